What follows belongs to an exercise in optimizing a design on an open flow for small area and a short achievable clock period; a production flow would make more cautious choices.
RTL that was checked went through simulation tests only; none was proved equivalent to the original.
Order is by start time. A run may have started before the one above it ended, and the first run may already hold edits.
Not every run is shown, and edits may drop behaviour that the tests do not exercise.
The RTL of runs 5 to 19, 21, 23 to 38, 41, 42, 46, 49, 50, 58, 62 and 63 was laid out without a check of its function.
No activity file was given, so power comes from the tool's default toggle rates.

### design/flow/config.mk
export PLATFORM = sky130hd
export DESIGN_NAME = CPU
export DESIGN_NICKNAME = CPU
export VERILOG_FILES = /design/flow/design.v
export SDC_FILE = /design/flow/constraint.sdc
export NUM_CORES = 4
export LEC_CHECK = 0
export CAP_MARGIN = 20
export CORE_MARGIN = 2
export CORE_UTILIZATION = 40
export SLEW_MARGIN = 20
### design/flow/constraint.sdc
create_clock -name core_clock -period 12.5 [get_ports {clk}]
set_input_delay 2.5000 -clock core_clock [delete_from_list [all_inputs] [get_ports {clk}]]
set_output_delay 2.5000 -clock core_clock [all_outputs]
set_load 0.01 [all_outputs]
### design/flow/design.v
module Nand(
	input logic a,
	input logic b,
	output logic out
);
	assign out = ~(a & b);
endmodule
module Not(
	input logic in,
	output logic out
);
	Nand nand_(
		.a(in),
		.b(in),
		.out(out)
	);
endmodule
module And(
	input logic a,
	input logic b,
	output logic out
);
	logic nand_out;
	Nand nand_(
		.a(a),
		.b(b),
		.out(nand_out)
	);
	Not not_(
		.in(nand_out),
		.out(out)
	);
endmodule
module Or(
	input logic a,
	input logic b,
	output logic out
);
	logic not_a_out;
	Not not_a(
		.in(a),
		.out(not_a_out)
	);
	logic not_b_out;
	Not not_b(
		.in(b),
		.out(not_b_out)
	);
	Nand nand_(
		.a(not_a_out),
		.b(not_b_out),
		.out(out)
	);
endmodule
module Xor(
	input logic a,
	input logic b,
	output logic out
);
	logic a_or_b;
	Or or_(
		.a(a),
		.b(b),
		.out(a_or_b)
	);
	logic a_nand_b;
	Nand nand_(
		.a(a),
		.b(b),
		.out(a_nand_b)
	);
	And and_(
		.a(a_or_b),
		.b(a_nand_b),
		.out(out)
	);
endmodule
module Mux(
	input logic a,
	input logic b,
	input logic sel,
	output logic out
);
	logic not_sel;
	Not not_(
		.in(sel),
		.out(not_sel)
	);
	logic a_and_not_sel;
	And and1(
		.a(a),
		.b(not_sel),
		.out(a_and_not_sel)
	);
	logic b_and_sel;
	And and2(
		.a(b),
		.b(sel),
		.out(b_and_sel)
	);
	Or or_(
		.a(a_and_not_sel),
		.b(b_and_sel),
		.out(out)
	);
endmodule
module Mux16(
	input logic [msb:lsb] a,
	input logic [msb:lsb] b,
	input logic sel,
	output logic [msb:lsb] out
);
	localparam lsb = 0;
	localparam msb = 15;
	for (genvar i = lsb; i <= msb; ++i)
	begin : mux_loop
		Mux mux(
			.a(a[i]),
			.b(b[i]),
			.sel(sel),
			.out(out[i])
		);
	end
endmodule
module Not16(
	input logic [msb:lsb] in,
	output logic [msb:lsb] out
);
	localparam lsb = 0;
	localparam msb = 15;
	for (genvar i = lsb; i <= msb; ++i)
	begin : not_loop
		Not not_(
			.in(in[i]),
			.out(out[i])
		);
	end
endmodule
module And16(
	input logic [msb:lsb] a,
	input logic [msb:lsb] b,
	output logic [msb:lsb] out
);
	localparam lsb = 0;
	localparam msb = 15;
	for (genvar i = lsb; i <= msb; ++i)
	begin : and_loop
		And and_(
			.a(a[i]),
			.b(b[i]),
			.out(out[i])
		);
	end
endmodule
module Or8Way(
	input logic [7:0] in,
	output logic out
);
	logic or1_out;
	Or or1(
		.a(in[0]),
		.b(in[1]),
		.out(or1_out)
	);
	logic or2_out;
	Or or2(
		.a(in[2]),
		.b(in[3]),
		.out(or2_out)
	);
	logic or3_out;
	Or or3(
		.a(in[4]),
		.b(in[5]),
		.out(or3_out)
	);
	logic or4_out;
	Or or4(
		.a(in[6]),
		.b(in[7]),
		.out(or4_out)
	);
	logic or5_out;
	Or or5(
		.a(or1_out),
		.b(or2_out),
		.out(or5_out)
	);
	logic or6_out;
	Or or6(
		.a(or3_out),
		.b(or4_out),
		.out(or6_out)
	);
	Or or7(
		.a(or5_out),
		.b(or6_out),
		.out(out)
	);
endmodule
module HalfAdder(
	input logic a,
	input logic b,
	output logic sum,
	output logic carry
);
	Xor xor_(
		.a(a),
		.b(b),
		.out(sum)
	);
	And and_(
		.a(a),
		.b(b),
		.out(carry)
	);
endmodule
module FullAdder(
	input logic a,
	input logic b,
	input logic c,
	output logic sum,
	output logic carry
);
	logic sum1;
	logic carry1;
	HalfAdder ha1(
		.a(a),
		.b(b),
		.sum(sum1),
		.carry(carry1)
	);
	logic carry2;
	HalfAdder ha2(
		.a(sum1),
		.b(c),
		.sum(sum),
		.carry(carry2)
	);
	Or or_(
		.a(carry1),
		.b(carry2),
		.out(carry)
	);
endmodule
module Add16(
	input logic [msb:lsb] a,
	input logic [msb:lsb] b,
	output logic [msb:lsb] out
);
	localparam lsb = 0;
	localparam msb = 15;
	logic carries [lsb + 1:msb + 1];  
	HalfAdder ha(
		.a(a[lsb]),
		.b(b[lsb]),
		.sum(out[lsb]),
		.carry(carries[lsb + 1])
	);
	for (genvar i = lsb + 1; i <= msb; ++i)
	begin : adder_loop
		FullAdder fa(
			.a(a[i]),
			.b(b[i]),
			.c(carries[i]),
			.sum(out[i]),
			.carry(carries[i + 1])
		);
	end
endmodule
module Inc16(
	input logic [msb:lsb] in,
	output logic [msb:lsb] out
);
	localparam lsb = 0;
	localparam msb = 15;
	logic carries [lsb:msb + 1];  
	assign carries[lsb] = 1;
	for (genvar i = lsb; i <= msb; ++i)
	begin : adder_loop
		HalfAdder ha(
			.a(in[i]),
			.b(carries[i]),
			.sum(out[i]),
			.carry(carries[i + 1])
		);
	end
endmodule
module ALU(
	input logic [msb:lsb] x,
	input logic [msb:lsb] y,
	input logic zx,
	input logic nx,
	input logic zy,
	input logic ny,
	input logic f,
	input logic no,
	output logic [msb:lsb] out,
	output logic zr,
	output logic ng
);
	localparam lsb = 0;
	localparam msb = 15;
	logic [msb:lsb] in [0:1];
	assign in[0] = x;
	assign in[1] = y;
	logic z [0:1];
	assign z[0] = zx;
	assign z[1] = zy;
	logic n [0:1];
	assign n[0] = nx;
	assign n[1] = ny;
	logic [msb:lsb] operands [0:1];
	for (genvar i = 0; i <= 1; ++i)
	begin : operands_loop
		logic [msb:lsb] mux_z_out;
		Mux16 mux_z(
			.a(in[i]),
			.b(0),
			.sel(z[i]),
			.out(mux_z_out)
		);
		logic [msb:lsb] not_mux_z_out;
		Not16 not_mux_z(
			.in(mux_z_out),
			.out(not_mux_z_out)
		);
		Mux16 mux_n(
			.a(mux_z_out),
			.b(not_mux_z_out),
			.sel(n[i]),
			.out(operands[i])
		);
	end
	logic [msb:lsb] x_and_y;
	And16 and_operands(
		.a(operands[0]),
		.b(operands[1]),
		.out(x_and_y)
	);
	logic [msb:lsb] x_plus_y;
	Add16 add_operands(
		.a(operands[0]),
		.b(operands[1]),
		.out(x_plus_y)
	);
	logic [msb:lsb] mux_f_out;
	Mux16 mux_f(
		.a(x_and_y),
		.b(x_plus_y),
		.sel(f),
		.out(mux_f_out)
	);
	logic [msb:lsb] not_mux_f_out;
	Not16 not_mux_f(
		.in(mux_f_out),
		.out(not_mux_f_out)
	);
	Mux16 mux_no(
		.a(mux_f_out),
		.b(not_mux_f_out),
		.sel(no),
		.out(out)
	);
	logic or1_out;
	Or8Way or1(
		.in(out[msb / 2 : lsb]),
		.out(or1_out)
	);
	logic or2_out;
	Or8Way or2(
		.in(out[msb : msb / 2 + 1]),
		.out(or2_out)
	);
	logic or3_out;
	Or or3(
		.a(or1_out),
		.b(or2_out),
		.out(or3_out)
	);
	Not not_or3(
		.in(or3_out),
		.out(zr)
	);
	assign ng = out[msb];
endmodule
module DFF(
	input logic clk,
	input logic in,
	output logic out
);
	always_ff @(posedge clk)
		out <= in;
endmodule
module Bit(
	input logic clk,
	input logic in,
	input logic load,
	output logic out
);
	logic mux_out;
	Mux mux(
		.a(out),
		.b(in),
		.sel(load),
		.out(mux_out)
	);
	DFF dff(
		.clk(clk),
		.in(mux_out),
		.out(out)
	);
endmodule
module Register(
	input logic clk,
	input logic [msb:lsb] in,
	input logic load,
	output logic [msb:lsb] out
);
	localparam lsb = 0;
	localparam msb = 15;
	for (genvar i = lsb; i <= msb; ++i)
	begin : bit_loop
		Bit bit_(
			.clk(clk),
			.in(in[i]),
			.load(load),
			.out(out[i])
		);
	end
endmodule
module PC(
	input logic clk,
	input logic [15:0] in,
	input logic inc,
	input logic load,
	input logic reset,
	output logic [15:0] out
);
	logic [15:0] incremented;
	Inc16 inc16(
		.in(out),
		.out(incremented)
	);
	logic [15:0] mux_inc_out;
	Mux16 mux_inc(
		.a(out),
		.b(incremented),
		.sel(inc),
		.out(mux_inc_out)
	);
	logic [15:0] mux_load_out;
	Mux16 mux_load(
		.a(mux_inc_out),
		.b(in),
		.sel(load),
		.out(mux_load_out)
	);
	logic [15:0] mux_reset_out;
	Mux16 mux_reset(
		.a(mux_load_out),
		.b(0),
		.sel(reset),
		.out(mux_reset_out)
	);
	Register register(
		.clk(clk),
		.in(mux_reset_out),
		.load(1),
		.out(out)
	);
endmodule
module CPU(
	input logic clk,
	input logic [15:0] inM,
	input logic [15:0] instruction,
	input logic reset,
	output logic [15:0] outM,
	output logic writeM,
	output logic [14:0] addressM,
	output logic [14:0] pc
);
	logic [15:0] A_in;
	Mux16 mux_A(
		.a({1'b0, instruction[14:0]}),  
		.b(outM),  
		.sel(instruction[15]),
		.out(A_in)
	);
	logic [15:0] A_out;
	Register A(
		.clk(clk),
		.in(A_in),
		.load(~instruction[15] | instruction[5]),  
		.out(A_out)
	);
	logic [15:0] D_out;
	Register D(
		.clk(clk),
		.in(outM),  
		.load(instruction[15] & instruction[4]),  
		.out(D_out)
	);
	logic [15:0] mux_a_out;  
	Mux16 mux_a(
		.a(A_out),  
		.b(inM),  
		.sel(instruction[12]),  
		.out(mux_a_out)
	);
	logic zr;
	logic ng;
	ALU ALU(
		.x(D_out),
		.y(mux_a_out),
		.zx(instruction[11]),
		.nx(instruction[10]),
		.zy(instruction[9]),
		.ny(instruction[8]),
		.f(instruction[7]),
		.no(instruction[6]),
		.out(outM),
		.zr(zr),
		.ng(ng)
	);
	PC PC(
		.clk(clk),
		.in(A_out),  
		.inc(1),
		.load(
			instruction[15] & (
				instruction[2] & ng
				| instruction[1] & zr
				| instruction[0] & ~ng & ~zr
			)
		),
		.reset(reset),
		/*verilator lint_off WIDTHEXPAND*/
		.out(pc)
		/*verilator lint_on WIDTHEXPAND*/
	);
	assign writeM = instruction[15] & instruction[3];  
	assign addressM = A_out[14:0];
endmodule
### design/flow/run.sh
#!/bin/bash
# synth_recipe.tcl (not shown) runs the flow's synth.tcl, then flattens the netlist and writes it again
# the make line also repeats each setting of config.mk as NAME=value (left out here)
make -C /OpenROAD-flow-scripts/flow DESIGN_CONFIG=/design/flow/config.mk WORK_HOME=/design/flow/orfs CLKGATE_MAP_FILE= SYNTH_SCRIPT=/design/flow/synth_recipe.tcl finish
==> impl_metrics.py, run 1 <==
metrics = {
    "outcome": {
        "outcome": "complete, no violations",
    },
    "die": {
        "core_um2": 10700,
        "die_w_um": 108,
        "num_rows": 38,
        "dieArea_um2": 11700,
        "fp.dieH_um": 108,
        "ioPinCount": 81,
        "initial_core_util_pct": 40.6,
    },
    "route": {
        "firstDrtPassIters": 4,
        "ant_nets": 0,
        "vias": 3134,
        "avgRoutedWirePerCell_um": 17.6,
        "vias_per_cell": 5.09,
        "wirelength_um": 10800,
        "drcViolationCount": 0,
        "drt_iter0_drc": 153,
    },
    "min_path": {
        "hp-class": "reg2reg",
    },
    "power": {
        "p_leak_nw": 2.14,
        "combPwrFrac_pct": 51.5,
        "internal_power_uw": 431,
        "fin_total_pwr_uw": 690,
        "seq_power_share_pct": 31.9,
        "switchingPower_uw": 258,
        "pwr-share-clk_pct": 16.6,
        "p_sw_share_pct": 37.5,
        "vdd_drop_max_uv": 63.5,
        "p_per_area_nw_per_um2": 136,
    },
    "yosys": {
        "ys_seq_area_share_pct": 28.9,
        "syn_area_per_cell_um2": 9.84,
        "synthTopCellsByArea": "edfxtp_1, ha_1, buf_4",
        "async_flop_share_pct": 0,
        "synth.distinct_cells": 53,
        "syn_nets": 520,
        "synth_top_area_share_pct": 22.0,
        "ys_dominant_reg_cell": "edfxtp_1",
        "synth_warnings": 18,
        "syn_inst": 443,
        "synth_common_cells": "buf_4, inv_1, xnor2_1",
        "ys_ff_latch": 47,
        "synth_area_um2": 4360,
        "synth_area_leader_cell": "edfxtp_1",
        "synth_edf_count": 32,
        "synth.most_common_cell": "buf_4",
    },
    "grt": {
        "overflow": 0,
        "grt_pass1_wl_um": 17100,
        "first_global_vias": 3122,
        "antenna_found_initial": 0,
        "grt_max_degree": 44,
        "track_usage_pct": 19.0,
    },
    "setup_path": {
        "crit_family": "adder cells",
        "worst-endpoint-arrival_ps": 9740,
        "max_stage_delay_ps": 490,
        "path_buf_inv": 4,
        "endpoint_kind": "output pin",
        "path_class": "in2out",
        "cp_slowest_cell": "clkdlybuf4s50_1",
        "crit_fanout": 4,
        "critPathRequiredTime_ps": 10000,
        "start_kind": "input port",
    },
    "sta": {
        "timing.final.crit_share_pct": 98.0,
        "slew_headroom_pct": 38.2,
        "finalMaxSlewViolations": 0,
        "tightest_slew_ps": 926,
        "skew_ps": 12.2,
        "report.final.hold_viol_count": 0,
        "max_clock_freq_mhz": 81.7,
        "fin_crit_ps": 12240,
        "finalSetupViolCount": 0,
        "finalSetupTns_ps": 0,
        "fin_hold_ws_ps": 581,
    },
    "cells_and_area": {
        "multi_input_area_um2": 2470,
        "finalNetCount": 552,
        "fin_util_pct": 47.3,
        "fill_cells": 1041,
        "antennaDiodeCount": 0,
        "layout-drive-gt1-share_pct": 14.1,
        "syn_to_final_growth_pct": 16.7,
        "final_cells": 616,
        "seqCellArea_um2": 1260,
    },
    "clock_network": {
        "clkSinkCount": 47,
        "cts-buffers-inserted": 5,
        "clock_latency_ps": 310,
        "cts_max_level": 2,
        "post_cts_buffers": 0,
        "cts-root-buf": "clkbuf_8",
        "path_clk_slew_ps": 100,
        "cts_tree": "yes",
        "clk_path_buf_depth": 2,
    },
    "placement": {
        "port_buffers": 80,
        "gp_congestion": 0.874,
        "dp.cells": 608,
        "dp_hpwl_um": 8190,
    },
    "job": {
        "drv_cap": 0,
    },
}
-- through the flow --
stage	instance area [um2]	setup WS (ps)
after detailed placement	4960	-502
final	5090	255
after CTS	5070	43.0
after global placement	4960	-380
after global routing	5090	-3.11
after floorplan	4360	131
-- layout by cell type (no fill, tap or decap), types with 5 or more instances in the layout --
cell,instances
buf_4,19
mux2i_1,22
edfxtp_1,32
a31oi_1,5
clkbuf_8,5
clkdlybuf4s50_1,76
a21oi_1,15
nand2_1,11
ha_1,28
nor2_1,20
fa_2,7
nor3_1,12
nand2b_1,17
dfxtp_1,15
inv_1,34
and3_1,6
fa_1,7
o31ai_1,13
mux2_2,14
xor2_1,16
nand4_1,14
xnor2_1,33
o21ai_0,8
-- tightest hold or removal path, delay by kind of cell, from the launching register on --
kind / cells / cell delay [ps]
flip-flops: 1 / 340
multiplexers: 1 / 120
AND/OR/NAND/NOR: 1 / 90
-- repair_timing --
| action | CTS | global route |
|---|---|---|
| hold buffers | 0 | 0 |
| pin swaps | 1 | 1 |
| resized for setup | 5 | 6 |
| endpoints found under the setup margin | 3 | 3 |
-- cell families after synthesis --
group / count (synthesis) / synth area share [%]
buffers and inverters: 110 / 14.8
and+or+nand+nor: 108 / 14.7
adders and majority gates: 43 / 14.8
DFF: 47 / 28.9
xor gates and xnor gates: 50 / 10.2
muxes: 38 / 9.24
AOI/OAI and AO/OA: 47 / 7.32
-- per-layer routing --
layer  track usage, %  part of all wire [%]  up-vias
li1                 -                     -     1513
met1             27.4                    47     1516
met2             29.9                    46      101
met3             2.83                   5.7        4
met4             4.85                  0.73        0
met5                0                     0        -
-- layout make-up --
type,count,area share [%]
repair buffers,99,18.4
clock buffers,6,1.84
multi-input cells,286,48.5
clock inverters,2,0.344
well taps,140,3.44
flip-flops and latches,47,24.8
inverters,36,2.66
-- power by group through the flow --
| stage | Clock, mW | Combinational, mW | Sequential [mW] |
|---|---|---|---|
| after global placement | 0 | 0.349 | 0.224 |
| after detailed placement | 0 | 0.354 | 0.225 |
| after CTS | 0.116 | 0.356 | 0.221 |
| after global routing | 0.122 | 0.391 | 0.223 |
| after floorplan | 0 | 0.262 | 0.215 |
| final | 0.114 | 0.355 | 0.220 |
-- worst paths after layout --
check,start,end,slack [ps],cells after the start
setup / recovery,inM[0],outM[15],260,25
hold / removal,PC.register.bit_loop[0].bit_.dff.out$_DFF_P_,PC.register.bit_loop[0].bit_.dff.out$_DFF_P_,580,2
setup reg to reg,flip-flop,PC.register.bit_loop[0].bit_.dff.out$_DFF_P_,4020,26
hold reg to reg,PC.register.bit_loop[0].bit_.dff.out$_DFF_P_,PC.register.bit_loop[0].bit_.dff.out$_DFF_P_,580,2
==> inputs of run 2 (changes only) <==
==> design/flow/design.v (replaced) <==
module CPU(
	input logic clk,
	input logic [15:0] inM,
	input logic [15:0] instruction,
	input logic reset,
	output logic [15:0] outM,
	output logic writeM,
	output logic [14:0] addressM,
	output logic [14:0] pc
);
	logic [15:0] A, D;
	logic [14:0] PC;
	wire c = instruction[15];
	wire [15:0] y0 = instruction[12] ? inM : A;
	wire [15:0] x = ({16{~instruction[11]}} & D) ^ {16{instruction[10]}};
	wire [15:0] y = ({16{~instruction[9]}} & y0) ^ {16{instruction[8]}};
	wire [15:0] r = instruction[7] ? (x + y) : (x & y);
	assign outM = r ^ {16{instruction[6]}};
	wire zr = (outM == 16'd0);
	wire ng = outM[15];
	wire jmp = c & ((instruction[2] & ng) | (instruction[1] & zr) | (instruction[0] & ~ng & ~zr));
	always_ff @(posedge clk) begin
		if (~c) A <= {1'b0, instruction[14:0]};
		else if (instruction[5]) A <= outM;
		if (c & instruction[4]) D <= outM;
		if (reset) PC <= 15'd0;
		else if (jmp) PC <= A[14:0];
		else PC <= PC + 15'd1;
	end
	assign writeM = c & instruction[3];
	assign addressM = A[14:0];
	assign pc = PC;
endmodule
==> impl_metrics.py, run 2 <==
metrics = {
    "outcome": {
        "outcome": "complete, no violations",
    },
    "route": {
        "wirelength_um": 11300,
        "ant_nets": 0,
        "avgRoutedWirePerCell_um": 16.7,
        "firstDrtPassIters": 5,
        "vias": 3684,
        "drcViolationCount": 0,
        "drt_iter0_drc": 218,
        "vias_per_cell": 5.46,
    },
    "die": {
        "fp.dieH_um": 109,
        "ioPinCount": 81,
        "num_rows": 38,
        "die_w_um": 109,
        "core_um2": 10700,
        "dieArea_um2": 11800,
        "initial_core_util_pct": 40.8,
    },
    "grt": {
        "track_usage_pct": 19.8,
        "antenna_found_initial": 0,
        "overflow": 0,
        "grt_max_degree": 44,
        "grt_pass1_wl_um": 18200,
        "first_global_vias": 3561,
    },
    "sta": {
        "skew_ps": 11.1,
        "tightest_slew_ps": 1100,
        "finalSetupTns_ps": 0,
        "report.final.hold_viol_count": 0,
        "setup_ws_ps": 2920,
        "finalSetupViolCount": 0,
        "fin_hold_ws_ps": 547,
        "timing.final.crit_share_pct": 76.7,
        "finalMaxSlewViolations": 0,
        "slew_headroom_pct": 26.3,
        "max_clock_freq_mhz": 104,
        "rsz0062_at_grt": "false",
        "fin_crit_ps": 9580,
    },
    "yosys": {
        "synth_area_leader_cell": "edfxtp_1",
        "synth_warnings": 1,
        "syn_nets": 539,
        "async_flop_share_pct": 0,
        "synth_common_cells": "nor2_1, xnor2_1, edfxtp_1",
        "syn_inst": 487,
        "synthTopCellsByArea": "edfxtp_1, dfxtp_1, xnor2_1",
        "synth_edf_count": 31,
        "synth.most_common_cell": "nor2_1",
        "synth.distinct_cells": 70,
        "syn_area_per_cell_um2": 8.99,
        "ys_seq_area_share_pct": 28.6,
        "synth_area_um2": 4380,
        "ys_dominant_reg_cell": "edfxtp_1",
        "synth_top_area_share_pct": 21.3,
        "ys_ff_latch": 47,
    },
    "clock_network": {
        "cts-buffers-inserted": 5,
        "clkSinkCount": 47,
        "cts-root-buf": "clkbuf_8",
        "cts_hold_buf": 0,
        "post_cts_resized": 0,
        "clock_latency_ps": 320,
        "cts_tree": "yes",
        "post_cts_buffers": 0,
        "cts_max_level": 2,
        "path_clk_slew_ps": 90,
        "clk_path_buf_depth": 2,
    },
    "job": {
        "drv_cap": 0,
    },
    "setup_path": {
        "r2r_slack_ps": 7760,
        "path_class": "in2out",
        "crit_fanout": 17,
        "start_kind": "input port",
        "worst-endpoint-arrival_ps": 7080,
        "endpoint_kind": "output pin",
        "critPathRequiredTime_ps": 10000,
    },
    "placement": {
        "port_buffers": 80,
        "pre_cts_slack_ps": 2930,
        "dp.cells": 667,
        "dp_hpwl_um": 8420,
        "gp_congestion": 0.882,
        "place_area_um2": 5130,
    },
    "power": {
        "fin_total_pwr_uw": 724,
        "p_leak_nw": 1.99,
        "p_per_area_nw_per_um2": 138,
        "vdd_drop_max_uv": 48.5,
    },
    "cells_and_area": {
        "final_cell_mix": "clkdlybuf4s50_1, nor2_1, xnor2_1",
        "antennaDiodeCount": 0,
        "top_regs": "A: 16 flops, D: 16 flops, PC: 15 flops",
        "syn_to_final_growth_pct": 20.0,
        "layout-drive-gt1-share_pct": 7.66,
        "final_cells": 675,
        "mostFrequentLayoutCell": "clkdlybuf4s50_1",
        "final_area_um2": 5260,
        "fill_cells": 1070,
        "fin_util_pct": 48.9,
        "finalNetCount": 586,
    },
    "min_path": {
        "hp-class": "reg2reg",
    },
}
[run 2: logic make-up (layout without fill, tap and decap cells)]
| family | count (synthesis) | in the layout | synth area share [%] |
|---|---|---|---|
| simple gates | 177 | 177 | 20.9 |
| compound gates | 83 | 83 | 14.5 |
| buf+inv | 57 | 105 | 6.77 |
| xor+xnor | 56 | 56 | 11.2 |
| mux | 49 | 49 | 12.7 |
| flops | 47 | 47 | 28.6 |
| fa+ha+maj | 18 | 18 | 5.31 |
[run 2: metal layers]
layer  global-route usage [%]  routed length (um)  up-vias
li1                         -                   -     1833
met1                     26.8                5310     1732
met2                     33.3                5170      108
met3                     2.81                 645       11
met4                     4.58                 174        0
met5                        0                   0        -
[run 2: worst paths after layout]
path,startpoint,end,cells after the start
min reg2reg,A[15]$_SDFFE_PN0P_,A[15]$_SDFFE_PN0P_,2
max,instruction[12],outM[12],13
min,A[15]$_SDFFE_PN0P_,A[15]$_SDFFE_PN0P_,2
max reg2reg,A[0]$_DFFE_PP_,PC[2]$_SDFF_PP0_,14
[run 2: cell type report]
| type | instances | area [um2] | area share, % |
|---|---|---|---|
| multi-input cells | 383 | 2830 | 53.9 |
| flip-flops and latches | 47 | 1250 | 23.8 |
| repair buffers | 83 | 823 | 15.7 |
| well taps | 140 | 175 | 3.33 |
| clock buffers | 8 | 123 | 2.33 |
| inverters | 14 | 52.6 | 1.00 |
[run 2: critical path, cell delays in order]
cell	delay, ps
clkdlybuf4s50_1	1090
mux2i_1	270
nor2_1	70
xor2_1	170
ha_1	330
fa_1	450
a211oi_1	320
nor4_1	120
or4_1	440
and3_1	200
or4_1	420
and2_1	210
clkdlybuf4s50_1	480
[run 2: power by group]
group          switching, mW  internal, mW  total, mW
Combinational          0.200         0.183      0.383
Sequential            0.0182         0.199      0.217
Clock                 0.0602        0.0641      0.124
Total                  0.278         0.446      0.724
==> inputs of run 3 (changes only) <==
--- a/design/flow/config.mk
+++ b/design/flow/config.mk
@@ -8,4 +8,5 @@
 export CAP_MARGIN = 20
 export CORE_MARGIN = 2
 export CORE_UTILIZATION = 40
+export SETUP_SLACK_MARGIN = 5
 export SLEW_MARGIN = 20
==> impl_metrics.py, run 3 <==
metrics = {
    "outcome": {
        "outcome": "complete, no violations",
    },
    "route": {
        "avgRoutedWirePerCell_um": 18.7,
        "vias": 4036,
        "ant_nets": 0,
        "drcViolationCount": 0,
        "route.met3.wl_um": 792,
        "drt_iter0_drc": 282,
        "wirelength_um": 13600,
    },
    "sta": {
        "finalSetupTns_ps": 0,
        "report.final.hold_viol_count": 0,
        "timing.final.crit_share_pct": 62.8,
        "skew_ps": 11.3,
        "slew_headroom_pct": 31.8,
        "fin_crit_ps": 7850,
        "tightest_slew_ps": 1020,
        "rsz0062_at_grt": "true",
    },
    "grt": {
        "antenna_found_initial": 1,
        "grt_max_degree": 44,
        "grt_pass1_wl_um": 20400,
        "track_usage_pct": 22.4,
        "grt-busiest-layer": "met2",
        "overflow": 0,
        "grt_util_met3_pct": 3.83,
    },
    "clock_network": {
        "clk_path_buf_depth": 2,
        "post_cts_buffers": 23,
        "cts-buffers-inserted": 5,
        "path_clk_slew_ps": 90,
        "cts_tree": "yes",
        "cts_hold_buf": 0,
        "cts_max_level": 2,
        "cts-root-buf": "clkbuf_8",
    },
    "setup_path": {
        "cp_slowest_cell": "or4_4",
        "max_stage_delay_ps": 440,
        "path_buf_inv": 3,
        "endpoint_kind": "output pin",
        "cp_common_cell": "or4_4",
        "crit_chain": "buf_16 -> mux2i_1 -> nor2_1 -> xor2_2 -> buf_4 -> fa_2 -> a211oi_4 -> nor4_4 -> or4_4 -> and3_4 -> or4_4 -> and2_4 -> buf_6",
        "worst-endpoint-arrival_ps": 5350,
        "critPathRequiredTime_ps": 10000,
        "start_kind": "input port",
        "crit_fanout": 5,
    },
    "power": {
        "internal_power_uw": 541,
        "seq_power_share_pct": 24.4,
        "top_power_group": "combinational logic",
        "p_sw_share_pct": 39.5,
        "powerSeq_uw": 218,
        "fin_total_pwr_uw": 894,
        "p_per_area_nw_per_um2": 143,
        "power_clock_uw": 125,
    },
    "yosys": {
        "ys_dominant_reg_cell": "edfxtp_1",
        "ys_ff_latch": 47,
        "synth_edf_count": 31,
        "synth_warnings": 1,
        "synth_area_leader_cell": "edfxtp_1",
        "syn_inst": 487,
        "synth.distinct_cells": 70,
        "ys_seq_area_share_pct": 28.6,
        "synth_top_area_share_pct": 21.3,
        "syn_nets": 539,
        "syn_area_per_cell_um2": 8.99,
    },
    "min_path": {
        "hp-class": "reg2reg",
    },
    "cells_and_area": {
        "final_cell_mix": "buf_4, clkdlybuf4s50_1, nor2_1",
        "finalNetCount": 639,
    },
    "die": {
        "dieArea_um2": 11800,
        "fp.dieH_um": 109,
        "core_um2": 10700,
        "initial_core_util_pct": 40.8,
    },
    "job": {
        "drv_cap": 0,
    },
    "placement": {
        "gp_congestion": 0.898,
        "dp_hpwl_um": 8700,
        "port_buffers": 80,
    },
}
==> run 3: final timing paths <==
| path | slack (ps) | cells after the start | to | from |
|---|---|---|---|---|
| worst max-delay path | 4650 | 13 | outM[12] | instruction[12] |
| worst min-delay path | 530 | 2 | A[15]$_SDFFE_PN0P_ | A[15]$_SDFFE_PN0P_ |
| worst max register to register | 7600 | 18 | PC[0]$_SDFF_PP0_ | A[1]$_DFFE_PP_ |
| worst min register to register | 530 | 2 | A[15]$_SDFFE_PN0P_ | A[15]$_SDFFE_PN0P_ |
==> run 3: kinds of logic after synthesis <==
group / Yosys count / synth area share [%]
and+or+nand+nor: 177 / 20.9
AOI/OAI and AO/OA: 83 / 14.5
adders and majority gates: 18 / 5.31
xor gates and xnor gates: 56 / 11.2
buffers and inverters: 57 / 6.77
muxes: 49 / 12.7
DFF: 47 / 28.6
==> run 3: final cells by class <==
| class | count | area [um2] | area share (%) |
|---|---|---|---|
| multi-input cells | 383 | 3400 | 54.2 |
| diodes | 1 | 2.50 | 0.0399 |
| repair buffers | 136 | 1270 | 20.2 |
| clock buffers | 8 | 123 | 1.95 |
| well taps | 140 | 175 | 2.79 |
| flip-flops and latches | 47 | 1250 | 19.9 |
| inverters | 14 | 52.6 | 0.837 |
==> run 3: worst min-delay path: cells and delay by family, from the launching register on <==
kind / cells / cell delay [ps]
flip-flops: 1 / 340
multiplexers: 1 / 60
AND/OR/NAND/NOR: 1 / 90
==> run 3: per-stage QoR <==
stage	cell area, um2	setup slack [ps]	utilization [%]	hold slack [ps]
after global routing	6280	4550	58.4	558
after CTS	5760	4460	53.6	531
after global placement	5160	3100	48.1	502
after detailed placement	5160	3100	48.1	510
after floorplan	4470	4830	-	482
final	6280	4650	58.4	527
==> inputs of run 4 (changes only) <==
==> design/flow/flow/run.sh (new file) <==
#!/bin/bash
cp standard.sh standard_sh_copy.txt
cp config.mk config_copy.txt
export BUFFER_PORTS_ARGS="-buffer_cell sky130_fd_sc_hd__buf_1"
bash standard.sh > standard.log 2>&1
==> design/flow/standard.sh (new file) <==
#!/bin/bash
# synth_recipe.tcl (not shown) runs the flow's synth.tcl, then flattens the netlist and writes it again
# the make line also repeats each setting of config.mk as NAME=value (left out here)
make -C /OpenROAD-flow-scripts/flow DESIGN_CONFIG=/design/flow/config.mk WORK_HOME=/design/flow/orfs CLKGATE_MAP_FILE= SYNTH_SCRIPT=/design/flow/synth_recipe.tcl "${@:-finish}"
--- a/design/flow/config.mk
+++ b/design/flow/config.mk
@@ -8,5 +8,4 @@
 export CAP_MARGIN = 20
 export CORE_MARGIN = 2
 export CORE_UTILIZATION = 40
-export SETUP_SLACK_MARGIN = 5
 export SLEW_MARGIN = 20
removed: design/flow/run.sh
==> impl_metrics.py, run 4 <==
metrics = {
    "setup_path": {
        "crit_fanout": 17,
        "path_buf_inv": 2,
        "reg2reg_from": "A[2]$_DFFE_PP_",
        "cp_slowest_cell": "buf_1",
        "worst-endpoint-arrival_ps": 5980,
        "r2r-end": "PC[2]$_SDFF_PP0_",
        "critPathRequiredTime_ps": 10000,
        "r2r_slack_ps": 7650,
        "start_kind": "input port",
        "reg2reg_depth": 13,
        "endpoint_kind": "output pin",
        "max_stage_delay_ps": 530,
    },
    "power": {
        "p_per_area_nw_per_um2": 140,
        "fin_total_pwr_uw": 664,
    },
    "clock_network": {
        "post_cts_buffers": 0,
        "clk_path_buf_depth": 2,
        "cts-root-buf": "clkbuf_8",
        "cts_tree": "yes",
        "cts-buffers-inserted": 5,
        "path_clk_slew_ps": 90,
        "cts_hold_buf": 0,
        "cts_max_level": 2,
    },
    "cells_and_area": {
        "finalNetCount": 588,
        "antennaDiodeCount": 0,
        "mostFrequentLayoutCell": "buf_1",
        "final_area_um2": 4760,
        "final_cell_mix": "buf_1, nor2_1, xnor2_1",
        "fin_util_pct": 44.3,
    },
    "yosys": {
        "syn_inst": 487,
        "synth.distinct_cells": 70,
        "ys_dominant_reg_cell": "edfxtp_1",
        "synth_area_leader_cell": "edfxtp_1",
        "synth_warnings": 1,
        "syn_nets": 539,
        "ys_ff_latch": 47,
        "ys_seq_area_share_pct": 28.6,
        "synth_edf_count": 31,
        "syn_area_per_cell_um2": 8.99,
    },
    "min_path": {
        "hp-class": "reg2reg",
        "min_path_cells": 2,
        "hp-start": "A[15]$_SDFFE_PN0P_",
        "whs_endpoint": "A[15]$_SDFFE_PN0P_",
    },
    "sta": {
        "setup_ws_ps": 4020,
        "fin_hold_ws_ps": 529,
        "tightest_slew_ps": 886,
        "slew_headroom_pct": 41.0,
        "rsz0062_at_grt": "false",
        "finalMaxSlewViolations": 0,
        "finalSetupTns_ps": 0,
        "report.final.hold_viol_count": 0,
        "timing.final.crit_share_pct": 67.9,
        "skew_ps": 12.9,
        "fin_crit_ps": 8480,
    },
    "route": {
        "ant_nets": 0,
        "drcViolationCount": 0,
        "avgRoutedWirePerCell_um": 16.7,
        "drt_iter0_drc": 357,
    },
    "grt": {
        "grt_pass1_wl_um": 17700,
        "overflow": 0,
        "antenna_found_initial": 0,
        "track_usage_pct": 19.3,
    },
    "die": {
        "fp.dieH_um": 109,
        "core_um2": 10700,
        "initial_core_util_pct": 40.8,
    },
    "placement": {
        "pre_cts_slack_ps": 3840,
        "port_buffers": 80,
        "dp_hpwl_um": 8390,
        "place_area_um2": 4650,
        "gp_congestion": 0.895,
    },
    "outcome": {
        "outcome": "complete, no violations",
    },
    "job": {
        "drv_cap": 0,
    },
}
run 4: cell counts after synthesis:
Identical to the previous run, type by type.
run 4: worst max-delay path by stage:
stage / startpoint / to / slack, ps / depth (start not counted)
finish: instruction[9] / outM[12] / 4020 / 12
global route: instruction[9] / outM[12] / 3800 / 12
CTS: instruction[8] / outM[12] / 3820 / 11
detailed placement: instruction[8] / outM[12] / 3840 / 11
global placement: instruction[8] / outM[12] / 3940 / 11
floorplan: instruction[12] / outM[12] / 4060 / 13
run 4: power by group:
part | total, mW | internal [mW] | switching, mW
Sequential | 0.218 | 0.199 | 0.0186
Combinational | 0.334 | 0.133 | 0.201
Clock | 0.113 | 0.0517 | 0.0612
run 4: metal layers:
metal / GRT usage [%] / up-vias / wire (um)
met5: 0 / - / 0
li1: - / 1838 / -
met3: 3.23 / 19 / 713
met4: 5.77 / 0 / 206
met2: 31.6 / 153 / 5220
met1: 26.3 / 1740 / 5190
run 4: worst reg2reg max path, cell delays in order, from the launching register on:
cell and delay, ps:
edfxtp_1 460, mux2i_1 160, nor2_1 90, xor2_1 180, ha_1 400, o211ai_1 350, o211a_1 270, a221oi_1 80
a2111oi_2 560, or4b_1 590, a2111oi_4 380, nand4_1 200, a31oi_4 630, mux2_1 400
run 4: area by class of cell:
type	count	area [um2]
fill	1073	5990
clock buffer	6	93.8
inverter	14	52.6
timing repair buffer	85	340
clock inverter	2	13.8
sequential	47	1250
multi-input combinational	383	2830
tap	140	175
run 4: cells by family after synthesis:
group,count (synthesis),share of synthesized area [%]
buffers and inverters,57,6.77
and+or+nand+nor,177,20.9
adders and majority gates,18,5.31
AOI/OAI and AO/OA,83,14.5
DFF,47,28.6
xor gates and xnor gates,56,11.2
muxes,49,12.7
==> inputs of run 5 (changes only) <==
--- a/design/flow/design.v
+++ b/design/flow/design.v
@@ -10,12 +10,38 @@
 );
 	logic [15:0] A, D;
 	logic [14:0] PC;
-	wire c = instruction[15];
-	wire [15:0] y0 = instruction[12] ? inM : A;
-	wire [15:0] x = ({16{~instruction[11]}} & D) ^ {16{instruction[10]}};
-	wire [15:0] y = ({16{~instruction[9]}} & y0) ^ {16{instruction[8]}};
-	wire [15:0] r = instruction[7] ? (x + y) : (x & y);
-	assign outM = r ^ {16{instruction[6]}};
+	wire c  = instruction[15];
+	wire am = instruction[12];
+	wire zx = instruction[11];
+	wire nx = instruction[10];
+	wire zy = instruction[9];
+	wire ny = instruction[8];
+	wire f  = instruction[7];
+	wire no = instruction[6];
+	wire [15:0] x = ({16{~zx}} & D) ^ {16{nx}};
+	wire [15:0] y = ((am ? inM : A) & {16{~zy}}) ^ {16{ny}};
+	wire [15:0] g = x & y;
+	wire [15:0] p = x ^ y;
+	wire [15:0] gf = g & {16{f}};
+	logic [15:0] G [0:4];
+	logic [15:0] P [0:4];
+	assign G[0] = gf;
+	assign P[0] = p;
+	for (genvar l = 0; l < 4; l++) begin : lvl
+		for (genvar i = 0; i < 16; i++) begin : bitn
+			if ((i >> l) & 1) begin : comb
+				localparam int j = ((i >> l) << l) - 1;
+				assign G[l+1][i] = G[l][i] | (P[l][i] & G[l][j]);
+				assign P[l+1][i] = P[l][i] & P[l][j];
+			end else begin : pass
+				assign G[l+1][i] = G[l][i];
+				assign P[l+1][i] = P[l][i];
+			end
+		end
+	end
+	wire [15:0] cin = {G[4][14:0], 1'b0};
+	wire [15:0] t = (f ? p : g) ^ {16{no}};
+	assign outM = t ^ cin;
 	wire zr = (outM == 16'd0);
 	wire ng = outM[15];
 	wire jmp = c & ((instruction[2] & ng) | (instruction[1] & zr) | (instruction[0] & ~ng & ~zr));
==> impl_metrics.py, run 5 <==
metrics = {
    "yosys": {
        "async_flop_share_pct": 0,
        "synth_edf_count": 31,
        "syn_area_per_cell_um2": 9.43,
        "synthMuxAreaShare_pct": 14.5,
        "synth_warnings": 3,
        "synth-xor-area-share_pct": 15.4,
        "ys_seq_area_share_pct": 31.0,
        "synth.distinct_cells": 52,
        "synth-simple-area-share_pct": 18.0,
        "ys_ff_latch": 47,
        "synth_top_family_by_area": "simple AND/OR/NAND/NOR gates",
        "synth_compound_area_share_pct": 9.39,
        "syn_inst": 428,
        "synth_area_leader_cell": "edfxtp_1",
        "ys_dominant_reg_cell": "edfxtp_1",
        "syn_nets": 479,
        "synth-adder-area-share_pct": 5.27,
    },
    "route": {
        "drcViolationCount": 0,
        "avgRoutedWirePerCell_um": 16.5,
        "ant_nets": 0,
        "drt_iter0_drc": 224,
    },
    "setup_path": {
        "critPathLaunch": "instruction[12]",
        "crit_fanout": 17,
        "cp_slowest_cell": "a2111o_1",
        "max_stage_delay_ps": 470,
        "r2r-end": "PC[0]$_SDFF_PP0_",
        "critPathRequiredTime_ps": 10000,
        "reg2reg_depth": 14,
        "reg2reg_from": "A[3]$_DFFE_PP_",
        "start_kind": "input port",
        "endpoint_kind": "output pin",
        "worst-endpoint-arrival_ps": 5880,
    },
    "grt": {
        "overflow": 0,
        "track_usage_pct": 18.6,
        "grt_max_degree": 33,
        "grt_pass1_wl_um": 16200,
        "antenna_found_initial": 0,
    },
    "cells_and_area": {
        "finalNetCount": 530,
        "layout-drive-gt1-share_pct": 9.38,
        "mostFrequentLayoutCell": "buf_1",
        "fill_cells": 996,
        "final_cell_mix": "buf_1, nor2_1, xnor2_1",
        "antennaDiodeCount": 0,
    },
    "min_path": {
        "whs_endpoint": "A[15]$_SDFFE_PN0P_",
        "hp-class": "reg2reg",
        "min_path_cells": 2,
        "hp-start": "A[15]$_SDFFE_PN0P_",
    },
    "die": {
        "core_um2": 9770,
        "fp.dieH_um": 104,
        "initial_core_util_pct": 41.3,
    },
    "sta": {
        "setup_ws_ps": 4120,
        "tightest_slew_ps": 981,
        "skew_ps": 10.1,
        "timing.final.crit_share_pct": 67.0,
        "report.final.hold_viol_count": 0,
        "finalMaxSlewViolations": 0,
        "fin_crit_ps": 8380,
        "finalSetupTns_ps": 0,
        "slew_headroom_pct": 34.6,
        "rsz0062_at_grt": "false",
    },
    "placement": {
        "port_buffers": 80,
        "dp_hpwl_um": 7720,
        "pre_cts_slack_ps": 3690,
    },
    "power": {
        "p_leak_nw": 1.72,
        "p_per_area_nw_per_um2": 150,
    },
    "job": {
        "drv_cap": 0,
    },
    "clock_network": {
        "cts-root-buf": "clkbuf_8",
        "cts-buffers-inserted": 5,
        "cts_hold_buf": 0,
        "post_cts_buffers": 0,
    },
    "outcome": {
        "outcome": "complete, no violations",
    },
}
==> run 5: cell count changes after synthesis, sizes merged, moves of 3 or more <==
cell / change
a211oi: -4
a21oi: -11
and3: -4
inv: -7
mux2i: +4
nand2: -4
nand3: -5
nor2: -5
nor3: -14
xnor2: +3
xor2: +12
==> run 5: area by class of cell <==
type / instances / area [um2] / share of cell area [%]
multi-input combinational: 334 / 2530 / 57.0
timing repair buffer: 85 / 342 / 7.71
sequential: 47 / 1250 / 28.2
inverter: 6 / 22.5 / 0.508
tap: 133 / 166 / 3.76
clock buffer: 8 / 123 / 2.77
==> run 5: metal layers <==
metal  share of wire [%]  vias up  GRT usage (%)
met5                   0        -              0
met4                 1.1        0           4.05
met3                 5.6        8           3.32
met2                  46       83           30.2
met1                  48     1524           25.9
li1                    -     1586              -
==> run 5: worst max-delay path, delay by kind of cell <==
kind	cells	cell delay, ps
AOI/OAI and AO/OA	4	1310
xor gates and xnor gates	3	650
buffers and inverters	2	630
muxes	2	350
adders and majority gates	1	350
and+or+nand+nor	1	70
==> run 5: stage by stage <==
| stage | hold WS (ps) | area (um2) | total power [mW] | utilization (%) |
|---|---|---|---|---|
| 6_report | 547 | 4430 | 0.663 | 45.3 |
| 5_1_grt | 608 | 4430 | 0.710 | 45.3 |
| 4_1_cts | 557 | 4430 | 0.668 | 45.3 |
| 3_5_place_dp | 534 | 4300 | 0.546 | 44.0 |
| 3_3_place_gp | 499 | 4300 | 0.541 | 44.0 |
| 2_1_floorplan | 482 | 4040 | 0.472 | - |
==> run 5: power by group <==
part           internal (mW)  leakage [nW]  total (mW)  switching [mW]
registers              0.203         0.434       0.224          0.0212
logic                  0.134          1.22       0.319           0.185
clock network         0.0640        0.0618       0.120          0.0563
total                  0.401          1.72       0.663           0.262
==> inputs of run 6 (changes only) <==
==> design/flow/flow/run.sh (replaced) <==
#!/bin/bash
# Layout flow: the standard ORFS flow (standard.sh) with two changes:
#  - synthesis maps the logic with the ABC script in flow/abc.script
#    (ORFS's synth.tcl otherwise unchanged; same -nofsm -noshare, flatten and renames)
#  - port buffers are sky130_fd_sc_hd__buf_1 instead of the default choice
set -euo pipefail
W=$PWD
sed "s#log_cmd abc {\*}\$abc_args#log_cmd abc {*}[lreplace \$abc_args 1 1 $W/flow/abc.script]#" \
  "$FLOW_HOME/scripts/synth.tcl" > "$W/synth_custom.tcl"
grep -q "flow/abc.script" "$W/synth_custom.tcl"
sed "s#\$::env(SCRIPTS_DIR)/synth.tcl#$W/synth_custom.tcl#" synth_recipe.tcl > "$W/synth_top.tcl"
grep -q "synth_custom.tcl" "$W/synth_top.tcl"
EXTRA=()
if [[ -f flow/make_args.txt ]]; then mapfile -t EXTRA < <(grep -v '^\s*$' flow/make_args.txt); fi
bash standard.sh SYNTH_SCRIPT="$W/synth_top.tcl" \
  "BUFFER_PORTS_ARGS=-buffer_cell sky130_fd_sc_hd__buf_1" "${EXTRA[@]}" finish > "$W/flow.log" 2>&1
==> design/flow/flow/abc.script (new file) <==
strash; dch; map -a; topo; stime -c
==> design/flow/flow/make_args.txt (new file) <==
==> impl_metrics.py, run 6 <==
metrics = {
    "power": {
        "fin_total_pwr_uw": 601,
        "switchingPower_uw": 250,
        "combPwrFrac_pct": 42.7,
        "p_sw_share_pct": 41.5,
        "internal_power_uw": 351,
        "p_leak_nw": 1.51,
        "pwr-share-clk_pct": 19.8,
        "seq_power_share_pct": 37.5,
        "p_per_area_nw_per_um2": 153,
    },
    "min_path": {
        "hp-start": "PC[0]$_SDFF_PP0_",
        "hp-class": "reg2reg",
    },
    "die": {
        "initial_core_util_pct": 41.8,
        "core_um2": 8300,
    },
    "placement": {
        "gp_congestion": 0.905,
        "pre_cts_slack_ps": 3120,
        "port_buffers": 80,
    },
    "setup_path": {
        "endpoint_kind": "output pin",
        "max_stage_delay_ps": 590,
        "worst-endpoint-arrival_ps": 7020,
        "critPathRequiredTime_ps": 10000,
        "critPathLaunch": "instruction[12]",
        "start_kind": "input port",
        "crit_fanout": 18,
        "cp_slowest_cell": "a2111oi_0",
        "crit_family": "buffers and inverters",
        "reg2reg_from": "A[1]$_DFFE_PP_",
        "path_buf_inv": 6,
    },
    "cells_and_area": {
        "antennaDiodeCount": 0,
        "layout-drive-gt1-share_pct": 2.35,
        "mostFrequentLayoutCell": "nand2_1",
        "multi_input_area_um2": 1980,
        "fill_cells": 862,
        "final_cell_mix": "nand2_1, buf_1, xor2_1",
        "finalNetCount": 561,
        "final_area_um2": 3920,
        "seqCellArea_um2": 1250,
    },
    "yosys": {
        "syn_nets": 487,
        "ys_dominant_reg_cell": "edfxtp_1",
        "synth.distinct_cells": 26,
        "syn_inst": 436,
        "synth_warnings": 3,
        "synth_common_cells": "nand2_1, xor2_1, a21oi_1",
        "synth_area_leader_cell": "edfxtp_1",
        "ys_ff_latch": 47,
        "syn_area_per_cell_um2": 7.96,
        "ys_seq_area_share_pct": 36.0,
    },
    "route": {
        "ant_nets": 0,
        "avgRoutedWirePerCell_um": 15.4,
        "drcViolationCount": 0,
        "drt_iter0_drc": 119,
    },
    "clock_network": {
        "clk_path_buf_depth": 2,
        "cts-buffers-inserted": 5,
        "post_cts_buffers": 0,
        "cts_hold_buf": 0,
    },
    "sta": {
        "report.final.hold_viol_count": 0,
        "skew_ps": 6.10,
        "fin_hold_ws_ps": 508,
        "finalMaxSlewViolations": 0,
        "fin_crit_ps": 9520,
        "setup_ws_ps": 2980,
        "slew_headroom_pct": 28.7,
        "tightest_slew_ps": 1070,
        "timing.final.crit_share_pct": 76.1,
        "finalSetupTns_ps": 0,
    },
    "grt": {
        "overflow": 0,
        "grt_max_degree": 28,
        "antenna_found_initial": 0,
        "track_usage_pct": 20.3,
        "grt_pass1_wl_um": 15400,
    },
    "job": {
        "drv_cap": 0,
    },
    "outcome": {
        "outcome": "complete, no violations",
    },
}
[run 6: changes by cell type after synthesis, sizes merged, moves of 19 or more]
| cell | change |
|---|---|
| mux2 | -26 |
| nand2b | -22 |
| clkinv | +33 |
| xnor2 | -29 |
| a21oi | +23 |
| nand2 | +106 |
| nor2b | -19 |
| nor2 | -22 |
| xor2 | +31 |
| mux2i | -26 |
[run 6: power by group through the flow]
stage	Combinational, mW	Sequential (mW)	Clock (mW)
4_1_cts	0.257	0.226	0.121
6_report	0.257	0.225	0.119
3_5_place_dp	0.255	0.229	0
5_1_grt	0.288	0.229	0.127
3_3_place_gp	0.252	0.228	0
2_1_floorplan	0.182	0.227	0
[run 6: kinds of logic (layout without fill, tap and decap cells)]
| group | after synthesis | count (layout) | share of synthesized area, % |
|---|---|---|---|
| AND/OR/NAND/NOR | 171 | 171 | 19.8 |
| XOR/XNOR | 73 | 73 | 18.4 |
| AO/OA/AOI/OAI | 79 | 79 | 12.6 |
| buffers and inverters | 49 | 124 | 7.03 |
| flip-flops | 47 | 47 | 36.0 |
| adder cells (fa/ha/maj) | 17 | 17 | 6.13 |
[run 6: layer usage]
layer  global-route usage, %  share of wire, %
met1                    29.5                49
met3                    2.88               5.1
met5                       0                 0
met4                    4.44              0.85
met2                    32.3                45
[run 6: worst paths after layout]
| check | endpoint | slack, ps | depth (start not counted) |
|---|---|---|---|
| worst max-delay path | outM[13] | 2980 | 18 |
| worst min-delay path | PC[0]$_SDFF_PP0_ | 510 | 1 |
| worst max register to register | PC[14]$_SDFF_PP0_ | 6890 | 23 |
| worst min register to register | PC[0]$_SDFF_PP0_ | 510 | 1 |
[run 6: area by class of cell]
cell class	count	share of cell area, %
inverters	33	3.16
repair buffers	83	8.23
clock inverters	3	1.21
multi-input cells	340	50.4
flip-flops and latches	47	31.9
well taps	105	3.35
clock buffers	5	1.75
==> inputs of run 7 (changes only) <==
--- a/design/flow/config.mk
+++ b/design/flow/config.mk
@@ -8,4 +8,5 @@
 export CAP_MARGIN = 20
 export CORE_MARGIN = 2
 export CORE_UTILIZATION = 40
+export SETUP_SLACK_MARGIN = 3.5
 export SLEW_MARGIN = 20
==> impl_metrics.py, run 7 <==
metrics = {
    "yosys": {
        "syn_inst": 436,
        "synth-adder-area-share_pct": 6.13,
        "ys_dominant_reg_cell": "edfxtp_1",
        "ys_seq_area_share_pct": 36.0,
        "synth-simple-area-share_pct": 19.8,
        "synth.distinct_cells": 26,
        "synth_common_cells": "nand2_1, xor2_1, a21oi_1",
        "syn_nets": 487,
        "synth_area_leader_cell": "edfxtp_1",
        "syn_area_per_cell_um2": 7.96,
        "synth_top_family_by_area": "simple AND/OR/NAND/NOR gates",
        "synth_warnings": 3,
        "ys_ff_latch": 47,
    },
    "grt": {
        "first_global_vias": 2993,
        "grtUsageMet2_pct": 32.3,
        "grt_max_degree": 28,
        "overflow": 0,
        "antenna_found_initial": 0,
        "use_met1_pct": 29.5,
        "grt_util_met3_pct": 2.88,
        "grt-busiest-layer": "met2",
        "grt_pass1_wl_um": 15400,
        "track_usage_pct": 20.3,
    },
    "die": {
        "core_um2": 8300,
        "num_rows": 33,
        "initial_core_util_pct": 41.8,
    },
    "power": {
        "switchingPower_uw": 250,
        "seq_power_share_pct": 37.4,
        "power_clock_uw": 119,
        "comb_power_uw": 258,
        "pwr-share-clk_pct": 19.7,
        "p_sw_share_pct": 41.5,
        "combPwrFrac_pct": 42.9,
        "internal_power_uw": 352,
    },
    "cells_and_area": {
        "fill_cells": 861,
        "antennaDiodeCount": 0,
        "finalNetCount": 561,
        "mostFrequentLayoutCell": "nand2_1",
        "final_cell_mix": "nand2_1, buf_1, xor2_1",
        "layout-drive-gt1-share_pct": 3.13,
    },
    "route": {
        "topRoutingLayerUsed": "met4",
        "ant_nets": 0,
        "drcViolationCount": 0,
        "met1_length_um": 4610,
        "met2_length_um": 4340,
        "drt_iter0_drc": 131,
        "route.met3.wl_um": 486,
        "avgRoutedWirePerCell_um": 15.5,
    },
    "sta": {
        "slew_headroom_pct": 29.1,
        "fin_crit_ps": 8600,
        "timing.final.crit_share_pct": 68.8,
        "report.final.hold_viol_count": 0,
        "finalSetupTns_ps": 0,
        "skew_ps": 5.94,
        "tightest_slew_ps": 1060,
        "finalMaxSlewViolations": 0,
    },
    "job": {
        "drv_cap": 0,
    },
    "clock_network": {
        "clk_path_buf_depth": 2,
        "cts_hold_buf": 0,
        "cts-buffers-inserted": 5,
    },
    "setup_path": {
        "endpoint_kind": "output pin",
        "crit_fanout": 17,
        "start_kind": "input port",
        "worst-endpoint-arrival_ps": 6100,
        "critPathRequiredTime_ps": 10000,
        "cp_slowest_cell": "buf_1",
        "max_stage_delay_ps": 760,
    },
    "min_path": {
        "hp-class": "reg2reg",
    },
    "placement": {
        "gp_congestion": 0.905,
        "port_buffers": 80,
    },
    "outcome": {
        "outcome": "complete, no violations",
    },
}
[run 7: area by class of cell]
type | count | area (um2) | share of cell area (%)
repair buffers | 83 | 324 | 8.24
inverters | 33 | 129 | 3.28
flip-flops and latches | 47 | 1250 | 31.8
clock inverters | 3 | 47.5 | 1.21
multi-input cells | 340 | 1980 | 50.4
well taps | 105 | 131 | 3.34
clock buffers | 5 | 68.8 | 1.75
[run 7: worst paths after layout]
check | startpoint | end | slack [ps] | depth (start not counted)
setup / recovery | instruction[8] | outM[13] | 3900 | 15
hold / removal | PC[0]$_SDFF_PP0_ | PC[0]$_SDFF_PP0_ | 510 | 1
setup reg to reg | A[1]$_DFFE_PP_ | PC[14]$_SDFF_PP0_ | 7260 | 23
hold reg to reg | PC[0]$_SDFF_PP0_ | PC[0]$_SDFF_PP0_ | 510 | 1
[run 7: logic make-up (layout without fill, tap and decap cells)]
kind of cell,count (synthesis),in the layout
and+or+nand+nor,171,171
AOI/OAI and AO/OA,79,79
xor gates and xnor gates,73,73
buffers and inverters,49,124
DFF,47,47
adders and majority gates,17,17
[run 7: what timing repair did]
item / CTS / global route
buffers inserted: 0 / 0
gates resized for setup: 2 / 3
endpoints found under the hold margin: 0 / 0
setup endpoints to repair: 7 / 6
gates cloned: 0 / 0
[run 7: stage by stage]
stage               utilization, %  power (mW)  hold WS (ps)  std cells  worst slack (ps)
floorplan                        -       0.409           491        436              4570
global placement              45.8       0.480           477        608              3360
detailed placement            45.8       0.484           494        608              3120
CTS                           47.3       0.604           516        616              3550
global route                  47.4       0.646           535        616              3580
finish                        47.4       0.602           508        616              3900
[run 7: critical path, delay by kind of cell]
kind,cells,cell delay (ps)
adders and majority gates,1,340
AOI/OAI and AO/OA,4,1210
and+or+nand+nor,3,340
xor gates and xnor gates,2,420
buffers and inverters,5,1280
==> inputs of run 8 (changes only) <==
--- a/design/flow/config.mk
+++ b/design/flow/config.mk
@@ -8,5 +8,5 @@
 export CAP_MARGIN = 20
 export CORE_MARGIN = 2
 export CORE_UTILIZATION = 40
-export SETUP_SLACK_MARGIN = 3.5
+export SETUP_SLACK_MARGIN = 4.5
 export SLEW_MARGIN = 20
==> impl_metrics.py, run 8 <==
metrics = {
    "outcome": {
        "outcome": "complete, no violations",
    },
    "yosys": {
        "syn_inst": 436,
        "ys_seq_area_share_pct": 36.0,
        "ys_ff_latch": 47,
        "ys_dominant_reg_cell": "edfxtp_1",
        "syn_nets": 487,
        "syn_area_per_cell_um2": 7.96,
        "synth_area_leader_cell": "edfxtp_1",
        "synth.distinct_cells": 26,
        "synth_common_cells": "nand2_1, xor2_1, a21oi_1",
        "synth_warnings": 3,
    },
    "min_path": {
        "hp-class": "reg2reg",
        "min_path_cells": 1,
        "whs_endpoint": "PC[0]$_SDFF_PP0_",
        "hp-start": "PC[0]$_SDFF_PP0_",
    },
    "sta": {
        "tightest_slew_ps": 759,
        "finalMaxSlewViolations": 0,
        "fin_crit_ps": 7900,
        "timing.final.crit_share_pct": 63.2,
        "setup_ws_ps": 4600,
        "report.final.hold_viol_count": 0,
        "skew_ps": 5.91,
    },
    "cells_and_area": {
        "finalNetCount": 564,
        "layout-drive-gt1-share_pct": 5.64,
        "final_cells": 619,
        "top_regs": "A: 16 flops, D: 16 flops, PC: 15 flops",
        "fin_util_pct": 48.4,
        "mostFrequentLayoutCell": "nand2_1",
        "antennaDiodeCount": 0,
        "final_cell_mix": "nand2_1, buf_1, xor2_1",
    },
    "grt": {
        "track_usage_pct": 20.8,
        "grtUsageMet2_pct": 33.5,
        "grt_max_degree": 28,
        "use_met1_pct": 29.7,
        "grt_pass1_wl_um": 15700,
        "grt_util_met3_pct": 2.88,
        "overflow": 0,
        "antenna_found_initial": 0,
        "first_global_vias": 3043,
    },
    "setup_path": {
        "r2r_slack_ps": 7600,
        "worst-endpoint-arrival_ps": 5400,
        "start_kind": "input port",
        "reg2reg_depth": 24,
        "endpoint_kind": "output pin",
        "r2r-end": "PC[14]$_SDFF_PP0_",
        "path_buf_inv": 7,
        "crit_fanout": 18,
        "cp_slowest_cell": "xor2_1",
        "reg2reg_from": "A[1]$_DFFE_PP_",
    },
    "power": {
        "seq_power_share_pct": 36.5,
        "p_sw_share_pct": 41.6,
        "switchingPower_uw": 256,
        "pwr-share-clk_pct": 19.4,
        "combPwrFrac_pct": 44.1,
        "internal_power_uw": 360,
    },
    "clock_network": {
        "clk_path_buf_depth": 2,
        "cts-root-buf": "clkbuf_8",
        "cts_hold_buf": 0,
    },
    "placement": {
        "port_buffers": 80,
        "dp.cells": 608,
        "pre_cts_slack_ps": 3120,
        "gp_congestion": 0.905,
    },
    "die": {
        "initial_core_util_pct": 41.8,
        "core_um2": 8300,
        "num_rows": 33,
        "fp.dieH_um": 97.2,
    },
    "route": {
        "drcViolationCount": 0,
        "ant_nets": 0,
        "drt_iter0_drc": 135,
        "avgRoutedWirePerCell_um": 15.6,
    },
    "job": {
        "drv_cap": 0,
    },
}
## run 8: cell counts after synthesis
Identical to the previous run, type by type.
## run 8: through the flow
| step | hold WS, ps | power (mW) | cell area, um2 |
|---|---|---|---|
| finish | 508 | 0.616 | 4020 |
| detailed placement | 494 | 0.484 | 3800 |
| global placement | 477 | 0.480 | 3800 |
| floorplan | 491 | 0.409 | 3470 |
| global route | 535 | 0.659 | 4020 |
| CTS | 516 | 0.614 | 4000 |
## run 8: layout make-up
class | instances | area [um2]
fill | 850 | 4280
tap | 105 | 131
inverter | 33 | 153
clock inverter | 3 | 47.5
sequential | 47 | 1250
timing repair buffer | 86 | 355
multi-input combinational | 340 | 2010
clock buffer | 5 | 68.8
## run 8: logic make-up after synthesis
kind of cell,after synthesis,synth area share [%]
simple gates,171,19.8
fa+ha+maj,17,6.13
flops,47,36.0
xor+xnor,73,18.4
buf+inv,49,7.03
compound gates,79,12.6
## run 8: how the worst max path moves through the flow
stage	from	endpoint	slack, ps	depth (start not counted)
detailed placement	instruction[12]	outM[13]	3120	18
finish	instruction[12]	outM[13]	4600	19
global route	instruction[12]	outM[13]	4460	19
floorplan	instruction[10]	outM[13]	4570	14
global placement	instruction[12]	outM[13]	3360	18
CTS	instruction[11]	outM[13]	4520	17
## run 8: timing repair
item                       4_1_cts  5_1_grt
setup endpoints to repair       17        7
pin swaps                        2        2
setup buffers                    2        1
resized for setup               21        4
## run 8: power by group through the flow
stage                     combinational (mW)  sequential, mW  clock (mW)
final                                  0.271           0.225       0.120
after global routing                   0.303           0.229       0.127
after CTS                              0.267           0.226       0.121
after detailed placement               0.255           0.229           0
after global placement                 0.252           0.228           0
after floorplan                        0.182           0.227           0
## run 8: layer usage
layer  wire length, um  part of all wire, %
met1              4690                   48
met2              4440                   46
met3               443                  4.6
met4                99                  1.0
met5                 0                    0
==> inputs of run 9 (changes only) <==
--- a/design/flow/config.mk
+++ b/design/flow/config.mk
@@ -8,5 +8,5 @@
 export CAP_MARGIN = 20
 export CORE_MARGIN = 2
 export CORE_UTILIZATION = 40
-export SETUP_SLACK_MARGIN = 4.5
+export SETUP_SLACK_MARGIN = 5
 export SLEW_MARGIN = 20
==> impl_metrics.py, run 9 <==
metrics = {
    "die": {
        "initial_core_util_pct": 41.8,
        "num_rows": 33,
        "core_um2": 8300,
        "fp.dieH_um": 97.2,
        "taps": 105,
    },
    "yosys": {
        "syn_inst": 436,
        "syn_nets": 487,
        "synth-xor-area-share_pct": 18.4,
        "synth_common_cells": "nand2_1, xor2_1, a21oi_1",
        "synth-simple-area-share_pct": 19.8,
        "synth_compound_area_share_pct": 12.6,
        "synthMuxAreaShare_pct": 0,
        "synth.distinct_cells": 26,
        "syn_area_per_cell_um2": 7.96,
        "synth-adder-area-share_pct": 6.13,
        "synth_area_leader_cell": "edfxtp_1",
        "synth_warnings": 3,
        "ys_seq_area_share_pct": 36.0,
        "synth_top_family_by_area": "simple AND/OR/NAND/NOR gates",
        "ys_ff_latch": 47,
    },
    "grt": {
        "grt_pass1_wl_um": 16300,
        "antenna_found_initial": 0,
        "first_global_vias": 3203,
        "track_usage_pct": 21.5,
        "grt_max_degree": 28,
        "overflow": 0,
    },
    "cells_and_area": {
        "n_all_inverters": 33,
        "final_area_um2": 4420,
        "antennaDiodeCount": 0,
        "seq_share_pct": 28.3,
        "final-clk-cell-share_pct": 2.27,
        "fill_cells": 798,
        "multi_input_area_um2": 2130,
        "n_all_buffers": 122,
        "finalNetCount": 600,
        "mostFrequentLayoutCell": "nand2_1",
        "final_cell_mix": "nand2_1, buf_1, xor2_1",
        "dominant_cells": "multi-input combinational cells",
        "buffer_area_share_pct": 14.9,
        "seqCellArea_um2": 1250,
        "layout-drive-gt1-share_pct": 16.0,
        "seq_cells": 47,
        "multi_input_area_share_pct": 48.1,
        "top_regs": "A: 16 flops, D: 16 flops, PC: 15 flops",
        "clock_buffers": 6,
        "num-multi-input-gates": 340,
    },
    "sta": {
        "skew_ps": 11.7,
        "fin_crit_ps": 7510,
        "timing.final.crit_share_pct": 60.1,
        "tightest_slew_ps": 643,
        "finalMaxSlewViolations": 0,
        "report.final.hold_viol_count": 0,
    },
    "setup_path": {
        "crit_fanout": 7,
        "start_kind": "input port",
        "path_buf_inv": 5,
        "endpoint_kind": "output pin",
        "cp_slowest_cell": "a2111oi_4",
        "worst-endpoint-arrival_ps": 5010,
    },
    "route": {
        "avgRoutedWirePerCell_um": 15.7,
        "ant_nets": 0,
        "drt_iter0_drc": 181,
        "drcViolationCount": 0,
    },
    "placement": {
        "gp_congestion": 0.903,
        "port_buffers": 80,
        "place_area_um2": 3820,
    },
    "job": {
        "drv_cap": 0,
    },
    "clock_network": {
        "cts_hold_buf": 0,
        "cts-root-buf": "clkbuf_8",
        "cts_tree": "yes",
    },
    "outcome": {
        "outcome": "complete, no violations",
    },
    "min_path": {
        "hp-class": "reg2reg",
    },
}
-- run 9: cell counts after synthesis --
No cell type changed its count.
-- run 9: stage by stage --
stage / power (mW) / hold WS, ps / std cells / setup slack (ps) / util, %
after detailed placement: 0.486 / 477 / 608 / 3730 / 46.0
final: 0.687 / 498 / 654 / 4990 / 53.2
after CTS: 0.661 / 499 / 645 / 4820 / 51.9
after global routing: 0.733 / 544 / 654 / 4780 / 53.2
after global placement: 0.483 / 469 / 608 / 3860 / 46.0
after floorplan: 0.411 / 491 / 436 / 5050 / -
-- run 9: report_power, final --
group / internal, mW / total (mW) / leakage (nW) / switching [mW]
clock network: 0.0507 / 0.106 / 0.0527 / 0.0552
registers: 0.204 / 0.225 / 0.438 / 0.0209
logic: 0.153 / 0.356 / 1.29 / 0.203
total: 0.408 / 0.687 / 1.78 / 0.279
-- run 9: per-layer routing --
layer,vias up,global-route usage (%),part of all wire (%)
met5,-,0,0
met4,0,5.74,1.7
met3,22,3.67,6.2
met2,129,35.3,47
met1,1557,29.3,45
li1,1675,-,-
-- run 9: final timing paths --
kind | startpoint | end | slack (ps) | cells after the start
max | instruction[12] | outM[10] | 4990 | 16
min | PC[0]$_SDFF_PP0_ | PC[0]$_SDFF_PP0_ | 500 | 1
max reg2reg | A[1]$_DFFE_PP_ | PC[12]$_SDFF_PP0_ | 7340 | 32
min reg2reg | PC[0]$_SDFF_PP0_ | PC[0]$_SDFF_PP0_ | 500 | 1
-- run 9: repair_timing --
action / in CTS / in global routing
pin swaps: 11 / 14
gates resized for setup: 41 / 13
setup buffers: 30 / 9
setup endpoints to repair: 18 / 15
==> inputs of run 10 (changes only) <==
==> design/flow/flow/make_args.txt (replaced) <==
SETUP_SLACK_MARGIN=6
--- a/design/flow/config.mk
+++ b/design/flow/config.mk
@@ -8,5 +8,4 @@
 export CAP_MARGIN = 20
 export CORE_MARGIN = 2
 export CORE_UTILIZATION = 40
-export SETUP_SLACK_MARGIN = 5
 export SLEW_MARGIN = 20
==> impl_metrics.py, run 10 <==
metrics = {
    "sta": {
        "tightest_slew_ps": 651,
        "fin_hold_ws_ps": 518,
        "finalMaxSlewViolations": 0,
        "setup_ws_ps": 4780,
        "report.final.hold_viol_count": 0,
        "finalSetupTns_ps": 0,
        "timing.final.crit_share_pct": 61.7,
        "fin_crit_ps": 7720,
    },
    "cells_and_area": {
        "fin_util_pct": 57.4,
        "final_area_um2": 4770,
        "mostFrequentLayoutCell": "nand2_1",
        "finalNetCount": 610,
        "final_cells": 665,
        "final_cell_mix": "nand2_1, buf_1, xor2_1",
        "fill_cells": 758,
        "antennaDiodeCount": 0,
        "layout-drive-gt1-share_pct": 24.5,
        "top_regs": "A: 16 flops, D: 16 flops, PC: 15 flops",
    },
    "route": {
        "met1_length_um": 4930,
        "topRoutingLayerUsed": "met4",
        "route.met3.wl_um": 628,
        "drcViolationCount": 0,
        "drt_iter0_drc": 210,
        "met2_length_um": 5300,
        "avgRoutedWirePerCell_um": 16.6,
        "ant_nets": 0,
    },
    "grt": {
        "antenna_found_initial": 0,
        "use_met1_pct": 29.4,
        "grt_util_met3_pct": 2.73,
        "overflow": 0,
        "grtUsageMet2_pct": 37.4,
        "grt_pass1_wl_um": 16600,
        "grt-busiest-layer": "met2",
        "track_usage_pct": 21.9,
        "grt_max_degree": 28,
    },
    "outcome": {
        "outcome": "complete, no violations",
    },
    "power": {
        "fin_total_pwr_uw": 737,
    },
    "yosys": {
        "synth.distinct_cells": 26,
        "synth_area_leader_cell": "edfxtp_1",
        "synth-adder-area-share_pct": 6.13,
        "syn_inst": 436,
        "synth-xor-area-share_pct": 18.4,
        "syn_area_per_cell_um2": 7.96,
        "ys_ff_latch": 47,
        "synth_compound_area_share_pct": 12.6,
        "synth-simple-area-share_pct": 19.8,
        "ys_seq_area_share_pct": 36.0,
        "synth_top_family_by_area": "simple AND/OR/NAND/NOR gates",
        "synth_common_cells": "nand2_1, xor2_1, a21oi_1",
        "synthMuxAreaShare_pct": 0,
        "syn_nets": 487,
    },
    "setup_path": {
        "cp_slowest_cell": "a21oi_1",
        "crit_fanout": 8,
        "endpoint_kind": "output pin",
        "start_kind": "input port",
        "path_buf_inv": 6,
        "worst-endpoint-arrival_ps": 5220,
        "reg2reg_depth": 26,
    },
    "placement": {
        "gp_congestion": 0.882,
        "dp.cells": 608,
        "pre_cts_slack_ps": 3800,
        "port_buffers": 80,
    },
    "job": {
        "drv_cap": 0,
    },
    "clock_network": {
        "cts_tree": "yes",
        "cts_hold_buf": 0,
        "cts-root-buf": "clkbuf_8",
    },
    "min_path": {
        "hp-class": "reg2reg",
        "min_path_cells": 2,
    },
    "die": {
        "num_rows": 33,
        "core_um2": 8300,
        "initial_core_util_pct": 41.8,
    },
}
run 10: cell counts after synthesis:
Identical to the previous run, type by type.
run 10: cell families after synthesis:
group | count (synthesis)
and+or+nand+nor | 171
AOI/OAI and AO/OA | 79
xor gates and xnor gates | 73
DFF | 47
buffers and inverters | 49
adders and majority gates | 17
run 10: path summary, 6_finish.rpt:
check	to	slack (ps)	startpoint
worst min-delay path	PC[7]$_SDFF_PP0_	520	PC[7]$_SDFF_PP0_
worst min register to register	PC[7]$_SDFF_PP0_	520	PC[7]$_SDFF_PP0_
worst max register to register	PC[12]$_SDFF_PP0_	8120	A[3]$_DFFE_PP_
worst max-delay path	outM[13]	4780	instruction[12]
run 10: repair_timing:
action | 4_1_cts | 5_1_grt
pin swaps | 20 | 12
endpoints found under the setup margin | 31 | 31
gates resized for setup | 51 | 38
setup buffers | 32 | 16
gates cloned | 0 | 1
run 10: layout make-up:
cell class | count | area [um2] | share of cell area (%)
Clock buffer | 5 | 68.8 | 1.44
Clock inverter | 3 | 47.5 | 0.997
Inverter | 33 | 170 | 3.57
Multi-Input combinational cell | 341 | 2310 | 48.4
Sequential cell | 47 | 1250 | 26.2
Tap cell | 105 | 131 | 2.76
Timing Repair Buffer | 131 | 791 | 16.6
run 10: worst reg2reg max path, delay by kind of cell, from the launching register on:
| kind | cells | cell delay [ps] |
|---|---|---|
| buffers and inverters | 8 | 1050 |
| XOR/XNOR | 2 | 330 |
| AO/OA/AOI/OAI | 3 | 190 |
| AND/OR/NAND/NOR | 12 | 1930 |
| flip-flops | 1 | 440 |
| adder cells (fa/ha/maj) | 1 | 390 |
run 10: where the power goes:
group | internal, mW | switching, mW | total [mW]
logic | 0.169 | 0.222 | 0.391
registers | 0.204 | 0.0215 | 0.226
clock network | 0.0608 | 0.0591 | 0.120
total | 0.434 | 0.303 | 0.737
==> inputs of run 11 (changes only) <==
==> design/flow/flow/abc.script (replaced) <==
strash; dch; map -D 2500; topo; buffer -c; upsize -c; dnsize -c
==> design/flow/flow/make_args.txt (replaced) <==
--- a/design/flow/config.mk
+++ b/design/flow/config.mk
@@ -8,4 +8,5 @@
 export CAP_MARGIN = 20
 export CORE_MARGIN = 2
 export CORE_UTILIZATION = 40
+export SETUP_SLACK_MARGIN = 4.5
 export SLEW_MARGIN = 20
==> impl_metrics.py, run 11 <==
metrics = {
    "sta": {
        "fin_crit_ps": 7840,
        "tightest_slew_ps": 675,
        "timing.final.crit_share_pct": 62.7,
        "finalSetupTns_ps": 0,
        "finalMaxSlewViolations": 0,
        "fin_hold_ws_ps": 499,
        "report.final.hold_viol_count": 0,
        "setup_ws_ps": 4660,
    },
    "min_path": {
        "whs_endpoint": "PC[0]$_SDFF_PP0_",
        "hp-class": "reg2reg",
        "min_path_cells": 1,
        "hp-start": "PC[0]$_SDFF_PP0_",
    },
    "cells_and_area": {
        "fill_cells": 897,
        "final_cells": 622,
        "n_all_buffers": 86,
        "buffer_area_share_pct": 8.84,
        "antennaDiodeCount": 0,
        "num-multi-input-gates": 340,
        "seq_share_pct": 30.9,
        "n_all_inverters": 33,
        "dominant_cells": "multi-input combinational cells",
        "layout-drive-gt1-share_pct": 7.78,
        "clock_buffers": 5,
        "fin_util_pct": 46.0,
        "multi_input_area_um2": 2080,
        "final_area_um2": 4050,
        "finalNetCount": 564,
        "multi_input_area_share_pct": 51.4,
        "seqCellArea_um2": 1250,
        "final_cell_mix": "nand2_1, buf_1, xor2_1",
        "top_regs": "A: 16 flops, D: 16 flops, PC: 15 flops",
        "final-clk-cell-share_pct": 2.16,
        "seq_cells": 47,
        "mostFrequentLayoutCell": "nand2_1",
    },
    "outcome": {
        "outcome": "complete, no violations",
    },
    "placement": {
        "gp_congestion": 0.891,
        "dp.cells": 611,
        "port_buffers": 80,
        "pre_cts_slack_ps": 3830,
        "dp_hpwl_um": 7030,
    },
    "route": {
        "ant_nets": 0,
        "met1_length_um": 4500,
        "avgRoutedWirePerCell_um": 14.7,
        "vias": 3133,
        "drcViolationCount": 0,
        "met2_length_um": 4100,
        "firstDrtPassIters": 5,
        "drt_iter0_drc": 182,
        "route.met3.wl_um": 458,
        "wirelength_um": 9160,
        "topRoutingLayerUsed": "met4",
    },
    "clock_network": {
        "clk_path_buf_depth": 2,
        "cts_hold_buf": 0,
        "cts-root-buf": "clkbuf_8",
        "clock_latency_ps": 310,
        "cts_tree": "yes",
    },
    "grt": {
        "track_usage_pct": 18.6,
        "overflow": 0,
        "antenna_found_initial": 0,
        "grt_max_degree": 28,
        "grt_pass1_wl_um": 14700,
    },
    "setup_path": {
        "endpoint_kind": "output pin",
        "reg2reg_depth": 23,
        "critPathRequiredTime_ps": 10000,
        "reg2reg_from": "A[1]$_DFFE_PP_",
        "worst-endpoint-arrival_ps": 5340,
        "crit_fanout": 18,
        "r2r-end": "PC[12]$_SDFF_PP0_",
        "r2r_slack_ps": 8470,
        "start_kind": "input port",
        "path_class": "in2out",
    },
    "yosys": {
        "synth.most_common_cell": "nand2_1",
        "synth_area_leader_cell": "edfxtp_1",
        "syn_nets": 508,
        "syn_inst": 457,
        "ys_seq_area_share_pct": 34.3,
        "synth_edf_count": 31,
        "synth.distinct_cells": 39,
        "synth_common_cells": "nand2_1, xor2_1, a21oi_1",
        "synth_area_um2": 3650,
        "synth_top_area_share_pct": 25.5,
        "ys_dominant_reg_cell": "edfxtp_1",
        "ys_ff_latch": 47,
        "syn_area_per_cell_um2": 7.99,
    },
    "power": {
        "seq_power_share_pct": 37.8,
        "switchingPower_uw": 255,
        "comb_power_uw": 271,
        "pwr-share-clk_pct": 16.5,
        "power_clock_uw": 97.8,
        "powerSeq_uw": 224,
        "top_power_group": "combinational logic",
        "fin_total_pwr_uw": 593,
        "p_sw_share_pct": 42.9,
        "internal_power_uw": 339,
        "combPwrFrac_pct": 45.7,
    },
    "die": {
        "num_rows": 34,
        "taps": 108,
        "fp.dieH_um": 99.5,
        "core_um2": 8810,
        "initial_core_util_pct": 41.5,
        "ioPinCount": 81,
    },
    "job": {
        "drv_cap": 0,
    },
}
-- run 11: changes by cell type after synthesis, sizes merged --
cell,previous run,this run
clkinv,33,2
inv,0,31
clkbuf,0,14
buf,16,23
-- run 11: repair_timing --
action | CTS | global route
gates cloned | 0 | 0
setup buffers | 0 | 3
gates resized for setup | 5 | 6
pin swaps | 0 | 1
endpoints found under the setup margin | 12 | 8
-- run 11: how the worst max path moves through the flow --
stage | endpoint | slack (ps) | startpoint
final | outM[13] | 4660 | instruction[12]
after global routing | outM[13] | 4420 | instruction[12]
after CTS | outM[13] | 4520 | instruction[11]
after detailed placement | outM[13] | 3830 | instruction[12]
after global placement | outM[15] | 3990 | instruction[12]
after floorplan | outM[15] | 4980 | instruction[12]
-- run 11: worst max-delay path: stages --
cell	delay [ps]
clkbuf_4	210
inv_8	140
nand2_1	60
a21oi_1	150
xor2_1	170
ha_1	280
a21oi_2	190
inv_2	60
a221oi_2	240
nor3_1	110
a2111oi_4	250
nor2_2	130
inv_2	90
nor2_1	50
a221oi_2	200
xor2_1	240
inv_1	120
buf_1	150
-- run 11: kinds of logic (layout without fill, tap and decap cells) --
| group | count (synthesis) | in the layout | share of synthesized area (%) |
|---|---|---|---|
| AND/OR/NAND/NOR | 171 | 171 | 19.6 |
| AO/OA/AOI/OAI | 79 | 79 | 13.6 |
| XOR/XNOR | 73 | 73 | 17.5 |
| buffers and inverters | 70 | 127 | 9.18 |
| flip-flops | 47 | 47 | 34.3 |
| adder cells (fa/ha/maj) | 17 | 17 | 5.83 |
-- run 11: routing by layer --
metal / vias to the layer above / global-route usage [%]
met2: 98 / 29.4
li1: 1600 / -
met3: 8 / 3.02
met5: - / 0
met1: 1427 / 26.6
met4: 0 / 4.53
==> inputs of run 12 (changes only) <==
--- a/design/flow/design.v
+++ b/design/flow/design.v
@@ -12,13 +12,14 @@
 	logic [14:0] PC;
 	wire c  = instruction[15];
 	wire am = instruction[12];
-	wire zx = instruction[11];
-	wire nx = instruction[10];
-	wire zy = instruction[9];
-	wire ny = instruction[8];
-	wire f  = instruction[7];
-	wire no = instruction[6];
-	wire [15:0] x = ({16{~zx}} & D) ^ {16{nx}};
+	wire zx = instruction[11] & c;
+	wire nx = instruction[10] & c;
+	wire zy = instruction[9] | ~c;
+	wire ny = instruction[8] & c;
+	wire f  = instruction[7] | ~c;
+	wire no = instruction[6] & c;
+	wire [15:0] xd = c ? (D & {16{~zx}}) : {1'b0, instruction[14:0]};
+	wire [15:0] x = xd ^ {16{nx}};
 	wire [15:0] y = ((am ? inM : A) & {16{~zy}}) ^ {16{ny}};
 	wire [15:0] g = x & y;
 	wire [15:0] p = x ^ y;
@@ -46,8 +47,7 @@
 	wire ng = outM[15];
 	wire jmp = c & ((instruction[2] & ng) | (instruction[1] & zr) | (instruction[0] & ~ng & ~zr));
 	always_ff @(posedge clk) begin
-		if (~c) A <= {1'b0, instruction[14:0]};
-		else if (instruction[5]) A <= outM;
+		if (~c | instruction[5]) A <= outM;
 		if (c & instruction[4]) D <= outM;
 		if (reset) PC <= 15'd0;
 		else if (jmp) PC <= A[14:0];
==> design/flow/flow/abc.script (replaced) <==
strash; dch; map -a; topo; stime -c
==> impl_metrics.py, run 12 <==
metrics = {
    "yosys": {
        "synth_top_family_by_area": "compound AO/OA/AOI/OAI gates",
        "syn_inst": 370,
        "synth_top_area_share_pct": 28.6,
        "synth-adder-area-share_pct": 6.33,
        "ys_seq_area_share_pct": 37.6,
        "ys_dominant_reg_cell": "edfxtp_1",
        "synth_compound_area_share_pct": 19.6,
        "ys_ff_latch": 47,
        "synth.distinct_cells": 27,
        "synth_common_cells": "xor2_1, nor2_1, nand2_1",
        "synthMuxAreaShare_pct": 2.09,
        "synth-simple-area-share_pct": 11.4,
        "synth-xor-area-share_pct": 16.4,
        "syn_area_per_cell_um2": 9.08,
        "synth_edf_count": 32,
        "syn_nets": 421,
        "synth_area_um2": 3360,
        "synth.most_common_cell": "xor2_1",
    },
    "setup_path": {
        "start_kind": "input port",
        "path_class": "in2out",
        "crit_family": "buffers and inverters",
        "endpoint_kind": "output pin",
        "cp_slowest_cell": "or2_2",
        "max_stage_delay_ps": 310,
        "crit_fanout": 8,
        "path_buf_inv": 6,
        "cp_common_cell": "nor2_4",
        "crit_chain": "buf_4 -> clkinv_4 -> nor2_4 -> buf_4 -> o21a_1 -> o21ai_0 -> xor2_1 -> ha_1 -> inv_2 -> nor2_2 -> o21ai_2 -> o21ai_4 -> inv_2 -> nor2_4 -> nor2_4 -> nor3_4 -> or2_2 -> a22oi_2 -> xor2_2 -> buf_2",
        "critPathRequiredTime_ps": 10000,
    },
    "job": {
        "drv_cap": 0,
    },
    "power": {
        "internal_power_uw": 365,
        "seq_power_share_pct": 40.3,
        "fin_total_pwr_uw": 628,
        "switchingPower_uw": 263,
    },
    "min_path": {
        "hp-class": "reg2reg",
    },
    "cells_and_area": {
        "final_cells": 570,
        "layout-drive-gt1-share_pct": 13.5,
        "antennaDiodeCount": 0,
        "top_regs": "A: 16 flops, D: 16 flops, PC: 15 flops",
        "final_area_um2": 4090,
        "final_cell_mix": "buf_1, xor2_1, edfxtp_1, nand2_1",
        "fin_util_pct": 50.0,
    },
    "grt": {
        "grt_max_degree": 37,
        "grt_pass1_wl_um": 14600,
        "overflow": 0,
        "track_usage_pct": 21.3,
        "antenna_found_initial": 0,
    },
    "die": {
        "num_rows": 33,
        "core_um2": 8180,
    },
    "placement": {
        "port_buffers": 80,
        "dp_hpwl_um": 6720,
        "pre_cts_slack_ps": 3460,
        "dp.cells": 541,
    },
    "route": {
        "drcViolationCount": 0,
        "firstDrtPassIters": 4,
        "avgRoutedWirePerCell_um": 16.9,
        "vias": 3059,
        "ant_nets": 0,
        "wirelength_um": 9640,
        "drt_iter0_drc": 181,
    },
    "clock_network": {
        "cts_hold_buf": 0,
        "clk_path_buf_depth": 2,
        "cts-root-buf": "clkbuf_8",
        "cts_tree": "yes",
    },
    "sta": {
        "finalMaxSlewViolations": 0,
        "setup_ws_ps": 4650,
        "fin_crit_ps": 7850,
        "report.final.hold_viol_count": 0,
        "fin_hold_ws_ps": 529,
        "tightest_slew_ps": 938,
    },
    "outcome": {
        "outcome": "complete, no violations",
    },
}
-- run 12: changes by cell type after synthesis, sizes merged, moves of 12 or more --
cell	previous run	this run
nand2	121	33
inv	31	0
clkinv	2	27
a21oi	35	12
xor2	63	46
o21a	0	15
clkbuf	14	0
nor2	23	35
-- run 12: cell families (layout without fill, tap and decap cells) --
group,count (synthesis),after routing
AOI/OAI and AO/OA,103,103
xor gates and xnor gates,63,63
adders and majority gates,17,17
buffers and inverters,43,136
DFF,47,47
muxes,7,7
and+or+nand+nor,90,92
-- run 12: path summary, 6_finish.rpt --
kind	endpoint	slack (ps)	start	cells past startpoint
hold reg to reg	PC[0]$_SDFF_PP0_	530	PC[0]$_SDFF_PP0_	1
hold / removal	PC[0]$_SDFF_PP0_	530	PC[0]$_SDFF_PP0_	1
setup / recovery	outM[13]	4650	instruction[15]	20
setup reg to reg	PC[0]$_SDFF_PP0_	7720	A[1]$_DFFE_PP_	22
-- run 12: power groups by stage --
stage	Combinational, mW	Clock, mW	Sequential (mW)
floorplan	0.182	0	0.249
global placement	0.241	0	0.257
detailed placement	0.242	0	0.257
CTS	0.261	0.0970	0.254
global route	0.308	0.102	0.259
finish	0.280	0.0948	0.253
-- run 12: cell type report --
class	count	area, um2	share of cell area, %
multi-input cells	282	2030	49.7
flip-flops and latches	47	1260	30.9
repair buffers	100	462	11.3
well taps	105	131	3.21
inverters	27	111	2.73
clock buffers	6	72.6	1.78
clock inverters	2	11.3	0.276
repair inverters	1	5.00	0.122
-- run 12: what timing repair did --
action	in CTS	in global routing
setup buffers	8	10
gates resized for setup	17	24
endpoints found under the setup margin	12	6
endpoints found under the hold margin	0	0
gates cloned	3	0
pin swaps	4	10
-- run 12: routing by layer --
layer	GRT usage [%]	part of all wire, %
met1	29.0	45
met2	34.6	47
met3	3.48	6.3
met4	6.55	1.6
met5	0	0
==> inputs of run 13 (changes only) <==
--- a/design/flow/design.v
+++ b/design/flow/design.v
@@ -12,14 +12,13 @@
 	logic [14:0] PC;
 	wire c  = instruction[15];
 	wire am = instruction[12];
-	wire zx = instruction[11] & c;
-	wire nx = instruction[10] & c;
-	wire zy = instruction[9] | ~c;
-	wire ny = instruction[8] & c;
-	wire f  = instruction[7] | ~c;
-	wire no = instruction[6] & c;
-	wire [15:0] xd = c ? (D & {16{~zx}}) : {1'b0, instruction[14:0]};
-	wire [15:0] x = xd ^ {16{nx}};
+	wire zx = instruction[11];
+	wire nx = instruction[10];
+	wire zy = instruction[9];
+	wire ny = instruction[8];
+	wire f  = instruction[7];
+	wire no = instruction[6];
+	wire [15:0] x = ({16{~zx}} & D) ^ {16{nx}};
 	wire [15:0] y = ((am ? inM : A) & {16{~zy}}) ^ {16{ny}};
 	wire [15:0] g = x & y;
 	wire [15:0] p = x ^ y;
@@ -47,7 +46,8 @@
 	wire ng = outM[15];
 	wire jmp = c & ((instruction[2] & ng) | (instruction[1] & zr) | (instruction[0] & ~ng & ~zr));
 	always_ff @(posedge clk) begin
-		if (~c | instruction[5]) A <= outM;
+		if (~c) A <= {1'b0, instruction[14:0]};
+		else if (instruction[5]) A <= outM;
 		if (c & instruction[4]) D <= outM;
 		if (reset) PC <= 15'd0;
 		else if (jmp) PC <= A[14:0];
==> design/flow/flow/abc.script (replaced) <==
&get -n
&st
&dch
&nf
&st
&syn2
&if -g -K 6
&synch2
&nf
&st
&syn2
&if -g -K 6
&synch2
&nf
&st
&syn2
&if -g -K 6
&synch2
&nf
&st
&syn2
&if -g -K 6
&synch2
&nf
&st
&syn2
&if -g -K 6
&synch2
&nf
&put
buffer -c
topo
stime -c
upsize -c
dnsize -c
==> impl_metrics.py, run 13 <==
metrics = {
    "outcome": {
        "outcome": "complete, no violations",
    },
    "power": {
        "comb_power_uw": 327,
        "top_power_group": "combinational logic",
        "switchingPower_uw": 269,
        "power_clock_uw": 112,
        "seq_power_share_pct": 33.8,
        "internal_power_uw": 395,
        "powerSeq_uw": 224,
        "fin_total_pwr_uw": 664,
    },
    "clock_network": {
        "cts_hold_buf": 0,
        "cts-root-buf": "clkbuf_8",
        "cts_tree": "yes",
        "post_cts_buffers": 0,
        "clk_path_buf_depth": 2,
        "post_cts_resized": 14,
    },
    "setup_path": {
        "reg2reg_from": "A[3]$_DFFE_PP_",
        "start_kind": "input port",
        "critPathLaunch": "instruction[12]",
        "critPathRequiredTime_ps": 10000,
        "reg2reg_depth": 14,
        "r2r-end": "PC[14]$_SDFF_PP0_",
        "path_class": "in2out",
        "crit_fanout": 17,
        "endpoint_kind": "output pin",
        "endpoint": "outM[11]",
    },
    "sta": {
        "setup_ws_ps": 4580,
        "finalMaxSlewViolations": 0,
        "tightest_slew_ps": 962,
        "report.final.hold_viol_count": 0,
        "fin_hold_ws_ps": 545,
    },
    "cells_and_area": {
        "multi_input_area_um2": 2540,
        "final_area_um2": 4460,
        "seqCellArea_um2": 1250,
        "top_regs": "A: 16 flops, D: 16 flops, PC: 15 flops",
        "final_cell_mix": "buf_1, nor2_1, xnor2_1",
        "antennaDiodeCount": 0,
        "layout-drive-gt1-share_pct": 10.8,
        "final_cells": 615,
        "fin_util_pct": 45.7,
    },
    "job": {
        "drv_cap": 0,
    },
    "die": {
        "num_rows": 36,
        "die_w_um": 104,
        "core_um2": 9770,
    },
    "route": {
        "drt_iter0_drc": 106,
        "ant_nets": 0,
        "wirelength_um": 10300,
        "firstDrtPassIters": 4,
        "vias": 3202,
    },
    "yosys": {
        "synth_area_um2": 4040,
        "synth-xor-area-share_pct": 15.4,
        "syn_area_per_cell_um2": 9.43,
        "synthMuxAreaShare_pct": 14.5,
        "synth_compound_area_share_pct": 9.39,
        "ys_ff_latch": 47,
        "synth-simple-area-share_pct": 18.0,
        "ys_dominant_reg_cell": "edfxtp_1",
        "synth.most_common_cell": "nor2_1",
        "synth_common_cells": "nor2_1, xnor2_1, xor2_1",
        "synth_edf_count": 31,
        "synth_top_area_share_pct": 23.1,
        "synth.distinct_cells": 52,
        "synth-adder-area-share_pct": 5.27,
        "syn_nets": 479,
    },
    "placement": {
        "pre_cts_slack_ps": 3740,
        "dp.cells": 605,
    },
    "grt": {
        "grt_max_degree": 33,
        "overflow": 0,
        "track_usage_pct": 18.6,
        "grt_pass1_wl_um": 16100,
        "antenna_found_initial": 0,
    },
    "min_path": {
        "hp-class": "reg2reg",
    },
}
==> run 13: cell count changes in the layout (fill, tap and decap cells not counted), sizes merged, moves of 14 or more <==
cell    change
clkinv     -25
mux2       +26
mux2i      +19
nand2      -18
nand2b     +22
nor2b      +19
o21ai      -22
xnor2      +22
xor2       -14
==> run 13: layout make-up <==
class	count	area share, %
well taps	133	3.73
inverters	6	0.504
clock buffers	7	2.19
flip-flops and latches	47	28.0
multi-input cells	334	57.0
repair buffers	87	8.46
clock inverters	1	0.140
==> run 13: per-layer routing <==
layer | vias to the layer above | global-route usage, % | part of all wire [%]
li1 | 1593 | - | -
met1 | 1505 | 26.2 | 47
met2 | 92 | 29.7 | 46
met3 | 12 | 2.63 | 5.1
met4 | 0 | 5.12 | 1.6
met5 | - | 0 | 0
==> run 13: worst max-delay path: stages <==
cell,delay [ps]
buf_12,140
mux2i_1,200
nor2_1,60
xor2_1,150
ha_1,360
a21o_1,210
a22o_4,290
a2111o_1,490
a31o_2,280
xor2_1,140
mux2i_1,240
xnor2_2,180
buf_2,170
==> run 13: how the worst min path moves through the flow <==
stage | from | to | slack, ps | cells after the start
after detailed placement | A[15]$_SDFFE_PN0P_ | A[15]$_SDFFE_PN0P_ | 510 | 2
final | A[15]$_SDFFE_PN0P_ | A[15]$_SDFFE_PN0P_ | 540 | 2
after floorplan | A[15]$_SDFFE_PN0P_ | A[15]$_SDFFE_PN0P_ | 480 | 2
after global routing | A[15]$_SDFFE_PN0P_ | A[15]$_SDFFE_PN0P_ | 600 | 2
after CTS | A[15]$_SDFFE_PN0P_ | A[15]$_SDFFE_PN0P_ | 530 | 2
after global placement | A[15]$_SDFFE_PN0P_ | A[15]$_SDFFE_PN0P_ | 500 | 2
==> inputs of run 14 (changes only) <==
==> design/flow/design.v (replaced) <==
module CPU(
	input logic clk,
	input logic [15:0] inM,
	input logic [15:0] instruction,
	input logic reset,
	output logic [15:0] outM,
	output logic writeM,
	output logic [14:0] addressM,
	output logic [14:0] pc
);
	logic [15:0] A, D;
	logic [14:0] PC;
	wire c  = instruction[15];
	wire am = instruction[12];
	wire zx = instruction[11];
	wire nx = instruction[10];
	wire zy = instruction[9];
	wire ny = instruction[8];
	wire f  = instruction[7];
	wire no = instruction[6];
	wire kx0 = c & ~(zx ^ nx);
	wire kx1 = c & nx;
	wire kI  = ~c;
	wire ky0 = c & ~(zy ^ ny);
	wire ky1 = c & ny;
	wire kM0 = ky0 & am;
	wire kM1 = ky1 & am;
	wire kA0 = ky0 & ~am;
	wire kA1 = ky1 & ~am;
	wire fe  = f | ~c;
	wire noe = no & c;
	wire [15:0] xi = {1'b0, instruction[14:0]};
	wire [15:0] x = (D & {16{kx0}}) | (~D & {16{kx1}}) | (xi & {16{kI}});
	wire [15:0] y = (A & {16{kA0}}) | (~A & {16{kA1}}) | (inM & {16{kM0}}) | (~inM & {16{kM1}});
	wire [15:0] g = x & y;
	wire [15:0] p = x ^ y;
	wire [15:0] gf = g & {16{fe}};
	wire g0 = gf[1] | (p[1] & gf[0]);
	wire p0 = p[1] & p[0];
	wire g1 = gf[3] | (p[3] & gf[2]);
	wire p1 = p[3] & p[2];
	wire g2 = gf[5] | (p[5] & gf[4]);
	wire p2 = p[5] & p[4];
	wire g3 = gf[7] | (p[7] & gf[6]);
	wire p3 = p[7] & p[6];
	wire g4 = gf[9] | (p[9] & gf[8]);
	wire p4 = p[9] & p[8];
	wire g5 = gf[11] | (p[11] & gf[10]);
	wire p5 = p[11] & p[10];
	wire g6 = gf[13] | (p[13] & gf[12]);
	wire p6 = p[13] & p[12];
	wire g7 = gf[15] | (p[15] & gf[14]);
	wire p7 = p[15] & p[14];
	wire g8 = gf[2] | (p[2] & g0);
	wire p8 = p[2] & p0;
	wire g9 = g1 | (p1 & g0);
	wire p9 = p1 & p0;
	wire g10 = gf[6] | (p[6] & g2);
	wire p10 = p[6] & p2;
	wire g11 = g3 | (p3 & g2);
	wire p11 = p3 & p2;
	wire g12 = gf[10] | (p[10] & g4);
	wire p12 = p[10] & p4;
	wire g13 = g5 | (p5 & g4);
	wire p13 = p5 & p4;
	wire g14 = gf[14] | (p[14] & g6);
	wire p14 = p[14] & p6;
	wire g15 = g7 | (p7 & g6);
	wire p15 = p7 & p6;
	wire g16 = gf[4] | (p[4] & g9);
	wire p16 = p[4] & p9;
	wire g17 = g2 | (p2 & g9);
	wire p17 = p2 & p9;
	wire g18 = g10 | (p10 & g9);
	wire p18 = p10 & p9;
	wire g19 = g11 | (p11 & g9);
	wire p19 = p11 & p9;
	wire g20 = gf[12] | (p[12] & g13);
	wire p20 = p[12] & p13;
	wire g21 = g6 | (p6 & g13);
	wire p21 = p6 & p13;
	wire g22 = g14 | (p14 & g13);
	wire p22 = p14 & p13;
	wire g23 = g15 | (p15 & g13);
	wire p23 = p15 & p13;
	wire g24 = gf[8] | (p[8] & g19);
	wire p24 = p[8] & p19;
	wire g25 = g4 | (p4 & g19);
	wire p25 = p4 & p19;
	wire g26 = g12 | (p12 & g19);
	wire p26 = p12 & p19;
	wire g27 = g13 | (p13 & g19);
	wire p27 = p13 & p19;
	wire g28 = g20 | (p20 & g19);
	wire p28 = p20 & p19;
	wire g29 = g21 | (p21 & g19);
	wire p29 = p21 & p19;
	wire g30 = g22 | (p22 & g19);
	wire p30 = p22 & p19;
	wire g31 = g23 | (p23 & g19);
	wire p31 = p23 & p19;
	wire [15:0] cin = {g30, g29, g28, g27, g26, g25, g24, g19, g18, g17, g16, g9, g8, g0, gf[0], 1'b0};
	wire [15:0] t = (fe ? p : g) ^ {16{noe}};
	assign outM = t ^ cin;
	wire zr = (outM == 16'd0);
	wire ng = outM[15];
	wire jmp = c & ((instruction[2] & ng) | (instruction[1] & zr) | (instruction[0] & ~ng & ~zr));
	always_ff @(posedge clk) begin
		if (~c | instruction[5]) A <= outM;
		if (c & instruction[4]) D <= outM;
		if (reset) PC <= 15'd0;
		else if (jmp) PC <= A[14:0];
		else PC <= PC + 15'd1;
	end
	assign writeM = c & instruction[3];
	assign addressM = A[14:0];
	assign pc = PC;
endmodule
==> design/flow/flow/abc.script (replaced) <==
strash; dch; map -a; topo; stime -c
==> impl_metrics.py, run 14 <==
metrics = {
    "outcome": {
        "outcome": "complete, no violations",
    },
    "route": {
        "met1_length_um": 4570,
        "drt_iter0_drc": 196,
        "wirelength_um": 10100,
        "route.met3.wl_um": 518,
        "met2_length_um": 4820,
        "vias": 3368,
        "ant_nets": 0,
        "topRoutingLayerUsed": "met4",
        "firstDrtPassIters": 4,
    },
    "sta": {
        "finalMaxSlewViolations": 0,
        "finalSetupViolCount": 0,
        "slew_headroom_pct": 36.3,
        "report.final.hold_viol_count": 0,
        "tightest_slew_ps": 953,
    },
    "min_path": {
        "hp-start": "PC[0]$_SDFF_PP0_",
        "whs_endpoint": "PC[0]$_SDFF_PP0_",
        "hp-class": "reg2reg",
        "min_path_cells": 1,
    },
    "grt": {
        "grt_util_met3_pct": 2.52,
        "use_met1_pct": 29.6,
        "grt_max_degree": 31,
        "grt_pass1_wl_um": 16400,
        "antenna_found_initial": 0,
        "grtUsageMet2_pct": 35.3,
        "track_usage_pct": 21.5,
        "grt-busiest-layer": "met2",
        "overflow": 0,
    },
    "yosys": {
        "synth-adder-area-share_pct": 6.10,
        "synth_compound_area_share_pct": 16.2,
        "syn_nets": 501,
        "synth-xor-area-share_pct": 10.8,
        "ys_dominant_reg_cell": "edfxtp_1",
        "synth_area_leader_cell": "edfxtp_1",
        "synthMuxAreaShare_pct": 2.01,
        "synth.most_common_cell": "nand2_1",
        "synth_edf_count": 32,
        "synth_top_area_share_pct": 27.6,
        "synth_common_cells": "nand2_1, o21ai_0, clkinv_1",
        "ys_ff_latch": 47,
        "synth.distinct_cells": 24,
        "ys_seq_area_share_pct": 36.2,
        "synth-simple-area-share_pct": 20.4,
        "syn_area_per_cell_um2": 7.75,
        "synth_area_um2": 3490,
        "async_flop_share_pct": 0,
    },
    "setup_path": {
        "reg2reg_from": "A[1]$_DFFE_PP_",
        "path_class": "in2out",
        "reg2reg_depth": 21,
        "critPathRequiredTime_ps": 10000,
        "endpoint_kind": "output pin",
        "start_kind": "input port",
        "r2r-end": "PC[1]$_SDFF_PP0_",
        "crit_fanout": 8,
    },
    "placement": {
        "dp_hpwl_um": 7470,
    },
    "job": {
        "drv_cap": 0,
    },
    "cells_and_area": {
        "final_cell_mix": "nand2_1, buf_1, o21ai_0",
        "top_regs": "A: 16 flops, D: 16 flops, PC: 15 flops",
        "fill_cells": 877,
        "layout-drive-gt1-share_pct": 9.81,
        "antennaDiodeCount": 0,
    },
    "die": {
        "dieArea_um2": 9480,
        "die_w_um": 97.4,
        "ioPinCount": 81,
        "core_um2": 8590,
    },
    "clock_network": {
        "cts_tree": "yes",
        "clk_path_buf_depth": 2,
        "cts_hold_buf": 0,
        "cts-root-buf": "clkbuf_8",
        "clock_latency_ps": 310,
    },
    "power": {
        "fin_total_pwr_mw": 1.19,
    },
}
==> run 14: stage by stage <==
step	setup slack [ps]	instances	hold slack [ps]	utilization (%)	cell area (um2)
finish	4740	648	530	48.4	4160
CTS	4500	644	526	47.5	4080
global route	4470	648	576	48.4	4160
detailed placement	3180	624	511	44.6	3840
floorplan	4540	450	527	-	3510
global placement	3320	624	506	44.6	3840
==> run 14: how the worst max path moves through the flow <==
| stage | cells after the start | start | endpoint | slack [ps] |
|---|---|---|---|---|
| after floorplan | 19 | instruction[15] | outM[13] | 4540 |
| after global placement | 20 | instruction[15] | outM[15] | 3320 |
| after detailed placement | 21 | instruction[15] | outM[13] | 3180 |
| after CTS | 16 | instruction[12] | outM[15] | 4500 |
| after global routing | 20 | instruction[8] | outM[13] | 4470 |
| final | 19 | instruction[8] | outM[12] | 4740 |
==> run 14: report_power, final <==
group	leakage [nW]	internal, mW	switching [mW]
sequential	0.438	0.289	0.0598
clock	0.0477	0.0385	0.0558
combinational	1.06	0.265	0.480
==> run 14: critical path, cell delays in order <==
cell	delay (ps)
buf_1	130
inv_4	90
a21oi_2	180
o21ai_4	130
nor2_4	200
buf_4	160
nand2_1	40
nand3_1	100
ha_1	280
a21oi_1	140
nor2_1	70
nand3_1	80
o21ai_0	90
nor2_2	220
clkinv_1	120
nand2_1	70
nand2_1	80
xor2_1	360
buf_1	200
==> run 14: area by class of cell <==
class                           instances  area, um2  share of cell area [%]
Timing Repair Buffer                   98        453                    10.9
Tap cell                              108        135                    3.25
Sequential cell                        47       1260                    30.3
Multi-Input combinational cell        341       2040                    49.1
Clock inverter                          3       15.0                   0.361
Clock buffer                            5       68.8                    1.65
Inverter                               46        186                    4.48
==> run 14: what timing repair did <==
item	in CTS	in global routing
endpoints found under the setup margin	21	9
pin swaps	5	7
gates cloned	0	0
resized for setup	18	20
buffers inserted	12	4
==> inputs of run 15 (changes only) <==
--- a/design/flow/design.v
+++ b/design/flow/design.v
@@ -51,55 +51,55 @@
 	wire p6 = p[13] & p[12];
 	wire g7 = gf[15] | (p[15] & gf[14]);
 	wire p7 = p[15] & p[14];
-	wire g8 = gf[2] | (p[2] & g0);
-	wire p8 = p[2] & p0;
-	wire g9 = g1 | (p1 & g0);
-	wire p9 = p1 & p0;
-	wire g10 = gf[6] | (p[6] & g2);
-	wire p10 = p[6] & p2;
-	wire g11 = g3 | (p3 & g2);
-	wire p11 = p3 & p2;
-	wire g12 = gf[10] | (p[10] & g4);
-	wire p12 = p[10] & p4;
-	wire g13 = g5 | (p5 & g4);
-	wire p13 = p5 & p4;
-	wire g14 = gf[14] | (p[14] & g6);
-	wire p14 = p[14] & p6;
-	wire g15 = g7 | (p7 & g6);
-	wire p15 = p7 & p6;
-	wire g16 = gf[4] | (p[4] & g9);
-	wire p16 = p[4] & p9;
-	wire g17 = g2 | (p2 & g9);
-	wire p17 = p2 & p9;
-	wire g18 = g10 | (p10 & g9);
-	wire p18 = p10 & p9;
-	wire g19 = g11 | (p11 & g9);
-	wire p19 = p11 & p9;
-	wire g20 = gf[12] | (p[12] & g13);
-	wire p20 = p[12] & p13;
-	wire g21 = g6 | (p6 & g13);
-	wire p21 = p6 & p13;
-	wire g22 = g14 | (p14 & g13);
-	wire p22 = p14 & p13;
-	wire g23 = g15 | (p15 & g13);
-	wire p23 = p15 & p13;
-	wire g24 = gf[8] | (p[8] & g19);
-	wire p24 = p[8] & p19;
-	wire g25 = g4 | (p4 & g19);
-	wire p25 = p4 & p19;
-	wire g26 = g12 | (p12 & g19);
-	wire p26 = p12 & p19;
-	wire g27 = g13 | (p13 & g19);
-	wire p27 = p13 & p19;
-	wire g28 = g20 | (p20 & g19);
-	wire p28 = p20 & p19;
-	wire g29 = g21 | (p21 & g19);
-	wire p29 = p21 & p19;
-	wire g30 = g22 | (p22 & g19);
-	wire p30 = p22 & p19;
-	wire g31 = g23 | (p23 & g19);
-	wire p31 = p23 & p19;
-	wire [15:0] cin = {g30, g29, g28, g27, g26, g25, g24, g19, g18, g17, g16, g9, g8, g0, gf[0], 1'b0};
+	wire g8 = g1 | (p1 & g0);
+	wire p8 = p1 & p0;
+	wire g9 = g2 | (p2 & g1);
+	wire p9 = p2 & p1;
+	wire g10 = g3 | (p3 & g2);
+	wire p10 = p3 & p2;
+	wire g11 = g4 | (p4 & g3);
+	wire p11 = p4 & p3;
+	wire g12 = g5 | (p5 & g4);
+	wire p12 = p5 & p4;
+	wire g13 = g6 | (p6 & g5);
+	wire p13 = p6 & p5;
+	wire g14 = g7 | (p7 & g6);
+	wire p14 = p7 & p6;
+	wire g15 = g9 | (p9 & g0);
+	wire p15 = p9 & p0;
+	wire g16 = g10 | (p10 & g8);
+	wire p16 = p10 & p8;
+	wire g17 = g11 | (p11 & g9);
+	wire p17 = p11 & p9;
+	wire g18 = g12 | (p12 & g10);
+	wire p18 = p12 & p10;
+	wire g19 = g13 | (p13 & g11);
+	wire p19 = p13 & p11;
+	wire g20 = g14 | (p14 & g12);
+	wire p20 = p14 & p12;
+	wire g21 = g17 | (p17 & g0);
+	wire p21 = p17 & p0;
+	wire g22 = g18 | (p18 & g8);
+	wire p22 = p18 & p8;
+	wire g23 = g19 | (p19 & g15);
+	wire p23 = p19 & p15;
+	wire g24 = g20 | (p20 & g16);
+	wire p24 = p20 & p16;
+	wire g25 = gf[2] | (p[2] & g0);
+	wire p25 = p[2] & p0;
+	wire g26 = gf[4] | (p[4] & g8);
+	wire p26 = p[4] & p8;
+	wire g27 = gf[6] | (p[6] & g15);
+	wire p27 = p[6] & p15;
+	wire g28 = gf[8] | (p[8] & g16);
+	wire p28 = p[8] & p16;
+	wire g29 = gf[10] | (p[10] & g21);
+	wire p29 = p[10] & p21;
+	wire g30 = gf[12] | (p[12] & g22);
+	wire p30 = p[12] & p22;
+	wire g31 = gf[14] | (p[14] & g23);
+	wire p31 = p[14] & p23;
+	wire [15:0] cin = {g31, g23, g30, g22, g29, g21, g28, g16, g27, g15, g26, g8, g25, g0, gf[0], 1'b0};
 	wire [15:0] t = (fe ? p : g) ^ {16{noe}};
 	assign outM = t ^ cin;
 	wire zr = (outM == 16'd0);
==> impl_metrics.py, run 15 <==
metrics = {
    "outcome": {
        "outcome": "complete, no violations",
    },
    "yosys": {
        "synth_common_cells": "nand2_1, o21ai_0, clkinv_1",
        "ys_ff_latch": 47,
        "synth.distinct_cells": 24,
        "synth_edf_count": 32,
        "synth_top_area_share_pct": 27.6,
        "synth.most_common_cell": "nand2_1",
        "ys_dominant_reg_cell": "edfxtp_1",
        "synth_area_leader_cell": "edfxtp_1",
        "syn_nets": 501,
        "async_flop_share_pct": 0,
        "syn_area_per_cell_um2": 7.74,
        "ys_seq_area_share_pct": 36.2,
        "synth_area_um2": 3480,
    },
    "sta": {
        "timing.final.crit_share_pct": 62.6,
        "max_clock_freq_mhz": 128,
        "setup_ws_ps": 4680,
        "tightest_slew_ps": 975,
        "finalSetupViolCount": 0,
        "slew_headroom_pct": 34.7,
        "finalMaxSlewViolations": 0,
        "fin_crit_ps": 7820,
        "report.final.hold_viol_count": 0,
    },
    "setup_path": {
        "crit_chain": "clkbuf_4 -> clkinvlp_4 -> nor3_4 -> buf_4 -> buf_4 -> nand2_1 -> nand3_1 -> ha_1 -> nand2_1 -> a21oi_1 -> a21oi_1 -> nand2_1 -> a22o_2 -> a22oi_2 -> xor2_2 -> clkbuf_2",
        "crit_fanout": 18,
        "endpoint": "outM[13]",
        "reg2reg_from": "A[1]$_DFFE_PP_",
        "endpoint_kind": "output pin",
        "critPathLaunch": "instruction[12]",
        "start_kind": "input port",
        "cp_slowest_cell": "nor3_4",
        "reg2reg_depth": 21,
        "cp_common_cell": "nand2_1",
        "r2r-end": "PC[1]$_SDFF_PP0_",
        "critPathRequiredTime_ps": 10000,
        "max_stage_delay_ps": 310,
    },
    "die": {
        "die_w_um": 97.3,
        "dieArea_um2": 9470,
        "ioPinCount": 81,
        "fp.dieH_um": 97.3,
        "core_um2": 8590,
    },
    "grt": {
        "overflow": 0,
        "grt_max_degree": 35,
        "grt_pass1_wl_um": 15600,
        "antenna_found_initial": 0,
        "track_usage_pct": 20.7,
    },
    "cells_and_area": {
        "final_cells": 647,
        "antennaDiodeCount": 0,
        "layout-drive-gt1-share_pct": 9.28,
        "final_cell_mix": "nand2_1, buf_1, o21ai_0",
        "final_area_um2": 4210,
        "fin_util_pct": 49.0,
        "top_regs": "A: 16 flops, D: 16 flops, PC: 15 flops",
    },
    "clock_network": {
        "clk_path_buf_depth": 2,
        "cts_tree": "yes",
        "cts_hold_buf": 0,
        "clock_latency_ps": 310,
        "cts-root-buf": "clkbuf_8",
    },
    "placement": {
        "dp.cells": 624,
        "dp_hpwl_um": 7280,
        "place_area_um2": 3840,
        "pre_cts_slack_ps": 3100,
    },
    "min_path": {
        "whs_endpoint": "PC[0]$_SDFF_PP0_",
        "hp-class": "reg2reg",
        "hp-start": "PC[0]$_SDFF_PP0_",
        "min_path_cells": 1,
    },
    "job": {
        "drv_cap": 0,
    },
    "route": {
        "ant_nets": 0,
        "drt_iter0_drc": 150,
        "firstDrtPassIters": 4,
        "wirelength_um": 10000,
    },
}
==> run 15: changes by cell type after synthesis, sizes merged, moves of 2 or more <==
| cell | previous run | this run |
|---|---|---|
| nor2 | 37 | 31 |
| a21oi | 11 | 15 |
| and3 | 2 | 0 |
| clkinv | 46 | 48 |
| mux2i | 7 | 5 |
| nand2 | 96 | 98 |
| nand4 | 3 | 1 |
==> run 15: logic make-up after synthesis <==
group,Yosys count,synth area share [%]
compound gates,108,17.2
flops,47,36.2
simple gates,166,19.5
buf+inv,64,8.62
fa+ha+maj,17,6.11
mux,5,1.44
xor+xnor,43,10.8
==> run 15: per-stage QoR <==
stage	power (mW)	hold slack (ps)
2_1_floorplan	0.815	527
3_3_place_gp	1.00	498
3_5_place_dp	1.01	518
4_1_cts	1.15	531
5_1_grt	1.29	564
6_report	1.19	521
==> run 15: layout make-up <==
type	count	area, um2
Sequential cell	47	1260
Multi-Input combinational cell	339	2070
Tap cell	108	135
Clock buffer	8	101
Inverter	48	199
Timing Repair Buffer	97	440
Fill cell	874	4380
==> run 15: critical path: cells and delay by family <==
kind	cells	cell delay, ps
compound gates	4	690
buf+inv	5	880
simple gates	5	670
xor+xnor	1	290
fa+ha+maj	1	270
==> run 15: power breakdown <==
group          internal (mW)  total [mW]  switching (mW)  leakage (nW)
Sequential             0.281       0.337          0.0560         0.438
Combinational          0.270       0.750           0.481          1.04
Clock                 0.0519       0.106          0.0540        0.0506
Total                  0.602        1.19           0.591          1.53
==> run 15: metal layers <==
metal | track usage [%] | wire length, um
met3 | 4.10 | 473
met5 | 0 | 0
met4 | 5.02 | 133
met1 | 27.0 | 4470
met2 | 35.4 | 4930
==> run 15: what timing repair did <==
action                                  4_1_cts  5_1_grt
buffers inserted                             10        5
endpoints found under the setup margin       18       11
hold endpoints to repair                      0        0
resized for setup                            17       16
pin swaps                                     5        3
==> inputs of run 16 (changes only) <==
--- a/design/flow/design.v
+++ b/design/flow/design.v
@@ -53,53 +53,41 @@
 	wire p7 = p[15] & p[14];
 	wire g8 = g1 | (p1 & g0);
 	wire p8 = p1 & p0;
-	wire g9 = g2 | (p2 & g1);
-	wire p9 = p2 & p1;
-	wire g10 = g3 | (p3 & g2);
-	wire p10 = p3 & p2;
-	wire g11 = g4 | (p4 & g3);
-	wire p11 = p4 & p3;
-	wire g12 = g5 | (p5 & g4);
-	wire p12 = p5 & p4;
-	wire g13 = g6 | (p6 & g5);
-	wire p13 = p6 & p5;
-	wire g14 = g7 | (p7 & g6);
-	wire p14 = p7 & p6;
-	wire g15 = g9 | (p9 & g0);
-	wire p15 = p9 & p0;
-	wire g16 = g10 | (p10 & g8);
-	wire p16 = p10 & p8;
-	wire g17 = g11 | (p11 & g9);
-	wire p17 = p11 & p9;
-	wire g18 = g12 | (p12 & g10);
-	wire p18 = p12 & p10;
-	wire g19 = g13 | (p13 & g11);
-	wire p19 = p13 & p11;
-	wire g20 = g14 | (p14 & g12);
-	wire p20 = p14 & p12;
-	wire g21 = g17 | (p17 & g0);
-	wire p21 = p17 & p0;
-	wire g22 = g18 | (p18 & g8);
-	wire p22 = p18 & p8;
-	wire g23 = g19 | (p19 & g15);
-	wire p23 = p19 & p15;
-	wire g24 = g20 | (p20 & g16);
-	wire p24 = p20 & p16;
-	wire g25 = gf[2] | (p[2] & g0);
-	wire p25 = p[2] & p0;
-	wire g26 = gf[4] | (p[4] & g8);
-	wire p26 = p[4] & p8;
-	wire g27 = gf[6] | (p[6] & g15);
-	wire p27 = p[6] & p15;
-	wire g28 = gf[8] | (p[8] & g16);
-	wire p28 = p[8] & p16;
-	wire g29 = gf[10] | (p[10] & g21);
-	wire p29 = p[10] & p21;
-	wire g30 = gf[12] | (p[12] & g22);
-	wire p30 = p[12] & p22;
-	wire g31 = gf[14] | (p[14] & g23);
-	wire p31 = p[14] & p23;
-	wire [15:0] cin = {g31, g23, g30, g22, g29, g21, g28, g16, g27, g15, g26, g8, g25, g0, gf[0], 1'b0};
+	wire g9 = g3 | (p3 & g2);
+	wire p9 = p3 & p2;
+	wire g10 = g5 | (p5 & g4);
+	wire p10 = p5 & p4;
+	wire g11 = g7 | (p7 & g6);
+	wire p11 = p7 & p6;
+	wire g12 = g9 | (p9 & g8);
+	wire p12 = p9 & p8;
+	wire g13 = g11 | (p11 & g10);
+	wire p13 = p11 & p10;
+	wire g14 = g13 | (p13 & g12);
+	wire p14 = p13 & p12;
+	wire g15 = g10 | (p10 & g12);
+	wire p15 = p10 & p12;
+	wire g16 = g2 | (p2 & g8);
+	wire p16 = p2 & p8;
+	wire g17 = g4 | (p4 & g12);
+	wire p17 = p4 & p12;
+	wire g18 = g6 | (p6 & g15);
+	wire p18 = p6 & p15;
+	wire g19 = gf[2] | (p[2] & g0);
+	wire p19 = p[2] & p0;
+	wire g20 = gf[4] | (p[4] & g8);
+	wire p20 = p[4] & p8;
+	wire g21 = gf[6] | (p[6] & g16);
+	wire p21 = p[6] & p16;
+	wire g22 = gf[8] | (p[8] & g12);
+	wire p22 = p[8] & p12;
+	wire g23 = gf[10] | (p[10] & g17);
+	wire p23 = p[10] & p17;
+	wire g24 = gf[12] | (p[12] & g15);
+	wire p24 = p[12] & p15;
+	wire g25 = gf[14] | (p[14] & g18);
+	wire p25 = p[14] & p18;
+	wire [15:0] cin = {g25, g18, g24, g15, g23, g17, g22, g12, g21, g16, g20, g8, g19, g0, gf[0], 1'b0};
 	wire [15:0] t = (fe ? p : g) ^ {16{noe}};
 	assign outM = t ^ cin;
 	wire zr = (outM == 16'd0);
==> impl_metrics.py, run 16 <==
metrics = {
    "outcome": {
        "outcome": "complete, no violations",
    },
    "yosys": {
        "ys_ff_latch": 47,
        "synth_common_cells": "nand2_1, o21ai_0, clkinv_1",
        "synth_top_area_share_pct": 27.9,
        "synth_area_leader_cell": "edfxtp_1",
        "synth.most_common_cell": "nand2_1",
        "ys_seq_area_share_pct": 36.6,
        "synth.distinct_cells": 24,
        "syn_area_per_cell_um2": 7.82,
        "synth_edf_count": 32,
        "synth_area_um2": 3450,
        "ys_dominant_reg_cell": "edfxtp_1",
        "syn_nets": 492,
    },
    "setup_path": {
        "reg2reg_from": "A[3]$_DFFE_PP_",
        "reg2reg_depth": 26,
        "endpoint_kind": "output pin",
        "crit_fanout": 7,
        "critPathRequiredTime_ps": 10000,
        "r2r-end": "PC[7]$_SDFF_PP0_",
        "crit_chain": "buf_6 -> buf_6 -> clkinv_8 -> a21oi_4 -> o21ai_4 -> nor2_4 -> nand2_1 -> nand3_1 -> ha_1 -> a21oi_1 -> nor2_1 -> nand2_1 -> o21ai_2 -> inv_2 -> nor3_2 -> nor2_2 -> inv_2 -> nand4_1 -> o221ai_4 -> a31oi_4 -> o21ai_2 -> xnor2_2 -> buf_2",
        "max_stage_delay_ps": 270,
        "start_kind": "input port",
    },
    "placement": {
        "place_area_um2": 3820,
        "dp_hpwl_um": 7230,
    },
    "cells_and_area": {
        "dominant_cells": "multi-input combinational cells",
        "num-multi-input-gates": 331,
        "n_all_buffers": 105,
        "final_cell_mix": "nand2_1, buf_1, o21ai_0",
        "antennaDiodeCount": 0,
        "final_area_um2": 4270,
        "fill_cells": 820,
        "seq_share_pct": 29.5,
        "final-clk-cell-share_pct": 1.87,
        "seqCellArea_um2": 1260,
        "n_all_inverters": 49,
        "top_regs": "A: 16 flops, D: 16 flops, PC: 15 flops",
        "multi_input_area_share_pct": 48.8,
        "clock_buffers": 8,
        "multi_input_area_um2": 2090,
        "buffer_area_share_pct": 11.9,
    },
    "clock_network": {
        "clock_latency_ps": 310,
        "cts_hold_buf": 0,
        "cts-root-buf": "clkbuf_8",
        "clk_path_buf_depth": 2,
    },
    "sta": {
        "fin_crit_ps": 7990,
        "report.final.hold_viol_count": 0,
        "tightest_slew_ps": 917,
        "max_clock_freq_mhz": 125,
        "finalSetupViolCount": 0,
        "timing.final.crit_share_pct": 63.9,
        "slew_headroom_pct": 38.7,
    },
    "route": {
        "drt_iter0_drc": 201,
        "wirelength_um": 10400,
        "route.met3.wl_um": 722,
        "ant_nets": 0,
        "topRoutingLayerUsed": "met4",
        "met1_length_um": 4720,
    },
    "grt": {
        "antenna_found_initial": 0,
        "grt_max_degree": 30,
        "grt_pass1_wl_um": 16000,
        "overflow": 0,
        "track_usage_pct": 21.3,
    },
    "die": {
        "ioPinCount": 81,
        "core_um2": 8300,
        "taps": 105,
        "die_w_um": 96.9,
        "fp.dieH_um": 96.9,
    },
    "job": {
        "drv_cap": 0,
    },
    "min_path": {
        "hp-class": "reg2reg",
        "hp-start": "PC[0]$_SDFF_PP0_",
        "whs_endpoint": "PC[0]$_SDFF_PP0_",
    },
}
==> run 16: repair_timing <==
item,in CTS,in global routing
cloned,1,1
buffers inserted,13,11
resized for setup,25,21
pin swaps,10,17
endpoints found under the setup margin,11,8
endpoints found under the hold margin,0,0
==> run 16: worst max path at each step <==
| stage | startpoint | endpoint | slack, ps | cells past startpoint |
|---|---|---|---|---|
| after global routing | instruction[15] | outM[15] | 4320 | 23 |
| after floorplan | instruction[8] | outM[15] | 4530 | 21 |
| after CTS | instruction[15] | outM[15] | 4470 | 23 |
| final | instruction[15] | outM[15] | 4510 | 23 |
| after detailed placement | instruction[12] | outM[15] | 3400 | 20 |
| after global placement | instruction[12] | outM[15] | 3500 | 20 |
==> run 16: cell families after synthesis <==
kind of cell / after synthesis / share of synthesized area [%]
adders and majority gates: 17 / 6.17
and+or+nand+nor: 161 / 19.1
AOI/OAI and AO/OA: 102 / 16.5
buffers and inverters: 64 / 8.71
xor gates and xnor gates: 42 / 10.7
DFF: 47 / 36.6
muxes: 8 / 2.32
==> run 16: per-stage QoR <==
| stage | power (mW) | setup slack, ps | cells |
|---|---|---|---|
| 6_report | 1.23 | 4510 | 645 |
| 5_1_grt | 1.32 | 4320 | 645 |
| 4_1_cts | 1.16 | 4470 | 633 |
| 3_5_place_dp | 1.00 | 3400 | 611 |
| 3_3_place_gp | 0.984 | 3500 | 611 |
| 2_1_floorplan | 0.815 | 4530 | 441 |
==> run 16: where the power goes <==
group          internal (mW)  switching [mW]
Sequential             0.282          0.0572
Combinational          0.311           0.484
Clock                 0.0399          0.0531
Total                  0.633           0.594
==> run 16: per-layer routing <==
| metal | GRT usage, % | up-vias |
|---|---|---|
| met5 | 0 | - |
| met4 | 5.85 | 0 |
| met3 | 3.40 | 17 |
| met2 | 34.1 | 125 |
| met1 | 29.9 | 1586 |
| li1 | - | 1695 |
==> inputs of run 17 (changes only) <==
==> design/flow/design.v: back to that of run 15 <==
--- a/design/flow/config.mk
+++ b/design/flow/config.mk
@@ -8,5 +8,5 @@
 export CAP_MARGIN = 20
 export CORE_MARGIN = 2
 export CORE_UTILIZATION = 40
-export SETUP_SLACK_MARGIN = 4.5
+export SETUP_SLACK_MARGIN = 4.0
 export SLEW_MARGIN = 20
==> impl_metrics.py, run 17 <==
metrics = {
    "yosys": {
        "synth_area_leader_cell": "edfxtp_1",
        "ys_dominant_reg_cell": "edfxtp_1",
        "syn_inst": 450,
        "synth.most_common_cell": "nand2_1",
        "synth_top_area_share_pct": 27.6,
        "synth_common_cells": "nand2_1, o21ai_0, clkinv_1",
        "synth_area_um2": 3480,
        "syn_nets": 501,
        "synth_edf_count": 32,
        "ys_ff_latch": 47,
        "ys_seq_area_share_pct": 36.2,
        "syn_area_per_cell_um2": 7.74,
        "synth.distinct_cells": 24,
    },
    "route": {
        "ant_nets": 0,
        "vias": 3315,
        "drt_iter0_drc": 174,
        "firstDrtPassIters": 5,
        "wirelength_um": 9670,
        "vias_per_cell": 5.19,
    },
    "cells_and_area": {
        "fill_cells": 874,
        "final_cell_mix": "nand2_1, buf_1, o21ai_0",
        "final_cells": 639,
        "top_regs": "A: 16 flops, D: 16 flops, PC: 15 flops",
        "final_area_um2": 4020,
        "antennaDiodeCount": 0,
    },
    "sta": {
        "setup_ws_ps": 4230,
        "slew_headroom_pct": 30.7,
        "max_clock_freq_mhz": 121,
        "fin_hold_ws_ps": 516,
        "report.final.hold_viol_count": 0,
        "tightest_slew_ps": 1040,
        "finalSetupViolCount": 0,
        "skew_ps": 12.0,
        "fin_crit_ps": 8270,
        "timing.final.crit_share_pct": 66.2,
        "rsz0062_at_grt": "true",
    },
    "job": {
        "drv_cap": 0,
    },
    "placement": {
        "place_area_um2": 3840,
        "dp_hpwl_um": 7290,
        "dp.cells": 627,
        "pre_cts_slack_ps": 3040,
    },
    "grt": {
        "antenna_found_initial": 0,
        "track_usage_pct": 20.5,
        "grt_pass1_wl_um": 15500,
        "use_met1_pct": 28.9,
        "grtUsageMet2_pct": 32.6,
        "overflow": 0,
        "grt_max_degree": 35,
        "grt-busiest-layer": "met2",
        "grt_util_met3_pct": 2.88,
    },
    "setup_path": {
        "crit_fanout": 17,
        "max_stage_delay_ps": 330,
        "crit_family": "compound AO/OA/AOI/OAI gates",
        "start_kind": "input port",
        "critPathRequiredTime_ps": 10000,
        "endpoint_kind": "output pin",
        "crit_chain": "buf_2 -> inv_4 -> a21oi_1 -> o21ai_0 -> buf_4 -> nor2_4 -> nand2_1 -> nand3_1 -> ha_1 -> a21oi_1 -> nor2_1 -> nand2_1 -> o22ai_1 -> a21oi_2 -> nor2_1 -> a221oi_1 -> o21ai_0 -> xnor2_2 -> buf_1",
    },
    "power": {
        "fin_total_pwr_mw": 1.14,
        "vdd_drop_max_uv": 133,
    },
    "die": {
        "die_w_um": 97.3,
        "core_um2": 8590,
        "num_rows": 34,
        "fp.dieH_um": 97.3,
        "ioPinCount": 81,
    },
    "clock_network": {
        "path_clk_slew_ps": 100,
        "clk_path_buf_depth": 2,
        "cts-root-buf": "clkbuf_8",
        "clock_latency_ps": 310,
        "cts_hold_buf": 0,
    },
    "min_path": {
        "hp-class": "reg2reg",
    },
    "outcome": {
        "outcome": "complete, no violations",
    },
}
## run 17: cell types whose count changed in the layout (fill, tap and decap cells not counted), sizes merged, moves of 3 or more
cell	delta
mux2i	-3
a21oi	+3
xor2	+11
nor2	-4
nand2	+6
xnor2	-10
buf	-16
## run 17: worst paths after layout
check,startpoint,endpoint,slack (ps),depth (start not counted)
min,PC[0]$_SDFF_PP0_,PC[0]$_SDFF_PP0_,520,1
max,instruction[15],outM[15],4230,19
max reg2reg,A[1]$_DFFE_PP_,PC[6]$_SDFF_PP0_,7940,22
min reg2reg,PC[0]$_SDFF_PP0_,PC[0]$_SDFF_PP0_,520,1
## run 17: what timing repair did
item / in CTS / in global routing
endpoints found under the setup margin: 14 / 10
gates resized for setup: 6 / 5
pin swaps: 1 / 1
setup buffers: 2 / 2
## run 17: cells by family after synthesis
group                      count (synthesis)  synth area share, %
AOI/OAI and AO/OA                        108                 17.2
DFF                                       47                 36.2
buffers and inverters                     64                 8.62
and+or+nand+nor                          166                 19.5
muxes                                      5                 1.44
adders and majority gates                 17                 6.11
xor gates and xnor gates                  43                 10.8
## run 17: final cells by class
class / count / area, um2 / area share (%)
well taps: 108 / 135 / 3.37
repair buffers: 89 / 370 / 9.22
clock buffers: 7 / 97.6 / 2.43
flip-flops and latches: 47 / 1260 / 31.4
multi-input cells: 339 / 1960 / 48.9
inverters: 48 / 183 / 4.55
clock inverters: 1 / 6.26 / 0.156
## run 17: power breakdown
group | internal (mW) | total [mW] | switching, mW
registers | 0.281 | 0.335 | 0.0539
clock network | 0.0519 | 0.109 | 0.0566
logic | 0.244 | 0.697 | 0.452
## run 17: metal layers
metal  wire (um)  vias to the layer above
li1            -                     1700
met5           0                        -
met3         465                       11
met4         188                        0
met2        4500                      108
met1        4510                     1496
==> inputs of run 18 (changes only) <==
==> design/flow/flow/make_args.txt (replaced) <==
ADDER_MAP_FILE=
--- a/design/flow/config.mk
+++ b/design/flow/config.mk
@@ -8,5 +8,5 @@
 export CAP_MARGIN = 20
 export CORE_MARGIN = 2
 export CORE_UTILIZATION = 40
-export SETUP_SLACK_MARGIN = 4.0
+export SETUP_SLACK_MARGIN = 4.5
 export SLEW_MARGIN = 20
==> impl_metrics.py, run 18 <==
metrics = {
    "route": {
        "vias_per_cell": 5.16,
        "ant_nets": 0,
        "drt_iter0_drc": 141,
        "drcViolationCount": 0,
        "wirelength_um": 9910,
        "avgRoutedWirePerCell_um": 15.0,
        "vias": 3417,
        "firstDrtPassIters": 4,
    },
    "cells_and_area": {
        "mostFrequentLayoutCell": "nand2_1",
        "antennaDiodeCount": 0,
        "finalNetCount": 590,
        "layout-drive-gt1-share_pct": 13.8,
        "syn_to_final_growth_pct": 23.5,
        "fin_util_pct": 50.6,
        "final_cell_mix": "nand2_1, buf_1, nor2_1",
        "final_cells": 662,
        "final_area_um2": 4140,
        "top_regs": "A: 16 flops, D: 16 flops, PC: 15 flops",
    },
    "die": {
        "num_rows": 33,
        "core_um2": 8180,
        "initial_core_util_pct": 41.0,
        "ioPinCount": 81,
        "fp.dieH_um": 95.6,
        "die_w_um": 95.6,
        "dieArea_um2": 9130,
    },
    "yosys": {
        "async_flop_share_pct": 0,
        "synth_top_area_share_pct": 28.7,
        "ys_seq_area_share_pct": 37.6,
        "synth_warnings": 1,
        "ys_ff_latch": 47,
        "synth_edf_count": 32,
        "synth_area_um2": 3350,
        "syn_area_per_cell_um2": 7.27,
        "synth_common_cells": "nand2_1, nor2_1, clkinv_1",
        "synthTopCellsByArea": "edfxtp_1, nand2_1, dfxtp_1",
        "syn_inst": 461,
        "ys_dominant_reg_cell": "edfxtp_1",
        "synth.distinct_cells": 26,
        "synth.most_common_cell": "nand2_1",
        "synth_area_leader_cell": "edfxtp_1",
        "syn_nets": 495,
    },
    "clock_network": {
        "clock_latency_ps": 310,
        "cts_max_level": 2,
        "path_clk_slew_ps": 100,
        "cts-root-buf": "clkbuf_8",
        "cts_tree": "yes",
        "cts-buffers-inserted": 5,
        "clkSinkCount": 47,
        "clk_path_buf_depth": 2,
    },
    "placement": {
        "pre_cts_slack_ps": 3800,
        "port_buffers": 80,
        "gp_congestion": 0.950,
        "place_area_um2": 3700,
        "dp.cells": 634,
        "dp_hpwl_um": 7180,
    },
    "sta": {
        "report.final.hold_viol_count": 0,
        "fin_crit_ps": 7800,
        "finalSetupViolCount": 0,
        "rsz0062_at_grt": "false",
        "setup_ws_ps": 4700,
        "tightest_slew_ps": 938,
        "skew_ps": 8.70,
        "fin_hold_ws_ps": 540,
        "finalSetupTns_ps": 0,
        "timing.final.crit_share_pct": 62.4,
        "max_clock_freq_mhz": 128,
        "finalMaxSlewViolations": 0,
        "slew_headroom_pct": 37.3,
    },
    "grt": {
        "first_global_vias": 3089,
        "grt_max_degree": 23,
        "grt_pass1_wl_um": 15300,
        "overflow": 0,
        "track_usage_pct": 21.8,
        "antenna_found_initial": 0,
    },
    "setup_path": {
        "crit_family": "simple AND/OR/NAND/NOR gates",
        "crit_chain": "buf_1 -> buf_6 -> buf_4 -> nand3_1 -> clkinvlp_4 -> buf_4 -> nand2_1 -> o221ai_1 -> or2_2 -> nand2_1 -> nor2_1 -> nand2_1 -> nand2_1 -> a221oi_1 -> nand2_1 -> a22oi_2 -> xnor2_2 -> buf_2",
        "r2r_slack_ps": 7900,
        "max_stage_delay_ps": 340,
        "worst-endpoint-arrival_ps": 5300,
        "critPathRequiredTime_ps": 10000,
        "endpoint_kind": "output pin",
        "path_class": "in2out",
        "crit_fanout": 12,
        "cp_common_cell": "nand2_1",
        "path_buf_inv": 6,
        "cp_slowest_cell": "or2_2",
        "start_kind": "input port",
    },
    "power": {
        "p_per_area_nw_per_um2": 162,
        "p_leak_nw": 1.51,
        "vdd_drop_max_uv": 71.8,
        "fin_total_pwr_uw": 671,
    },
    "min_path": {
        "hp-class": "reg2reg",
    },
    "outcome": {
        "outcome": "complete, no violations",
    },
    "job": {
        "drv_cap": 0,
    },
}
-- run 18: worst reg2reg max path: cells and delay by family (launching register included) --
family	cells	cell delay [ps]
AND/OR/NAND/NOR	11	2050
AO/OA/AOI/OAI	6	1030
XOR/XNOR	1	140
buffers and inverters	4	880
flip-flops	1	440
-- run 18: where the power goes --
group          leakage, nW  total, mW  internal [mW]  switching (mW)
registers            0.437      0.255          0.221          0.0344
logic                 1.02      0.307          0.114           0.193
clock network       0.0563      0.109         0.0517          0.0570
-- run 18: cells by family after synthesis --
logic type	count (synthesis)	share of synthesized area [%]
compound gates	97	17.8
xor+xnor	38	9.93
buf+inv	63	8.84
flops	47	37.6
simple gates	216	25.9
-- run 18: layout make-up --
type	instances	area (um2)
Multi-Input combinational cell	351	1930
Clock buffer	6	93.8
Sequential cell	47	1260
Inverter	47	194
Fill cell	833	4040
Clock inverter	2	13.8
Tap cell	105	131
Timing Repair Buffer	104	512
-- run 18: layer usage --
metal | share of wire, % | GRT usage, % | vias up
met3 | 5.7 | 2.69 | 16
met5 | 0 | 0 | -
met2 | 49 | 36.4 | 104
met4 | 2.0 | 6.67 | 0
met1 | 44 | 29.6 | 1557
li1 | - | - | 1740
-- run 18: final timing paths --
path | startpoint | endpoint | cells past startpoint
setup / recovery | instruction[15] | outM[15] | 18
hold / removal | PC[0]$_SDFF_PP0_ | PC[0]$_SDFF_PP0_ | 1
setup reg to reg | D[7]$_DFFE_PP_ | PC[2]$_SDFF_PP0_ | 22
hold reg to reg | PC[0]$_SDFF_PP0_ | PC[0]$_SDFF_PP0_ | 1
-- run 18: repair_timing --
item,in CTS,in global routing
pin swaps,0,15
resized for setup,18,35
hold endpoints to repair,0,0
setup buffers,4,16
endpoints found under the setup margin,12,12
hold buffers,0,0
==> inputs of run 19 (changes only) <==
==> design/flow/design.v (replaced) <==
module CPU(
	input logic clk,
	input logic [15:0] inM,
	input logic [15:0] instruction,
	input logic reset,
	output logic [15:0] outM,
	output logic writeM,
	output logic [14:0] addressM,
	output logic [14:0] pc
);
	logic [15:0] A, D;
	logic [14:0] PC;
	wire c  = instruction[15];
	wire am = instruction[12];
	wire zx = instruction[11];
	wire nx = instruction[10];
	wire zy = instruction[9];
	wire ny = instruction[8];
	wire f  = instruction[7];
	wire no = instruction[6];
	wire [15:0] x = ({16{~zx}} & D) ^ {16{nx}};
	wire [15:0] y = ((am ? inM : A) & {16{~zy}}) ^ {16{ny}};
	wire [15:0] g = x & y;
	wire [15:0] p = x ^ y;
	wire [15:0] gf = g & {16{f}};
	wire g0 = gf[1] | (p[1] & gf[0]);
	wire p0 = p[1] & p[0];
	wire g1 = gf[3] | (p[3] & gf[2]);
	wire p1 = p[3] & p[2];
	wire g2 = gf[5] | (p[5] & gf[4]);
	wire p2 = p[5] & p[4];
	wire g3 = gf[7] | (p[7] & gf[6]);
	wire p3 = p[7] & p[6];
	wire g4 = gf[9] | (p[9] & gf[8]);
	wire p4 = p[9] & p[8];
	wire g5 = gf[11] | (p[11] & gf[10]);
	wire p5 = p[11] & p[10];
	wire g6 = gf[13] | (p[13] & gf[12]);
	wire p6 = p[13] & p[12];
	wire g7 = gf[15] | (p[15] & gf[14]);
	wire p7 = p[15] & p[14];
	wire g8 = gf[2] | (p[2] & g0);
	wire p8 = p[2] & p0;
	wire g9 = g1 | (p1 & g0);
	wire p9 = p1 & p0;
	wire g10 = gf[6] | (p[6] & g2);
	wire p10 = p[6] & p2;
	wire g11 = g3 | (p3 & g2);
	wire p11 = p3 & p2;
	wire g12 = gf[10] | (p[10] & g4);
	wire p12 = p[10] & p4;
	wire g13 = g5 | (p5 & g4);
	wire p13 = p5 & p4;
	wire g14 = gf[14] | (p[14] & g6);
	wire p14 = p[14] & p6;
	wire g15 = g7 | (p7 & g6);
	wire p15 = p7 & p6;
	wire g16 = gf[4] | (p[4] & g9);
	wire p16 = p[4] & p9;
	wire g17 = g2 | (p2 & g9);
	wire p17 = p2 & p9;
	wire g18 = g10 | (p10 & g9);
	wire p18 = p10 & p9;
	wire g19 = g11 | (p11 & g9);
	wire p19 = p11 & p9;
	wire g20 = gf[12] | (p[12] & g13);
	wire p20 = p[12] & p13;
	wire g21 = g6 | (p6 & g13);
	wire p21 = p6 & p13;
	wire g22 = g14 | (p14 & g13);
	wire p22 = p14 & p13;
	wire g23 = g15 | (p15 & g13);
	wire p23 = p15 & p13;
	wire g24 = gf[8] | (p[8] & g19);
	wire p24 = p[8] & p19;
	wire g25 = g4 | (p4 & g19);
	wire p25 = p4 & p19;
	wire g26 = g12 | (p12 & g19);
	wire p26 = p12 & p19;
	wire g27 = g13 | (p13 & g19);
	wire p27 = p13 & p19;
	wire g28 = g20 | (p20 & g19);
	wire p28 = p20 & p19;
	wire g29 = g21 | (p21 & g19);
	wire p29 = p21 & p19;
	wire g30 = g22 | (p22 & g19);
	wire p30 = p22 & p19;
	wire g31 = g23 | (p23 & g19);
	wire p31 = p23 & p19;
	wire [15:0] cin = {g30, g29, g28, g27, g26, g25, g24, g19, g18, g17, g16, g9, g8, g0, gf[0], 1'b0};
	wire [15:0] t = (f ? p : g) ^ {16{no}};
	assign outM = t ^ cin;
	wire zr = (outM == 16'd0);
	wire ng = outM[15];
	wire jmp = c & ((instruction[2] & ng) | (instruction[1] & zr) | (instruction[0] & ~ng & ~zr));
	always_ff @(posedge clk) begin
		if (~c) A <= {1'b0, instruction[14:0]};
		else if (instruction[5]) A <= outM;
		if (c & instruction[4]) D <= outM;
		if (reset) PC <= 15'd0;
		else if (jmp) PC <= A[14:0];
		else PC <= PC + 15'd1;
	end
	assign writeM = c & instruction[3];
	assign addressM = A[14:0];
	assign pc = PC;
endmodule
==> impl_metrics.py, run 19 <==
metrics = {
    "outcome": {
        "outcome": "complete, no violations",
    },
    "sta": {
        "fin_hold_ws_ps": 530,
        "fin_crit_ps": 7740,
        "timing.final.crit_share_pct": 61.9,
        "report.final.hold_viol_count": 0,
        "slew_headroom_pct": 41.4,
        "tightest_slew_ps": 879,
        "finalSetupViolCount": 0,
    },
    "cells_and_area": {
        "final_area_um2": 4110,
        "finalNetCount": 590,
        "mostFrequentLayoutCell": "nand2_1",
        "layout-drive-gt1-share_pct": 11.0,
        "fin_util_pct": 47.9,
        "top_regs": "A: 16 flops, D: 16 flops, PC: 15 flops",
    },
    "power": {
        "switchingPower_uw": 240,
        "vdd_drop_max_uv": 67.2,
        "fin_total_pwr_uw": 584,
        "seq_power_share_pct": 37.6,
        "internal_power_uw": 344,
        "p_sw_share_pct": 41.1,
        "powerSeq_uw": 220,
        "comb_power_uw": 264,
        "power_clock_uw": 101,
        "pwr-share-clk_pct": 17.2,
        "p_leak_nw": 1.56,
    },
    "route": {
        "vias": 3285,
        "firstDrtPassIters": 4,
    },
    "setup_path": {
        "max_stage_delay_ps": 390,
        "crit_family": "simple AND/OR/NAND/NOR gates",
        "reg2reg_depth": 23,
        "crit_fanout": 17,
        "path_buf_inv": 4,
        "r2r-end": "PC[4]$_SDFF_PP0_",
        "start_kind": "input port",
        "cp_slowest_cell": "a311o_2",
        "reg2reg_from": "A[2]$_DFFE_PP_",
        "worst-endpoint-arrival_ps": 5240,
        "path_class": "in2out",
    },
    "min_path": {
        "min_path_cells": 1,
        "whs_endpoint": "PC[0]$_SDFF_PP0_",
    },
    "placement": {
        "dp_hpwl_um": 7030,
        "port_buffers": 80,
        "dp.cells": 650,
        "pre_cts_slack_ps": 3520,
    },
    "die": {
        "die_w_um": 97.4,
        "core_um2": 8590,
        "initial_core_util_pct": 40.6,
        "ioPinCount": 81,
        "fp.dieH_um": 97.4,
        "num_rows": 34,
    },
    "clock_network": {
        "clk_path_buf_depth": 2,
        "cts_tree": "yes",
        "cts-buffers-inserted": 5,
        "path_clk_slew_ps": 90,
        "cts_max_level": 2,
        "clkSinkCount": 47,
    },
    "yosys": {
        "synth.distinct_cells": 23,
        "synth_edf_count": 31,
        "synthTopCellsByArea": "edfxtp_1, xor2_1, nand2_1",
        "synth_area_um2": 3490,
        "syn_inst": 475,
        "ys_seq_area_share_pct": 35.8,
        "ys_ff_latch": 47,
        "synth_area_leader_cell": "edfxtp_1",
        "async_flop_share_pct": 0,
        "synth_warnings": 1,
    },
    "grt": {
        "grt_max_degree": 36,
        "first_global_vias": 2927,
        "track_usage_pct": 19.4,
        "antenna_found_initial": 0,
    },
    "job": {
        "drv_cap": 0,
    },
}
## run 19: worst max-delay path by stage
stage                    end  depth (start not counted)
finish              outM[13]                         16
global route        outM[10]                         20
CTS                 outM[15]                         18
detailed placement  outM[15]                         16
global placement    outM[15]                         20
floorplan           outM[15]                         14
## run 19: metal layers
layer	share of wire [%]	vias up	global-route usage (%)	wire, um
met3	4.9	16	2.73	456
met1	48	1472	27.9	4400
met5	0	-	0	0
met2	45	99	30.1	4140
li1	-	1698	-	-
met4	2.7	0	6.09	251
## run 19: worst register-to-register path, cell delays in order (launching register included)
cell	delay, ps
edfxtp_1	440
or2_2	300
o211ai_1	100
xor2_1	250
nand2_1	140
clkinv_1	60
nor2_1	50
a311o_2	390
nand2_1	120
nor3_2	70
a2111oi_4	230
buf_4	200
buf_4	120
o22ai_2	70
xor2_2	210
nor4_1	440
nand4_1	180
nand3_1	100
o211ai_1	90
nand2_1	420
clkinv_1	470
nor3_1	250
a21oi_1	60
nor2_1	90
## run 19: cell type report
type                    instances  area, um2
flip-flops and latches         47       1250
clock inverters                 1       8.76
inverters                      47        203
fillers                       883       4480
clock buffers                   7       86.3
repair buffers                 90        384
well taps                     108        135
multi-input cells             365       2040
## run 19: kinds of logic (layout without fill, tap and decap cells)
family / after synthesis / after routing / share of synthesized area [%]
and+or+nand+nor: 213 / 213 / 25.6
xor gates and xnor gates: 68 / 68 / 17.1
buffers and inverters: 63 / 145 / 8.49
AOI/OAI and AO/OA: 84 / 84 / 13.0
DFF: 47 / 47 / 35.8
## run 19: what timing repair did
item	in CTS	in global routing
endpoints found under the setup margin	11	8
gates resized for setup	13	18
endpoints found under the hold margin	0	0
pin swaps	1	6
setup buffers	2	5
==> inputs of run 20 (changes only) <==
==> design/flow/design.v (replaced) <==
module CPU(
	input logic clk,
	input logic [15:0] inM,
	input logic [15:0] instruction,
	input logic reset,
	output logic [15:0] outM,
	output logic writeM,
	output logic [14:0] addressM,
	output logic [14:0] pc
);
	logic [15:0] A, D;
	logic [14:0] PC;
	wire c  = instruction[15];
	wire am = instruction[12];
	wire zx = instruction[11];
	wire nx = instruction[10];
	wire zy = instruction[9];
	wire ny = instruction[8];
	wire f  = instruction[7];
	wire no = instruction[6];
	wire [15:0] x = ({16{~zx}} & D) ^ {16{nx}};
	wire [15:0] y = ((am ? inM : A) & {16{~zy}}) ^ {16{ny}};
	wire [15:0] g = x & y;
	wire [15:0] p = x ^ y;
	wire [15:0] gf = g & {16{f}};
	wire g0 = gf[1] | (p[1] & gf[0]);
	wire p0 = p[1] & p[0];
	wire g1 = gf[3] | (p[3] & gf[2]);
	wire p1 = p[3] & p[2];
	wire g2 = gf[5] | (p[5] & gf[4]);
	wire p2 = p[5] & p[4];
	wire g3 = gf[7] | (p[7] & gf[6]);
	wire p3 = p[7] & p[6];
	wire g4 = gf[9] | (p[9] & gf[8]);
	wire p4 = p[9] & p[8];
	wire g5 = gf[11] | (p[11] & gf[10]);
	wire p5 = p[11] & p[10];
	wire g6 = gf[13] | (p[13] & gf[12]);
	wire p6 = p[13] & p[12];
	wire g7 = gf[15] | (p[15] & gf[14]);
	wire p7 = p[15] & p[14];
	wire g8 = g1 | (p1 & g0);
	wire p8 = p1 & p0;
	wire g9 = g2 | (p2 & g1);
	wire p9 = p2 & p1;
	wire g10 = g3 | (p3 & g2);
	wire p10 = p3 & p2;
	wire g11 = g4 | (p4 & g3);
	wire p11 = p4 & p3;
	wire g12 = g5 | (p5 & g4);
	wire p12 = p5 & p4;
	wire g13 = g6 | (p6 & g5);
	wire p13 = p6 & p5;
	wire g14 = g7 | (p7 & g6);
	wire p14 = p7 & p6;
	wire g15 = g9 | (p9 & g0);
	wire p15 = p9 & p0;
	wire g16 = g10 | (p10 & g8);
	wire p16 = p10 & p8;
	wire g17 = g11 | (p11 & g9);
	wire p17 = p11 & p9;
	wire g18 = g12 | (p12 & g10);
	wire p18 = p12 & p10;
	wire g19 = g13 | (p13 & g11);
	wire p19 = p13 & p11;
	wire g20 = g14 | (p14 & g12);
	wire p20 = p14 & p12;
	wire g21 = g17 | (p17 & g0);
	wire p21 = p17 & p0;
	wire g22 = g18 | (p18 & g8);
	wire p22 = p18 & p8;
	wire g23 = g19 | (p19 & g15);
	wire p23 = p19 & p15;
	wire g24 = g20 | (p20 & g16);
	wire p24 = p20 & p16;
	wire g25 = gf[2] | (p[2] & g0);
	wire p25 = p[2] & p0;
	wire g26 = gf[4] | (p[4] & g8);
	wire p26 = p[4] & p8;
	wire g27 = gf[6] | (p[6] & g15);
	wire p27 = p[6] & p15;
	wire g28 = gf[8] | (p[8] & g16);
	wire p28 = p[8] & p16;
	wire g29 = gf[10] | (p[10] & g21);
	wire p29 = p[10] & p21;
	wire g30 = gf[12] | (p[12] & g22);
	wire p30 = p[12] & p22;
	wire g31 = gf[14] | (p[14] & g23);
	wire p31 = p[14] & p23;
	wire [15:0] cin = {g31, g23, g30, g22, g29, g21, g28, g16, g27, g15, g26, g8, g25, g0, gf[0], 1'b0};
	wire [15:0] t = (f ? p : g) ^ {16{no}};
	assign outM = t ^ cin;
	wire zr = (outM == 16'd0);
	wire ng = outM[15];
	wire jmp = c & ((instruction[2] & ng) | (instruction[1] & zr) | (instruction[0] & ~ng & ~zr));
	always_ff @(posedge clk) begin
		if (~c) A <= {1'b0, instruction[14:0]};
		else if (instruction[5]) A <= outM;
		if (c & instruction[4]) D <= outM;
		if (reset) PC <= 15'd0;
		else if (jmp) PC <= A[14:0];
		else PC <= PC + 15'd1;
	end
	assign writeM = c & instruction[3];
	assign addressM = A[14:0];
	assign pc = PC;
endmodule
==> impl_metrics.py, run 20 <==
metrics = {
    "sta": {
        "setup_ws_ps": 4770,
        "timing.final.crit_share_pct": 61.8,
        "tightest_slew_ps": 655,
        "report.final.hold_viol_count": 0,
        "fin_hold_ws_ps": 494,
        "finalSetupViolCount": 0,
        "fin_crit_ps": 7730,
        "slew_headroom_pct": 56.3,
    },
    "power": {
        "p_sw_share_pct": 42.4,
        "seq_power_share_pct": 38.9,
        "fin_total_pwr_uw": 564,
        "switchingPower_uw": 239,
        "vdd_drop_max_uv": 44.6,
        "pwr-share-clk_pct": 17.3,
        "p_leak_nw": 1.50,
        "internal_power_uw": 325,
    },
    "outcome": {
        "outcome": "complete, no violations",
    },
    "grt": {
        "grt_util_met3_pct": 2.81,
        "use_met1_pct": 26.3,
        "grt-busiest-layer": "met2",
        "antenna_found_initial": 0,
        "grt_max_degree": 24,
        "grtUsageMet2_pct": 32.7,
        "first_global_vias": 3062,
    },
    "setup_path": {
        "crit_fanout": 11,
        "path_class": "in2out",
        "start_kind": "input port",
        "worst-endpoint-arrival_ps": 5230,
    },
    "cells_and_area": {
        "top_regs": "A: 16 flops, D: 16 flops, PC: 15 flops",
        "finalNetCount": 584,
        "final_area_um2": 3990,
        "fin_util_pct": 46.4,
        "layout-drive-gt1-share_pct": 7.80,
        "mostFrequentLayoutCell": "nand2_1",
    },
    "job": {
        "drv_cap": 0,
    },
    "placement": {
        "port_buffers": 80,
        "pre_cts_slack_ps": 3930,
        "dp_hpwl_um": 7110,
        "dp.cells": 647,
    },
    "die": {
        "die_w_um": 97.6,
        "num_rows": 34,
        "initial_core_util_pct": 40.8,
        "core_um2": 8590,
        "fp.dieH_um": 97.6,
        "ioPinCount": 81,
    },
    "clock_network": {
        "cts_max_level": 2,
        "clk_path_buf_depth": 2,
        "clock_latency_ps": 310,
        "post_cts_resized": 7,
        "post_cts_buffers": 0,
        "path_clk_slew_ps": 100,
        "cts_tree": "yes",
        "cts-buffers-inserted": 5,
    },
    "yosys": {
        "synth_edf_count": 31,
        "synthTopCellsByArea": "edfxtp_1, xor2_1, nand2_1",
        "ys_ff_latch": 47,
        "ys_seq_area_share_pct": 35.7,
        "synth.distinct_cells": 25,
        "syn_area_per_cell_um2": 7.43,
        "synth_warnings": 1,
        "syn_inst": 472,
        "async_flop_share_pct": 0,
        "synth_area_leader_cell": "edfxtp_1",
        "synth_area_um2": 3510,
    },
    "route": {
        "firstDrtPassIters": 4,
        "drt_iter0_drc": 196,
        "vias": 3273,
        "route.met3.wl_um": 350,
        "met1_length_um": 4410,
        "met2_length_um": 4300,
        "topRoutingLayerUsed": "met4",
    },
}
-- run 20: cell count changes in the layout (fill, tap and decap cells not counted), sizes merged, moves of 3 or more --
cell    previous run  this run
nor3              11         8
o21ai             49        52
nor2              80        70
clkinv            43        51
clkbuf             9         5
-- run 20: cell families (layout without fill, tap and decap cells) --
kind of cell / Yosys count / count (layout) / share of synthesized area [%]
xor+xnor: 71 / 71 / 17.7
simple gates: 196 / 196 / 23.5
buf+inv: 67 / 146 / 8.89
flops: 47 / 47 / 35.7
compound gates: 91 / 91 / 14.2
-- run 20: worst max-delay path, cell delays in order --
cell	delay [ps]
buf_2	220
clkinv_1	250
o211ai_1	200
or2_2	150
nand2_1	60
and2_2	190
o21ai_0	270
o21ai_0	180
a21oi_2	210
clkinv_1	140
a21oi_2	190
o22ai_1	100
xor2_1	240
clkinv_1	170
buf_1	160
-- run 20: path summary, 6_finish.rpt --
kind	startpoint	to	slack [ps]	depth (start not counted)
setup / recovery	instruction[9]	outM[11]	4770	15
setup reg to reg	A[3]$_DFFE_PP_	PC[12]$_SDFF_PP0_	7680	22
hold reg to reg	PC[0]$_SDFF_PP0_	PC[0]$_SDFF_PP0_	490	1
hold / removal	PC[0]$_SDFF_PP0_	PC[0]$_SDFF_PP0_	490	1
-- run 20: power by group through the flow --
stage / clock network, mW / registers (mW) / logic [mW]
finish: 0.0974 / 0.220 / 0.247
global route: 0.106 / 0.223 / 0.277
CTS: 0.100 / 0.220 / 0.244
detailed placement: 0 / 0.224 / 0.241
global placement: 0 / 0.222 / 0.241
floorplan: 0 / 0.222 / 0.175
-- run 20: final cells by class --
cell class	count	area (um2)
Clock inverter	3	18.8
Sequential cell	47	1250
Inverter	51	200
Clock buffer	5	68.8
Timing Repair Buffer	87	357
Fill cell	906	4600
Multi-Input combinational cell	358	1960
Tap cell	108	135
==> inputs of run 21 (changes only) <==
==> design/flow/design.v: back to that of run 14 <==
==> impl_metrics.py, run 21 <==
metrics = {
    "cells_and_area": {
        "top_regs": "A: 16 flops, D: 16 flops, PC: 15 flops",
        "layout-drive-gt1-share_pct": 13.2,
        "finalNetCount": 588,
        "fill_cells": 824,
        "mostFrequentLayoutCell": "nand2_1",
        "final_area_um2": 4130,
        "final_cells": 660,
        "seqCellArea_um2": 1260,
        "multi_input_area_um2": 1910,
    },
    "sta": {
        "fin_hold_ws_ps": 560,
        "max_clock_freq_mhz": 127,
        "report.final.hold_viol_count": 0,
        "tightest_slew_ps": 977,
        "finalSetupViolCount": 0,
        "slew_headroom_pct": 34.8,
        "setup_ws_ps": 4650,
        "fin_crit_ps": 7850,
        "timing.final.crit_share_pct": 62.8,
    },
    "die": {
        "initial_core_util_pct": 40.9,
        "dieArea_um2": 9100,
        "die_w_um": 95.4,
        "core_um2": 8180,
    },
    "clock_network": {
        "clk_path_buf_depth": 2,
        "cts-buffers-inserted": 5,
        "cts_tree": "yes",
        "cts_max_level": 2,
        "post_cts_resized": 20,
        "clock_latency_ps": 310,
        "post_cts_buffers": 13,
        "path_clk_slew_ps": 100,
    },
    "yosys": {
        "synth_area_um2": 3340,
        "syn_area_per_cell_um2": 7.33,
        "synth_warnings": 1,
        "ys_seq_area_share_pct": 37.7,
        "synth_area_leader_cell": "edfxtp_1",
        "synth.distinct_cells": 29,
        "syn_inst": 456,
        "synth_edf_count": 32,
        "ys_ff_latch": 47,
    },
    "route": {
        "met2_length_um": 4850,
        "vias_per_cell": 5.35,
        "vias": 3534,
        "route.met3.wl_um": 716,
        "topRoutingLayerUsed": "met4",
        "firstDrtPassIters": 5,
        "met1_length_um": 4510,
    },
    "setup_path": {
        "max_stage_delay_ps": 370,
        "worst-endpoint-arrival_ps": 5350,
        "endpoint": "outM[13]",
        "critPathLaunch": "instruction[15]",
        "reg2reg_from": "A[5]$_DFFE_PP_",
        "crit_fanout": 14,
        "start_kind": "input port",
        "r2r_slack_ps": 7890,
        "r2r-end": "PC[2]$_SDFF_PP0_",
        "cp_slowest_cell": "a221oi_4",
        "path_class": "in2out",
        "crit_chain": "clkbuf_2 -> buf_6 -> clkinv_8 -> buf_4 -> nor2_4 -> clkinv_2 -> nand2_1 -> a21oi_2 -> nand3_1 -> o311ai_4 -> a221oi_4 -> nor4_1 -> nor2_1 -> o21ai_1 -> xnor2_1 -> buf_2",
    },
    "grt": {
        "antenna_found_initial": 0,
        "grt_max_degree": 18,
        "grt_pass1_wl_um": 15300,
        "first_global_vias": 3241,
    },
    "power": {
        "p_leak_nw": 1.46,
        "vdd_drop_max_uv": 84.1,
        "fin_total_pwr_uw": 677,
    },
    "placement": {
        "port_buffers": 80,
        "dp_hpwl_um": 7160,
        "pre_cts_slack_ps": 3000,
        "dp.cells": 626,
    },
    "job": {
        "drv_cap": 0,
    },
    "outcome": {
        "outcome": "complete, no violations",
    },
}
[run 21: area by class of cell]
type	instances	share of cell area, %
Multi-Input combinational cell	346	46.3
Sequential cell	47	30.5
Timing Repair Buffer	106	12.3
Inverter	48	4.87
Tap cell	105	3.18
Clock buffer	5	1.67
Clock inverter	3	1.15
[run 21: kinds of logic after synthesis]
family | share of synthesized area (%)
compound gates | 19.7
xor+xnor | 9.43
buf+inv | 8.98
flops | 37.7
simple gates | 24.1
[run 21: worst min path at each step]
| stage | start | end | slack (ps) | cells past startpoint |
|---|---|---|---|---|
| floorplan | A[4]$_DFFE_PP_ | PC[4]$_SDFF_PP0_ | 530 | 2 |
| global placement | PC[0]$_SDFF_PP0_ | PC[0]$_SDFF_PP0_ | 530 | 1 |
| detailed placement | PC[0]$_SDFF_PP0_ | PC[0]$_SDFF_PP0_ | 550 | 1 |
| CTS | PC[0]$_SDFF_PP0_ | PC[0]$_SDFF_PP0_ | 560 | 1 |
| global route | PC[0]$_SDFF_PP0_ | PC[0]$_SDFF_PP0_ | 620 | 1 |
| finish | PC[0]$_SDFF_PP0_ | PC[0]$_SDFF_PP0_ | 560 | 1 |
[run 21: power breakdown]
part	switching (mW)	total, mW	internal [mW]
clock	0.0580	0.119	0.0607
sequential	0.0405	0.261	0.221
combinational	0.185	0.297	0.112
total	0.283	0.677	0.394
[run 21: metal layers]
metal  global-route usage (%)  vias to the layer above
li1                         -                     1751
met1                     28.1                     1616
met2                     37.6                      144
met3                     3.00                       23
met4                     8.10                        0
met5                        0                        -
[run 21: critical path: cells and delay by family]
family                 cells  cell delay [ps]
buffers and inverters      6              990
AND/OR/NAND/NOR            5              970
AO/OA/AOI/OAI              4              690
XOR/XNOR                   1              180
==> inputs of run 22 (changes only) <==
==> design/flow/design.v: back to that of run 20 <==
==> design/flow/flow/make_args.txt (replaced) <==
==> impl_metrics.py, run 22 <==
metrics = {
    "outcome": {
        "outcome": "complete, no violations",
    },
    "yosys": {
        "synth_area_leader_cell": "edfxtp_1",
        "ys_seq_area_share_pct": 35.8,
        "syn_area_per_cell_um2": 7.98,
        "synth_warnings": 1,
        "syn_inst": 438,
        "synth.distinct_cells": 24,
        "synth_area_um2": 3490,
        "synth_edf_count": 31,
    },
    "setup_path": {
        "critPathLaunch": "instruction[12]",
        "start_kind": "input port",
        "reg2reg_from": "A[3]$_DFFE_PP_",
        "crit_fanout": 19,
        "r2r-end": "PC[13]$_SDFF_PP0_",
        "crit_family": "simple AND/OR/NAND/NOR gates",
        "r2r_slack_ps": 8010,
        "crit_chain": "buf_2 -> inv_4 -> nand2_1 -> a21oi_1 -> xor2_1 -> ha_1 -> nand2_1 -> nor3_1 -> nand2_1 -> nand2_1 -> clkinv_1 -> o21ai_0 -> a22oi_1 -> xor2_2 -> buf_1",
        "worst-endpoint-arrival_ps": 5210,
        "path_buf_inv": 4,
        "max_stage_delay_ps": 360,
    },
    "power": {
        "combPwrFrac_pct": 44.5,
        "pwr-share-clk_pct": 16.8,
        "p_sw_share_pct": 42.0,
        "switchingPower_uw": 245,
        "p_leak_nw": 1.50,
        "internal_power_uw": 338,
        "seq_power_share_pct": 38.7,
    },
    "route": {
        "firstDrtPassIters": 5,
        "vias_per_cell": 4.98,
        "met2_length_um": 4320,
        "topRoutingLayerUsed": "met4",
        "met1_length_um": 4140,
        "route.met3.wl_um": 314,
    },
    "clock_network": {
        "post_cts_buffers": 0,
        "path_clk_slew_ps": 90,
        "clk_path_buf_depth": 2,
        "cts-buffers-inserted": 5,
        "cts_tree": "yes",
    },
    "placement": {
        "dp_hpwl_um": 6910,
        "pre_cts_slack_ps": 4010,
        "port_buffers": 80,
    },
    "die": {
        "num_rows": 34,
        "die_w_um": 97.5,
        "initial_core_util_pct": 40.7,
        "dieArea_um2": 9500,
        "core_um2": 8590,
    },
    "sta": {
        "report.final.hold_viol_count": 0,
        "setup_ws_ps": 4790,
        "slew_headroom_pct": 39.7,
        "fin_hold_ws_ps": 514,
        "tightest_slew_ps": 904,
        "fin_crit_ps": 7710,
        "finalSetupViolCount": 0,
        "timing.final.crit_share_pct": 61.7,
        "rsz0062_at_grt": "false",
        "max_clock_freq_mhz": 130,
    },
    "cells_and_area": {
        "mostFrequentLayoutCell": "nand2_1",
        "multi_input_area_um2": 1990,
        "fill_cells": 886,
        "layout-drive-gt1-share_pct": 3.91,
        "seqCellArea_um2": 1250,
    },
    "grt": {
        "antenna_found_initial": 0,
        "first_global_vias": 2906,
        "grt-busiest-layer": "met2",
        "grt_util_met3_pct": 3.02,
        "grt_pass1_wl_um": 14600,
        "use_met1_pct": 25.0,
        "grtUsageMet2_pct": 31.3,
    },
    "min_path": {
        "hp-start": "PC[0]$_SDFF_PP0_",
        "min_path_cells": 1,
    },
    "job": {
        "drv_cap": 0,
    },
}
run 22: changes by cell type in the layout (fill, tap and decap cells not counted), moves of 4 or more:
cell,previous run,this run
o221ai_1,6,0
nor3_1,6,2
a21oi_1,33,28
nor2_1,75,27
o21ai_0,21,34
nor2_2,6,1
o211ai_1,17,1
xor2_1,22,61
a22oi_1,3,7
ha_1,0,17
buf_4,22,2
nand2_1,91,112
run 22: cells by family (layout without fill, tap and decap cells):
logic type	Yosys count	after routing	synth area share, %
DFF	47	47	35.8
and+or+nand+nor	158	158	17.9
AOI/OAI and AO/OA	87	87	14.0
adders and majority gates	17	17	6.09
xor gates and xnor gates	74	74	18.5
buffers and inverters	55	129	7.63
run 22: final cells by class:
| class | instances | share of cell area (%) |
|---|---|---|
| Clock inverter | 1 | 0.127 |
| Timing Repair Buffer | 82 | 8.09 |
| Inverter | 39 | 3.90 |
| Sequential cell | 47 | 31.7 |
| Multi-Input combinational cell | 336 | 50.6 |
| Tap cell | 108 | 3.43 |
| Clock buffer | 7 | 2.19 |
run 22: metrics by stage:
| step | total power [mW] | instances |
|---|---|---|
| global route | 0.628 | 620 |
| detailed placement | 0.485 | 612 |
| finish | 0.583 | 620 |
| CTS | 0.585 | 620 |
| global placement | 0.483 | 612 |
| floorplan | 0.413 | 438 |
run 22: what timing repair did:
item | CTS | global route
hold buffers | 0 | 0
hold endpoints to repair | 0 | 0
endpoints found under the setup margin | 10 | 3
gates resized for setup | 3 | 7
run 22: power by group through the flow:
| stage | Sequential [mW] | Combinational, mW | Clock, mW |
|---|---|---|---|
| after floorplan | 0.229 | 0.184 | 0 |
| final | 0.226 | 0.259 | 0.0980 |
| after CTS | 0.226 | 0.258 | 0.101 |
| after global placement | 0.229 | 0.254 | 0 |
| after detailed placement | 0.229 | 0.256 | 0 |
| after global routing | 0.230 | 0.291 | 0.107 |
## Run 23: large edit since run 22, in outline
design/flow/design.v: 107 -> 522 lines; modules unchanged: 0
  CPU: edited, 107 -> 495 lines, shown in part
  hk_inv: new, 3 lines
  hk_nand2: new, 3 lines
  hk_nor2: new, 3 lines
  hk_nand3: new, 3 lines
  hk_xor2: new, 3 lines
  hk_xnor2: new, 3 lines
  hk_mux2i: new, 3 lines
  hk_aoi21: new, 3 lines
  hk_oai21: new, 3 lines, not shown
==> module CPU as of run 23, first 46 of 495 lines <==
module CPU(
	input logic clk,
	input logic [15:0] inM,
	input logic [15:0] instruction,
	input logic reset,
	output logic [15:0] outM,
	output logic writeM,
	output logic [14:0] addressM,
	output logic [14:0] pc
);
	logic [15:0] A, D;
	logic [14:0] PC;
	wire c  = instruction[15];
	wire am = instruction[12];
	wire zx = instruction[11];
	wire nx = instruction[10];
	wire zy = instruction[9];
	wire ny = instruction[8];
	wire f  = instruction[7];
	wire no = instruction[6];
	logic dn0;
	logic xa0;
	logic x0;
	logic ymn0;
	logic ya0;
	logic y0;
	logic gn0;
	logic gfn0;
	logic pn0;
	logic q0;
	logic t0;
	logic dn1;
	logic xa1;
	logic x1;
	logic ymn1;
	logic ya1;
	logic y1;
	logic gn1;
	logic gfn1;
	logic pn1;
	logic q1;
	logic t1;
	logic dn2;
	logic xa2;
	logic x2;
	logic ymn2;
==> module hk_inv as of run 23 <==
module hk_inv(input logic a, output logic y);
	assign y = ~a;
endmodule
==> module hk_nand2 as of run 23 <==
module hk_nand2(input logic a, b, output logic y);
	assign y = ~(a & b);
endmodule
==> module hk_nor2 as of run 23 <==
module hk_nor2(input logic a, b, output logic y);
	assign y = ~(a | b);
endmodule
==> module hk_nand3 as of run 23 <==
module hk_nand3(input logic a, b, c, output logic y);
	assign y = ~(a & b & c);
endmodule
==> module hk_xor2 as of run 23 <==
module hk_xor2(input logic a, b, output logic y);
	assign y = a ^ b;
endmodule
==> module hk_xnor2 as of run 23 <==
module hk_xnor2(input logic a, b, output logic y);
	assign y = ~(a ^ b);
endmodule
==> module hk_mux2i as of run 23 <==
module hk_mux2i(input logic a, b, s, output logic y);
	assign y = ~(s ? b : a);
endmodule
==> module hk_aoi21 as of run 23 <==
module hk_aoi21(input logic a1, a2, b, output logic y);
	assign y = ~((a1 & a2) | b);
endmodule
==> design/flow/flow/make_args.txt (replaced) <==
SYNTH_KEEP_MODULES=hk_inv hk_nand2 hk_nor2 hk_nand3 hk_xor2 hk_xnor2 hk_mux2i hk_aoi21 hk_oai21
==> impl_metrics.py, run 23 <==
metrics = {
    "setup_path": {
        "reg2reg_from": "A[3]$_DFFE_PP_",
        "reg2reg_depth": 16,
        "crit_chain": "clkbuf_4 -> mux2i_1 -> nor2_1 -> xor2_1 -> nand3_1 -> o21ai_2 -> clkinv_1 -> o21ai_1 -> a21oi_1 -> o21ai_0 -> xor2_1 -> buf_1",
        "crit_fanout": 17,
        "crit_family": "compound AO/OA/AOI/OAI gates",
        "r2r_slack_ps": 8120,
        "worst-endpoint-arrival_ps": 5230,
        "max_stage_delay_ps": 410,
        "r2r-end": "PC[13]$_SDFF_PP0_",
        "cp_common_cell": "xor2_1",
        "start_kind": "input port",
        "path_buf_inv": 3,
    },
    "sta": {
        "timing.final.crit_share_pct": 61.9,
        "report.final.hold_viol_count": 0,
        "fin_crit_ps": 7730,
        "finalSetupViolCount": 0,
        "skew_ps": 12.0,
        "setup_ws_ps": 4770,
        "slew_headroom_pct": 42.7,
        "finalSetupTns_ps": 0,
        "fin_hold_ws_ps": 518,
        "rsz0062_at_grt": "false",
        "tightest_slew_ps": 857,
    },
    "route": {
        "met1_length_um": 3960,
        "vias": 3049,
        "topRoutingLayerUsed": "met4",
        "firstDrtPassIters": 4,
        "met2_length_um": 4020,
        "vias_per_cell": 4.97,
        "route.met3.wl_um": 439,
    },
    "yosys": {
        "synthMuxAreaShare_pct": 9.00,
        "async_flop_share_pct": 0,
        "synth-simple-area-share_pct": 16.5,
        "synth-adder-area-share_pct": 0.352,
        "syn_inst": 430,
        "syn_area_per_cell_um2": 8.28,
        "synth.distinct_cells": 18,
        "synth-xor-area-share_pct": 22.6,
        "synth_warnings": 1,
        "ys_seq_area_share_pct": 35.2,
        "synth_area_leader_cell": "edfxtp_1",
        "synth_area_um2": 3560,
        "synth_compound_area_share_pct": 9.11,
        "synth_top_family_by_area": "XOR/XNOR gates",
        "synth_edf_count": 31,
    },
    "grt": {
        "first_global_vias": 2824,
        "grt_max_degree": 33,
        "antenna_found_initial": 0,
        "grt_pass1_wl_um": 13900,
    },
    "placement": {
        "pre_cts_slack_ps": 3820,
        "port_buffers": 80,
        "dp_hpwl_um": 6490,
    },
    "min_path": {
        "hp-class": "reg2reg",
        "min_path_cells": 1,
        "hp-start": "PC[0]$_SDFF_PP0_",
    },
    "die": {
        "core_um2": 8680,
        "die_w_um": 98.3,
        "dieArea_um2": 9670,
        "initial_core_util_pct": 41.0,
    },
    "clock_network": {
        "cts-buffers-inserted": 5,
        "path_clk_slew_ps": 110,
        "cts_hold_buf": 0,
        "cts_tree": "yes",
        "clk_path_buf_depth": 2,
        "cts-root-buf": "clkbuf_8",
    },
    "cells_and_area": {
        "antennaDiodeCount": 0,
        "layout-drive-gt1-share_pct": 3.76,
        "mostFrequentLayoutCell": "buf_1",
    },
    "power": {
        "p_leak_nw": 1.58,
    },
    "outcome": {
        "outcome": "complete, no violations",
    },
    "job": {
        "drv_cap": 0,
    },
}
-- run 23: cell types whose count changed after synthesis, sizes merged, moves of 4 or more --
cell    delta
nand2     -52
mux2i     +32
nor2      +22
ha        -16
nand3     +15
xnor2     +14
a22oi      -7
a21oi      -6
o22ai      -6
a211oi     -5
clkinv     -4
o21ai      +4
xor2       +4
-- run 23: timing repair --
item | CTS | global route
endpoints found under the setup margin | 13 | 6
buffers inserted | 0 | 0
pin swaps | 0 | 1
resized for setup | 9 | 5
-- run 23: power breakdown --
part           switching (mW)  total, mW  internal (mW)  leakage (nW)
logic                   0.193      0.294          0.101          1.08
clock network          0.0600      0.121         0.0608        0.0587
registers              0.0240      0.234          0.210         0.438
total                   0.277      0.649          0.372          1.58
-- run 23: layout make-up --
class,count,area (um2)
Clock buffer,5,68.8
Clock inverter,3,47.5
Fill cell,895,4640
Inverter,35,131
Multi-Input combinational cell,331,2060
Sequential cell,47,1250
Tap cell,108,135
Timing Repair Buffer,84,345
-- run 23: through the flow --
stage	power, mW	instances	area, um2	utilization, %
6_report	0.649	613	4040	46.5
5_1_grt	0.699	613	4040	46.5
4_1_cts	0.652	613	4020	46.4
3_5_place_dp	0.530	605	3900	44.9
3_3_place_gp	0.526	605	3900	44.9
2_1_floorplan	0.449	430	3560	-
-- run 23: Yosys stat by module (local to each module, per instance) --
module	times used	area [um2]	cells inside
CPU	1	2020	194
hk_aoi21	9	5.00	1
hk_inv	20	3.75	1
hk_mux2i	32	10.0	1
hk_nand2	21	3.75	1
hk_nand3	15	5.00	1
hk_nor2	41	3.75	1
hk_oai21	19	5.00	1
hk_xnor2	21	8.76	1
hk_xor2	58	8.76	1
-- run 23: layer usage --
layer | up-vias | track usage, %
met2 | 85 | 29.6
met4 | 0 | 3.69
met3 | 8 | 3.15
li1 | 1575 | -
met1 | 1381 | 24.3
met5 | - | 0
==> inputs of run 24 (changes only) <==
--- a/design/flow/design.v
+++ b/design/flow/design.v
@@ -208,6 +208,7 @@
 	logic G6;
 	logic P6;
 	logic G7;
+	logic P7;
 	logic G8;
 	logic P8;
 	logic G9;
@@ -218,28 +219,62 @@
 	logic P11;
 	logic G12;
 	logic P12;
-	logic iv0;
 	logic G13;
+	logic P13;
+	logic iv0;
+	logic iv1;
 	logic G14;
 	logic G15;
-	logic P15;
 	logic G16;
 	logic P16;
 	logic G17;
 	logic P17;
 	logic G18;
-	logic iv1;
+	logic P18;
 	logic G19;
+	logic P19;
 	logic G20;
+	logic P20;
 	logic G21;
+	logic P21;
 	logic G22;
-	logic iv2;
+	logic P22;
 	logic G23;
-	logic iv3;
+	logic P23;
 	logic G24;
+	logic P24;
 	logic G25;
+	logic P25;
 	logic G26;
+	logic P26;
 	logic G27;
+	logic iv2;
+	logic G28;
+	logic G29;
+	logic G30;
+	logic G31;
+	logic P31;
+	logic G32;
+	logic P32;
+	logic G33;
+	logic P33;
+	logic G34;
+	logic P34;
+	logic G35;
+	logic P35;
+	logic G36;
+	logic P36;
+	logic G37;
+	logic P37;
+	logic G38;
+	logic G39;
+	logic iv3;
+	logic G40;
+	logic iv4;
+	logic G41;
+	logic G42;
+	logic G43;
+	logic G44;
 	hk_inv u_dn0 (D[0], dn0);
 	hk_nor2 u_xa0 (dn0, zx, xa0);
 	hk_xor2 u_x0 (xa0, nx, x0);
@@ -417,67 +452,102 @@
 	hk_mux2i u_q15 (gn15, pn15, f, q15);
 	hk_xor2 u_t15 (q15, no, t15);
 	hk_oai21 u_G0 (pn1, gfn0, gfn1, G0);
-	hk_oai21 u_G1 (pn3, gfn2, gfn3, G1);
-	hk_nor2 u_P1 (pn3, pn2, P1);
-	hk_oai21 u_G2 (pn5, gfn4, gfn5, G2);
-	hk_nor2 u_P2 (pn5, pn4, P2);
-	hk_oai21 u_G3 (pn7, gfn6, gfn7, G3);
-	hk_nor2 u_P3 (pn7, pn6, P3);
-	hk_oai21 u_G4 (pn9, gfn8, gfn9, G4);
-	hk_nor2 u_P4 (pn9, pn8, P4);
-	hk_oai21 u_G5 (pn11, gfn10, gfn11, G5);
-	hk_nor2 u_P5 (pn11, pn10, P5);
-	hk_oai21 u_G6 (pn13, gfn12, gfn13, G6);
-	hk_nor2 u_P6 (pn13, pn12, P6);
-	hk_aoi21 u_G7 (P1, G0, G1, G7);
-	hk_aoi21 u_G8 (P2, G1, G2, G8);
-	hk_nand2 u_P8 (P2, P1, P8);
-	hk_aoi21 u_G9 (P3, G2, G3, G9);
-	hk_nand2 u_P9 (P3, P2, P9);
-	hk_aoi21 u_G10 (P4, G3, G4, G10);
-	hk_nand2 u_P10 (P4, P3, P10);
-	hk_aoi21 u_G11 (P5, G4, G5, G11);
-	hk_nand2 u_P11 (P5, P4, P11);
-	hk_aoi21 u_G12 (P6, G5, G6, G12);
-	hk_nand2 u_P12 (P6, P5, P12);
-	hk_inv u_iv0 (G0, iv0);
-	hk_oai21 u_G13 (P8, iv0, G8, G13);
-	hk_oai21 u_G14 (P9, G7, G9, G14);
-	hk_oai21 u_G15 (P10, G8, G10, G15);
-	hk_nor2 u_P15 (P10, P8, P15);
-	hk_oai21 u_G16 (P11, G9, G11, G16);
-	hk_nor2 u_P16 (P11, P9, P16);
-	hk_oai21 u_G17 (P12, G10, G12, G17);
-	hk_nor2 u_P17 (P12, P10, P17);
-	hk_aoi21 u_G18 (P15, G0, G15, G18);
-	hk_inv u_iv1 (G7, iv1);
-	hk_aoi21 u_G19 (P16, iv1, G16, G19);
-	hk_aoi21 u_G20 (P17, G13, G17, G20);
-	hk_oai21 u_G21 (pn2, iv0, gfn2, G21);
-	hk_oai21 u_G22 (pn4, G7, gfn4, G22);
-	hk_inv u_iv2 (G13, iv2);
-	hk_oai21 u_G23 (pn6, iv2, gfn6, G23);
+	hk_oai21 u_G1 (pn2, gfn1, gfn2, G1);
+	hk_nor2 u_P1 (pn2, pn1, P1);
+	hk_oai21 u_G2 (pn3, gfn2, gfn3, G2);
+	hk_nor2 u_P2 (pn3, pn2, P2);
+	hk_oai21 u_G3 (pn4, gfn3, gfn4, G3);
+	hk_nor2 u_P3 (pn4, pn3, P3);
+	hk_oai21 u_G4 (pn5, gfn4, gfn5, G4);
+	hk_nor2 u_P4 (pn5, pn4, P4);
+	hk_oai21 u_G5 (pn6, gfn5, gfn6, G5);
+	hk_nor2 u_P5 (pn6, pn5, P5);
+	hk_oai21 u_G6 (pn7, gfn6, gfn7, G6);
+	hk_nor2 u_P6 (pn7, pn6, P6);
+	hk_oai21 u_G7 (pn8, gfn7, gfn8, G7);
+	hk_nor2 u_P7 (pn8, pn7, P7);
+	hk_oai21 u_G8 (pn9, gfn8, gfn9, G8);
+	hk_nor2 u_P8 (pn9, pn8, P8);
+	hk_oai21 u_G9 (pn10, gfn9, gfn10, G9);
+	hk_nor2 u_P9 (pn10, pn9, P9);
+	hk_oai21 u_G10 (pn11, gfn10, gfn11, G10);
+	hk_nor2 u_P10 (pn11, pn10, P10);
+	hk_oai21 u_G11 (pn12, gfn11, gfn12, G11);
+	hk_nor2 u_P11 (pn12, pn11, P11);
+	hk_oai21 u_G12 (pn13, gfn12, gfn13, G12);
+	hk_nor2 u_P12 (pn13, pn12, P12);
+	hk_oai21 u_G13 (pn14, gfn13, gfn14, G13);
+	hk_nor2 u_P13 (pn14, pn13, P13);
+	hk_inv u_iv0 (gfn0, iv0);
+	hk_inv u_iv1 (pn0, iv1);
+	hk_aoi21 u_G14 (P1, iv0, G1, G14);
+	hk_aoi21 u_G15 (P2, G0, G2, G15);
+	hk_aoi21 u_G16 (P3, G1, G3, G16);
+	hk_nand2 u_P16 (P3, P1, P16);
+	hk_aoi21 u_G17 (P4, G2, G4, G17);
+	hk_nand2 u_P17 (P4, P2, P17);
+	hk_aoi21 u_G18 (P5, G3, G5, G18);
+	hk_nand2 u_P18 (P5, P3, P18);
+	hk_aoi21 u_G19 (P6, G4, G6, G19);
+	hk_nand2 u_P19 (P6, P4, P19);
+	hk_aoi21 u_G20 (P7, G5, G7, G20);
+	hk_nand2 u_P20 (P7, P5, P20);
+	hk_aoi21 u_G21 (P8, G6, G8, G21);
+	hk_nand2 u_P21 (P8, P6, P21);
+	hk_aoi21 u_G22 (P9, G7, G9, G22);
+	hk_nand2 u_P22 (P9, P7, P22);
+	hk_aoi21 u_G23 (P10, G8, G10, G23);
+	hk_nand2 u_P23 (P10, P8, P23);
+	hk_aoi21 u_G24 (P11, G9, G11, G24);
+	hk_nand2 u_P24 (P11, P9, P24);
+	hk_aoi21 u_G25 (P12, G10, G12, G25);
+	hk_nand2 u_P25 (P12, P10, P25);
+	hk_aoi21 u_G26 (P13, G11, G13, G26);
+	hk_nand2 u_P26 (P13, P11, P26);
+	hk_oai21 u_G27 (P16, gfn0, G16, G27);
+	hk_inv u_iv2 (G0, iv2);
+	hk_oai21 u_G28 (P17, iv2, G17, G28);
+	hk_oai21 u_G29 (P18, G14, G18, G29);
+	hk_oai21 u_G30 (P19, G15, G19, G30);
+	hk_oai21 u_G31 (P20, G16, G20, G31);
+	hk_nor2 u_P31 (P20, P16, P31);
+	hk_oai21 u_G32 (P21, G17, G21, G32);
+	hk_nor2 u_P32 (P21, P17, P32);
+	hk_oai21 u_G33 (P22, G18, G22, G33);
+	hk_nor2 u_P33 (P22, P18, P33);
+	hk_oai21 u_G34 (P23, G19, G23, G34);
+	hk_nor2 u_P34 (P23, P19, P34);
+	hk_oai21 u_G35 (P24, G20, G24, G35);
+	hk_nor2 u_P35 (P24, P20, P35);
+	hk_oai21 u_G36 (P25, G21, G25, G36);
+	hk_nor2 u_P36 (P25, P21, P36);
+	hk_oai21 u_G37 (P26, G22, G26, G37);
+	hk_nor2 u_P37 (P26, P22, P37);
+	hk_aoi21 u_G38 (P31, iv0, G31, G38);
+	hk_aoi21 u_G39 (P32, G0, G32, G39);
 	hk_inv u_iv3 (G14, iv3);
-	hk_oai21 u_G24 (pn8, iv3, gfn8, G24);
-	hk_oai21 u_G25 (pn10, G18, gfn10, G25);
-	hk_oai21 u_G26 (pn12, G19, gfn12, G26);
-	hk_oai21 u_G27 (pn14, G20, gfn14, G27);
+	hk_aoi21 u_G40 (P33, iv3, G33, G40);
+	hk_inv u_iv4 (G15, iv4);
+	hk_aoi21 u_G41 (P34, iv4, G34, G41);
+	hk_aoi21 u_G42 (P35, G27, G35, G42);
+	hk_aoi21 u_G43 (P36, G28, G36, G43);
+	hk_aoi21 u_G44 (P37, G29, G37, G44);
 	assign outM[0] = t0;
 	hk_xnor2 u_outM_1 (t1, gfn0, outM[1]);
 	hk_xor2 u_outM_2 (t2, G0, outM[2]);
-	hk_xor2 u_outM_3 (t3, G21, outM[3]);
-	hk_xnor2 u_outM_4 (t4, G7, outM[4]);
-	hk_xor2 u_outM_5 (t5, G22, outM[5]);
-	hk_xor2 u_outM_6 (t6, G13, outM[6]);
-	hk_xor2 u_outM_7 (t7, G23, outM[7]);
-	hk_xor2 u_outM_8 (t8, G14, outM[8]);
-	hk_xor2 u_outM_9 (t9, G24, outM[9]);
-	hk_xnor2 u_outM_10 (t10, G18, outM[10]);
-	hk_xor2 u_outM_11 (t11, G25, outM[11]);
-	hk_xnor2 u_outM_12 (t12, G19, outM[12]);
-	hk_xor2 u_outM_13 (t13, G26, outM[13]);
-	hk_xnor2 u_outM_14 (t14, G20, outM[14]);
-	hk_xor2 u_outM_15 (t15, G27, outM[15]);
+	hk_xnor2 u_outM_3 (t3, G14, outM[3]);
+	hk_xnor2 u_outM_4 (t4, G15, outM[4]);
+	hk_xor2 u_outM_5 (t5, G27, outM[5]);
+	hk_xor2 u_outM_6 (t6, G28, outM[6]);
+	hk_xor2 u_outM_7 (t7, G29, outM[7]);
+	hk_xor2 u_outM_8 (t8, G30, outM[8]);
+	hk_xnor2 u_outM_9 (t9, G38, outM[9]);
+	hk_xnor2 u_outM_10 (t10, G39, outM[10]);
+	hk_xnor2 u_outM_11 (t11, G40, outM[11]);
+	hk_xnor2 u_outM_12 (t12, G41, outM[12]);
+	hk_xnor2 u_outM_13 (t13, G42, outM[13]);
+	hk_xnor2 u_outM_14 (t14, G43, outM[14]);
+	hk_xnor2 u_outM_15 (t15, G44, outM[15]);
 	wire zr = (outM == 16'd0);
 	wire ng = outM[15];
 	wire jmp = c & ((instruction[2] & ng) | (instruction[1] & zr) | (instruction[0] & ~ng & ~zr));
==> impl_metrics.py, run 24 <==
metrics = {
    "outcome": {
        "outcome": "complete, no violations",
    },
    "sta": {
        "fin_crit_ps": 7690,
        "report.final.hold_viol_count": 0,
        "setup_ws_ps": 4810,
        "rsz0062_at_grt": "false",
        "slew_headroom_pct": 43.3,
        "timing.final.crit_share_pct": 61.6,
        "finalSetupViolCount": 0,
        "fin_hold_ws_ps": 532,
        "tightest_slew_ps": 851,
        "skew_ps": 9.96,
        "finalSetupTns_ps": 0,
    },
    "yosys": {
        "synth_top_area_share_pct": 25.1,
        "synth.most_common_cell": "nand2_1",
        "synthTopCellsByArea": "edfxtp_1, xor2_1, dfxtp_1",
        "async_flop_share_pct": 0,
        "synth.distinct_cells": 18,
        "synth_area_leader_cell": "edfxtp_1",
        "syn_area_per_cell_um2": 7.99,
        "synth_warnings": 1,
        "ys_seq_area_share_pct": 33.7,
        "synth_edf_count": 31,
        "synth_area_um2": 3710,
        "syn_inst": 464,
    },
    "cells_and_area": {
        "finalNetCount": 574,
        "dominant_cells": "multi-input combinational cells",
        "layout-drive-gt1-share_pct": 2.96,
        "final_area_um2": 4150,
        "n_all_inverters": 35,
        "buffer_area_share_pct": 8.23,
        "antennaDiodeCount": 0,
        "seq_cells": 47,
        "multi_input_area_share_pct": 52.9,
        "clock_buffers": 5,
        "seqCellArea_um2": 1250,
        "multi_input_area_um2": 2200,
        "n_all_buffers": 85,
        "final-clk-cell-share_pct": 2.20,
        "seq_share_pct": 30.1,
        "num-multi-input-gates": 365,
        "fill_cells": 951,
        "mostFrequentLayoutCell": "buf_1",
    },
    "clock_network": {
        "cts_tree": "yes",
        "cts-root-buf": "clkbuf_8",
        "clkSinkCount": 47,
        "cts_max_level": 2,
        "post_cts_buffers": 0,
        "cts-buffers-inserted": 5,
        "path_clk_slew_ps": 90,
        "clk_path_buf_depth": 2,
    },
    "power": {
        "switchingPower_uw": 300,
        "combPwrFrac_pct": 49.5,
        "p_sw_share_pct": 45.5,
        "top_power_group": "combinational logic",
        "comb_power_uw": 326,
        "p_leak_nw": 1.59,
        "seq_power_share_pct": 35.8,
        "fin_total_pwr_uw": 659,
        "pwr-share-clk_pct": 14.7,
        "powerSeq_uw": 236,
        "internal_power_uw": 359,
        "power_clock_uw": 97.1,
        "vdd_drop_max_uv": 60.4,
    },
    "grt": {
        "track_usage_pct": 19.2,
        "antenna_found_initial": 0,
        "grt-busiest-layer": "met2",
        "grt_max_degree": 33,
        "grt_pass1_wl_um": 15300,
        "grtUsageMet2_pct": 31.3,
        "use_met1_pct": 26.1,
        "overflow": 0,
        "first_global_vias": 3116,
        "grt_util_met3_pct": 2.72,
    },
    "die": {
        "ioPinCount": 81,
        "initial_core_util_pct": 40.7,
        "dieArea_um2": 10100,
        "die_w_um": 100,
        "taps": 111,
        "core_um2": 9110,
    },
    "setup_path": {
        "endpoint_kind": "output pin",
        "crit_fanout": 17,
        "cp_common_cell": "buf_1",
        "path_buf_inv": 4,
        "start_kind": "input port",
        "crit_family": "compound AO/OA/AOI/OAI gates",
        "max_stage_delay_ps": 410,
        "crit_chain": "buf_1 -> buf_4 -> mux2i_1 -> nor2_1 -> xor2_1 -> nand3_1 -> o21ai_1 -> clkinv_1 -> o21ai_0 -> a21oi_1 -> xnor2_1 -> buf_1",
        "path_class": "in2out",
        "worst-endpoint-arrival_ps": 5190,
    },
    "placement": {
        "port_buffers": 80,
        "dp_hpwl_um": 7510,
        "pre_cts_slack_ps": 4530,
        "gp_congestion": 0.981,
        "place_area_um2": 4060,
    },
    "min_path": {
        "hp-class": "reg2reg",
    },
    "job": {
        "drv_cap": 0,
    },
    "route": {
        "drt_iter0_drc": 169,
        "vias": 3384,
        "firstDrtPassIters": 5,
        "vias_per_cell": 5.20,
        "ant_nets": 0,
        "wirelength_um": 9730,
    },
}
-- run 24: cell families (layout without fill, tap and decap cells) --
logic type	after synthesis	count (layout)	share of synthesized area [%]
AND/OR/NAND/NOR	160	160	17.5
XOR/XNOR	92	92	21.7
AO/OA/AOI/OAI	80	80	11.0
buffers and inverters	52	128	6.99
flip-flops	47	47	33.7
multiplexers	32	32	8.64
adder cells (fa/ha/maj)	1	1	0.337
-- run 24: what timing repair did --
item                                    in CTS  in global routing
gates resized for setup                      0                  5
endpoints found under the hold margin        0                  0
endpoints found under the setup margin       0                  7
hold buffers                                 0                  0
-- run 24: final timing paths --
check / startpoint / end / slack [ps] / cells after the start
setup / recovery: instruction[12] / outM[14] / 4810 / 12
hold reg to reg: PC[0]$_SDFF_PP0_ / PC[0]$_SDFF_PP0_ / 530 / 1
setup reg to reg: A[0]$_DFFE_PP_ / PC[10]$_SDFF_PP0_ / 8070 / 15
hold / removal: PC[0]$_SDFF_PP0_ / PC[0]$_SDFF_PP0_ / 530 / 1
-- run 24: modules after synthesis (local to each module, per instance), excerpt --
module    flops+latches  copies in the design  area [um2]
hk_inv                0                    20        3.75
hk_nand2              0                    27        3.75
hk_aoi21              0                    20        5.00
CPU                  47                     1        2020
hk_oai21              0                    25        5.00
hk_nand3              0                    15        5.00
hk_xor2               0                    53        8.76
-- run 24: metrics by stage --
stage | std cells | util, %
floorplan | 464 | -
detailed placement | 643 | 44.5
finish | 651 | 45.6
global route | 651 | 45.6
CTS | 651 | 45.5
global placement | 643 | 44.5
-- run 24: routing by layer --
layer | vias to the layer above | share of wire, %
met5 | - | 0
met4 | 0 | 2.3
met3 | 18 | 4.9
met2 | 116 | 45
met1 | 1563 | 47
li1 | 1687 | -
==> inputs of run 25 (changes only) <==
==> design/flow/design.v: back to that of run 23 <==
--- a/design/flow/config.mk
+++ b/design/flow/config.mk
@@ -8,5 +8,5 @@
 export CAP_MARGIN = 20
 export CORE_MARGIN = 2
 export CORE_UTILIZATION = 40
-export SETUP_SLACK_MARGIN = 4.5
+export SETUP_SLACK_MARGIN = 5
 export SLEW_MARGIN = 20
==> impl_metrics.py, run 25 <==
metrics = {
    "sta": {
        "finalSetupTns_ps": 0,
        "finalSetupViolCount": 0,
        "timing.final.crit_share_pct": 58.9,
        "skew_ps": 9.52,
        "fin_hold_ws_ps": 517,
        "tightest_slew_ps": 841,
        "rsz0062_at_grt": "true",
        "slew_headroom_pct": 43.8,
        "finalMaxSlewViolations": 0,
        "fin_crit_ps": 7360,
        "report.final.hold_viol_count": 0,
    },
    "die": {
        "die_w_um": 98.3,
        "ioPinCount": 81,
        "dieArea_um2": 9670,
        "core_um2": 8680,
        "num_rows": 34,
        "fp.dieH_um": 98.3,
        "initial_core_util_pct": 41.0,
    },
    "yosys": {
        "synth_area_um2": 3560,
        "synth_top_area_share_pct": 26.2,
        "async_flop_share_pct": 0,
        "ys_seq_area_share_pct": 35.2,
        "syn_inst": 430,
        "synth-adder-area-share_pct": 0.352,
        "syn_area_per_cell_um2": 8.28,
        "synth-simple-area-share_pct": 16.5,
        "synth_edf_count": 31,
        "synth-xor-area-share_pct": 22.6,
        "synth_warnings": 1,
        "synth_top_family_by_area": "XOR/XNOR gates",
        "synth_compound_area_share_pct": 9.11,
        "synth.most_common_cell": "xor2_1",
        "synth.distinct_cells": 18,
        "synthMuxAreaShare_pct": 9.00,
        "synth_area_leader_cell": "edfxtp_1",
        "synthTopCellsByArea": "edfxtp_1, xor2_1, dfxtp_1",
    },
    "placement": {
        "gp_congestion": 0.916,
        "dp.cells": 605,
        "dp_hpwl_um": 6490,
        "port_buffers": 80,
        "place_area_um2": 3900,
    },
    "route": {
        "ant_nets": 0,
        "wirelength_um": 8760,
        "drt_iter0_drc": 128,
        "firstDrtPassIters": 4,
        "avgRoutedWirePerCell_um": 14.1,
        "vias": 3069,
        "vias_per_cell": 4.95,
        "drcViolationCount": 0,
    },
    "clock_network": {
        "cts-root-buf": "clkbuf_8",
        "cts_hold_buf": 0,
        "cts_max_level": 2,
        "clk_path_buf_depth": 2,
        "cts-buffers-inserted": 5,
        "cts_tree": "yes",
        "clock_latency_ps": 320,
        "post_cts_buffers": 4,
        "path_clk_slew_ps": 100,
        "post_cts_resized": 12,
        "clkSinkCount": 47,
    },
    "setup_path": {
        "r2r_slack_ps": 8120,
        "worst-endpoint-arrival_ps": 4860,
        "critPathLaunch": "instruction[12]",
        "crit_fanout": 17,
        "path_class": "in2out",
        "r2r-end": "PC[13]$_SDFF_PP0_",
        "endpoint_kind": "output pin",
        "reg2reg_depth": 17,
        "start_kind": "input port",
        "reg2reg_from": "A[2]$_DFFE_PP_",
        "critPathRequiredTime_ps": 10000,
        "endpoint": "outM[13]",
    },
    "grt": {
        "track_usage_pct": 18.0,
        "first_global_vias": 2862,
        "overflow": 0,
        "grt_pass1_wl_um": 14100,
        "grt_max_degree": 33,
        "antenna_found_initial": 0,
    },
    "power": {
        "seq_power_share_pct": 34.7,
        "pwr-share-clk_pct": 17.7,
        "power_clock_uw": 120,
        "top_power_group": "combinational logic",
        "combPwrFrac_pct": 47.6,
        "p_leak_nw": 1.64,
        "switchingPower_uw": 287,
        "vdd_drop_max_uv": 72.6,
        "p_per_area_nw_per_um2": 161,
        "internal_power_uw": 390,
        "p_sw_share_pct": 42.4,
        "powerSeq_uw": 234,
        "comb_power_uw": 322,
    },
    "cells_and_area": {
        "final_cell_mix": "buf_1, nand2_1, xor2_1",
        "fin_util_pct": 48.4,
        "layout-drive-gt1-share_pct": 8.01,
        "antennaDiodeCount": 0,
        "mostFrequentLayoutCell": "buf_1",
        "finalNetCount": 546,
        "final_cells": 620,
        "final_area_um2": 4200,
    },
    "job": {
        "drv_cap": 0,
    },
    "min_path": {
        "hp-class": "reg2reg",
    },
    "outcome": {
        "outcome": "complete, no violations",
    },
}
[run 25: worst max-delay path: stages]
cell and delay, ps:
buf_6 200, mux2i_1 230, nor2_1 70, xor2_1 290, xnor2_1 210, nor2_1 110
a21oi_1 340, clkinv_1 130, a21oi_1 240, o21ai_0 160, xor2_1 190, buf_1 180
[run 25: worst min path at each step]
stage                             from                  to  slack [ps]  depth (start not counted)
finish                PC[0]$_SDFF_PP0_    PC[0]$_SDFF_PP0_         520                          1
global route          PC[0]$_SDFF_PP0_    PC[0]$_SDFF_PP0_         590                          1
CTS                   PC[0]$_SDFF_PP0_    PC[0]$_SDFF_PP0_         530                          1
detailed placement    PC[0]$_SDFF_PP0_    PC[0]$_SDFF_PP0_         500                          1
global placement      PC[0]$_SDFF_PP0_    PC[0]$_SDFF_PP0_         490                          1
floorplan           A[15]$_SDFFE_PN0P_  A[15]$_SDFFE_PN0P_         500                          2
[run 25: area by class of cell]
| type | instances | area, um2 |
|---|---|---|
| Fill cell | 884 | 4480 |
| Multi-Input combinational cell | 331 | 2160 |
| Sequential cell | 47 | 1250 |
| Timing Repair Buffer | 91 | 400 |
| Tap cell | 108 | 135 |
| Inverter | 35 | 131 |
| Clock buffer | 5 | 68.8 |
| Clock inverter | 3 | 47.5 |
[run 25: per-layer routing]
| metal | up-vias | wire length [um] | track usage [%] |
|---|---|---|---|
| met5 | - | 0 | 0 |
| met4 | 0 | 53 | 4.32 |
| met3 | 4 | 433 | 3.36 |
| met2 | 80 | 4220 | 29.7 |
| met1 | 1408 | 4050 | 24.5 |
| li1 | 1577 | - | - |
[run 25: metrics by stage]
stage	setup WS (ps)	power, mW
2_1_floorplan	5320	0.449
3_3_place_gp	3970	0.526
3_5_place_dp	3820	0.530
4_1_cts	4930	0.666
5_1_grt	4960	0.728
6_report	5140	0.676
==> inputs of run 26 (changes only) <==
==> design/flow/flow/make_args.txt (replaced) <==
SYNTH_KEEP_MODULES=hk_inv hk_nand2 hk_nor2 hk_nand3 hk_xor2 hk_xnor2 hk_mux2i hk_aoi21 hk_oai21
SETUP_SLACK_MARGIN=5.5
--- a/design/flow/config.mk
+++ b/design/flow/config.mk
@@ -8,5 +8,5 @@
 export CAP_MARGIN = 20
 export CORE_MARGIN = 2
 export CORE_UTILIZATION = 40
-export SETUP_SLACK_MARGIN = 5
+export SETUP_SLACK_MARGIN = 4.5
 export SLEW_MARGIN = 20
==> impl_metrics.py, run 26 <==
metrics = {
    "placement": {
        "dp.cells": 605,
        "gp_congestion": 0.939,
        "dp_hpwl_um": 6580,
        "place_area_um2": 3900,
    },
    "job": {
        "drv_cap": 0,
    },
    "min_path": {
        "hp-class": "reg2reg",
    },
    "power": {
        "internal_power_uw": 419,
        "powerSeq_uw": 236,
        "power_clock_uw": 105,
        "p_per_area_nw_per_um2": 156,
        "comb_power_uw": 401,
        "switchingPower_uw": 323,
        "vdd_drop_max_uv": 69.9,
        "p_sw_share_pct": 43.6,
        "pwr-share-clk_pct": 14.2,
    },
    "clock_network": {
        "clkSinkCount": 47,
        "cts_max_level": 2,
        "cts_tree": "yes",
        "path_clk_slew_ps": 100,
        "cts-root-buf": "clkbuf_8",
        "cts-buffers-inserted": 5,
        "clk_path_buf_depth": 2,
        "clock_latency_ps": 310,
        "post_cts_resized": 88,
    },
    "cells_and_area": {
        "seqCellArea_um2": 1250,
        "antennaDiodeCount": 0,
        "fill_cells": 802,
        "finalNetCount": 570,
        "final_area_um2": 4760,
        "multi_input_area_um2": 2510,
        "mostFrequentLayoutCell": "buf_1",
        "final_cells": 644,
    },
    "sta": {
        "finalSetupViolCount": 0,
        "report.final.hold_viol_count": 0,
        "fin_crit_ps": 7110,
        "timing.final.crit_share_pct": 56.9,
        "slew_headroom_pct": 43.7,
        "fin_hold_ws_ps": 529,
        "finalSetupTns_ps": 0,
    },
    "setup_path": {
        "critPathRequiredTime_ps": 10000,
        "path_class": "in2out",
        "start_kind": "input port",
        "worst-endpoint-arrival_ps": 4610,
        "max_stage_delay_ps": 270,
        "cp_slowest_cell": "xor2_1",
        "endpoint_kind": "output pin",
    },
    "yosys": {
        "ys_seq_area_share_pct": 35.2,
        "synth_warnings": 1,
        "synth_area_leader_cell": "edfxtp_1",
        "async_flop_share_pct": 0,
        "synth_area_um2": 3560,
        "synth.most_common_cell": "xor2_1",
    },
    "die": {
        "dieArea_um2": 9670,
        "fp.dieH_um": 98.3,
        "die_w_um": 98.3,
        "core_um2": 8680,
        "ioPinCount": 81,
        "num_rows": 34,
    },
    "route": {
        "drt_iter0_drc": 182,
        "ant_nets": 0,
        "avgRoutedWirePerCell_um": 15.6,
        "wirelength_um": 10100,
        "firstDrtPassIters": 5,
        "vias": 3244,
        "drcViolationCount": 0,
    },
    "grt": {
        "first_global_vias": 3139,
        "antenna_found_initial": 0,
        "track_usage_pct": 19.7,
        "overflow": 0,
        "grt_pass1_wl_um": 15400,
    },
    "outcome": {
        "outcome": "complete, no violations",
    },
}
[run 26: cell counts after synthesis]
No cell type changed its count.
[run 26: layer usage]
metal  track usage [%]  routed length [um]
met3              2.58                 438
met5                 0                   0
met4              3.90                 102
met2              34.1                5170
met1              26.5                4350
[run 26: through the flow]
| stage | setup WS [ps] | power, mW |
|---|---|---|
| 4_1_cts | 5480 | 0.696 |
| 6_report | 5390 | 0.742 |
| 5_1_grt | 5300 | 0.787 |
| 2_1_floorplan | 5540 | 0.449 |
| 3_5_place_dp | 4120 | 0.531 |
| 3_3_place_gp | 4220 | 0.528 |
[run 26: worst paths after layout]
kind                            depth (start not counted)        startpoint           endpoint  slack (ps)
worst min register to register                          1  PC[0]$_SDFF_PP0_   PC[0]$_SDFF_PP0_         530
worst max-delay path                                   13   instruction[12]           outM[15]        5390
worst min-delay path                                    1  PC[0]$_SDFF_PP0_   PC[0]$_SDFF_PP0_         530
worst max register to register                         17    A[5]$_DFFE_PP_  PC[13]$_SDFF_PP0_        8310
[run 26: critical path: cells and delay by family]
kind	cells	cell delay, ps
AOI/OAI and AO/OA	5	660
xor gates and xnor gates	2	510
buffers and inverters	3	470
and+or+nand+nor	2	260
muxes	1	190
[run 26: logic make-up after synthesis]
logic type	count (synthesis)	synth area share [%]
and+or+nand+nor	143	16.5
xor gates and xnor gates	92	22.6
AOI/OAI and AO/OA	63	9.11
buffers and inverters	52	7.28
DFF	47	35.2
muxes	32	9.00
adders and majority gates	1	0.352
[run 26: layout make-up]
type                            count  area share [%]
Sequential cell                    47            26.3
Clock buffer                        6            1.73
Clock inverter                      2           0.315
Tap cell                          108            2.84
Multi-Input combinational cell    331            52.8
Inverter                           35            2.79
Timing Repair Buffer              115            13.3
==> inputs of run 27 (changes only) <==
--- a/design/flow/design.v
+++ b/design/flow/design.v
@@ -12,12 +12,14 @@
 	logic [14:0] PC;
 	wire c  = instruction[15];
 	wire am = instruction[12];
-	wire zx = instruction[11];
-	wire nx = instruction[10];
-	wire zy = instruction[9];
-	wire ny = instruction[8];
-	wire f  = instruction[7];
-	wire no = instruction[6];
+	wire kd = c & ~instruction[11];
+	wire ki = ~c;
+	wire zx = ~kd;
+	wire nx = instruction[10] & c;
+	wire zy = instruction[9] | ~c;
+	wire ny = instruction[8] & c;
+	wire f  = instruction[7] | ~c;
+	wire no = instruction[6] & c;
 	logic dn0;
 	logic xa0;
 	logic x0;
@@ -240,8 +242,7 @@
 	logic G25;
 	logic G26;
 	logic G27;
-	hk_inv u_dn0 (D[0], dn0);
-	hk_nor2 u_xa0 (dn0, zx, xa0);
+	hk_a22o u_xa0 (D[0], kd, instruction[0], ki, xa0);
 	hk_xor2 u_x0 (xa0, nx, x0);
 	hk_mux2i u_ymn0 (A[0], inM[0], am, ymn0);
 	hk_nor2 u_ya0 (ymn0, zy, ya0);
@@ -251,8 +252,7 @@
 	hk_xnor2 u_pn0 (x0, y0, pn0);
 	hk_mux2i u_q0 (gn0, pn0, f, q0);
 	hk_xor2 u_t0 (q0, no, t0);
-	hk_inv u_dn1 (D[1], dn1);
-	hk_nor2 u_xa1 (dn1, zx, xa1);
+	hk_a22o u_xa1 (D[1], kd, instruction[1], ki, xa1);
 	hk_xor2 u_x1 (xa1, nx, x1);
 	hk_mux2i u_ymn1 (A[1], inM[1], am, ymn1);
 	hk_nor2 u_ya1 (ymn1, zy, ya1);
@@ -262,8 +262,7 @@
 	hk_xnor2 u_pn1 (x1, y1, pn1);
 	hk_mux2i u_q1 (gn1, pn1, f, q1);
 	hk_xor2 u_t1 (q1, no, t1);
-	hk_inv u_dn2 (D[2], dn2);
-	hk_nor2 u_xa2 (dn2, zx, xa2);
+	hk_a22o u_xa2 (D[2], kd, instruction[2], ki, xa2);
 	hk_xor2 u_x2 (xa2, nx, x2);
 	hk_mux2i u_ymn2 (A[2], inM[2], am, ymn2);
 	hk_nor2 u_ya2 (ymn2, zy, ya2);
@@ -273,8 +272,7 @@
 	hk_xnor2 u_pn2 (x2, y2, pn2);
 	hk_mux2i u_q2 (gn2, pn2, f, q2);
 	hk_xor2 u_t2 (q2, no, t2);
-	hk_inv u_dn3 (D[3], dn3);
-	hk_nor2 u_xa3 (dn3, zx, xa3);
+	hk_a22o u_xa3 (D[3], kd, instruction[3], ki, xa3);
 	hk_xor2 u_x3 (xa3, nx, x3);
 	hk_mux2i u_ymn3 (A[3], inM[3], am, ymn3);
 	hk_nor2 u_ya3 (ymn3, zy, ya3);
@@ -284,8 +282,7 @@
 	hk_xnor2 u_pn3 (x3, y3, pn3);
 	hk_mux2i u_q3 (gn3, pn3, f, q3);
 	hk_xor2 u_t3 (q3, no, t3);
-	hk_inv u_dn4 (D[4], dn4);
-	hk_nor2 u_xa4 (dn4, zx, xa4);
+	hk_a22o u_xa4 (D[4], kd, instruction[4], ki, xa4);
 	hk_xor2 u_x4 (xa4, nx, x4);
 	hk_mux2i u_ymn4 (A[4], inM[4], am, ymn4);
 	hk_nor2 u_ya4 (ymn4, zy, ya4);
@@ -295,8 +292,7 @@
 	hk_xnor2 u_pn4 (x4, y4, pn4);
 	hk_mux2i u_q4 (gn4, pn4, f, q4);
 	hk_xor2 u_t4 (q4, no, t4);
-	hk_inv u_dn5 (D[5], dn5);
-	hk_nor2 u_xa5 (dn5, zx, xa5);
+	hk_a22o u_xa5 (D[5], kd, instruction[5], ki, xa5);
 	hk_xor2 u_x5 (xa5, nx, x5);
 	hk_mux2i u_ymn5 (A[5], inM[5], am, ymn5);
 	hk_nor2 u_ya5 (ymn5, zy, ya5);
@@ -306,8 +302,7 @@
 	hk_xnor2 u_pn5 (x5, y5, pn5);
 	hk_mux2i u_q5 (gn5, pn5, f, q5);
 	hk_xor2 u_t5 (q5, no, t5);
-	hk_inv u_dn6 (D[6], dn6);
-	hk_nor2 u_xa6 (dn6, zx, xa6);
+	hk_a22o u_xa6 (D[6], kd, instruction[6], ki, xa6);
 	hk_xor2 u_x6 (xa6, nx, x6);
 	hk_mux2i u_ymn6 (A[6], inM[6], am, ymn6);
 	hk_nor2 u_ya6 (ymn6, zy, ya6);
@@ -317,8 +312,7 @@
 	hk_xnor2 u_pn6 (x6, y6, pn6);
 	hk_mux2i u_q6 (gn6, pn6, f, q6);
 	hk_xor2 u_t6 (q6, no, t6);
-	hk_inv u_dn7 (D[7], dn7);
-	hk_nor2 u_xa7 (dn7, zx, xa7);
+	hk_a22o u_xa7 (D[7], kd, instruction[7], ki, xa7);
 	hk_xor2 u_x7 (xa7, nx, x7);
 	hk_mux2i u_ymn7 (A[7], inM[7], am, ymn7);
 	hk_nor2 u_ya7 (ymn7, zy, ya7);
@@ -328,8 +322,7 @@
 	hk_xnor2 u_pn7 (x7, y7, pn7);
 	hk_mux2i u_q7 (gn7, pn7, f, q7);
 	hk_xor2 u_t7 (q7, no, t7);
-	hk_inv u_dn8 (D[8], dn8);
-	hk_nor2 u_xa8 (dn8, zx, xa8);
+	hk_a22o u_xa8 (D[8], kd, instruction[8], ki, xa8);
 	hk_xor2 u_x8 (xa8, nx, x8);
 	hk_mux2i u_ymn8 (A[8], inM[8], am, ymn8);
 	hk_nor2 u_ya8 (ymn8, zy, ya8);
@@ -339,8 +332,7 @@
 	hk_xnor2 u_pn8 (x8, y8, pn8);
 	hk_mux2i u_q8 (gn8, pn8, f, q8);
 	hk_xor2 u_t8 (q8, no, t8);
-	hk_inv u_dn9 (D[9], dn9);
-	hk_nor2 u_xa9 (dn9, zx, xa9);
+	hk_a22o u_xa9 (D[9], kd, instruction[9], ki, xa9);
 	hk_xor2 u_x9 (xa9, nx, x9);
 	hk_mux2i u_ymn9 (A[9], inM[9], am, ymn9);
 	hk_nor2 u_ya9 (ymn9, zy, ya9);
@@ -350,8 +342,7 @@
 	hk_xnor2 u_pn9 (x9, y9, pn9);
 	hk_mux2i u_q9 (gn9, pn9, f, q9);
 	hk_xor2 u_t9 (q9, no, t9);
-	hk_inv u_dn10 (D[10], dn10);
-	hk_nor2 u_xa10 (dn10, zx, xa10);
+	hk_a22o u_xa10 (D[10], kd, instruction[10], ki, xa10);
 	hk_xor2 u_x10 (xa10, nx, x10);
 	hk_mux2i u_ymn10 (A[10], inM[10], am, ymn10);
 	hk_nor2 u_ya10 (ymn10, zy, ya10);
@@ -361,8 +352,7 @@
 	hk_xnor2 u_pn10 (x10, y10, pn10);
 	hk_mux2i u_q10 (gn10, pn10, f, q10);
 	hk_xor2 u_t10 (q10, no, t10);
-	hk_inv u_dn11 (D[11], dn11);
-	hk_nor2 u_xa11 (dn11, zx, xa11);
+	hk_a22o u_xa11 (D[11], kd, instruction[11], ki, xa11);
 	hk_xor2 u_x11 (xa11, nx, x11);
 	hk_mux2i u_ymn11 (A[11], inM[11], am, ymn11);
 	hk_nor2 u_ya11 (ymn11, zy, ya11);
@@ -372,8 +362,7 @@
 	hk_xnor2 u_pn11 (x11, y11, pn11);
 	hk_mux2i u_q11 (gn11, pn11, f, q11);
 	hk_xor2 u_t11 (q11, no, t11);
-	hk_inv u_dn12 (D[12], dn12);
-	hk_nor2 u_xa12 (dn12, zx, xa12);
+	hk_a22o u_xa12 (D[12], kd, instruction[12], ki, xa12);
 	hk_xor2 u_x12 (xa12, nx, x12);
 	hk_mux2i u_ymn12 (A[12], inM[12], am, ymn12);
 	hk_nor2 u_ya12 (ymn12, zy, ya12);
@@ -383,8 +372,7 @@
 	hk_xnor2 u_pn12 (x12, y12, pn12);
 	hk_mux2i u_q12 (gn12, pn12, f, q12);
 	hk_xor2 u_t12 (q12, no, t12);
-	hk_inv u_dn13 (D[13], dn13);
-	hk_nor2 u_xa13 (dn13, zx, xa13);
+	hk_a22o u_xa13 (D[13], kd, instruction[13], ki, xa13);
 	hk_xor2 u_x13 (xa13, nx, x13);
 	hk_mux2i u_ymn13 (A[13], inM[13], am, ymn13);
 	hk_nor2 u_ya13 (ymn13, zy, ya13);
@@ -394,8 +382,7 @@
 	hk_xnor2 u_pn13 (x13, y13, pn13);
 	hk_mux2i u_q13 (gn13, pn13, f, q13);
 	hk_xor2 u_t13 (q13, no, t13);
-	hk_inv u_dn14 (D[14], dn14);
-	hk_nor2 u_xa14 (dn14, zx, xa14);
+	hk_a22o u_xa14 (D[14], kd, instruction[14], ki, xa14);
 	hk_xor2 u_x14 (xa14, nx, x14);
 	hk_mux2i u_ymn14 (A[14], inM[14], am, ymn14);
 	hk_nor2 u_ya14 (ymn14, zy, ya14);
@@ -482,8 +469,7 @@
 	wire ng = outM[15];
 	wire jmp = c & ((instruction[2] & ng) | (instruction[1] & zr) | (instruction[0] & ~ng & ~zr));
 	always_ff @(posedge clk) begin
-		if (~c) A <= {1'b0, instruction[14:0]};
-		else if (instruction[5]) A <= outM;
+		if (~c | instruction[5]) A <= outM;
 		if (c & instruction[4]) D <= outM;
 		if (reset) PC <= 15'd0;
 		else if (jmp) PC <= A[14:0];
@@ -496,6 +482,9 @@
 module hk_inv(input logic a, output logic y);
 	assign y = ~a;
 endmodule
+module hk_a22o(input logic a1, a2, b1, b2, output logic y);
+	assign y = (a1 & a2) | (b1 & b2);
+endmodule
 module hk_nand2(input logic a, b, output logic y);
 	assign y = ~(a & b);
 endmodule
==> design/flow/flow/make_args.txt (replaced) <==
SYNTH_KEEP_MODULES=hk_inv hk_a22o hk_nand2 hk_nor2 hk_nand3 hk_xor2 hk_xnor2 hk_mux2i hk_aoi21 hk_oai21
==> impl_metrics.py, run 27 <==
metrics = {
    "setup_path": {
        "critPathRequiredTime_ps": 10000,
        "cp_slowest_cell": "or2_4",
        "r2r_slack_ps": 8140,
        "r2r-end": "PC[11]$_SDFF_PP0_",
        "path_class": "in2out",
        "reg2reg_depth": 17,
        "endpoint": "outM[15]",
        "reg2reg_from": "A[2]$_DFFE_PP_",
        "endpoint_kind": "output pin",
        "critPathLaunch": "instruction[15]",
        "path_buf_inv": 4,
        "start_kind": "input port",
        "worst-endpoint-arrival_ps": 5330,
    },
    "die": {
        "dieArea_um2": 9440,
        "core_um2": 8300,
        "ioPinCount": 81,
        "die_w_um": 97.2,
    },
    "yosys": {
        "synth_area_leader_cell": "edfxtp_1",
        "async_flop_share_pct": 0,
        "synth.most_common_cell": "xor2_1",
        "synth_area_um2": 3470,
        "synth_warnings": 1,
        "ys_seq_area_share_pct": 36.3,
    },
    "grt": {
        "overflow": 0,
        "use_met1_pct": 24.7,
        "grt_util_met3_pct": 3.74,
        "track_usage_pct": 18.2,
        "first_global_vias": 2834,
        "grt_pass1_wl_um": 14000,
        "antenna_found_initial": 0,
        "grt-busiest-layer": "met2",
    },
    "clock_network": {
        "clkSinkCount": 47,
        "cts_tree": "yes",
        "clk_path_buf_depth": 2,
        "cts-root-buf": "clkbuf_8",
        "cts-buffers-inserted": 5,
        "post_cts_resized": 8,
        "path_clk_slew_ps": 90,
        "clock_latency_ps": 300,
        "cts_max_level": 2,
    },
    "power": {
        "comb_power_uw": 301,
        "fin_total_pwr_uw": 671,
        "pwr-share-clk_pct": 17.1,
        "vdd_drop_max_uv": 63.8,
        "p_per_area_nw_per_um2": 162,
        "internal_power_uw": 393,
        "switchingPower_uw": 278,
    },
    "route": {
        "vias": 2943,
        "wirelength_um": 8940,
        "avgRoutedWirePerCell_um": 15.7,
        "route.met3.wl_um": 647,
        "met1_length_um": 3950,
        "drt_iter0_drc": 181,
        "met2_length_um": 4270,
        "ant_nets": 0,
    },
    "placement": {
        "dp_hpwl_um": 6660,
        "gp_congestion": 0.867,
        "port_buffers": 80,
    },
    "cells_and_area": {
        "mostFrequentLayoutCell": "buf_1",
    },
    "outcome": {
        "outcome": "complete, no violations",
    },
    "sta": {
        "finalSetupViolCount": 0,
        "slew_headroom_pct": 40.8,
        "finalSetupTns_ps": 0,
        "timing.final.crit_share_pct": 62.7,
        "report.final.hold_viol_count": 0,
        "fin_hold_ws_ps": 507,
        "fin_crit_ps": 7830,
    },
    "job": {
        "drv_cap": 0,
    },
    "min_path": {
        "min_path_cells": 1,
        "hp-class": "reg2reg",
        "hp-start": "PC[0]$_SDFF_PP0_",
    },
}
[run 27: changes by cell type in the layout (fill, tap and decap cells not counted), moves of 6 or more]
cell / before / now
nand2_1: 59 / 28
buf_4: 35 / 15
xor2_2: 22 / 2
xor2_1: 44 / 63
clkinv_1: 33 / 15
a22o_2: 0 / 15
xnor2_1: 12 / 27
a211oi_1: 2 / 14
buf_1: 68 / 80
xnor2_2: 12 / 0
a21oi_1: 15 / 7
nor2_2: 7 / 0
o21ai_0: 21 / 14
o21ai_2: 7 / 1
[run 27: per-module statistics from Yosys (local to each module, per instance)]
module	flops+latches	cells inside	area, um2	copies in the design
CPU	47	154	1900	1
hk_a22o	0	1	10.0	15
hk_mux2i	0	1	10.0	32
hk_xnor2	0	1	8.76	21
hk_xor2	0	1	8.76	58
hk_aoi21	0	1	5.00	9
hk_nand3	0	1	5.00	15
hk_oai21	0	1	5.00	19
hk_inv	0	1	3.75	5
hk_nand2	0	1	3.75	21
hk_nor2	0	1	3.75	26
[run 27: through the flow]
stage / setup WS [ps] / area, um2 / utilization [%] / std cells
2_1_floorplan: 4630 / 3500 / - / 375
3_3_place_gp: 3880 / 3820 / 46.1 / 546
3_5_place_dp: 3790 / 3820 / 46.1 / 546
4_1_cts: 4490 / 3990 / 48.0 / 558
5_1_grt: 4410 / 4140 / 49.9 / 569
6_report: 4670 / 4140 / 49.9 / 569
[run 27: logic make-up after synthesis]
family	Yosys count	synth area share, %
AOI/OAI and AO/OA	59	11.7
xor gates and xnor gates	92	23.2
adders and majority gates	1	0.360
buffers and inverters	33	5.41
DFF	47	36.3
muxes	32	9.23
and+or+nand+nor	111	13.7
[run 27: cell type report]
type                       instances  area, um2
timing repair buffer              98        473
clock buffer                       5       68.8
multi-input combinational        295       2090
clock inverter                     3       43.8
fill                             818       4160
tap                              105        131
sequential                        47       1260
inverter                          16       73.8
==> inputs of run 28 (changes only) <==
==> design/flow/design.v: back to that of run 23 <==
==> design/flow/flow/make_args.txt (replaced) <==
SYNTH_KEEP_MODULES=hk_inv hk_nand2 hk_nor2 hk_nand3 hk_xor2 hk_xnor2 hk_mux2i hk_aoi21 hk_oai21
RECOVER_POWER=100
==> impl_metrics.py, run 28 <==
metrics = {
    "yosys": {
        "synth-simple-area-share_pct": 16.5,
        "synthMuxAreaShare_pct": 9.00,
        "synth_top_family_by_area": "XOR/XNOR gates",
        "synth.most_common_cell": "xor2_1",
        "synth_warnings": 1,
        "async_flop_share_pct": 0,
        "synth-adder-area-share_pct": 0.352,
        "synth_area_leader_cell": "edfxtp_1",
        "synth_area_um2": 3560,
        "synth-xor-area-share_pct": 22.6,
        "synth_compound_area_share_pct": 9.11,
        "ys_seq_area_share_pct": 35.2,
    },
    "power": {
        "vdd_drop_max_uv": 71.5,
        "p_per_area_nw_per_um2": 161,
        "fin_total_pwr_uw": 648,
        "switchingPower_uw": 277,
    },
    "grt": {
        "grt-busiest-layer": "met2",
        "overflow": 0,
        "grt_util_met3_pct": 3.15,
        "antenna_found_initial": 0,
        "use_met1_pct": 24.3,
        "first_global_vias": 2824,
    },
    "cells_and_area": {
        "clock_buffers": 5,
        "fill_cells": 902,
        "multi_input_area_share_pct": 51.0,
        "final-clk-cell-share_pct": 2.90,
        "seqCellArea_um2": 1250,
        "seq_share_pct": 31.2,
        "num-multi-input-gates": 331,
        "n_all_buffers": 84,
        "final_area_um2": 4020,
        "n_all_inverters": 35,
        "seq_cells": 47,
        "multi_input_area_um2": 2050,
        "fin_util_pct": 46.3,
        "dominant_cells": "multi-input combinational cells",
        "mostFrequentLayoutCell": "buf_1",
    },
    "min_path": {
        "hp-class": "reg2reg",
    },
    "setup_path": {
        "worst-endpoint-arrival_ps": 6260,
        "path_class": "in2out",
        "cp_slowest_cell": "clkbuf_1",
        "start_kind": "input port",
        "endpoint_kind": "output pin",
        "path_buf_inv": 3,
    },
    "route": {
        "met1_length_um": 3910,
        "wirelength_um": 8540,
        "vias": 3052,
        "avgRoutedWirePerCell_um": 13.9,
        "route.met3.wl_um": 500,
        "met2_length_um": 4050,
    },
    "sta": {
        "report.final.hold_viol_count": 0,
        "fin_hold_ws_ps": 517,
        "finalSetupViolCount": 0,
        "slew_headroom_pct": 22.1,
        "timing.final.crit_share_pct": 70.1,
    },
    "clock_network": {
        "path_clk_slew_ps": 110,
        "cts-buffers-inserted": 5,
        "cts-root-buf": "clkbuf_8",
        "cts_max_level": 2,
        "cts_tree": "yes",
        "clk_path_buf_depth": 2,
        "clkSinkCount": 47,
    },
    "job": {
        "drv_cap": 0,
    },
    "die": {
        "die_w_um": 98.3,
        "dieArea_um2": 9670,
        "ioPinCount": 81,
    },
    "outcome": {
        "outcome": "complete, no violations",
    },
    "placement": {
        "place_area_um2": 3900,
        "gp_congestion": 0.916,
        "dp_hpwl_um": 6490,
        "port_buffers": 80,
    },
}
[run 28: cell count changes in the layout (fill, tap and decap cells not counted), sizes merged, moves of 12 or more]
cell / previous run / this run
nand2: 28 / 60
buf: 98 / 78
clkinv: 17 / 36
o21ai: 19 / 38
a22o: 15 / 0
a211oi: 14 / 2
a21oi: 10 / 22
[run 28: per-stage QoR]
stage,std cells,setup WS [ps]
after global routing,613,3410
after CTS,613,4570
final,613,3740
after global placement,605,3970
after detailed placement,605,3820
after floorplan,430,5320
[run 28: per-module statistics from Yosys (local to each module, per instance), excerpt]
| module | copies in the design | cells | flops+latches |
|---|---|---|---|
| hk_nor2 | 41 | 1 | 0 |
| hk_inv | 20 | 1 | 0 |
| hk_nand3 | 15 | 1 | 0 |
| hk_xor2 | 58 | 1 | 0 |
| hk_nand2 | 21 | 1 | 0 |
| hk_oai21 | 19 | 1 | 0 |
| hk_aoi21 | 9 | 1 | 0 |
| hk_mux2i | 32 | 1 | 0 |
| CPU | 1 | 194 | 47 |
[run 28: what timing repair did]
item	in CTS	in global routing
resized for setup	9	5
endpoints found under the setup margin	13	6
pin swaps	0	1
[run 28: kinds of logic after synthesis]
| kind of cell | Yosys count |
|---|---|
| adder cells (fa/ha/maj) | 1 |
| XOR/XNOR | 92 |
| AND/OR/NAND/NOR | 143 |
| flip-flops | 47 |
| buffers and inverters | 52 |
| multiplexers | 32 |
| AO/OA/AOI/OAI | 63 |
[run 28: worst paths after layout]
check	startpoint	slack [ps]	cells after the start	end
min reg2reg	PC[0]$_SDFF_PP0_	520	1	PC[0]$_SDFF_PP0_
max reg2reg	A[1]$_DFFE_PP_	7810	16	PC[13]$_SDFF_PP0_
min	PC[0]$_SDFF_PP0_	520	1	PC[0]$_SDFF_PP0_
max	instruction[12]	3740	12	outM[15]
==> inputs of run 29 (changes only) <==
==> design/flow/flow/make_args.txt (replaced) <==
SYNTH_KEEP_MODULES=hk_inv hk_nand2 hk_nor2 hk_nand3 hk_xor2 hk_xnor2 hk_mux2i hk_aoi21 hk_oai21
CTS_ARGS=-sink_clustering_enable -repair_clock_nets -dont_use_dummy_load
==> impl_metrics.py, run 29 <==
metrics = {
    "job": {
        "drv_cap": 0,
    },
    "yosys": {
        "syn_nets": 465,
        "ys_ff_latch": 47,
        "synth_warnings": 1,
        "synth_area_um2": 3560,
        "ys_seq_area_share_pct": 35.2,
        "synth.distinct_cells": 18,
        "synth.most_common_cell": "xor2_1",
        "synth_area_leader_cell": "edfxtp_1",
        "async_flop_share_pct": 0,
    },
    "placement": {
        "dp_hpwl_um": 6490,
        "port_buffers": 80,
        "gp_congestion": 0.916,
    },
    "route": {
        "met1_length_um": 3990,
        "firstDrtPassIters": 4,
        "met2_length_um": 4010,
        "wirelength_um": 8470,
        "avgRoutedWirePerCell_um": 13.9,
        "vias_per_cell": 5.00,
        "vias": 3051,
        "route.met3.wl_um": 379,
    },
    "grt": {
        "antenna_found_initial": 0,
        "overflow": 0,
        "grt_util_met3_pct": 2.51,
        "first_global_vias": 2813,
        "use_met1_pct": 24.1,
        "grt-busiest-layer": "met2",
        "grt_pass1_wl_um": 13800,
    },
    "setup_path": {
        "r2r_slack_ps": 8120,
        "reg2reg_from": "A[3]$_DFFE_PP_",
        "endpoint": "outM[15]",
        "r2r-end": "PC[13]$_SDFF_PP0_",
        "cp_slowest_cell": "xor2_1",
        "max_stage_delay_ps": 410,
        "reg2reg_depth": 16,
        "critPathLaunch": "instruction[12]",
        "path_class": "in2out",
        "worst-endpoint-arrival_ps": 5240,
        "endpoint_kind": "output pin",
        "start_kind": "input port",
    },
    "cells_and_area": {
        "seq_cells": 47,
        "multi_input_area_share_pct": 51.6,
        "final-clk-cell-share_pct": 1.72,
        "num-multi-input-gates": 331,
        "seq_share_pct": 31.3,
        "multi_input_area_um2": 2060,
        "n_all_buffers": 84,
        "n_all_inverters": 35,
        "clock_buffers": 5,
        "fin_util_pct": 46.0,
        "seqCellArea_um2": 1250,
    },
    "outcome": {
        "outcome": "complete, no violations",
    },
    "power": {
        "vdd_drop_max_uv": 59.3,
        "p_per_area_nw_per_um2": 154,
        "fin_total_pwr_uw": 616,
    },
    "sta": {
        "slew_headroom_pct": 42.8,
        "fin_hold_ws_ps": 517,
        "finalSetupViolCount": 0,
        "fin_crit_ps": 7740,
    },
    "clock_network": {
        "clk_path_buf_depth": 2,
        "path_clk_slew_ps": 110,
        "clkSinkCount": 47,
        "cts-buffers-inserted": 5,
        "post_cts_resized": 9,
        "cts_max_level": 2,
        "cts_tree": "yes",
        "clock_latency_ps": 320,
        "cts-root-buf": "clkbuf_8",
    },
    "die": {
        "die_w_um": 98.3,
        "ioPinCount": 81,
    },
    "min_path": {
        "hp-class": "reg2reg",
    },
}
[run 29: worst min path at each step]
| stage | startpoint | slack (ps) | end | cells after the start |
|---|---|---|---|---|
| 5_1_grt | PC[0]$_SDFF_PP0_ | 590 | PC[0]$_SDFF_PP0_ | 1 |
| 3_5_place_dp | PC[0]$_SDFF_PP0_ | 500 | PC[0]$_SDFF_PP0_ | 1 |
| 3_3_place_gp | PC[0]$_SDFF_PP0_ | 490 | PC[0]$_SDFF_PP0_ | 1 |
| 2_1_floorplan | A[15]$_SDFFE_PN0P_ | 500 | A[15]$_SDFFE_PN0P_ | 2 |
| 6_report | PC[0]$_SDFF_PP0_ | 520 | PC[0]$_SDFF_PP0_ | 1 |
| 4_1_cts | PC[0]$_SDFF_PP0_ | 530 | PC[0]$_SDFF_PP0_ | 1 |
[run 29: stage by stage]
step | std cells | area, um2 | setup slack, ps
after floorplan | 430 | 3560 | 5320
after global placement | 605 | 3900 | 3970
after detailed placement | 605 | 3900 | 3820
after CTS | 610 | 3980 | 4570
after global routing | 610 | 3990 | 4510
final | 610 | 3990 | 4760
[run 29: critical path, delay by kind of cell]
family,cells,cell delay [ps]
mux,1,220
buf+inv,3,620
simple gates,2,240
xor+xnor,2,660
compound gates,4,1000
[run 29: kinds of logic after synthesis]
logic type | after synthesis | synth area share (%)
XOR/XNOR | 92 | 22.6
buffers and inverters | 52 | 7.28
multiplexers | 32 | 9.00
adder cells (fa/ha/maj) | 1 | 0.352
flip-flops | 47 | 35.2
AO/OA/AOI/OAI | 63 | 9.11
AND/OR/NAND/NOR | 143 | 16.5
[run 29: where the power goes]
part           internal, mW  switching, mW
combinational         0.101          0.192
clock                0.0363         0.0521
sequential            0.210         0.0240
total                 0.348          0.268
==> inputs of run 30 (changes only) <==
==> design/flow/flow/make_args.txt (replaced) <==
SYNTH_KEEP_MODULES=hk_inv hk_nand2 hk_nor2 hk_nand3 hk_xor2 hk_xnor2 hk_mux2i hk_aoi21 hk_oai21
CTS_ARGS=-sink_clustering_enable -repair_clock_nets -dont_use_dummy_load
RECOVER_POWER=100
--- a/design/flow/config.mk
+++ b/design/flow/config.mk
@@ -8,5 +8,5 @@
 export CAP_MARGIN = 20
 export CORE_MARGIN = 2
 export CORE_UTILIZATION = 40
-export SETUP_SLACK_MARGIN = 4.5
+export SETUP_SLACK_MARGIN = 5
 export SLEW_MARGIN = 20
==> impl_metrics.py, run 30 <==
metrics = {
    "outcome": {
        "outcome": "complete, no violations",
    },
    "sta": {
        "finalMaxSlewViolations": 0,
        "finalSetupTns_ps": 0,
        "skew_ps": 21.7,
        "rsz0062_at_grt": "true",
        "finalSetupViolCount": 0,
        "slew_headroom_pct": 22.4,
        "tightest_slew_ps": 1160,
        "timing.final.crit_share_pct": 69.5,
        "report.final.hold_viol_count": 0,
        "fin_crit_ps": 8690,
        "fin_hold_ws_ps": 517,
    },
    "setup_path": {
        "start_kind": "input port",
        "r2r-end": "PC[13]$_SDFF_PP0_",
        "reg2reg_depth": 18,
        "path_class": "in2out",
        "r2r_slack_ps": 7520,
        "reg2reg_from": "A[1]$_DFFE_PP_",
        "worst-endpoint-arrival_ps": 6190,
        "endpoint_kind": "output pin",
        "critPathRequiredTime_ps": 10000,
        "endpoint": "outM[15]",
        "critPathLaunch": "instruction[12]",
        "crit_fanout": 17,
    },
    "job": {
        "drv_cap": 0,
    },
    "die": {
        "die_w_um": 98.3,
        "taps": 108,
        "dieArea_um2": 9670,
        "core_um2": 8680,
        "initial_core_util_pct": 41.0,
        "ioPinCount": 81,
        "num_rows": 34,
    },
    "cells_and_area": {
        "seq_share_pct": 30.6,
        "n_all_inverters": 35,
        "final_cell_mix": "buf_1, nand2_1, xor2_1",
        "finalNetCount": 546,
        "antennaDiodeCount": 0,
        "top_regs": "A: 16 flops, D: 16 flops, PC: 15 flops",
        "multi_input_area_share_pct": 52.1,
        "buffer_area_share_pct": 9.06,
        "clock_buffers": 5,
        "n_all_buffers": 91,
        "syn_to_final_growth_pct": 14.9,
        "multi_input_area_um2": 2130,
        "dominant_cells": "multi-input combinational cells",
        "final-clk-cell-share_pct": 1.68,
        "layout-drive-gt1-share_pct": 4.91,
        "seq_cells": 47,
        "seqCellArea_um2": 1250,
        "fill_cells": 897,
        "num-multi-input-gates": 331,
    },
    "yosys": {
        "syn_area_per_cell_um2": 8.28,
        "synthTopCellsByArea": "edfxtp_1, xor2_1, dfxtp_1",
        "synth_warnings": 1,
        "syn_nets": 465,
        "synth.most_common_cell": "xor2_1",
        "synth_area_um2": 3560,
        "ys_ff_latch": 47,
        "synth_area_leader_cell": "edfxtp_1",
        "synth_top_area_share_pct": 26.2,
        "synth.distinct_cells": 18,
        "ys_seq_area_share_pct": 35.2,
        "ys_dominant_reg_cell": "edfxtp_1",
        "synth_edf_count": 31,
        "synth_common_cells": "xor2_1, nand2_1, nor2_1",
        "syn_inst": 430,
        "async_flop_share_pct": 0,
    },
    "placement": {
        "dp_hpwl_um": 6490,
        "gp_congestion": 0.916,
        "port_buffers": 80,
    },
    "clock_network": {
        "cts_tree": "yes",
        "path_clk_slew_ps": 100,
        "cts-root-buf": "clkbuf_8",
        "cts-buffers-inserted": 5,
        "clock_latency_ps": 320,
        "clkSinkCount": 47,
        "cts_hold_buf": 0,
        "cts_max_level": 2,
        "clk_path_buf_depth": 2,
    },
    "min_path": {
        "whs_endpoint": "PC[0]$_SDFF_PP0_",
        "hp-start": "PC[0]$_SDFF_PP0_",
        "min_path_cells": 1,
        "hp-class": "reg2reg",
    },
    "grt": {
        "grt-busiest-layer": "met2",
        "overflow": 0,
        "grt_max_degree": 33,
        "grtUsageMet2_pct": 29.7,
        "grt_util_met3_pct": 2.72,
        "first_global_vias": 2851,
        "track_usage_pct": 17.9,
        "antenna_found_initial": 0,
        "use_met1_pct": 24.4,
        "grt_pass1_wl_um": 14000,
    },
    "power": {
        "vdd_drop_max_uv": 60.6,
        "p_per_area_nw_per_um2": 155,
    },
    "route": {
        "drt_iter0_drc": 134,
        "avgRoutedWirePerCell_um": 14.1,
        "vias_per_cell": 4.97,
        "vias": 3069,
        "firstDrtPassIters": 4,
        "ant_nets": 0,
        "wirelength_um": 8690,
    },
}
run 30: logic make-up (layout without fill, tap and decap cells):
family / Yosys count / count (layout) / share of synthesized area, %
fa+ha+maj: 1 / 1 / 0.352
simple gates: 143 / 143 / 16.5
xor+xnor: 92 / 92 / 22.6
compound gates: 63 / 63 / 9.11
flops: 47 / 47 / 35.2
buf+inv: 52 / 131 / 7.28
mux: 32 / 32 / 9.00
run 30: stage by stage:
stage | utilization, % | area, um2 | worst slack [ps] | total power [mW] | cells
after floorplan | - | 3560 | 5320 | 0.449 | 430
after detailed placement | 44.9 | 3900 | 3820 | 0.530 | 605
after global placement | 44.9 | 3900 | 3970 | 0.526 | 605
after global routing | 47.1 | 4090 | 3480 | 0.683 | 617
after CTS | 46.3 | 4010 | 4930 | 0.633 | 614
final | 47.1 | 4090 | 3810 | 0.632 | 617
run 30: what timing repair did:
| action | CTS | global route |
|---|---|---|
| cloned | 0 | 0 |
| gates resized for setup | 12 | 28 |
| pin swaps | 4 | 4 |
| setup endpoints to repair | 15 | 10 |
| setup buffers | 4 | 3 |
run 30: layer usage:
metal,up-vias,wire [um]
li1,1577,-
met1,1417,4070
met2,70,4200
met3,5,353
met4,0,60
met5,-,0
run 30: where the power goes:
group / internal, mW / switching (mW) / leakage [nW] / total, mW
clock: 0.0363 / 0.0515 / 0.0359 / 0.0878
combinational: 0.110 / 0.199 / 1.11 / 0.310
sequential: 0.210 / 0.0240 / 0.438 / 0.234
run 30: critical path, cell delays in order:
cell and delay (ps):
clkbuf_1 830, mux2i_1 200, nor2_1 170, xor2_1 360, xnor2_2 130, o21ai_0 460, clkinv_1 160, o21ai_0 450
a21oi_1 190, o21ai_0 240, xor2_1 300, buf_1 190
--- run 31: outline of the changes from run 30 ---
design/flow/design.v: 522 -> 511 lines; modules unchanged: 9
  CPU: edited, 495 -> 481 lines, not shown
  hk_o22ai: new, 3 lines
==> module hk_o22ai as of run 31 <==
module hk_o22ai(input logic a1, a2, b1, b2, output logic y);
	assign y = ~((a1 | a2) & (b1 | b2));
endmodule
==> design/flow/flow/make_args.txt (replaced) <==
SYNTH_KEEP_MODULES=hk_inv hk_nand2 hk_nor2 hk_nand3 hk_xor2 hk_xnor2 hk_mux2i hk_aoi21 hk_oai21 hk_o22ai
CTS_ARGS=-sink_clustering_enable -repair_clock_nets -dont_use_dummy_load
--- a/design/flow/config.mk
+++ b/design/flow/config.mk
@@ -8,5 +8,5 @@
 export CAP_MARGIN = 20
 export CORE_MARGIN = 2
 export CORE_UTILIZATION = 40
-export SETUP_SLACK_MARGIN = 5
+export SETUP_SLACK_MARGIN = 4.5
 export SLEW_MARGIN = 20
==> impl_metrics.py, run 31 <==
metrics = {
    "outcome": {
        "outcome": "complete, no violations",
    },
    "setup_path": {
        "reg2reg_depth": 17,
        "crit_fanout": 17,
        "critPathRequiredTime_ps": 10000,
        "critPathLaunch": "instruction[12]",
        "path_class": "in2out",
        "start_kind": "input port",
        "endpoint_kind": "output pin",
        "endpoint": "outM[10]",
        "r2r_slack_ps": 7930,
    },
    "sta": {
        "finalSetupTns_ps": 0,
        "finalSetupViolCount": 0,
        "setup_ws_ps": 4780,
        "timing.final.crit_share_pct": 61.7,
        "fin_crit_ps": 7720,
        "report.final.hold_viol_count": 0,
        "slew_headroom_pct": 47.9,
    },
    "min_path": {
        "hp-start": "PC[0]$_SDFF_PP0_",
        "min_path_cells": 1,
    },
    "route": {
        "topRoutingLayerUsed": "met4",
        "met1_length_um": 4120,
        "vias": 3094,
        "avgRoutedWirePerCell_um": 14.4,
        "vias_per_cell": 5.09,
        "wirelength_um": 8780,
        "firstDrtPassIters": 4,
        "met2_length_um": 4130,
        "route.met3.wl_um": 432,
    },
    "clock_network": {
        "cts_max_level": 2,
        "cts-buffers-inserted": 5,
        "path_clk_slew_ps": 90,
        "clock_latency_ps": 300,
    },
    "power": {
        "p_per_area_nw_per_um2": 188,
    },
    "grt": {
        "grt_util_met3_pct": 3.13,
        "antenna_found_initial": 0,
        "use_met1_pct": 26.6,
        "first_global_vias": 2844,
        "grt-busiest-layer": "met2",
        "overflow": 0,
    },
    "yosys": {
        "syn_area_per_cell_um2": 8.06,
        "synthTopCellsByArea": "edfxtp_1, xor2_1, dfxtp_1",
        "synth_compound_area_share_pct": 13.2,
        "synth-xor-area-share_pct": 20.3,
        "synth_area_leader_cell": "edfxtp_1",
        "synth_edf_count": 31,
        "ys_seq_area_share_pct": 36.7,
        "synth-simple-area-share_pct": 17.7,
        "synth.most_common_cell": "nand2_1",
        "synth_area_um2": 3410,
        "ys_ff_latch": 47,
        "synthMuxAreaShare_pct": 4.70,
        "syn_nets": 458,
        "syn_inst": 423,
        "synth_warnings": 1,
    },
    "die": {
        "initial_core_util_pct": 41.3,
        "core_um2": 8260,
        "die_w_um": 96.3,
        "dieArea_um2": 9270,
        "ioPinCount": 81,
        "num_rows": 33,
    },
    "placement": {
        "dp_hpwl_um": 6720,
        "port_buffers": 80,
        "pre_cts_slack_ps": 3940,
        "gp_congestion": 0.915,
    },
    "cells_and_area": {
        "syn_to_final_growth_pct": 15.5,
        "antennaDiodeCount": 0,
        "layout-drive-gt1-share_pct": 4.97,
        "fin_util_pct": 47.7,
        "fill_cells": 839,
        "finalNetCount": 540,
    },
    "job": {
        "drv_cap": 0,
    },
}
-- run 31: cell count changes after synthesis, sizes merged --
cell / before / now
a211oi: 2 / 0
a21oi: 22 / 27
buf: 17 / 16
clkinv: 35 / 32
mux2i: 32 / 16
nand2: 60 / 64
nand4: 2 / 4
nor2: 50 / 51
nor3: 4 / 0
nor4: 4 / 5
o21ai: 38 / 41
o22ai: 0 / 16
xnor2: 25 / 26
xor2: 67 / 53
-- run 31: repair_timing --
| item | CTS | global route |
|---|---|---|
| hold endpoints to repair | 0 | 0 |
| buffers inserted | 5 | 1 |
| endpoints found under the setup margin | 14 | 8 |
| pin swaps | 2 | 4 |
| resized for setup | 3 | 8 |
-- run 31: report_power, final --
part           leakage [nW]  switching (mW)  internal (mW)
Sequential            0.439          0.0310          0.224
Clock                0.0359          0.0499         0.0362
Combinational         0.985           0.264          0.136
Total                  1.46           0.345          0.396
-- run 31: worst max-delay path, stage by stage --
cell and delay [ps]:
buf_1 70, buf_4 280, mux2i_1 260, nor2_1 80, xor2_1 340, xnor2_1 210, o21ai_0 180, a21oi_1 210
o21ai_0 110, a21oi_1 250, o21ai_0 190, xor2_2 320, buf_1 190
-- run 31: layout make-up --
type	count	area, um2	area share [%]
multi-input combinational	328	1980	50.3
sequential	47	1250	31.8
timing repair buffer	91	385	9.79
tap	105	131	3.34
inverter	32	120	3.05
clock buffer	5	68.8	1.75
-- run 31: through the flow --
| step | total power, mW | cells | cell area [um2] |
|---|---|---|---|
| 4_1_cts | 0.735 | 607 | 3900 |
| 6_report | 0.740 | 608 | 3940 |
| 3_3_place_gp | 0.638 | 597 | 3770 |
| 2_1_floorplan | 0.536 | 423 | 3420 |
| 5_1_grt | 0.800 | 608 | 3940 |
| 3_5_place_dp | 0.643 | 597 | 3770 |
==> inputs of run 32 (changes only) <==
--- a/design/flow/config.mk
+++ b/design/flow/config.mk
@@ -8,5 +8,5 @@
 export CAP_MARGIN = 20
 export CORE_MARGIN = 2
 export CORE_UTILIZATION = 40
-export SETUP_SLACK_MARGIN = 4.5
+export SETUP_SLACK_MARGIN = 5
 export SLEW_MARGIN = 20
==> impl_metrics.py, run 32 <==
metrics = {
    "outcome": {
        "outcome": "complete, no violations",
    },
    "sta": {
        "slew_headroom_pct": 45.2,
        "fin_crit_ps": 7380,
        "rsz0062_at_grt": "true",
        "timing.final.crit_share_pct": 59.0,
        "report.final.hold_viol_count": 0,
        "finalSetupViolCount": 0,
        "finalSetupTns_ps": 0,
    },
    "yosys": {
        "syn_area_per_cell_um2": 8.06,
        "ys_ff_latch": 47,
        "ys_seq_area_share_pct": 36.7,
        "ys_dominant_reg_cell": "edfxtp_1",
        "synthTopCellsByArea": "edfxtp_1, xor2_1, dfxtp_1",
        "syn_inst": 423,
        "synth_area_leader_cell": "edfxtp_1",
        "synth_warnings": 1,
        "syn_nets": 458,
    },
    "grt": {
        "first_global_vias": 2989,
        "use_met1_pct": 27.6,
        "antenna_found_initial": 0,
        "track_usage_pct": 20.4,
        "overflow": 0,
        "grt_util_met3_pct": 3.21,
        "grt-busiest-layer": "met2",
    },
    "die": {
        "dieArea_um2": 9270,
        "core_um2": 8260,
        "num_rows": 33,
        "ioPinCount": 81,
        "die_w_um": 96.3,
    },
    "route": {
        "avgRoutedWirePerCell_um": 15.4,
        "met1_length_um": 4160,
        "topRoutingLayerUsed": "met4",
        "met2_length_um": 4580,
        "vias": 3174,
        "wirelength_um": 9450,
        "route.met3.wl_um": 555,
    },
    "clock_network": {
        "path_clk_slew_ps": 90,
        "clock_latency_ps": 300,
        "post_cts_resized": 16,
        "cts_max_level": 2,
        "post_cts_buffers": 8,
        "cts-buffers-inserted": 5,
    },
    "power": {
        "pwr-share-clk_pct": 10.9,
        "internal_power_uw": 428,
        "fin_total_pwr_uw": 792,
        "combPwrFrac_pct": 56.8,
        "p_per_area_nw_per_um2": 187,
        "seq_power_share_pct": 32.3,
    },
    "setup_path": {
        "path_buf_inv": 3,
        "start_kind": "input port",
        "endpoint": "outM[12]",
        "critPathLaunch": "instruction[6]",
        "crit_family": "compound AO/OA/AOI/OAI gates",
        "critPathRequiredTime_ps": 10000,
        "crit_fanout": 15,
        "r2r_slack_ps": 7950,
        "reg2reg_depth": 18,
        "path_class": "in2out",
        "cp_slowest_cell": "xor2_1",
        "crit_cells": 12,
    },
    "placement": {
        "port_buffers": 80,
        "gp_congestion": 0.860,
        "dp_hpwl_um": 6790,
    },
    "cells_and_area": {
        "mostFrequentLayoutCell": "buf_1",
        "layout-drive-gt1-share_pct": 12.4,
        "antennaDiodeCount": 0,
        "fin_util_pct": 51.3,
        "syn_to_final_growth_pct": 24.4,
    },
    "min_path": {
        "hp-start": "PC[0]$_SDFF_PP0_",
        "min_path_cells": 1,
    },
    "job": {
        "drv_cap": 0,
    },
}
-- run 32: Yosys stat by module, one instance, submodules excluded, a selection --
module | cell area [um2] | cells inside
CPU | 2030 | 195
hk_xor2 | 8.76 | 1
hk_o22ai | 6.26 | 1
hk_nand3 | 5.00 | 1
hk_oai21 | 5.00 | 1
hk_nand2 | 3.75 | 1
hk_nor2 | 3.75 | 1
hk_inv | 3.75 | 1
-- run 32: kinds of logic after synthesis --
logic type                 synth area share, %
adders and majority gates                0.367
xor gates and xnor gates                  20.3
and+or+nand+nor                           17.7
muxes                                     4.70
AOI/OAI and AO/OA                         13.2
buffers and inverters                     7.05
DFF                                       36.7
-- run 32: worst register-to-register path, delay by kind of cell (launching register included) --
family / cells / cell delay (ps)
compound gates: 7 / 1470
simple gates: 4 / 1320
xor+xnor: 3 / 640
flops: 1 / 440
buf+inv: 3 / 400
mux: 1 / 150
-- run 32: power groups by stage --
stage | registers [mW] | logic (mW) | clock network, mW
3_3_place_gp | 0.259 | 0.379 | 0
6_report | 0.256 | 0.450 | 0.0861
4_1_cts | 0.257 | 0.414 | 0.0884
2_1_floorplan | 0.258 | 0.278 | 0
3_5_place_dp | 0.261 | 0.384 | 0
5_1_grt | 0.262 | 0.496 | 0.0951
-- run 32: stage by stage --
step | cell area (um2) | instances | hold slack, ps | setup slack, ps
final | 4240 | 615 | 533 | 5120
after global routing | 4240 | 615 | 563 | 4940
after CTS | 3980 | 610 | 537 | 5020
after detailed placement | 3790 | 597 | 514 | 4060
after global placement | 3790 | 597 | 488 | 4230
after floorplan | 3450 | 423 | 500 | 5130
-- run 32: final cells by class --
cell class                      count  area, um2
Inverter                           32        120
Clock buffer                        5       68.8
Sequential cell                    47       1250
Multi-Input combinational cell    328       2190
Tap cell                          105        131
Fill cell                         855       4020
Timing Repair Buffer               98        474
==> inputs of run 33 (changes only) <==
--- a/design/flow/design.v
+++ b/design/flow/design.v
@@ -197,40 +197,47 @@
 	logic P6;
 	logic G7;
 	logic P7;
+	logic iv0;
 	logic G8;
 	logic G9;
-	logic P9;
+	logic iv1;
+	logic iv2;
 	logic G10;
 	logic P10;
 	logic G11;
 	logic P11;
+	logic iv3;
+	logic iv4;
 	logic G12;
 	logic P12;
 	logic G13;
 	logic P13;
+	logic iv5;
+	logic iv6;
 	logic G14;
 	logic P14;
-	logic iv0;
 	logic G15;
+	logic P15;
 	logic G16;
+	logic iv7;
 	logic G17;
-	logic P17;
 	logic G18;
-	logic P18;
 	logic G19;
-	logic P19;
 	logic G20;
 	logic P20;
+	logic iv8;
+	logic iv9;
 	logic G21;
-	logic iv1;
+	logic P21;
 	logic G22;
+	logic P22;
 	logic G23;
+	logic P23;
+	logic iv10;
 	logic G24;
 	logic G25;
 	logic G26;
-	logic iv2;
 	logic G27;
-	logic iv3;
 	logic G28;
 	logic G29;
 	logic G30;
@@ -410,60 +417,67 @@
 	hk_nor2 u_P6 (pn12, pn11, P6);
 	hk_oai21 u_G7 (pn14, gfn13, gfn14, G7);
 	hk_nor2 u_P7 (pn14, pn13, P7);
-	hk_aoi21 u_G8 (P1, G0, G1, G8);
-	hk_aoi21 u_G9 (P2, G1, G2, G9);
-	hk_nand2 u_P9 (P2, P1, P9);
-	hk_aoi21 u_G10 (P3, G2, G3, G10);
-	hk_nand2 u_P10 (P3, P2, P10);
-	hk_aoi21 u_G11 (P4, G3, G4, G11);
-	hk_nand2 u_P11 (P4, P3, P11);
-	hk_aoi21 u_G12 (P5, G4, G5, G12);
-	hk_nand2 u_P12 (P5, P4, P12);
-	hk_aoi21 u_G13 (P6, G5, G6, G13);
-	hk_nand2 u_P13 (P6, P5, P13);
-	hk_aoi21 u_G14 (P7, G6, G7, G14);
-	hk_nand2 u_P14 (P7, P6, P14);
 	hk_inv u_iv0 (G0, iv0);
-	hk_oai21 u_G15 (P9, iv0, G9, G15);
-	hk_oai21 u_G16 (P10, G8, G10, G16);
-	hk_oai21 u_G17 (P11, G9, G11, G17);
-	hk_nor2 u_P17 (P11, P9, P17);
-	hk_oai21 u_G18 (P12, G10, G12, G18);
-	hk_nor2 u_P18 (P12, P10, P18);
-	hk_oai21 u_G19 (P13, G11, G13, G19);
-	hk_nor2 u_P19 (P13, P11, P19);
-	hk_oai21 u_G20 (P14, G12, G14, G20);
-	hk_nor2 u_P20 (P14, P12, P20);
-	hk_aoi21 u_G21 (P17, G0, G17, G21);
-	hk_inv u_iv1 (G8, iv1);
-	hk_aoi21 u_G22 (P18, iv1, G18, G22);
-	hk_aoi21 u_G23 (P19, G15, G19, G23);
-	hk_aoi21 u_G24 (P20, G16, G20, G24);
-	hk_oai21 u_G25 (pn1, iv0, gfn1, G25);
-	hk_oai21 u_G26 (pn3, G8, gfn3, G26);
-	hk_inv u_iv2 (G15, iv2);
-	hk_oai21 u_G27 (pn5, iv2, gfn5, G27);
-	hk_inv u_iv3 (G16, iv3);
-	hk_oai21 u_G28 (pn7, iv3, gfn7, G28);
-	hk_oai21 u_G29 (pn9, G21, gfn9, G29);
-	hk_oai21 u_G30 (pn11, G22, gfn11, G30);
-	hk_oai21 u_G31 (pn13, G23, gfn13, G31);
+	hk_oai21 u_G8 (pn1, iv0, gfn1, G8);
+	hk_aoi21 u_G9 (P1, G0, G1, G9);
+	hk_inv u_iv1 (G2, iv1);
+	hk_inv u_iv2 (P2, iv2);
+	hk_oai21 u_G10 (pn5, iv1, gfn5, G10);
+	hk_nor2 u_P10 (pn5, iv2, P10);
+	hk_aoi21 u_G11 (P3, G2, G3, G11);
+	hk_nand2 u_P11 (P3, P2, P11);
+	hk_inv u_iv3 (G4, iv3);
+	hk_inv u_iv4 (P4, iv4);
+	hk_oai21 u_G12 (pn9, iv3, gfn9, G12);
+	hk_nor2 u_P12 (pn9, iv4, P12);
+	hk_aoi21 u_G13 (P5, G4, G5, G13);
+	hk_nand2 u_P13 (P5, P4, P13);
+	hk_inv u_iv5 (G6, iv5);
+	hk_inv u_iv6 (P6, iv6);
+	hk_oai21 u_G14 (pn13, iv5, gfn13, G14);
+	hk_nor2 u_P14 (pn13, iv6, P14);
+	hk_aoi21 u_G15 (P7, G6, G7, G15);
+	hk_nand2 u_P15 (P7, P6, P15);
+	hk_oai21 u_G16 (pn3, G9, gfn3, G16);
+	hk_inv u_iv7 (G9, iv7);
+	hk_aoi21 u_G17 (P2, iv7, G2, G17);
+	hk_aoi21 u_G18 (P10, iv7, G10, G18);
+	hk_oai21 u_G19 (P11, G9, G11, G19);
+	hk_oai21 u_G20 (pn11, G13, gfn11, G20);
+	hk_nor2 u_P20 (pn11, P13, P20);
+	hk_inv u_iv8 (G13, iv8);
+	hk_inv u_iv9 (P13, iv9);
+	hk_aoi21 u_G21 (P6, iv8, G6, G21);
+	hk_nand2 u_P21 (P6, iv9, P21);
+	hk_aoi21 u_G22 (P14, iv8, G14, G22);
+	hk_nand2 u_P22 (P14, iv9, P22);
+	hk_oai21 u_G23 (P15, G13, G15, G23);
+	hk_nor2 u_P23 (P15, P13, P23);
+	hk_inv u_iv10 (G19, iv10);
+	hk_oai21 u_G24 (pn7, iv10, gfn7, G24);
+	hk_aoi21 u_G25 (P4, G19, G4, G25);
+	hk_aoi21 u_G26 (P12, G19, G12, G26);
+	hk_oai21 u_G27 (P13, iv10, G13, G27);
+	hk_aoi21 u_G28 (P20, G19, G20, G28);
+	hk_oai21 u_G29 (P21, iv10, G21, G29);
+	hk_oai21 u_G30 (P22, iv10, G22, G30);
+	hk_aoi21 u_G31 (P23, G19, G23, G31);
 	hk_xnor2 u_outM_0 (q0, cinn, outM[0]);
 	hk_xor2 u_outM_1 (q1, G0, outM[1]);
-	hk_xor2 u_outM_2 (q2, G25, outM[2]);
-	hk_xnor2 u_outM_3 (q3, G8, outM[3]);
-	hk_xor2 u_outM_4 (q4, G26, outM[4]);
-	hk_xor2 u_outM_5 (q5, G15, outM[5]);
-	hk_xor2 u_outM_6 (q6, G27, outM[6]);
-	hk_xor2 u_outM_7 (q7, G16, outM[7]);
-	hk_xor2 u_outM_8 (q8, G28, outM[8]);
-	hk_xnor2 u_outM_9 (q9, G21, outM[9]);
-	hk_xor2 u_outM_10 (q10, G29, outM[10]);
-	hk_xnor2 u_outM_11 (q11, G22, outM[11]);
-	hk_xor2 u_outM_12 (q12, G30, outM[12]);
-	hk_xnor2 u_outM_13 (q13, G23, outM[13]);
-	hk_xor2 u_outM_14 (q14, G31, outM[14]);
-	hk_xnor2 u_outM_15 (q15, G24, outM[15]);
+	hk_xor2 u_outM_2 (q2, G8, outM[2]);
+	hk_xnor2 u_outM_3 (q3, G9, outM[3]);
+	hk_xor2 u_outM_4 (q4, G16, outM[4]);
+	hk_xnor2 u_outM_5 (q5, G17, outM[5]);
+	hk_xnor2 u_outM_6 (q6, G18, outM[6]);
+	hk_xor2 u_outM_7 (q7, G19, outM[7]);
+	hk_xor2 u_outM_8 (q8, G24, outM[8]);
+	hk_xnor2 u_outM_9 (q9, G25, outM[9]);
+	hk_xnor2 u_outM_10 (q10, G26, outM[10]);
+	hk_xor2 u_outM_11 (q11, G27, outM[11]);
+	hk_xnor2 u_outM_12 (q12, G28, outM[12]);
+	hk_xor2 u_outM_13 (q13, G29, outM[13]);
+	hk_xor2 u_outM_14 (q14, G30, outM[14]);
+	hk_xnor2 u_outM_15 (q15, G31, outM[15]);
 	wire zr = (outM == 16'd0);
 	wire ng = outM[15];
 	wire jmp = c & ((instruction[2] & ng) | (instruction[1] & zr) | (instruction[0] & ~ng & ~zr));
==> impl_metrics.py, run 33 <==
metrics = {
    "outcome": {
        "outcome": "complete, no violations",
    },
    "yosys": {
        "synth_warnings": 1,
        "synthTopCellsByArea": "edfxtp_1, xor2_1, dfxtp_1",
        "ys_seq_area_share_pct": 36.4,
        "syn_nets": 465,
        "synth_area_um2": 3430,
        "syn_area_per_cell_um2": 7.99,
        "synth_area_leader_cell": "edfxtp_1",
        "synth_edf_count": 31,
        "synth.distinct_cells": 17,
        "syn_inst": 430,
        "async_flop_share_pct": 0,
        "synth_top_area_share_pct": 27.1,
        "synth.most_common_cell": "nand2_1",
        "synth_common_cells": "nand2_1, nor2_1, xor2_1",
        "ys_ff_latch": 47,
        "ys_dominant_reg_cell": "edfxtp_1",
    },
    "setup_path": {
        "crit_fanout": 8,
        "endpoint_kind": "output pin",
        "start_kind": "input port",
        "worst-endpoint-arrival_ps": 4870,
        "r2r_slack_ps": 7970,
        "reg2reg_from": "A[1]$_DFFE_PP_",
        "path_class": "in2out",
        "critPathRequiredTime_ps": 10000,
        "r2r-end": "PC[13]$_SDFF_PP0_",
        "reg2reg_depth": 18,
    },
    "clock_network": {
        "cts_max_level": 2,
        "clkSinkCount": 47,
        "clk_path_buf_depth": 2,
        "path_clk_slew_ps": 90,
        "cts-buffers-inserted": 5,
        "cts_tree": "yes",
        "clock_latency_ps": 300,
        "cts-root-buf": "clkbuf_8",
        "cts_hold_buf": 0,
    },
    "power": {
        "p_per_area_nw_per_um2": 186,
        "vdd_drop_max_uv": 92.9,
        "fin_total_pwr_uw": 785,
        "p_leak_nw": 1.56,
    },
    "placement": {
        "dp.cells": 602,
        "pre_cts_slack_ps": 3880,
        "dp_hpwl_um": 6350,
        "place_area_um2": 3810,
        "port_buffers": 80,
        "gp_congestion": 0.959,
    },
    "min_path": {
        "hp-class": "reg2reg",
        "hp-start": "PC[0]$_SDFF_PP0_",
        "whs_endpoint": "PC[0]$_SDFF_PP0_",
        "min_path_cells": 1,
    },
    "job": {
        "drv_cap": 0,
    },
    "die": {
        "num_rows": 33,
        "initial_core_util_pct": 41.6,
        "die_w_um": 96.7,
        "dieArea_um2": 9340,
        "fp.dieH_um": 96.7,
        "ioPinCount": 81,
        "core_um2": 8260,
    },
    "cells_and_area": {
        "antennaDiodeCount": 0,
        "final_area_um2": 4230,
        "fin_util_pct": 51.2,
        "top_regs": "A: 16 flops, D: 16 flops, PC: 15 flops",
        "mostFrequentLayoutCell": "buf_1",
        "fill_cells": 817,
        "syn_to_final_growth_pct": 23.2,
        "finalNetCount": 551,
        "layout-drive-gt1-share_pct": 10.7,
        "final_cell_mix": "buf_1, nand2_1, nor2_1",
        "final_cells": 619,
    },
    "sta": {
        "setup_ws_ps": 5130,
        "tightest_slew_ps": 743,
        "fin_hold_ws_ps": 519,
        "skew_ps": 16.1,
        "report.final.hold_viol_count": 0,
        "rsz0062_at_grt": "true",
        "max_clock_freq_mhz": 136,
        "finalSetupTns_ps": 0,
        "timing.final.crit_share_pct": 59.0,
        "finalMaxSlewViolations": 0,
        "fin_crit_ps": 7370,
        "slew_headroom_pct": 50.3,
        "finalSetupViolCount": 0,
    },
    "grt": {
        "antenna_found_initial": 0,
        "first_global_vias": 2841,
        "overflow": 0,
        "grt_max_degree": 35,
        "track_usage_pct": 18.2,
        "grt_pass1_wl_um": 13900,
    },
    "route": {
        "drt_iter0_drc": 154,
        "vias_per_cell": 5.00,
        "avgRoutedWirePerCell_um": 14.0,
        "ant_nets": 0,
        "vias": 3092,
        "firstDrtPassIters": 4,
        "wirelength_um": 8690,
        "drcViolationCount": 0,
    },
}
==> run 33: worst max path at each step <==
stage,from,to,slack (ps),cells past startpoint
after global placement,instruction[12],outM[11],3950,12
after global routing,instruction[6],outM[13],4950,13
after CTS,instruction[6],outM[15],5000,12
after floorplan,instruction[8],outM[13],5100,9
after detailed placement,instruction[12],outM[8],3880,12
final,instruction[6],outM[15],5130,11
==> run 33: critical path: stages <==
cell,delay (ps)
clkbuf_4,180
xor2_4,260
buf_4,220
xor2_1,340
nand3_1,180
o21ai_1,290
a21oi_2,120
o21ai_0,230
a21oi_2,80
xnor2_2,260
buf_1,180
==> run 33: repair_timing <==
action	4_1_cts	5_1_grt
gates resized for setup	23	30
pin swaps	7	1
endpoints found under the setup margin	29	10
buffers inserted	9	2
endpoints found under the hold margin	0	0
==> run 33: report_power, final <==
part	switching (mW)	total, mW	leakage (nW)	internal [mW]
clock network	0.0505	0.0867	0.0359	0.0363
logic	0.277	0.444	1.09	0.167
registers	0.0310	0.255	0.439	0.224
total	0.359	0.785	1.56	0.427
==> run 33: kinds of logic after synthesis <==
family,synth area share (%)
compound gates,13.1
mux,4.66
simple gates,17.6
xor+xnor,20.1
flops,36.4
buf+inv,7.76
fa+ha+maj,0.364
==> run 33: per-layer routing <==
layer | vias to the layer above | track usage [%] | routed length, um
met5 | - | 0 | 0
met4 | 0 | 5.31 | 129
met3 | 8 | 3.18 | 488
met2 | 91 | 28.4 | 3940
met1 | 1392 | 26.0 | 4130
li1 | 1601 | - | -
==> run 33: layout make-up <==
type / count / area, um2 / share of cell area (%)
sequential: 47 / 1250 / 29.6
multi-input combinational: 328 / 2190 / 51.7
tap: 105 / 131 / 3.10
timing repair buffer: 95 / 444 / 10.5
clock buffer: 5 / 68.8 / 1.63
inverter: 39 / 146 / 3.46
## Run 34: large edit since run 33, in outline
design/flow/design.v: 525 -> 500 lines; modules unchanged: 10
  CPU: edited, 495 -> 467 lines, shown in part
  hk_a22o: new, 3 lines
==> module CPU, changes in run 34, first 80 of 350 lines <==
@@ -12,12 +12,14 @@
 	logic [14:0] PC;
 	wire c  = instruction[15];
 	wire am = instruction[12];
-	wire zx = instruction[11];
-	wire nx = instruction[10];
-	wire zy = instruction[9];
-	wire ny = instruction[8];
-	wire f  = instruction[7];
-	wire no = instruction[6];
+	wire kd = c & ~instruction[11];
+	wire ki = ~c;
+	wire zx = ~kd;
+	wire nx = instruction[10] & c;
+	wire zy = instruction[9] | ~c;
+	wire ny = instruction[8] & c;
+	wire f  = instruction[7] | ~c;
+	wire no = instruction[6] & c;
 	wire nxo = nx ^ no;
 	wire nyo = ny ^ no;
 	wire kn1 = ~(f | no);
@@ -197,53 +199,45 @@
 	logic P6;
 	logic G7;
 	logic P7;
-	logic iv0;
 	logic G8;
 	logic G9;
-	logic iv1;
-	logic iv2;
+	logic P9;
 	logic G10;
 	logic P10;
 	logic G11;
 	logic P11;
-	logic iv3;
-	logic iv4;
 	logic G12;
 	logic P12;
 	logic G13;
 	logic P13;
-	logic iv5;
-	logic iv6;
 	logic G14;
 	logic P14;
+	logic iv0;
 	logic G15;
-	logic P15;
 	logic G16;
-	logic iv7;
 	logic G17;
+	logic P17;
 	logic G18;
+	logic P18;
 	logic G19;
+	logic P19;
 	logic G20;
 	logic P20;
-	logic iv8;
-	logic iv9;
 	logic G21;
-	logic P21;
+	logic iv1;
 	logic G22;
-	logic P22;
 	logic G23;
-	logic P23;
-	logic iv10;
 	logic G24;
 	logic G25;
 	logic G26;
+	logic iv2;
 	logic G27;
+	logic iv3;
 	logic G28;
 	logic G29;
 	logic G30;
 	logic G31;
-	hk_inv u_dn0 (D[0], dn0);
-	hk_nor2 u_xa0 (dn0, zx, xa0);
==> module hk_a22o as of run 34 <==
module hk_a22o(input logic a1, a2, b1, b2, output logic y);
	assign y = (a1 & a2) | (b1 & b2);
endmodule
==> design/flow/flow/make_args.txt (replaced) <==
SYNTH_KEEP_MODULES=hk_inv hk_a22o hk_nand2 hk_nor2 hk_nand3 hk_xor2 hk_xnor2 hk_mux2i hk_aoi21 hk_oai21 hk_o22ai
CTS_ARGS=-sink_clustering_enable -repair_clock_nets -dont_use_dummy_load
--- a/design/flow/config.mk
+++ b/design/flow/config.mk
@@ -8,5 +8,5 @@
 export CAP_MARGIN = 20
 export CORE_MARGIN = 2
 export CORE_UTILIZATION = 40
-export SETUP_SLACK_MARGIN = 5
+export SETUP_SLACK_MARGIN = 4.5
 export SLEW_MARGIN = 20
==> impl_metrics.py, run 34 <==
metrics = {
    "die": {
        "num_rows": 33,
        "die_w_um": 95.3,
        "dieArea_um2": 9070,
        "ioPinCount": 81,
        "fp.dieH_um": 95.3,
    },
    "power": {
        "fin_total_pwr_uw": 673,
        "p_per_area_nw_per_um2": 171,
        "vdd_drop_max_uv": 77.4,
    },
    "route": {
        "vias_per_cell": 5.33,
        "drcViolationCount": 0,
        "drt_iter0_drc": 182,
        "firstDrtPassIters": 5,
        "wirelength_um": 9180,
        "vias": 3028,
    },
    "placement": {
        "gp_congestion": 0.903,
        "place_area_um2": 3660,
        "dp.cells": 549,
    },
    "sta": {
        "finalMaxSlewViolations": 0,
        "slew_headroom_pct": 40.8,
        "fin_crit_ps": 7840,
        "finalSetupTns_ps": 0,
        "report.final.hold_viol_count": 0,
        "setup_ws_ps": 4660,
        "max_clock_freq_mhz": 127,
        "fin_hold_ws_ps": 522,
        "rsz0062_at_grt": "false",
        "tightest_slew_ps": 886,
    },
    "cells_and_area": {
        "final_area_um2": 3940,
        "final_cells": 568,
        "mostFrequentLayoutCell": "buf_1",
        "antennaDiodeCount": 0,
        "fill_cells": 795,
        "final_cell_mix": "buf_1, nor2_1, xor2_1",
        "seqCellArea_um2": 1260,
        "top_regs": "A: 16 flops, D: 16 flops, PC: 15 flops",
    },
    "yosys": {
        "synth.distinct_cells": 24,
        "syn_nets": 413,
        "syn_inst": 378,
        "synth_area_um2": 3330,
        "synth_warnings": 1,
        "async_flop_share_pct": 0,
        "ys_dominant_reg_cell": "edfxtp_1",
        "synth.most_common_cell": "nor2_1",
    },
    "setup_path": {
        "max_stage_delay_ps": 290,
        "crit_fanout": 23,
        "reg2reg_depth": 19,
        "endpoint_kind": "output pin",
        "critPathRequiredTime_ps": 10000,
        "reg2reg_from": "A[7]$_DFFE_PP_",
        "cp_slowest_cell": "xor2_1",
        "r2r_slack_ps": 7790,
        "worst-endpoint-arrival_ps": 5340,
        "r2r-end": "PC[1]$_SDFF_PP0_",
    },
    "min_path": {
        "whs_endpoint": "PC[0]$_SDFF_PP0_",
        "hp-class": "reg2reg",
        "min_path_cells": 1,
        "hp-start": "PC[0]$_SDFF_PP0_",
    },
    "grt": {
        "grtUsageMet2_pct": 31.6,
        "grt_max_degree": 33,
        "overflow": 0,
        "track_usage_pct": 19.9,
        "grt-busiest-layer": "met2",
        "grt_pass1_wl_um": 13800,
    },
    "clock_network": {
        "cts_hold_buf": 0,
        "path_clk_slew_ps": 80,
        "clkSinkCount": 47,
        "cts_max_level": 2,
        "clk_path_buf_depth": 2,
        "clock_latency_ps": 300,
    },
    "job": {
        "drv_cap": 0,
    },
    "outcome": {
        "outcome": "complete, no violations",
    },
}
==> run 34: cell count changes after synthesis, moves of 3 or more <==
cell and change:
nand2_1 -27, clkinv_1 -22, o21ai_0 -16, a22o_2 +15
a21oi_1 -10, a211oi_1 +9, or2_2 +4, xnor2_1 -4
nor3_1 +3, xor2_1 -3
==> run 34: area by class of cell <==
type,count,area share (%)
multi-input cells,298,50.0
repair buffers,96,11.0
flip-flops and latches,47,32.0
inverters,17,1.97
well taps,105,3.33
clock buffers,5,1.75
==> run 34: how the worst max path moves through the flow <==
stage | endpoint | slack [ps] | cells after the start
3_3_place_gp | outM[8] | 3690 | 13
4_1_cts | outM[14] | 4480 | 13
5_1_grt | outM[9] | 4470 | 12
6_report | outM[14] | 4660 | 14
3_5_place_dp | outM[14] | 3600 | 13
2_1_floorplan | outM[8] | 4620 | 11
==> run 34: timing repair <==
item / 4_1_cts / 5_1_grt
buffers inserted: 4 / 10
pin swaps: 1 / 4
resized for setup: 10 / 12
cloned: 0 / 0
setup endpoints to repair: 16 / 10
==> run 34: cells by family (layout without fill, tap and decap cells) <==
kind of cell	after synthesis	in the layout	synth area share (%)
AND/OR/NAND/NOR	123	123	15.7
AO/OA/AOI/OAI	86	86	16.8
XOR/XNOR	72	72	18.9
flip-flops	47	47	37.9
buffers and inverters	33	118	5.52
multiplexers	16	16	4.81
adder cells (fa/ha/maj)	1	1	0.376
==> run 34: per-layer routing <==
metal	vias to the layer above	wire (um)
li1	1503	-
met1	1415	4230
met2	99	4300
met3	11	533
met4	0	116
met5	-	0
==> run 34: critical path: cells and delay by family <==
family	cells	cell delay [ps]
compound gates	7	1300
xor+xnor	3	760
buf+inv	4	780
==> run 34: report_power, final <==
part	switching, mW	total (mW)	internal [mW]
Sequential	0.0348	0.263	0.229
Combinational	0.207	0.325	0.118
Clock	0.0483	0.0844	0.0362
Total	0.290	0.673	0.383
==> inputs of run 35 (changes only) <==
==> design/flow/design.v: back to that of run 31 <==
==> design/flow/flow/make_args.txt (replaced) <==
SYNTH_KEEP_MODULES=hk_inv hk_nand2 hk_nor2 hk_nand3 hk_xor2 hk_xnor2 hk_mux2i hk_aoi21 hk_oai21 hk_o22ai
CTS_ARGS=-repair_clock_nets -dont_use_dummy_load -buf_list sky130_fd_sc_hd__clkbuf_16
==> impl_metrics.py, run 35 <==
metrics = {
    "yosys": {
        "synth.most_common_cell": "nand2_1",
        "synth_compound_area_share_pct": 13.2,
        "syn_nets": 458,
        "synth-xor-area-share_pct": 20.3,
        "synth.distinct_cells": 17,
        "synth-adder-area-share_pct": 0.367,
        "ys_dominant_reg_cell": "edfxtp_1",
        "synth_common_cells": "nand2_1, xor2_1, nor2_1",
        "synth_top_family_by_area": "XOR/XNOR gates",
        "synth-simple-area-share_pct": 17.7,
        "synthMuxAreaShare_pct": 4.70,
        "synth_top_area_share_pct": 27.3,
        "synth_area_um2": 3410,
        "synth_warnings": 1,
        "async_flop_share_pct": 0,
    },
    "clock_network": {
        "path_clk_slew_ps": 60,
        "post_cts_buffers": 4,
        "cts_hold_buf": 0,
        "clkSinkCount": 47,
        "post_cts_resized": 3,
        "clock_latency_ps": 290,
        "cts-root-buf": "clkbuf_16",
        "clk_path_buf_depth": 2,
        "cts_max_level": 2,
        "cts_tree": "yes",
    },
    "grt": {
        "track_usage_pct": 19.6,
        "grt_pass1_wl_um": 13900,
        "grtUsageMet2_pct": 32.2,
        "grt_max_degree": 35,
        "overflow": 0,
        "grt-busiest-layer": "met2",
    },
    "outcome": {
        "outcome": "complete, no violations",
    },
    "sta": {
        "fin_hold_ws_ps": 516,
        "fin_crit_ps": 7710,
        "setup_ws_ps": 4790,
        "max_clock_freq_mhz": 130,
        "report.final.hold_viol_count": 0,
        "finalSetupTns_ps": 0,
        "slew_headroom_pct": 48.1,
        "tightest_slew_ps": 776,
        "rsz0062_at_grt": "true",
        "finalMaxSlewViolations": 0,
    },
    "cells_and_area": {
        "antennaDiodeCount": 0,
        "finalNetCount": 538,
        "top_regs": "A: 16 flops, D: 16 flops, PC: 15 flops",
        "n_all_inverters": 32,
        "clock_buffers": 5,
        "seq_share_pct": 31.5,
        "mostFrequentLayoutCell": "buf_1",
        "seq_cells": 47,
        "final_area_um2": 3970,
        "dominant_cells": "multi-input combinational cells",
        "seqCellArea_um2": 1250,
        "fill_cells": 836,
        "final_cell_mix": "buf_1, nand2_1, nor2_1, xor2_1, o21ai_0",
        "final_cells": 606,
        "fin_util_pct": 48.1,
        "buffer_area_share_pct": 9.33,
        "num-multi-input-gates": 328,
        "final-clk-cell-share_pct": 3.15,
        "multi_input_area_share_pct": 49.7,
    },
    "route": {
        "vias": 3092,
        "route.met3.wl_um": 439,
        "wirelength_um": 8800,
        "met1_length_um": 4130,
        "avgRoutedWirePerCell_um": 14.5,
        "drt_iter0_drc": 145,
        "topRoutingLayerUsed": "met4",
        "drcViolationCount": 0,
        "met2_length_um": 4120,
        "vias_per_cell": 5.10,
        "firstDrtPassIters": 4,
    },
    "power": {
        "vdd_drop_max_uv": 89.2,
        "p_sw_share_pct": 44.9,
        "fin_total_pwr_uw": 775,
        "switchingPower_uw": 348,
        "internal_power_uw": 427,
        "p_per_area_nw_per_um2": 195,
        "pwr-share-clk_pct": 16.2,
        "seq_power_share_pct": 33.0,
    },
    "die": {
        "dieArea_um2": 9270,
        "die_w_um": 96.3,
        "ioPinCount": 81,
        "taps": 105,
        "fp.dieH_um": 96.3,
        "core_um2": 8260,
        "num_rows": 33,
    },
    "setup_path": {
        "cp_slowest_cell": "xor2_1",
        "r2r_slack_ps": 8110,
        "crit_fanout": 12,
        "worst-endpoint-arrival_ps": 5210,
        "max_stage_delay_ps": 320,
        "path_buf_inv": 4,
        "critPathRequiredTime_ps": 10000,
        "endpoint_kind": "output pin",
        "crit_family": "XOR/XNOR gates",
    },
    "job": {
        "drv_cap": 0,
    },
    "placement": {
        "gp_congestion": 0.915,
        "place_area_um2": 3770,
        "dp.cells": 597,
        "port_buffers": 80,
    },
    "min_path": {
        "hp-class": "reg2reg",
    },
}
[run 35: cell count changes in the layout (fill, tap and decap cells not counted), sizes merged, moves of 3 or more]
| cell | change |
|---|---|
| nand2 | +28 |
| o21ai | +17 |
| clkinv | +16 |
| a22o | -15 |
| a211oi | -9 |
| a21oi | +9 |
| buf | -9 |
| xor2 | +5 |
| or2 | -4 |
| nor3 | -3 |
[run 35: modules after synthesis (local to each module, per instance), excerpt]
module | cell area (um2) | cells
hk_nand3 | 5.00 | 1
hk_xor2 | 8.76 | 1
hk_aoi21 | 5.00 | 1
hk_o22ai | 6.26 | 1
hk_nand2 | 3.75 | 1
hk_mux2i | 10.0 | 1
hk_xnor2 | 8.76 | 1
[run 35: power groups by stage]
stage | Clock [mW] | Sequential, mW | Combinational (mW)
4_1_cts | 0.126 | 0.256 | 0.390
3_3_place_gp | 0 | 0.257 | 0.381
6_report | 0.125 | 0.255 | 0.394
2_1_floorplan | 0 | 0.258 | 0.278
5_1_grt | 0.132 | 0.261 | 0.442
3_5_place_dp | 0 | 0.259 | 0.384
[run 35: worst register-to-register path, cell delays in order, from the launching register on]
cell and delay, ps:
edfxtp_1 420, mux2i_1 180, nor2_1 80, xor2_1 340
xnor2_1 210, o21ai_0 180, a21oi_1 200, o21ai_0 110
a21oi_1 230, o21ai_0 160, xor2_1 210, nor4_1 470
nand4_1 240, o221ai_1 290, nand2_1 520, o21ai_0 370
a21oi_1 60
[run 35: worst paths after layout]
kind,startpoint,end,depth (start not counted)
max,instruction[10],outM[12],13
min,PC[0]$_SDFF_PP0_,PC[0]$_SDFF_PP0_,1
min reg2reg,PC[0]$_SDFF_PP0_,PC[0]$_SDFF_PP0_,1
max reg2reg,A[8]$_DFFE_PP_,PC[13]$_SDFF_PP0_,16
==> inputs of run 36 (changes only) <==
==> design/flow/flow/make_args.txt (replaced) <==
SYNTH_KEEP_MODULES=hk_inv hk_nand2 hk_nor2 hk_nand3 hk_xor2 hk_xnor2 hk_mux2i hk_aoi21 hk_oai21 hk_o22ai
CTS_ARGS=-sink_clustering_enable -repair_clock_nets -dont_use_dummy_load -buf_list sky130_fd_sc_hd__clkbuf_8 -sink_clustering_size 30 -sink_clustering_max_diameter 200
==> impl_metrics.py, run 36 <==
metrics = {
    "sta": {
        "tightest_slew_ps": 780,
        "fin_crit_ps": 7720,
        "report.final.hold_viol_count": 0,
        "finalMaxSlewViolations": 0,
        "rsz0062_at_grt": "false",
        "slew_headroom_pct": 47.9,
        "finalSetupTns_ps": 0,
        "fin_hold_ws_ps": 522,
        "max_clock_freq_mhz": 130,
        "setup_ws_ps": 4780,
    },
    "yosys": {
        "ys_dominant_reg_cell": "edfxtp_1",
        "synth_common_cells": "nand2_1, xor2_1, nor2_1",
        "synth_top_area_share_pct": 27.3,
        "syn_nets": 458,
        "synth_area_um2": 3410,
        "synth_warnings": 1,
        "synth.distinct_cells": 17,
        "async_flop_share_pct": 0,
    },
    "clock_network": {
        "cts_max_level": 2,
        "cts_tree": "yes",
        "cts-root-buf": "clkbuf_8",
        "clk_path_buf_depth": 2,
        "clkSinkCount": 47,
        "clock_latency_ps": 300,
        "cts_hold_buf": 0,
        "path_clk_slew_ps": 90,
    },
    "min_path": {
        "hp-start": "PC[0]$_SDFF_PP0_",
        "whs_endpoint": "PC[0]$_SDFF_PP0_",
        "min_path_cells": 1,
    },
    "placement": {
        "port_buffers": 80,
        "dp.cells": 597,
        "dp_hpwl_um": 6720,
        "place_area_um2": 3770,
    },
    "setup_path": {
        "reg2reg_from": "A[8]$_DFFE_PP_",
        "r2r-end": "PC[13]$_SDFF_PP0_",
        "max_stage_delay_ps": 340,
        "r2r_slack_ps": 7930,
        "endpoint_kind": "output pin",
        "worst-endpoint-arrival_ps": 5220,
        "cp_slowest_cell": "xor2_1",
        "reg2reg_depth": 17,
    },
    "cells_and_area": {
        "fin_util_pct": 47.7,
        "mostFrequentLayoutCell": "buf_1",
        "antennaDiodeCount": 0,
        "top_regs": "A: 16 flops, D: 16 flops, PC: 15 flops",
        "final_area_um2": 3940,
        "final_cell_mix": "buf_1, nand2_1, nor2_1",
        "finalNetCount": 540,
        "fill_cells": 839,
    },
    "die": {
        "fp.dieH_um": 96.3,
        "ioPinCount": 81,
        "dieArea_um2": 9270,
        "die_w_um": 96.3,
        "core_um2": 8260,
        "num_rows": 33,
    },
    "route": {
        "vias": 3094,
        "wirelength_um": 8780,
        "firstDrtPassIters": 4,
        "vias_per_cell": 5.09,
        "drcViolationCount": 0,
        "drt_iter0_drc": 190,
        "avgRoutedWirePerCell_um": 14.4,
    },
    "outcome": {
        "outcome": "complete, no violations",
    },
    "power": {
        "p_per_area_nw_per_um2": 188,
        "vdd_drop_max_uv": 78.8,
        "fin_total_pwr_uw": 740,
    },
    "grt": {
        "grt_max_degree": 35,
        "track_usage_pct": 19.6,
        "grt_pass1_wl_um": 13900,
        "overflow": 0,
    },
    "job": {
        "drv_cap": 0,
    },
}
==> run 36: critical path, delay by kind of cell <==
kind,cells,cell delay (ps)
buffers and inverters,3,540
muxes,1,260
and+or+nand+nor,1,80
xor gates and xnor gates,3,870
AOI/OAI and AO/OA,5,940
==> run 36: final cells by class <==
cell class	instances	area (um2)	area share, %
inverters	32	120	3.05
flip-flops and latches	47	1250	31.8
clock buffers	5	68.8	1.75
repair buffers	91	385	9.79
multi-input cells	328	1980	50.3
well taps	105	131	3.34
==> run 36: per-layer routing <==
metal  global-route usage [%]  vias up  routed length, um
met5                        0        -                  0
met1                     26.6     1410               4120
li1                         -     1580                  -
met2                     32.3       97               4130
met3                     3.13        7                432
met4                     5.40        0                102
==> run 36: logic make-up (layout without fill, tap and decap cells) <==
family | after synthesis | count (layout) | share of synthesized area, %
and+or+nand+nor | 147 | 147 | 17.7
AOI/OAI and AO/OA | 85 | 85 | 13.2
xor gates and xnor gates | 79 | 79 | 20.3
buffers and inverters | 48 | 128 | 7.05
DFF | 47 | 47 | 36.7
muxes | 16 | 16 | 4.70
adders and majority gates | 1 | 1 | 0.367
==> run 36: worst max-delay path by stage <==
stage                               start  endpoint  depth (start not counted)
after CTS                  instruction[6]   outM[8]                         12
final                     instruction[12]  outM[10]                         13
after detailed placement   instruction[6]  outM[14]                         11
after global routing       instruction[6]  outM[14]                         12
after global placement     instruction[6]  outM[14]                         11
after floorplan            instruction[8]   outM[8]                          9
==> run 36: power breakdown <==
| group | total, mW | switching, mW | internal (mW) |
|---|---|---|---|
| sequential | 0.255 | 0.0310 | 0.224 |
| clock | 0.0861 | 0.0499 | 0.0362 |
| combinational | 0.399 | 0.264 | 0.136 |
==> run 36: repair_timing <==
item	4_1_cts	5_1_grt
resized for setup	3	8
setup endpoints to repair	14	8
cloned	0	0
pin swaps	2	4
setup buffers	5	1
==> inputs of run 37 (changes only) <==
==> design/flow/flow/make_args.txt (replaced) <==
SYNTH_KEEP_MODULES=hk_inv hk_nand2 hk_nor2 hk_nand3 hk_xor2 hk_xnor2 hk_mux2i hk_aoi21 hk_oai21 hk_o22ai
CTS_ARGS=-sink_clustering_enable -repair_clock_nets -dont_use_dummy_load -buf_list sky130_fd_sc_hd__clkbuf_16 -sink_clustering_size 50 -sink_clustering_max_diameter 500
==> impl_metrics.py, run 37 <==
metrics = {
    "power": {
        "fin_total_pwr_uw": 775,
        "vdd_drop_max_uv": 89.2,
        "internal_power_uw": 427,
        "switchingPower_uw": 348,
        "p_sw_share_pct": 44.9,
        "p_per_area_nw_per_um2": 195,
        "combPwrFrac_pct": 50.9,
        "seq_power_share_pct": 33.0,
    },
    "min_path": {
        "min_path_cells": 1,
        "hp-start": "PC[0]$_SDFF_PP0_",
        "whs_endpoint": "PC[0]$_SDFF_PP0_",
    },
    "sta": {
        "fin_hold_ws_ps": 516,
        "finalMaxSlewViolations": 0,
        "rsz0062_at_grt": "true",
        "max_clock_freq_mhz": 130,
        "finalSetupTns_ps": 0,
        "setup_ws_ps": 4790,
        "slew_headroom_pct": 48.1,
        "tightest_slew_ps": 776,
        "fin_crit_ps": 7710,
        "report.final.hold_viol_count": 0,
    },
    "grt": {
        "grt_util_met3_pct": 3.05,
        "use_met1_pct": 26.3,
        "grtUsageMet2_pct": 32.2,
        "overflow": 0,
    },
    "cells_and_area": {
        "top_regs": "A: 16 flops, D: 16 flops, PC: 15 flops",
        "antennaDiodeCount": 0,
        "finalNetCount": 538,
        "fin_util_pct": 48.1,
        "final_area_um2": 3970,
    },
    "die": {
        "dieArea_um2": 9270,
        "core_um2": 8260,
        "ioPinCount": 81,
        "fp.dieH_um": 96.3,
        "num_rows": 33,
    },
    "job": {
        "drv_cap": 0,
    },
    "route": {
        "drt_iter0_drc": 145,
        "met2_length_um": 4120,
        "drcViolationCount": 0,
        "topRoutingLayerUsed": "met4",
        "wirelength_um": 8800,
        "avgRoutedWirePerCell_um": 14.5,
        "vias_per_cell": 5.10,
        "route.met3.wl_um": 439,
        "met1_length_um": 4130,
    },
    "yosys": {
        "syn_nets": 458,
        "synth_warnings": 1,
        "synth.distinct_cells": 17,
        "synth_top_area_share_pct": 27.3,
        "async_flop_share_pct": 0,
        "ys_dominant_reg_cell": "edfxtp_1",
        "synth_common_cells": "nand2_1, xor2_1, nor2_1",
    },
    "clock_network": {
        "cts-root-buf": "clkbuf_16",
        "clk_path_buf_depth": 2,
        "path_clk_slew_ps": 60,
        "cts_tree": "yes",
        "clkSinkCount": 47,
        "cts_hold_buf": 0,
    },
    "setup_path": {
        "r2r-end": "PC[13]$_SDFF_PP0_",
        "path_buf_inv": 4,
        "endpoint_kind": "output pin",
        "worst-endpoint-arrival_ps": 5210,
        "max_stage_delay_ps": 320,
        "cp_slowest_cell": "xor2_1",
        "crit_family": "XOR/XNOR gates",
        "reg2reg_from": "A[8]$_DFFE_PP_",
        "r2r_slack_ps": 8110,
        "reg2reg_depth": 16,
    },
    "placement": {
        "dp_hpwl_um": 6720,
        "port_buffers": 80,
    },
    "outcome": {
        "outcome": "complete, no violations",
    },
}
run 37: timing repair:
item / CTS / global route
resized for setup: 3 / 7
pin swaps: 2 / 3
setup buffers: 4 / 0
endpoints found under the setup margin: 14 / 9
cloned: 0 / 0
run 37: worst max-delay path by stage:
stage	startpoint	to	slack, ps	cells past startpoint
2_1_floorplan	instruction[8]	outM[8]	4900	9
6_report	instruction[10]	outM[12]	4790	13
4_1_cts	instruction[6]	outM[8]	4540	12
3_3_place_gp	instruction[6]	outM[14]	4060	11
3_5_place_dp	instruction[6]	outM[14]	3940	11
5_1_grt	instruction[12]	outM[14]	4470	13
run 37: Yosys stat by module, one instance, submodules excluded, excerpt:
module	cells inside	cell area (um2)	copies in the design
hk_nor2	1	3.75	43
hk_inv	1	3.75	20
hk_xor2	1	8.76	42
hk_oai21	1	5.00	21
hk_xnor2	1	8.76	22
hk_o22ai	1	6.26	16
hk_nand2	1	3.75	22
hk_mux2i	1	10.0	16
hk_nand3	1	5.00	15
hk_aoi21	1	5.00	11
run 37: area by class of cell:
cell class              count  area [um2]
inverters                  32         120
fillers                   836        4290
clock buffers               5         125
flip-flops and latches     47        1250
repair buffers             89         370
multi-input cells         328        1970
well taps                 105         131
run 37: power groups by stage:
stage / Clock (mW) / Sequential, mW / Combinational (mW)
after floorplan: 0 / 0.258 / 0.278
after global placement: 0 / 0.257 / 0.381
after detailed placement: 0 / 0.259 / 0.384
after CTS: 0.126 / 0.256 / 0.390
after global routing: 0.132 / 0.261 / 0.442
final: 0.125 / 0.255 / 0.394
run 37: cell families after synthesis:
kind of cell	after synthesis	synth area share, %
flip-flops	47	36.7
XOR/XNOR	79	20.3
adder cells (fa/ha/maj)	1	0.367
AO/OA/AOI/OAI	85	13.2
buffers and inverters	48	7.05
multiplexers	16	4.70
AND/OR/NAND/NOR	147	17.7
--- run 38: outline of the changes from run 37 ---
design/flow/design.v: 511 -> 488 lines; modules unchanged: 9
  CPU: edited, 481 -> 452 lines, not shown
  hk_a22o: new, 3 lines
  hk_and2: new, 3 lines
  hk_aoi22: new, 3 lines
  removed: hk_mux2i
==> module hk_a22o as of run 38 <==
module hk_a22o(input logic a1, a2, b1, b2, output logic y);
	assign y = (a1 & a2) | (b1 & b2);
endmodule
==> module hk_and2 as of run 38 <==
module hk_and2(input logic a, b, output logic y);
	assign y = a & b;
endmodule
==> module hk_aoi22 as of run 38 <==
module hk_aoi22(input logic a1, a2, b1, b2, output logic y);
	assign y = ~((a1 & a2) | (b1 & b2));
endmodule
==> design/flow/flow/make_args.txt (replaced) <==
SYNTH_KEEP_MODULES=hk_inv hk_a22o hk_and2 hk_nand2 hk_nor2 hk_nand3 hk_xor2 hk_xnor2 hk_aoi22 hk_aoi21 hk_oai21 hk_o22ai
CTS_ARGS=-sink_clustering_enable -repair_clock_nets -dont_use_dummy_load
==> impl_metrics.py, run 38 <==
metrics = {
    "cells_and_area": {
        "finalNetCount": 490,
        "final-clk-cell-share_pct": 1.68,
        "clock_buffers": 5,
        "multi_input_area_um2": 1980,
        "fin_util_pct": 52.9,
        "top_regs": "A: 16 flops, D: 16 flops, PC: 15 flops",
        "num-multi-input-gates": 275,
        "seq_share_pct": 30.7,
        "dominant_cells": "multi-input combinational cells",
        "antennaDiodeCount": 0,
        "fill_cells": 750,
        "buffer_area_share_pct": 15.1,
        "multi_input_area_share_pct": 48.2,
        "seqCellArea_um2": 1260,
        "n_all_inverters": 12,
    },
    "yosys": {
        "ys_dominant_reg_cell": "edfxtp_1",
        "synth_compound_area_share_pct": 20.9,
        "synth.distinct_cells": 26,
        "synth-adder-area-share_pct": 0.389,
        "async_flop_share_pct": 0,
        "synth_warnings": 1,
        "synth_common_cells": "xnor2_1, xor2_1, edfxtp_1, nor2_1, nand2_1",
        "syn_nets": 384,
        "synth-xor-area-share_pct": 21.0,
    },
    "sta": {
        "tightest_slew_ps": 1090,
        "finalSetupTns_ps": 0,
        "max_clock_freq_mhz": 128,
        "rsz0062_at_grt": "true",
        "slew_headroom_pct": 27.0,
        "fin_hold_ws_ps": 519,
        "finalMaxSlewViolations": 0,
        "report.final.hold_viol_count": 0,
    },
    "min_path": {
        "whs_endpoint": "PC[0]$_SDFF_PP0_",
        "min_path_cells": 1,
    },
    "setup_path": {
        "r2r-end": "PC[2]$_SDFF_PP0_",
        "reg2reg_from": "A[0]$_DFFE_PP_",
        "max_stage_delay_ps": 270,
        "reg2reg_depth": 16,
        "worst-endpoint-arrival_ps": 5340,
        "endpoint_kind": "output pin",
        "cp_slowest_cell": "nor3_4",
        "crit_family": "buffers and inverters",
    },
    "job": {
        "drv_cap": 0,
    },
    "die": {
        "dieArea_um2": 8780,
        "core_um2": 7770,
        "fp.dieH_um": 93.7,
        "ioPinCount": 81,
        "taps": 102,
        "num_rows": 32,
    },
    "power": {
        "powerSeq_uw": 264,
        "switchingPower_uw": 288,
        "seq_power_share_pct": 38.8,
        "p_per_area_nw_per_um2": 166,
        "vdd_drop_max_uv": 60.1,
        "power_clock_uw": 84.5,
        "internal_power_uw": 392,
    },
    "clock_network": {
        "cts-root-buf": "clkbuf_8",
        "clk_path_buf_depth": 2,
        "path_clk_slew_ps": 90,
        "cts_hold_buf": 0,
        "post_cts_resized": 17,
        "cts_tree": "yes",
        "clkSinkCount": 47,
    },
    "placement": {
        "port_buffers": 80,
        "dp_hpwl_um": 6300,
    },
    "grt": {
        "grt_util_met3_pct": 2.81,
        "use_met1_pct": 29.7,
        "grtUsageMet2_pct": 36.8,
    },
    "outcome": {
        "outcome": "complete, no violations",
    },
    "route": {
        "avgRoutedWirePerCell_um": 17.3,
        "drcViolationCount": 0,
    },
}
==> run 38: modules after synthesis, one instance, submodules excluded <==
| module | flip-flops and latches | copies in the design | area, um2 |
|---|---|---|---|
| CPU | 47 | 1 | 1910 |
| hk_and2 | 0 | 1 | 7.51 |
| hk_nand2 | 0 | 22 | 3.75 |
| hk_aoi22 | 0 | 16 | 7.51 |
| hk_nand3 | 0 | 15 | 5.00 |
| hk_nor2 | 0 | 11 | 3.75 |
| hk_aoi21 | 0 | 11 | 5.00 |
| hk_xor2 | 0 | 26 | 8.76 |
| hk_oai21 | 0 | 21 | 5.00 |
| hk_a22o | 0 | 15 | 10.0 |
| hk_o22ai | 0 | 16 | 6.26 |
| hk_xnor2 | 0 | 38 | 8.76 |
| hk_inv | 0 | 4 | 3.75 |
==> run 38: routing by layer <==
| metal | vias to the layer above | wire length [um] | share of wire, % |
|---|---|---|---|
| met5 | - | 0 | 0 |
| met1 | 1427 | 4180 | 44 |
| met3 | 12 | 522 | 5.5 |
| met2 | 87 | 4700 | 49 |
| met4 | 0 | 178 | 1.9 |
| li1 | 1481 | - | - |
==> run 38: worst max path at each step <==
stage | start | slack, ps | to | cells past startpoint
after floorplan | instruction[15] | 4760 | outM[8] | 11
after global placement | instruction[15] | 3720 | outM[14] | 13
after detailed placement | instruction[15] | 3600 | outM[14] | 13
after CTS | instruction[15] | 4560 | outM[14] | 15
after global routing | instruction[15] | 4460 | outM[14] | 16
final | instruction[15] | 4660 | outM[10] | 16
==> run 38: metrics by stage <==
stage                     setup WS (ps)  power (mW)  std cells  cell area [um2]
final                              4660       0.680        555             4110
after detailed placement           3600       0.555        516             3560
after CTS                          4560       0.661        535             3860
after global placement             3720       0.550        516             3560
after floorplan                    4760       0.481        349             3250
after global routing               4460       0.721        555             4110
==> inputs of run 39 (changes only) <==
--- a/design/flow/design.v
+++ b/design/flow/design.v
@@ -12,17 +12,16 @@
 	logic [14:0] PC;
 	wire c  = instruction[15];
 	wire am = instruction[12];
-	wire kd = c & ~instruction[11];
-	wire ki = ~c;
-	wire zx = ~kd;
-	wire nx = instruction[10] & c;
-	wire zy = instruction[9] | ~c;
-	wire ny = instruction[8] & c;
-	wire f  = instruction[7] | ~c;
-	wire no = instruction[6] & c;
+	wire zx = instruction[11];
+	wire nx = instruction[10];
+	wire zy = instruction[9];
+	wire ny = instruction[8];
+	wire f  = instruction[7];
+	wire no = instruction[6];
 	wire nxo = nx ^ no;
 	wire nyo = ny ^ no;
 	wire kn1 = ~(f | no);
+	wire kd = ~zx;
 	wire kA = ~am & ~zy;
 	wire kM = am & ~zy;
 	wire cinn = ~(f & no);
@@ -239,7 +238,7 @@
 	logic G29;
 	logic G30;
 	logic G31;
-	hk_a22o u_xa0 (D[0], kd, instruction[0], ki, xa0);
+	hk_and2 u_xa0 (D[0], kd, xa0);
 	hk_xor2 u_x0 (xa0, nxo, x0);
 	hk_aoi22 u_ymn0 (A[0], kA, inM[0], kM, ymn0);
 	hk_xnor2 u_y0 (ymn0, nyo, y0);
@@ -247,7 +246,7 @@
 	hk_nand3 u_gfn0 (x0, y0, f, gfn0);
 	hk_xnor2 u_pn0 (x0, y0, pn0);
 	hk_o22ai u_q0 (pn0, kn1, gn0, f, q0);
-	hk_a22o u_xa1 (D[1], kd, instruction[1], ki, xa1);
+	hk_and2 u_xa1 (D[1], kd, xa1);
 	hk_xor2 u_x1 (xa1, nxo, x1);
 	hk_aoi22 u_ymn1 (A[1], kA, inM[1], kM, ymn1);
 	hk_xnor2 u_y1 (ymn1, nyo, y1);
@@ -255,7 +254,7 @@
 	hk_nand3 u_gfn1 (x1, y1, f, gfn1);
 	hk_xnor2 u_pn1 (x1, y1, pn1);
 	hk_o22ai u_q1 (pn1, kn1, gn1, f, q1);
-	hk_a22o u_xa2 (D[2], kd, instruction[2], ki, xa2);
+	hk_and2 u_xa2 (D[2], kd, xa2);
 	hk_xor2 u_x2 (xa2, nxo, x2);
 	hk_aoi22 u_ymn2 (A[2], kA, inM[2], kM, ymn2);
 	hk_xnor2 u_y2 (ymn2, nyo, y2);
@@ -263,7 +262,7 @@
 	hk_nand3 u_gfn2 (x2, y2, f, gfn2);
 	hk_xnor2 u_pn2 (x2, y2, pn2);
 	hk_o22ai u_q2 (pn2, kn1, gn2, f, q2);
-	hk_a22o u_xa3 (D[3], kd, instruction[3], ki, xa3);
+	hk_and2 u_xa3 (D[3], kd, xa3);
 	hk_xor2 u_x3 (xa3, nxo, x3);
 	hk_aoi22 u_ymn3 (A[3], kA, inM[3], kM, ymn3);
 	hk_xnor2 u_y3 (ymn3, nyo, y3);
@@ -271,7 +270,7 @@
 	hk_nand3 u_gfn3 (x3, y3, f, gfn3);
 	hk_xnor2 u_pn3 (x3, y3, pn3);
 	hk_o22ai u_q3 (pn3, kn1, gn3, f, q3);
-	hk_a22o u_xa4 (D[4], kd, instruction[4], ki, xa4);
+	hk_and2 u_xa4 (D[4], kd, xa4);
 	hk_xor2 u_x4 (xa4, nxo, x4);
 	hk_aoi22 u_ymn4 (A[4], kA, inM[4], kM, ymn4);
 	hk_xnor2 u_y4 (ymn4, nyo, y4);
@@ -279,7 +278,7 @@
 	hk_nand3 u_gfn4 (x4, y4, f, gfn4);
 	hk_xnor2 u_pn4 (x4, y4, pn4);
 	hk_o22ai u_q4 (pn4, kn1, gn4, f, q4);
-	hk_a22o u_xa5 (D[5], kd, instruction[5], ki, xa5);
+	hk_and2 u_xa5 (D[5], kd, xa5);
 	hk_xor2 u_x5 (xa5, nxo, x5);
 	hk_aoi22 u_ymn5 (A[5], kA, inM[5], kM, ymn5);
 	hk_xnor2 u_y5 (ymn5, nyo, y5);
@@ -287,7 +286,7 @@
 	hk_nand3 u_gfn5 (x5, y5, f, gfn5);
 	hk_xnor2 u_pn5 (x5, y5, pn5);
 	hk_o22ai u_q5 (pn5, kn1, gn5, f, q5);
-	hk_a22o u_xa6 (D[6], kd, instruction[6], ki, xa6);
+	hk_and2 u_xa6 (D[6], kd, xa6);
 	hk_xor2 u_x6 (xa6, nxo, x6);
 	hk_aoi22 u_ymn6 (A[6], kA, inM[6], kM, ymn6);
 	hk_xnor2 u_y6 (ymn6, nyo, y6);
@@ -295,7 +294,7 @@
 	hk_nand3 u_gfn6 (x6, y6, f, gfn6);
 	hk_xnor2 u_pn6 (x6, y6, pn6);
 	hk_o22ai u_q6 (pn6, kn1, gn6, f, q6);
-	hk_a22o u_xa7 (D[7], kd, instruction[7], ki, xa7);
+	hk_and2 u_xa7 (D[7], kd, xa7);
 	hk_xor2 u_x7 (xa7, nxo, x7);
 	hk_aoi22 u_ymn7 (A[7], kA, inM[7], kM, ymn7);
 	hk_xnor2 u_y7 (ymn7, nyo, y7);
@@ -303,7 +302,7 @@
 	hk_nand3 u_gfn7 (x7, y7, f, gfn7);
 	hk_xnor2 u_pn7 (x7, y7, pn7);
 	hk_o22ai u_q7 (pn7, kn1, gn7, f, q7);
-	hk_a22o u_xa8 (D[8], kd, instruction[8], ki, xa8);
+	hk_and2 u_xa8 (D[8], kd, xa8);
 	hk_xor2 u_x8 (xa8, nxo, x8);
 	hk_aoi22 u_ymn8 (A[8], kA, inM[8], kM, ymn8);
 	hk_xnor2 u_y8 (ymn8, nyo, y8);
@@ -311,7 +310,7 @@
 	hk_nand3 u_gfn8 (x8, y8, f, gfn8);
 	hk_xnor2 u_pn8 (x8, y8, pn8);
 	hk_o22ai u_q8 (pn8, kn1, gn8, f, q8);
-	hk_a22o u_xa9 (D[9], kd, instruction[9], ki, xa9);
+	hk_and2 u_xa9 (D[9], kd, xa9);
 	hk_xor2 u_x9 (xa9, nxo, x9);
 	hk_aoi22 u_ymn9 (A[9], kA, inM[9], kM, ymn9);
 	hk_xnor2 u_y9 (ymn9, nyo, y9);
@@ -319,7 +318,7 @@
 	hk_nand3 u_gfn9 (x9, y9, f, gfn9);
 	hk_xnor2 u_pn9 (x9, y9, pn9);
 	hk_o22ai u_q9 (pn9, kn1, gn9, f, q9);
-	hk_a22o u_xa10 (D[10], kd, instruction[10], ki, xa10);
+	hk_and2 u_xa10 (D[10], kd, xa10);
 	hk_xor2 u_x10 (xa10, nxo, x10);
 	hk_aoi22 u_ymn10 (A[10], kA, inM[10], kM, ymn10);
 	hk_xnor2 u_y10 (ymn10, nyo, y10);
@@ -327,7 +326,7 @@
 	hk_nand3 u_gfn10 (x10, y10, f, gfn10);
 	hk_xnor2 u_pn10 (x10, y10, pn10);
 	hk_o22ai u_q10 (pn10, kn1, gn10, f, q10);
-	hk_a22o u_xa11 (D[11], kd, instruction[11], ki, xa11);
+	hk_and2 u_xa11 (D[11], kd, xa11);
 	hk_xor2 u_x11 (xa11, nxo, x11);
 	hk_aoi22 u_ymn11 (A[11], kA, inM[11], kM, ymn11);
 	hk_xnor2 u_y11 (ymn11, nyo, y11);
@@ -335,7 +334,7 @@
 	hk_nand3 u_gfn11 (x11, y11, f, gfn11);
 	hk_xnor2 u_pn11 (x11, y11, pn11);
 	hk_o22ai u_q11 (pn11, kn1, gn11, f, q11);
-	hk_a22o u_xa12 (D[12], kd, instruction[12], ki, xa12);
+	hk_and2 u_xa12 (D[12], kd, xa12);
 	hk_xor2 u_x12 (xa12, nxo, x12);
 	hk_aoi22 u_ymn12 (A[12], kA, inM[12], kM, ymn12);
 	hk_xnor2 u_y12 (ymn12, nyo, y12);
@@ -343,7 +342,7 @@
 	hk_nand3 u_gfn12 (x12, y12, f, gfn12);
 	hk_xnor2 u_pn12 (x12, y12, pn12);
 	hk_o22ai u_q12 (pn12, kn1, gn12, f, q12);
-	hk_a22o u_xa13 (D[13], kd, instruction[13], ki, xa13);
+	hk_and2 u_xa13 (D[13], kd, xa13);
 	hk_xor2 u_x13 (xa13, nxo, x13);
 	hk_aoi22 u_ymn13 (A[13], kA, inM[13], kM, ymn13);
 	hk_xnor2 u_y13 (ymn13, nyo, y13);
@@ -351,7 +350,7 @@
 	hk_nand3 u_gfn13 (x13, y13, f, gfn13);
 	hk_xnor2 u_pn13 (x13, y13, pn13);
 	hk_o22ai u_q13 (pn13, kn1, gn13, f, q13);
-	hk_a22o u_xa14 (D[14], kd, instruction[14], ki, xa14);
+	hk_and2 u_xa14 (D[14], kd, xa14);
 	hk_xor2 u_x14 (xa14, nxo, x14);
 	hk_aoi22 u_ymn14 (A[14], kA, inM[14], kM, ymn14);
 	hk_xnor2 u_y14 (ymn14, nyo, y14);
@@ -440,7 +439,8 @@
 	wire ng = outM[15];
 	wire jmp = c & ((instruction[2] & ng) | (instruction[1] & zr) | (instruction[0] & ~ng & ~zr));
 	always_ff @(posedge clk) begin
-		if (~c | instruction[5]) A <= outM;
+		if (~c) A <= {1'b0, instruction[14:0]};
+		else if (instruction[5]) A <= outM;
 		if (c & instruction[4]) D <= outM;
 		if (reset) PC <= 15'd0;
 		else if (jmp) PC <= A[14:0];
@@ -453,9 +453,6 @@
 module hk_inv(input logic a, output logic y);
 	assign y = ~a;
 endmodule
-module hk_a22o(input logic a1, a2, b1, b2, output logic y);
-	assign y = (a1 & a2) | (b1 & b2);
-endmodule
 module hk_and2(input logic a, b, output logic y);
 	assign y = a & b;
 endmodule
==> design/flow/flow/make_args.txt (replaced) <==
SYNTH_KEEP_MODULES=hk_inv hk_and2 hk_nand2 hk_nor2 hk_nand3 hk_xor2 hk_xnor2 hk_aoi22 hk_aoi21 hk_oai21 hk_o22ai
CTS_ARGS=-sink_clustering_enable -repair_clock_nets -dont_use_dummy_load
==> impl_metrics.py, run 39 <==
metrics = {
    "yosys": {
        "ys_dominant_reg_cell": "edfxtp_1",
        "synth.distinct_cells": 19,
        "synth_warnings": 1,
        "synth.most_common_cell": "nand2_1",
        "synth_common_cells": "nand2_1, o21ai_0, xnor2_1",
        "syn_nets": 429,
        "async_flop_share_pct": 0,
        "syn_area_per_cell_um2": 8.43,
        "synth_area_um2": 3320,
    },
    "placement": {
        "dp.cells": 568,
        "gp_congestion": 0.909,
        "place_area_um2": 3690,
        "port_buffers": 80,
        "dp_hpwl_um": 6620,
        "pre_cts_slack_ps": 3930,
    },
    "setup_path": {
        "endpoint_kind": "output pin",
        "start_kind": "input port",
        "reg2reg_depth": 15,
        "worst-endpoint-arrival_ps": 5280,
        "critPathRequiredTime_ps": 10000,
    },
    "power": {
        "combPwrFrac_pct": 53.6,
        "p_per_area_nw_per_um2": 188,
        "switchingPower_uw": 332,
        "internal_power_uw": 392,
        "fin_total_pwr_uw": 724,
        "power_clock_uw": 85.5,
        "vdd_drop_max_uv": 103,
        "seq_power_share_pct": 34.6,
        "powerSeq_uw": 251,
    },
    "job": {
        "drv_cap": 0,
    },
    "die": {
        "num_rows": 33,
        "fp.dieH_um": 95.1,
        "dieArea_um2": 9050,
        "core_um2": 8130,
        "ioPinCount": 81,
    },
    "clock_network": {
        "cts_tree": "yes",
        "clock_latency_ps": 300,
        "cts-root-buf": "clkbuf_8",
        "cts_hold_buf": 0,
        "clk_path_buf_depth": 2,
        "path_clk_slew_ps": 90,
        "clkSinkCount": 47,
    },
    "route": {
        "route.met3.wl_um": 644,
        "met2_length_um": 4190,
        "met1_length_um": 3720,
        "topRoutingLayerUsed": "met4",
        "wirelength_um": 8690,
        "drcViolationCount": 0,
        "ant_nets": 0,
        "avgRoutedWirePerCell_um": 15.0,
    },
    "cells_and_area": {
        "finalNetCount": 511,
        "syn_to_final_growth_pct": 15.7,
        "antennaDiodeCount": 0,
        "layout-drive-gt1-share_pct": 8.23,
        "final_cell_mix": "buf_1, nand2_1, o21ai_0, xnor2_1, xor2_1",
        "fin_util_pct": 47.3,
        "final_cells": 579,
        "top_regs": "A: 16 flops, D: 16 flops, PC: 15 flops",
        "final_area_um2": 3840,
    },
    "sta": {
        "finalSetupTns_ps": 0,
        "finalMaxSlewViolations": 0,
        "rsz0062_at_grt": "true",
        "setup_ws_ps": 4720,
        "fin_hold_ws_ps": 509,
        "max_clock_freq_mhz": 129,
        "tightest_slew_ps": 762,
        "slew_headroom_pct": 49.1,
        "report.final.hold_viol_count": 0,
    },
    "min_path": {
        "min_path_cells": 1,
    },
    "grt": {
        "grt_max_degree": 35,
    },
    "outcome": {
        "outcome": "complete, no violations",
    },
}
-- run 39: changes by cell type after synthesis, sizes merged, moves of 3 or more --
| cell | change |
|---|---|
| xor2 | +5 |
| xnor2 | -3 |
| nor2 | -13 |
| a22o | -15 |
| a21oi | +13 |
| and2 | +15 |
| nand2 | +30 |
| a211oi | -14 |
| o21ai | +22 |
| clkinv | +9 |
-- run 39: worst max-delay path, cell delays in order --
cell and delay, ps:
buf_2 190, xor2_4 210, buf_4 180, buf_4 140, xnor2_1 400, xnor2_1 190, nor2_1 230, nand2_1 130
o21ai_0 180, a21oi_1 100, o21ai_0 310, xor2_2 310, buf_1 190
-- run 39: logic make-up after synthesis --
family	count (synthesis)	share of synthesized area (%)
AND/OR/NAND/NOR	128	17.8
flip-flops	47	37.7
buffers and inverters	36	5.88
AO/OA/AOI/OAI	103	17.4
adder cells (fa/ha/maj)	1	0.377
XOR/XNOR	79	20.8
-- run 39: what timing repair did --
item                                    4_1_cts  5_1_grt
endpoints found under the setup margin       14        6
setup buffers                                 6        0
gates resized for setup                       4        5
pin swaps                                     2        1
hold endpoints to repair                      0        0
-- run 39: final timing paths --
path / to / from / slack [ps]
setup / recovery: outM[10] / instruction[6] / 4720
hold / removal: PC[0]$_SDFF_PP0_ / PC[0]$_SDFF_PP0_ / 510
setup reg to reg: PC[12]$_SDFF_PP0_ / A[2]$_DFFE_PP_ / 8080
hold reg to reg: PC[0]$_SDFF_PP0_ / PC[0]$_SDFF_PP0_ / 510
-- run 39: routing by layer --
metal | track usage [%] | up-vias
li1 | - | 1533
met1 | 25.6 | 1380
met2 | 33.4 | 123
met3 | 2.53 | 17
met4 | 4.23 | 0
met5 | 0 | -
-- run 39: area by class of cell --
type	count	area, um2
sequential	47	1250
multi-input combinational	311	1930
timing repair buffer	91	384
clock buffer	5	68.8
tap	105	131
fill	803	4290
inverter	20	78.8
==> inputs of run 40 (changes only) <==
--- a/design/flow/config.mk
+++ b/design/flow/config.mk
@@ -8,5 +8,5 @@
 export CAP_MARGIN = 20
 export CORE_MARGIN = 2
 export CORE_UTILIZATION = 40
-export SETUP_SLACK_MARGIN = 4.5
+export SETUP_SLACK_MARGIN = 5.0
 export SLEW_MARGIN = 20
==> impl_metrics.py, run 40 <==
metrics = {
    "clock_network": {
        "cts-root-buf": "clkbuf_8",
        "path_clk_slew_ps": 80,
        "clock_latency_ps": 310,
        "cts_tree": "yes",
        "clk_path_buf_depth": 2,
    },
    "power": {
        "p_per_area_nw_per_um2": 185,
        "seq_power_share_pct": 30.8,
        "vdd_drop_max_uv": 85.6,
        "internal_power_uw": 445,
        "combPwrFrac_pct": 58.7,
        "powerSeq_uw": 251,
        "fin_total_pwr_uw": 815,
        "power_clock_uw": 85.9,
    },
    "sta": {
        "slew_headroom_pct": 48.5,
        "finalSetupTns_ps": 0,
        "setup_ws_ps": 5070,
        "finalMaxSlewViolations": 0,
        "fin_hold_ws_ps": 522,
        "tightest_slew_ps": 770,
        "rsz0062_at_grt": "true",
        "max_clock_freq_mhz": 135,
        "report.final.hold_viol_count": 0,
    },
    "yosys": {
        "synth_common_cells": "nand2_1, o21ai_0, xnor2_1",
        "syn_area_per_cell_um2": 8.43,
        "syn_nets": 429,
        "synth_area_um2": 3320,
        "ys_dominant_reg_cell": "edfxtp_1",
        "async_flop_share_pct": 0,
        "synth.distinct_cells": 19,
        "synth_warnings": 1,
    },
    "cells_and_area": {
        "antennaDiodeCount": 0,
        "layout-drive-gt1-share_pct": 23.7,
        "final_cells": 599,
        "final_cell_mix": "buf_1, nand2_1, edfxtp_1",
        "top_regs": "A: 16 flops, D: 16 flops, PC: 15 flops",
        "syn_to_final_growth_pct": 32.2,
        "seqCellArea_um2": 1250,
        "fin_util_pct": 54.0,
        "fill_cells": 762,
        "multi_input_area_um2": 2290,
    },
    "route": {
        "wirelength_um": 9790,
        "ant_nets": 0,
        "drt_iter0_drc": 238,
    },
    "die": {
        "fp.dieH_um": 95.1,
        "num_rows": 33,
        "dieArea_um2": 9050,
        "initial_core_util_pct": 40.8,
        "ioPinCount": 81,
        "core_um2": 8130,
    },
    "setup_path": {
        "reg2reg_depth": 18,
        "r2r_slack_ps": 8150,
        "start_kind": "input port",
        "max_stage_delay_ps": 290,
        "worst-endpoint-arrival_ps": 4930,
        "endpoint_kind": "output pin",
        "critPathLaunch": "instruction[6]",
        "crit_chain": "buf_2 -> xor2_4 -> buf_12 -> xnor2_2 -> xnor2_1 -> nor2_1 -> a21oi_1 -> o21ai_0 -> a21oi_2 -> o21ai_1 -> xor2_2 -> buf_1",
        "cp_slowest_cell": "xnor2_1",
        "critPathRequiredTime_ps": 10000,
        "r2r-end": "PC[12]$_SDFF_PP0_",
    },
    "grt": {
        "grt_max_degree": 35,
    },
    "outcome": {
        "outcome": "complete, no violations",
    },
    "min_path": {
        "hp-start": "PC[0]$_SDFF_PP0_",
        "min_path_cells": 1,
        "whs_endpoint": "PC[0]$_SDFF_PP0_",
    },
    "job": {
        "drv_cap": 0,
    },
    "placement": {
        "pre_cts_slack_ps": 4010,
        "dp.cells": 566,
        "port_buffers": 80,
        "place_area_um2": 3700,
        "dp_hpwl_um": 6540,
    },
}
run 40: cell counts after synthesis:
Identical to the previous run, type by type.
run 40: logic make-up after synthesis:
group	share of synthesized area (%)
compound gates	17.4
flops	37.7
fa+ha+maj	0.377
xor+xnor	20.8
buf+inv	5.88
simple gates	17.8
run 40: final cells by class:
cell class	instances	area share [%]
inverter	20	1.82
timing repair buffer	109	12.9
sequential	47	28.5
tap	105	2.99
clock buffer	5	1.57
multi-input combinational	313	52.2
run 40: worst max-delay path, delay by kind of cell:
kind                   cells  cell delay [ps]
XOR/XNOR                   4              900
AO/OA/AOI/OAI              4              740
buffers and inverters      3              650
AND/OR/NAND/NOR            1              130
run 40: worst max path at each step:
stage	endpoint	slack, ps	cells after the start
after floorplan	outM[8]	5050	11
after global placement	outM[14]	4210	11
after detailed placement	outM[14]	4010	11
after CTS	outM[14]	4970	13
after global routing	outM[14]	4920	13
final	outM[10]	5070	12
run 40: layer usage:
layer,up-vias,part of all wire [%],track usage [%]
met5,-,0,0
met4,0,2.9,5.80
met3,27,6.3,2.85
met2,136,49,35.7
met1,1498,42,26.4
li1,1558,-,-
run 40: timing repair:
action | CTS | global route
gates resized for setup | 23 | 63
pin swaps | 12 | 8
cloned | 1 | 2
buffers inserted | 15 | 10
setup endpoints to repair | 15 | 13
run 40: modules after synthesis, one instance, submodules excluded:
module | flops+latches | area, um2
hk_nand2 | 0 | 3.75
hk_inv | 0 | 3.75
hk_aoi22 | 0 | 7.51
hk_aoi21 | 0 | 5.00
hk_xnor2 | 0 | 8.76
hk_o22ai | 0 | 6.26
hk_xor2 | 0 | 8.76
hk_oai21 | 0 | 5.00
CPU | 47 | 2050
hk_nand3 | 0 | 5.00
hk_and2 | 0 | 7.51
hk_nor2 | 0 | 3.75
==> inputs of run 41 (changes only) <==
==> design/flow/design.v: back to that of run 38 <==
==> design/flow/flow/make_args.txt (replaced) <==
SYNTH_KEEP_MODULES=hk_inv hk_a22o hk_and2 hk_nand2 hk_nor2 hk_nand3 hk_xor2 hk_xnor2 hk_aoi22 hk_aoi21 hk_oai21 hk_o22ai
CTS_ARGS=-sink_clustering_enable -repair_clock_nets -dont_use_dummy_load
==> impl_metrics.py, run 41 <==
metrics = {
    "cells_and_area": {
        "final_cell_mix": "buf_1, buf_4, edfxtp_1",
        "antennaDiodeCount": 0,
        "final-clk-cell-share_pct": 1.54,
        "clock_buffers": 5,
        "multi_input_area_um2": 2260,
        "seq_cells": 47,
        "fill_cells": 721,
        "final_cells": 562,
        "seq_share_pct": 28.2,
        "num-multi-input-gates": 275,
        "layout-drive-gt1-share_pct": 32.4,
        "dominant_cells": "multi-input combinational cells",
        "fin_util_pct": 57.5,
    },
    "clock_network": {
        "path_clk_slew_ps": 90,
        "cts-root-buf": "clkbuf_8",
        "clk_path_buf_depth": 2,
        "clock_latency_ps": 310,
    },
    "route": {
        "met2_length_um": 5050,
        "drt_iter0_drc": 196,
        "ant_nets": 0,
        "route.met3.wl_um": 508,
        "met1_length_um": 4120,
        "topRoutingLayerUsed": "met4",
        "wirelength_um": 9920,
    },
    "setup_path": {
        "start_kind": "input port",
        "r2r-end": "PC[10]$_SDFF_PP0_",
        "reg2reg_depth": 16,
        "max_stage_delay_ps": 310,
        "endpoint_kind": "output pin",
        "critPathRequiredTime_ps": 10000,
        "r2r_slack_ps": 8080,
        "cp_slowest_cell": "xnor2_1",
        "path_buf_inv": 6,
        "crit_family": "compound AO/OA/AOI/OAI gates",
    },
    "die": {
        "taps": 102,
        "initial_core_util_pct": 41.4,
        "dieArea_um2": 8780,
    },
    "yosys": {
        "syn_area_per_cell_um2": 9.22,
        "synth_common_cells": "xnor2_1, xor2_1, edfxtp_1, nor2_1, nand2_1",
        "synth.distinct_cells": 26,
        "synth_area_um2": 3220,
        "async_flop_share_pct": 0,
        "ys_dominant_reg_cell": "edfxtp_1",
        "synth_warnings": 1,
    },
    "power": {
        "fin_total_pwr_uw": 744,
        "vdd_drop_max_uv": 56.5,
        "combPwrFrac_pct": 52.8,
        "internal_power_uw": 426,
        "seq_power_share_pct": 35.4,
    },
    "grt": {
        "grt-busiest-layer": "met2",
        "use_met1_pct": 28.2,
        "grt_util_met3_pct": 2.89,
        "grt_max_degree": 33,
    },
    "sta": {
        "report.final.hold_viol_count": 0,
        "slew_headroom_pct": 36.3,
        "setup_ws_ps": 5040,
        "max_clock_freq_mhz": 134,
        "finalSetupTns_ps": 0,
        "fin_hold_ws_ps": 514,
        "finalMaxSlewViolations": 0,
        "rsz0062_at_grt": "true",
        "tightest_slew_ps": 955,
    },
    "min_path": {
        "hp-start": "PC[0]$_SDFF_PP0_",
        "min_path_cells": 1,
    },
    "placement": {
        "port_buffers": 80,
        "place_area_um2": 3560,
        "dp.cells": 515,
        "dp_hpwl_um": 6230,
        "pre_cts_slack_ps": 3900,
    },
    "outcome": {
        "outcome": "complete, no violations",
    },
    "job": {
        "drv_cap": 0,
    },
}
-- run 41: worst max path at each step --
| stage | startpoint | to | slack (ps) | cells after the start |
|---|---|---|---|---|
| floorplan | instruction[15] | outM[8] | 4990 | 11 |
| global placement | instruction[15] | outM[14] | 4040 | 13 |
| detailed placement | instruction[15] | outM[14] | 3900 | 13 |
| finish | instruction[15] | outM[8] | 5040 | 15 |
| CTS | instruction[15] | outM[13] | 4990 | 15 |
| global route | instruction[15] | outM[6] | 4890 | 15 |
-- run 41: cells by family after synthesis --
group,synth area share [%]
xor gates and xnor gates,21.0
and+or+nand+nor,13.5
DFF,39.2
adders and majority gates,0.389
buffers and inverters,5.02
AOI/OAI and AO/OA,20.9
-- run 41: power by group through the flow --
stage / sequential (mW) / clock (mW) / combinational (mW)
after floorplan: 0.262 / 0 / 0.220
after global placement: 0.267 / 0 / 0.284
after detailed placement: 0.267 / 0 / 0.287
after CTS: 0.264 / 0.0884 / 0.337
after global routing: 0.270 / 0.0930 / 0.421
final: 0.264 / 0.0871 / 0.393
-- run 41: per-module statistics from Yosys (local to each module, per instance), a selection --
| module | cells inside | flops+latches | times used | area [um2] |
|---|---|---|---|---|
| hk_nor2 | 1 | 0 | 11 | 3.75 |
| hk_and2 | 1 | 0 | 1 | 7.51 |
| hk_nand2 | 1 | 0 | 22 | 3.75 |
| hk_aoi21 | 1 | 0 | 11 | 5.00 |
| hk_xnor2 | 1 | 0 | 38 | 8.76 |
| hk_a22o | 1 | 0 | 15 | 10.0 |
| hk_oai21 | 1 | 0 | 21 | 5.00 |
| hk_o22ai | 1 | 0 | 16 | 6.26 |
| hk_nand3 | 1 | 0 | 15 | 5.00 |
| hk_aoi22 | 1 | 0 | 16 | 7.51 |
| hk_inv | 1 | 0 | 4 | 3.75 |
==> run 42: too many edits to list; what changed since run 41 <==
design/flow/design.v: 488 -> 499 lines; modules unchanged: 11
  CPU: edited, 452 -> 466 lines, shown in part
  removed: hk_a22o
==> module CPU, changes in run 42, first 85 of 339 lines <==
@@ -12,17 +12,16 @@
 	logic [14:0] PC;
 	wire c  = instruction[15];
 	wire am = instruction[12];
-	wire kd = c & ~instruction[11];
-	wire ki = ~c;
-	wire zx = ~kd;
-	wire nx = instruction[10] & c;
-	wire zy = instruction[9] | ~c;
-	wire ny = instruction[8] & c;
-	wire f  = instruction[7] | ~c;
-	wire no = instruction[6] & c;
+	wire zx = instruction[11];
+	wire nx = instruction[10];
+	wire zy = instruction[9];
+	wire ny = instruction[8];
+	wire f  = instruction[7];
+	wire no = instruction[6];
 	wire nxo = nx ^ no;
 	wire nyo = ny ^ no;
 	wire kn1 = ~(f | no);
+	wire kd = ~zx;
 	wire kA = ~am & ~zy;
 	wire kM = am & ~zy;
 	wire cinn = ~(f & no);
@@ -201,45 +200,52 @@
 	logic P6;
 	logic G7;
 	logic P7;
+	logic iv0;
 	logic G8;
 	logic G9;
-	logic P9;
+	logic iv1;
+	logic iv2;
 	logic G10;
 	logic P10;
 	logic G11;
 	logic P11;
+	logic iv3;
+	logic iv4;
 	logic G12;
 	logic P12;
 	logic G13;
 	logic P13;
+	logic iv5;
+	logic iv6;
 	logic G14;
 	logic P14;
-	logic iv0;
 	logic G15;
+	logic P15;
 	logic G16;
+	logic iv7;
 	logic G17;
-	logic P17;
 	logic G18;
-	logic P18;
 	logic G19;
-	logic P19;
 	logic G20;
 	logic P20;
+	logic iv8;
+	logic iv9;
 	logic G21;
-	logic iv1;
+	logic P21;
 	logic G22;
+	logic P22;
 	logic G23;
+	logic P23;
+	logic iv10;
 	logic G24;
 	logic G25;
 	logic G26;
-	logic iv2;
 	logic G27;
-	logic iv3;
 	logic G28;
 	logic G29;
 	logic G30;
 	logic G31;
-	hk_a22o u_xa0 (D[0], kd, instruction[0], ki, xa0);
+	hk_and2 u_xa0 (D[0], kd, xa0);
 	hk_xor2 u_x0 (xa0, nxo, x0);
==> design/flow/flow/make_args.txt (replaced) <==
SYNTH_KEEP_MODULES=hk_inv hk_and2 hk_nand2 hk_nor2 hk_nand3 hk_xor2 hk_xnor2 hk_aoi22 hk_aoi21 hk_oai21 hk_o22ai
CTS_ARGS=-sink_clustering_enable -repair_clock_nets -dont_use_dummy_load
--- a/design/flow/config.mk
+++ b/design/flow/config.mk
@@ -8,5 +8,5 @@
 export CAP_MARGIN = 20
 export CORE_MARGIN = 2
 export CORE_UTILIZATION = 40
-export SETUP_SLACK_MARGIN = 5.0
+export SETUP_SLACK_MARGIN = 4.5
 export SLEW_MARGIN = 20
==> impl_metrics.py, run 42 <==
metrics = {
    "outcome": {
        "outcome": "complete, no violations",
    },
    "power": {
        "power_clock_uw": 85.2,
        "vdd_drop_max_uv": 91.1,
        "seq_power_share_pct": 34.7,
        "fin_total_pwr_uw": 730,
        "comb_power_uw": 392,
        "internal_power_uw": 397,
        "combPwrFrac_pct": 53.7,
        "top_power_group": "combinational logic",
        "pwr-share-clk_pct": 11.7,
        "powerSeq_uw": 253,
    },
    "yosys": {
        "synth-xor-area-share_pct": 20.7,
        "syn_area_per_cell_um2": 8.35,
        "synth-simple-area-share_pct": 17.7,
        "synth_warnings": 1,
        "synth_common_cells": "nand2_1, xnor2_1, o21ai_0",
        "async_flop_share_pct": 0,
        "synth.distinct_cells": 19,
        "synthMuxAreaShare_pct": 0,
        "synth-adder-area-share_pct": 0.374,
        "synth_compound_area_share_pct": 17.3,
        "synth.most_common_cell": "nand2_1",
        "synth_area_um2": 3350,
        "synth_top_family_by_area": "XOR/XNOR gates",
        "ys_dominant_reg_cell": "edfxtp_1",
    },
    "clock_network": {
        "clk_path_buf_depth": 2,
        "clock_latency_ps": 300,
        "path_clk_slew_ps": 90,
        "cts-root-buf": "clkbuf_8",
        "cts-buffers-inserted": 5,
    },
    "sta": {
        "slew_headroom_pct": 49.4,
        "rsz0062_at_grt": "false",
        "finalSetupTns_ps": 0,
        "max_clock_freq_mhz": 128,
        "finalMaxSlewViolations": 0,
        "report.final.hold_viol_count": 0,
        "tightest_slew_ps": 757,
    },
    "cells_and_area": {
        "dominant_cells": "multi-input combinational cells",
        "clock_buffers": 5,
        "num-multi-input-gates": 311,
        "seq_share_pct": 32.4,
        "syn_to_final_growth_pct": 15.3,
        "finalNetCount": 517,
        "multi_input_area_um2": 1930,
        "final_cell_mix": "buf_1, nand2_1, xnor2_1",
        "seq_cells": 47,
        "layout-drive-gt1-share_pct": 7.92,
        "final-clk-cell-share_pct": 1.78,
        "n_all_inverters": 27,
        "antennaDiodeCount": 0,
    },
    "route": {
        "vias_per_cell": 5.20,
        "ant_nets": 0,
        "drt_iter0_drc": 123,
        "wirelength_um": 8910,
    },
    "setup_path": {
        "max_stage_delay_ps": 360,
        "reg2reg_from": "A[0]$_DFFE_PP_",
        "r2r_slack_ps": 7870,
        "start_kind": "input port",
        "r2r-end": "PC[5]$_SDFF_PP0_",
        "endpoint": "outM[8]",
        "critPathLaunch": "instruction[9]",
        "endpoint_kind": "output pin",
        "reg2reg_depth": 15,
    },
    "die": {
        "taps": 105,
        "initial_core_util_pct": 41.0,
        "dieArea_um2": 9120,
    },
    "min_path": {
        "min_path_cells": 1,
        "hp-start": "PC[0]$_SDFF_PP0_",
    },
    "placement": {
        "port_buffers": 80,
    },
    "grt": {
        "grt_max_degree": 35,
    },
    "job": {
        "drv_cap": 0,
    },
}
run 42: cell count changes in the layout (fill, tap and decap cells not counted), sizes merged, moves of 3 or more:
cell / change
a211oi: -14
nand2: +29
nor2: -12
clkinv: +16
a22o: -15
a21oi: +14
buf: -29
xor2: +3
and2: +15
o21ai: +21
run 42: cells by family after synthesis:
family	Yosys count
AND/OR/NAND/NOR	128
buffers and inverters	43
AO/OA/AOI/OAI	103
XOR/XNOR	79
adder cells (fa/ha/maj)	1
flip-flops	47
run 42: stage by stage:
| step | hold slack [ps] | utilization, % | instances | setup WS [ps] | instance area, um2 |
|---|---|---|---|---|---|
| 5_1_grt | 541 | 47.2 | 585 | 4470 | 3860 |
| 3_3_place_gp | 488 | 45.4 | 575 | 3710 | 3710 |
| 2_1_floorplan | 502 | - | 401 | 4630 | 3360 |
| 6_report | 511 | 47.2 | 585 | 4680 | 3860 |
| 4_1_cts | 521 | 46.9 | 584 | 4550 | 3840 |
| 3_5_place_dp | 500 | 45.4 | 575 | 3530 | 3710 |
run 42: timing repair:
item                       4_1_cts  5_1_grt
pin swaps                        2        2
resized for setup                4        5
setup endpoints to repair       12        6
hold buffers                     0        0
setup buffers                    4        1
run 42: modules after synthesis, one instance, submodules excluded, a selection:
module    copies in the design  flip-flops and latches
CPU                          1                      47
hk_aoi21                    12                       0
hk_aoi22                    16                       0
hk_nand3                    15                       0
hk_nor2                     12                       0
hk_oai21                    20                       0
hk_xnor2                    40                       0
run 42: metal layers:
layer  vias up  GRT usage, %  routed length [um]
li1       1546             -                   -
met1      1399          26.0                4100
met2        91          34.0                4290
met3         6          2.92                 453
met4         0          4.17                  66
met5         -             0                   0
run 42: critical path, delay by kind of cell:
family	cells	cell delay, ps
AND/OR/NAND/NOR	1	70
XOR/XNOR	3	660
AO/OA/AOI/OAI	5	1370
buffers and inverters	4	720
==> inputs of run 43 (changes only) <==
==> design/flow/design.v: back to that of run 39 <==
--- a/design/flow/config.mk
+++ b/design/flow/config.mk
@@ -8,5 +8,5 @@
 export CAP_MARGIN = 20
 export CORE_MARGIN = 2
 export CORE_UTILIZATION = 40
-export SETUP_SLACK_MARGIN = 4.5
+export SETUP_SLACK_MARGIN = 4.6
 export SLEW_MARGIN = 20
==> impl_metrics.py, run 43 <==
metrics = {
    "outcome": {
        "outcome": "complete, no violations",
    },
    "setup_path": {
        "start_kind": "input port",
        "max_stage_delay_ps": 340,
        "endpoint_kind": "output pin",
        "crit_family": "compound AO/OA/AOI/OAI gates",
        "path_buf_inv": 3,
        "crit_chain": "buf_1 -> xor2_4 -> buf_4 -> xor2_1 -> nand3_1 -> o21ai_0 -> a21oi_1 -> o21ai_0 -> a21oi_1 -> o21ai_0 -> xor2_2 -> buf_1",
        "r2r_slack_ps": 8090,
    },
    "power": {
        "p_per_area_nw_per_um2": 188,
        "fin_total_pwr_uw": 733,
        "vdd_drop_max_uv": 102,
    },
    "placement": {
        "port_buffers": 80,
        "dp.cells": 568,
        "place_area_um2": 3690,
        "pre_cts_slack_ps": 3930,
    },
    "die": {
        "taps": 105,
        "initial_core_util_pct": 40.8,
        "dieArea_um2": 9050,
    },
    "yosys": {
        "synth_area_um2": 3320,
        "async_flop_share_pct": 0,
        "synth-adder-area-share_pct": 0.377,
        "syn_area_per_cell_um2": 8.43,
        "synth.most_common_cell": "nand2_1",
        "synth_warnings": 1,
        "synth_common_cells": "nand2_1, o21ai_0, xnor2_1",
        "synth_compound_area_share_pct": 17.4,
        "synth-simple-area-share_pct": 17.8,
        "synth-xor-area-share_pct": 20.8,
        "ys_dominant_reg_cell": "edfxtp_1",
        "synth.distinct_cells": 19,
    },
    "cells_and_area": {
        "multi_input_area_um2": 1980,
        "dominant_cells": "multi-input combinational cells",
        "num-multi-input-gates": 311,
        "clock_buffers": 5,
        "finalNetCount": 512,
        "fin_util_pct": 47.9,
        "seq_cells": 47,
        "seq_share_pct": 32.1,
        "final-clk-cell-share_pct": 1.77,
        "final_cells": 580,
        "n_all_inverters": 20,
        "final_cell_mix": "buf_1, nand2_1, o21ai_0",
        "antennaDiodeCount": 0,
        "final_area_um2": 3900,
        "syn_to_final_growth_pct": 17.3,
        "layout-drive-gt1-share_pct": 9.89,
    },
    "sta": {
        "tightest_slew_ps": 769,
        "setup_ws_ps": 4810,
        "finalMaxSlewViolations": 0,
        "finalSetupTns_ps": 0,
        "rsz0062_at_grt": "true",
        "fin_hold_ws_ps": 510,
        "report.final.hold_viol_count": 0,
        "max_clock_freq_mhz": 130,
        "slew_headroom_pct": 48.6,
        "timing.final.crit_share_pct": 61.5,
    },
    "grt": {
        "grt_max_degree": 35,
    },
    "route": {
        "topRoutingLayerUsed": "met4",
        "ant_nets": 0,
        "drt_iter0_drc": 221,
        "wirelength_um": 8790,
        "met2_length_um": 4240,
        "firstDrtPassIters": 5,
        "route.met3.wl_um": 673,
        "vias_per_cell": 5.35,
    },
    "clock_network": {
        "cts-root-buf": "clkbuf_8",
        "path_clk_slew_ps": 90,
        "clk_path_buf_depth": 2,
        "clock_latency_ps": 310,
        "cts-buffers-inserted": 5,
    },
    "job": {
        "drv_cap": 0,
    },
}
-- run 43: cell types whose count changed after synthesis, sizes merged --
cell	previous run	this run
o21ai	42	43
a21oi	28	27
clkinv	27	20
xor2	36	38
nand2	58	59
xnor2	43	41
nor2	20	19
-- run 43: worst paths after layout --
path	start	cells past startpoint	end
worst min-delay path	PC[0]$_SDFF_PP0_	1	PC[0]$_SDFF_PP0_
worst max-delay path	instruction[10]	12	outM[10]
worst min register to register	PC[0]$_SDFF_PP0_	1	PC[0]$_SDFF_PP0_
worst max register to register	A[2]$_DFFE_PP_	16	PC[12]$_SDFF_PP0_
-- run 43: timing repair --
item                                    CTS  global route
gates resized for setup                   4            12
endpoints found under the setup margin   14             7
hold buffers                              0             0
pin swaps                                 2             2
cloned                                    0             0
buffers inserted                          6             1
-- run 43: power breakdown --
part	switching (mW)	leakage, nW	internal, mW
logic	0.258	0.878	0.138
registers	0.0280	0.439	0.223
clock network	0.0494	0.0359	0.0362
total	0.335	1.35	0.398
-- run 43: layer usage --
metal  vias up  track usage, %
met4         0            4.23
met3        14            2.53
met2       132            33.4
met1      1426            25.6
met5         -               0
li1       1531               -
-- run 43: cells by family (layout without fill, tap and decap cells) --
kind of cell,after synthesis,count (layout)
AOI/OAI and AO/OA,103,103
xor gates and xnor gates,79,79
adders and majority gates,1,1
buffers and inverters,36,117
DFF,47,47
and+or+nand+nor,128,128
-- run 43: Yosys stat by module (local to each module, per instance) --
module    cell area (um2)  times used  cells
CPU                  2050           1    198
hk_xor2              8.76          26      1
hk_xnor2             8.76          38      1
hk_oai21             5.00          21      1
hk_o22ai             6.26          16      1
hk_nand2             3.75          22      1
hk_aoi21             5.00          11      1
hk_nand3             5.00          15      1
hk_nor2              3.75          11      1
hk_aoi22             7.51          16      1
hk_and2              7.51          16      1
hk_inv               3.75           4      1
==> inputs of run 44 (changes only) <==
--- a/design/flow/config.mk
+++ b/design/flow/config.mk
@@ -8,5 +8,5 @@
 export CAP_MARGIN = 20
 export CORE_MARGIN = 2
 export CORE_UTILIZATION = 40
-export SETUP_SLACK_MARGIN = 4.6
+export SETUP_SLACK_MARGIN = 4.75
 export SLEW_MARGIN = 20
==> impl_metrics.py, run 44 <==
metrics = {
    "sta": {
        "finalSetupTns_ps": 0,
        "rsz0062_at_grt": "true",
        "timing.final.crit_share_pct": 60.6,
        "fin_hold_ws_ps": 510,
        "tightest_slew_ps": 763,
        "report.final.hold_viol_count": 0,
        "slew_headroom_pct": 49.0,
        "finalMaxSlewViolations": 0,
        "setup_ws_ps": 4930,
    },
    "setup_path": {
        "path_buf_inv": 4,
        "path_class": "in2out",
        "reg2reg_depth": 16,
        "crit_family": "XOR/XNOR gates",
        "start_kind": "input port",
        "worst-endpoint-arrival_ps": 5070,
        "max_stage_delay_ps": 300,
        "crit_chain": "buf_2 -> xor2_4 -> buf_4 -> buf_4 -> xnor2_2 -> xnor2_1 -> nor2_1 -> nand2_1 -> o21ai_0 -> a21oi_1 -> o21ai_0 -> xor2_1 -> buf_1",
        "endpoint_kind": "output pin",
    },
    "clock_network": {
        "clock_latency_ps": 300,
        "cts-buffers-inserted": 5,
        "cts-root-buf": "clkbuf_8",
        "clk_path_buf_depth": 2,
        "path_clk_slew_ps": 90,
    },
    "grt": {
        "track_usage_pct": 19.3,
        "grt_max_degree": 35,
        "grt-busiest-layer": "met2",
        "grt_util_met3_pct": 2.53,
        "use_met1_pct": 25.6,
        "grtUsageMet2_pct": 33.4,
    },
    "cells_and_area": {
        "fin_util_pct": 48.8,
        "syn_to_final_growth_pct": 19.5,
        "final_area_um2": 3970,
        "final_cell_mix": "buf_1, nand2_1, o21ai_0",
        "layout-drive-gt1-share_pct": 12.2,
        "finalNetCount": 514,
        "final_cells": 582,
        "top_regs": "A: 16 flops, D: 16 flops, PC: 15 flops",
        "antennaDiodeCount": 0,
    },
    "power": {
        "fin_total_pwr_uw": 747,
        "seq_power_share_pct": 33.6,
        "power_clock_uw": 86.4,
        "powerSeq_uw": 251,
        "pwr-share-clk_pct": 11.6,
        "internal_power_uw": 406,
        "top_power_group": "combinational logic",
        "p_sw_share_pct": 45.6,
        "switchingPower_uw": 341,
        "combPwrFrac_pct": 54.9,
        "vdd_drop_max_uv": 101,
        "p_per_area_nw_per_um2": 188,
    },
    "job": {
        "drv_cap": 0,
    },
    "route": {
        "drt_iter0_drc": 254,
        "ant_nets": 0,
        "wirelength_um": 8900,
        "firstDrtPassIters": 5,
    },
    "die": {
        "dieArea_um2": 9050,
        "core_um2": 8130,
        "initial_core_util_pct": 40.8,
        "die_w_um": 95.1,
    },
    "yosys": {
        "synth.most_common_cell": "nand2_1",
        "syn_inst": 394,
        "syn_area_per_cell_um2": 8.43,
        "async_flop_share_pct": 0,
        "synth.distinct_cells": 19,
        "synth_common_cells": "nand2_1, o21ai_0, xnor2_1",
        "ys_dominant_reg_cell": "edfxtp_1",
    },
    "min_path": {
        "min_path_cells": 1,
    },
    "placement": {
        "pre_cts_slack_ps": 3930,
        "dp.cells": 568,
        "place_area_um2": 3690,
    },
    "outcome": {
        "outcome": "complete, no violations",
    },
}
-- run 44: path summary, 6_finish.rpt --
path	from	slack [ps]	end
min reg2reg	PC[0]$_SDFF_PP0_	510	PC[0]$_SDFF_PP0_
max	instruction[6]	4930	outM[12]
max reg2reg	A[3]$_DFFE_PP_	8090	PC[12]$_SDFF_PP0_
min	PC[0]$_SDFF_PP0_	510	PC[0]$_SDFF_PP0_
-- run 44: per-layer routing --
metal | vias to the layer above | share of wire, %
met4 | 0 | 0.94
met1 | 1409 | 43
met5 | - | 0
met2 | 124 | 49
met3 | 10 | 6.9
li1 | 1532 | -
-- run 44: kinds of logic after synthesis --
kind of cell	after synthesis	synth area share (%)
AOI/OAI and AO/OA	103	17.4
buffers and inverters	36	5.88
xor gates and xnor gates	79	20.8
DFF	47	37.7
adders and majority gates	1	0.377
and+or+nand+nor	128	17.8
-- run 44: modules after synthesis, one instance, submodules excluded --
module | flops+latches | area, um2 | cells inside
hk_nor2 | 0 | 3.75 | 1
hk_aoi22 | 0 | 7.51 | 1
CPU | 47 | 2050 | 198
hk_and2 | 0 | 7.51 | 1
hk_inv | 0 | 3.75 | 1
hk_xor2 | 0 | 8.76 | 1
hk_nand3 | 0 | 5.00 | 1
hk_nand2 | 0 | 3.75 | 1
hk_xnor2 | 0 | 8.76 | 1
hk_o22ai | 0 | 6.26 | 1
hk_oai21 | 0 | 5.00 | 1
hk_aoi21 | 0 | 5.00 | 1
-- run 44: area by class of cell --
type                    count  area, um2
clock buffers               5       68.8
flip-flops and latches     47       1250
fillers                   791       4160
well taps                 105        131
multi-input cells         311       2040
inverters                  20       76.3
repair buffers             94        407
-- run 44: repair_timing --
item	4_1_cts	5_1_grt
pin swaps	2	4
gates resized for setup	7	23
endpoints found under the setup margin	14	6
hold buffers	0	0
setup buffers	6	3
==> inputs of run 45 (changes only) <==
--- a/design/flow/config.mk
+++ b/design/flow/config.mk
@@ -8,5 +8,5 @@
 export CAP_MARGIN = 20
 export CORE_MARGIN = 2
 export CORE_UTILIZATION = 40
-export SETUP_SLACK_MARGIN = 4.75
+export SETUP_SLACK_MARGIN = 4.25
 export SLEW_MARGIN = 20
==> impl_metrics.py, run 45 <==
metrics = {
    "route": {
        "firstDrtPassIters": 4,
        "met1_length_um": 3970,
        "route.met3.wl_um": 405,
        "ant_nets": 0,
        "met2_length_um": 4020,
        "drt_iter0_drc": 180,
        "wirelength_um": 8500,
    },
    "die": {
        "dieArea_um2": 9050,
        "die_w_um": 95.1,
        "core_um2": 8130,
        "initial_core_util_pct": 40.8,
    },
    "sta": {
        "timing.final.crit_share_pct": 62.5,
        "finalSetupTns_ps": 0,
        "finalMaxSlewViolations": 0,
        "rsz0062_at_grt": "false",
        "slew_headroom_pct": 49.6,
        "fin_hold_ws_ps": 514,
        "tightest_slew_ps": 754,
        "report.final.hold_viol_count": 0,
    },
    "cells_and_area": {
        "top_regs": "A: 16 flops, D: 16 flops, PC: 15 flops",
        "antennaDiodeCount": 0,
        "final_cell_mix": "buf_1, nand2_1, o21ai_0",
        "finalNetCount": 509,
    },
    "setup_path": {
        "endpoint_kind": "output pin",
        "worst-endpoint-arrival_ps": 5320,
        "path_buf_inv": 4,
        "start_kind": "input port",
        "max_stage_delay_ps": 400,
        "crit_chain": "clkbuf_2 -> xor2_4 -> buf_4 -> xnor2_1 -> xnor2_1 -> o21ai_0 -> a21oi_1 -> o21ai_0 -> clkinv_1 -> o21ai_0 -> xor2_1 -> buf_1",
        "path_class": "in2out",
        "crit_family": "XOR/XNOR gates",
    },
    "power": {
        "power_clock_uw": 86.2,
        "switchingPower_uw": 327,
        "powerSeq_uw": 251,
        "seq_power_share_pct": 35.0,
        "combPwrFrac_pct": 53.0,
        "p_sw_share_pct": 45.6,
        "top_power_group": "combinational logic",
        "pwr-share-clk_pct": 12.0,
        "p_per_area_nw_per_um2": 188,
        "fin_total_pwr_uw": 717,
        "vdd_drop_max_uv": 72.8,
    },
    "clock_network": {
        "post_cts_buffers": 4,
        "post_cts_resized": 2,
        "clk_path_buf_depth": 2,
        "cts-root-buf": "clkbuf_8",
        "clock_latency_ps": 310,
        "cts-buffers-inserted": 5,
        "path_clk_slew_ps": 80,
        "cts_hold_buf": 0,
        "cts_tree": "yes",
    },
    "grt": {
        "grt_util_met3_pct": 2.29,
        "use_met1_pct": 26.0,
        "grtUsageMet2_pct": 31.2,
        "grt_max_degree": 35,
    },
    "yosys": {
        "async_flop_share_pct": 0,
        "synth_top_family_by_area": "XOR/XNOR gates",
        "synth.most_common_cell": "nand2_1",
        "synth_top_area_share_pct": 28.0,
        "synth-adder-area-share_pct": 0.377,
        "syn_area_per_cell_um2": 8.43,
        "synth-xor-area-share_pct": 20.8,
        "synth-simple-area-share_pct": 17.8,
        "synth_compound_area_share_pct": 17.4,
        "synth.distinct_cells": 19,
        "ys_dominant_reg_cell": "edfxtp_1",
        "syn_inst": 394,
        "synth_common_cells": "nand2_1, o21ai_0, xnor2_1",
    },
    "outcome": {
        "outcome": "complete, no violations",
    },
    "placement": {
        "place_area_um2": 3690,
    },
    "job": {
        "drv_cap": 0,
    },
}
run 45: cell count changes in the layout (fill, tap and decap cells not counted), sizes merged:
cell / delta
buf: -6
clkbuf: +1
run 45: cells by family (layout without fill, tap and decap cells):
| kind of cell | count (synthesis) | count (layout) |
|---|---|---|
| xor+xnor | 79 | 79 |
| flops | 47 | 47 |
| compound gates | 103 | 103 |
| buf+inv | 36 | 114 |
| simple gates | 128 | 128 |
| fa+ha+maj | 1 | 1 |
run 45: stage by stage:
step / util [%] / std cells / worst slack [ps]
after floorplan: - / 394 / 4390
after global placement: 45.3 / 568 / 4050
after detailed placement: 45.3 / 568 / 3860
after CTS: 46.8 / 577 / 4450
after global routing: 46.9 / 577 / 4270
final: 46.9 / 577 / 4680
run 45: final cells by class:
cell class	instances	area (um2)	share of cell area (%)
flip-flops and latches	47	1250	32.8
multi-input cells	311	1920	50.3
inverters	20	75.1	1.97
repair buffers	89	369	9.68
well taps	105	131	3.45
clock buffers	5	68.8	1.81
run 45: path summary, 6_finish.rpt:
check,startpoint,to,slack [ps],cells after the start
hold reg to reg,PC[0]$_SDFF_PP0_,PC[0]$_SDFF_PP0_,510,1
hold / removal,PC[0]$_SDFF_PP0_,PC[0]$_SDFF_PP0_,510,1
setup / recovery,instruction[6],outM[8],4680,12
setup reg to reg,A[2]$_DFFE_PP_,PC[2]$_SDFF_PP0_,8150,15
run 45: modules after synthesis (local to each module, per instance):
module    times used  flops+latches  cells inside  cell area [um2]
hk_aoi21          11              0             1             5.00
hk_xor2           26              0             1             8.76
CPU                1             47           198             2050
hk_oai21          21              0             1             5.00
hk_aoi22          16              0             1             7.51
hk_nor2           11              0             1             3.75
hk_inv             4              0             1             3.75
hk_nand3          15              0             1             5.00
hk_o22ai          16              0             1             6.26
hk_xnor2          38              0             1             8.76
hk_and2           16              0             1             7.51
hk_nand2          22              0             1             3.75
==> inputs of run 46 (changes only) <==
--- a/design/flow/design.v
+++ b/design/flow/design.v
@@ -200,40 +200,54 @@
 	logic P6;
 	logic G7;
 	logic P7;
+	logic iv0;
+	logic iv1;
 	logic G8;
 	logic G9;
-	logic P9;
+	logic iv2;
+	logic iv3;
 	logic G10;
 	logic P10;
 	logic G11;
 	logic P11;
+	logic iv4;
+	logic iv5;
 	logic G12;
 	logic P12;
 	logic G13;
 	logic P13;
+	logic iv6;
+	logic iv7;
 	logic G14;
 	logic P14;
-	logic iv0;
 	logic G15;
+	logic P15;
 	logic G16;
+	logic iv8;
+	logic iv9;
 	logic G17;
-	logic P17;
 	logic G18;
-	logic P18;
 	logic G19;
-	logic P19;
 	logic G20;
 	logic P20;
+	logic iv10;
+	logic iv11;
 	logic G21;
-	logic iv1;
+	logic P21;
 	logic G22;
+	logic P22;
 	logic G23;
+	logic P23;
+	logic iv12;
+	logic iv13;
 	logic G24;
 	logic G25;
+	logic iv14;
+	logic iv15;
 	logic G26;
-	logic iv2;
+	logic iv16;
+	logic iv17;
 	logic G27;
-	logic iv3;
 	logic G28;
 	logic G29;
 	logic G30;
@@ -381,60 +395,74 @@
 	hk_nor2 u_P6 (pn12, pn11, P6);
 	hk_oai21 u_G7 (pn14, gfn13, gfn14, G7);
 	hk_nor2 u_P7 (pn14, pn13, P7);
-	hk_aoi21 u_G8 (P1, G0, G1, G8);
-	hk_aoi21 u_G9 (P2, G1, G2, G9);
-	hk_nand2 u_P9 (P2, P1, P9);
-	hk_aoi21 u_G10 (P3, G2, G3, G10);
-	hk_nand2 u_P10 (P3, P2, P10);
-	hk_aoi21 u_G11 (P4, G3, G4, G11);
-	hk_nand2 u_P11 (P4, P3, P11);
-	hk_aoi21 u_G12 (P5, G4, G5, G12);
-	hk_nand2 u_P12 (P5, P4, P12);
-	hk_aoi21 u_G13 (P6, G5, G6, G13);
-	hk_nand2 u_P13 (P6, P5, P13);
-	hk_aoi21 u_G14 (P7, G6, G7, G14);
-	hk_nand2 u_P14 (P7, P6, P14);
-	hk_inv u_iv0 (G0, iv0);
-	hk_oai21 u_G15 (P9, iv0, G9, G15);
-	hk_oai21 u_G16 (P10, G8, G10, G16);
-	hk_oai21 u_G17 (P11, G9, G11, G17);
-	hk_nor2 u_P17 (P11, P9, P17);
-	hk_oai21 u_G18 (P12, G10, G12, G18);
-	hk_nor2 u_P18 (P12, P10, P18);
-	hk_oai21 u_G19 (P13, G11, G13, G19);
-	hk_nor2 u_P19 (P13, P11, P19);
-	hk_oai21 u_G20 (P14, G12, G14, G20);
-	hk_nor2 u_P20 (P14, P12, P20);
-	hk_aoi21 u_G21 (P17, G0, G17, G21);
-	hk_inv u_iv1 (G8, iv1);
-	hk_aoi21 u_G22 (P18, iv1, G18, G22);
-	hk_aoi21 u_G23 (P19, G15, G19, G23);
-	hk_aoi21 u_G24 (P20, G16, G20, G24);
-	hk_oai21 u_G25 (pn1, iv0, gfn1, G25);
-	hk_oai21 u_G26 (pn3, G8, gfn3, G26);
-	hk_inv u_iv2 (G15, iv2);
-	hk_oai21 u_G27 (pn5, iv2, gfn5, G27);
-	hk_inv u_iv3 (G16, iv3);
-	hk_oai21 u_G28 (pn7, iv3, gfn7, G28);
-	hk_oai21 u_G29 (pn9, G21, gfn9, G29);
-	hk_oai21 u_G30 (pn11, G22, gfn11, G30);
-	hk_oai21 u_G31 (pn13, G23, gfn13, G31);
+	hk_inv u_iv0 (gfn1, iv0);
+	hk_inv u_iv1 (pn1, iv1);
+	hk_aoi21 u_G8 (iv1, G0, iv0, G8);
+	hk_aoi21 u_G9 (P1, G0, G1, G9);
+	hk_inv u_iv2 (gfn5, iv2);
+	hk_inv u_iv3 (pn5, iv3);
+	hk_aoi21 u_G10 (iv3, G2, iv2, G10);
+	hk_nand2 u_P10 (iv3, P2, P10);
+	hk_aoi21 u_G11 (P3, G2, G3, G11);
+	hk_nand2 u_P11 (P3, P2, P11);
+	hk_inv u_iv4 (gfn9, iv4);
+	hk_inv u_iv5 (pn9, iv5);
+	hk_aoi21 u_G12 (iv5, G4, iv4, G12);
+	hk_nand2 u_P12 (iv5, P4, P12);
+	hk_aoi21 u_G13 (P5, G4, G5, G13);
+	hk_nand2 u_P13 (P5, P4, P13);
+	hk_inv u_iv6 (gfn13, iv6);
+	hk_inv u_iv7 (pn13, iv7);
+	hk_aoi21 u_G14 (iv7, G6, iv6, G14);
+	hk_nand2 u_P14 (iv7, P6, P14);
+	hk_aoi21 u_G15 (P7, G6, G7, G15);
+	hk_nand2 u_P15 (P7, P6, P15);
+	hk_oai21 u_G16 (pn3, G9, gfn3, G16);
+	hk_inv u_iv8 (G2, iv8);
+	hk_inv u_iv9 (P2, iv9);
+	hk_oai21 u_G17 (iv9, G9, iv8, G17);
+	hk_oai21 u_G18 (P10, G9, G10, G18);
+	hk_oai21 u_G19 (P11, G9, G11, G19);
+	hk_oai21 u_G20 (pn11, G13, gfn11, G20);
+	hk_nor2 u_P20 (pn11, P13, P20);
+	hk_inv u_iv10 (G6, iv10);
+	hk_inv u_iv11 (P6, iv11);
+	hk_oai21 u_G21 (iv11, G13, iv10, G21);
+	hk_nor2 u_P21 (iv11, P13, P21);
+	hk_oai21 u_G22 (P14, G13, G14, G22);
+	hk_nor2 u_P22 (P14, P13, P22);
+	hk_oai21 u_G23 (P15, G13, G15, G23);
+	hk_nor2 u_P23 (P15, P13, P23);
+	hk_inv u_iv12 (gfn7, iv12);
+	hk_inv u_iv13 (pn7, iv13);
+	hk_aoi21 u_G24 (iv13, G19, iv12, G24);
+	hk_aoi21 u_G25 (P4, G19, G4, G25);
+	hk_inv u_iv14 (G12, iv14);
+	hk_inv u_iv15 (P12, iv15);
+	hk_aoi21 u_G26 (iv15, G19, iv14, G26);
+	hk_inv u_iv16 (G13, iv16);
+	hk_inv u_iv17 (P13, iv17);
+	hk_aoi21 u_G27 (iv17, G19, iv16, G27);
+	hk_aoi21 u_G28 (P20, G19, G20, G28);
+	hk_aoi21 u_G29 (P21, G19, G21, G29);
+	hk_aoi21 u_G30 (P22, G19, G22, G30);
+	hk_aoi21 u_G31 (P23, G19, G23, G31);
 	hk_xnor2 u_outM_0 (q0, cinn, outM[0]);
 	hk_xor2 u_outM_1 (q1, G0, outM[1]);
-	hk_xor2 u_outM_2 (q2, G25, outM[2]);
-	hk_xnor2 u_outM_3 (q3, G8, outM[3]);
-	hk_xor2 u_outM_4 (q4, G26, outM[4]);
-	hk_xor2 u_outM_5 (q5, G15, outM[5]);
-	hk_xor2 u_outM_6 (q6, G27, outM[6]);
-	hk_xor2 u_outM_7 (q7, G16, outM[7]);
-	hk_xor2 u_outM_8 (q8, G28, outM[8]);
-	hk_xnor2 u_outM_9 (q9, G21, outM[9]);
-	hk_xor2 u_outM_10 (q10, G29, outM[10]);
-	hk_xnor2 u_outM_11 (q11, G22, outM[11]);
-	hk_xor2 u_outM_12 (q12, G30, outM[12]);
-	hk_xnor2 u_outM_13 (q13, G23, outM[13]);
-	hk_xor2 u_outM_14 (q14, G31, outM[14]);
-	hk_xnor2 u_outM_15 (q15, G24, outM[15]);
+	hk_xnor2 u_outM_2 (q2, G8, outM[2]);
+	hk_xnor2 u_outM_3 (q3, G9, outM[3]);
+	hk_xor2 u_outM_4 (q4, G16, outM[4]);
+	hk_xor2 u_outM_5 (q5, G17, outM[5]);
+	hk_xor2 u_outM_6 (q6, G18, outM[6]);
+	hk_xor2 u_outM_7 (q7, G19, outM[7]);
+	hk_xnor2 u_outM_8 (q8, G24, outM[8]);
+	hk_xnor2 u_outM_9 (q9, G25, outM[9]);
+	hk_xnor2 u_outM_10 (q10, G26, outM[10]);
+	hk_xnor2 u_outM_11 (q11, G27, outM[11]);
+	hk_xnor2 u_outM_12 (q12, G28, outM[12]);
+	hk_xnor2 u_outM_13 (q13, G29, outM[13]);
+	hk_xnor2 u_outM_14 (q14, G30, outM[14]);
+	hk_xnor2 u_outM_15 (q15, G31, outM[15]);
 	wire zr = (outM == 16'd0);
 	wire ng = outM[15];
 	wire jmp = c & ((instruction[2] & ng) | (instruction[1] & zr) | (instruction[0] & ~ng & ~zr));
==> design/flow/flow/make_args.txt (replaced) <==
SYNTH_KEEP_MODULES=hk_inv hk_and2 hk_nand2 hk_nor2 hk_nand3 hk_xor2 hk_xnor2 hk_aoi22 hk_aoi21 hk_oai21 hk_o22ai
CTS_ARGS=-sink_clustering_enable -repair_clock_nets -dont_use_dummy_load
DONT_USE_CELLS=sky130_fd_sc_hd__probe_p_8 sky130_fd_sc_hd__probec_p_8 sky130_fd_sc_hd__lpflow_bleeder_1 sky130_fd_sc_hd__lpflow_clkbufkapwr_1 sky130_fd_sc_hd__lpflow_clkbufkapwr_16 sky130_fd_sc_hd__lpflow_clkbufkapwr_2 sky130_fd_sc_hd__lpflow_clkbufkapwr_4 sky130_fd_sc_hd__lpflow_clkbufkapwr_8 sky130_fd_sc_hd__lpflow_clkinvkapwr_1 sky130_fd_sc_hd__lpflow_clkinvkapwr_16 sky130_fd_sc_hd__lpflow_clkinvkapwr_2 sky130_fd_sc_hd__lpflow_clkinvkapwr_4 sky130_fd_sc_hd__lpflow_clkinvkapwr_8 sky130_fd_sc_hd__lpflow_decapkapwr_12 sky130_fd_sc_hd__lpflow_decapkapwr_3 sky130_fd_sc_hd__lpflow_decapkapwr_4 sky130_fd_sc_hd__lpflow_decapkapwr_6 sky130_fd_sc_hd__lpflow_decapkapwr_8 sky130_fd_sc_hd__lpflow_inputiso0n_1 sky130_fd_sc_hd__lpflow_inputiso0p_1 sky130_fd_sc_hd__lpflow_inputiso1n_1 sky130_fd_sc_hd__lpflow_inputiso1p_1 sky130_fd_sc_hd__lpflow_inputisolatch_1 sky130_fd_sc_hd__lpflow_isobufsrc_1 sky130_fd_sc_hd__lpflow_isobufsrc_16 sky130_fd_sc_hd__lpflow_isobufsrc_2 sky130_fd_sc_hd__lpflow_isobufsrc_4 sky130_fd_sc_hd__lpflow_isobufsrc_8 sky130_fd_sc_hd__lpflow_isobufsrckapwr_16 sky130_fd_sc_hd__lpflow_lsbuf_lh_hl_isowell_tap_1 sky130_fd_sc_hd__lpflow_lsbuf_lh_hl_isowell_tap_2 sky130_fd_sc_hd__lpflow_lsbuf_lh_hl_isowell_tap_4 sky130_fd_sc_hd__lpflow_lsbuf_lh_isowell_4 sky130_fd_sc_hd__lpflow_lsbuf_lh_isowell_tap_1 sky130_fd_sc_hd__lpflow_lsbuf_lh_isowell_tap_2 sky130_fd_sc_hd__lpflow_lsbuf_lh_isowell_tap_4  sky130_fd_sc_hd__o21ai_0 sky130_fd_sc_hd__a21boi_0 sky130_fd_sc_hd__and2_0 sky130_fd_sc_hd__or2_0 sky130_fd_sc_hd__o311ai_0
--- a/design/flow/config.mk
+++ b/design/flow/config.mk
@@ -8,5 +8,5 @@
 export CAP_MARGIN = 20
 export CORE_MARGIN = 2
 export CORE_UTILIZATION = 40
-export SETUP_SLACK_MARGIN = 4.25
+export SETUP_SLACK_MARGIN = 4.5
 export SLEW_MARGIN = 20
==> impl_metrics.py, run 46 <==
metrics = {
    "outcome": {
        "outcome": "complete, no violations",
    },
    "setup_path": {
        "start_kind": "input port",
        "crit_chain": "buf_1 -> xor2_4 -> buf_4 -> buf_4 -> xnor2_1 -> nand3_1 -> o21ai_1 -> a21oi_1 -> o21ai_1 -> a21oi_1 -> xnor2_1 -> buf_1",
        "r2r_slack_ps": 8080,
        "worst-endpoint-arrival_ps": 5280,
        "critPathLaunch": "instruction[6]",
        "max_stage_delay_ps": 430,
        "path_buf_inv": 4,
        "reg2reg_from": "A[0]$_DFFE_PP_",
        "endpoint_kind": "output pin",
        "r2r-end": "PC[13]$_SDFF_PP0_",
        "crit_cells": 12,
        "path_class": "in2out",
        "crit_family": "buffers and inverters",
        "endpoint": "outM[15]",
    },
    "die": {
        "core_um2": 8220,
        "dieArea_um2": 9190,
        "die_w_um": 95.9,
        "ioPinCount": 81,
    },
    "yosys": {
        "synth_area_leader_cell": "edfxtp_1",
        "synth_top_area_share_pct": 27.6,
        "synth.distinct_cells": 19,
        "syn_inst": 408,
        "synth-adder-area-share_pct": 0.371,
        "synth-simple-area-share_pct": 17.5,
        "syn_area_per_cell_um2": 8.27,
        "synth.most_common_cell": "nand2_1",
        "synth_top_family_by_area": "XOR/XNOR gates",
        "synth-xor-area-share_pct": 20.5,
        "async_flop_share_pct": 0,
        "ys_dominant_reg_cell": "edfxtp_1",
        "synth_common_cells": "nand2_1, xnor2_1, o21ai_1",
        "synth_compound_area_share_pct": 17.2,
    },
    "route": {
        "firstDrtPassIters": 4,
        "ant_nets": 0,
        "drt_iter0_drc": 147,
        "wirelength_um": 8760,
    },
    "cells_and_area": {
        "final_cells": 595,
        "fin_util_pct": 47.9,
        "top_regs": "A: 16 flops, D: 16 flops, PC: 15 flops",
        "finalNetCount": 527,
        "antennaDiodeCount": 0,
    },
    "clock_network": {
        "cts-buffers-inserted": 5,
        "path_clk_slew_ps": 90,
        "post_cts_buffers": 9,
        "cts-root-buf": "clkbuf_8",
        "post_cts_resized": 4,
        "clock_latency_ps": 310,
        "cts_hold_buf": 0,
    },
    "power": {
        "switchingPower_uw": 337,
        "seq_power_share_pct": 34.2,
        "fin_total_pwr_uw": 739,
        "p_per_area_nw_per_um2": 188,
        "combPwrFrac_pct": 54.3,
        "pwr-share-clk_pct": 11.5,
        "p_sw_share_pct": 45.5,
    },
    "sta": {
        "timing.final.crit_share_pct": 62.2,
        "tightest_slew_ps": 849,
        "finalSetupTns_ps": 0,
        "report.final.hold_viol_count": 0,
        "rsz0062_at_grt": "false",
        "setup_ws_ps": 4720,
        "slew_headroom_pct": 43.3,
        "max_clock_freq_mhz": 129,
        "finalMaxSlewViolations": 0,
        "fin_hold_ws_ps": 523,
    },
    "min_path": {
        "whs_endpoint": "PC[0]$_SDFF_PP0_",
        "hp-start": "PC[0]$_SDFF_PP0_",
    },
    "job": {
        "drv_cap": 0,
    },
    "placement": {
        "dp.cells": 581,
        "place_area_um2": 3730,
    },
}
==> run 46: cell types whose count changed after synthesis <==
cell | previous run | this run
o21ai_0 | 43 | 0
o21ai_1 | 0 | 38
clkinv_1 | 20 | 34
a21oi_1 | 27 | 32
xnor2_1 | 41 | 46
xor2_1 | 38 | 33
==> run 46: layer usage <==
| metal | vias to the layer above | part of all wire, % | track usage (%) |
|---|---|---|---|
| met5 | - | 0 | 0 |
| met4 | 0 | 1.4 | 4.76 |
| met3 | 10 | 5.7 | 2.82 |
| met2 | 96 | 47 | 32.8 |
| met1 | 1416 | 46 | 26.2 |
| li1 | 1572 | - | - |
==> run 46: worst register-to-register path, delay by kind of cell (launching register included) <==
kind                      cells  cell delay [ps]
DFF                           1              430
xor gates and xnor gates      3              590
and+or+nand+nor               3             1250
AOI/OAI and AO/OA             8             2020
==> run 46: area by class of cell <==
cell class	instances	area, um2
flip-flops and latches	47	1250
fillers	827	4280
repair buffers	93	423
clock buffers	5	68.8
well taps	105	131
multi-input cells	311	1930
inverters	34	128
==> run 46: power by group through the flow <==
stage	Combinational [mW]	Sequential (mW)	Clock (mW)
floorplan	0.290	0.256	0
global placement	0.384	0.256	0
detailed placement	0.389	0.257	0
CTS	0.400	0.253	0.0879
global route	0.445	0.258	0.0947
finish	0.401	0.253	0.0848
==> run 46: Yosys stat by module, one instance, submodules excluded <==
module / area (um2) / flip-flops and latches / cells inside
hk_inv: 3.75 / 0 / 1
hk_nand2: 3.75 / 0 / 1
hk_and2: 7.51 / 0 / 1
hk_nor2: 3.75 / 0 / 1
hk_oai21: 5.00 / 0 / 1
hk_nand3: 5.00 / 0 / 1
hk_aoi22: 7.51 / 0 / 1
hk_aoi21: 5.00 / 0 / 1
hk_xnor2: 8.76 / 0 / 1
CPU: 2050 / 47 / 198
hk_xor2: 8.76 / 0 / 1
hk_o22ai: 6.26 / 0 / 1
==> inputs of run 47 (changes only) <==
==> design/flow/design.v: back to that of run 39 <==
==> impl_metrics.py, run 47 <==
metrics = {
    "yosys": {
        "async_flop_share_pct": 0,
        "synth-simple-area-share_pct": 17.8,
        "synth_top_area_share_pct": 28.0,
        "ys_dominant_reg_cell": "edfxtp_1",
        "synth.most_common_cell": "nand2_1",
        "synthMuxAreaShare_pct": 0,
        "synth.distinct_cells": 19,
        "synth-xor-area-share_pct": 20.8,
        "syn_area_per_cell_um2": 8.43,
        "ys_seq_area_share_pct": 37.7,
        "synthTopCellsByArea": "edfxtp_1, xnor2_1, xor2_1",
        "syn_inst": 394,
        "synth_top_family_by_area": "XOR/XNOR gates",
        "synth-adder-area-share_pct": 0.377,
        "synth_area_leader_cell": "edfxtp_1",
        "synth_area_um2": 3320,
        "synth_edf_count": 31,
        "synth_warnings": 1,
        "synth_compound_area_share_pct": 17.4,
        "synth_common_cells": "nand2_1, o21ai_1, xnor2_1",
    },
    "grt": {
        "track_usage_pct": 19.6,
        "overflow": 0,
        "first_global_vias": 2869,
    },
    "clock_network": {
        "path_clk_slew_ps": 90,
        "cts-root-buf": "clkbuf_8",
        "cts_tree": "yes",
        "clock_latency_ps": 300,
        "cts-buffers-inserted": 5,
        "cts_hold_buf": 0,
    },
    "die": {
        "ioPinCount": 81,
        "core_um2": 8130,
        "die_w_um": 95.1,
        "dieArea_um2": 9050,
    },
    "setup_path": {
        "crit_cells": 13,
        "max_stage_delay_ps": 530,
        "path_class": "in2out",
        "worst-endpoint-arrival_ps": 5250,
        "path_buf_inv": 4,
        "endpoint_kind": "output pin",
        "crit_chain": "buf_1 -> clkinv_1 -> nor2_4 -> buf_12 -> a22oi_1 -> xnor2_1 -> xnor2_1 -> o21ai_2 -> a21oi_1 -> o21ai_1 -> a21oi_1 -> xnor2_1 -> buf_1",
        "crit_family": "XOR/XNOR gates",
        "cp_slowest_cell": "xnor2_1",
        "crit_fanout": 14,
        "start_kind": "input port",
        "cp_common_cell": "xnor2_1",
    },
    "sta": {
        "finalSetupTns_ps": 0,
        "finalSetupViolCount": 0,
        "rsz0062_at_grt": "false",
        "max_clock_freq_mhz": 129,
        "tightest_slew_ps": 861,
        "slew_headroom_pct": 42.5,
        "finalMaxSlewViolations": 0,
        "report.final.hold_viol_count": 0,
        "timing.final.crit_share_pct": 62.0,
    },
    "cells_and_area": {
        "finalNetCount": 514,
        "final_area_um2": 3920,
        "top_regs": "A: 16 flops, D: 16 flops, PC: 15 flops",
        "fill_cells": 806,
        "antennaDiodeCount": 0,
        "layout-drive-gt1-share_pct": 9.43,
    },
    "route": {
        "drt_iter0_drc": 186,
        "firstDrtPassIters": 4,
        "wirelength_um": 8700,
        "ant_nets": 0,
    },
    "job": {
        "drv_cap": 0,
    },
    "min_path": {
        "min_path_cells": 1,
        "hp-class": "reg2reg",
    },
    "outcome": {
        "outcome": "complete, no violations",
    },
    "placement": {
        "place_area_um2": 3670,
        "dp_hpwl_um": 6630,
    },
    "power": {
        "p_per_area_nw_per_um2": 187,
    },
}
-- run 47: where the power goes --
part	switching, mW	internal (mW)	total, mW
Combinational	0.256	0.138	0.395
Clock	0.0494	0.0362	0.0856
Sequential	0.0289	0.223	0.252
-- run 47: final timing paths --
path	from	to	slack, ps
max	instruction[12]	outM[15]	4750
min	PC[0]$_SDFF_PP0_	PC[0]$_SDFF_PP0_	520
max reg2reg	A[2]$_DFFE_PP_	PC[2]$_SDFF_PP0_	8120
min reg2reg	PC[0]$_SDFF_PP0_	PC[0]$_SDFF_PP0_	520
-- run 47: cell families after synthesis --
logic type,after synthesis
DFF,47
AOI/OAI and AO/OA,103
and+or+nand+nor,128
buffers and inverters,36
xor gates and xnor gates,79
adders and majority gates,1
-- run 47: per-stage QoR --
stage               total power [mW]  util (%)  hold slack, ps  worst slack (ps)  cells
global route                   0.790      48.2             549              4490    582
detailed placement             0.638      45.1             501              4250    566
CTS                            0.730      47.1             521              4510    577
floorplan                      0.537         -             490              4660    394
finish                         0.732      48.2             519              4750    582
global placement               0.633      45.1             486              4250    566
-- run 47: metal layers --
| metal | GRT usage, % | vias up | wire length, um |
|---|---|---|---|
| met3 | 2.92 | 14 | 461 |
| li1 | - | 1545 | - |
| met4 | 5.19 | 0 | 175 |
| met2 | 32.9 | 93 | 4130 |
| met1 | 26.3 | 1358 | 3930 |
| met5 | 0 | - | 0 |
-- run 47: cell type report --
type | count | area, um2 | area share, %
multi-input combinational | 311 | 1950 | 49.7
tap | 105 | 131 | 3.35
sequential | 47 | 1250 | 31.9
timing repair buffer | 94 | 444 | 11.3
clock buffer | 5 | 68.8 | 1.75
inverter | 20 | 78.8 | 2.01
-- run 47: repair_timing --
action                                  4_1_cts  5_1_grt
gates resized for setup                       5        6
setup buffers                                 6        5
pin swaps                                     2        2
endpoints found under the setup margin        9       10
==> inputs of run 48 (changes only) <==
--- a/design/flow/design.v
+++ b/design/flow/design.v
@@ -229,11 +229,15 @@
 	logic G22;
 	logic G23;
 	logic G24;
+	logic iv2;
+	logic iv3;
 	logic G25;
 	logic G26;
-	logic iv2;
+	logic iv4;
+	logic iv5;
 	logic G27;
-	logic iv3;
+	logic iv6;
+	logic iv7;
 	logic G28;
 	logic G29;
 	logic G30;
@@ -410,24 +414,28 @@
 	hk_aoi21 u_G22 (P18, iv1, G18, G22);
 	hk_aoi21 u_G23 (P19, G15, G19, G23);
 	hk_aoi21 u_G24 (P20, G16, G20, G24);
-	hk_oai21 u_G25 (pn1, iv0, gfn1, G25);
+	hk_inv u_iv2 (gfn1, iv2);
+	hk_inv u_iv3 (pn1, iv3);
+	hk_aoi21 u_G25 (iv3, G0, iv2, G25);
 	hk_oai21 u_G26 (pn3, G8, gfn3, G26);
-	hk_inv u_iv2 (G15, iv2);
-	hk_oai21 u_G27 (pn5, iv2, gfn5, G27);
-	hk_inv u_iv3 (G16, iv3);
-	hk_oai21 u_G28 (pn7, iv3, gfn7, G28);
+	hk_inv u_iv4 (gfn5, iv4);
+	hk_inv u_iv5 (pn5, iv5);
+	hk_aoi21 u_G27 (iv5, G15, iv4, G27);
+	hk_inv u_iv6 (gfn7, iv6);
+	hk_inv u_iv7 (pn7, iv7);
+	hk_aoi21 u_G28 (iv7, G16, iv6, G28);
 	hk_oai21 u_G29 (pn9, G21, gfn9, G29);
 	hk_oai21 u_G30 (pn11, G22, gfn11, G30);
 	hk_oai21 u_G31 (pn13, G23, gfn13, G31);
 	hk_xnor2 u_outM_0 (q0, cinn, outM[0]);
 	hk_xor2 u_outM_1 (q1, G0, outM[1]);
-	hk_xor2 u_outM_2 (q2, G25, outM[2]);
+	hk_xnor2 u_outM_2 (q2, G25, outM[2]);
 	hk_xnor2 u_outM_3 (q3, G8, outM[3]);
 	hk_xor2 u_outM_4 (q4, G26, outM[4]);
 	hk_xor2 u_outM_5 (q5, G15, outM[5]);
-	hk_xor2 u_outM_6 (q6, G27, outM[6]);
+	hk_xnor2 u_outM_6 (q6, G27, outM[6]);
 	hk_xor2 u_outM_7 (q7, G16, outM[7]);
-	hk_xor2 u_outM_8 (q8, G28, outM[8]);
+	hk_xnor2 u_outM_8 (q8, G28, outM[8]);
 	hk_xnor2 u_outM_9 (q9, G21, outM[9]);
 	hk_xor2 u_outM_10 (q10, G29, outM[10]);
 	hk_xnor2 u_outM_11 (q11, G22, outM[11]);
==> impl_metrics.py, run 48 <==
metrics = {
    "power": {
        "power_clock_uw": 84.9,
        "internal_power_uw": 404,
        "seq_power_share_pct": 33.9,
        "fin_total_pwr_uw": 745,
        "combPwrFrac_pct": 54.7,
        "p_sw_share_pct": 45.8,
        "switchingPower_uw": 341,
    },
    "sta": {
        "tightest_slew_ps": 833,
        "max_clock_freq_mhz": 129,
        "finalMaxSlewViolations": 0,
        "finalSetupViolCount": 0,
        "finalSetupTns_ps": 0,
        "timing.final.crit_share_pct": 62.0,
        "slew_headroom_pct": 44.3,
        "report.final.hold_viol_count": 0,
        "rsz0062_at_grt": "false",
    },
    "setup_path": {
        "r2r_slack_ps": 8180,
        "crit_chain": "buf_1 -> clkinv_1 -> nor2_4 -> buf_4 -> a22oi_1 -> xnor2_1 -> xnor2_1 -> nor2_1 -> a21oi_1 -> o21ai_1 -> a21oi_1 -> o21ai_1 -> xor2_1 -> buf_1",
        "crit_cells": 14,
        "path_class": "in2out",
        "crit_family": "XOR/XNOR gates",
        "critPathLaunch": "instruction[12]",
        "r2r-end": "PC[7]$_SDFF_PP0_",
        "reg2reg_from": "A[1]$_DFFE_PP_",
        "crit_fanout": 12,
        "worst-endpoint-arrival_ps": 5250,
        "path_buf_inv": 4,
        "endpoint": "outM[12]",
        "start_kind": "input port",
        "cp_slowest_cell": "xor2_1",
    },
    "grt": {
        "grt-busiest-layer": "met2",
        "use_met1_pct": 27.7,
        "track_usage_pct": 20.0,
        "overflow": 0,
        "grtUsageMet2_pct": 32.8,
        "grt_util_met3_pct": 3.08,
    },
    "yosys": {
        "syn_area_per_cell_um2": 8.38,
        "synth.most_common_cell": "nand2_1",
        "synth.distinct_cells": 19,
        "synth_area_um2": 3340,
        "ys_dominant_reg_cell": "edfxtp_1",
        "synthTopCellsByArea": "edfxtp_1, xnor2_1, dfxtp_1",
        "synth_warnings": 1,
        "synth_area_leader_cell": "edfxtp_1",
        "syn_inst": 398,
        "synth_edf_count": 31,
    },
    "clock_network": {
        "path_clk_slew_ps": 80,
        "clock_latency_ps": 300,
        "cts-buffers-inserted": 5,
        "cts_tree": "yes",
        "cts-root-buf": "clkbuf_8",
    },
    "route": {
        "topRoutingLayerUsed": "met4",
        "drt_iter0_drc": 232,
        "met2_length_um": 4070,
        "route.met3.wl_um": 472,
        "wirelength_um": 8840,
    },
    "die": {
        "dieArea_um2": 9090,
        "ioPinCount": 81,
        "core_um2": 8130,
        "die_w_um": 95.3,
    },
    "cells_and_area": {
        "seqCellArea_um2": 1250,
        "multi_input_area_um2": 1980,
        "final_cells": 588,
        "fill_cells": 804,
        "fin_util_pct": 48.7,
        "antennaDiodeCount": 0,
        "layout-drive-gt1-share_pct": 11.0,
    },
    "min_path": {
        "min_path_cells": 1,
        "whs_endpoint": "PC[0]$_SDFF_PP0_",
    },
    "placement": {
        "dp.cells": 571,
    },
    "outcome": {
        "outcome": "complete, no violations",
    },
}
[run 48: changes by cell type after synthesis, sizes merged]
| cell | change |
|---|---|
| a21oi | +3 |
| xor2 | -3 |
| o21ai | -3 |
| xnor2 | +3 |
| clkinv | +4 |
[run 48: stage by stage]
step / setup WS, ps / area [um2] / hold slack (ps)
after floorplan: 4660 / 3340 / 490
after global placement: 4050 / 3690 / 489
after detailed placement: 4020 / 3690 / 504
after CTS: 4560 / 3860 / 525
after global routing: 4490 / 3960 / 539
final: 4750 / 3960 / 533
[run 48: cell type report]
cell class / instances / share of cell area, %
Clock buffer: 5 / 1.74
Multi-Input combinational cell: 311 / 50.1
Sequential cell: 47 / 31.6
Timing Repair Buffer: 96 / 11.0
Tap cell: 105 / 3.32
Inverter: 24 / 2.28
[run 48: modules after synthesis (local to each module, per instance)]
module | copies in the design | area, um2
hk_nand2 | 22 | 3.75
hk_xnor2 | 41 | 8.76
hk_inv | 8 | 3.75
hk_oai21 | 18 | 5.00
hk_nand3 | 15 | 5.00
hk_xor2 | 23 | 8.76
CPU | 1 | 2050
hk_aoi21 | 14 | 5.00
hk_and2 | 16 | 7.51
hk_o22ai | 16 | 6.26
hk_nor2 | 11 | 3.75
hk_aoi22 | 16 | 7.51
[run 48: logic make-up (layout without fill, tap and decap cells)]
group,Yosys count,after routing,synth area share [%]
DFF,47,47,37.5
and+or+nand+nor,128,128,17.7
xor gates and xnor gates,79,79,20.7
buffers and inverters,40,125,6.30
adders and majority gates,1,1,0.375
AOI/OAI and AO/OA,103,103,17.4
[run 48: timing repair]
action | in CTS | in global routing
buffers inserted | 6 | 6
endpoints found under the hold margin | 0 | 0
pin swaps | 1 | 1
setup endpoints to repair | 12 | 8
resized for setup | 8 | 9
==> inputs of run 49 (changes only) <==
--- a/design/flow/design.v
+++ b/design/flow/design.v
@@ -22,6 +22,7 @@
 	wire nyo = ny ^ no;
 	wire kn1 = ~(f | no);
 	wire kd = ~zx;
+	wire ki = ~c;
 	wire kA = ~am & ~zy;
 	wire kM = am & ~zy;
 	wire cinn = ~(f & no);
@@ -446,13 +447,25 @@
 	wire zr = (outM == 16'd0);
 	wire ng = outM[15];
 	wire jmp = c & ((instruction[2] & ng) | (instruction[1] & zr) | (instruction[0] & ~ng & ~zr));
+	logic [15:0] A_in;
+	for (genvar i = 0; i < 15; i++) begin : a_in
+		hk_a22o u_ain (outM[i], c, instruction[i], ki, A_in[i]);
+	end
+	assign A_in[15] = outM[15] & c;
+	wire sA = jmp & ~reset;
+	wire sI = ~(jmp | reset);
+	logic [15:0] cy;
+	logic [14:0] inc, pc_next;
+	assign cy[0] = 1'b1;
+	for (genvar i = 0; i < 15; i++) begin : pc_bit
+		assign cy[i+1] = cy[i] & PC[i];
+		assign inc[i] = PC[i] ^ cy[i];
+		hk_a22o u_pcn (A[i], sA, inc[i], sI, pc_next[i]);
+	end
 	always_ff @(posedge clk) begin
-		if (~c) A <= {1'b0, instruction[14:0]};
-		else if (instruction[5]) A <= outM;
+		if (~c | instruction[5]) A <= A_in;
 		if (c & instruction[4]) D <= outM;
-		if (reset) PC <= 15'd0;
-		else if (jmp) PC <= A[14:0];
-		else PC <= PC + 15'd1;
+		PC <= pc_next;
 	end
 	assign writeM = c & instruction[3];
 	assign addressM = A[14:0];
@@ -461,6 +474,9 @@
 module hk_inv(input logic a, output logic y);
 	assign y = ~a;
 endmodule
+module hk_a22o(input logic a1, a2, b1, b2, output logic y);
+	assign y = (a1 & a2) | (b1 & b2);
+endmodule
 module hk_and2(input logic a, b, output logic y);
 	assign y = a & b;
 endmodule
==> design/flow/flow/make_args.txt (replaced) <==
SYNTH_KEEP_MODULES=hk_inv hk_a22o hk_and2 hk_nand2 hk_nor2 hk_nand3 hk_xor2 hk_xnor2 hk_aoi22 hk_aoi21 hk_oai21 hk_o22ai
CTS_ARGS=-sink_clustering_enable -repair_clock_nets -dont_use_dummy_load
--- a/design/flow/config.mk
+++ b/design/flow/config.mk
@@ -8,5 +8,5 @@
 export CAP_MARGIN = 20
 export CORE_MARGIN = 2
 export CORE_UTILIZATION = 40
-export SETUP_SLACK_MARGIN = 4.5
+export SETUP_SLACK_MARGIN = 4.25
 export SLEW_MARGIN = 20
==> impl_metrics.py, run 49 <==
metrics = {
    "route": {
        "drt_iter0_drc": 193,
        "wirelength_um": 8490,
    },
    "sta": {
        "timing.final.crit_share_pct": 64.0,
        "report.final.hold_viol_count": 0,
        "finalSetupTns_ps": 0,
        "finalMaxSlewViolations": 0,
        "tightest_slew_ps": 771,
        "max_clock_freq_mhz": 125,
        "slew_headroom_pct": 48.5,
        "finalSetupViolCount": 0,
        "rsz0062_at_grt": "false",
        "fin_hold_ws_ps": 520,
    },
    "setup_path": {
        "crit_family": "XOR/XNOR gates",
        "path_class": "in2out",
        "critPathRequiredTime_ps": 10000,
        "start_kind": "input port",
        "crit_chain": "buf_2 -> xor2_4 -> buf_4 -> xor2_1 -> xnor2_1 -> nor2_1 -> nand2_1 -> o21ai_0 -> a21oi_1 -> o21ai_0 -> xor2_1 -> buf_1",
        "crit_fanout": 9,
        "cp_slowest_cell": "xor2_4",
        "path_buf_inv": 3,
        "worst-endpoint-arrival_ps": 5500,
    },
    "cells_and_area": {
        "seqCellArea_um2": 1260,
        "antennaDiodeCount": 0,
        "final_cells": 520,
        "final_area_um2": 3790,
        "n_all_buffers": 89,
        "dominant_cells": "multi-input combinational cells",
        "seq_cells": 47,
        "multi_input_area_share_pct": 50.0,
        "final-clk-cell-share_pct": 1.82,
        "fill_cells": 830,
        "num-multi-input-gates": 257,
        "layout-drive-gt1-share_pct": 16.4,
        "seq_share_pct": 33.3,
        "multi_input_area_um2": 1890,
        "clock_buffers": 5,
    },
    "power": {
        "internal_power_uw": 402,
        "fin_total_pwr_uw": 715,
        "combPwrFrac_pct": 54.0,
        "p_sw_share_pct": 43.8,
        "seq_power_share_pct": 34.1,
        "switchingPower_uw": 313,
        "power_clock_uw": 85.3,
    },
    "die": {
        "fp.dieH_um": 94.6,
        "ioPinCount": 81,
        "dieArea_um2": 8950,
        "taps": 105,
        "core_um2": 8090,
        "die_w_um": 94.6,
    },
    "yosys": {
        "synth_area_um2": 3280,
        "synth_edf_count": 32,
        "synth.distinct_cells": 20,
        "synth_warnings": 1,
        "syn_inst": 337,
        "synthTopCellsByArea": "edfxtp_1, xnor2_1, a22o_2",
        "ys_dominant_reg_cell": "edfxtp_1",
        "synth_area_leader_cell": "edfxtp_1",
        "synth.most_common_cell": "xnor2_1",
        "syn_area_per_cell_um2": 9.75,
        "synth_common_cells": "xnor2_1, edfxtp_1, a22o_2",
    },
    "grt": {
        "overflow": 0,
        "track_usage_pct": 19.3,
    },
    "placement": {
        "dp.cells": 511,
        "place_area_um2": 3640,
        "port_buffers": 80,
    },
    "outcome": {
        "outcome": "complete, no violations",
    },
    "clock_network": {
        "path_clk_slew_ps": 90,
        "clock_latency_ps": 300,
        "cts_tree": "yes",
        "cts_hold_buf": 0,
        "cts-buffers-inserted": 5,
    },
}
==> run 49: metal layers <==
metal / part of all wire [%] / vias up / track usage [%]
li1: - / 1377 / -
met1: 45 / 1354 / 26.1
met2: 48 / 115 / 32.2
met3: 6.3 / 7 / 3.03
met4: 1.2 / 0 / 4.59
met5: 0 / - / 0
==> run 49: logic make-up after synthesis <==
| logic type | count (synthesis) | share of synthesized area (%) |
|---|---|---|
| AO/OA/AOI/OAI | 95 | 20.9 |
| XOR/XNOR | 67 | 17.9 |
| adder cells (fa/ha/maj) | 13 | 4.95 |
| buffers and inverters | 33 | 5.60 |
| flip-flops | 47 | 38.4 |
| AND/OR/NAND/NOR | 82 | 12.3 |
==> run 49: final timing paths <==
kind | from | to | slack, ps | depth (start not counted)
max | instruction[6] | outM[14] | 4500 | 12
min | PC[0]$_DFF_P_ | PC[0]$_DFF_P_ | 520 | 2
max reg2reg | A[3]$_DFFE_PP_ | PC[7]$_DFF_P_ | 8040 | 17
min reg2reg | PC[0]$_DFF_P_ | PC[0]$_DFF_P_ | 520 | 2
==> run 49: per-stage QoR <==
| stage | util [%] | worst slack (ps) |
|---|---|---|
| after floorplan | - | 4370 |
| after global placement | 45.0 | 3940 |
| after detailed placement | 45.0 | 3780 |
| after CTS | 46.5 | 4470 |
| after global routing | 46.8 | 4250 |
| final | 46.8 | 4500 |
==> run 49: what timing repair did <==
item,4_1_cts,5_1_grt
pin swaps,1,0
resized for setup,5,2
setup endpoints to repair,11,3
setup buffers,3,0
==> run 49: worst register-to-register path: cells and delay by family (launching register included) <==
family | cells | cell delay, ps
AO/OA/AOI/OAI | 6 | 1570
XOR/XNOR | 3 | 590
buffers and inverters | 2 | 220
flip-flops | 1 | 450
AND/OR/NAND/NOR | 6 | 1570
==> inputs of run 50 (changes only) <==
--- a/design/flow/config.mk
+++ b/design/flow/config.mk
@@ -8,5 +8,5 @@
 export CAP_MARGIN = 20
 export CORE_MARGIN = 2
 export CORE_UTILIZATION = 40
-export SETUP_SLACK_MARGIN = 4.25
+export SETUP_SLACK_MARGIN = 4.5
 export SLEW_MARGIN = 20
==> impl_metrics.py, run 50 <==
metrics = {
    "die": {
        "ioPinCount": 81,
        "fp.dieH_um": 94.6,
        "dieArea_um2": 8950,
        "core_um2": 8090,
        "die_w_um": 94.6,
    },
    "clock_network": {
        "cts_tree": "yes",
        "cts_hold_buf": 0,
        "path_clk_slew_ps": 90,
        "clock_latency_ps": 300,
    },
    "yosys": {
        "synth_warnings": 1,
        "synth_area_um2": 3280,
        "ys_dominant_reg_cell": "edfxtp_1",
        "synth_top_area_share_pct": 29.3,
        "synth.distinct_cells": 20,
        "syn_area_per_cell_um2": 9.75,
        "synth_edf_count": 32,
        "synth.most_common_cell": "xnor2_1",
        "syn_inst": 337,
        "synth_common_cells": "xnor2_1, edfxtp_1, a22o_2",
        "synth_area_leader_cell": "edfxtp_1",
    },
    "sta": {
        "finalSetupTns_ps": 0,
        "fin_hold_ws_ps": 524,
        "rsz0062_at_grt": "false",
        "finalSetupViolCount": 0,
        "tightest_slew_ps": 1030,
        "finalMaxSlewViolations": 0,
        "max_clock_freq_mhz": 128,
        "setup_ws_ps": 4700,
        "timing.final.crit_share_pct": 62.4,
    },
    "setup_path": {
        "path_class": "in2out",
        "reg2reg_from": "A[1]$_DFFE_PP_",
        "crit_chain": "buf_2 -> xor2_4 -> buf_4 -> buf_4 -> xor2_1 -> xnor2_1 -> o21ai_0 -> a21oi_1 -> o21ai_0 -> a21oi_1 -> o21ai_0 -> xor2_1 -> buf_1",
        "cp_slowest_cell": "xor2_1",
        "crit_fanout": 8,
        "start_kind": "input port",
        "path_buf_inv": 4,
        "reg2reg_depth": 16,
        "critPathLaunch": "instruction[6]",
        "crit_family": "XOR/XNOR gates",
        "worst-endpoint-arrival_ps": 5300,
        "critPathRequiredTime_ps": 10000,
        "cp_common_cell": "o21ai_0",
        "crit_cells": 13,
    },
    "min_path": {
        "min_path_cells": 2,
        "hp-start": "PC[0]$_DFF_P_",
    },
    "outcome": {
        "outcome": "complete, no violations",
    },
    "placement": {
        "place_area_um2": 3640,
        "port_buffers": 80,
        "pre_cts_slack_ps": 3730,
        "dp.cells": 510,
    },
    "cells_and_area": {
        "antennaDiodeCount": 0,
        "fin_util_pct": 47.2,
        "final_cells": 521,
        "layout-drive-gt1-share_pct": 17.8,
        "final_area_um2": 3820,
    },
    "power": {
        "p_sw_share_pct": 43.8,
        "power_clock_uw": 83.8,
        "fin_total_pwr_uw": 731,
        "internal_power_uw": 411,
        "seq_power_share_pct": 33.3,
        "combPwrFrac_pct": 55.2,
        "switchingPower_uw": 320,
        "vdd_drop_max_uv": 78.6,
    },
    "grt": {
        "use_met1_pct": 26.7,
        "grt-busiest-layer": "met2",
        "grtUsageMet2_pct": 33.3,
        "overflow": 0,
        "grt_util_met3_pct": 3.59,
        "track_usage_pct": 20.1,
    },
    "route": {
        "wirelength_um": 8820,
        "drt_iter0_drc": 204,
    },
}
## run 50: repair_timing
item                       in CTS  in global routing
setup endpoints to repair      14                  8
hold endpoints to repair        0                  0
gates resized for setup         4                  9
setup buffers                   3                  3
pin swaps                       2                  3
## run 50: final timing paths
path	slack [ps]	endpoint
hold reg to reg	520	PC[0]$_DFF_P_
hold / removal	520	PC[0]$_DFF_P_
setup / recovery	4700	outM[12]
setup reg to reg	8050	PC[7]$_DFF_P_
## run 50: tightest hold or removal path, cell delays in order, from the launching register on
cell      delay, ps
dfxtp_1         340
clkinv_1         50
a22o_2          110
## run 50: modules after synthesis (local to each module, per instance), a selection
module    cells  copies in the design
CPU         107                     1
hk_aoi21      1                    14
hk_oai21      1                    18
hk_nand2      1                    22
hk_xor2       1                    23
hk_nor2       1                    11
hk_a22o       1                    30
hk_xnor2      1                    41
hk_and2       1                    16
hk_inv        1                     8
hk_o22ai      1                    16
## run 50: layout make-up
type / count / area, um2
Multi-Input combinational cell: 257 / 1910
Fill cell: 825 / 4270
Sequential cell: 47 / 1260
Tap cell: 105 / 131
Clock buffer: 5 / 68.8
Inverter: 17 / 67.6
Timing Repair Buffer: 90 / 378
## run 50: cell families after synthesis
| family | synth area share, % |
|---|---|
| AOI/OAI and AO/OA | 20.9 |
| xor gates and xnor gates | 17.9 |
| adders and majority gates | 4.95 |
| buffers and inverters | 5.60 |
| DFF | 38.4 |
| and+or+nand+nor | 12.3 |
## run 50: per-layer routing
layer | vias to the layer above | wire length (um) | share of wire, %
met5 | - | 0 | 0
met4 | 0 | 195 | 2.2
met3 | 17 | 516 | 5.8
met2 | 108 | 4220 | 48
met1 | 1349 | 3880 | 44
li1 | 1377 | - | -
==> inputs of run 51 (changes only) <==
--- a/design/flow/design.v
+++ b/design/flow/design.v
@@ -22,7 +22,6 @@
 	wire nyo = ny ^ no;
 	wire kn1 = ~(f | no);
 	wire kd = ~zx;
-	wire ki = ~c;
 	wire kA = ~am & ~zy;
 	wire kM = am & ~zy;
 	wire cinn = ~(f & no);
@@ -447,25 +446,13 @@
 	wire zr = (outM == 16'd0);
 	wire ng = outM[15];
 	wire jmp = c & ((instruction[2] & ng) | (instruction[1] & zr) | (instruction[0] & ~ng & ~zr));
-	logic [15:0] A_in;
-	for (genvar i = 0; i < 15; i++) begin : a_in
-		hk_a22o u_ain (outM[i], c, instruction[i], ki, A_in[i]);
-	end
-	assign A_in[15] = outM[15] & c;
-	wire sA = jmp & ~reset;
-	wire sI = ~(jmp | reset);
-	logic [15:0] cy;
-	logic [14:0] inc, pc_next;
-	assign cy[0] = 1'b1;
-	for (genvar i = 0; i < 15; i++) begin : pc_bit
-		assign cy[i+1] = cy[i] & PC[i];
-		assign inc[i] = PC[i] ^ cy[i];
-		hk_a22o u_pcn (A[i], sA, inc[i], sI, pc_next[i]);
-	end
 	always_ff @(posedge clk) begin
-		if (~c | instruction[5]) A <= A_in;
+		if (~c) A <= {1'b0, instruction[14:0]};
+		else if (instruction[5]) A <= outM;
 		if (c & instruction[4]) D <= outM;
-		PC <= pc_next;
+		if (reset) PC <= 15'd0;
+		else if (jmp) PC <= A[14:0];
+		else PC <= PC + 15'd1;
 	end
 	assign writeM = c & instruction[3];
 	assign addressM = A[14:0];
@@ -474,9 +461,6 @@
 module hk_inv(input logic a, output logic y);
 	assign y = ~a;
 endmodule
-module hk_a22o(input logic a1, a2, b1, b2, output logic y);
-	assign y = (a1 & a2) | (b1 & b2);
-endmodule
 module hk_and2(input logic a, b, output logic y);
 	assign y = a & b;
 endmodule
==> design/flow/flow/make_args.txt (replaced) <==
SYNTH_KEEP_MODULES=hk_inv hk_and2 hk_nand2 hk_nor2 hk_nand3 hk_xor2 hk_xnor2 hk_aoi22 hk_aoi21 hk_oai21 hk_o22ai
CTS_ARGS=-sink_clustering_enable -repair_clock_nets -dont_use_dummy_load
==> impl_metrics.py, run 51 <==
metrics = {
    "outcome": {
        "outcome": "complete, no violations",
    },
    "yosys": {
        "async_flop_share_pct": 0,
        "synth_top_area_share_pct": 27.9,
        "synth-simple-area-share_pct": 17.7,
        "synth_compound_area_share_pct": 17.4,
        "ys_dominant_reg_cell": "edfxtp_1",
        "synth-xor-area-share_pct": 20.7,
        "synth_common_cells": "nand2_1, xnor2_1, o21ai_0",
        "synth_area_um2": 3340,
        "synth.distinct_cells": 19,
        "syn_inst": 398,
        "synthMuxAreaShare_pct": 0,
        "synth_warnings": 1,
        "synth-adder-area-share_pct": 0.375,
        "synth.most_common_cell": "nand2_1",
        "synth_top_family_by_area": "XOR/XNOR gates",
        "synth_edf_count": 31,
    },
    "sta": {
        "timing.final.crit_share_pct": 62.0,
        "max_clock_freq_mhz": 129,
        "fin_hold_ws_ps": 516,
        "finalSetupTns_ps": 0,
        "finalMaxSlewViolations": 0,
        "rsz0062_at_grt": "false",
        "finalSetupViolCount": 0,
    },
    "setup_path": {
        "worst-endpoint-arrival_ps": 5250,
        "reg2reg_from": "A[0]$_DFFE_PP_",
        "critPathRequiredTime_ps": 10000,
        "r2r-end": "PC[12]$_SDFF_PP0_",
        "critPathLaunch": "instruction[6]",
        "crit_fanout": 12,
        "start_kind": "input port",
        "endpoint": "outM[12]",
        "reg2reg_depth": 15,
        "path_class": "in2out",
        "r2r_slack_ps": 8070,
    },
    "die": {
        "fp.dieH_um": 95.3,
        "num_rows": 33,
        "ioPinCount": 81,
        "dieArea_um2": 9090,
        "die_w_um": 95.3,
        "core_um2": 8130,
    },
    "clock_network": {
        "post_cts_buffers": 4,
        "post_cts_resized": 3,
        "cts_tree": "yes",
        "path_clk_slew_ps": 90,
        "clock_latency_ps": 300,
        "cts-buffers-inserted": 5,
        "cts_hold_buf": 0,
    },
    "route": {
        "met1_length_um": 3880,
        "route.met3.wl_um": 563,
        "drt_iter0_drc": 151,
        "wirelength_um": 8550,
        "ant_nets": 0,
        "topRoutingLayerUsed": "met4",
        "vias": 2993,
    },
    "power": {
        "switchingPower_uw": 330,
        "internal_power_uw": 393,
        "combPwrFrac_pct": 53.3,
        "power_clock_uw": 86.1,
        "p_sw_share_pct": 45.7,
        "seq_power_share_pct": 34.8,
    },
    "cells_and_area": {
        "layout-drive-gt1-share_pct": 7.77,
        "multi_input_area_um2": 1930,
        "antennaDiodeCount": 0,
        "fill_cells": 813,
        "seqCellArea_um2": 1250,
    },
    "grt": {
        "track_usage_pct": 19.0,
        "overflow": 0,
    },
    "placement": {
        "port_buffers": 80,
    },
    "min_path": {
        "min_path_cells": 1,
        "whs_endpoint": "PC[0]$_SDFF_PP0_",
    },
}
==> run 51: cell count changes after synthesis, moves of 7 or more <==
cell | before | now
xor2_1 | 26 | 35
ha_1 | 13 | 1
o21ai_0 | 18 | 40
nand3_1 | 16 | 23
a22o_2 | 30 | 0
nand2_1 | 25 | 59
a21oi_1 | 14 | 30
clkinv_1 | 17 | 24
==> run 51: metal layers <==
layer  GRT usage (%)  vias to the layer above
met4            4.95                        0
met1            26.6                     1356
met3            2.85                       14
li1                -                     1529
met2            30.6                       94
met5               0                        -
==> run 51: cell type report <==
type,instances,share of cell area [%]
Clock buffer,5,1.79
Timing Repair Buffer,89,9.61
Inverter,24,2.44
Sequential cell,47,32.6
Tap cell,105,3.42
Multi-Input combinational cell,311,50.2
==> run 51: worst max-delay path, cell delays in order <==
cell,delay (ps)
clkbuf_2,260
xor2_4,190
buf_4,260
buf_4,200
xor2_1,280
xnor2_1,220
nor2_1,130
a21oi_1,180
o21ai_0,100
a21oi_1,220
o21ai_0,150
xor2_1,350
buf_1,200
==> run 51: per-stage QoR <==
step | util, % | cells | area (um2) | setup WS (ps) | power [mW]
4_1_cts | 47.0 | 581 | 3820 | 4520 | 0.727
5_1_grt | 47.2 | 581 | 3840 | 4500 | 0.779
2_1_floorplan | - | 398 | 3350 | 4860 | 0.533
3_5_place_dp | 45.5 | 572 | 3700 | 3870 | 0.636
3_3_place_gp | 45.5 | 572 | 3700 | 4000 | 0.630
6_report | 47.2 | 581 | 3840 | 4750 | 0.724
==> run 51: modules after synthesis, one instance, submodules excluded, excerpt <==
module    cells inside  times used  cell area, um2
hk_xor2              1          23            8.76
hk_xnor2             1          41            8.76
hk_aoi22             1          16            7.51
hk_and2              1          16            7.51
hk_aoi21             1          14            5.00
hk_oai21             1          18            5.00
hk_nand2             1          22            3.75
==> inputs of run 52 (changes only) <==
==> design/flow/flow/make_args.txt (replaced) <==
SYNTH_KEEP_MODULES=hk_inv hk_and2 hk_nand2 hk_nor2 hk_nand3 hk_xor2 hk_xnor2 hk_aoi22 hk_aoi21 hk_oai21 hk_o22ai
CTS_ARGS=-sink_clustering_enable -repair_clock_nets -dont_use_dummy_load
SETUP_MOVE_SEQUENCE=sizeup,swap
--- a/design/flow/config.mk
+++ b/design/flow/config.mk
@@ -8,5 +8,5 @@
 export CAP_MARGIN = 20
 export CORE_MARGIN = 2
 export CORE_UTILIZATION = 40
-export SETUP_SLACK_MARGIN = 4.5
+export SETUP_SLACK_MARGIN = 5
 export SLEW_MARGIN = 20
==> impl_metrics.py, run 52 <==
metrics = {
    "sta": {
        "timing.final.crit_share_pct": 63.2,
        "rsz0062_at_grt": "true",
        "setup_ws_ps": 4610,
        "fin_hold_ws_ps": 514,
        "max_clock_freq_mhz": 127,
        "finalSetupViolCount": 0,
        "report.final.hold_viol_count": 0,
        "finalMaxSlewViolations": 0,
        "finalSetupTns_ps": 0,
    },
    "placement": {
        "port_buffers": 80,
        "pre_cts_slack_ps": 4110,
        "dp_hpwl_um": 6600,
    },
    "power": {
        "seq_power_share_pct": 31.2,
        "fin_total_pwr_uw": 807,
        "p_sw_share_pct": 46.2,
        "powerSeq_uw": 251,
        "internal_power_uw": 434,
        "vdd_drop_max_uv": 91.5,
        "power_clock_uw": 83.5,
        "combPwrFrac_pct": 58.5,
        "switchingPower_uw": 373,
    },
    "cells_and_area": {
        "fill_cells": 771,
        "fin_util_pct": 52.7,
        "syn_to_final_growth_pct": 28.5,
        "antennaDiodeCount": 0,
        "layout-drive-gt1-share_pct": 21.3,
    },
    "outcome": {
        "outcome": "complete, no violations",
    },
    "die": {
        "core_um2": 8130,
        "fp.dieH_um": 95.3,
        "dieArea_um2": 9090,
        "die_w_um": 95.3,
        "ioPinCount": 81,
        "num_rows": 33,
    },
    "route": {
        "vias": 3074,
        "ant_nets": 0,
        "wirelength_um": 9220,
        "drcViolationCount": 0,
        "drt_iter0_drc": 133,
    },
    "yosys": {
        "async_flop_share_pct": 0,
        "syn_inst": 398,
        "synth_top_area_share_pct": 27.9,
        "synth.distinct_cells": 19,
        "synth_edf_count": 31,
        "synth_warnings": 1,
        "synthTopCellsByArea": "edfxtp_1, xnor2_1, dfxtp_1",
        "ys_dominant_reg_cell": "edfxtp_1",
        "synth_common_cells": "nand2_1, xnor2_1, o21ai_0",
        "synth_area_um2": 3340,
    },
    "setup_path": {
        "endpoint": "outM[10]",
        "cp_common_cell": "o21ai_2",
        "crit_chain": "buf_12 -> xor2_4 -> xor2_2 -> xnor2_2 -> o21ai_2 -> a21oi_2 -> o21ai_2 -> a21oi_4 -> o21ai_2 -> xor2_2 -> buf_2",
        "path_class": "in2out",
        "critPathRequiredTime_ps": 10000,
        "max_stage_delay_ps": 970,
        "crit_cells": 11,
        "start_kind": "input port",
        "critPathLaunch": "instruction[6]",
        "reg2reg_from": "A[5]$_DFFE_PP_",
        "worst-endpoint-arrival_ps": 5390,
        "crit_fanout": 16,
    },
    "clock_network": {
        "cts_tree": "yes",
        "clock_latency_ps": 300,
        "path_clk_slew_ps": 90,
        "cts-buffers-inserted": 5,
    },
    "min_path": {
        "hp-class": "reg2reg",
        "hp-start": "PC[0]$_SDFF_PP0_",
        "min_path_cells": 1,
        "whs_endpoint": "PC[0]$_SDFF_PP0_",
    },
    "grt": {
        "grt_max_degree": 35,
        "track_usage_pct": 19.6,
        "overflow": 0,
    },
}
==> run 52: logic make-up (layout without fill, tap and decap cells) <==
kind of cell | Yosys count | in the layout | synth area share, %
flops | 47 | 47 | 37.5
fa+ha+maj | 1 | 1 | 0.375
simple gates | 128 | 128 | 17.7
buf+inv | 40 | 112 | 6.30
xor+xnor | 79 | 79 | 20.7
compound gates | 103 | 103 | 17.4
==> run 52: metrics by stage <==
step | cell area (um2) | cells
after floorplan | 3380 | 398
after global placement | 3710 | 570
after detailed placement | 3710 | 570
after CTS | 3840 | 575
after global routing | 4290 | 575
final | 4290 | 575
==> run 52: Yosys stat by module, one instance, submodules excluded <==
| module | copies in the design | cells |
|---|---|---|
| hk_o22ai | 16 | 1 |
| CPU | 1 | 198 |
| hk_nand3 | 15 | 1 |
| hk_oai21 | 18 | 1 |
| hk_inv | 8 | 1 |
| hk_and2 | 16 | 1 |
| hk_nand2 | 22 | 1 |
| hk_xor2 | 23 | 1 |
| hk_xnor2 | 41 | 1 |
| hk_aoi22 | 16 | 1 |
| hk_nor2 | 11 | 1 |
| hk_aoi21 | 14 | 1 |
==> run 52: repair_timing <==
item,4_1_cts,5_1_grt
endpoints found under the setup margin,15,13
buffers inserted,0,0
pin swaps,4,37
hold buffers,0,0
resized for setup,13,100
==> run 52: metal layers <==
metal	routed length (um)	global-route usage (%)
met1	4020	26.7
met2	4520	32.7
met3	502	3.16
met4	176	4.23
met5	0	0
==> run 52: cell type report <==
class / count / area, um2 / share of cell area, %
clock buffers: 5 / 68.8 / 1.60
inverters: 24 / 90.1 / 2.10
multi-input cells: 311 / 2390 / 55.8
flip-flops and latches: 47 / 1250 / 29.2
well taps: 105 / 131 / 3.06
repair buffers: 83 / 355 / 8.28
==> inputs of run 53 (changes only) <==
==> design/flow/flow/make_args.txt (replaced) <==
SYNTH_KEEP_MODULES=hk_inv hk_and2 hk_nand2 hk_nor2 hk_nand3 hk_xor2 hk_xnor2 hk_aoi22 hk_aoi21 hk_oai21 hk_o22ai
CTS_ARGS=-sink_clustering_enable -repair_clock_nets -dont_use_dummy_load
==> impl_metrics.py, run 53 <==
metrics = {
    "cells_and_area": {
        "antennaDiodeCount": 0,
        "fin_util_pct": 52.3,
        "layout-drive-gt1-share_pct": 20.0,
        "syn_to_final_growth_pct": 27.4,
        "fill_cells": 802,
    },
    "yosys": {
        "async_flop_share_pct": 0,
        "synthTopCellsByArea": "edfxtp_1, xnor2_1, dfxtp_1",
        "synth_compound_area_share_pct": 17.4,
        "synth_top_family_by_area": "XOR/XNOR gates",
        "synth_area_um2": 3340,
        "synth-adder-area-share_pct": 0.375,
        "synth_common_cells": "nand2_1, xnor2_1, o21ai_0",
        "syn_area_per_cell_um2": 8.38,
        "synth-simple-area-share_pct": 17.7,
        "ys_dominant_reg_cell": "edfxtp_1",
        "synth_edf_count": 31,
        "synth.distinct_cells": 19,
        "syn_inst": 398,
        "syn_nets": 433,
        "synth_top_area_share_pct": 27.9,
        "synth_warnings": 1,
        "synthMuxAreaShare_pct": 0,
        "synth-xor-area-share_pct": 20.7,
    },
    "clock_network": {
        "clkSinkCount": 47,
        "clock_latency_ps": 300,
        "post_cts_resized": 22,
        "post_cts_buffers": 10,
        "cts_hold_buf": 0,
        "path_clk_slew_ps": 90,
        "cts-buffers-inserted": 5,
        "cts_tree": "yes",
    },
    "setup_path": {
        "max_stage_delay_ps": 520,
        "cp_slowest_cell": "xnor2_1",
        "start_kind": "input port",
        "crit_chain": "buf_2 -> xor2_4 -> buf_6 -> xnor2_2 -> xnor2_2 -> nor2_1 -> nand2_1 -> nor2_1 -> a21oi_2 -> xnor2_1 -> buf_1",
        "path_class": "in2out",
        "crit_cells": 11,
        "reg2reg_depth": 17,
        "worst-endpoint-arrival_ps": 4900,
        "crit_fanout": 12,
    },
    "sta": {
        "finalSetupViolCount": 0,
        "finalMaxSlewViolations": 0,
        "report.final.hold_viol_count": 0,
        "setup_ws_ps": 5100,
        "max_clock_freq_mhz": 135,
        "rsz0062_at_grt": "false",
        "finalSetupTns_ps": 0,
        "timing.final.crit_share_pct": 59.2,
    },
    "route": {
        "drcViolationCount": 0,
        "ant_nets": 0,
        "drt_iter0_drc": 181,
        "wirelength_um": 9470,
        "vias": 3150,
    },
    "outcome": {
        "outcome": "complete, no violations",
    },
    "grt": {
        "overflow": 0,
        "track_usage_pct": 20.6,
        "antenna_found_initial": 0,
        "grt_max_degree": 35,
    },
    "die": {
        "ioPinCount": 81,
        "die_w_um": 95.3,
        "fp.dieH_um": 95.3,
        "num_rows": 33,
        "core_um2": 8130,
        "dieArea_um2": 9090,
    },
    "placement": {
        "port_buffers": 80,
        "dp_hpwl_um": 6600,
        "pre_cts_slack_ps": 4110,
    },
    "power": {
        "vdd_drop_max_uv": 88.1,
        "fin_total_pwr_uw": 797,
    },
    "min_path": {
        "hp-class": "reg2reg",
        "min_path_cells": 1,
    },
}
-- run 53: cell counts after synthesis --
Identical to the previous run, type by type.
-- run 53: final timing paths --
kind                       to             start
min          PC[0]$_SDFF_PP0_  PC[0]$_SDFF_PP0_
min reg2reg  PC[0]$_SDFF_PP0_  PC[0]$_SDFF_PP0_
max                   outM[9]    instruction[6]
max reg2reg  PC[8]$_SDFF_PP0_    A[4]$_DFFE_PP_
-- run 53: metal layers --
metal / track usage (%) / wire length (um) / share of wire (%) / vias up
met1: 27.7 / 4180 / 44 / 1495
met3: 3.00 / 492 / 5.2 / 10
met5: 0 / 0 / 0 / -
met2: 35.0 / 4690 / 50 / 89
met4: 4.47 / 108 / 1.1 / 0
li1: - / - / - / 1556
-- run 53: area by class of cell --
type	count	area, um2	share of cell area (%)
multi-input combinational	313	2260	53.2
sequential	47	1250	29.4
timing repair buffer	96	444	10.4
tap	105	131	3.09
inverter	24	93.8	2.21
clock buffer	5	68.8	1.62
-- run 53: modules after synthesis, one instance, submodules excluded, a selection --
module	flip-flops and latches	area, um2	cells
hk_xor2	0	8.76	1
hk_inv	0	3.75	1
CPU	47	2050	198
hk_nand2	0	3.75	1
hk_aoi21	0	5.00	1
hk_nor2	0	3.75	1
hk_aoi22	0	7.51	1
hk_o22ai	0	6.26	1
hk_and2	0	7.51	1
-- run 53: power by group --
group	leakage, nW	switching (mW)	internal, mW
clock	0.0359	0.0474	0.0362
sequential	0.439	0.0287	0.223
combinational	1.04	0.286	0.176
-- run 53: metrics by stage --
step / hold slack (ps) / area [um2] / cells
floorplan: 502 / 3380 / 398
global placement: 497 / 3710 / 570
detailed placement: 501 / 3710 / 570
CTS: 523 / 3950 / 587
global route: 538 / 4250 / 590
finish: 514 / 4250 / 590
==> inputs of run 54 (changes only) <==
==> design/flow/flow/make_args.txt (replaced) <==
SYNTH_KEEP_MODULES=hk_inv hk_and2 hk_nand2 hk_nor2 hk_nand3 hk_xor2 hk_xnor2 hk_aoi22 hk_aoi21 hk_oai21 hk_o22ai
CTS_ARGS=-sink_clustering_enable -repair_clock_nets -dont_use_dummy_load
SETUP_MOVE_SEQUENCE=sizeup,swap
--- a/design/flow/config.mk
+++ b/design/flow/config.mk
@@ -8,5 +8,5 @@
 export CAP_MARGIN = 20
 export CORE_MARGIN = 2
 export CORE_UTILIZATION = 40
-export SETUP_SLACK_MARGIN = 5
+export SETUP_SLACK_MARGIN = 4.75
 export SLEW_MARGIN = 20
==> impl_metrics.py, run 54 <==
metrics = {
    "clock_network": {
        "cts_tree": "yes",
        "cts_hold_buf": 0,
        "cts-buffers-inserted": 5,
        "clkSinkCount": 47,
        "post_cts_buffers": 0,
        "clock_latency_ps": 300,
        "path_clk_slew_ps": 90,
    },
    "die": {
        "fp.dieH_um": 95.3,
        "core_um2": 8130,
        "die_w_um": 95.3,
        "num_rows": 33,
        "dieArea_um2": 9090,
    },
    "sta": {
        "finalSetupTns_ps": 0,
        "fin_hold_ws_ps": 515,
        "timing.final.crit_share_pct": 62.5,
        "finalSetupViolCount": 0,
        "setup_ws_ps": 4690,
        "skew_ps": 7.16,
        "report.final.hold_viol_count": 0,
        "rsz0062_at_grt": "true",
        "max_clock_freq_mhz": 128,
    },
    "min_path": {
        "hp-start": "PC[0]$_SDFF_PP0_",
        "hp-class": "reg2reg",
        "whs_endpoint": "PC[0]$_SDFF_PP0_",
        "min_path_cells": 1,
    },
    "yosys": {
        "syn_area_per_cell_um2": 8.38,
        "syn_nets": 433,
        "synth.distinct_cells": 19,
        "synth_area_um2": 3340,
        "synthTopCellsByArea": "edfxtp_1, xnor2_1, dfxtp_1",
        "async_flop_share_pct": 0,
        "synth_common_cells": "nand2_1, xnor2_1, o21ai_0",
        "synth_warnings": 1,
        "ys_dominant_reg_cell": "edfxtp_1",
        "synth_top_area_share_pct": 27.9,
        "syn_inst": 398,
    },
    "grt": {
        "grt_max_degree": 35,
        "track_usage_pct": 19.5,
        "antenna_found_initial": 0,
        "overflow": 0,
    },
    "cells_and_area": {
        "seqCellArea_um2": 1250,
        "fin_util_pct": 51.8,
        "syn_to_final_growth_pct": 26.2,
        "layout-drive-gt1-share_pct": 18.9,
        "fill_cells": 758,
        "multi_input_area_um2": 2300,
        "antennaDiodeCount": 0,
    },
    "setup_path": {
        "r2r_slack_ps": 8240,
        "reg2reg_from": "A[8]$_DFFE_PP_",
        "max_stage_delay_ps": 920,
        "reg2reg_depth": 15,
        "crit_fanout": 16,
        "path_class": "in2out",
        "start_kind": "input port",
        "worst-endpoint-arrival_ps": 5310,
        "path_buf_inv": 2,
        "r2r-end": "PC[12]$_SDFF_PP0_",
        "crit_cells": 11,
        "cp_slowest_cell": "xor2_4",
    },
    "route": {
        "vias": 3032,
        "ant_nets": 0,
        "drt_iter0_drc": 127,
        "drcViolationCount": 0,
        "wirelength_um": 8860,
    },
    "power": {
        "p_leak_nw": 1.45,
        "vdd_drop_max_uv": 106,
        "p_per_area_nw_per_um2": 188,
    },
    "placement": {
        "pre_cts_slack_ps": 3870,
        "port_buffers": 80,
        "dp_hpwl_um": 6640,
    },
    "outcome": {
        "outcome": "complete, no violations",
    },
}
[run 54: cell count changes in the layout (fill, tap and decap cells not counted), sizes merged]
cell,previous run,this run
clkinv,23,24
clkbuf,8,5
nor2,21,19
buf,93,85
inv,1,0
[run 54: area by class of cell]
type	instances	share of cell area (%)
Clock buffer	5	1.63
Inverter	24	2.17
Multi-Input combinational cell	311	54.6
Sequential cell	47	29.7
Tap cell	105	3.12
Timing Repair Buffer	85	8.73
[run 54: cells by family (layout without fill, tap and decap cells)]
group	Yosys count	in the layout	synth area share, %
fa+ha+maj	1	1	0.375
simple gates	128	128	17.7
flops	47	47	37.5
xor+xnor	79	79	20.7
compound gates	103	103	17.4
buf+inv	40	114	6.30
[run 54: worst max-delay path by stage]
stage,from,end
after global placement,instruction[6],outM[14]
after floorplan,instruction[12],outM[14]
after detailed placement,instruction[6],outM[14]
after global routing,instruction[6],outM[10]
after CTS,instruction[6],outM[14]
final,instruction[6],outM[12]
[run 54: timing repair]
action,4_1_cts,5_1_grt
resized for setup,58,34
cloned,0,0
pin swaps,23,11
endpoints found under the setup margin,15,12
[run 54: report_power, final]
group,internal (mW),switching (mW)
Sequential,0.223,0.0285
Combinational,0.168,0.288
Clock,0.0363,0.0501
[run 54: per-stage QoR]
| step | instance area, um2 | total power, mW | std cells |
|---|---|---|---|
| after floorplan | 3350 | 0.533 | 398 |
| after global placement | 3700 | 0.630 | 572 |
| after detailed placement | 3700 | 0.636 | 572 |
| after CTS | 4050 | 0.762 | 577 |
| after global routing | 4210 | 0.848 | 577 |
| final | 4210 | 0.794 | 577 |
[run 54: routing by layer]
metal  track usage [%]  vias up  routed length [um]
li1                  -     1517                   -
met1              27.2     1420                3960
met2              31.2       79                4220
met3              2.85       16                 504
met4              5.80        0                 174
met5                 0        -                   0
==> inputs of run 55 (changes only) <==
==> design/flow/flow/make_args.txt (replaced) <==
SYNTH_KEEP_MODULES=hk_inv hk_and2 hk_nand2 hk_nor2 hk_nand3 hk_xor2 hk_xnor2 hk_aoi22 hk_aoi21 hk_oai21 hk_o22ai
CTS_ARGS=-sink_clustering_enable -repair_clock_nets -dont_use_dummy_load
CORE_UTILIZATION=70
PLACE_DENSITY=0.85
--- a/design/flow/config.mk
+++ b/design/flow/config.mk
@@ -8,5 +8,5 @@
 export CAP_MARGIN = 20
 export CORE_MARGIN = 2
 export CORE_UTILIZATION = 40
-export SETUP_SLACK_MARGIN = 4.75
+export SETUP_SLACK_MARGIN = 4.5
 export SLEW_MARGIN = 20
==> impl_metrics.py, run 55 <==
metrics = {
    "outcome": {
        "outcome": "complete, no violations",
    },
    "grt": {
        "use_met1_pct": 39.3,
        "grt_pass1_wl_um": 12500,
        "antenna_found_initial": 0,
        "track_usage_pct": 30.5,
        "grt_max_degree": 35,
        "overflow": 0,
        "grt_util_met3_pct": 7.46,
    },
    "clock_network": {
        "cts-buffers-inserted": 5,
        "clkSinkCount": 47,
        "post_cts_buffers": 3,
        "path_clk_slew_ps": 90,
        "cts_tree": "yes",
        "post_cts_resized": 2,
        "clock_latency_ps": 300,
    },
    "sta": {
        "max_clock_freq_mhz": 129,
        "finalSetupViolCount": 0,
        "fin_hold_ws_ps": 506,
        "finalSetupTns_ps": 0,
        "timing.final.crit_share_pct": 61.8,
        "report.final.hold_viol_count": 0,
        "rsz0062_at_grt": "false",
    },
    "setup_path": {
        "path_class": "in2out",
        "crit_fanout": 15,
        "path_buf_inv": 4,
        "worst-endpoint-arrival_ps": 5220,
        "start_kind": "input port",
        "cp_slowest_cell": "xor2_1",
        "max_stage_delay_ps": 340,
    },
    "yosys": {
        "synthMuxAreaShare_pct": 0,
        "synth_warnings": 1,
        "synth_area_leader_cell": "edfxtp_1",
        "synth_top_area_share_pct": 27.9,
        "syn_inst": 398,
        "synthTopCellsByArea": "edfxtp_1, xnor2_1, dfxtp_1",
        "synth-simple-area-share_pct": 17.7,
        "synth_compound_area_share_pct": 17.4,
        "synth.distinct_cells": 19,
        "syn_nets": 433,
        "ys_ff_latch": 47,
        "syn_area_per_cell_um2": 8.38,
        "synth_common_cells": "nand2_1, xnor2_1, o21ai_0",
        "synth-xor-area-share_pct": 20.7,
        "synth_area_um2": 3340,
    },
    "route": {
        "topRoutingLayerUsed": "met4",
        "met1_length_um": 3270,
        "drcViolationCount": 0,
        "firstDrtPassIters": 6,
        "met2_length_um": 3950,
        "wirelength_um": 8080,
        "vias": 3120,
        "route.met3.wl_um": 720,
        "ant_nets": 0,
    },
    "cells_and_area": {
        "antennaDiodeCount": 0,
        "fin_util_pct": 80.6,
        "finalNetCount": 512,
        "syn_to_final_growth_pct": 12.6,
        "layout-drive-gt1-share_pct": 6.95,
        "final_area_um2": 3760,
    },
    "placement": {
        "port_buffers": 80,
        "dp_hpwl_um": 6090,
        "place_area_um2": 3640,
    },
    "power": {
        "p_per_area_nw_per_um2": 192,
        "p_leak_nw": 1.30,
        "vdd_drop_max_uv": 108,
        "fin_total_pwr_uw": 720,
    },
    "die": {
        "num_rows": 25,
        "fp.dieH_um": 73.0,
        "dieArea_um2": 5340,
        "core_um2": 4660,
    },
    "min_path": {
        "hp-class": "reg2reg",
    },
}
## run 55: cell counts after synthesis
Identical to the previous run, type by type.
## run 55: layout make-up
| class | count | area, um2 |
|---|---|---|
| Clock buffer | 5 | 68.8 |
| Multi-Input combinational cell | 311 | 1920 |
| Fill cell | 344 | 905 |
| Sequential cell | 47 | 1250 |
| Inverter | 24 | 90.1 |
| Timing Repair Buffer | 88 | 362 |
| Tap cell | 54 | 67.6 |
## run 55: final timing paths
check	depth (start not counted)	start	endpoint	slack (ps)
worst max-delay path	12	instruction[6]	outM[12]	4780
worst min-delay path	1	PC[0]$_SDFF_PP0_	PC[0]$_SDFF_PP0_	510
worst max register to register	15	A[1]$_DFFE_PP_	PC[3]$_SDFF_PP0_	8030
worst min register to register	1	PC[0]$_SDFF_PP0_	PC[0]$_SDFF_PP0_	510
## run 55: cell families after synthesis
| logic type | Yosys count |
|---|---|
| and+or+nand+nor | 128 |
| AOI/OAI and AO/OA | 103 |
| xor gates and xnor gates | 79 |
| DFF | 47 |
| buffers and inverters | 40 |
| adders and majority gates | 1 |
## run 55: per-module statistics from Yosys, one instance, submodules excluded, a selection
module / copies in the design / cells / area, um2 / flip-flops and latches
CPU: 1 / 198 / 2050 / 47
hk_aoi22: 16 / 1 / 7.51 / 0
hk_inv: 8 / 1 / 3.75 / 0
hk_nand3: 15 / 1 / 5.00 / 0
hk_nor2: 11 / 1 / 3.75 / 0
hk_xor2: 23 / 1 / 8.76 / 0
## run 55: through the flow
step	setup slack (ps)	cells
3_3_place_gp	4120	521
4_1_cts	4550	529
2_1_floorplan	4860	398
6_report	4780	529
5_1_grt	4550	529
3_5_place_dp	3980	521
## run 55: power breakdown
part	internal, mW	switching, mW
logic	0.133	0.252
registers	0.223	0.0280
clock network	0.0362	0.0471
==> inputs of run 56 (changes only) <==
==> design/flow/flow/make_args.txt (replaced) <==
SYNTH_KEEP_MODULES=hk_inv hk_and2 hk_nand2 hk_nor2 hk_nand3 hk_xor2 hk_xnor2 hk_aoi22 hk_aoi21 hk_oai21 hk_o22ai
CTS_ARGS=-sink_clustering_enable -repair_clock_nets -dont_use_dummy_load
GPL_TIMING_DRIVEN=1
==> impl_metrics.py, run 56 <==
metrics = {
    "grt": {
        "track_usage_pct": 19.0,
        "grt_max_degree": 35,
        "grt_pass1_wl_um": 13400,
    },
    "die": {
        "fp.dieH_um": 95.3,
        "num_rows": 33,
        "dieArea_um2": 9090,
        "core_um2": 8130,
        "taps": 105,
    },
    "cells_and_area": {
        "antennaDiodeCount": 0,
        "seq_cells": 47,
        "n_all_buffers": 89,
        "num-multi-input-gates": 311,
        "final-clk-cell-share_pct": 1.79,
        "fin_util_pct": 47.2,
        "buffer_area_share_pct": 9.61,
        "final_area_um2": 3840,
        "finalNetCount": 513,
        "dominant_cells": "multi-input combinational cells",
        "seq_share_pct": 32.6,
        "multi_input_area_share_pct": 50.2,
        "syn_to_final_growth_pct": 15.1,
        "clock_buffers": 5,
        "seqCellArea_um2": 1250,
    },
    "sta": {
        "finalSetupTns_ps": 0,
        "setup_ws_ps": 4750,
        "finalSetupViolCount": 0,
        "report.final.hold_viol_count": 0,
        "max_clock_freq_mhz": 129,
        "timing.final.crit_share_pct": 62.0,
        "skew_ps": 7.35,
        "rsz0062_at_grt": "false",
    },
    "setup_path": {
        "critPathLaunch": "instruction[6]",
        "start_kind": "input port",
        "crit_fanout": 12,
        "endpoint_kind": "output pin",
        "max_stage_delay_ps": 350,
        "path_class": "in2out",
        "endpoint": "outM[12]",
        "cp_slowest_cell": "xor2_1",
        "reg2reg_from": "A[0]$_DFFE_PP_",
        "reg2reg_depth": 15,
        "r2r-end": "PC[12]$_SDFF_PP0_",
        "crit_cells": 13,
    },
    "power": {
        "vdd_drop_max_uv": 95.2,
        "p_leak_nw": 1.30,
        "combPwrFrac_pct": 53.3,
        "p_per_area_nw_per_um2": 188,
        "p_sw_share_pct": 45.7,
        "internal_power_uw": 393,
        "pwr-share-clk_pct": 11.9,
        "fin_total_pwr_uw": 724,
    },
    "yosys": {
        "syn_area_per_cell_um2": 8.38,
        "synth_area_leader_cell": "edfxtp_1",
        "syn_nets": 433,
        "synth.distinct_cells": 19,
        "synth_area_um2": 3340,
        "synth_warnings": 1,
        "ys_ff_latch": 47,
        "synth_common_cells": "nand2_1, xnor2_1, o21ai_0",
        "syn_inst": 398,
    },
    "clock_network": {
        "clkSinkCount": 47,
        "cts_tree": "yes",
        "clock_latency_ps": 300,
        "path_clk_slew_ps": 90,
    },
    "route": {
        "wirelength_um": 8550,
        "drcViolationCount": 0,
        "vias": 2993,
    },
    "min_path": {
        "hp-class": "reg2reg",
    },
    "outcome": {
        "outcome": "complete, no violations",
    },
    "placement": {
        "pre_cts_slack_ps": 3870,
        "dp_hpwl_um": 6640,
    },
}
## run 56: per-layer routing
layer  global-route usage, %  part of all wire [%]
met5                       0                     0
met4                    4.95                   1.7
met3                    2.85                   6.6
met2                    30.6                    46
met1                    26.6                    45
## run 56: worst min path at each step
stage,startpoint,end,depth (start not counted)
5_1_grt,PC[0]$_SDFF_PP0_,PC[0]$_SDFF_PP0_,1
3_5_place_dp,PC[0]$_SDFF_PP0_,PC[0]$_SDFF_PP0_,1
2_1_floorplan,A[15]$_SDFFE_PN0P_,A[15]$_SDFFE_PN0P_,2
4_1_cts,PC[0]$_SDFF_PP0_,PC[0]$_SDFF_PP0_,1
3_3_place_gp,PC[0]$_SDFF_PP0_,PC[0]$_SDFF_PP0_,1
6_report,PC[0]$_SDFF_PP0_,PC[0]$_SDFF_PP0_,1
## run 56: logic make-up after synthesis
family                   after synthesis  share of synthesized area [%]
flip-flops                            47                           37.5
AO/OA/AOI/OAI                        103                           17.4
XOR/XNOR                              79                           20.7
adder cells (fa/ha/maj)                1                          0.375
buffers and inverters                 40                           6.30
AND/OR/NAND/NOR                      128                           17.7
## run 56: stage by stage
step	instances	hold WS, ps
final	581	516
after global routing	581	578
after CTS	581	522
after detailed placement	572	501
after global placement	572	496
after floorplan	398	502
## run 56: what timing repair did
item,4_1_cts,5_1_grt
pin swaps,2,1
resized for setup,3,5
endpoints found under the setup margin,13,10
setup buffers,4,0
## run 56: power groups by stage
stage | logic (mW) | registers, mW | clock network, mW
2_1_floorplan | 0.278 | 0.255 | 0
3_3_place_gp | 0.376 | 0.254 | 0
3_5_place_dp | 0.380 | 0.256 | 0
4_1_cts | 0.385 | 0.252 | 0.0897
5_1_grt | 0.428 | 0.257 | 0.0932
6_report | 0.386 | 0.252 | 0.0861
==> inputs of run 57 (changes only) <==
==> design/flow/flow/make_args.txt (replaced) <==
SYNTH_KEEP_MODULES=hk_inv hk_and2 hk_nand2 hk_nor2 hk_nand3 hk_xor2 hk_xnor2 hk_aoi22 hk_aoi21 hk_oai21 hk_o22ai
CTS_ARGS=-sink_clustering_enable -repair_clock_nets -dont_use_dummy_load
CORE_UTILIZATION=65
PLACE_DENSITY=0.8
==> impl_metrics.py, run 57 <==
metrics = {
    "die": {
        "dieArea_um2": 5720,
        "die_w_um": 75.7,
        "num_rows": 26,
        "core_um2": 5040,
        "fp.dieH_um": 75.7,
    },
    "setup_path": {
        "crit_fanout": 16,
        "endpoint_kind": "output pin",
        "start_kind": "input port",
        "path_class": "in2out",
        "max_stage_delay_ps": 430,
        "cp_slowest_cell": "xor2_1",
    },
    "placement": {
        "pre_cts_slack_ps": 4040,
        "dp.cells": 538,
        "port_buffers": 80,
        "dp_hpwl_um": 6040,
        "gp_congestion": 0.933,
    },
    "cells_and_area": {
        "fin_util_pct": 74.7,
        "final_cells": 545,
        "final_area_um2": 3770,
        "antennaDiodeCount": 0,
        "top_regs": "A: 16 flops, D: 16 flops, PC: 15 flops",
        "syn_to_final_growth_pct": 12.9,
        "finalNetCount": 512,
        "seqCellArea_um2": 1250,
    },
    "grt": {
        "grt-busiest-layer": "met2",
        "use_met1_pct": 36.2,
        "grt_pass1_wl_um": 12300,
        "grt_util_met3_pct": 5.82,
        "grtUsageMet2_pct": 49.4,
        "grt_max_degree": 35,
        "track_usage_pct": 28.6,
    },
    "sta": {
        "finalSetupViolCount": 0,
        "rsz0062_at_grt": "false",
        "finalSetupTns_ps": 0,
        "max_clock_freq_mhz": 129,
        "timing.final.crit_share_pct": 62.2,
        "setup_ws_ps": 4730,
        "fin_hold_ws_ps": 508,
    },
    "power": {
        "p_leak_nw": 1.29,
        "fin_total_pwr_uw": 717,
        "pwr-share-clk_pct": 11.6,
        "p_per_area_nw_per_um2": 190,
        "vdd_drop_max_uv": 107,
        "p_sw_share_pct": 45.3,
        "combPwrFrac_pct": 53.5,
        "internal_power_uw": 392,
    },
    "clock_network": {
        "post_cts_buffers": 2,
        "clkSinkCount": 47,
        "cts_tree": "yes",
        "path_clk_slew_ps": 80,
        "post_cts_resized": 2,
    },
    "yosys": {
        "synth_area_leader_cell": "edfxtp_1",
        "syn_inst": 398,
        "synth_warnings": 1,
        "synth_area_um2": 3340,
        "synth.distinct_cells": 19,
        "ys_ff_latch": 47,
        "syn_nets": 433,
        "synthTopCellsByArea": "edfxtp_1, xnor2_1, dfxtp_1",
        "synth_common_cells": "nand2_1, xnor2_1, o21ai_0",
        "synth_edf_count": 31,
        "syn_area_per_cell_um2": 8.38,
    },
    "route": {
        "wirelength_um": 7980,
        "topRoutingLayerUsed": "met4",
        "route.met3.wl_um": 666,
        "vias": 3089,
        "met2_length_um": 3910,
        "drcViolationCount": 0,
    },
    "min_path": {
        "hp-class": "reg2reg",
    },
    "job": {
        "drv_cap": 0,
    },
    "outcome": {
        "outcome": "complete, no violations",
    },
}
run 57: cell counts after synthesis:
No cell type changed its count.
run 57: area by class of cell:
type,instances,area share [%]
multi-input combinational,311,50.6
timing repair buffer,88,9.59
sequential,47,33.2
inverter,24,2.49
tap,70,2.32
clock buffer,5,1.83
run 57: power by group through the flow:
stage	registers (mW)	logic [mW]	clock network, mW
after floorplan	0.255	0.278	0
after global placement	0.251	0.367	0
after detailed placement	0.254	0.373	0
after CTS	0.251	0.379	0.0842
after global routing	0.256	0.425	0.0896
final	0.251	0.384	0.0829
run 57: per-module statistics from Yosys, one instance, submodules excluded, excerpt:
| module | cell area (um2) | cells inside | flip-flops and latches | copies in the design |
|---|---|---|---|---|
| CPU | 2050 | 198 | 47 | 1 |
| hk_xor2 | 8.76 | 1 | 0 | 23 |
| hk_xnor2 | 8.76 | 1 | 0 | 41 |
| hk_aoi22 | 7.51 | 1 | 0 | 16 |
| hk_o22ai | 6.26 | 1 | 0 | 16 |
| hk_aoi21 | 5.00 | 1 | 0 | 14 |
| hk_nand2 | 3.75 | 1 | 0 | 22 |
run 57: path summary, 6_finish.rpt:
path,endpoint,slack [ps],cells past startpoint,startpoint
worst max-delay path,outM[10],4730,12,instruction[6]
worst min-delay path,PC[0]$_SDFF_PP0_,510,1,PC[0]$_SDFF_PP0_
worst max register to register,PC[3]$_SDFF_PP0_,8050,15,A[2]$_DFFE_PP_
worst min register to register,PC[0]$_SDFF_PP0_,510,1,PC[0]$_SDFF_PP0_
run 57: cells by family after synthesis:
| logic type | synth area share (%) |
|---|---|
| flip-flops | 37.5 |
| AO/OA/AOI/OAI | 17.4 |
| buffers and inverters | 6.30 |
| AND/OR/NAND/NOR | 17.7 |
| adder cells (fa/ha/maj) | 0.375 |
| XOR/XNOR | 20.7 |
==> inputs of run 58 (changes only) <==
--- a/design/flow/design.v
+++ b/design/flow/design.v
@@ -22,6 +22,7 @@
 	wire nyo = ny ^ no;
 	wire kn1 = ~(f | no);
 	wire kd = ~zx;
+	wire ki = ~c;
 	wire kA = ~am & ~zy;
 	wire kM = am & ~zy;
 	wire cinn = ~(f & no);
@@ -446,13 +447,25 @@
 	wire zr = (outM == 16'd0);
 	wire ng = outM[15];
 	wire jmp = c & ((instruction[2] & ng) | (instruction[1] & zr) | (instruction[0] & ~ng & ~zr));
+	logic [15:0] A_in;
+	for (genvar i = 0; i < 15; i++) begin : a_in
+		hk_a22o u_ain (outM[i], c, instruction[i], ki, A_in[i]);
+	end
+	assign A_in[15] = outM[15] & c;
+	wire sA = jmp & ~reset;
+	wire sI = ~(jmp | reset);
+	logic [15:0] cy;
+	logic [14:0] inc, pc_next;
+	assign cy[0] = 1'b1;
+	for (genvar i = 0; i < 15; i++) begin : pc_bit
+		assign cy[i+1] = cy[i] & PC[i];
+		assign inc[i] = PC[i] ^ cy[i];
+		hk_a22o u_pcn (A[i], sA, inc[i], sI, pc_next[i]);
+	end
 	always_ff @(posedge clk) begin
-		if (~c) A <= {1'b0, instruction[14:0]};
-		else if (instruction[5]) A <= outM;
+		if (~c | instruction[5]) A <= A_in;
 		if (c & instruction[4]) D <= outM;
-		if (reset) PC <= 15'd0;
-		else if (jmp) PC <= A[14:0];
-		else PC <= PC + 15'd1;
+		PC <= pc_next;
 	end
 	assign writeM = c & instruction[3];
 	assign addressM = A[14:0];
@@ -461,6 +474,9 @@
 module hk_inv(input logic a, output logic y);
 	assign y = ~a;
 endmodule
+module hk_a22o(input logic a1, a2, b1, b2, output logic y);
+	assign y = (a1 & a2) | (b1 & b2);
+endmodule
 module hk_and2(input logic a, b, output logic y);
 	assign y = a & b;
 endmodule
==> design/flow/flow/make_args.txt (replaced) <==
SYNTH_KEEP_MODULES=hk_inv hk_a22o hk_and2 hk_nand2 hk_nor2 hk_nand3 hk_xor2 hk_xnor2 hk_aoi22 hk_aoi21 hk_oai21 hk_o22ai
CTS_ARGS=-sink_clustering_enable -repair_clock_nets -dont_use_dummy_load
CORE_UTILIZATION=55
PLACE_DENSITY=0.7
==> impl_metrics.py, run 58 <==
metrics = {
    "cells_and_area": {
        "num-multi-input-gates": 257,
        "n_all_buffers": 88,
        "dominant_cells": "multi-input combinational cells",
        "seqCellArea_um2": 1260,
        "seq_cells": 47,
        "seq_share_pct": 33.7,
        "final-clk-cell-share_pct": 1.84,
        "buffer_area_share_pct": 9.68,
        "top_regs": "A: 16 flops, D: 16 flops, PC: 15 flops",
        "syn_to_final_growth_pct": 13.8,
        "clock_buffers": 5,
        "multi_input_area_share_pct": 50.4,
        "antennaDiodeCount": 0,
    },
    "route": {
        "route.met3.wl_um": 517,
        "met2_length_um": 3980,
        "topRoutingLayerUsed": "met4",
        "drcViolationCount": 0,
        "ant_nets": 0,
        "wirelength_um": 8010,
        "vias": 2850,
    },
    "yosys": {
        "ys_ff_latch": 47,
        "synth_common_cells": "xnor2_1, edfxtp_1, a22o_2",
        "syn_area_per_cell_um2": 9.75,
        "synth_area_um2": 3280,
        "synth_area_leader_cell": "edfxtp_1",
        "syn_nets": 384,
        "synthTopCellsByArea": "edfxtp_1, xnor2_1, a22o_2",
    },
    "power": {
        "combPwrFrac_pct": 54.5,
        "powerSeq_uw": 242,
        "comb_power_uw": 390,
        "p_leak_nw": 1.39,
        "p_sw_share_pct": 43.6,
        "vdd_drop_max_uv": 104,
        "internal_power_uw": 404,
        "p_per_area_nw_per_um2": 192,
        "fin_total_pwr_uw": 716,
    },
    "clock_network": {
        "path_clk_slew_ps": 90,
        "clkSinkCount": 47,
        "cts_tree": "yes",
    },
    "die": {
        "dieArea_um2": 6610,
        "core_um2": 5850,
        "die_w_um": 81.3,
        "num_rows": 28,
        "taps": 75,
    },
    "setup_path": {
        "critPathLaunch": "instruction[10]",
        "path_class": "in2out",
        "endpoint_kind": "output pin",
        "reg2reg_from": "A[0]$_DFFE_PP_",
        "crit_fanout": 15,
        "cp_slowest_cell": "xor2_1",
        "start_kind": "input port",
    },
    "grt": {
        "grt_pass1_wl_um": 12400,
        "use_met1_pct": 31.7,
        "grt-busiest-layer": "met2",
        "grt_max_degree": 35,
        "track_usage_pct": 24.8,
        "grtUsageMet2_pct": 43.6,
    },
    "sta": {
        "max_clock_freq_mhz": 127,
        "report.final.hold_viol_count": 0,
        "finalSetupTns_ps": 0,
        "timing.final.crit_share_pct": 62.9,
        "finalSetupViolCount": 0,
        "rsz0062_at_grt": "true",
    },
    "placement": {
        "port_buffers": 80,
        "gp_congestion": 0.921,
        "dp_hpwl_um": 6070,
    },
    "outcome": {
        "outcome": "complete, no violations",
    },
    "min_path": {
        "min_path_cells": 2,
        "hp-class": "reg2reg",
        "hp-start": "PC[0]$_DFF_P_",
    },
    "job": {
        "drv_cap": 0,
    },
}
==> run 58: worst paths after layout <==
kind / endpoint / slack, ps
setup / recovery: outM[10] / 4630
hold / removal: PC[0]$_DFF_P_ / 520
setup reg to reg: PC[11]$_DFF_P_ / 7910
hold reg to reg: PC[0]$_DFF_P_ / 520
==> run 58: critical path: cells and delay by family <==
family	cells	cell delay [ps]
AO/OA/AOI/OAI	4	820
XOR/XNOR	4	1170
buffers and inverters	3	730
AND/OR/NAND/NOR	1	140
==> run 58: kinds of logic (layout without fill, tap and decap cells) <==
family          after synthesis  count (layout)  synth area share (%)
simple gates                 82              82                  12.3
compound gates               95              95                  20.9
flops                        47              47                  38.4
buf+inv                      33             110                  5.60
fa+ha+maj                    13              13                  4.95
xor+xnor                     67              67                  17.9
==> run 58: timing repair <==
action / CTS / global route
pin swaps: 2 / 1
setup buffers: 2 / 1
endpoints found under the setup margin: 13 / 7
resized for setup: 3 / 5
==> run 58: metrics by stage <==
| step | instances | area [um2] | setup slack [ps] | util, % | hold slack [ps] |
|---|---|---|---|---|---|
| after global routing | 489 | 3740 | 4470 | 63.9 | 549 |
| after detailed placement | 480 | 3600 | 3870 | 61.6 | 494 |
| after global placement | 480 | 3600 | 4050 | 61.6 | 495 |
| after floorplan | 337 | 3300 | 4820 | - | 506 |
| final | 489 | 3740 | 4630 | 63.9 | 515 |
| after CTS | 487 | 3710 | 4560 | 63.4 | 521 |
==> run 58: modules after synthesis (local to each module, per instance), excerpt <==
module	flops+latches	times used	cells inside
hk_xor2	0	23	1
CPU	47	1	107
hk_nand3	0	15	1
hk_a22o	0	30	1
hk_and2	0	16	1
hk_aoi21	0	14	1
hk_aoi22	0	16	1
hk_nand2	0	22	1
hk_nor2	0	11	1
hk_o22ai	0	16	1
hk_oai21	0	18	1
hk_xnor2	0	41	1
==> inputs of run 59 (changes only) <==
--- a/design/flow/design.v
+++ b/design/flow/design.v
@@ -22,7 +22,6 @@
 	wire nyo = ny ^ no;
 	wire kn1 = ~(f | no);
 	wire kd = ~zx;
-	wire ki = ~c;
 	wire kA = ~am & ~zy;
 	wire kM = am & ~zy;
 	wire cinn = ~(f & no);
@@ -447,25 +446,13 @@
 	wire zr = (outM == 16'd0);
 	wire ng = outM[15];
 	wire jmp = c & ((instruction[2] & ng) | (instruction[1] & zr) | (instruction[0] & ~ng & ~zr));
-	logic [15:0] A_in;
-	for (genvar i = 0; i < 15; i++) begin : a_in
-		hk_a22o u_ain (outM[i], c, instruction[i], ki, A_in[i]);
-	end
-	assign A_in[15] = outM[15] & c;
-	wire sA = jmp & ~reset;
-	wire sI = ~(jmp | reset);
-	logic [15:0] cy;
-	logic [14:0] inc, pc_next;
-	assign cy[0] = 1'b1;
-	for (genvar i = 0; i < 15; i++) begin : pc_bit
-		assign cy[i+1] = cy[i] & PC[i];
-		assign inc[i] = PC[i] ^ cy[i];
-		hk_a22o u_pcn (A[i], sA, inc[i], sI, pc_next[i]);
-	end
 	always_ff @(posedge clk) begin
-		if (~c | instruction[5]) A <= A_in;
+		if (~c) A <= {1'b0, instruction[14:0]};
+		else if (instruction[5]) A <= outM;
 		if (c & instruction[4]) D <= outM;
-		PC <= pc_next;
+		if (reset) PC <= 15'd0;
+		else if (jmp) PC <= A[14:0];
+		else PC <= PC + 15'd1;
 	end
 	assign writeM = c & instruction[3];
 	assign addressM = A[14:0];
@@ -474,9 +461,6 @@
 module hk_inv(input logic a, output logic y);
 	assign y = ~a;
 endmodule
-module hk_a22o(input logic a1, a2, b1, b2, output logic y);
-	assign y = (a1 & a2) | (b1 & b2);
-endmodule
 module hk_and2(input logic a, b, output logic y);
 	assign y = a & b;
 endmodule
==> design/flow/flow/make_args.txt (replaced) <==
SYNTH_KEEP_MODULES=hk_inv hk_and2 hk_nand2 hk_nor2 hk_nand3 hk_xor2 hk_xnor2 hk_aoi22 hk_aoi21 hk_oai21 hk_o22ai
CTS_ARGS=-sink_clustering_enable -repair_clock_nets -dont_use_dummy_load
CORE_UTILIZATION=60
PLACE_DENSITY=0.75
==> impl_metrics.py, run 59 <==
metrics = {
    "outcome": {
        "outcome": "complete, no violations",
    },
    "route": {
        "wirelength_um": 8210,
        "drcViolationCount": 0,
        "vias": 2997,
        "drt_iter0_drc": 166,
        "avgRoutedWirePerCell_um": 15.0,
        "ant_nets": 0,
    },
    "cells_and_area": {
        "final_cells": 548,
        "mostFrequentLayoutCell": "buf_1",
        "fin_util_pct": 70.0,
        "antennaDiodeCount": 0,
        "final_area_um2": 3800,
        "top_regs": "A: 16 flops, D: 16 flops, PC: 15 flops",
        "seqCellArea_um2": 1250,
        "syn_to_final_growth_pct": 14.0,
    },
    "setup_path": {
        "endpoint_kind": "output pin",
        "start_kind": "input port",
        "path_buf_inv": 3,
        "crit_fanout": 10,
        "crit_family": "XOR/XNOR gates",
        "cp_slowest_cell": "xor2_1",
        "path_class": "in2out",
        "crit_chain": "clkbuf_2 -> xor2_4 -> buf_4 -> xor2_1 -> xnor2_1 -> o21ai_0 -> a21oi_1 -> o21ai_0 -> a21oi_1 -> o21ai_0 -> xor2_1 -> buf_1",
    },
    "job": {
        "drv_cap": 0,
    },
    "sta": {
        "max_clock_freq_mhz": 128,
        "finalSetupViolCount": 0,
        "timing.final.crit_share_pct": 62.5,
        "fin_hold_ws_ps": 506,
        "finalSetupTns_ps": 0,
        "rsz0062_at_grt": "false",
        "report.final.hold_viol_count": 0,
        "setup_ws_ps": 4690,
    },
    "placement": {
        "gp_congestion": 0.926,
        "place_area_um2": 3660,
        "dp_hpwl_um": 6270,
        "port_buffers": 80,
        "dp.cells": 539,
        "pre_cts_slack_ps": 3950,
    },
    "power": {
        "p_leak_nw": 1.30,
        "fin_total_pwr_uw": 721,
        "p_per_area_nw_per_um2": 189,
        "vdd_drop_max_uv": 93.2,
    },
    "yosys": {
        "synthTopCellsByArea": "edfxtp_1, xnor2_1, dfxtp_1",
        "synth-xor-area-share_pct": 20.7,
        "synth_common_cells": "nand2_1, xnor2_1, o21ai_0",
        "ys_ff_latch": 47,
        "synth_area_um2": 3340,
        "synthMuxAreaShare_pct": 0,
        "syn_area_per_cell_um2": 8.38,
        "synth-adder-area-share_pct": 0.375,
        "synth_area_leader_cell": "edfxtp_1",
        "synth-simple-area-share_pct": 17.7,
        "syn_nets": 433,
        "synth_top_family_by_area": "XOR/XNOR gates",
        "synth_compound_area_share_pct": 17.4,
    },
    "grt": {
        "track_usage_pct": 27.2,
        "grt_max_degree": 35,
        "grt_pass1_wl_um": 13100,
        "overflow": 0,
    },
    "die": {
        "die_w_um": 78.6,
        "initial_core_util_pct": 61.4,
        "fp.dieH_um": 78.6,
        "core_um2": 5440,
        "num_rows": 27,
        "dieArea_um2": 6170,
    },
    "clock_network": {
        "clkSinkCount": 47,
        "cts_hold_buf": 0,
        "path_clk_slew_ps": 90,
        "cts_max_level": 2,
        "cts_tree": "yes",
    },
    "min_path": {
        "hp-class": "reg2reg",
    },
}
-- run 59: changes by cell type after synthesis, sizes merged, moves of 9 or more --
cell	before	now
ha	13	1
a22o	30	0
nand2	25	59
a21oi	14	30
xor2	26	35
o21ai	18	40
-- run 59: path summary, 6_finish.rpt --
path	from	endpoint	slack, ps	depth (start not counted)
min reg2reg	PC[0]$_SDFF_PP0_	PC[0]$_SDFF_PP0_	510	1
max reg2reg	A[2]$_DFFE_PP_	PC[7]$_SDFF_PP0_	8030	15
max	instruction[6]	outM[10]	4690	12
min	PC[0]$_SDFF_PP0_	PC[0]$_SDFF_PP0_	510	1
-- run 59: layout make-up --
type | count | area share (%)
Multi-Input combinational cell | 311 | 50.4
Timing Repair Buffer | 89 | 10.0
Clock buffer | 5 | 1.81
Inverter | 24 | 2.47
Sequential cell | 47 | 32.9
Tap cell | 72 | 2.37
-- run 59: per-layer routing --
metal | GRT usage [%] | wire length, um | vias up
met5 | 0 | 0 | -
met4 | 6.49 | 56 | 0
met3 | 4.14 | 397 | 6
met2 | 46.2 | 3950 | 92
met1 | 36.5 | 3800 | 1367
li1 | - | - | 1532
-- run 59: where the power goes --
group | leakage, nW | internal (mW) | switching [mW] | total, mW
Sequential | 0.439 | 0.223 | 0.0269 | 0.250
Combinational | 0.828 | 0.135 | 0.253 | 0.387
Clock | 0.0359 | 0.0362 | 0.0477 | 0.0839
Total | 1.30 | 0.394 | 0.327 | 0.721
-- run 59: kinds of logic after synthesis --
group	after synthesis
adders and majority gates	1
xor gates and xnor gates	79
AOI/OAI and AO/OA	103
and+or+nand+nor	128
DFF	47
buffers and inverters	40
-- run 59: what timing repair did --
item	CTS	global route
endpoints found under the setup margin	13	10
setup buffers	4	0
pin swaps	2	1
resized for setup	2	5
gates cloned	0	0
==> inputs of run 60 (changes only) <==
==> design/flow/flow/make_args.txt (replaced) <==
SYNTH_KEEP_MODULES=hk_inv hk_and2 hk_nand2 hk_nor2 hk_nand3 hk_xor2 hk_xnor2 hk_aoi22 hk_aoi21 hk_oai21 hk_o22ai
CTS_ARGS=-sink_clustering_enable -repair_clock_nets -dont_use_dummy_load
CORE_UTILIZATION=55
PLACE_DENSITY=0.7
==> impl_metrics.py, run 60 <==
metrics = {
    "outcome": {
        "outcome": "complete, no violations",
    },
    "cells_and_area": {
        "n_all_buffers": 87,
        "num-multi-input-gates": 311,
        "seqCellArea_um2": 1250,
        "multi_input_area_share_pct": 50.8,
        "n_all_inverters": 24,
        "syn_to_final_growth_pct": 13.2,
        "seq_cells": 47,
        "final_cells": 549,
        "seq_share_pct": 33.1,
        "buffer_area_share_pct": 9.37,
        "fin_util_pct": 64.2,
        "final_area_um2": 3780,
        "antennaDiodeCount": 0,
        "mostFrequentLayoutCell": "buf_1",
    },
    "placement": {
        "port_buffers": 80,
        "place_area_um2": 3670,
        "dp.cells": 543,
        "pre_cts_slack_ps": 4010,
        "gp_congestion": 0.885,
        "dp_hpwl_um": 6330,
    },
    "route": {
        "drcViolationCount": 0,
        "wirelength_um": 8230,
        "drt_iter0_drc": 167,
        "vias": 2999,
    },
    "clock_network": {
        "cts_hold_buf": 0,
        "post_cts_buffers": 1,
        "post_cts_resized": 2,
        "path_clk_slew_ps": 90,
        "clkSinkCount": 47,
        "cts_max_level": 2,
    },
    "power": {
        "comb_power_uw": 386,
        "switchingPower_uw": 327,
        "top_power_group": "combinational logic",
        "power_clock_uw": 83.6,
        "pwr-share-clk_pct": 11.6,
        "p_per_area_nw_per_um2": 191,
        "p_leak_nw": 1.29,
        "seq_power_share_pct": 34.8,
        "p_sw_share_pct": 45.4,
    },
    "die": {
        "core_um2": 5890,
        "dieArea_um2": 6710,
        "initial_core_util_pct": 56.7,
        "fp.dieH_um": 81.9,
        "die_w_um": 81.9,
    },
    "sta": {
        "max_clock_freq_mhz": 130,
        "rsz0062_at_grt": "true",
        "fin_hold_ws_ps": 519,
        "setup_ws_ps": 4810,
        "report.final.hold_viol_count": 0,
        "timing.final.crit_share_pct": 61.5,
        "finalSetupTns_ps": 0,
        "finalSetupViolCount": 0,
    },
    "yosys": {
        "synth_area_um2": 3340,
        "synthTopCellsByArea": "edfxtp_1, xnor2_1, dfxtp_1",
        "synth_common_cells": "nand2_1, xnor2_1, o21ai_0",
        "synth_area_leader_cell": "edfxtp_1",
    },
    "grt": {
        "overflow": 0,
        "track_usage_pct": 25.3,
        "grt_pass1_wl_um": 12800,
        "grt_max_degree": 35,
    },
    "job": {
        "drv_cap": 0,
    },
    "setup_path": {
        "start_kind": "input port",
        "r2r_slack_ps": 8230,
        "r2r-end": "PC[12]$_SDFF_PP0_",
        "cp_slowest_cell": "xor2_1",
        "critPathLaunch": "instruction[6]",
        "endpoint": "outM[14]",
        "reg2reg_depth": 15,
        "crit_chain": "clkbuf_2 -> xor2_2 -> buf_4 -> xor2_1 -> nand3_1 -> o21ai_0 -> a21oi_1 -> o21ai_1 -> a21oi_1 -> o21ai_0 -> xor2_1 -> buf_1",
        "crit_family": "compound AO/OA/AOI/OAI gates",
    },
}
run 60: changes by cell type in the layout (fill, tap and decap cells not counted):
cell        previous run  this run
buf_4                  8         7
clkinv_1              23        24
clkinvlp_4             1         0
xor2_1                33        32
a21oi_2                0         1
a21oi_1               30        29
xor2_4                 2         1
buf_12                 1         0
xor2_2                 0         2
run 60: worst reg2reg max path, cell delays in order, from the launching register on:
cell	delay (ps)
edfxtp_1	440
a22oi_1	300
xnor2_1	260
xnor2_1	210
o21ai_0	160
a21oi_1	180
o21ai_0	110
a21oi_1	220
o21ai_0	150
xor2_1	230
nor4_1	440
nand4_1	240
o221ai_1	280
nand2_1	500
o21ai_0	350
a21oi_1	60
run 60: logic make-up (layout without fill, tap and decap cells):
group / after synthesis / count (layout) / synth area share (%)
AO/OA/AOI/OAI: 103 / 103 / 17.4
XOR/XNOR: 79 / 79 / 20.7
adder cells (fa/ha/maj): 1 / 1 / 0.375
buffers and inverters: 40 / 116 / 6.30
flip-flops: 47 / 47 / 37.5
AND/OR/NAND/NOR: 128 / 128 / 17.7
run 60: worst min-delay path by stage:
stage,from,to,slack (ps),cells after the start
5_1_grt,PC[0]$_SDFF_PP0_,PC[0]$_SDFF_PP0_,560,1
2_1_floorplan,A[15]$_SDFFE_PN0P_,A[15]$_SDFFE_PN0P_,500,2
3_5_place_dp,PC[0]$_SDFF_PP0_,PC[0]$_SDFF_PP0_,490,1
3_3_place_gp,PC[0]$_SDFF_PP0_,PC[0]$_SDFF_PP0_,490,1
6_report,PC[0]$_SDFF_PP0_,PC[0]$_SDFF_PP0_,520,1
4_1_cts,PC[0]$_SDFF_PP0_,PC[0]$_SDFF_PP0_,510,1
run 60: per-layer routing:
layer	vias up	wire, um	GRT usage (%)
met2	77	4020	43.5
met5	-	0	0
met4	0	54	5.33
li1	1533	-	-
met3	5	389	4.29
met1	1384	3760	33.4
==> inputs of run 61 (changes only) <==
--- a/design/flow/config.mk
+++ b/design/flow/config.mk
@@ -8,5 +8,5 @@
 export CAP_MARGIN = 20
 export CORE_MARGIN = 2
 export CORE_UTILIZATION = 40
-export SETUP_SLACK_MARGIN = 4.5
+export SETUP_SLACK_MARGIN = 4.75
 export SLEW_MARGIN = 20
==> impl_metrics.py, run 61 <==
metrics = {
    "yosys": {
        "synth.most_common_cell": "nand2_1",
        "ys_seq_area_share_pct": 37.5,
        "synth_top_area_share_pct": 27.9,
        "ys_ff_latch": 47,
        "syn_nets": 433,
        "synth_compound_area_share_pct": 17.4,
        "synthMuxAreaShare_pct": 0,
        "synth_warnings": 1,
        "async_flop_share_pct": 0,
        "synth_edf_count": 31,
        "synthTopCellsByArea": "edfxtp_1, xnor2_1, dfxtp_1",
        "synth_area_um2": 3340,
        "synth_common_cells": "nand2_1, xnor2_1, o21ai_0",
        "synth-simple-area-share_pct": 17.7,
        "ys_dominant_reg_cell": "edfxtp_1",
        "synth-adder-area-share_pct": 0.375,
        "synth-xor-area-share_pct": 20.7,
        "synth.distinct_cells": 19,
        "syn_area_per_cell_um2": 8.38,
        "synth_top_family_by_area": "XOR/XNOR gates",
        "syn_inst": 398,
        "synth_area_leader_cell": "edfxtp_1",
    },
    "route": {
        "firstDrtPassIters": 4,
        "ant_nets": 0,
        "drcViolationCount": 0,
        "vias": 3061,
        "drt_iter0_drc": 168,
        "wirelength_um": 8430,
        "avgRoutedWirePerCell_um": 15.2,
        "vias_per_cell": 5.52,
    },
    "clock_network": {
        "cts_tree": "yes",
        "cts-buffers-inserted": 5,
        "cts_hold_buf": 0,
        "clk_path_buf_depth": 2,
        "path_clk_slew_ps": 100,
        "cts_max_level": 2,
        "clock_latency_ps": 310,
        "cts-root-buf": "clkbuf_8",
        "clkSinkCount": 47,
    },
    "sta": {
        "report.final.hold_viol_count": 0,
        "slew_headroom_pct": 51.1,
        "fin_crit_ps": 7610,
        "max_clock_freq_mhz": 131,
        "rsz0062_at_grt": "true",
        "finalMaxSlewViolations": 0,
        "skew_ps": 22.5,
        "tightest_slew_ps": 732,
        "finalSetupViolCount": 0,
        "timing.final.crit_share_pct": 60.9,
        "finalSetupTns_ps": 0,
        "setup_ws_ps": 4890,
    },
    "min_path": {
        "hp-class": "reg2reg",
    },
    "placement": {
        "port_buffers": 80,
        "pre_cts_slack_ps": 4010,
        "gp_congestion": 0.885,
        "dp_hpwl_um": 6330,
    },
    "die": {
        "num_rows": 28,
        "dieArea_um2": 6710,
        "ioPinCount": 81,
        "die_w_um": 81.9,
        "initial_core_util_pct": 56.7,
        "core_um2": 5890,
        "fp.dieH_um": 81.9,
    },
    "cells_and_area": {
        "top_regs": "A: 16 flops, D: 16 flops, PC: 15 flops",
        "finalNetCount": 517,
        "final_cell_mix": "buf_1, nand2_1, xnor2_1",
        "layout-drive-gt1-share_pct": 10.8,
        "antennaDiodeCount": 0,
        "syn_to_final_growth_pct": 16.9,
        "mostFrequentLayoutCell": "buf_1",
    },
    "setup_path": {
        "crit_family": "XOR/XNOR gates",
        "worst-endpoint-arrival_ps": 5110,
        "max_stage_delay_ps": 320,
        "crit_fanout": 16,
        "path_class": "in2out",
        "critPathRequiredTime_ps": 10000,
        "path_buf_inv": 3,
        "start_kind": "input port",
        "crit_chain": "buf_2 -> xor2_2 -> buf_4 -> xor2_1 -> xnor2_1 -> o21ai_0 -> a21oi_1 -> o21ai_2 -> a21oi_1 -> o21ai_0 -> xor2_1 -> buf_1",
        "cp_slowest_cell": "buf_4",
        "endpoint_kind": "output pin",
    },
    "power": {
        "p_per_area_nw_per_um2": 192,
        "vdd_drop_max_uv": 126,
        "p_leak_nw": 1.37,
        "fin_total_pwr_uw": 749,
    },
    "grt": {
        "overflow": 0,
        "grt_pass1_wl_um": 12800,
        "antenna_found_initial": 0,
        "first_global_vias": 2775,
        "grt_max_degree": 35,
        "track_usage_pct": 25.3,
    },
    "outcome": {
        "outcome": "complete, no violations",
    },
    "job": {
        "drv_cap": 0,
    },
}
-- run 61: per-stage QoR --
| step | util [%] | instances | hold WS, ps | area [um2] |
|---|---|---|---|---|
| 3_5_place_dp | 62.4 | 543 | 491 | 3670 |
| 3_3_place_gp | 62.4 | 543 | 486 | 3670 |
| 4_1_cts | 63.9 | 549 | 513 | 3760 |
| 6_report | 66.3 | 555 | 520 | 3900 |
| 2_1_floorplan | - | 398 | 502 | 3350 |
| 5_1_grt | 66.3 | 555 | 555 | 3900 |
-- run 61: repair_timing --
item,in CTS,in global routing
pin swaps,1,4
gates resized for setup,4,19
setup endpoints to repair,14,12
setup buffers,1,6
-- run 61: path summary, 6_finish.rpt --
path,from,end,slack [ps],cells after the start
max reg2reg,A[0]$_DFFE_PP_,PC[14]$_SDFF_PP0_,8130,16
max,instruction[6],outM[14],4890,12
min reg2reg,PC[0]$_SDFF_PP0_,PC[0]$_SDFF_PP0_,520,1
min,PC[0]$_SDFF_PP0_,PC[0]$_SDFF_PP0_,520,1
-- run 61: per-layer routing --
layer | track usage, % | part of all wire [%]
met4 | 5.33 | 0.84
met3 | 4.29 | 4.9
met5 | 0 | 0
met1 | 33.4 | 46
met2 | 43.5 | 49
-- run 61: where the power goes --
part	switching (mW)	internal, mW	total (mW)
registers	0.0272	0.223	0.250
logic	0.263	0.150	0.414
clock network	0.0491	0.0362	0.0853
-- run 61: area by class of cell --
type | count | area (um2)
Multi-Input combinational cell | 311 | 1990
Fill cell | 525 | 1980
Sequential cell | 47 | 1250
Timing Repair Buffer | 93 | 403
Inverter | 24 | 93.8
Tap cell | 75 | 93.8
Clock buffer | 5 | 68.8
==> inputs of run 62 (changes only) <==
==> design/flow/design.v: back to that of run 46 <==
--- a/design/flow/config.mk
+++ b/design/flow/config.mk
@@ -8,5 +8,5 @@
 export CAP_MARGIN = 20
 export CORE_MARGIN = 2
 export CORE_UTILIZATION = 40
-export SETUP_SLACK_MARGIN = 4.75
+export SETUP_SLACK_MARGIN = 4.5
 export SLEW_MARGIN = 20
==> impl_metrics.py, run 62 <==
metrics = {
    "power": {
        "p_per_area_nw_per_um2": 190,
        "p_leak_nw": 1.32,
    },
    "setup_path": {
        "crit_chain": "buf_1 -> clkinv_1 -> nor2_4 -> a22oi_1 -> xnor2_1 -> xnor2_1 -> o21ai_0 -> a21oi_2 -> o21ai_4 -> a21oi_1 -> xnor2_1 -> buf_1",
        "r2r_slack_ps": 8250,
        "crit_cells": 12,
        "path_buf_inv": 3,
        "critPathLaunch": "instruction[12]",
        "start_kind": "input port",
        "worst-endpoint-arrival_ps": 5290,
        "max_stage_delay_ps": 420,
        "cp_slowest_cell": "xnor2_1",
        "endpoint": "outM[11]",
        "reg2reg_from": "A[2]$_DFFE_PP_",
    },
    "grt": {
        "overflow": 0,
        "track_usage_pct": 26.1,
        "first_global_vias": 2791,
        "grt_pass1_wl_um": 13300,
        "antenna_found_initial": 0,
    },
    "cells_and_area": {
        "multi_input_area_um2": 1950,
        "layout-drive-gt1-share_pct": 7.82,
        "n_all_buffers": 89,
        "seqCellArea_um2": 1250,
        "buffer_area_share_pct": 9.57,
        "seq_share_pct": 32.4,
        "top_regs": "A: 16 flops, D: 16 flops, PC: 15 flops",
        "fill_cells": 577,
    },
    "min_path": {
        "hp-start": "PC[0]$_SDFF_PP0_",
        "hp-class": "reg2reg",
        "min_path_cells": 1,
    },
    "route": {
        "avgRoutedWirePerCell_um": 15.5,
        "firstDrtPassIters": 5,
        "wirelength_um": 8680,
        "ant_nets": 0,
        "vias": 3050,
    },
    "sta": {
        "timing.final.crit_share_pct": 62.3,
        "finalMaxSlewViolations": 0,
        "fin_crit_ps": 7790,
        "fin_hold_ws_ps": 514,
        "tightest_slew_ps": 739,
        "setup_ws_ps": 4710,
        "report.final.hold_viol_count": 0,
        "rsz0062_at_grt": "false",
    },
    "yosys": {
        "async_flop_share_pct": 0,
        "syn_nets": 443,
        "syn_inst": 408,
        "ys_dominant_reg_cell": "edfxtp_1",
        "syn_area_per_cell_um2": 8.27,
        "synth-adder-area-share_pct": 0.371,
        "synth_top_area_share_pct": 27.6,
        "synth_area_um2": 3370,
        "synth_edf_count": 31,
        "synth_common_cells": "nand2_1, xnor2_1, o21ai_0",
        "synthMuxAreaShare_pct": 0,
        "ys_seq_area_share_pct": 37.1,
        "synth.distinct_cells": 19,
    },
    "job": {
        "drv_cap": 0,
    },
    "die": {
        "num_rows": 28,
        "dieArea_um2": 6780,
        "taps": 75,
        "core_um2": 5920,
        "die_w_um": 82.3,
        "initial_core_util_pct": 57.0,
        "fp.dieH_um": 82.3,
    },
    "clock_network": {
        "cts_hold_buf": 0,
        "cts_max_level": 2,
        "cts-root-buf": "clkbuf_8",
        "cts-buffers-inserted": 5,
        "clk_path_buf_depth": 2,
    },
    "placement": {
        "gp_congestion": 0.908,
        "dp_hpwl_um": 6420,
    },
    "outcome": {
        "outcome": "complete, no violations",
    },
}
[run 62: changes by cell type in the layout (fill, tap and decap cells not counted), sizes merged]
cell / change
clkinv: +11
o21ai: -2
clkinvlp: -1
buf: -5
clkbuf: +1
xnor2: +2
xor2: -2
a21oi: +2
[run 62: per-layer routing]
layer | routed length (um) | GRT usage, %
met1 | 3910 | 35.3
met2 | 4160 | 44.4
met3 | 556 | 4.02
met4 | 49 | 5.33
met5 | 0 | 0
[run 62: through the flow]
stage                     std cells  instance area (um2)  power, mW
after floorplan                 408                 3390      0.540
after global placement          550                 3690      0.630
after detailed placement        550                 3690      0.637
after CTS                       561                 3840      0.729
after global routing            561                 3860      0.792
final                           561                 3860      0.733
[run 62: cell families (layout without fill, tap and decap cells)]
family                   Yosys count  after routing
AND/OR/NAND/NOR                  128            128
flip-flops                        47             47
AO/OA/AOI/OAI                    103            103
buffers and inverters             50            128
XOR/XNOR                          79             79
adder cells (fa/ha/maj)            1              1
[run 62: power by group]
part           internal, mW  total, mW  switching [mW]  leakage (nW)
Clock                0.0362     0.0852          0.0490        0.0359
Combinational         0.138      0.394           0.256         0.841
Sequential            0.223      0.253          0.0298         0.439
Total                 0.398      0.733           0.335          1.32
[run 62: worst register-to-register path, cell delays in order, from the launching register on]
cell      delay, ps
edfxtp_1        430
a22oi_1         270
xnor2_1         280
xnor2_1         180
o21ai_0         280
a21oi_2         130
o21ai_4         320
a21oi_1         130
xnor2_1         210
nor4_1          480
nand4_1         250
o221ai_1        270
nand2_1         490
o21ai_0         330
a21oi_1          60
[run 62: repair_timing]
| item | in CTS | in global routing |
|---|---|---|
| endpoints found under the setup margin | 12 | 9 |
| setup buffers | 6 | 0 |
| resized for setup | 7 | 5 |
| pin swaps | 2 | 0 |
## Run 63: large edit since run 62, in outline
design/flow/design.v: 513 -> 553 lines; modules unchanged: 11
  CPU: edited, 480 -> 520 lines, shown in part
==> module CPU, changes in run 63, first 110 of 287 lines <==
@@ -200,58 +200,78 @@
 	logic P6;
 	logic G7;
 	logic P7;
-	logic iv0;
-	logic iv1;
 	logic G8;
+	logic P8;
 	logic G9;
-	logic iv2;
-	logic iv3;
+	logic P9;
 	logic G10;
 	logic P10;
 	logic G11;
 	logic P11;
-	logic iv4;
-	logic iv5;
 	logic G12;
 	logic P12;
 	logic G13;
 	logic P13;
-	logic iv6;
-	logic iv7;
 	logic G14;
 	logic P14;
+	logic iv0;
 	logic G15;
-	logic P15;
 	logic G16;
-	logic iv8;
-	logic iv9;
 	logic G17;
+	logic P17;
 	logic G18;
+	logic P18;
 	logic G19;
+	logic P19;
 	logic G20;
 	logic P20;
-	logic iv10;
-	logic iv11;
 	logic G21;
 	logic P21;
 	logic G22;
 	logic P22;
 	logic G23;
 	logic P23;
-	logic iv12;
-	logic iv13;
 	logic G24;
+	logic P24;
 	logic G25;
-	logic iv14;
-	logic iv15;
+	logic P25;
 	logic G26;
-	logic iv16;
-	logic iv17;
+	logic P26;
 	logic G27;
+	logic P27;
 	logic G28;
+	logic P28;
 	logic G29;
+	logic iv1;
 	logic G30;
 	logic G31;
+	logic G32;
+	logic G33;
+	logic P33;
+	logic G34;
+	logic P34;
+	logic G35;
+	logic P35;
+	logic G36;
+	logic P36;
+	logic G37;
+	logic P37;
+	logic G38;
+	logic P38;
+	logic G39;
+	logic P39;
+	logic G40;
+	logic P40;
+	logic G41;
+	logic G42;
+	logic iv2;
+	logic G43;
+	logic iv3;
+	logic G44;
+	logic G45;
+	logic G46;
+	logic G47;
+	logic G48;
 	hk_and2 u_xa0 (D[0], kd, xa0);
 	hk_xor2 u_x0 (xa0, nxo, x0);
 	hk_aoi22 u_ymn0 (A[0], kA, inM[0], kM, ymn0);
@@ -381,88 +401,108 @@
 	hk_xnor2 u_pn15 (x15, y15, pn15);
 	hk_o22ai u_q15 (pn15, kn1, gn15, f, q15);
 	hk_oai21 u_G0 (pn0, cinn, gfn0, G0);
-	hk_oai21 u_G1 (pn2, gfn1, gfn2, G1);
-	hk_nor2 u_P1 (pn2, pn1, P1);
-	hk_oai21 u_G2 (pn4, gfn3, gfn4, G2);
-	hk_nor2 u_P2 (pn4, pn3, P2);
-	hk_oai21 u_G3 (pn6, gfn5, gfn6, G3);
-	hk_nor2 u_P3 (pn6, pn5, P3);
-	hk_oai21 u_G4 (pn8, gfn7, gfn8, G4);
-	hk_nor2 u_P4 (pn8, pn7, P4);
==> impl_metrics.py, run 63 <==
metrics = {
    "clock_network": {
        "clock_latency_ps": 310,
        "cts-root-buf": "clkbuf_8",
        "cts-buffers-inserted": 5,
        "path_clk_slew_ps": 90,
        "clk_path_buf_depth": 2,
        "cts_hold_buf": 0,
        "cts_max_level": 2,
    },
    "cells_and_area": {
        "final_cells": 583,
        "multi_input_area_um2": 2080,
        "final_area_um2": 3950,
        "layout-drive-gt1-share_pct": 7.48,
        "top_regs": "A: 16 flops, D: 16 flops, PC: 15 flops",
        "syn_to_final_growth_pct": 13.9,
        "fill_cells": 574,
        "antennaDiodeCount": 0,
    },
    "sta": {
        "finalSetupTns_ps": 0,
        "finalSetupViolCount": 0,
        "report.final.hold_viol_count": 0,
        "tightest_slew_ps": 771,
        "fin_crit_ps": 7700,
        "timing.final.crit_share_pct": 61.6,
        "finalMaxSlewViolations": 0,
        "setup_ws_ps": 4800,
        "fin_hold_ws_ps": 536,
        "rsz0062_at_grt": "false",
    },
    "route": {
        "avgRoutedWirePerCell_um": 15.8,
        "vias_per_cell": 5.65,
        "wirelength_um": 9190,
        "firstDrtPassIters": 5,
        "vias": 3294,
        "ant_nets": 0,
        "drt_iter0_drc": 266,
    },
    "die": {
        "dieArea_um2": 6960,
        "fp.dieH_um": 83.4,
        "core_um2": 6030,
        "die_w_um": 83.4,
        "initial_core_util_pct": 57.6,
        "num_rows": 28,
    },
    "power": {
        "p_leak_nw": 1.34,
        "p_per_area_nw_per_um2": 193,
        "fin_total_pwr_uw": 761,
    },
    "min_path": {
        "hp-start": "PC[0]$_SDFF_PP0_",
        "hp-class": "reg2reg",
        "min_path_cells": 1,
    },
    "placement": {
        "gp_congestion": 0.935,
        "dp.cells": 571,
        "dp_hpwl_um": 7010,
        "place_area_um2": 3790,
        "port_buffers": 80,
    },
    "grt": {
        "first_global_vias": 2951,
        "track_usage_pct": 25.7,
        "grt_pass1_wl_um": 14400,
        "overflow": 0,
        "antenna_found_initial": 0,
    },
    "yosys": {
        "synth_top_area_share_pct": 26.8,
        "syn_inst": 428,
        "synth_edf_count": 31,
        "ys_seq_area_share_pct": 36.0,
        "synth_common_cells": "nand2_1, o21ai_0, xnor2_1",
        "synth-adder-area-share_pct": 0.360,
        "synth_area_um2": 3470,
        "syn_nets": 463,
        "ys_dominant_reg_cell": "edfxtp_1",
        "synth.distinct_cells": 19,
        "async_flop_share_pct": 0,
    },
    "job": {
        "drv_cap": 0,
    },
    "setup_path": {
        "critPathLaunch": "instruction[6]",
        "reg2reg_from": "A[1]$_DFFE_PP_",
        "worst-endpoint-arrival_ps": 5200,
        "r2r_slack_ps": 8070,
    },
    "outcome": {
        "outcome": "complete, no violations",
    },
}
run 63: cell count changes after synthesis, sizes merged:
cell,delta
o21ai,+11
a21oi,+6
clkinv,-14
nor2,+11
nand2,+6
run 63: worst max path at each step:
stage | end | slack, ps | depth (start not counted)
floorplan | outM[15] | 4540 | 9
global placement | outM[15] | 4320 | 10
detailed placement | outM[15] | 4100 | 12
CTS | outM[15] | 4570 | 12
global route | outM[15] | 4570 | 12
finish | outM[14] | 4800 | 11
run 63: repair_timing:
item | CTS | global route
setup endpoints to repair | 12 | 5
gates resized for setup | 4 | 3
buffers inserted | 4 | 3
endpoints found under the hold margin | 0 | 0
pin swaps | 2 | 1
run 63: metal layers:
metal  track usage [%]  vias to the layer above  part of all wire, %
met5                 0                        -                    0
met2              44.8                      116                   48
li1                  -                     1649                    -
met1              34.2                     1517                   44
met3              3.88                       12                  6.2
met4              4.55                        0                  1.1
run 63: worst max-delay path: stages:
cell	delay (ps)
clkbuf_2	200
xor2_4	240
buf_4	180
xnor2_1	360
xnor2_1	210
o21ai_0	280
a21oi_1	140
o21ai_0	360
a21oi_1	160
xnor2_1	370
buf_1	200
run 63: final cells by class:
cell class,instances,area share (%)
multi-input combinational,345,52.6
sequential,47,31.7
timing repair buffer,91,9.72
tap,75,2.37
inverter,20,1.90
clock buffer,5,1.74
run 63: Yosys stat by module, one instance, submodules excluded, a selection:
module    copies in the design  cells  flip-flops and latches  cell area (um2)
hk_xnor2                    43      1                       0             8.76
hk_xor2                     21      1                       0             8.76
hk_nand3                    15      1                       0             5.00
hk_aoi22                    16      1                       0             7.51
hk_inv                       4      1                       0             3.75
hk_aoi21                    22      1                       0             5.00
run 63: power by group:
group          switching (mW)  total, mW  leakage, nW  internal (mW)
Sequential             0.0289      0.252        0.439          0.224
Combinational           0.281      0.424        0.869          0.143
Clock                  0.0482     0.0844       0.0359         0.0362
==> inputs of run 64 (changes only) <==
==> design/flow/design.v: back to that of run 39 <==
==> impl_metrics.py, run 64 <==
metrics = {
    "placement": {
        "gp_congestion": 0.885,
        "place_area_um2": 3650,
        "port_buffers": 80,
        "dp_hpwl_um": 6120,
    },
    "yosys": {
        "ys_dominant_reg_cell": "edfxtp_1",
        "ys_seq_area_share_pct": 37.7,
        "synth.distinct_cells": 19,
        "syn_inst": 394,
        "synth_top_area_share_pct": 28.0,
        "syn_nets": 429,
        "synth_edf_count": 31,
        "async_flop_share_pct": 0,
        "synth_area_um2": 3320,
    },
    "sta": {
        "fin_hold_ws_ps": 520,
        "report.final.hold_viol_count": 0,
        "rsz0062_at_grt": "true",
        "timing.final.crit_share_pct": 62.2,
        "finalSetupTns_ps": 0,
        "finalSetupViolCount": 0,
        "finalMaxSlewViolations": 0,
        "tightest_slew_ps": 749,
        "fin_crit_ps": 7770,
    },
    "clock_network": {
        "path_clk_slew_ps": 80,
        "post_cts_resized": 3,
        "clk_path_buf_depth": 2,
        "post_cts_buffers": 4,
        "cts-buffers-inserted": 5,
        "cts_max_level": 2,
        "cts_hold_buf": 0,
        "clock_latency_ps": 300,
        "cts-root-buf": "clkbuf_8",
    },
    "job": {
        "drv_cap": 0,
    },
    "die": {
        "num_rows": 28,
        "core_um2": 5890,
        "initial_core_util_pct": 56.4,
        "dieArea_um2": 6680,
        "fp.dieH_um": 81.7,
        "die_w_um": 81.7,
    },
    "setup_path": {
        "crit_chain": "clkbuf_2 -> xor2_4 -> buf_4 -> buf_4 -> xor2_1 -> xnor2_1 -> o21ai_0 -> a21oi_1 -> o21ai_0 -> a21oi_1 -> o21ai_0 -> xor2_1 -> buf_1",
        "cp_slowest_cell": "xor2_1",
        "worst-endpoint-arrival_ps": 5270,
        "path_buf_inv": 4,
        "crit_family": "XOR/XNOR gates",
        "cp_common_cell": "o21ai_0",
        "reg2reg_from": "A[6]$_DFFE_PP_",
        "r2r_slack_ps": 8160,
    },
    "route": {
        "ant_nets": 0,
        "avgRoutedWirePerCell_um": 14.8,
        "firstDrtPassIters": 5,
        "drt_iter0_drc": 145,
        "vias_per_cell": 5.46,
        "wirelength_um": 8130,
        "vias": 2996,
    },
    "grt": {
        "first_global_vias": 2652,
        "grt_pass1_wl_um": 12600,
        "overflow": 0,
        "track_usage_pct": 24.9,
        "antenna_found_initial": 0,
    },
    "cells_and_area": {
        "syn_to_final_growth_pct": 14.5,
        "fill_cells": 567,
        "antennaDiodeCount": 0,
        "top_regs": "A: 16 flops, D: 16 flops, PC: 15 flops",
        "final_area_um2": 3800,
    },
    "min_path": {
        "min_path_cells": 1,
        "hp-start": "PC[0]$_SDFF_PP0_",
        "hp-class": "reg2reg",
        "whs_endpoint": "PC[0]$_SDFF_PP0_",
    },
    "power": {
        "p_leak_nw": 1.32,
        "p_per_area_nw_per_um2": 191,
        "fin_total_pwr_uw": 725,
    },
    "outcome": {
        "outcome": "complete, no violations",
    },
}
run 64: routing by layer:
layer  track usage, %  up-vias  wire (um)
met5                0        -          0
met3             3.85        9        488
met2             41.3      102       3810
met1             34.3     1352       3730
li1                 -     1533          -
met4             5.67        0         98
run 64: layout make-up:
| class | count | area, um2 | area share (%) |
|---|---|---|---|
| flip-flops and latches | 47 | 1250 | 32.9 |
| clock buffers | 5 | 68.8 | 1.81 |
| multi-input cells | 311 | 1930 | 50.7 |
| inverters | 20 | 78.8 | 2.07 |
| repair buffers | 91 | 384 | 10.1 |
| well taps | 75 | 93.8 | 2.47 |
run 64: worst max-delay path by stage:
| stage | depth (start not counted) | start | end | slack [ps] |
|---|---|---|---|---|
| floorplan | 11 | instruction[12] | outM[8] | 4840 |
| global placement | 11 | instruction[6] | outM[8] | 4050 |
| detailed placement | 11 | instruction[6] | outM[8] | 3920 |
| CTS | 13 | instruction[6] | outM[10] | 4550 |
| global route | 14 | instruction[12] | outM[14] | 4490 |
| finish | 13 | instruction[6] | outM[12] | 4730 |
run 64: where the power goes:
group / switching (mW) / leakage [nW] / internal [mW] / total [mW]
Combinational: 0.251 / 0.840 / 0.138 / 0.389
Sequential: 0.0274 / 0.439 / 0.223 / 0.250
Clock: 0.0494 / 0.0359 / 0.0362 / 0.0856
Total: 0.328 / 1.32 / 0.397 / 0.725
run 64: logic make-up after synthesis:
logic type	after synthesis	share of synthesized area, %
compound gates	103	17.4
flops	47	37.7
buf+inv	36	5.88
fa+ha+maj	1	0.377
xor+xnor	79	20.8
simple gates	128	17.8
run 64: stage by stage:
stage | std cells | worst slack (ps)
after floorplan | 394 | 4840
after detailed placement | 538 | 3920
final | 549 | 4730
after CTS | 547 | 4550
after global routing | 549 | 4490
after global placement | 538 | 4050
==> inputs of run 65 (changes only) <==
--- a/design/flow/design.v
+++ b/design/flow/design.v
@@ -229,11 +229,15 @@
 	logic G22;
 	logic G23;
 	logic G24;
+	logic iv2;
+	logic iv3;
 	logic G25;
 	logic G26;
-	logic iv2;
+	logic iv4;
+	logic iv5;
 	logic G27;
-	logic iv3;
+	logic iv6;
+	logic iv7;
 	logic G28;
 	logic G29;
 	logic G30;
@@ -410,24 +414,28 @@
 	hk_aoi21 u_G22 (P18, iv1, G18, G22);
 	hk_aoi21 u_G23 (P19, G15, G19, G23);
 	hk_aoi21 u_G24 (P20, G16, G20, G24);
-	hk_oai21 u_G25 (pn1, iv0, gfn1, G25);
+	hk_inv u_iv2 (gfn1, iv2);
+	hk_inv u_iv3 (pn1, iv3);
+	hk_aoi21 u_G25 (iv3, G0, iv2, G25);
 	hk_oai21 u_G26 (pn3, G8, gfn3, G26);
-	hk_inv u_iv2 (G15, iv2);
-	hk_oai21 u_G27 (pn5, iv2, gfn5, G27);
-	hk_inv u_iv3 (G16, iv3);
-	hk_oai21 u_G28 (pn7, iv3, gfn7, G28);
+	hk_inv u_iv4 (gfn5, iv4);
+	hk_inv u_iv5 (pn5, iv5);
+	hk_aoi21 u_G27 (iv5, G15, iv4, G27);
+	hk_inv u_iv6 (gfn7, iv6);
+	hk_inv u_iv7 (pn7, iv7);
+	hk_aoi21 u_G28 (iv7, G16, iv6, G28);
 	hk_oai21 u_G29 (pn9, G21, gfn9, G29);
 	hk_oai21 u_G30 (pn11, G22, gfn11, G30);
 	hk_oai21 u_G31 (pn13, G23, gfn13, G31);
 	hk_xnor2 u_outM_0 (q0, cinn, outM[0]);
 	hk_xor2 u_outM_1 (q1, G0, outM[1]);
-	hk_xor2 u_outM_2 (q2, G25, outM[2]);
+	hk_xnor2 u_outM_2 (q2, G25, outM[2]);
 	hk_xnor2 u_outM_3 (q3, G8, outM[3]);
 	hk_xor2 u_outM_4 (q4, G26, outM[4]);
 	hk_xor2 u_outM_5 (q5, G15, outM[5]);
-	hk_xor2 u_outM_6 (q6, G27, outM[6]);
+	hk_xnor2 u_outM_6 (q6, G27, outM[6]);
 	hk_xor2 u_outM_7 (q7, G16, outM[7]);
-	hk_xor2 u_outM_8 (q8, G28, outM[8]);
+	hk_xnor2 u_outM_8 (q8, G28, outM[8]);
 	hk_xnor2 u_outM_9 (q9, G21, outM[9]);
 	hk_xor2 u_outM_10 (q10, G29, outM[10]);
 	hk_xnor2 u_outM_11 (q11, G22, outM[11]);
--- a/design/flow/config.mk
+++ b/design/flow/config.mk
@@ -8,5 +8,5 @@
 export CAP_MARGIN = 20
 export CORE_MARGIN = 2
 export CORE_UTILIZATION = 40
-export SETUP_SLACK_MARGIN = 4.5
+export SETUP_SLACK_MARGIN = 4.25
 export SLEW_MARGIN = 20
==> impl_metrics.py, run 65 <==
metrics = {
    "die": {
        "die_w_um": 81.9,
        "core_um2": 5890,
        "taps": 75,
        "initial_core_util_pct": 56.7,
        "num_rows": 28,
        "dieArea_um2": 6710,
    },
    "power": {
        "p_per_area_nw_per_um2": 189,
        "pwr-share-clk_pct": 11.7,
        "switchingPower_uw": 322,
        "seq_power_share_pct": 35.0,
        "internal_power_uw": 393,
        "fin_total_pwr_uw": 714,
        "p_leak_nw": 1.30,
        "power_clock_uw": 83.9,
        "combPwrFrac_pct": 53.3,
        "p_sw_share_pct": 45.0,
        "top_power_group": "combinational logic",
    },
    "job": {
        "drv_cap": 0,
    },
    "cells_and_area": {
        "clock_buffers": 5,
        "seqCellArea_um2": 1250,
        "top_regs": "A: 16 flops, D: 16 flops, PC: 15 flops",
        "buffer_area_share_pct": 9.95,
        "syn_to_final_growth_pct": 13.1,
        "final_area_um2": 3770,
        "final-clk-cell-share_pct": 1.82,
        "n_all_buffers": 90,
        "dominant_cells": "multi-input combinational cells",
        "num-multi-input-gates": 311,
        "multi_input_area_um2": 1890,
        "antennaDiodeCount": 0,
        "multi_input_area_share_pct": 50.2,
        "final_cells": 552,
        "seq_share_pct": 33.2,
        "seq_cells": 47,
    },
    "clock_network": {
        "cts-root-buf": "clkbuf_8",
        "clock_latency_ps": 300,
        "cts_hold_buf": 0,
        "cts-buffers-inserted": 5,
    },
    "grt": {
        "use_met1_pct": 31.7,
        "first_global_vias": 2659,
        "grt_pass1_wl_um": 12300,
        "grtUsageMet2_pct": 41.1,
    },
    "route": {
        "wirelength_um": 7840,
        "ant_nets": 0,
        "avgRoutedWirePerCell_um": 14.2,
        "vias_per_cell": 5.33,
        "firstDrtPassIters": 4,
    },
    "yosys": {
        "synth_edf_count": 31,
        "ys_dominant_reg_cell": "edfxtp_1",
        "syn_nets": 433,
        "synth_top_area_share_pct": 27.9,
        "synth_area_um2": 3340,
    },
    "placement": {
        "port_buffers": 80,
        "dp.cells": 542,
        "place_area_um2": 3660,
        "dp_hpwl_um": 6030,
        "gp_congestion": 0.887,
    },
    "min_path": {
        "whs_endpoint": "PC[0]$_SDFF_PP0_",
        "hp-class": "reg2reg",
        "min_path_cells": 1,
    },
    "sta": {
        "finalMaxSlewViolations": 0,
        "report.final.hold_viol_count": 0,
        "timing.final.crit_share_pct": 63.4,
        "rsz0062_at_grt": "false",
        "finalSetupTns_ps": 0,
    },
    "setup_path": {
        "worst-endpoint-arrival_ps": 5430,
        "reg2reg_from": "A[0]$_DFFE_PP_",
        "cp_slowest_cell": "a21oi_1",
        "cp_common_cell": "xor2_1",
        "crit_chain": "buf_1 -> xor2_1 -> buf_4 -> xor2_1 -> xnor2_1 -> o21ai_1 -> a21oi_1 -> clkinv_1 -> a21oi_1 -> o21ai_0 -> xor2_1 -> buf_1",
    },
    "outcome": {
        "outcome": "complete, no violations",
    },
}
## run 65: changes by cell type after synthesis
cell,delta
xor2_1,-3
o21ai_0,-3
clkinv_1,+4
xnor2_1,+3
a21oi_1,+3
## run 65: logic make-up (layout without fill, tap and decap cells)
logic type	count (synthesis)	in the layout	synth area share [%]
AND/OR/NAND/NOR	128	128	17.7
buffers and inverters	40	119	6.30
adder cells (fa/ha/maj)	1	1	0.375
AO/OA/AOI/OAI	103	103	17.4
flip-flops	47	47	37.5
XOR/XNOR	79	79	20.7
## run 65: timing repair
item / in CTS / in global routing
pin swaps: 0 / 1
resized for setup: 1 / 2
buffers inserted: 0 / 5
endpoints found under the setup margin: 7 / 7
## run 65: layer usage
| layer | share of wire (%) | up-vias |
|---|---|---|
| li1 | - | 1534 |
| met1 | 46 | 1324 |
| met2 | 47 | 72 |
| met3 | 4.8 | 13 |
| met4 | 2.1 | 0 |
| met5 | 0 | - |
## run 65: how the worst max path moves through the flow
stage,end,cells past startpoint
finish,outM[12],12
global route,outM[14],12
CTS,outM[14],11
detailed placement,outM[14],11
global placement,outM[14],11
floorplan,outM[14],9
## run 65: modules after synthesis (local to each module, per instance), excerpt
module | times used | cells inside | area, um2
hk_aoi22 | 16 | 1 | 7.51
hk_aoi21 | 14 | 1 | 5.00
CPU | 1 | 198 | 2050
hk_nand2 | 22 | 1 | 3.75
hk_inv | 8 | 1 | 3.75
hk_xnor2 | 41 | 1 | 8.76
hk_and2 | 16 | 1 | 7.51
hk_nand3 | 15 | 1 | 5.00
hk_o22ai | 16 | 1 | 6.26
hk_nor2 | 11 | 1 | 3.75
## run 65: worst max-delay path, delay by kind of cell
family | cells | cell delay, ps
buffers and inverters | 4 | 940
xor gates and xnor gates | 4 | 1070
AOI/OAI and AO/OA | 4 | 940

## port drivers added, routing unchanged
In the flow no input, the clock included, has a driving cell. The finished layouts below were timed again as built, in two steps. Step 1, drivers: a clkbuf_16 drives clk and a buf_2 each remaining input, both assumed. Step 2 moves the port delays by t, midway between the first and last clock arrival at a register: inputs arrive t later, outputs are due t later. That takes back most of the time a late clock gives input paths. Three values: ideal, step 1, step 2; two values: the first two.
| run | t, ns | setup slack, ns | worst hold slack (ns) | slew at the worst register clock pin (ns) | pins driven straight from the clock port |
|---|---|---|---|---|---|
| run 1 | 0.338 | 0.255 / 0.232 / 0.232 | 0.581 / 0.581 / 0.581 | 0.11 / 0.11 | 1 |
| run 2 | 0.349 | 2.918 / 2.892 / 2.892 | 0.547 / 0.547 / 0.547 | 0.11 / 0.11 | 1 |
| run 3 | 0.350 | 4.649 / 4.556 / 4.556 | 0.527 / 0.527 / 0.527 | 0.10 / 0.10 | 1 |
| run 4 | 0.347 | 4.017 / 3.975 / 3.975 | 0.529 / 0.529 / 0.529 | 0.11 / 0.11 | 1 |
| run 5 | 0.332 | 4.120 / 4.095 / 4.095 | 0.547 / 0.547 / 0.547 | 0.10 / 0.10 | 1 |
| run 6 | 0.338 | 2.982 / 2.956 / 2.956 | 0.508 / 0.508 / 0.508 | 0.10 / 0.10 | 1 |
| run 7 | 0.337 | 3.903 / 3.874 / 3.874 | 0.508 / 0.508 / 0.508 | 0.10 / 0.10 | 1 |
| run 8 | 0.338 | 4.603 / 4.565 / 4.565 | 0.508 / 0.508 / 0.508 | 0.10 / 0.10 | 1 |
| run 9 | 0.330 | 4.993 / 4.932 / 4.932 | 0.498 / 0.498 / 0.498 | 0.10 / 0.10 | 1 |
| run 10 | 0.336 | 4.783 / 4.697 / 4.697 | 0.518 / 0.518 / 0.518 | 0.10 / 0.10 | 1 |
| run 11 | 0.335 | 4.663 / 4.632 / 4.632 | 0.499 / 0.499 / 0.499 | 0.10 / 0.10 | 1 |
| run 12 | 0.340 | 4.651 / 4.616 / 4.616 | 0.529 / 0.529 / 0.529 | 0.10 / 0.10 | 1 |
| run 13 | 0.335 | 4.578 / 4.517 / 4.517 | 0.545 / 0.545 / 0.545 | 0.11 / 0.11 | 1 |
| run 14 | 0.338 | 4.742 / 4.704 / 4.704 | 0.530 / 0.530 / 0.530 | 0.10 / 0.10 | 1 |
| run 15 | 0.334 | 4.679 / 4.651 / 4.651 | 0.521 / 0.521 / 0.521 | 0.09 / 0.09 | 1 |
| run 16 | 0.330 | 4.509 / 4.471 / 4.471 | 0.509 / 0.509 / 0.509 | 0.09 / 0.09 | 1 |
| run 17 | 0.336 | 4.225 / 4.203 / 4.203 | 0.516 / 0.516 / 0.516 | 0.10 / 0.10 | 1 |
| run 18 | 0.332 | 4.704 / 4.677 / 4.677 | 0.540 / 0.540 / 0.540 | 0.10 / 0.10 | 1 |
| run 19 | 0.327 | 4.763 / 4.734 / 4.734 | 0.530 / 0.530 / 0.530 | 0.09 / 0.09 | 1 |
| run 20 | 0.331 | 4.770 / 4.732 / 4.732 | 0.494 / 0.494 / 0.494 | 0.10 / 0.10 | 1 |
| run 21 | 0.336 | 4.646 / 4.620 / 4.620 | 0.560 / 0.560 / 0.560 | 0.10 / 0.10 | 1 |
| run 22 | 0.328 | 4.790 / 4.768 / 4.768 | 0.514 / 0.514 / 0.514 | 0.10 / 0.10 | 1 |
| run 23 | 0.343 | 4.766 / 4.744 / 4.744 | 0.518 / 0.518 / 0.518 | 0.11 / 0.11 | 1 |
| run 24 | 0.336 | 4.806 / 4.781 / 4.781 | 0.532 / 0.532 / 0.532 | 0.10 / 0.10 | 1 |
| run 25 | 0.342 | 5.143 / 5.104 / 5.104 | 0.517 / 0.517 / 0.517 | 0.10 / 0.10 | 1 |
| run 26 | 0.340 | 5.385 / 5.282 / 5.282 | 0.529 / 0.529 / 0.529 | 0.10 / 0.10 | 1 |
| run 27 | 0.332 | 4.667 / 4.640 / 4.640 | 0.507 / 0.507 / 0.507 | 0.10 / 0.10 | 1 |
| run 28 | 0.345 | 3.735 / 3.707 / 3.707 | 0.517 / 0.517 / 0.517 | 0.11 / 0.11 | 1 |
| run 29 | 0.338 | 4.759 / 4.737 / 4.737 | 0.517 / 0.517 / 0.517 | 0.11 / 0.11 | 1 |
| run 30 | 0.336 | 3.807 / 3.775 / 3.775 | 0.517 / 0.517 / 0.517 | 0.10 / 0.10 | 1 |
| run 31 | 0.325 | 4.783 / 4.759 / 4.759 | 0.522 / 0.522 / 0.522 | 0.09 / 0.09 | 1 |
| run 32 | 0.321 | 5.124 / 5.081 / 5.081 | 0.533 / 0.533 / 0.533 | 0.10 / 0.10 | 1 |
| run 33 | 0.325 | 5.128 / 5.108 / 5.108 | 0.519 / 0.519 / 0.519 | 0.09 / 0.09 | 1 |
| run 34 | 0.331 | 4.657 / 4.633 / 4.633 | 0.522 / 0.522 / 0.522 | 0.09 / 0.09 | 1 |
| run 35 | 0.323 | 4.792 / 4.770 / 4.770 | 0.516 / 0.516 / 0.516 | 0.07 / 0.07 | 1 |
| run 36 | 0.325 | 4.783 / 4.759 / 4.759 | 0.522 / 0.522 / 0.522 | 0.09 / 0.09 | 1 |
| run 37 | 0.323 | 4.792 / 4.770 / 4.770 | 0.516 / 0.516 / 0.516 | 0.07 / 0.07 | 1 |
| run 38 | 0.327 | 4.658 / 4.630 / 4.630 | 0.519 / 0.519 / 0.519 | 0.10 / 0.10 | 1 |
| run 39 | 0.326 | 4.723 / 4.692 / 4.692 | 0.509 / 0.509 / 0.509 | 0.10 / 0.10 | 1 |
| run 40 | 0.329 | 5.074 / 5.018 / 5.018 | 0.522 / 0.522 / 0.522 | 0.09 / 0.09 | 1 |
| run 41 | 0.333 | 5.044 / 4.991 / 4.991 | 0.514 / 0.514 / 0.514 | 0.10 / 0.10 | 1 |
| run 42 | 0.324 | 4.684 / 4.657 / 4.657 | 0.511 / 0.511 / 0.511 | 0.09 / 0.09 | 1 |
| run 43 | 0.327 | 4.808 / 4.774 / 4.774 | 0.510 / 0.510 / 0.510 | 0.10 / 0.10 | 1 |
| run 44 | 0.328 | 4.930 / 4.898 / 4.898 | 0.510 / 0.510 / 0.510 | 0.10 / 0.10 | 1 |
| run 45 | 0.327 | 4.683 / 4.649 / 4.649 | 0.514 / 0.514 / 0.514 | 0.09 / 0.09 | 1 |
| run 46 | 0.320 | 4.721 / 4.674 / 4.674 | 0.523 / 0.523 / 0.523 | 0.10 / 0.10 | 1 |
| run 47 | 0.323 | 4.747 / 4.722 / 4.722 | 0.519 / 0.519 / 0.519 | 0.09 / 0.09 | 1 |
| run 48 | 0.326 | 4.749 / 4.727 / 4.727 | 0.533 / 0.533 / 0.533 | 0.08 / 0.08 | 1 |
| run 49 | 0.322 | 4.496 / 4.466 / 4.466 | 0.520 / 0.520 / 0.520 | 0.09 / 0.09 | 1 |
| run 50 | 0.320 | 4.698 / 4.667 / 4.667 | 0.524 / 0.524 / 0.524 | 0.09 / 0.09 | 1 |
| run 51 | 0.324 | 4.754 / 4.724 / 4.724 | 0.516 / 0.516 / 0.516 | 0.09 / 0.09 | 1 |
| run 52 | 0.324 | 4.606 / 4.542 / 4.542 | 0.514 / 0.514 / 0.514 | 0.09 / 0.09 | 1 |
| run 53 | 0.321 | 5.099 / 5.059 / 5.059 | 0.514 / 0.514 / 0.514 | 0.09 / 0.09 | 1 |
| run 54 | 0.324 | 4.686 / 4.635 / 4.635 | 0.515 / 0.515 / 0.515 | 0.09 / 0.09 | 1 |
| run 55 | 0.319 | 4.777 / 4.745 / 4.745 | 0.506 / 0.506 / 0.506 | 0.09 / 0.09 | 1 |
| run 56 | 0.324 | 4.754 / 4.724 / 4.724 | 0.516 / 0.516 / 0.516 | 0.09 / 0.09 | 1 |
| run 57 | 0.324 | 4.727 / 4.704 / 4.704 | 0.508 / 0.508 / 0.508 | 0.09 / 0.09 | 1 |
| run 58 | 0.318 | 4.634 / 4.612 / 4.612 | 0.515 / 0.515 / 0.515 | 0.09 / 0.09 | 1 |
| run 59 | 0.321 | 4.692 / 4.667 / 4.667 | 0.506 / 0.506 / 0.506 | 0.09 / 0.09 | 1 |
| run 60 | 0.320 | 4.807 / 4.772 / 4.772 | 0.519 / 0.519 / 0.519 | 0.09 / 0.09 | 1 |
| run 61 | 0.328 | 4.892 / 4.856 / 4.856 | 0.520 / 0.520 / 0.520 | 0.10 / 0.10 | 1 |
| run 62 | 0.322 | 4.706 / 4.679 / 4.679 | 0.514 / 0.514 / 0.514 | 0.09 / 0.09 | 1 |
| run 63 | 0.329 | 4.803 / 4.771 / 4.771 | 0.536 / 0.536 / 0.536 | 0.10 / 0.10 | 1 |
| run 64 | 0.322 | 4.730 / 4.694 / 4.694 | 0.520 / 0.520 / 0.520 | 0.09 / 0.09 | 1 |
| run 65 | 0.323 | 4.575 / 4.533 / 4.533 | 0.521 / 0.521 / 0.521 | 0.09 / 0.09 | 1 |
After both steps every run listed still meets setup and hold. For run 26, which loses most, drivers alone change the setup slack by -0.103 ns; drivers and shift together by -0.103 ns.
